Background: an optimization exercise with open tools, aiming at small area and a short achievable clock period. Do not read the settings as production practice. In this exercise RTL edits were held to simulation tests only and were not proved equivalent to the original. The runs stand in the order in which they began. Some may have run side by side, so a run need not build on the results above it, and the first need not be the original design. The series may have gaps, and a smaller design here may also do less where the tests do not look. Power and IR drop assume default switching activity.

==> flow/design.v <==
`timescale 1 ns / 1 ps
module gaussian_lzd (
    input [60:0] data_in,         
    output [5:0] data_out         
);
wire [63:0] d;
wire p1 [31:0];
wire [31:0] v1;
wire [1:0] p2 [15:0];
wire [15:0] v2;
wire [2:0] p3 [7:0];
wire [7:0] v3;
wire [3:0] p4 [3:0];
wire [3:0] v4;
wire [4:0] p5 [1:0];
wire [1:0] v5;
wire [5:0] p6;
assign d = {data_in, 3'b111};     
assign p1[0 ] = ~d[1 ];
assign p1[1 ] = ~d[3 ];
assign p1[2 ] = ~d[5 ];
assign p1[3 ] = ~d[7 ];
assign p1[4 ] = ~d[9 ];
assign p1[5 ] = ~d[11];
assign p1[6 ] = ~d[13];
assign p1[7 ] = ~d[15];
assign p1[8 ] = ~d[17];
assign p1[9 ] = ~d[19];
assign p1[10] = ~d[21];
assign p1[11] = ~d[23];
assign p1[12] = ~d[25];
assign p1[13] = ~d[27];
assign p1[14] = ~d[29];
assign p1[15] = ~d[31];
assign p1[16] = ~d[33];
assign p1[17] = ~d[35];
assign p1[18] = ~d[37];
assign p1[19] = ~d[39];
assign p1[20] = ~d[41];
assign p1[21] = ~d[43];
assign p1[22] = ~d[45];
assign p1[23] = ~d[47];
assign p1[24] = ~d[49];
assign p1[25] = ~d[51];
assign p1[26] = ~d[53];
assign p1[27] = ~d[55];
assign p1[28] = ~d[57];
assign p1[29] = ~d[59];
assign p1[30] = ~d[61];
assign p1[31] = ~d[63];
assign v1[0 ] = d[0 ] | d[1 ];
assign v1[1 ] = d[2 ] | d[3 ];
assign v1[2 ] = d[4 ] | d[5 ];
assign v1[3 ] = d[6 ] | d[7 ];
assign v1[4 ] = d[8 ] | d[9 ];
assign v1[5 ] = d[10] | d[11];
assign v1[6 ] = d[12] | d[13];
assign v1[7 ] = d[14] | d[15];
assign v1[8 ] = d[16] | d[17];
assign v1[9 ] = d[18] | d[19];
assign v1[10] = d[20] | d[21];
assign v1[11] = d[22] | d[23];
assign v1[12] = d[24] | d[25];
assign v1[13] = d[26] | d[27];
assign v1[14] = d[28] | d[29];
assign v1[15] = d[30] | d[31];
assign v1[16] = d[32] | d[33];
assign v1[17] = d[34] | d[35];
assign v1[18] = d[36] | d[37];
assign v1[19] = d[38] | d[39];
assign v1[20] = d[40] | d[41];
assign v1[21] = d[42] | d[43];
assign v1[22] = d[44] | d[45];
assign v1[23] = d[46] | d[47];
assign v1[24] = d[48] | d[49];
assign v1[25] = d[50] | d[51];
assign v1[26] = d[52] | d[53];
assign v1[27] = d[54] | d[55];
assign v1[28] = d[56] | d[57];
assign v1[29] = d[58] | d[59];
assign v1[30] = d[60] | d[61];
assign v1[31] = d[62] | d[63];
assign p2[0 ] = {~v1[1 ], (v1[1 ] ? p1[1 ] : p1[0 ])};
assign p2[1 ] = {~v1[3 ], (v1[3 ] ? p1[3 ] : p1[2 ])};
assign p2[2 ] = {~v1[5 ], (v1[5 ] ? p1[5 ] : p1[4 ])};
assign p2[3 ] = {~v1[7 ], (v1[7 ] ? p1[7 ] : p1[6 ])};
assign p2[4 ] = {~v1[9 ], (v1[9 ] ? p1[9 ] : p1[8 ])};
assign p2[5 ] = {~v1[11], (v1[11] ? p1[11] : p1[10])};
assign p2[6 ] = {~v1[13], (v1[13] ? p1[13] : p1[12])};
assign p2[7 ] = {~v1[15], (v1[15] ? p1[15] : p1[14])};
assign p2[8 ] = {~v1[17], (v1[17] ? p1[17] : p1[16])};
assign p2[9 ] = {~v1[19], (v1[19] ? p1[19] : p1[18])};
assign p2[10] = {~v1[21], (v1[21] ? p1[21] : p1[20])};
assign p2[11] = {~v1[23], (v1[23] ? p1[23] : p1[22])};
assign p2[12] = {~v1[25], (v1[25] ? p1[25] : p1[24])};
assign p2[13] = {~v1[27], (v1[27] ? p1[27] : p1[26])};
assign p2[14] = {~v1[29], (v1[29] ? p1[29] : p1[28])};
assign p2[15] = {~v1[31], (v1[31] ? p1[31] : p1[30])};
assign v2[0 ] = v1[1 ] | v1[0 ];
assign v2[1 ] = v1[3 ] | v1[2 ];
assign v2[2 ] = v1[5 ] | v1[4 ];
assign v2[3 ] = v1[7 ] | v1[6 ];
assign v2[4 ] = v1[9 ] | v1[8 ];
assign v2[5 ] = v1[11] | v1[10];
assign v2[6 ] = v1[13] | v1[12];
assign v2[7 ] = v1[15] | v1[14];
assign v2[8 ] = v1[17] | v1[16];
assign v2[9 ] = v1[19] | v1[18];
assign v2[10] = v1[21] | v1[20];
assign v2[11] = v1[23] | v1[22];
assign v2[12] = v1[25] | v1[24];
assign v2[13] = v1[27] | v1[26];
assign v2[14] = v1[29] | v1[28];
assign v2[15] = v1[31] | v1[30];
assign p3[0] = {~v2[1 ], (v2[1 ] ? p2[1 ] : p2[0 ])};
assign p3[1] = {~v2[3 ], (v2[3 ] ? p2[3 ] : p2[2 ])};
assign p3[2] = {~v2[5 ], (v2[5 ] ? p2[5 ] : p2[4 ])};
assign p3[3] = {~v2[7 ], (v2[7 ] ? p2[7 ] : p2[6 ])};
assign p3[4] = {~v2[9 ], (v2[9 ] ? p2[9 ] : p2[8 ])};
assign p3[5] = {~v2[11], (v2[11] ? p2[11] : p2[10])};
assign p3[6] = {~v2[13], (v2[13] ? p2[13] : p2[12])};
assign p3[7] = {~v2[15], (v2[15] ? p2[15] : p2[14])};
assign v3[0] = v2[1 ] | v2[0 ];
assign v3[1] = v2[3 ] | v2[2 ];
assign v3[2] = v2[5 ] | v2[4 ];
assign v3[3] = v2[7 ] | v2[6 ];
assign v3[4] = v2[9 ] | v2[8 ];
assign v3[5] = v2[11] | v2[10];
assign v3[6] = v2[13] | v2[12];
assign v3[7] = v2[15] | v2[14];
assign p4[0] = {~v3[1], (v3[1] ? p3[1] : p3[0])};
assign p4[1] = {~v3[3], (v3[3] ? p3[3] : p3[2])};
assign p4[2] = {~v3[5], (v3[5] ? p3[5] : p3[4])};
assign p4[3] = {~v3[7], (v3[7] ? p3[7] : p3[6])};
assign v4[0] = v3[1] | v3[0];
assign v4[1] = v3[3] | v3[2];
assign v4[2] = v3[5] | v3[4];
assign v4[3] = v3[7] | v3[6];
assign p5[0] = {~v4[1], (v4[1] ? p4[1] : p4[0])};
assign p5[1] = {~v4[3], (v4[3] ? p4[3] : p4[2])};
assign v5[0] = v4[1] | v4[0];
assign v5[1] = v4[3] | v4[2];
assign p6 = {~v5[1], (v5[1] ? p5[1] : p5[0])};
assign data_out = p6;
endmodule
`timescale 1 ns / 1 ps
module gaussian_coef (
    input clk,                     
    input [7:0] addr,              
    output reg [17:0] c0,          
    output reg [17:0] c1,          
    output reg [16:0] c2           
);
reg [52:0] d;     
always @ (*) begin
    case (addr)
        8'd0  : d = 53'b000010101100101001_100110111110001110_10100011110000000;
        8'd1  : d = 53'b000001111101000111_101001011111011001_01011111011110011;
        8'd2  : d = 53'b000001010001100100_101010111101101110_00110010101000000;
        8'd3  : d = 53'b000000101000010001_101011101111111001_00001111111010011;
        8'd4  : d = 53'b000100100110011110_101100101100100010_10101101110011100;
        8'd5  : d = 53'b000100000010100011_101111010111110111_01110101000001100;
        8'd6  : d = 53'b000011100011000111_110001001011101011_01010011011010011;
        8'd7  : d = 53'b000011000110110001_110010011110011100_00111101101011001;
        8'd8  : d = 53'b000110001000101110_101111110110101010_10100011001000110;
        8'd9  : d = 53'b000101101010111101_110010010111100001_01101111010111011;
        8'd10 : d = 53'b000101010001011010_110100000101110001_01010000111111000;
        8'd11 : d = 53'b000100111010110110_110101010110001001_00111101100100011;
        8'd12 : d = 53'b000111011100110110_110001111001100101_10010111001100011;
        8'd13 : d = 53'b000111000010111111_110100001110101001_01100111010010101;
        8'd14 : d = 53'b000110101101000010_110101110100111010_01001011010000101;
        8'd15 : d = 53'b000110011001110111_110110111111100110_00111001011001010;
        8'd16 : d = 53'b001000100111011000_110011010110100101_10001100100110110;
        8'd17 : d = 53'b001000010000010000_110101100001001100_01011111111010010;
        8'd18 : d = 53'b000111111100110010_110111000000001000_01000101110011111;
        8'd19 : d = 53'b000111101011110111_111000000101011011_00110101001101001;
        8'd20 : d = 53'b001001101010111000_110100011100101111_10000011100100011;
        8'd21 : d = 53'b001001010101110100_110110011110011100_01011001100101001;
        8'd22 : d = 53'b001001000100001010_110111110111000110_01000001000110100;
        8'd23 : d = 53'b001000110100111000_111000110111101101_00110001100011100;
        8'd24 : d = 53'b001010101000111110_110101010011111110_01111011110111110;
        8'd25 : d = 53'b001010010101100000_110111001110000100_01010100001100011;
        8'd26 : d = 53'b001010000101010000_111000100001011001_00111101000110010;
        8'd27 : d = 53'b001001110111001111_111001011110000001_00101110011100100;
        8'd28 : d = 53'b001011100010101101_110110000000110101_01110101010001000;
        8'd29 : d = 53'b001011010000100011_110111110100011001_01001111100101010;
        8'd30 : d = 53'b001011000001011011_111001000011001010_00111001101011010;
        8'd31 : d = 53'b001010110100011010_111001111100011001_00101011110010110;
        8'd32 : d = 53'b001100011000111001_110110100110001001_01101111100010101;
        8'd33 : d = 53'b001100000111110011_111000010100000101_01001011100110010;
        8'd34 : d = 53'b001011111001100110_111001011110111001_00110110101110100;
        8'd35 : d = 53'b001011101101011011_111010010101001100_00101001100000110;
        8'd36 : d = 53'b001101001100000100_110111000101110100_01101010100010001;
        8'd37 : d = 53'b001100111011111001_111000101110110010_01001000000111110;
        8'd38 : d = 53'b001100101110011110_111001110110001010_00110100001010001;
        8'd39 : d = 53'b001100100010111110_111010101001111011_00100111100001111;
        8'd40 : d = 53'b001101111100101100_110111100001000101_01100110000110111;
        8'd41 : d = 53'b001101101101010011_111001000101101101_01000101000011110;
        8'd42 : d = 53'b001101100000100011_111010001010000011_00110001111001101;
        8'd43 : d = 53'b001101010101101000_111010111011100011_00100101110010101;
        8'd44 : d = 53'b001110101011000101_110111111000111001_01100010001010110;
        8'd45 : d = 53'b001110011100011000_111001011001101000_01000010010101101;
        8'd46 : d = 53'b001110010000001101_111010011011010001_00101111111001101;
        8'd47 : d = 53'b001110000101110011_111011001010110011_00100100010000001;
        8'd48 : d = 53'b001111010111100001_111000001101111010_01011110101000100;
        8'd49 : d = 53'b001111001001011011_111001101011001001_00111111111001110;
        8'd50 : d = 53'b001110111101110000_111010101010011000_00101110000111001;
        8'd51 : d = 53'b001110110011110011_111011011000001000_00100010111000010;
        8'd52 : d = 53'b010000000010001111_111000100000100111_01011011011100010;
        8'd53 : d = 53'b001111110100101011_111001111010101101_00111101101101001;
        8'd54 : d = 53'b001111101001011101_111010110111110001_00101100100000001;
        8'd55 : d = 53'b001111011111111001_111011100011111010_00100001101001010;
        8'd56 : d = 53'b010000101011011010_111000110001011010_01011000100010101;
        8'd57 : d = 53'b010000011110010100_111010001000101001_00111011101101101;
        8'd58 : d = 53'b010000010011100000_111011000011101110_00101011000010110;
        8'd59 : d = 53'b010000001010010010_111011101110011011_00100000100001110;
        8'd60 : d = 53'b010001010011001011_111001000000100110_01010101111001000;
        8'd61 : d = 53'b010001000110100001_111010010101001110_00111001111001011;
        8'd62 : d = 53'b010000111100000101_111011001110100000_00101001101101110;
        8'd63 : d = 53'b010000110011001011_111011110111111001_00011111100000110;
        8'd64 : d = 53'b010001111001101011_111001001110011010_01010011011101011;
        8'd65 : d = 53'b010001101101011010_111010100000101000_00111000001110110;
        8'd66 : d = 53'b010001100011010011_111011011000010001_00101000011111111;
        8'd67 : d = 53'b010001011010101100_111100000000011100_00011110100101010;
        8'd68 : d = 53'b010010011111000010_111001011011000010_01010001001101111;
        8'd69 : d = 53'b010010010011001000_111010101011000011_00110110101100101;
        8'd70 : d = 53'b010010001001010100_111011100001001011_00100111011000011;
        8'd71 : d = 53'b010010000000111110_111100001000001111_00011101101110101;
        8'd72 : d = 53'b010011000011010100_111001100110101010_01001111001001001;
        8'd73 : d = 53'b010010110111110000_111010110100101000_00110101010001111;
        8'd74 : d = 53'b010010101110001110_111011101001010101_00100110010110010;
        8'd75 : d = 53'b010010100110000111_111100001111011000_00011100111100001;
        8'd76 : d = 53'b010011100110101001_111001110001011000_01001101001101110;
        8'd77 : d = 53'b010011011011011000_111010111101011100_00110011111101110;
        8'd78 : d = 53'b010011010010000110_111011110000110110_00100101011000111;
        8'd79 : d = 53'b010011001010001101_111100010101111100_00011100001101100;
        8'd80 : d = 53'b010100001001000100_111001111011010100_01001011011010110;
        8'd81 : d = 53'b010011111110000101_111011000101100111_00110010101111010;
        8'd82 : d = 53'b010011110101000010_111011110111110011_00100100011111111;
        8'd83 : d = 53'b010011101101010110_111100011100000001_00011011100010000;
        8'd84 : d = 53'b010100101010101001_111010000100100011_01001001101111010;
        8'd85 : d = 53'b010100011111111011_111011001101001100_00110001100110000;
        8'd86 : d = 53'b010100010111000110_111011111110010000_00100011101010101;
        8'd87 : d = 53'b010100001111100110_111100100001101001_00011010111001100;
        8'd88 : d = 53'b010101001011011100_111010001101001011_01001000001010100;
        8'd89 : d = 53'b010101000000111110_111011010100010000_00110000100001100;
        8'd90 : d = 53'b010100111000010110_111100000100010001_00100010111000110;
        8'd91 : d = 53'b010100110001000001_111100100110111000_00011010010011100;
        8'd92 : d = 53'b010101101011100000_111010010101001111_01000110101011110;
        8'd93 : d = 53'b010101100001010001_111011011010111000_00101111100001000;
        8'd94 : d = 53'b010101011000110110_111100001001111000_00100010001010000;
        8'd95 : d = 53'b010101010001101011_111100101011110001_00011001110000000;
        8'd96 : d = 53'b010110001010111001_111010011100110100_01000101010010101;
        8'd97 : d = 53'b010110000000110111_111011100001000100_00101110100100011;
        8'd98 : d = 53'b010101111000101000_111100001111001001_00100001011110000;
        8'd99 : d = 53'b010101110001100111_111100110000010110_00011001001110100;
        8'd100: d = 53'b010110101001101001_111010100011111100_01000011111110011;
        8'd101: d = 53'b010110011111110100_111011100110111001_00101101101011001;
        8'd102: d = 53'b010110010111101111_111100010100000101_00100000110100100;
        8'd103: d = 53'b010110010000111000_111100110100101001_00011000101111000;
        8'd104: d = 53'b010111000111110010_111010101010101010_01000010101110101;
        8'd105: d = 53'b010110111110001010_111011101100011001_00101100110101000;
        8'd106: d = 53'b010110110110001111_111100011000101111_00100000001101010;
        8'd107: d = 53'b010110101111100000_111100111000101100_00011000010001010;
        8'd108: d = 53'b010111100101010111_111010110001000000_01000001100011001;
        8'd109: d = 53'b010111011011111010_111011110001100101_00101100000001110;
        8'd110: d = 53'b010111010100001000_111100011101001000_00011111101000001;
        8'd111: d = 53'b010111001101100010_111100111100100000_00010111110101000;
        8'd112: d = 53'b011000000010011001_111010110111000001_01000000011011011;
        8'd113: d = 53'b010111111001000111_111011110110011111_00101011010001001;
        8'd114: d = 53'b010111110001011110_111100100001010011_00011111000100111;
        8'd115: d = 53'b010111101011000000_111101000000000111_00010111011010010;
        8'd116: d = 53'b011000011110111010_111010111100101110_00111111010111001;
        8'd117: d = 53'b011000010101110010_111011111011001001_00101010100010111;
        8'd118: d = 53'b011000001110010011_111100100101001111_00011110100011011;
        8'd119: d = 53'b011000000111111011_111101000011100010_00010111000000111;
        8'd120: d = 53'b011000111010111100_111011000010001010_00111110010110001;
        8'd121: d = 53'b011000110001111110_111011111111100100_00101001110110111;
        8'd122: d = 53'b011000101010100111_111100101000111110_00011110000011100;
        8'd123: d = 53'b011000100100010110_111101000110110010_00010110101000110;
        8'd124: d = 53'b011001010110100001_111011000111010100_00111101011000001;
        8'd125: d = 53'b011001001101101100_111100000011110001_00101001001100110;
        8'd126: d = 53'b011001000110011100_111100101100100010_00011101100101001;
        8'd127: d = 53'b011001000000010011_111101001001111000_00010110010001110;
        8'd128: d = 53'b011001110001101001_111011001100001111_00111100011100111;
        8'd129: d = 53'b011001101000111101_111100000111110010_00101000100100101;
        8'd130: d = 53'b011001100001110101_111100101111111011_00011101001000001;
        8'd131: d = 53'b011001011011110010_111101001100110100_00010101111011110;
        8'd132: d = 53'b011010001100010110_111011010000111100_00111011100100001;
        8'd133: d = 53'b011010000011110011_111100001011100111_00100111111110010;
        8'd134: d = 53'b011001111100110010_111100110011001001_00011100101100011;
        8'd135: d = 53'b011001110110110101_111101001111100111_00010101100110101;
        8'd136: d = 53'b011010100110101010_111011010101011011_00111010101101111;
        8'd137: d = 53'b011010011110001111_111100001111010001_00100111011001101;
        8'd138: d = 53'b011010010111010101_111100110110001111_00011100010001111;
        8'd139: d = 53'b011010010001011101_111101010010010010_00010101010010101;
        8'd140: d = 53'b011011000000100101_111011011001101110_00111001111001110;
        8'd141: d = 53'b011010111000010010_111100010010110001_00100110110110011;
        8'd142: d = 53'b011010110001011110_111100111001001100_00011011111000011;
        8'd143: d = 53'b011010101011101100_111101010100110110_00010100111111010;
        8'd144: d = 53'b011011011010001001_111011011101110110_00111001000111110;
        8'd145: d = 53'b011011010001111101_111100010110000111_00100110010100100;
        8'd146: d = 53'b011011001011001111_111100111100000001_00011011100000000;
        8'd147: d = 53'b011011000101100010_111101010111010011_00010100101100111;
        8'd148: d = 53'b011011110011010110_111011100001110011_00111000010111101;
        8'd149: d = 53'b011011101011010001_111100011001010101_00100101110100000;
        8'd150: d = 53'b011011100100101001_111100111110101111_00011011001000100;
        8'd151: d = 53'b011011011111000010_111101011001101010_00010100011011000;
        8'd152: d = 53'b011100001100001101_111011100101100111_00110111101001100;
        8'd153: d = 53'b011100000100001111_111100011100011011_00100101010100110;
        8'd154: d = 53'b011011111101101101_111101000001010110_00011010110001111;
        8'd155: d = 53'b011011111000001010_111101011011111010_00010100001010000;
        8'd156: d = 53'b011100100100110000_111011101001010001_00110110111100111;
        8'd157: d = 53'b011100011100111000_111100011111011001_00100100110110110;
        8'd158: d = 53'b011100010110011100_111101000011110110_00011010011100010;
        8'd159: d = 53'b011100010000111110_111101011110000101_00010011111001101;
        8'd160: d = 53'b011100111100111110_111011101100110010_00110110010010000;
        8'd161: d = 53'b011100110101001101_111100100010001111_00100100011001110;
        8'd162: d = 53'b011100101110110110_111101000110010000_00011010000111010;
        8'd163: d = 53'b011100101001011100_111101100000001010_00010011101001110;
        8'd164: d = 53'b011101010100111001_111011110000001011_00110101101000101;
        8'd165: d = 53'b011101001101001110_111100100101000000_00100011111101110;
        8'd166: d = 53'b011101000110111100_111101001000100101_00011001110011001;
        8'd167: d = 53'b011101000001100111_111101100010001010_00010011011010100;
        8'd168: d = 53'b011101101100100001_111011110011011100_00110101000000101;
        8'd169: d = 53'b011101100100111101_111100100111101001_00100011100010111;
        8'd170: d = 53'b011101011110101111_111101001010110100_00011001011111101;
        8'd171: d = 53'b011101011001011110_111101100100000110_00010011001011110;
        8'd172: d = 53'b011110000011111000_111011110110100110_00110100011010000;
        8'd173: d = 53'b011101111100011001_111100101010001101_00100011001000110;
        8'd174: d = 53'b011101110110010000_111101001100111110_00011001001100111;
        8'd175: d = 53'b011101110001000011_111101100101111110_00010010111101101;
        8'd176: d = 53'b011110011010111101_111011111001101001_00110011110100110;
        8'd177: d = 53'b011110010011100100_111100101100101011_00100010101111100;
        8'd178: d = 53'b011110001101011111_111101001111000011_00011000111010110;
        8'd179: d = 53'b011110001000010110_111101100111110001_00010010101111111;
        8'd180: d = 53'b011110110001110001_111011111100100101_00110011010000101;
        8'd181: d = 53'b011110101010011101_111100101111000100_00100010010111001;
        8'd182: d = 53'b011110100100011101_111101010001000100_00011000101001001;
        8'd183: d = 53'b011110011111011000_111101101001100000_00010010100010100;
        8'd184: d = 53'b011111001000010110_111011111111011011_00110010101101101;
        8'd185: d = 53'b011111000001000111_111100110001011000_00100001111111101;
        8'd186: d = 53'b011110111011001011_111101010011000000_00011000011000001;
        8'd187: d = 53'b011110110110001001_111101101011001100_00010010010101110;
        8'd188: d = 53'b011111011110101010_111100000010001100_00110010001011110;
        8'd189: d = 53'b011111010111100000_111100110011100111_00100001101000110;
        8'd190: d = 53'b011111010001101001_111101010100111001_00011000000111101;
        8'd191: d = 53'b011111001100101010_111101101100110100_00010010001001010;
        8'd192: d = 53'b011111110100101111_111100000100110111_00110001101011000;
        8'd193: d = 53'b011111101101101010_111100110101110010_00100001010010101;
        8'd194: d = 53'b011111100111110111_111101010110101101_00010111110111110;
        8'd195: d = 53'b011111100010111100_111101101110011001_00010001111101010;
        8'd196: d = 53'b100000001010100110_111100000111011101_00110001001011010;
        8'd197: d = 53'b100000000011100101_111100110111111000_00100000111101010;
        8'd198: d = 53'b011111111101110110_111101011000011110_00010111101000010;
        8'd199: d = 53'b011111111000111110_111101101111111010_00010001110001100;
        8'd200: d = 53'b100000100000001110_111100001001111101_00110000101100101;
        8'd201: d = 53'b100000011001010010_111100111001111010_00100000101000100;
        8'd202: d = 53'b100000010011100110_111101011010001100_00010111011001011;
        8'd203: d = 53'b100000001110110010_111101110001011001_00010001100110010;
        8'd204: d = 53'b100000110101101001_111100001100011001_00110000001111001;
        8'd205: d = 53'b100000101110110001_111100111011111000_00100000010100101;
        8'd206: d = 53'b100000101001001001_111101011011110110_00010111001011000;
        8'd207: d = 53'b100000100100011000_111101110010110101_00010001011011011;
        8'd208: d = 53'b100001001010110110_111100001110110000_00101111110011010;
        8'd209: d = 53'b100001000100000010_111100111101110011_00100000000001101;
        8'd210: d = 53'b100000111110011110_111101011101011101_00010110111101010;
        8'd211: d = 53'b100000111001101111_111101110100001110_00010001010001000;
        8'd212: d = 53'b100001011111110110_111100010001000010_00101111011001100;
        8'd213: d = 53'b100001011001000111_111100111111101001_00011111101111111;
        8'd214: d = 53'b100001010011100101_111101011111000001_00010110110000010;
        8'd215: d = 53'b100001001110111010_111101110101100100_00010001000111001;
        8'd216: d = 53'b100001110100101001_111100010011001110_00101111000011000;
        8'd217: d = 53'b100001101101111110_111101000001011100_00011111100000001;
        8'd218: d = 53'b100001101000100000_111101100000100010_00010110100100101;
        8'd219: d = 53'b100001100011110111_111101110110111000_00010000111110001;
        8'd220: d = 53'b100010001001010000_111100010101010100_00101110110010010;
        8'd221: d = 53'b100010000010101001_111101000011001010_00011111010011101;
        8'd222: d = 53'b100001111101001110_111101100001111111_00010110011011000;
        8'd223: d = 53'b100001111000101000_111101111000001001_00010000110110100;
        8'd224: d = 53'b100010011101101011_111100010111010010_00101110101100100;
        8'd225: d = 53'b100010010111000111_111101000100110010_00011111001101001;
        8'd226: d = 53'b100010010001110000_111101100011011000_00010110010101000;
        8'd227: d = 53'b100010001101001101_111101111001010110_00010000110001010;
        8'd228: d = 53'b100010110001111010_111100011001000101_00101110111011101;
        8'd229: d = 53'b100010101011011010_111101000110010011_00011111010010001;
        8'd230: d = 53'b100010100110000110_111101100100101100_00010110010110000;
        8'd231: d = 53'b100010100001100101_111101111010100000_00010000110000101;
        8'd232: d = 53'b100011000101111110_111100011010100111_00101111110100001;
        8'd233: d = 53'b100010111111100010_111101000111101011_00011111101101110;
        8'd234: d = 53'b100010111010010000_111101100101111001_00010110100100111;
        8'd235: d = 53'b100010110101110010_111101111011100101_00010000111001000;
        8'd236: d = 53'b100011011001110111_111100101000100000_00000000000000000;
        8'd237: d = 53'b100011010011011110_111101010001001010_00000000000000000;
        8'd238: d = 53'b100011001110010000_111101101100110110_00000000000000000;
        8'd239: d = 53'b100011001001110100_111110000000111011_00000000000000000;
        8'd240: d = 53'b100011101101100101_000000000000000000_00000000000000000;
        8'd241: d = 53'b100011100111010000_000000000000000000_00000000000000000;
        8'd242: d = 53'b100011100010000100_000000000000000000_00000000000000000;
        8'd243: d = 53'b100011011101101011_000000000000000000_00000000000000000;
        8'd244: d = 53'b100100100111110000_000000000000000000_00000000000000000;
        8'd245: d = 53'b100100010100100001_000000000000000000_00000000000000000;
        8'd246: d = 53'b100100000001001000_000000000000000000_00000000000000000;
        8'd247: d = 53'b100011110101101101_000000000000000000_00000000000000000;
        default: d = 53'd0;
    endcase
end
always @ (posedge clk) begin
    c0 <= d[52:35];
    c1 <= d[34:17];
    c2 <= d[16:0];
end
endmodule
`timescale 1 ns / 1 ps
module gaussian_smul_16_18 (
    input clk,                   
    input [15:0] a,              
    input [17:0] b,              
    output [33:0] p              
);
reg signed [15:0] a_reg;
reg signed [17:0] b_reg;
reg signed [33:0] prod;
always @ (posedge clk) begin
    a_reg <= a;
    b_reg <= b;
end
always @ (posedge clk) begin
    prod <= a_reg * b_reg;
end
assign p = prod;
endmodule
`timescale 1 ns / 1 ps
module gaussian_smul_16_18_sadd_37 (
    input clk,                   
    input [15:0] a,              
    input [17:0] b,              
    input [36:0] c,              
    output [37:0] p              
);
reg signed [15:0] a_reg;
reg signed [17:0] b_reg;
reg signed [36:0] c_reg;
reg signed [33:0] prod;
wire signed [37:0] sum;
reg [37:0] result;
always @ (posedge clk) begin
    a_reg <= a;
    b_reg <= b;
    c_reg <= c;
end
always @ (posedge clk) begin
    prod <= a_reg * b_reg;
end
assign sum = c_reg + prod;
always @ (posedge clk) begin
    result <= sum;
end
assign p = result;
endmodule
`timescale 1 ns / 1 ps
module gaussian_ctg #(
    parameter INIT_Z1 = 64'd5030521883283424767,
    parameter INIT_Z2 = 64'd18445829279364155008,
    parameter INIT_Z3 = 64'd18436106298727503359
)
(
    input clk,                     
    input rstn,                    
    input ce,                      
    output reg valid_out,          
    output reg [63:0] data_out     
);
reg [63:0] z1, z2, z3;
wire [63:0] z1_next, z2_next, z3_next;
assign z1_next = {z1[39:1], z1[58:34] ^ z1[63:39]};
assign z2_next = {z2[50:6], z2[44:26] ^ z2[63:45]};
assign z3_next = {z3[56:9], z3[39:24] ^ z3[63:48]};
always @ (posedge clk) begin
    if (!rstn) begin
        z1 <= INIT_Z1;
        z2 <= INIT_Z2;
        z3 <= INIT_Z3;
    end
    else if (ce) begin
        z1 <= z1_next;
        z2 <= z2_next;
        z3 <= z3_next;
    end
end
always @ (posedge clk) begin
    if (!rstn)
        valid_out <= 1'b0;
    else
        valid_out <= ce;
end
always @ (posedge clk) begin
    if (!rstn)
        data_out <= 64'd0;
    else
        data_out <= z1_next ^ z2_next ^ z3_next;
end
endmodule
`timescale 1 ns / 1 ps
module gaussian_interp (
    input clk,                     
    input rstn,                    
    input valid_in,                
    input [63:0] data_in,          
    output reg valid_out,          
    output reg [15:0] data_out     
);
wire [5:0] num_lzd;
reg [5:0] num_lzd_r;
reg [14:0] mask;
reg [1:0] offset;
wire [7:0] addr;
wire [17:0] c0;     
wire [17:0] c1;     
wire [16:0] c2;     
reg [14:0] x;       
reg [14:0] x_r1, x_r2, x_r3, x_r4;    
reg [17:0] c1_r1;     
wire [37:0] sum1;     
wire [17:0] sum1_new;     
wire [33:0] mul1;     
wire signed [13:0] mul1_new;     
reg [17:0] c0_r1, c0_r2, c0_r3, c0_r4, c0_r5;    
reg signed [18:0] sum2;     
reg [14:0] sum2_rnd;     
reg [8:0] sign_r;
reg [8:0] valid_in_r;
gaussian_lzd u_gaussian_lzd (
    .data_in(data_in[63:3]),
    .data_out(num_lzd)
);
always @ (posedge clk) begin
    if (!rstn)
        num_lzd_r <= 6'd0;
    else
        num_lzd_r <= num_lzd;
end
always @ (posedge clk) begin
    if (!rstn)
        mask <= 15'b111111111111111;
    else begin
        case (num_lzd_r)
            6'd61:   mask <= 15'b111111111111111;
            6'd60:   mask <= 15'b011111111111111;
            6'd59:   mask <= 15'b101111111111111;
            6'd58:   mask <= 15'b110111111111111;
            6'd57:   mask <= 15'b111011111111111;
            6'd56:   mask <= 15'b111101111111111;
            6'd55:   mask <= 15'b111110111111111;
            6'd54:   mask <= 15'b111111011111111;
            6'd53:   mask <= 15'b111111101111111;
            6'd52:   mask <= 15'b111111110111111;
            6'd51:   mask <= 15'b111111111011111;
            6'd50:   mask <= 15'b111111111101111;
            6'd49:   mask <= 15'b111111111110111;
            6'd48:   mask <= 15'b111111111111011;
            6'd47:   mask <= 15'b111111111111101;
            6'd46:   mask <= 15'b111111111111110;
            default: mask <= 15'b111111111111111;
        endcase
    end
end
always @ (posedge clk) begin
    if (!rstn)
        offset <= 2'd0;
    else
        offset <= {data_in[1], data_in[2]};
end
assign addr = {num_lzd_r, offset};
gaussian_coef u_gaussian_coef (
    .clk(clk),
    .addr(addr),
    .c0(c0),
    .c1(c1),
    .c2(c2)
);
always @ (posedge clk) begin
    if (!rstn)
        x <= 15'd0;
    else
        x <= {data_in[3], data_in[4], data_in[5], data_in[6], data_in[7],
              data_in[8], data_in[9], data_in[10], data_in[11], data_in[12],
              data_in[13], data_in[14], data_in[15], data_in[16], data_in[17]};
end
always @ (posedge clk) begin
    x_r1 <= x & mask;
    x_r2 <= x_r1;
    x_r3 <= x_r2;
    x_r4 <= x_r3;
end
always @ (posedge clk) begin
    c1_r1 <= c1;
end
always @ (posedge clk) begin
    c0_r1 <= c0;
    c0_r2 <= c0_r1;
    c0_r3 <= c0_r2;
    c0_r4 <= c0_r3;
    c0_r5 <= c0_r4;
end
always @ (posedge clk) begin
    sign_r <= {sign_r[7:0], data_in[0]};
end
always @ (posedge clk) begin
    if (!rstn)
        valid_in_r <= 9'd0;
    else
        valid_in_r <= {valid_in_r[7:0], valid_in};
end
gaussian_smul_16_18_sadd_37 u_gaussian_smul_16_18_sadd_37 (
    .clk(clk),
    .a({1'b0, x_r1}),
    .b({1'b0, c2}),
    .c({c1_r1, 19'd0}),
    .p(sum1)
);
assign sum1_new = sum1[37:20];
gaussian_smul_16_18 u_gaussian_smul_16_18 (
    .clk(clk),
    .a({1'b0, x_r4}),
    .b(sum1_new),
    .p(mul1)
);
assign mul1_new = mul1[32:19];
always @ (posedge clk) begin
    sum2 <= $signed({1'b0, c0_r5}) + mul1_new;
end
always @ (posedge clk) begin
    sum2_rnd <= sum2[17:3] + sum2[2];
end
always @ (posedge clk) begin
    if (!rstn)
        valid_out <= 1'b0;
    else
        valid_out <= valid_in_r[8];
end
always @ (posedge clk) begin
    if (!rstn)
        data_out <= 16'd0;
    else if (sign_r[8])
        data_out <= {1'b1, ~sum2_rnd} + 1'b1;
    else
        data_out <= {1'b0, sum2_rnd};
end
endmodule
`timescale 1 ns / 1 ps
module gaussian #(
    parameter INIT_Z1 = 64'd5030521883283424767,
    parameter INIT_Z2 = 64'd18445829279364155008,
    parameter INIT_Z3 = 64'd18436106298727503359
)
(
    input clk,                     
    input rstn,                    
    input ce,                      
    output valid_out,              
    output [15:0] data_out         
);
wire valid_out_ctg;
wire [63:0] data_out_ctg;
gaussian_ctg #(
    .INIT_Z1(INIT_Z1),
    .INIT_Z2(INIT_Z2),
    .INIT_Z3(INIT_Z3)
) u_gaussian_ctg (
    .clk(clk),
    .rstn(rstn),
    .ce(ce),
    .valid_out(valid_out_ctg),
    .data_out(data_out_ctg)
);
gaussian_interp u_gaussian_interp (
    .clk(clk),
    .rstn(rstn),
    .valid_in(valid_out_ctg),
    .data_in(data_out_ctg),
    .valid_out(valid_out),
    .data_out(data_out)
);
endmodule
==> flow/run.sh <==
#!/bin/bash
# synth_recipe.tcl (not shown) runs the flow's synth.tcl, then flattens the netlist and writes it again
# the make line also repeats each setting of config.mk as NAME=value (left out here)
make -C /OpenROAD-flow-scripts/flow DESIGN_CONFIG=/design/flow/config.mk WORK_HOME=/design/flow/orfs CLKGATE_MAP_FILE= SYNTH_SCRIPT=/design/flow/synth_recipe.tcl finish
==> flow/config.mk <==
export PLATFORM = sky130hd
export DESIGN_NAME = gaussian
export DESIGN_NICKNAME = gaussian
export VERILOG_FILES = /design/flow/design.v
export SDC_FILE = /design/flow/constraint.sdc
export NUM_CORES = 4
export LEC_CHECK = 0
export CAP_MARGIN = 20
export CORE_MARGIN = 2
export CORE_UTILIZATION = 40
export SLEW_MARGIN = 20
export SYNTH_MEMORY_MAX_BITS = 32768
==> flow/constraint.sdc <==
create_clock -name core_clock -period 8.0 [get_ports {clk}]
set_input_delay 1.6000 -clock core_clock [delete_from_list [all_inputs] [get_ports {clk}]]
set_output_delay 1.6000 -clock core_clock [all_outputs]
set_load 0.01 [all_outputs]
==> PnR_summary.wiki, run 1 <==
{| class="wikitable"
! Metric !! Value
|-
| Required time of the critical path || 8600 ps
|-
| Slowest cell on the critical path || sky130_fd_sc_hd__dfxtp_1
|-
| Number of hold buffers added after CTS || 0
|-
| Synthesis-stage register bit count || 679
|-
| Count of cells resized by post-cts repair || 0
|-
| Worst slew margin relative to its limit || 0.137
|-
| Initial core utilization || 0.403
|-
| Max-capacitance violation count || 0
|-
| Initial antenna violation count || 39
|-
| Clock tree from TritonCTS || yes
|-
| Final setup skew || 55.4 ps
|-
| Highest achievable clock rate || 0.150 GHz
|-
| Delay contributed by the slowest stage of the critical path || 920 ps
|-
| Port buffer count || 19
|-
| Clock slew seen by the registers of the worst setup and hold paths || 60 ps
|-
| Final layout net count || 6,319
|-
| Fill cells || 12,298
|-
| Area of the multi-input gates || 32,500 um^2
|-
| Final Hold Fails || 0
|-
| Largest net degree at the start of global routing || 139
|-
| Total negative setup slack || 0 ps
|-
| Share of final-layout standard cells stronger than drive strength 1 || 0.0690
|-
| Final std cells w/o fill || 7,351
|-
| Sequential cell area fraction in the yosys report || 0.273
|-
| Global-route wire length before repair || 342,000 um
|-
| Arrival time worst endpoint || 7260 ps
|-
| Most frequent CP cell || sky130_fd_sc_hd__fa_1
|-
| Clock H-tree levels || 3
|-
| Net count after synthesis || 6,451
|-
| Die outline width || 357 um
|-
| Unique cell type count in the Yosys netlist || 86
|-
| Number of detailed-routing iterations run before antenna repair || 7
|-
| DIE AREA || 127,000 um^2
|-
| Vias in the first global route || 43,666
|-
| Ordered list of cells on the worst path || nand2_1 > fa_1 > fa_1 > inv_1 > fa_1 > fa_1 > fa_1 > inv_1 > fa_1 > inv_1 > ha_1 > a21oi_1 > o211ai_1 > a211oi_2 > o211ai_1 > a211oi_2 > o31ai_2 > a211o_1 > a21oi_2 > xnor2_1
|-
| Run status || timing/DRC/antenna clean
|-
| Design area || 54,700 um^2
|-
| Internal Power || 10,900 uW
|-
| YS warnings || 6
|-
| Fin crit period || 6650 ps
|-
| Register Area || 13,600 um^2
|-
| Mapped cell area || 49,700 um^2
|-
| Post-detail-place hpwl || 175,000 um
|-
| Post-Syn Area per Cell || 8.63 um^2
|-
| Placed cells || 7,185
|-
| CTS Buf Count || 76
|-
| Psw || 9770 uW
|-
| Most frequent standard cell in the layout excluding fill and tap cells || sky130_fd_sc_hd__nand2_1
|-
| Buffers & Inverters on Critical Path || 3
|-
| Total core area || 123,000 um^2
|-
| Dominant delay contributor by cell family on the critical path || adder cells
|-
| Final antenna-violating net count || 0
|-
| Placement row count || 129
|-
| Endpoint class of the critical path || flop
|-
| Postcts setup bufs || 0
|-
| Total number of vias || 44,736
|-
| Kind of path behind the tightest hold check || flop to flop
|-
| Power per cell area || 379 nW/um^2
|-
| Fin. max-slew vios || 0
|-
| Area delta synth->final || 9.97%
|-
| Routed length per placed instance || 33.2 um
|-
| Critical path peak fanout || 18
|-
| Most flops, register || u_gaussian_ctg.data_out
|-
| Cell at the root of the clock tree || sky130_fd_sc_hd__clkbuf_16
|-
| Sequential group share of total power || 0.251
|-
| Most frequently used flop master after synthesis || sky130_fd_sc_hd__dfxtp_1
|-
| Worst skew pair latency || 680 ps
|-
| Number of endpoints failing setup at the final stage || 0
|-
| Switching portion of total power || 0.472
|-
| Number of enable-type register cells in the synthesized netlist || 0
|-
| Top flop regs || u_gaussian_ctg.data_out (64), u_gaussian_ctg.z1 (63), u_gaussian_ctg.z2 (58)
|-
| WS Path Type || flop to flop
|-
| Detailed-route DRC error count || 0
|-
| Leak || 0.0236 uW
|-
| Placed Instance Area || 51,800 um^2
|-
| Worst Max-Slew Pin Slew || 1290 ps
|-
| Most frequent cells in the layout || sky130_fd_sc_hd__nand2_1, sky130_fd_sc_hd__dfxtp_1, sky130_fd_sc_hd__inv_1, sky130_fd_sc_hd__fa_1, sky130_fd_sc_hd__and2_1
|-
| Async S/R FF share, synth || 0
|-
| Part of the power in combinational logic || 0.571
|-
| Vias per Instance || 6.09
|-
| Clock Power Share || 0.177
|-
| Worst-case clock buffer depth || 3
|-
| Gpl congestion || 1.11
|-
| RSZ-0062 raised after global routing || false
|-
| I/O pin total || 20
|-
| 1st-iter DRT viols || 5,853
|-
| IR Drop Worst-Case VDD || 0.637 mV
|-
| Syn Inst Count || 5,762
|-
| Height of the die || 357 um
|-
| Number of flip-flops under the largest register name || 64
|-
| Overall Global Routing Usage || 0.382
|-
| Overflow left after global routing || 0
|-
| Kind of start point of the critical path || flop
|-
| Ratio of final minimum period to clock period || 0.832
|-
| Detailed Route WL || 244,000 um
|-
| CTS sink cnt || 679
|}
-- final cells by class --
cell class / count / share of cell area
clock buffers: 104 / 0.0396
flip-flops and latches: 679 / 0.249
diodes: 22 / 0.00101
inverters: 580 / 0.0398
multi-input cells: 4107 / 0.594
clock inverters: 36 / 0.00981
repair buffers: 186 / 0.0292
well taps: 1637 / 0.0374
-- path summary, 6_finish.rpt --
kind / endpoint / slack [ps] / cells after the start / startpoint
worst max-delay path: flop / 1350 / 20 / u_gaussian_interp.x_r2[6]
worst min-delay path: u_gaussian_interp.c0_r2[14] / 300 / 0 / u_gaussian_interp.c0_r1[14]
worst max register to register: flop / 1350 / 20 / u_gaussian_interp.x_r2[6]
worst min register to register: u_gaussian_interp.c0_r2[14] / 300 / 0 / u_gaussian_interp.c0_r1[14]
-- per-stage QoR --
| stage | hold WS (ps) | setup slack, ps | total power [uW] | utilization |
|---|---|---|---|---|
| final | 303 | 1350 | 20700 | 0.443 |
| after global routing | 310 | 1020 | 22200 | 0.443 |
| after CTS | 298 | 1340 | 20600 | 0.442 |
| after detailed placement | 312 | 1330 | 16800 | 0.420 |
| after global placement | 310 | 1520 | 16700 | 0.420 |
| after floorplan | 310 | 1980 | 12700 | - |
-- worst reg2reg max path, stage by stage (launching register included) --
cell and delay, ps:
sky130_fd_sc_hd__dfxtp_1 920, sky130_fd_sc_hd__nand2_1 190, sky130_fd_sc_hd__fa_1 540, sky130_fd_sc_hd__fa_1 530, sky130_fd_sc_hd__inv_1 60, sky130_fd_sc_hd__fa_1 550
sky130_fd_sc_hd__fa_1 430, sky130_fd_sc_hd__fa_1 490, sky130_fd_sc_hd__inv_1 50, sky130_fd_sc_hd__fa_1 520, sky130_fd_sc_hd__inv_1 60, sky130_fd_sc_hd__ha_1 300
sky130_fd_sc_hd__a21oi_1 270, sky130_fd_sc_hd__o211ai_1 170, sky130_fd_sc_hd__a211oi_2 210, sky130_fd_sc_hd__o211ai_1 260, sky130_fd_sc_hd__a211oi_2 350, sky130_fd_sc_hd__o31ai_2 130
sky130_fd_sc_hd__a211o_1 310, sky130_fd_sc_hd__a21oi_2 150, sky130_fd_sc_hd__xnor2_1 120
-- routing by layer --
| layer | vias to the layer above | GRT usage | routed length (um) |
|---|---|---|---|
| met5 | - | 0.00333 | 252 |
| met4 | 36 | 0.241 | 18600 |
| met3 | 886 | 0.148 | 28800 |
| met2 | 2804 | 0.533 | 99000 |
| met1 | 22053 | 0.491 | 97700 |
| li1 | 18957 | - | - |
-- power by group through the flow --
stage | combinational (uW) | clock [uW] | sequential (uW)
global route | 13100 | 3900 | 5280
CTS | 11600 | 3770 | 5190
global placement | 11500 | 0 | 5240
finish | 11800 | 3670 | 5200
floorplan | 8070 | 0 | 4640
detailed placement | 11500 | 0 | 5250
-- cell families after synthesis --
group / Yosys count / share of synthesized area
buffers and inverters: 976 / 0.0762
multiplexers: 154 / 0.0325
AND/OR/NAND/NOR: 1782 / 0.170
XOR/XNOR: 274 / 0.0482
adder cells (fa/ha/maj): 687 / 0.242
flip-flops: 679 / 0.273
AO/OA/AOI/OAI: 1210 / 0.158
-- synthesized netlist by cell type (9+ instances only) --
| master | n | share of area |
|---|---|---|
| sky130_fd_sc_hd__a311oi_1 | 29 | 0.0051 |
| sky130_fd_sc_hd__a21oi_1 | 319 | 0.032 |
| sky130_fd_sc_hd__fa_1 | 460 | 0.19 |
| sky130_fd_sc_hd__mux2i_1 | 146 | 0.029 |
| sky130_fd_sc_hd__ha_1 | 226 | 0.057 |
| sky130_fd_sc_hd__nor2b_1 | 81 | 0.010 |
| sky130_fd_sc_hd__o21a_1 | 12 | 0.0018 |
| sky130_fd_sc_hd__xnor2_1 | 227 | 0.040 |
| sky130_fd_sc_hd__nand3_1 | 82 | 0.0083 |
| sky130_fd_sc_hd__a211o_1 | 13 | 0.0023 |
| sky130_fd_sc_hd__o32ai_1 | 16 | 0.0028 |
| sky130_fd_sc_hd__and3_1 | 13 | 0.0016 |
| sky130_fd_sc_hd__o2111ai_1 | 17 | 0.0030 |
| sky130_fd_sc_hd__a31oi_1 | 79 | 0.0099 |
| sky130_fd_sc_hd__o31ai_1 | 33 | 0.0050 |
| sky130_fd_sc_hd__or2_2 | 9 | 0.0011 |
| sky130_fd_sc_hd__a21o_1 | 14 | 0.0021 |
| sky130_fd_sc_hd__buf_2 | 96 | 0.0097 |
| sky130_fd_sc_hd__nand2b_1 | 23 | 0.0029 |
| sky130_fd_sc_hd__o311ai_0 | 44 | 0.0077 |
| sky130_fd_sc_hd__nand4_1 | 18 | 0.0023 |
| sky130_fd_sc_hd__nor3_1 | 111 | 0.011 |
| sky130_fd_sc_hd__o211ai_1 | 62 | 0.0094 |
| sky130_fd_sc_hd__nor2_1 | 304 | 0.023 |
| sky130_fd_sc_hd__inv_1 | 578 | 0.044 |
| sky130_fd_sc_hd__a32oi_1 | 11 | 0.0019 |
| sky130_fd_sc_hd__o211a_1 | 23 | 0.0046 |
| sky130_fd_sc_hd__clkbuf_1 | 254 | 0.019 |
| sky130_fd_sc_hd__nand2_1 | 691 | 0.052 |
| sky130_fd_sc_hd__o21ai_0 | 310 | 0.031 |
| sky130_fd_sc_hd__o311a_1 | 9 | 0.0018 |
| sky130_fd_sc_hd__a221oi_1 | 23 | 0.0040 |
| sky130_fd_sc_hd__a211oi_1 | 50 | 0.0075 |
| sky130_fd_sc_hd__dfxtp_1 | 679 | 0.27 |
| sky130_fd_sc_hd__xor2_1 | 47 | 0.0083 |
| sky130_fd_sc_hd__or3_1 | 14 | 0.0018 |
| sky130_fd_sc_hd__nor4_1 | 19 | 0.0024 |
| sky130_fd_sc_hd__and2_1 | 396 | 0.050 |
| sky130_fd_sc_hd__o22ai_1 | 34 | 0.0043 |
| sky130_fd_sc_hd__buf_1 | 43 | 0.0032 |
| sky130_fd_sc_hd__o221ai_1 | 21 | 0.0037 |
| sky130_fd_sc_hd__a21boi_0 | 11 | 0.0017 |
==> run 2: changes to the inputs <==
==> flow/design.v (replaced) <==
`timescale 1 ns / 1 ps
module gaussian_lzd (
    input [60:0] data_in,         
    output [5:0] data_out         
);
wire [63:0] d;
wire p1 [31:0];
wire [31:0] v1;
wire [1:0] p2 [15:0];
wire [15:0] v2;
wire [2:0] p3 [7:0];
wire [7:0] v3;
wire [3:0] p4 [3:0];
wire [3:0] v4;
wire [4:0] p5 [1:0];
wire [1:0] v5;
wire [5:0] p6;
assign d = {data_in, 3'b111};     
assign p1[0 ] = ~d[1 ];
assign p1[1 ] = ~d[3 ];
assign p1[2 ] = ~d[5 ];
assign p1[3 ] = ~d[7 ];
assign p1[4 ] = ~d[9 ];
assign p1[5 ] = ~d[11];
assign p1[6 ] = ~d[13];
assign p1[7 ] = ~d[15];
assign p1[8 ] = ~d[17];
assign p1[9 ] = ~d[19];
assign p1[10] = ~d[21];
assign p1[11] = ~d[23];
assign p1[12] = ~d[25];
assign p1[13] = ~d[27];
assign p1[14] = ~d[29];
assign p1[15] = ~d[31];
assign p1[16] = ~d[33];
assign p1[17] = ~d[35];
assign p1[18] = ~d[37];
assign p1[19] = ~d[39];
assign p1[20] = ~d[41];
assign p1[21] = ~d[43];
assign p1[22] = ~d[45];
assign p1[23] = ~d[47];
assign p1[24] = ~d[49];
assign p1[25] = ~d[51];
assign p1[26] = ~d[53];
assign p1[27] = ~d[55];
assign p1[28] = ~d[57];
assign p1[29] = ~d[59];
assign p1[30] = ~d[61];
assign p1[31] = ~d[63];
assign v1[0 ] = d[0 ] | d[1 ];
assign v1[1 ] = d[2 ] | d[3 ];
assign v1[2 ] = d[4 ] | d[5 ];
assign v1[3 ] = d[6 ] | d[7 ];
assign v1[4 ] = d[8 ] | d[9 ];
assign v1[5 ] = d[10] | d[11];
assign v1[6 ] = d[12] | d[13];
assign v1[7 ] = d[14] | d[15];
assign v1[8 ] = d[16] | d[17];
assign v1[9 ] = d[18] | d[19];
assign v1[10] = d[20] | d[21];
assign v1[11] = d[22] | d[23];
assign v1[12] = d[24] | d[25];
assign v1[13] = d[26] | d[27];
assign v1[14] = d[28] | d[29];
assign v1[15] = d[30] | d[31];
assign v1[16] = d[32] | d[33];
assign v1[17] = d[34] | d[35];
assign v1[18] = d[36] | d[37];
assign v1[19] = d[38] | d[39];
assign v1[20] = d[40] | d[41];
assign v1[21] = d[42] | d[43];
assign v1[22] = d[44] | d[45];
assign v1[23] = d[46] | d[47];
assign v1[24] = d[48] | d[49];
assign v1[25] = d[50] | d[51];
assign v1[26] = d[52] | d[53];
assign v1[27] = d[54] | d[55];
assign v1[28] = d[56] | d[57];
assign v1[29] = d[58] | d[59];
assign v1[30] = d[60] | d[61];
assign v1[31] = d[62] | d[63];
assign p2[0 ] = {~v1[1 ], (v1[1 ] ? p1[1 ] : p1[0 ])};
assign p2[1 ] = {~v1[3 ], (v1[3 ] ? p1[3 ] : p1[2 ])};
assign p2[2 ] = {~v1[5 ], (v1[5 ] ? p1[5 ] : p1[4 ])};
assign p2[3 ] = {~v1[7 ], (v1[7 ] ? p1[7 ] : p1[6 ])};
assign p2[4 ] = {~v1[9 ], (v1[9 ] ? p1[9 ] : p1[8 ])};
assign p2[5 ] = {~v1[11], (v1[11] ? p1[11] : p1[10])};
assign p2[6 ] = {~v1[13], (v1[13] ? p1[13] : p1[12])};
assign p2[7 ] = {~v1[15], (v1[15] ? p1[15] : p1[14])};
assign p2[8 ] = {~v1[17], (v1[17] ? p1[17] : p1[16])};
assign p2[9 ] = {~v1[19], (v1[19] ? p1[19] : p1[18])};
assign p2[10] = {~v1[21], (v1[21] ? p1[21] : p1[20])};
assign p2[11] = {~v1[23], (v1[23] ? p1[23] : p1[22])};
assign p2[12] = {~v1[25], (v1[25] ? p1[25] : p1[24])};
assign p2[13] = {~v1[27], (v1[27] ? p1[27] : p1[26])};
assign p2[14] = {~v1[29], (v1[29] ? p1[29] : p1[28])};
assign p2[15] = {~v1[31], (v1[31] ? p1[31] : p1[30])};
assign v2[0 ] = v1[1 ] | v1[0 ];
assign v2[1 ] = v1[3 ] | v1[2 ];
assign v2[2 ] = v1[5 ] | v1[4 ];
assign v2[3 ] = v1[7 ] | v1[6 ];
assign v2[4 ] = v1[9 ] | v1[8 ];
assign v2[5 ] = v1[11] | v1[10];
assign v2[6 ] = v1[13] | v1[12];
assign v2[7 ] = v1[15] | v1[14];
assign v2[8 ] = v1[17] | v1[16];
assign v2[9 ] = v1[19] | v1[18];
assign v2[10] = v1[21] | v1[20];
assign v2[11] = v1[23] | v1[22];
assign v2[12] = v1[25] | v1[24];
assign v2[13] = v1[27] | v1[26];
assign v2[14] = v1[29] | v1[28];
assign v2[15] = v1[31] | v1[30];
assign p3[0] = {~v2[1 ], (v2[1 ] ? p2[1 ] : p2[0 ])};
assign p3[1] = {~v2[3 ], (v2[3 ] ? p2[3 ] : p2[2 ])};
assign p3[2] = {~v2[5 ], (v2[5 ] ? p2[5 ] : p2[4 ])};
assign p3[3] = {~v2[7 ], (v2[7 ] ? p2[7 ] : p2[6 ])};
assign p3[4] = {~v2[9 ], (v2[9 ] ? p2[9 ] : p2[8 ])};
assign p3[5] = {~v2[11], (v2[11] ? p2[11] : p2[10])};
assign p3[6] = {~v2[13], (v2[13] ? p2[13] : p2[12])};
assign p3[7] = {~v2[15], (v2[15] ? p2[15] : p2[14])};
assign v3[0] = v2[1 ] | v2[0 ];
assign v3[1] = v2[3 ] | v2[2 ];
assign v3[2] = v2[5 ] | v2[4 ];
assign v3[3] = v2[7 ] | v2[6 ];
assign v3[4] = v2[9 ] | v2[8 ];
assign v3[5] = v2[11] | v2[10];
assign v3[6] = v2[13] | v2[12];
assign v3[7] = v2[15] | v2[14];
assign p4[0] = {~v3[1], (v3[1] ? p3[1] : p3[0])};
assign p4[1] = {~v3[3], (v3[3] ? p3[3] : p3[2])};
assign p4[2] = {~v3[5], (v3[5] ? p3[5] : p3[4])};
assign p4[3] = {~v3[7], (v3[7] ? p3[7] : p3[6])};
assign v4[0] = v3[1] | v3[0];
assign v4[1] = v3[3] | v3[2];
assign v4[2] = v3[5] | v3[4];
assign v4[3] = v3[7] | v3[6];
assign p5[0] = {~v4[1], (v4[1] ? p4[1] : p4[0])};
assign p5[1] = {~v4[3], (v4[3] ? p4[3] : p4[2])};
assign v5[0] = v4[1] | v4[0];
assign v5[1] = v4[3] | v4[2];
assign p6 = {~v5[1], (v5[1] ? p5[1] : p5[0])};
assign data_out = p6;
endmodule
module gaussian_coef (
    input      [7:0]  addr,
    output     [16:0] c2,
    output     [16:0] k1,
    output     [17:0] kc
);
reg [51:0] d;
always @(*) begin
    case (addr)
        8'd0  : d = {17'd83840, 17'd28556, 18'd251090};
        8'd1  : d = {17'd48883, 17'd38871, 18'd254132};
        8'd2  : d = {17'd25920, 17'd44908, 18'd256919};
        8'd3  : d = {17'd8147, 17'd48119, 18'd259562};
        8'd4  : d = {17'd88988, 17'd52000, 18'd243293};
        8'd5  : d = {17'd59916, 17'd62965, 18'd245592};
        8'd6  : d = {17'd42707, 17'd70377, 18'd247604};
        8'd7  : d = {17'd31577, 17'd75674, 18'd249418};
        8'd8  : d = {17'd83526, 17'd64936, 18'd237005};
        8'd9  : d = {17'd57019, 17'd75231, 18'd238910};
        8'd10 : d = {17'd41464, 17'd82287, 18'd240545};
        8'd11 : d = {17'd31523, 17'd87431, 18'd241989};
        8'd12 : d = {17'd77411, 17'd73315, 18'd231621};
        8'd13 : d = {17'd52885, 17'd82855, 18'd233276};
        8'd14 : d = {17'd38533, 17'd89400, 18'd234681};
        8'd15 : d = {17'd29386, 17'd94180, 18'd235908};
        8'd16 : d = {17'd71990, 17'd79267, 18'd226851};
        8'd17 : d = {17'd49106, 17'd88138, 18'd228331};
        8'd18 : d = {17'd35743, 17'd94214, 18'd229577};
        8'd19 : d = {17'd27241, 17'd98649, 18'd230660};
        8'd20 : d = {17'd67363, 17'd83757, 18'd222531};
        8'd21 : d = {17'd45865, 17'd92058, 18'd223879};
        8'd22 : d = {17'd33332, 17'd97732, 18'd225009};
        8'd23 : d = {17'd25372, 17'd101867, 18'd225987};
        8'd24 : d = {17'd63422, 17'd87292, 18'd218557};
        8'd25 : d = {17'd43107, 17'd95106, 18'd219803};
        8'd26 : d = {17'd31282, 17'd100439, 18'd220843};
        8'd27 : d = {17'd23780, 17'd104319, 18'd221740};
        8'd28 : d = {17'd60040, 17'd90163, 18'd214862};
        8'd29 : d = {17'd40746, 17'd97559, 18'd216024};
        8'd30 : d = {17'd29530, 17'd102600, 18'd216992};
        8'd31 : d = {17'd22422, 17'd106263, 18'd217825};
        8'd32 : d = {17'd57109, 17'd92551, 18'd211394};
        8'd33 : d = {17'd38706, 17'd99587, 18'd212488};
        8'd34 : d = {17'd28020, 17'd104375, 18'd213397};
        8'd35 : d = {17'd21254, 17'd107850, 18'd214176};
        8'd36 : d = {17'd54545, 17'd94578, 18'd208119};
        8'd37 : d = {17'd36926, 17'd101296, 18'd209154};
        8'd38 : d = {17'd26705, 17'd105864, 18'd210013};
        8'd39 : d = {17'd20239, 17'd109177, 18'd210749};
        8'd40 : d = {17'd52279, 17'd96323, 18'd205007};
        8'd41 : d = {17'd35358, 17'd102763, 18'd205992};
        8'd42 : d = {17'd25549, 17'd107137, 18'd206808};
        8'd43 : d = {17'd19349, 17'd110305, 18'd207507};
        8'd44 : d = {17'd50262, 17'd97847, 18'd202038};
        8'd45 : d = {17'd33965, 17'd104038, 18'd202979};
        8'd46 : d = {17'd24525, 17'd108239, 18'd203758};
        8'd47 : d = {17'd18561, 17'd111281, 18'd204424};
        8'd48 : d = {17'd48452, 17'd99192, 18'd199194};
        8'd49 : d = {17'd32718, 17'd105159, 18'd200096};
        8'd50 : d = {17'd23609, 17'd109206, 18'd200843};
        8'd51 : d = {17'd17858, 17'd112134, 18'd201480};
        8'd52 : d = {17'd46818, 17'd100389, 18'd196460};
        8'd53 : d = {17'd31593, 17'd106155, 18'd197328};
        8'd54 : d = {17'd22785, 17'd110063, 18'd198046};
        8'd55 : d = {17'd17226, 17'd112888, 18'd198658};
        8'd56 : d = {17'd45333, 17'd101464, 18'd193825};
        8'd57 : d = {17'd30573, 17'd107047, 18'd194663};
        8'd58 : d = {17'd22038, 17'd110828, 18'd195355};
        8'd59 : d = {17'd16654, 17'd113561, 18'd195945};
        8'd60 : d = {17'd43976, 17'd102436, 18'd191280};
        8'd61 : d = {17'd29643, 17'd107852, 18'd192090};
        8'd62 : d = {17'd21358, 17'd111518, 18'd192758};
        8'd63 : d = {17'd16134, 17'd114167, 18'd193328};
        8'd64 : d = {17'd42731, 17'd103320, 18'd188816};
        8'd65 : d = {17'd28790, 17'd108582, 18'd189601};
        8'd66 : d = {17'd20735, 17'd112143, 18'd190248};
        8'd67 : d = {17'd15658, 17'd114714, 18'd190799};
        8'd68 : d = {17'd41583, 17'd104128, 18'd186425};
        8'd69 : d = {17'd28005, 17'd109249, 18'd187187};
        8'd70 : d = {17'd20163, 17'd112713, 18'd187815};
        8'd71 : d = {17'd15221, 17'd115213, 18'd188349};
        8'd72 : d = {17'd40521, 17'd104872, 18'd184103};
        8'd73 : d = {17'd27279, 17'd109862, 18'd184843};
        8'd74 : d = {17'd19634, 17'd113235, 18'd185453};
        8'd75 : d = {17'd14817, 17'd115670, 18'd185972};
        8'd76 : d = {17'd39534, 17'd105558, 18'd181842};
        8'd77 : d = {17'd26606, 17'd110426, 18'd182563};
        8'd78 : d = {17'd19143, 17'd113716, 18'd183157};
        8'd79 : d = {17'd14444, 17'd116090, 18'd183662};
        8'd80 : d = {17'd38614, 17'd106194, 18'd179639};
        8'd81 : d = {17'd25978, 17'd110949, 18'd180342};
        8'd82 : d = {17'd18687, 17'd114161, 18'd180921};
        8'd83 : d = {17'd14096, 17'd116479, 18'd181413};
        8'd84 : d = {17'd37754, 17'd106785, 18'd177490};
        8'd85 : d = {17'd25392, 17'd111434, 18'd178176};
        8'd86 : d = {17'd18261, 17'd114574, 18'd178741};
        8'd87 : d = {17'd13772, 17'd116839, 18'd179221};
        8'd88 : d = {17'd36948, 17'd107337, 18'd175391};
        8'd89 : d = {17'd24844, 17'd111886, 18'd176061};
        8'd90 : d = {17'd17862, 17'd114959, 18'd176613};
        8'd91 : d = {17'd13468, 17'd117174, 18'd177082};
        8'd92 : d = {17'd36190, 17'd107853, 18'd173339};
        8'd93 : d = {17'd24328, 17'd112310, 18'd173994};
        8'd94 : d = {17'd17488, 17'd115318, 18'd174533};
        8'd95 : d = {17'd13184, 17'd117487, 18'd174992};
        8'd96 : d = {17'd35477, 17'd108338, 18'd171330};
        8'd97 : d = {17'd23843, 17'd112706, 18'd171972};
        8'd98 : d = {17'd17136, 17'd115655, 18'd172499};
        8'd99 : d = {17'd12916, 17'd117780, 18'd172948};
        8'd100: d = {17'd34803, 17'd108794, 18'd169362};
        8'd101: d = {17'd23385, 17'd113079, 18'd169991};
        8'd102: d = {17'd16804, 17'd115971, 18'd170508};
        8'd103: d = {17'd12664, 17'd118055, 18'd170947};
        8'd104: d = {17'd34165, 17'd109224, 18'd167433};
        8'd105: d = {17'd22952, 17'd113431, 18'd168049};
        8'd106: d = {17'd16490, 17'd116269, 18'd168556};
        8'd107: d = {17'd12426, 17'd118314, 18'd168987};
        8'd108: d = {17'd33561, 17'd109630, 18'd165540};
        8'd109: d = {17'd22542, 17'd113763, 18'd166145};
        8'd110: d = {17'd16193, 17'd116550, 18'd166643};
        8'd111: d = {17'd12200, 17'd118558, 18'd167065};
        8'd112: d = {17'd32987, 17'd110015, 18'd163682};
        8'd113: d = {17'd22153, 17'd114077, 18'd164276};
        8'd114: d = {17'd15911, 17'd116817, 18'd164765};
        8'd115: d = {17'd11986, 17'd118789, 18'd165179};
        8'd116: d = {17'd32441, 17'd110380, 18'd161857};
        8'd117: d = {17'd21783, 17'd114375, 18'd162441};
        8'd118: d = {17'd15643, 17'd117069, 18'd162920};
        8'd119: d = {17'd11783, 17'd119008, 18'd163328};
        8'd120: d = {17'd31921, 17'd110728, 18'd160063};
        8'd121: d = {17'd21431, 17'd114658, 18'd160637};
        8'd122: d = {17'd15388, 17'd117308, 18'd161108};
        8'd123: d = {17'd11590, 17'd119216, 18'd161509};
        8'd124: d = {17'd31425, 17'd111058, 18'd158298};
        8'd125: d = {17'd21094, 17'd114927, 18'd158863};
        8'd126: d = {17'd15145, 17'd117536, 18'd159327};
        8'd127: d = {17'd11406, 17'd119414, 18'd159720};
        8'd128: d = {17'd30951, 17'd111373, 18'd156562};
        8'd129: d = {17'd20773, 17'd115184, 18'd157118};
        8'd130: d = {17'd14913, 17'd117753, 18'd157574};
        8'd131: d = {17'd11230, 17'd119602, 18'd157961};
        8'd132: d = {17'd30497, 17'd111674, 18'd154853};
        8'd133: d = {17'd20466, 17'd115429, 18'd155400};
        8'd134: d = {17'd14691, 17'd117959, 18'd155849};
        8'd135: d = {17'd11061, 17'd119781, 18'd156230};
        8'd136: d = {17'd30063, 17'd111961, 18'd153169};
        8'd137: d = {17'd20173, 17'd115663, 18'd153708};
        8'd138: d = {17'd14479, 17'd118157, 18'd154150};
        8'd139: d = {17'd10901, 17'd119952, 18'd154526};
        8'd140: d = {17'd29646, 17'd112236, 18'd151510};
        8'd141: d = {17'd19891, 17'd115887, 18'd152041};
        8'd142: d = {17'd14275, 17'd118346, 18'd152477};
        8'd143: d = {17'd10746, 17'd120116, 18'd152847};
        8'd144: d = {17'd29246, 17'd112500, 18'd149874};
        8'd145: d = {17'd19620, 17'd116101, 18'd150398};
        8'd146: d = {17'd14080, 17'd118527, 18'd150828};
        8'd147: d = {17'd10599, 17'd120273, 18'd151193};
        8'd148: d = {17'd28861, 17'd112753, 18'd148261};
        8'd149: d = {17'd19360, 17'd116307, 18'd148778};
        8'd150: d = {17'd13892, 17'd118701, 18'd149202};
        8'd151: d = {17'd10456, 17'd120424, 18'd149561};
        8'd152: d = {17'd28492, 17'd112997, 18'd146670};
        8'd153: d = {17'd19110, 17'd116505, 18'd147180};
        8'd154: d = {17'd13711, 17'd118868, 18'd147598};
        8'd155: d = {17'd10320, 17'd120568, 18'd147953};
        8'd156: d = {17'd28135, 17'd113231, 18'd145099};
        8'd157: d = {17'd18870, 17'd116695, 18'd145603};
        8'd158: d = {17'd13538, 17'd119028, 18'd146015};
        8'd159: d = {17'd10189, 17'd120707, 18'd146365};
        8'd160: d = {17'd27792, 17'd113456, 18'd143549};
        8'd161: d = {17'd18638, 17'd116877, 18'd144046};
        8'd162: d = {17'd13370, 17'd119182, 18'd144453};
        8'd163: d = {17'd10062, 17'd120840, 18'd144799};
        8'd164: d = {17'd27461, 17'd113673, 18'd142018};
        8'd165: d = {17'd18414, 17'd117054, 18'd142509};
        8'd166: d = {17'd13209, 17'd119331, 18'd142911};
        8'd167: d = {17'd9940, 17'd120968, 18'd143252};
        8'd168: d = {17'd27141, 17'd113882, 18'd140506};
        8'd169: d = {17'd18199, 17'd117223, 18'd140990};
        8'd170: d = {17'd13053, 17'd119474, 18'd141388};
        8'd171: d = {17'd9822, 17'd121092, 18'd141725};
        8'd172: d = {17'd26832, 17'd114084, 18'd139011};
        8'd173: d = {17'd17990, 17'd117387, 18'd139490};
        8'd174: d = {17'd12903, 17'd119612, 18'd139883};
        8'd175: d = {17'd9709, 17'd121212, 18'd140216};
        8'd176: d = {17'd26534, 17'd114279, 18'd137534};
        8'd177: d = {17'd17788, 17'd117545, 18'd138007};
        8'd178: d = {17'd12758, 17'd119745, 18'd138396};
        8'd179: d = {17'd9599, 17'd121327, 18'd138725};
        8'd180: d = {17'd26245, 17'd114467, 18'd136074};
        8'd181: d = {17'd17593, 17'd117698, 18'd136542};
        8'd182: d = {17'd12617, 17'd119874, 18'd136926};
        8'd183: d = {17'd9492, 17'd121438, 18'd137251};
        8'd184: d = {17'd25965, 17'd114649, 18'd134629};
        8'd185: d = {17'd17405, 17'd117846, 18'd135092};
        8'd186: d = {17'd12481, 17'd119998, 18'd135472};
        8'd187: d = {17'd9390, 17'd121546, 18'd135794};
        8'd188: d = {17'd25694, 17'd114826, 18'd133201};
        8'd189: d = {17'd17222, 17'd117989, 18'd133659};
        8'd190: d = {17'd12349, 17'd120119, 18'd134034};
        8'd191: d = {17'd9290, 17'd121650, 18'd134353};
        8'd192: d = {17'd25432, 17'd114997, 18'd131788};
        8'd193: d = {17'd17045, 17'd118128, 18'd132241};
        8'd194: d = {17'd12222, 17'd120235, 18'd132612};
        8'd195: d = {17'd9194, 17'd121751, 18'd132927};
        8'd196: d = {17'd25178, 17'd115163, 18'd130389};
        8'd197: d = {17'd16874, 17'd118262, 18'd130838};
        8'd198: d = {17'd12098, 17'd120348, 18'd131205};
        8'd199: d = {17'd9100, 17'd121848, 18'd131517};
        8'd200: d = {17'd24933, 17'd115323, 18'd129005};
        8'd201: d = {17'd16708, 17'd118392, 18'd129449};
        8'd202: d = {17'd11979, 17'd120458, 18'd129813};
        8'd203: d = {17'd9010, 17'd121943, 18'd130121};
        8'd204: d = {17'd24697, 17'd115479, 18'd127634};
        8'd205: d = {17'd16549, 17'd118518, 18'd128074};
        8'd206: d = {17'd11864, 17'd120564, 18'd128434};
        8'd207: d = {17'd8923, 17'd122035, 18'd128739};
        8'd208: d = {17'd24474, 17'd115630, 18'd126277};
        8'd209: d = {17'd16397, 17'd118641, 18'd126713};
        8'd210: d = {17'd11754, 17'd120667, 18'd127069};
        8'd211: d = {17'd8840, 17'd122124, 18'd127372};
        8'd212: d = {17'd24268, 17'd115776, 18'd124933};
        8'd213: d = {17'd16255, 17'd118759, 18'd125364};
        8'd214: d = {17'd11650, 17'd120767, 18'd125718};
        8'd215: d = {17'd8761, 17'd122210, 18'd126017};
        8'd216: d = {17'd24088, 17'd115916, 18'd123602};
        8'd217: d = {17'd16129, 17'd118874, 18'd124029};
        8'd218: d = {17'd11557, 17'd120864, 18'd124379};
        8'd219: d = {17'd8689, 17'd122294, 18'd124676};
        8'd220: d = {17'd23954, 17'd116050, 18'd122283};
        8'd221: d = {17'd16029, 17'd118984, 18'd122706};
        8'd222: d = {17'd11480, 17'd120957, 18'd123053};
        8'd223: d = {17'd8628, 17'd122375, 18'd123347};
        8'd224: d = {17'd23908, 17'd116176, 18'd120976};
        8'd225: d = {17'd15977, 17'd119088, 18'd121396};
        8'd226: d = {17'd11432, 17'd121046, 18'd121739};
        8'd227: d = {17'd8586, 17'd122452, 18'd122030};
        8'd228: d = {17'd24029, 17'd116291, 18'd119681};
        8'd229: d = {17'd16017, 17'd119185, 18'd120097};
        8'd230: d = {17'd11440, 17'd121130, 18'd120437};
        8'd231: d = {17'd8581, 17'd122526, 18'd120726};
        8'd232: d = {17'd24481, 17'd116389, 18'd118397};
        8'd233: d = {17'd16238, 17'd119273, 18'd118809};
        8'd234: d = {17'd11559, 17'd121207, 18'd119147};
        8'd235: d = {17'd8648, 17'd122595, 18'd119433};
        8'd236: d = {17'd0, 17'd117278, 18'd117124};
        8'd237: d = {17'd0, 17'd119880, 18'd117533};
        8'd238: d = {17'd0, 17'd121652, 18'd117867};
        8'd239: d = {17'd0, 17'd122937, 18'd118151};
        8'd240: d = {17'd0, 17'd131070, 18'd115862};
        8'd241: d = {17'd0, 17'd131070, 18'd116267};
        8'd242: d = {17'd0, 17'd131070, 18'd116599};
        8'd243: d = {17'd0, 17'd131070, 18'd116880};
        8'd244: d = {17'd0, 17'd131070, 18'd112139};
        8'd245: d = {17'd0, 17'd131070, 18'd113370};
        8'd246: d = {17'd0, 17'd131070, 18'd114611};
        8'd247: d = {17'd0, 17'd131070, 18'd115342};
        default: d = 52'd0;
    endcase
end
assign c2 = d[51:35];
assign k1 = d[34:18];
assign kc = d[17:0];
endmodule
`timescale 1 ns / 1 ps
module gaussian_ctg #(
    parameter INIT_Z1 = 64'd5030521883283424767,
    parameter INIT_Z2 = 64'd18445829279364155008,
    parameter INIT_Z3 = 64'd18436106298727503359
)
(
    input clk,
    input rstn,
    input ce,
    output [63:0] word,
    output word_rst
);
function [63:0] next1(input [63:0] z);
    next1 = {z[39:1], z[58:34] ^ z[63:39]};
endfunction
function [63:0] next2(input [63:0] z);
    next2 = {z[50:6], z[44:26] ^ z[63:45]};
endfunction
function [63:0] next3(input [63:0] z);
    next3 = {z[56:9], z[39:24] ^ z[63:48]};
endfunction
localparam [63:0] R1 = next1(INIT_Z1);
localparam [63:0] R2 = next2(INIT_Z2);
localparam [63:0] R3 = next3(INIT_Z3);
reg rst_r, ce_r;
reg [63:0] z1, z2, z3;
always @(posedge clk) begin
    rst_r <= !rstn;
    ce_r  <= ce;
end
always @(posedge clk) begin
    if (rst_r) begin
        z1 <= R1;
        z2 <= R2;
        z3 <= R3;
    end
    else if (ce_r) begin
        z1 <= next1(z1);
        z2 <= next2(z2);
        z3 <= next3(z3);
    end
end
assign word = z1 ^ z2 ^ z3;
assign word_rst = rst_r;
endmodule
`timescale 1 ns / 1 ps
module gaussian_interp (
    input clk,
    input rstn,
    input ce,
    input [63:0] word,
    input word_rst,
    output valid_out,
    output reg [15:0] data_out
);
reg [6:0] vld;
always @(posedge clk) begin
    if (!rstn)
        vld <= 7'd0;
    else
        vld <= {vld[5:0], ce};
end
assign valid_out = vld[6];
wire [5:0] lz;
gaussian_lzd u_gaussian_lzd (
    .data_in(word[63:3]),
    .data_out(lz)
);
reg [5:0]  a_lz;       
reg [5:0]  a_lzp;      
reg [1:0]  a_off;
reg [14:0] a_x;
reg        a_sign;
always @(posedge clk) begin
    a_lz   <= word_rst ? 6'd0 : lz;
    a_lzp  <= a_lz;
    a_off  <= {word[1], word[2]};
    a_x    <= {word[3], word[4], word[5], word[6], word[7],
               word[8], word[9], word[10], word[11], word[12],
               word[13], word[14], word[15], word[16], word[17]};
    a_sign <= word[0];
end
wire [16:0] c2, k1;
wire [17:0] kc;
gaussian_coef u_gaussian_coef (
    .addr({a_lz, a_off}),
    .c2(c2),
    .k1(k1),
    .kc(kc)
);
reg [14:0] mask_n;
integer i;
always @(*) begin
    for (i = 0; i < 15; i = i + 1)
        mask_n[i] = (a_lzp == 6'd46 + i);
end
reg [16:0] b_c2, b_k1;
reg [17:0] b_kc;
reg [14:0] b_x;
reg        b_sign;
always @(posedge clk) begin
    b_c2   <= c2;
    b_k1   <= k1;
    b_kc   <= kc;
    b_x    <= a_x & ~mask_n;
    b_sign <= a_sign;
end
reg [24:0] c_qlo;
reg [23:0] c_qhi;
reg [16:0] c_k1;
reg [17:0] c_kc;
reg [14:0] c_x;
reg        c_sign;
always @(posedge clk) begin
    c_qlo  <= b_x[7:0] * b_c2;
    c_qhi  <= b_x[14:8] * b_c2;
    c_k1   <= b_k1;
    c_kc   <= b_kc;
    c_x    <= b_x;
    c_sign <= b_sign;
end
wire [35:0] xsum = {c_k1, 19'd0} + {c_qhi, 8'd0} + c_qlo;
reg [15:0] d_n1;
reg [17:0] d_kc;
reg [14:0] d_x;
reg        d_sign;
always @(posedge clk) begin
    d_n1   <= ~xsum[35:20];
    d_kc   <= c_kc;
    d_x    <= c_x;
    d_sign <= c_sign;
end
reg [23:0] e_rlo;
reg [22:0] e_rhi;
reg [17:0] e_kc;
reg        e_sign;
always @(posedge clk) begin
    e_rlo  <= d_x[7:0] * d_n1;
    e_rhi  <= d_x[14:8] * d_n1;
    e_kc   <= d_kc;
    e_sign <= d_sign;
end
wire [37:0] usum = {1'b1, e_kc, 19'h7ffff} + {e_sign, 22'd0} + {e_rhi, 8'd0} + e_rlo;
always @(posedge clk) begin
    data_out <= usum[37:22] ^ {16{~e_sign}};
end
endmodule
`timescale 1 ns / 1 ps
module gaussian #(
    parameter INIT_Z1 = 64'd5030521883283424767,
    parameter INIT_Z2 = 64'd18445829279364155008,
    parameter INIT_Z3 = 64'd18436106298727503359
)
(
    input clk,
    input rstn,
    input ce,
    output valid_out,
    output [15:0] data_out
);
wire [63:0] word;      
wire        word_rst;  
gaussian_ctg #(
    .INIT_Z1(INIT_Z1),
    .INIT_Z2(INIT_Z2),
    .INIT_Z3(INIT_Z3)
) u_gaussian_ctg (
    .clk(clk),
    .rstn(rstn),
    .ce(ce),
    .word(word),
    .word_rst(word_rst)
);
gaussian_interp u_gaussian_interp (
    .clk(clk),
    .rstn(rstn),
    .ce(ce),
    .word(word),
    .word_rst(word_rst),
    .valid_out(valid_out),
    .data_out(data_out)
);
endmodule
==> PnR_summary.wiki, run 2 <==
{| class="wikitable"
! Metric !! Value
|-
| Total core area || 113,000 um^2
|-
| Final setup skew || 42.3 ps
|-
| Sequential cell area fraction in the yosys report || 0.230
|-
| Most used standard cells in the synthesized netlist || sky130_fd_sc_hd__dfxtp_1, sky130_fd_sc_hd__nand2_1, sky130_fd_sc_hd__nor2_1, sky130_fd_sc_hd__inv_1, sky130_fd_sc_hd__and2_1
|-
| Vias per Instance || 6.41
|-
| Most frequent cell after synthesis || sky130_fd_sc_hd__dfxtp_1
|-
| Initial core utilization || 0.404
|-
| Most frequent CP cell || sky130_fd_sc_hd__fa_1
|-
| Detailed Route WL || 233,000 um
|-
| Clock slew seen by the registers of the worst setup and hold paths || 90 ps
|-
| Height of the die || 341 um
|-
| YS warnings || 4
|-
| Worst-case clock buffer depth || 3
|-
| Async S/R FF share, synth || 0
|-
| Highest achievable clock rate || 0.183 GHz
|-
| Cell at the root of the clock tree || sky130_fd_sc_hd__clkbuf_16
|-
| Top flop regs || u_gaussian_ctg.z1 (64), u_gaussian_ctg.z2 (64), u_gaussian_ctg.z3 (64)
|-
| Met1 usage || 0.506
|-
| Top post-synthesis cells by area || sky130_fd_sc_hd__dfxtp_1, sky130_fd_sc_hd__fa_1, sky130_fd_sc_hd__ha_1
|-
| Post-Syn Area per Cell || 8.27 um^2
|-
| Synthesis-stage register bit count || 523
|-
| Vias in the first global route || 41,728
|-
| Most frequently used flop master after synthesis || sky130_fd_sc_hd__dfxtp_1
|-
| Largest net degree at the start of global routing || 105
|-
| Gpl congestion || 1.12
|-
| Number of enable-type register cells in the synthesized netlist || 0
|-
| Number of endpoints failing setup at the final stage || 0
|-
| WS Path Type || flop to flop
|-
| Delay contributed by the slowest stage of the critical path || 990 ps
|-
| Global-route track usage on met2 || 0.534
|-
| Overflow left after global routing || 0
|-
| Die outline width || 341 um
|-
| Most frequent standard cell in the layout excluding fill and tap cells || sky130_fd_sc_hd__dfxtp_1
|-
| Final Hold Fails || 0
|-
| CTS Buf Count || 61
|-
| Ratio of final minimum period to clock period || 0.681
|-
| Final layout net count || 5,983
|-
| RSZ-0062 raised after global routing || false
|-
| Dominant delay contributor by cell family on the critical path || adder cells
|-
| Final antenna-violating net count || 0
|-
| Net count after synthesis || 6,139
|-
| Layer carrying the most global-route usage || met2
|-
| Run status || timing/DRC/antenna clean
|-
| Top-area cell type share of the netlist area || 0.230
|-
| Critical path peak fanout || 15
|-
| Cell type with the largest total area after synthesis || sky130_fd_sc_hd__dfxtp_1
|-
| Global-route wire length before repair || 325,000 um
|-
| Routed length per placed instance || 33.7 um
|-
| CTS sink cnt || 523
|-
| Fill cells || 11,373
|-
| Worst slew margin relative to its limit || 0.0781
|-
| Kind of path behind the tightest hold check || flop to flop
|-
| Overall Global Routing Usage || 0.393
|-
| Area delta synth->final || 8.82%
|-
| Worst Max-Slew Pin Slew || 1380 ps
|-
| Fin crit period || 5450 ps
|-
| Endpoint class of the critical path || flop
|-
| GR Layer Usage met3 || 0.169
|-
| Postcts setup bufs || 0
|-
| Placement row count || 123
|-
| Total negative setup slack || 0 ps
|-
| Unique cell type count in the Yosys netlist || 88
|-
| Most frequent cells in the layout || sky130_fd_sc_hd__dfxtp_1, sky130_fd_sc_hd__nand2_1, sky130_fd_sc_hd__inv_1, sky130_fd_sc_hd__nor2_1, sky130_fd_sc_hd__and2_1
|-
| Share of final-layout standard cells stronger than drive strength 1 || 0.0708
|-
| Slowest cell on the critical path || sky130_fd_sc_hd__dfxtp_1
|-
| Clock H-tree levels || 2
|-
| Worst skew pair latency || 700 ps
|-
| 1st-iter DRT viols || 6,809
|-
| Count of cells resized by post-cts repair || 0
|-
| Total number of vias || 44,365
|-
| Fin. max-slew vios || 0
|-
| I/O pin total || 20
|-
| Detailed-route DRC error count || 0
|-
| Number of hold buffers added after CTS || 0
|-
| Arrival time worst endpoint || 6080 ps
|-
| Clock tree from TritonCTS || yes
|-
| Buffers & Inverters on Critical Path || 2
|-
| Required time of the critical path || 8630 ps
|-
| Number of detailed-routing iterations run before antenna repair || 9
|-
| Port buffer count || 19
|-
| Post-detail-place hpwl || 167,000 um
|-
| Ordered list of cells on the worst path || and2_1 > fa_1 > fa_1 > fa_1 > inv_1 > fa_1 > inv_1 > ha_1 > a21o_1 > a21o_1 > a21oi_1 > nor2_1 > a2111oi_0 > o21bai_1 > a21oi_1 > xnor2_1
|-
| Syn Inst Count || 5,499
|-
| DIE AREA || 116,000 um^2
|-
| Kind of start point of the critical path || flop
|-
| Initial antenna violation count || 44
|-
| Max-capacitance violation count || 0
|-
| Mapped cell area || 45,500 um^2
|}
[run 2: cell count changes in the layout (fill, tap and decap cells not counted), moves of 27 or more]
cell / change
sky130_fd_sc_hd__nand2_1: -237
sky130_fd_sc_hd__dfxtp_1: -159
sky130_fd_sc_hd__nor2_1: +146
sky130_fd_sc_hd__inv_1: -137
sky130_fd_sc_hd__fa_1: -131
sky130_fd_sc_hd__ha_1: +86
sky130_fd_sc_hd__mux2i_1: -82
sky130_fd_sc_hd__a211o_1: +71
sky130_fd_sc_hd__a211oi_1: +53
sky130_fd_sc_hd__or2_2: +43
sky130_fd_sc_hd__o21ai_0: -38
sky130_fd_sc_hd__a21o_1: +29
sky130_fd_sc_hd__nor2b_1: +27
[run 2: layout make-up]
class | count | area (um^2) | area share
Multi-Input combinational cell | 4140 | 31900 | 0.645
Timing Repair Buffer | 172 | 1360 | 0.0274
Clock buffer | 81 | 1680 | 0.0340
Tap cell | 1500 | 1880 | 0.0379
Sequential cell | 523 | 10500 | 0.212
Antenna cell | 31 | 77.6 | 0.00157
Inverter | 445 | 1670 | 0.0338
Clock inverter | 31 | 405 | 0.00819
[run 2: worst reg2reg max path: cells and delay by family, from the launching register on]
family          cells  cell delay, ps
fa+ha+maj           5            2260
compound gates      6            1530
flops               1             990
simple gates        2             380
xor+xnor            1             140
buf+inv             2              90
[run 2: cells by family (layout without fill, tap and decap cells)]
family	Yosys count	count (layout)	synth area share
and+or+nand+nor	1781	1781	0.192
adders and majority gates	637	637	0.229
other	0	31	0
xor gates and xnor gates	295	295	0.0600
AOI/OAI and AO/OA	1349	1349	0.198
buffers and inverters	836	729	0.0697
muxes	78	78	0.0208
DFF	523	523	0.230
[run 2: metrics by stage]
step | cells | worst slack [ps] | cell area, um^2 | hold slack (ps) | util
global route | 6898 | 2290 | 49500 | 303 | 0.439
detailed placement | 6777 | 2610 | 47300 | 312 | 0.420
finish | 6923 | 2550 | 49500 | 297 | 0.440
floorplan | 5499 | 3290 | 45500 | 310 | -
CTS | 6889 | 2590 | 49400 | 314 | 0.438
global placement | 6777 | 2660 | 47300 | 310 | 0.420
[run 2: path summary, 6_finish.rpt]
path	startpoint	end	slack (ps)	cells past startpoint
max	u_gaussian_interp.b_c2[9]	u_gaussian_interp.c_qhi[22]	2550	16
min	u_gaussian_interp.b_kc[17]	u_gaussian_interp.c_kc[17]	300	0
max reg2reg	u_gaussian_interp.b_c2[9]	u_gaussian_interp.c_qhi[22]	2550	16
min reg2reg	u_gaussian_interp.b_kc[17]	u_gaussian_interp.c_kc[17]	300	0
[run 2: per-layer routing]
metal,share of wire,routed length (um)
met1,0.40,93400
met2,0.39,91500
met3,0.13,30000
met4,0.078,18200
met5,0.00086,200
Power of run 2 is not shown: default switching activity piles up to over one toggle a cycle in this logic, so the estimate is an artifact.
==> run 3: too many edits to list; what changed since run 2 <==
flow/design.v: 593 -> 4369 lines; modules unchanged: 4
  gaussian_interp: edited, 101 -> 62 lines
  gaussian_poly: new, 3815 lines, shown in part
==> module gaussian_interp as of run 3 <==
module gaussian_interp (
    input clk,
    input rstn,
    input ce,
    input [63:0] word,         
    input word_rst,            
    output valid_out,
    output [15:0] data_out
);
localparam LAT = 7;        
localparam VL = LAT + 2;       
reg [VL-1:0] vld;
always @(posedge clk) begin
    if (!rstn)
        vld <= {VL{1'b0}};
    else
        vld <= {vld[VL-2:0], ce};
end
assign valid_out = vld[VL-1];
wire [5:0] lz;
gaussian_lzd u_gaussian_lzd (
    .data_in(word[63:3]),
    .data_out(lz)
);
reg [5:0]  a_lz;       
reg [5:0]  a_lzp;      
reg [1:0]  a_off;
reg [14:0] a_x;
reg        a_sign;
always @(posedge clk) begin
    a_lz   <= word_rst ? 6'd0 : lz;
    a_lzp  <= a_lz;
    a_off  <= {word[1], word[2]};
    a_x    <= {word[3], word[4], word[5], word[6], word[7],
               word[8], word[9], word[10], word[11], word[12],
               word[13], word[14], word[15], word[16], word[17]};
    a_sign <= word[0];
end
wire [16:0] c2, k1;
wire [17:0] kc;
gaussian_coef u_gaussian_coef (
    .addr({a_lz, a_off}),
    .c2(c2),
    .k1(k1),
    .kc(kc)
);
reg [14:0] mask_n;
integer i;
always @(*) begin
    for (i = 0; i < 15; i = i + 1)
        mask_n[i] = (a_lzp == 6'd46 + i);
end
gaussian_poly u_gaussian_poly (
    .clk(clk),
    .x(a_x & ~mask_n),
    .c2(c2),
    .k1(k1),
    .kc(kc),
    .sign(a_sign),
    .out(data_out)
);
endmodule
==> module gaussian_poly as of run 3, first 169 of 3815 lines <==
module gaussian_poly (
    input clk,
    input [14:0] x,
    input [16:0] c2,
    input [16:0] k1,
    input [17:0] kc,
    input sign,
    output reg [15:0] out
);
reg r1;
reg r2;
wire p3;
reg r4;
wire p5;
reg r6;
wire p7;
reg r8;
wire p9;
reg r10;
wire p11;
reg r12;
wire p13;
reg r14;
wire p15;
reg r16;
wire p17;
reg r18;
wire p19;
reg r20;
wire p21;
reg r22;
wire p23;
reg r24;
wire p25;
reg r26;
wire p27;
reg r28;
wire p29;
reg r30;
wire p31;
reg r32;
wire p33;
reg r34;
wire p35;
reg r36;
wire p37;
wire p38;
wire p39;
wire p40;
wire p41;
wire p42;
wire p43;
wire p44;
wire p45;
wire p46;
wire p47;
wire p48;
wire p49;
wire p50;
wire p51;
wire p52;
wire p53;
reg r54;
wire p55;
wire p56;
wire p57;
wire p58;
wire p59;
wire p60;
wire p61;
wire p62;
wire p63;
wire p64;
wire p65;
wire p66;
wire p67;
wire p68;
wire p69;
wire p70;
wire p71;
reg r72;
wire p73;
wire p74;
wire p75;
wire p76;
wire p77;
wire p78;
wire p79;
wire p80;
wire p81;
wire p82;
wire p83;
wire p84;
wire p85;
wire p86;
wire p87;
wire p88;
wire p89;
reg r90;
wire p91;
wire p92;
wire p93;
wire p94;
wire p95;
wire p96;
wire p97;
wire p98;
wire p99;
wire p100;
wire p101;
wire p102;
wire p103;
wire p104;
wire p105;
wire p106;
wire p107;
reg r108;
wire p109;
wire p110;
wire p111;
wire p112;
wire p113;
wire p114;
wire p115;
wire p116;
wire p117;
wire p118;
wire p119;
wire p120;
wire p121;
wire p122;
wire p123;
wire p124;
wire p125;
reg r126;
wire p127;
wire p128;
wire p129;
wire p130;
wire p131;
wire p132;
wire p133;
wire p134;
wire p135;
wire p136;
wire p137;
wire p138;
wire p139;
wire p140;
wire p141;
wire p142;
wire p143;
reg r144;
wire p145;
wire p146;
wire p147;
wire p148;
wire p149;
wire p150;
wire p151;
wire p152;
wire p153;
wire p154;
wire p155;
wire p156;
wire p157;
wire p158;
wire p159;
wire p160;
==> PnR_summary.wiki, run 3 <==
{| class="wikitable"
! Metric !! Value
|-
| CTS Buf Count || 83
|-
| Clock Power Share || 0.152
|-
| Register-to-Register Path Depth || 10
|-
| Design area || 50,700 um^2
|-
| Total negative setup slack || 0 ps
|-
| Final layout net count || 5,603
|-
| Worst r2r dst || u_gaussian_interp.u_gaussian_poly.r16
|-
| Number of enable-type register cells in the synthesized netlist || 0
|-
| Post-detail-place hpwl || 164,000 um
|-
| Final setup skew || 49.0 ps
|-
| Mapped cell area || 45,700 um^2
|-
| Leak || 0.0213 uW
|-
| Most frequent cells in the layout || sky130_fd_sc_hd__dfxtp_1, sky130_fd_sc_hd__nand2_1, sky130_fd_sc_hd__inv_1, sky130_fd_sc_hd__fa_1, sky130_fd_sc_hd__nor2_1
|-
| CTS sink cnt || 729
|-
| Top flop regs || u_gaussian_ctg.z1 (64), u_gaussian_ctg.z2 (64), u_gaussian_ctg.z3 (64)
|-
| Height of the die || 342 um
|-
| Initial antenna violation count || 32
|-
| Worst min-delay path endpoint || u_gaussian_interp.u_gaussian_poly.r1025
|-
| Dominant delay contributor by cell family on the critical path || compound AO/OA/AOI/OAI gates
|-
| Die outline width || 342 um
|-
| Top-area cell type share of the netlist area || 0.319
|-
| Final antenna-violating net count || 0
|-
| Syn Inst Count || 5,164
|-
| Kind of path behind the tightest hold check || flop to flop
|-
| Ordered list of cells on the worst path || buf_4 > inv_1 > ha_1 > buf_4 > and2_1 > nor3_1 > a21oi_1 > o22ai_1 > o311ai_0 > o21ai_0
|-
| Hold wc startpoint || u_gaussian_interp.u_gaussian_poly.r1024
|-
| Most frequent cell after synthesis || sky130_fd_sc_hd__dfxtp_1
|-
| Clock H-tree levels || 3
|-
| Overall Global Routing Usage || 0.389
|-
| WS Path Type || flop to flop
|-
| Endpoint class of the critical path || flop
|-
| Worst skew pair latency || 690 ps
|-
| Final total power || 25,200 uW
|-
| DIE AREA || 117,000 um^2
|-
| Critical path peak fanout || 25
|-
| Share of final-layout standard cells stronger than drive strength 1 || 0.0749
|-
| Tightest hold margin || 306 ps
|-
| Psw || 12,100 uW
|-
| Detailed-route DRC error count || 0
|-
| Number of hold buffers added after CTS || 0
|-
| Overflow left after global routing || 0
|-
| IR Drop Worst-Case VDD || 0.205 mV
|-
| Most frequently used flop master after synthesis || sky130_fd_sc_hd__dfxtp_1
|-
| Top post-synthesis cells by area || sky130_fd_sc_hd__dfxtp_1, sky130_fd_sc_hd__fa_1, sky130_fd_sc_hd__and2_1
|-
| Final Hold Fails || 0
|-
| Placement row count || 124
|-
| Fill cells || 11,286
|-
| Cell type with the largest total area after synthesis || sky130_fd_sc_hd__dfxtp_1
|-
| Fin crit period || 4720 ps
|-
| Part of the power in combinational logic || 0.599
|-
| I/O pin total || 20
|-
| Count of cells resized by post-cts repair || 0
|-
| Fin. max-slew vios || 0
|-
| Initial core utilization || 0.402
|-
| Worst-case clock buffer depth || 3
|-
| Vias in the first global route || 40,055
|-
| 1st-iter DRT viols || 5,278
|-
| Async S/R FF share, synth || 0
|-
| Area of the multi-input gates || 28,300 um^2
|-
| Unique cell type count in the Yosys netlist || 81
|-
| Switching portion of total power || 0.479
|-
| Slowest cell on the critical path || sky130_fd_sc_hd__and2_1
|-
| Buffers & Inverters on Critical Path || 3
|-
| Sequential group share of total power || 0.250
|-
| Share of the synthesized netlist area taken by xor and xnor gates || 0.0454
|-
| Detailed Route WL || 230,000 um
|-
| Main combinational cell family by area after synthesis || adder cells
|-
| RSZ-0062 raised after global routing || false
|-
| Fraction of the mapped netlist area in adder cells || 0.211
|-
| Kind of start point of the critical path || flop
|-
| Postcts setup bufs || 0
|-
| Fraction of the mapped netlist area in simple logic gates || 0.168
|-
| Arrival time worst endpoint || 5230 ps
|-
| Number of detailed-routing iterations run before antenna repair || 8
|-
| Total number of vias || 41,606
|-
| Worst slew margin relative to its limit || 0.0849
|-
| Portion of netlist area occupied by mux cells || 0.0150
|-
| Sequential cell area fraction in the yosys report || 0.319
|-
| Clock tree from TritonCTS || yes
|-
| YS warnings || 5
|-
| Cell at the root of the clock tree || sky130_fd_sc_hd__clkbuf_16
|-
| Most frequent standard cell in the layout excluding fill and tap cells || sky130_fd_sc_hd__dfxtp_1
|-
| Gpl congestion || 1.14
|-
| Power per cell area || 497 nW/um^2
|-
| Synthesis-stage register bit count || 729
|-
| Area delta synth->final || 10.8%
|-
| Hold depth || 0
|-
| Clock slew seen by the registers of the worst setup and hold paths || 70 ps
|-
| Register Area || 14,600 um^2
|-
| Total core area || 114,000 um^2
|-
| Required time of the critical path || 8500 ps
|-
| Max-capacitance violation count || 0
|-
| Startpoint of the most critical register-to-register path || u_gaussian_interp.a_off[0]
|-
| Placed Instance Area || 47,800 um^2
|-
| Ratio of final minimum period to clock period || 0.590
|-
| Most frequent CP cell || sky130_fd_sc_hd__buf_4
|-
| Post-synthesis compound-gate area fraction || 0.176
|-
| Internal Power || 13,100 uW
|-
| Worst Max-Slew Pin Slew || 1360 ps
|-
| Global-route wire length before repair || 319,000 um
|-
| Number of endpoints failing setup at the final stage || 0
|-
| Port buffer count || 19
|-
| Routed length per placed instance || 34.5 um
|-
| Most used standard cells in the synthesized netlist || sky130_fd_sc_hd__dfxtp_1, sky130_fd_sc_hd__nand2_1, sky130_fd_sc_hd__inv_1, sky130_fd_sc_hd__nor2_1, sky130_fd_sc_hd__fa_1
|-
| Highest achievable clock rate || 0.212 GHz
|-
| R2R Setup Slk || 3280 ps
|-
| Net count after synthesis || 5,701
|-
| Vias per Instance || 6.24
|-
| Delay contributed by the slowest stage of the critical path || 900 ps
|-
| Run status || timing/DRC/antenna clean
|-
| Post-Syn Area per Cell || 8.86 um^2
|-
| Largest net degree at the start of global routing || 229
|}
[run 3: cells by family after synthesis]
family | Yosys count
compound gates | 1225
xor+xnor | 234
fa+ha+maj | 534
buf+inv | 787
flops | 729
mux | 66
simple gates | 1589
[run 3: per-stage QoR]
stage	util	instances	setup WS, ps
3_3_place_gp	0.419	6487	3650
6_report	0.445	6666	3280
4_1_cts	0.444	6636	3620
2_1_floorplan	-	5164	4920
3_5_place_dp	0.420	6489	3660
5_1_grt	0.444	6640	3430
[run 3: power groups by stage]
stage | combinational (uW) | sequential (uW) | clock [uW]
finish | 15100 | 6290 | 3820
floorplan | 10400 | 5720 | 0
CTS | 15000 | 6280 | 3920
global placement | 14700 | 6350 | 0
global route | 17400 | 6420 | 4050
detailed placement | 15000 | 6360 | 0
[run 3: metal layers]
| metal | up-vias | wire, um | part of all wire | track usage |
|---|---|---|---|---|
| li1 | 17237 | - | - | - |
| met2 | 2692 | 91800 | 0.40 | 0.542 |
| met5 | - | 374 | 0.0016 | 0.0106 |
| met3 | 964 | 27300 | 0.12 | 0.164 |
| met4 | 34 | 18100 | 0.079 | 0.252 |
| met1 | 20679 | 92200 | 0.40 | 0.489 |
[run 3: worst max-delay path by stage]
stage	start	to	slack, ps	depth (start not counted)
CTS	u_gaussian_interp.a_off[0]	u_gaussian_interp.u_gaussian_poly.r16	3620	10
detailed placement	u_gaussian_interp.a_off[0]	u_gaussian_interp.u_gaussian_poly.r16	3660	10
finish	u_gaussian_interp.a_off[0]	u_gaussian_interp.u_gaussian_poly.r16	3280	10
global placement	u_gaussian_interp.a_off[0]	u_gaussian_interp.u_gaussian_poly.r16	3650	10
global route	u_gaussian_interp.a_off[0]	u_gaussian_interp.u_gaussian_poly.r16	3430	10
floorplan	u_gaussian_interp.u_gaussian_poly.r513	u_gaussian_interp.u_gaussian_poly.r870	4920	10
[run 3: layout make-up]
cell class | count | area share
inverters | 443 | 0.0329
repair buffers | 161 | 0.0270
clock buffers | 110 | 0.0460
clock inverters | 37 | 0.00820
flip-flops and latches | 729 | 0.289
multi-input cells | 3648 | 0.559
diodes | 26 | 0.00128
well taps | 1512 | 0.0373
[run 3: worst reg2reg max path, cell delays in order (launching register included)]
cell and delay [ps]:
sky130_fd_sc_hd__dfxtp_1 320, sky130_fd_sc_hd__buf_4 370, sky130_fd_sc_hd__inv_1 390, sky130_fd_sc_hd__ha_1 410
sky130_fd_sc_hd__buf_4 380, sky130_fd_sc_hd__and2_1 900, sky130_fd_sc_hd__nor3_1 340, sky130_fd_sc_hd__a21oi_1 470
sky130_fd_sc_hd__o22ai_1 150, sky130_fd_sc_hd__o311ai_0 610, sky130_fd_sc_hd__o21ai_0 210
==> run 4: changes to the inputs <==
--- a/flow/config.mk
+++ b/flow/config.mk
@@ -9,4 +9,5 @@
 export CORE_MARGIN = 2
 export CORE_UTILIZATION = 40
+export SETUP_SLACK_MARGIN = 5.0
 export SLEW_MARGIN = 20
 export SYNTH_MEMORY_MAX_BITS = 32768
==> PnR_summary.wiki, run 4 <==
{| class="wikitable"
! Metric !! Value
|-
| R2R Setup Slk || 4570 ps
|-
| Worst-case clock buffer depth || 3
|-
| Sequential cell area fraction in the yosys report || 0.319
|-
| Vias per Instance || 6.27
|-
| Initial core utilization || 0.402
|-
| Arrival time worst endpoint || 4000 ps
|-
| Overall Global Routing Usage || 0.405
|-
| 1st-iter DRT viols || 5,615
|-
| Cell at the root of the clock tree || sky130_fd_sc_hd__clkbuf_16
|-
| Cell type with the largest total area after synthesis || sky130_fd_sc_hd__dfxtp_1
|-
| Number of detailed-routing iterations run before antenna repair || 8
|-
| Most frequent standard cell in the layout excluding fill and tap cells || sky130_fd_sc_hd__dfxtp_1
|-
| Final std cells w/o fill || 6,789
|-
| Post-detail-place hpwl || 166,000 um
|-
| Syn Inst Count || 5,164
|-
| Share of final-layout standard cells stronger than drive strength 1 || 0.149
|-
| Detailed-route DRC error count || 0
|-
| Most used standard cells in the synthesized netlist || sky130_fd_sc_hd__dfxtp_1, sky130_fd_sc_hd__nand2_1, sky130_fd_sc_hd__inv_1, sky130_fd_sc_hd__nor2_1, sky130_fd_sc_hd__fa_1
|-
| Worst slew margin relative to its limit || 0.184
|-
| Critical path peak fanout || 21
|-
| Number of enable-type register cells in the synthesized netlist || 0
|-
| Fill cells || 11,125
|-
| Hold wc startpoint || u_gaussian_interp.u_gaussian_poly.r1384
|-
| Highest achievable clock rate || 0.292 GHz
|-
| YS warnings || 5
|-
| Top post-synthesis cells by area || sky130_fd_sc_hd__dfxtp_1, sky130_fd_sc_hd__fa_1, sky130_fd_sc_hd__and2_1
|-
| Worst min-delay path endpoint || u_gaussian_interp.u_gaussian_poly.r1385
|-
| Required time of the critical path || 8570 ps
|-
| Detailed Route WL || 241,000 um
|-
| Most frequent cell after synthesis || sky130_fd_sc_hd__dfxtp_1
|-
| Gpl congestion || 1.13
|-
| Total negative setup slack || 0 ps
|-
| Number of endpoints failing setup at the final stage || 0
|-
| Worst r2r dst || u_gaussian_interp.u_gaussian_poly.r22
|-
| Register-to-Register Path Depth || 12
|-
| Initial antenna violation count || 31
|-
| Port buffer count || 19
|-
| Final setup skew || 37.4 ps
|-
| IR Drop Worst-Case VDD || 0.245 mV
|-
| Total number of vias || 42,588
|-
| Worst Max-Slew Pin Slew || 1220 ps
|-
| DIE AREA || 117,000 um^2
|-
| Fin crit period || 3430 ps
|-
| Final total power || 26,300 uW
|-
| RSZ-0062 raised after global routing || true
|-
| Clock H-tree levels || 3
|-
| Clock tree from TritonCTS || yes
|-
| Kind of path behind the tightest hold check || flop to flop
|-
| Global-route wire length before repair || 330,000 um
|-
| Final layout net count || 5,726
|-
| Top flop regs || u_gaussian_ctg.z1 (64), u_gaussian_ctg.z2 (64), u_gaussian_ctg.z3 (64)
|-
| Kind of start point of the critical path || flop
|-
| Die outline width || 342 um
|-
| Placed cells || 6,490
|-
| Placement row count || 124
|-
| Total core area || 114,000 um^2
|-
| Post-Syn Area per Cell || 8.86 um^2
|-
| Synthesis-stage register bit count || 729
|-
| Vias in the first global route || 40,976
|-
| Largest net degree at the start of global routing || 186
|-
| CTS Buf Count || 83
|-
| Area delta synth->final || 17.4%
|-
| CTS sink cnt || 729
|-
| Final Hold Fails || 0
|-
| Most frequently used flop master after synthesis || sky130_fd_sc_hd__dfxtp_1
|-
| Overflow left after global routing || 0
|-
| Endpoint class of the critical path || flop
|-
| Hold depth || 0
|-
| I/O pin total || 20
|-
| Leak || 0.0224 uW
|-
| Max-capacitance violation count || 0
|-
| Unique cell type count in the Yosys netlist || 81
|-
| Final antenna-violating net count || 0
|-
| Height of the die || 342 um
|-
| Most frequent cells in the layout || sky130_fd_sc_hd__dfxtp_1, sky130_fd_sc_hd__inv_1, sky130_fd_sc_hd__nand2_1, sky130_fd_sc_hd__fa_1, sky130_fd_sc_hd__and2_1
|-
| Top-area cell type share of the netlist area || 0.319
|-
| Mapped cell area || 45,700 um^2
|-
| Routed length per placed instance || 35.5 um
|-
| Run status || timing/DRC/antenna clean
|-
| WS Path Type || flop to flop
|-
| Startpoint of the most critical register-to-register path || u_gaussian_interp.a_off[0]
|-
| Clock slew seen by the registers of the worst setup and hold paths || 70 ps
|-
| Ratio of final minimum period to clock period || 0.428
|-
| Power per cell area || 489 nW/um^2
|-
| Net count after synthesis || 5,701
|-
| Worst skew pair latency || 710 ps
|-
| Async S/R FF share, synth || 0
|-
| Fin. max-slew vios || 0
|}
run 4: per-layer routing:
layer  global-route usage  share of wire  vias to the layer above  wire, um
met4                0.269          0.087                       18     21000
li1                     -              -                    17496         -
met5               0.0106        0.00082                        -       197
met2                0.559           0.39                     2876     94800
met3                0.175           0.12                     1013     30000
met1                0.507           0.39                    21185     94900
run 4: logic make-up after synthesis:
kind of cell,share of synthesized area
DFF,0.319
adders and majority gates,0.211
and+or+nand+nor,0.168
muxes,0.0150
AOI/OAI and AO/OA,0.176
xor gates and xnor gates,0.0454
buffers and inverters,0.0651
run 4: how the worst max path moves through the flow:
stage | endpoint | slack [ps] | startpoint
3_5_place_dp | u_gaussian_interp.u_gaussian_poly.r10 | 3430 | u_gaussian_interp.a_off[0]
6_report | u_gaussian_interp.u_gaussian_poly.r22 | 4570 | u_gaussian_interp.a_off[0]
2_1_floorplan | u_gaussian_interp.u_gaussian_poly.r858 | 5020 | u_gaussian_interp.u_gaussian_poly.r513
4_1_cts | u_gaussian_interp.u_gaussian_poly.r10 | 4860 | u_gaussian_interp.a_off[1]
3_3_place_gp | u_gaussian_interp.u_gaussian_poly.r172 | 3490 | u_gaussian_interp.a_off[0]
5_1_grt | u_gaussian_interp.u_gaussian_poly.r22 | 4760 | u_gaussian_interp.a_off[0]
run 4: through the flow:
| step | hold WS (ps) | cell area, um^2 | utilization | setup WS, ps |
|---|---|---|---|---|
| final | 319 | 53700 | 0.472 | 4570 |
| after global routing | 315 | 53600 | 0.471 | 4760 |
| after CTS | 302 | 52100 | 0.458 | 4860 |
| after detailed placement | 312 | 47800 | 0.420 | 3430 |
| after global placement | 310 | 47800 | 0.419 | 3490 |
| after floorplan | 310 | 45700 | - | 5020 |
run 4: power breakdown:
group | total [uW] | switching (uW) | internal [uW] | leakage (uW)
sequential | 6270 | 1050 | 5220 | 0.00610
combinational | 16000 | 9830 | 6220 | 0.0150
clock | 3950 | 1660 | 2290 | 0.00137
run 4: area by class of cell:
class | count | area (um^2) | area share
clock inverters | 34 | 458 | 0.00853
well taps | 1512 | 1890 | 0.0352
multi-input cells | 3649 | 29500 | 0.550
diodes | 23 | 57.6 | 0.00107
clock buffers | 116 | 2340 | 0.0436
repair buffers | 283 | 2960 | 0.0552
inverters | 443 | 1680 | 0.0313
flip-flops and latches | 729 | 14800 | 0.275
run 4: critical path, cell delays in order (launching register included):
cell and delay, ps:
sky130_fd_sc_hd__dfxtp_4 370, sky130_fd_sc_hd__buf_12 140, sky130_fd_sc_hd__clkinvlp_4 150, sky130_fd_sc_hd__ha_2 230, sky130_fd_sc_hd__buf_12 210, sky130_fd_sc_hd__nor2_2 40, sky130_fd_sc_hd__buf_4 230, sky130_fd_sc_hd__nor2_1 620
sky130_fd_sc_hd__a21oi_2 160, sky130_fd_sc_hd__a211oi_4 530, sky130_fd_sc_hd__a31oi_2 130, sky130_fd_sc_hd__a211o_1 320, sky130_fd_sc_hd__o211ai_1 110
run 4: timing repair:
item	CTS	global route
gates resized for setup	314	218
cloned	4	1
endpoints found under the hold margin	0	0
setup endpoints to repair	193	201
hold buffers	0	0
pin swaps	19	45
setup buffers	43	78
## Run 5: large edit since run 4, in outline
flow/design.v: 4369 -> 8925 lines; modules unchanged: 4
  gaussian_coef: edited, 264 -> 4866 lines, shown in part
  gaussian_poly: edited, 3815 -> 3769 lines, not shown
==> module gaussian_coef as of run 5, first 116 of 4866 lines <==
module gaussian_coef(addr, c2, k1, kc);
  input [7:0] addr;
  wire [7:0] addr;
  output [16:0] c2;
  wire [16:0] c2;
  output [16:0] k1;
  wire [16:0] k1;
  output [17:0] kc;
  wire [17:0] kc;
  wire _0000_;
  wire _0001_;
  wire _0002_;
  wire _0003_;
  wire _0004_;
  wire _0005_;
  wire _0006_;
  wire _0007_;
  wire _0008_;
  wire _0009_;
  wire _0010_;
  wire _0011_;
  wire _0012_;
  wire _0013_;
  wire _0014_;
  wire _0015_;
  wire _0016_;
  wire _0017_;
  wire _0018_;
  wire _0019_;
  wire _0020_;
  wire _0021_;
  wire _0022_;
  wire _0023_;
  wire _0024_;
  wire _0025_;
  wire _0026_;
  wire _0027_;
  wire _0028_;
  wire _0029_;
  wire _0030_;
  wire _0031_;
  wire _0032_;
  wire _0033_;
  wire _0034_;
  wire _0035_;
  wire _0036_;
  wire _0037_;
  wire _0038_;
  wire _0039_;
  wire _0040_;
  wire _0041_;
  wire _0042_;
  wire _0043_;
  wire _0044_;
  wire _0045_;
  wire _0046_;
  wire _0047_;
  wire _0048_;
  wire _0049_;
  wire _0050_;
  wire _0051_;
  wire _0052_;
  wire _0053_;
  wire _0054_;
  wire _0055_;
  wire _0056_;
  wire _0057_;
  wire _0058_;
  wire _0059_;
  wire _0060_;
  wire _0061_;
  wire _0062_;
  wire _0063_;
  wire _0064_;
  wire _0065_;
  wire _0066_;
  wire _0067_;
  wire _0068_;
  wire _0069_;
  wire _0070_;
  wire _0071_;
  wire _0072_;
  wire _0073_;
  wire _0074_;
  wire _0075_;
  wire _0076_;
  wire _0077_;
  wire _0078_;
  wire _0079_;
  wire _0080_;
  wire _0081_;
  wire _0082_;
  wire _0083_;
  wire _0084_;
  wire _0085_;
  wire _0086_;
  wire _0087_;
  wire _0088_;
  wire _0089_;
  wire _0090_;
  wire _0091_;
  wire _0092_;
  wire _0093_;
  wire _0094_;
  wire _0095_;
  wire _0096_;
  wire _0097_;
  wire _0098_;
  wire _0099_;
  wire _0100_;
  wire _0101_;
  wire _0102_;
  wire _0103_;
  wire _0104_;
  wire _0105_;
  wire _0106_;
==> PnR_summary.wiki, run 5 <==
{| class="wikitable"
! Metric !! Value
|-
| Min setup slack post-route || 4770 ps
|-
| Detailed-route DRC error count || 0
|-
| Final setup skew || 44.1 ps
|-
| Overflow left after global routing || 0
|-
| Synthesis-stage register bit count || 701
|-
| WS Path Type || flop to flop
|-
| Vias in the first global route || 38,589
|-
| Post-Syn Area per Cell || 9.20 um^2
|-
| Mapped cell area || 44,300 um^2
|-
| Fin crit period || 3230 ps
|-
| Initial core utilization || 0.402
|-
| Total core area || 110,000 um^2
|-
| YS warnings || 4
|-
| Fin. max-slew vios || 0
|-
| Share of final-layout standard cells stronger than drive strength 1 || 0.139
|-
| Kind of path behind the tightest hold check || flop to flop
|-
| DIE AREA || 113,000 um^2
|-
| Async S/R FF share, synth || 0
|-
| Clock slew seen by the registers of the worst setup and hold paths || 60 ps
|-
| Worst-case clock buffer depth || 3
|-
| Worst Max-Slew Pin Slew || 1200 ps
|-
| Critical path peak fanout || 16
|-
| Top-area cell type share of the netlist area || 0.317
|-
| Area delta synth->final || 15.5%
|-
| Top flop regs || u_gaussian_ctg.z1 (64), u_gaussian_ctg.z2 (64), u_gaussian_ctg.z3 (64)
|-
| RSZ-0062 raised after global routing || true
|-
| Final antenna-violating net count || 0
|-
| Unique cell type count in the Yosys netlist || 83
|-
| Final Hold Fails || 0
|-
| Net count after synthesis || 5,353
|-
| Total number of vias || 39,904
|-
| Gpl congestion || 1.17
|-
| Leak || 0.0215 uW
|-
| Worst slew margin relative to its limit || 0.187
|-
| Final layout net count || 5,347
|-
| Highest achievable clock rate || 0.309 GHz
|-
| Die outline width || 337 um
|-
| Power per cell area || 496 nW/um^2
|-
| Endpoint class of the critical path || flop
|-
| Overall Global Routing Usage || 0.393
|-
| Max-capacitance violation count || 0
|-
| Most used standard cells in the synthesized netlist || sky130_fd_sc_hd__dfxtp_1, sky130_fd_sc_hd__nand2_1, sky130_fd_sc_hd__fa_1, sky130_fd_sc_hd__nor2_1, sky130_fd_sc_hd__inv_1
|-
| Cell type with the largest total area after synthesis || sky130_fd_sc_hd__dfxtp_1
|-
| Most frequent cells in the layout || sky130_fd_sc_hd__dfxtp_1, sky130_fd_sc_hd__nand2_1, sky130_fd_sc_hd__fa_1, sky130_fd_sc_hd__inv_1, sky130_fd_sc_hd__nor2_1
|-
| Largest net degree at the start of global routing || 121
|-
| Most frequent cell after synthesis || sky130_fd_sc_hd__dfxtp_1
|-
| Detailed Route WL || 226,000 um
|-
| Run status || timing/DRC/antenna clean
|-
| Vias per Instance || 6.26
|-
| Height of the die || 337 um
|-
| Port buffer count || 19
|-
| I/O pin total || 20
|-
| Required time of the critical path || 8610 ps
|-
| Design area || 51,200 um^2
|-
| Routed length per placed instance || 35.4 um
|-
| Number of enable-type register cells in the synthesized netlist || 0
|-
| CTS sink cnt || 701
|-
| Global-route wire length before repair || 308,000 um
|-
| Syn Inst Count || 4,811
|-
| Register-to-Register Path Depth || 10
|-
| Post-placement worst setup slack || 2890 ps
|-
| Most frequently used flop master after synthesis || sky130_fd_sc_hd__dfxtp_1
|-
| Hold depth || 0
|-
| Ratio of final minimum period to clock period || 0.404
|-
| Initial antenna violation count || 18
|-
| IR Drop Worst-Case VDD || 0.278 mV
|-
| Post-detail-place hpwl || 159,000 um
|-
| Sequential cell area fraction in the yosys report || 0.317
|-
| Fill cells || 10,697
|-
| Total negative setup slack || 0 ps
|-
| Placed Instance Area || 46,200 um^2
|-
| Placement row count || 122
|-
| Worst skew pair latency || 710 ps
|-
| CTS Buf Count || 78
|-
| 1st-iter DRT viols || 5,005
|-
| Top post-synthesis cells by area || sky130_fd_sc_hd__dfxtp_1, sky130_fd_sc_hd__fa_1, sky130_fd_sc_hd__nand2_1
|-
| Most frequent standard cell in the layout excluding fill and tap cells || sky130_fd_sc_hd__dfxtp_1
|-
| Clock H-tree levels || 3
|-
| Number of detailed-routing iterations run before antenna repair || 6
|-
| Cell at the root of the clock tree || sky130_fd_sc_hd__clkbuf_16
|-
| Arrival time worst endpoint || 3850 ps
|-
| Number of endpoints failing setup at the final stage || 0
|-
| Kind of start point of the critical path || flop
|-
| Clock tree from TritonCTS || yes
|}
[run 5: changes by cell type after synthesis, moves of 34 or more]
cell                      previous run  this run
sky130_fd_sc_hd__a21oi_1           309       243
sky130_fd_sc_hd__and2_1            348       262
sky130_fd_sc_hd__inv_1             441       358
sky130_fd_sc_hd__nand2_1           446       492
sky130_fd_sc_hd__nor2_1            401       367
sky130_fd_sc_hd__o21ai_0           272       219
sky130_fd_sc_hd__xnor2_1           197       116
sky130_fd_sc_hd__xnor3_1             2        39
[run 5: report_power, final]
| group | switching (uW) | internal [uW] |
|---|---|---|
| Combinational | 9160 | 6340 |
| Clock | 1600 | 2130 |
| Sequential | 1120 | 5030 |
[run 5: final timing paths]
| kind | from | end | slack (ps) |
|---|---|---|---|
| max | u_gaussian_interp.a_lz[0] | u_gaussian_interp.u_gaussian_poly.q1_168 | 4770 |
| max reg2reg | u_gaussian_interp.a_lz[0] | u_gaussian_interp.u_gaussian_poly.q1_168 | 4770 |
| min | u_gaussian_interp.u_gaussian_poly.q4_1407 | u_gaussian_interp.u_gaussian_poly.q5_1408 | 310 |
| min reg2reg | u_gaussian_interp.u_gaussian_poly.q4_1407 | u_gaussian_interp.u_gaussian_poly.q5_1408 | 310 |
[run 5: cell families after synthesis]
kind of cell,count (synthesis),share of synthesized area
and+or+nand+nor,1559,0.170
AOI/OAI and AO/OA,1067,0.162
buffers and inverters,691,0.0601
xor gates and xnor gates,184,0.0546
adders and majority gates,539,0.220
DFF,701,0.317
muxes,70,0.0167
[run 5: cell type report]
| class | instances | area [um^2] | area share |
|---|---|---|---|
| Inverter | 362 | 1400 | 0.0273 |
| Tap cell | 1488 | 1860 | 0.0364 |
| Multi-Input combinational cell | 3420 | 28700 | 0.560 |
| Clock buffer | 103 | 2200 | 0.0429 |
| Clock inverter | 40 | 477 | 0.00932 |
| Sequential cell | 701 | 14200 | 0.277 |
| Antenna cell | 17 | 42.5 | 0.000831 |
| Timing Repair Buffer | 242 | 2340 | 0.0457 |
[run 5: layer usage]
metal / global-route usage / vias to the layer above / routed length, um
met2: 0.548 / 2747 / 88800
met5: 0.0217 / - / 489
li1: - / 16337 / -
met4: 0.251 / 18 / 18400
met3: 0.170 / 952 / 28500
met1: 0.492 / 19850 / 89600
[run 5: what timing repair did]
item | 4_1_cts | 5_1_grt
cloned | 3 | 3
resized for setup | 280 | 105
pin swaps | 11 | 13
buffers inserted | 41 | 45
hold buffers | 0 | 0
setup endpoints to repair | 183 | 79
[run 5: critical path, stage by stage, from the launching register on]
cell	delay, ps
sky130_fd_sc_hd__dfxtp_4	430
sky130_fd_sc_hd__buf_16	180
sky130_fd_sc_hd__inv_6	120
sky130_fd_sc_hd__ha_4	240
sky130_fd_sc_hd__buf_8	190
sky130_fd_sc_hd__nand2b_1	380
sky130_fd_sc_hd__o21ai_4	580
sky130_fd_sc_hd__nor2_1	260
sky130_fd_sc_hd__o311a_1	410
sky130_fd_sc_hd__o21ai_0	160
sky130_fd_sc_hd__and3_1	160
[run 5: stage by stage]
step / hold slack [ps] / util / instances / total power (uW)
floorplan: 310 / - / 4811 / 16000
global placement: 310 / 0.419 / 6118 / 20800
detailed placement: 312 / 0.419 / 6121 / 21000
CTS: 307 / 0.456 / 6308 / 25100
global route: 318 / 0.464 / 6358 / 27800
finish: 312 / 0.464 / 6373 / 25400
## Run 6: large edit since run 5, in outline
flow/design.v: 8925 -> 9319 lines; modules unchanged: 3
  gaussian_coef: edited, 4866 -> 3384 lines, not shown
  gaussian_coef_kc: new, 1936 lines, not shown
  gaussian_interp: edited, 62 -> 60 lines
  gaussian_poly: edited, 3769 -> 3711 lines, shown in part
==> module gaussian_interp, changes in run 6 <==
@@ -38,10 +38,8 @@
 end
 wire [16:0] c2, k1;
-wire [17:0] kc;
 gaussian_coef u_gaussian_coef (
     .addr({a_lz, a_off}),
     .c2(c2),
-    .k1(k1),
-    .kc(kc)
+    .k1(k1)
 );
 reg [14:0] mask_n;
@@ -56,5 +54,5 @@
     .c2(c2),
     .k1(k1),
-    .kc(kc),
+    .addr({a_lz, a_off}),    
     .sign(a_sign),
     .out(data_out)
==> module gaussian_poly, changes in run 6, first 144 of 5082 lines <==
@@ -4,33 +4,34 @@
     input [16:0] c2,
     input [16:0] k1,
-    input [17:0] kc,
+    input [7:0] addr,
     input sign,
     output reg [15:0] out
 );
 reg q1_1;
-reg q1_2;
-wire p3;
+reg q2_2;
+reg q3_3;
 reg q1_4;
-wire p5;
-reg q1_6;
-wire p7;
-reg q1_8;
-wire p9;
+reg q2_5;
+reg q3_6;
+reg q1_7;
+reg q2_8;
+reg q3_9;
 reg q1_10;
-wire p11;
-reg q1_12;
-wire p13;
-reg q1_14;
-wire p15;
+reg q2_11;
+reg q3_12;
+reg q1_13;
+reg q2_14;
+reg q3_15;
 reg q1_16;
-wire p17;
-reg q1_18;
-wire p19;
-reg q1_20;
-wire p21;
+reg q2_17;
+reg q3_18;
+reg q1_19;
+reg q2_20;
+reg q3_21;
 reg q1_22;
-wire p23;
-reg q1_24;
-wire p25;
+reg q2_23;
+reg q3_24;
+wire [17:0] kcv;
+reg q1_25;
 reg q1_26;
 wire p27;
@@ -45,27 +46,27 @@
 reg q1_36;
 wire p37;
-wire p38;
+reg q1_38;
 wire p39;
-wire p40;
+reg q1_40;
 wire p41;
-wire p42;
+reg q1_42;
 wire p43;
-wire p44;
+reg q1_44;
 wire p45;
-wire p46;
+reg q1_46;
 wire p47;
-wire p48;
+reg q1_48;
 wire p49;
-wire p50;
+reg q1_50;
 wire p51;
-wire p52;
+reg q1_52;
 wire p53;
 reg q1_54;
 wire p55;
-wire p56;
+reg q1_56;
 wire p57;
-wire p58;
+reg q1_58;
 wire p59;
-wire p60;
+reg q1_60;
 wire p61;
 wire p62;
@@ -79,5 +80,5 @@
 wire p70;
 wire p71;
-reg q1_72;
+wire p72;
 wire p73;
 wire p74;
@@ -85,5 +86,5 @@
 wire p76;
 wire p77;
-wire p78;
+reg q1_78;
 wire p79;
 wire p80;
@@ -97,5 +98,5 @@
 wire p88;
 wire p89;
-reg q1_90;
+wire p90;
 wire p91;
 wire p92;
@@ -103,5 +104,5 @@
 wire p94;
 wire p95;
-wire p96;
+reg q1_96;
 wire p97;
 wire p98;
@@ -115,5 +116,5 @@
 wire p106;
 wire p107;
-reg q1_108;
+wire p108;
 wire p109;
 wire p110;
@@ -121,5 +122,5 @@
 wire p112;
 wire p113;
-wire p114;
+reg q1_114;
 wire p115;
 wire p116;
@@ -133,5 +134,5 @@
 wire p124;
 wire p125;
-reg q1_126;
+wire p126;
 wire p127;
 wire p128;
==> PnR_summary.wiki, run 6 <==
{| class="wikitable"
! Metric !! Value
|-
| Critical path peak fanout || 26
|-
| Share of final-layout standard cells stronger than drive strength 1 || 0.109
|-
| I/O pin total || 20
|-
| Kind of start point of the critical path || flop
|-
| Worst Max-Slew Pin Slew || 1260 ps
|-
| Cell at the root of the clock tree || sky130_fd_sc_hd__clkbuf_16
|-
| Arrival time worst endpoint || 3730 ps
|-
| Clock H-tree levels || 3
|-
| R2R Setup Slk || 4760 ps
|-
| Final antenna-violating net count || 0
|-
| DIE AREA || 113,000 um^2
|-
| Top flop regs || u_gaussian_ctg.z1 (64), u_gaussian_ctg.z2 (64), u_gaussian_ctg.z3 (64)
|-
| Detailed-route DRC error count || 0
|-
| Clock tree from TritonCTS || yes
|-
| Most frequently used flop master after synthesis || sky130_fd_sc_hd__dfxtp_1
|-
| Endpoint class of the critical path || flop
|-
| Delay contributed by the slowest stage of the critical path || 520 ps
|-
| Slowest cell on the critical path || sky130_fd_sc_hd__o21ai_0
|-
| Syn Inst Count || 4,935
|-
| CTS sink cnt || 665
|-
| CTS Buf Count || 78
|-
| Cell type with the largest total area after synthesis || sky130_fd_sc_hd__dfxtp_1
|-
| Worst r2r dst || u_gaussian_interp.u_gaussian_poly.q1_194
|-
| Total core area || 109,000 um^2
|-
| Startpoint of the most critical register-to-register path || u_gaussian_interp.a_off[0]
|-
| Die outline width || 336 um
|-
| Mapped cell area || 44,000 um^2
|-
| Post-detail-place hpwl || 129,000 um
|-
| Synthesis-stage register bit count || 665
|-
| 1st-iter DRT viols || 4,096
|-
| Vias per Instance || 5.99
|-
| Largest net degree at the start of global routing || 202
|-
| Fin crit period || 3240 ps
|-
| Initial core utilization || 0.403
|-
| Overall Global Routing Usage || 0.320
|-
| Clock slew seen by the registers of the worst setup and hold paths || 70 ps
|-
| Worst skew pair latency || 670 ps
|-
| Most used standard cells in the synthesized netlist || sky130_fd_sc_hd__dfxtp_1, sky130_fd_sc_hd__nand2_1, sky130_fd_sc_hd__fa_1, sky130_fd_sc_hd__nor2_1, sky130_fd_sc_hd__inv_1
|-
| Sequential cell area fraction in the yosys report || 0.303
|-
| Required time of the critical path || 8480 ps
|-
| Worst-case clock buffer depth || 3
|-
| Final setup skew || 37.9 ps
|-
| Final total power || 23,100 uW
|-
| RSZ-0062 raised after global routing || true
|-
| Most frequent cells in the layout || sky130_fd_sc_hd__nand2_1, sky130_fd_sc_hd__dfxtp_1, sky130_fd_sc_hd__fa_1, sky130_fd_sc_hd__inv_1, sky130_fd_sc_hd__nor2_1
|-
| Number of detailed-routing iterations run before antenna repair || 7
|-
| Most frequent standard cell in the layout excluding fill and tap cells || sky130_fd_sc_hd__nand2_1
|-
| Detailed Route WL || 183,000 um
|-
| Run status || timing/DRC/antenna clean
|-
| Async S/R FF share, synth || 0
|-
| Top post-synthesis cells by area || sky130_fd_sc_hd__dfxtp_1, sky130_fd_sc_hd__fa_1, sky130_fd_sc_hd__nand2_1
|-
| IR Drop Worst-Case VDD || 0.238 mV
|-
| Power per cell area || 462 nW/um^2
|-
| Global-route wire length before repair || 265,000 um
|-
| Unique cell type count in the Yosys netlist || 87
|-
| Vias in the first global route || 37,644
|-
| Kind of path behind the tightest hold check || flop to flop
|-
| Number of enable-type register cells in the synthesized netlist || 0
|-
| Final layout net count || 5,454
|-
| Routed length per placed instance || 28.7 um
|-
| YS warnings || 4
|-
| Leak || 0.0208 uW
|-
| Most frequent cell after synthesis || sky130_fd_sc_hd__dfxtp_1
|-
| Final Hold Fails || 0
|-
| Gpl congestion || 1.07
|-
| Post-Route Utilization || 0.459
|-
| Worst slew margin relative to its limit || 0.159
|-
| WS Path Type || flop to flop
|-
| Post-Syn Area per Cell || 8.91 um^2
|-
| Total number of vias || 38,132
|-
| Max-capacitance violation count || 0
|-
| Port buffer count || 19
|-
| Total negative setup slack || 0 ps
|-
| Placement row count || 121
|-
| Ratio of final minimum period to clock period || 0.405
|-
| Overflow left after global routing || 0
|-
| Ordered list of cells on the worst path || buf_12 > buf_16 > ha_1 > buf_8 > nor2_1 > buf_4 > nand2_1 > nor2_1 > a21oi_1 > o21ai_0 > a21oi_1 > o21ai_0
|-
| Net count after synthesis || 5,504
|-
| Fin. max-slew vios || 0
|-
| Number of endpoints failing setup at the final stage || 0
|-
| Hold depth || 0
|-
| Register-to-Register Path Depth || 12
|-
| Top-area cell type share of the netlist area || 0.303
|-
| Highest achievable clock rate || 0.308 GHz
|-
| Hold wc startpoint || u_gaussian_interp.u_gaussian_poly.q2_23
|-
| Height of the die || 336 um
|-
| Initial antenna violation count || 4
|-
| Worst min-delay path endpoint || u_gaussian_interp.u_gaussian_poly.q3_24
|-
| Area delta synth->final || 13.9%
|}
[run 6: changes by cell type after synthesis, moves of 36 or more]
| cell | previous run | this run |
|---|---|---|
| sky130_fd_sc_hd__dfxtp_1 | 701 | 665 |
| sky130_fd_sc_hd__or2_2 | 48 | 7 |
| sky130_fd_sc_hd__o21ai_0 | 219 | 271 |
| sky130_fd_sc_hd__a211o_1 | 75 | 5 |
| sky130_fd_sc_hd__nor2b_1 | 105 | 35 |
| sky130_fd_sc_hd__nand2_1 | 492 | 641 |
| sky130_fd_sc_hd__mux2i_1 | 67 | 140 |
[run 6: cell type report]
class | count | area (um^2)
timing repair buffer | 176 | 1760
clock buffer | 107 | 2280
inverter | 370 | 1440
antenna | 5 | 12.5
multi-input combinational | 3593 | 28900
timing repair inverter | 1 | 5.00
sequential | 665 | 13500
clock inverter | 33 | 480
tap | 1414 | 1770
fill | 10623 | 58900
[run 6: stage by stage]
stage	hold WS, ps	worst slack [ps]	std cells	cell area (um^2)
floorplan	310	5000	4935	44000
CTS	309	4970	6332	49300
global placement	310	3650	6156	45500
finish	302	4760	6364	50100
global route	317	4840	6359	50100
detailed placement	312	3710	6156	45500
[run 6: how the worst max path moves through the flow]
stage                                                   from                                         to  slack, ps  cells past startpoint
floorplan           u_gaussian_interp.u_gaussian_poly.q2_518   u_gaussian_interp.u_gaussian_poly.q3_878       5000                      8
global placement      u_gaussian_interp.u_gaussian_poly.q3_6  u_gaussian_interp.u_gaussian_poly.q4_1092       3650                      9
detailed placement    u_gaussian_interp.u_gaussian_poly.q3_6  u_gaussian_interp.u_gaussian_poly.q4_1092       3710                      9
CTS                               u_gaussian_interp.a_off[1]    u_gaussian_interp.u_gaussian_poly.q1_34       4970                     11
global route                       u_gaussian_interp.a_lz[1]    u_gaussian_interp.u_gaussian_poly.q1_26       4840                     11
finish                            u_gaussian_interp.a_off[0]   u_gaussian_interp.u_gaussian_poly.q1_194       4760                     12
[run 6: metal layers]
| metal | GRT usage | up-vias | share of wire |
|---|---|---|---|
| li1 | - | 16598 | - |
| met1 | 0.424 | 18890 | 0.41 |
| met2 | 0.484 | 2060 | 0.43 |
| met3 | 0.0742 | 580 | 0.091 |
| met4 | 0.174 | 4 | 0.063 |
| met5 | 0 | - | 0.00015 |
[run 6: kinds of logic (layout without fill, tap and decap cells)]
| logic type | after synthesis | count (layout) | share of synthesized area |
|---|---|---|---|
| DFF | 665 | 665 | 0.303 |
| muxes | 146 | 146 | 0.0347 |
| adders and majority gates | 567 | 567 | 0.230 |
| other | 0 | 5 | 0 |
| AOI/OAI and AO/OA | 1071 | 1071 | 0.157 |
| buffers and inverters | 677 | 687 | 0.0585 |
| xor gates and xnor gates | 214 | 214 | 0.0519 |
| and+or+nand+nor | 1595 | 1595 | 0.166 |
[run 6: timing repair]
action,in CTS,in global routing
pin swaps,4,9
setup endpoints to repair,175,90
cloned,2,1
hold endpoints to repair,0,0
resized for setup,243,141
hold buffers,0,0
setup buffers,34,24
[run 6: report_power, final]
part | switching, uW | total [uW] | internal (uW)
Combinational | 7820 | 13700 | 5830
Sequential | 949 | 5650 | 4700
Clock | 1540 | 3810 | 2270
Total | 10300 | 23100 | 12800
[run 6: worst max-delay path, delay by kind of cell, from the launching register on]
| family | cells | cell delay [ps] |
|---|---|---|
| AOI/OAI and AO/OA | 4 | 870 |
| DFF | 1 | 330 |
| buffers and inverters | 4 | 820 |
| adders and majority gates | 1 | 250 |
| and+or+nand+nor | 3 | 730 |
--- run 7: outline of the changes from run 6 ---
flow/design.v: 9319 -> 9570 lines; modules unchanged: 4
  gaussian_coef: edited, 3384 -> 1825 lines, not shown
  gaussian_coef_k1: new, 1837 lines, not shown
  gaussian_interp: edited, 60 -> 58 lines
  gaussian_poly: edited, 3711 -> 3686 lines, shown in part
==> module gaussian_interp, changes in run 7 <==
@@ -37,9 +37,8 @@
     a_sign <= word[0];
 end
-wire [16:0] c2, k1;
+wire [16:0] c2;
 gaussian_coef u_gaussian_coef (
     .addr({a_lz, a_off}),
-    .c2(c2),
-    .k1(k1)
+    .c2(c2)
 );
 reg [14:0] mask_n;
@@ -53,5 +52,4 @@
     .x(a_x & ~mask_n),
     .c2(c2),
-    .k1(k1),
     .addr({a_lz, a_off}),    
     .sign(a_sign),
==> module gaussian_poly, changes in run 7, first 144 of 5184 lines <==
@@ -3,5 +3,4 @@
     input [14:0] x,
     input [16:0] c2,
-    input [16:0] k1,
     input [7:0] addr,
     input sign,
@@ -9,25 +8,26 @@
 );
 reg q1_1;
-reg q2_2;
-reg q3_3;
+reg q1_2;
+reg q1_3;
 reg q1_4;
-reg q2_5;
-reg q3_6;
+reg q1_5;
+reg q1_6;
 reg q1_7;
-reg q2_8;
-reg q3_9;
-reg q1_10;
+reg q1_8;
+wire [16:0] k1v;
+reg q2_9;
+reg q3_10;
 reg q2_11;
 reg q3_12;
-reg q1_13;
-reg q2_14;
-reg q3_15;
-reg q1_16;
+reg q2_13;
+reg q3_14;
+reg q2_15;
+reg q3_16;
 reg q2_17;
 reg q3_18;
-reg q1_19;
-reg q2_20;
-reg q3_21;
-reg q1_22;
+reg q2_19;
+reg q3_20;
+reg q2_21;
+reg q3_22;
 reg q2_23;
 reg q3_24;
@@ -195,283 +195,283 @@
 wire p185;
 reg q1_186;
-reg q1_187;
-reg q1_188;
-reg q1_189;
-reg q1_190;
-reg q1_191;
-reg q1_192;
-reg q1_193;
-reg q1_194;
-reg q1_195;
-reg q1_196;
-reg q1_197;
-reg q1_198;
-reg q1_199;
-reg q1_200;
-reg q1_201;
-reg q1_202;
-wire s203;
-wire c204;
-wire s205;
-wire c206;
-wire s207;
-wire c208;
-wire s209;
-wire c210;
-wire s211;
-wire c212;
-wire s213;
-wire c214;
-wire s215;
-wire c216;
-wire s217;
-wire c218;
-wire s219;
-wire c220;
-wire s221;
-wire c222;
-wire s223;
-wire c224;
-wire s225;
-wire c226;
-wire s227;
-wire c228;
-wire s229;
-wire c230;
-wire s231;
-wire c232;
-wire s233;
-wire c234;
-wire s235;
-wire c236;
-wire s237;
-wire c238;
-wire s239;
-wire c240;
-wire s241;
-wire c242;
-wire s243;
-wire c244;
-wire s245;
-wire c246;
-wire s247;
-wire c248;
-wire s249;
-wire c250;
-wire s251;
-wire c252;
-wire s253;
-wire c254;
-wire s255;
-wire c256;
-wire s257;
-wire c258;
-wire s259;
-wire c260;
-wire s261;
-wire c262;
-wire s263;
-wire c264;
-wire s265;
-wire c266;
-wire s267;
-wire c268;
-wire s269;
-wire c270;
-wire s271;
-wire c272;
-wire s273;
-wire c274;
-wire s275;
-wire c276;
-wire s277;
-wire c278;
-wire s279;
==> PnR_summary.wiki, run 7 <==
{| class="wikitable"
! Metric !! Value
|-
| Overflow left after global routing || 0
|-
| Post-detail-place hpwl || 113,000 um
|-
| Run status || timing/DRC/antenna clean
|-
| Worst Max-Slew Pin Slew || 1060 ps
|-
| Highest achievable clock rate || 0.331 GHz
|-
| Leak || 0.0214 uW
|-
| Delay contributed by the slowest stage of the critical path || 460 ps
|-
| Mapped cell area || 45,500 um^2
|-
| Height of the die || 341 um
|-
| Kind of start point of the critical path || flop
|-
| Share of final-layout standard cells stronger than drive strength 1 || 0.0913
|-
| Worst r2r dst || u_gaussian_interp.u_gaussian_poly.q4_1089
|-
| Final layout net count || 5,536
|-
| Final setup skew || 44.7 ps
|-
| Detailed-route DRC error count || 0
|-
| Register-to-Register Path Depth || 11
|-
| CTS sink cnt || 652
|-
| Number of enable-type register cells in the synthesized netlist || 0
|-
| Syn Inst Count || 5,074
|-
| Post-Route Utilization || 0.450
|-
| Vias per Instance || 5.83
|-
| Fill cells || 11,087
|-
| Fin. max-slew vios || 0
|-
| Worst-case clock buffer depth || 3
|-
| Cell type with the largest total area after synthesis || sky130_fd_sc_hd__dfxtp_1
|-
| Number of endpoints failing setup at the final stage || 0
|-
| Ordered list of cells on the worst path || buf_12 > clkinvlp_4 > buf_4 > ha_1 > buf_4 > o21ai_0 > a211oi_1 > a21oi_1 > o22ai_1 > a21oi_1 > o21ai_0
|-
| R2R Setup Slk || 4980 ps
|-
| I/O pin total || 20
|-
| Most used standard cells in the synthesized netlist || sky130_fd_sc_hd__dfxtp_1, sky130_fd_sc_hd__nand2_1, sky130_fd_sc_hd__fa_1, sky130_fd_sc_hd__inv_1, sky130_fd_sc_hd__nor2_1
|-
| CTS Buf Count || 77
|-
| Die outline width || 341 um
|-
| Worst slew margin relative to its limit || 0.284
|-
| Top post-synthesis cells by area || sky130_fd_sc_hd__dfxtp_1, sky130_fd_sc_hd__fa_1, sky130_fd_sc_hd__ha_1
|-
| Cell at the root of the clock tree || sky130_fd_sc_hd__clkbuf_16
|-
| Most frequently used flop master after synthesis || sky130_fd_sc_hd__dfxtp_1
|-
| Worst skew pair latency || 680 ps
|-
| Buffers & Inverters on Critical Path || 4
|-
| Total number of vias || 37,979
|-
| Startpoint of the most critical register-to-register path || u_gaussian_interp.u_gaussian_poly.q3_10
|-
| Ratio of final minimum period to clock period || 0.377
|-
| Endpoint class of the critical path || flop
|-
| Critical path peak fanout || 18
|-
| Clock tree from TritonCTS || yes
|-
| Top-area cell type share of the netlist area || 0.287
|-
| Fraction of the mapped netlist area in simple logic gates || 0.172
|-
| Slowest cell on the critical path || sky130_fd_sc_hd__o22ai_1
|-
| Fraction of the mapped netlist area in adder cells || 0.228
|-
| Vias in the first global route || 37,597
|-
| Share of the synthesized netlist area taken by xor and xnor gates || 0.0517
|-
| RSZ-0062 raised after global routing || true
|-
| Clock slew seen by the registers of the worst setup and hold paths || 60 ps
|-
| Placed cells || 6,330
|-
| Kind of path behind the tightest hold check || flop to flop
|-
| Hold depth || 0
|-
| Power per cell area || 468 nW/um^2
|-
| Detailed Route WL || 160,000 um
|-
| Post-synthesis compound-gate area fraction || 0.164
|-
| Most frequent cell after synthesis || sky130_fd_sc_hd__dfxtp_1
|-
| Total negative setup slack || 0 ps
|-
| Fin crit period || 3020 ps
|-
| Clock H-tree levels || 3
|-
| Max-capacitance violation count || 0
|-
| Worst min-delay path endpoint || u_gaussian_interp.u_gaussian_poly.q5_1403
|-
| Tightest hold margin || 304 ps
|-
| Total core area || 113,000 um^2
|-
| Most frequent cells in the layout || sky130_fd_sc_hd__nand2_1, sky130_fd_sc_hd__dfxtp_1, sky130_fd_sc_hd__fa_1, sky130_fd_sc_hd__inv_1, sky130_fd_sc_hd__nor2_1
|-
| Portion of netlist area occupied by mux cells || 0.0366
|-
| Number of detailed-routing iterations run before antenna repair || 8
|-
| Area of the multi-input gates || 30,100 um^2
|-
| YS warnings || 4
|-
| Main combinational cell family by area after synthesis || adder cells
|-
| Global-route wire length before repair || 241,000 um
|-
| Gpl congestion || 1.02
|-
| Sequential cell area fraction in the yosys report || 0.287
|-
| Top flop regs || u_gaussian_ctg.z1 (64), u_gaussian_ctg.z2 (64), u_gaussian_ctg.z3 (64)
|-
| Overall Global Routing Usage || 0.270
|-
| Arrival time worst endpoint || 3610 ps
|-
| Hold wc startpoint || u_gaussian_interp.u_gaussian_poly.q4_1402
|-
| Most frequent standard cell in the layout excluding fill and tap cells || sky130_fd_sc_hd__nand2_1
|-
| Final antenna-violating net count || 0
|-
| Largest net degree at the start of global routing || 187
|-
| Final std cells w/o fill || 6,512
|-
| Area delta synth->final || 11.5%
|-
| Post-Syn Area per Cell || 8.96 um^2
|-
| Initial antenna violation count || 4
|-
| Routed length per placed instance || 24.5 um
|-
| Required time of the critical path || 8590 ps
|-
| Unique cell type count in the Yosys netlist || 92
|-
| Initial core utilization || 0.404
|-
| Port buffer count || 19
|-
| Register Area || 13,200 um^2
|-
| Async S/R FF share, synth || 0
|-
| Final Hold Fails || 0
|-
| Net count after synthesis || 5,664
|-
| 1st-iter DRT viols || 4,025
|-
| Synthesis-stage register bit count || 652
|-
| Dominant delay contributor by cell family on the critical path || compound AO/OA/AOI/OAI gates
|-
| IR Drop Worst-Case VDD || 0.234 mV
|-
| Placement row count || 123
|-
| DIE AREA || 116,000 um^2
|-
| WS Path Type || flop to flop
|}
-- run 7: changes by cell type in the layout (fill, tap and decap cells not counted), sizes merged, moves of 25 or more --
cell	change
buf	-56
nand2	-27
a21oi	-37
nor2b	+39
nor2	-25
nand2b	+40
-- run 7: power by group --
part,total [uW],internal [uW],switching (uW),leakage (uW)
Clock,3750,2200,1540,0.00133
Sequential,5640,4650,997,0.00546
Combinational,14300,6260,8080,0.0146
-- run 7: final cells by class --
cell class	count	share of cell area
well taps	1500	0.0370
flip-flops and latches	652	0.261
inverters	379	0.0288
repair buffers	121	0.0243
multi-input cells	3714	0.594
repair inverters	1	0.0000988
clock buffers	96	0.0416
clock inverters	45	0.0123
diodes	4	0.000198
-- run 7: per-stage QoR --
step | worst slack (ps) | total power, uW | area, um^2
finish | 4980 | 23700 | 50700
global route | 4910 | 26500 | 50700
CTS | 4990 | 23800 | 50000
detailed placement | 4060 | 19800 | 46700
global placement | 4110 | 19500 | 46700
floorplan | 4990 | 15600 | 45500
-- run 7: repair_timing --
action,4_1_cts,5_1_grt
pin swaps,3,7
setup endpoints to repair,168,102
gates cloned,1,4
buffers inserted,13,19
hold buffers,0,0
resized for setup,167,126
-- run 7: per-layer routing --
metal / global-route usage / routed length, um
met5: 0 / 0
met4: 0.131 / 8950
met3: 0.0473 / 13000
met2: 0.418 / 70300
met1: 0.365 / 67300
-- run 7: cell families after synthesis --
kind of cell / count (synthesis)
XOR/XNOR: 195
flip-flops: 652
AND/OR/NAND/NOR: 1661
AO/OA/AOI/OAI: 1121
buffers and inverters: 708
adder cells (fa/ha/maj): 587
multiplexers: 150
-- run 7: worst max path at each step --
stage / startpoint / slack (ps) / cells past startpoint / endpoint
after floorplan: u_gaussian_interp.u_gaussian_poly.q1_78 / 4990 / 9 / u_gaussian_interp.u_gaussian_poly.q2_589
after global placement: u_gaussian_interp.u_gaussian_poly.q3_10 / 4110 / 12 / u_gaussian_interp.u_gaussian_poly.q4_1084
after detailed placement: u_gaussian_interp.u_gaussian_poly.q3_10 / 4060 / 12 / u_gaussian_interp.u_gaussian_poly.q4_1084
after CTS: u_gaussian_interp.a_off[1] / 4990 / 10 / u_gaussian_interp.u_gaussian_poly.q1_46
after global routing: u_gaussian_interp.u_gaussian_poly.q3_10 / 4910 / 12 / u_gaussian_interp.u_gaussian_poly.q4_1079
final: u_gaussian_interp.u_gaussian_poly.q3_10 / 4980 / 11 / u_gaussian_interp.u_gaussian_poly.q4_1089
-- run 7: worst register-to-register path, stage by stage, from the launching register on --
cell	delay, ps
sky130_fd_sc_hd__dfxtp_4	370
sky130_fd_sc_hd__buf_12	160
sky130_fd_sc_hd__clkinvlp_4	110
sky130_fd_sc_hd__buf_4	250
sky130_fd_sc_hd__ha_1	190
sky130_fd_sc_hd__buf_4	300
sky130_fd_sc_hd__o21ai_0	300
sky130_fd_sc_hd__a211oi_1	310
sky130_fd_sc_hd__a21oi_1	70
sky130_fd_sc_hd__o22ai_1	460
sky130_fd_sc_hd__a21oi_1	190
sky130_fd_sc_hd__o21ai_0	240
==> run 8: changes to the inputs <==
--- a/flow/design.v
+++ b/flow/design.v
@@ -5814,15 +5814,19 @@
 );
 reg [5:0]  a_lz;       
-reg [5:0]  a_lzp;      
 reg [1:0]  a_off;
-reg [14:0] a_x;
+reg [14:0] a_x;        
 reg        a_sign;
+reg [14:0] mask_n;
+integer i;
+always @(*) begin
+    for (i = 0; i < 15; i = i + 1)
+        mask_n[i] = (a_lz == 6'd46 + i);
+end
 always @(posedge clk) begin
     a_lz   <= word_rst ? 6'd0 : lz;
-    a_lzp  <= a_lz;
     a_off  <= {word[1], word[2]};
     a_x    <= {word[3], word[4], word[5], word[6], word[7],
                word[8], word[9], word[10], word[11], word[12],
-               word[13], word[14], word[15], word[16], word[17]};
+               word[13], word[14], word[15], word[16], word[17]} & ~mask_n;
     a_sign <= word[0];
 end
@@ -5832,13 +5836,7 @@
     .c2(c2)
 );
-reg [14:0] mask_n;
-integer i;
-always @(*) begin
-    for (i = 0; i < 15; i = i + 1)
-        mask_n[i] = (a_lzp == 6'd46 + i);
-end
 gaussian_poly u_gaussian_poly (
     .clk(clk),
-    .x(a_x & ~mask_n),
+    .x(a_x),
     .c2(c2),
     .addr({a_lz, a_off}),    
@@ -7689,7 +7687,7 @@
 reg q6_1830;
 wire [37:0] us;
+wire [15:0] res;
 reg q5_1831;
 reg q6_1832;
-wire [15:0] res;
 gaussian_coef_k1 u_gaussian_coef_k1 (.addr({q1_8, q1_7, q1_6, q1_5, q1_4, q1_3, q1_2, q1_1}), .k1(k1v));
 gaussian_coef_kc u_gaussian_coef_kc (.addr({q3_24, q3_22, q3_20, q3_18, q3_16, q3_14, q3_12, q3_10}), .kc(kcv));
--- a/flow/config.mk
+++ b/flow/config.mk
@@ -8,5 +8,5 @@
 export CAP_MARGIN = 20
 export CORE_MARGIN = 2
-export CORE_UTILIZATION = 40
+export CORE_UTILIZATION = 50
 export SETUP_SLACK_MARGIN = 5.0
 export SLEW_MARGIN = 20
==> PnR_summary.wiki, run 8 <==
{| class="wikitable"
! Metric !! Value
|-
| Run status || timing/DRC/antenna clean
|-
| Most used standard cells in the synthesized netlist || sky130_fd_sc_hd__dfxtp_1, sky130_fd_sc_hd__nand2_1, sky130_fd_sc_hd__fa_1, sky130_fd_sc_hd__inv_1, sky130_fd_sc_hd__nor2_1
|-
| Overflow left after global routing || 0
|-
| Most frequent cells in the layout || sky130_fd_sc_hd__nand2_1, sky130_fd_sc_hd__dfxtp_1, sky130_fd_sc_hd__fa_1, sky130_fd_sc_hd__inv_1, sky130_fd_sc_hd__nor2_1
|-
| Port buffer count || 19
|-
| CTS Buf Count || 73
|-
| Startpoint of the most critical register-to-register path || u_gaussian_interp.u_gaussian_poly.q1_3
|-
| Clock H-tree levels || 3
|-
| DIE AREA || 91,800 um^2
|-
| Fin crit period || 3070 ps
|-
| Vias per Instance || 6.17
|-
| 1st-iter DRT viols || 5,254
|-
| Worst min-delay path endpoint || u_gaussian_interp.u_gaussian_poly.q3_24
|-
| RSZ-0062 raised after global routing || true
|-
| Worst-case clock buffer depth || 3
|-
| Initial antenna violation count || 5
|-
| Power per cell area || 449 nW/um^2
|-
| Worst Max-Slew Pin Slew || 1230 ps
|-
| Sequential cell area fraction in the yosys report || 0.292
|-
| Share of final-layout standard cells stronger than drive strength 1 || 0.0886
|-
| Largest net degree at the start of global routing || 201
|-
| Endpoint class of the critical path || flop
|-
| Final Hold Fails || 0
|-
| Synthesis-stage register bit count || 652
|-
| Placement row count || 109
|-
| Required time of the critical path || 8490 ps
|-
| Global-route wire length before repair || 231,000 um
|-
| Post-detail-place hpwl || 106,000 um
|-
| Total core area || 88,500 um^2
|-
| Max-capacitance violation count || 0
|-
| Top post-synthesis cells by area || sky130_fd_sc_hd__dfxtp_1, sky130_fd_sc_hd__fa_1, sky130_fd_sc_hd__nand2_1
|-
| Kind of start point of the critical path || flop
|-
| R2R Setup Slk || 4930 ps
|-
| Height of the die || 303 um
|-
| Number of detailed-routing iterations run before antenna repair || 9
|-
| Most frequent cell after synthesis || sky130_fd_sc_hd__dfxtp_1
|-
| Vias in the first global route || 37,363
|-
| Post-Syn Area per Cell || 8.83 um^2
|-
| Delay contributed by the slowest stage of the critical path || 760 ps
|-
| Overall Global Routing Usage || 0.329
|-
| Total number of vias || 38,080
|-
| Syn Inst Count || 5,062
|-
| CTS sink cnt || 652
|-
| IR Drop Worst-Case VDD || 0.244 mV
|-
| Area delta synth->final || 10.2%
|-
| Slowest cell on the critical path || sky130_fd_sc_hd__ha_1
|-
| Post-Route Utilization || 0.556
|-
| Critical path peak fanout || 41
|-
| Gpl congestion || 1.07
|-
| Top-area cell type share of the netlist area || 0.292
|-
| Detailed Route WL || 152,000 um
|-
| I/O pin total || 20
|-
| Async S/R FF share, synth || 0
|-
| Number of enable-type register cells in the synthesized netlist || 0
|-
| Number of endpoints failing setup at the final stage || 0
|-
| Initial core utilization || 0.505
|-
| Cell at the root of the clock tree || sky130_fd_sc_hd__clkbuf_16
|-
| Final layout net count || 5,535
|-
| Top flop regs || u_gaussian_ctg.z1 (64), u_gaussian_ctg.z2 (64), u_gaussian_ctg.z3 (64)
|-
| Clock slew seen by the registers of the worst setup and hold paths || 70 ps
|-
| Cell type with the largest total area after synthesis || sky130_fd_sc_hd__dfxtp_1
|-
| Die outline width || 303 um
|-
| Unique cell type count in the Yosys netlist || 88
|-
| Fill cells || 8,093
|-
| Net count after synthesis || 5,653
|-
| Register-to-Register Path Depth || 8
|-
| Arrival time worst endpoint || 3560 ps
|-
| Worst r2r dst || u_gaussian_interp.u_gaussian_poly.q2_560
|-
| Buffers & Inverters on Critical Path || 1
|-
| Hold wc startpoint || u_gaussian_interp.u_gaussian_poly.q2_23
|-
| WS Path Type || flop to flop
|-
| Clock tree from TritonCTS || yes
|-
| Ordered list of cells on the worst path || clkbuf_8 > ha_1 > nor3_1 > a2111oi_0 > a211o_1 > o21ai_0 > nand2_1 > o311ai_0
|-
| Worst slew margin relative to its limit || 0.182
|-
| Fin. max-slew vios || 0
|-
| Mapped cell area || 44,700 um^2
|-
| Leak || 0.0206 uW
|-
| Final setup skew || 36.8 ps
|-
| Dominant delay contributor by cell family on the critical path || compound AO/OA/AOI/OAI gates
|-
| Most frequently used flop master after synthesis || sky130_fd_sc_hd__dfxtp_1
|-
| Detailed-route DRC error count || 0
|-
| Ratio of final minimum period to clock period || 0.383
|-
| Worst skew pair latency || 650 ps
|-
| Most frequent standard cell in the layout excluding fill and tap cells || sky130_fd_sc_hd__nand2_1
|-
| Hold depth || 0
|-
| YS warnings || 4
|-
| Final antenna-violating net count || 0
|-
| Kind of path behind the tightest hold check || flop to flop
|-
| Routed length per placed instance || 24.6 um
|-
| Highest achievable clock rate || 0.326 GHz
|-
| Final antenna diode count || 0
|-
| Total negative setup slack || 0 ps
|}
-- run 8: changes by cell type after synthesis, sizes merged, moves of 12 or more --
cell    delta
a21oi     +25
a211o     -14
nand2     +29
xnor2     +26
o211ai    +16
xor3      -14
nor2b     -33
buf       -15
o21ai     +23
nand2b    -24
nand3     -12
nor3      +17
xor2      +23
a211oi    -27
-- run 8: worst max path at each step --
| stage | from | to | slack [ps] | depth (start not counted) |
|---|---|---|---|---|
| floorplan | u_gaussian_interp.u_gaussian_poly.q3_10 | u_gaussian_interp.u_gaussian_poly.q4_1078 | 5040 | 13 |
| global placement | u_gaussian_interp.u_gaussian_poly.q3_12 | u_gaussian_interp.u_gaussian_poly.q4_1081 | 4150 | 11 |
| detailed placement | u_gaussian_interp.u_gaussian_poly.q3_14 | u_gaussian_interp.u_gaussian_poly.q4_1079 | 4290 | 10 |
| CTS | u_gaussian_interp.u_gaussian_poly.q3_14 | u_gaussian_interp.u_gaussian_poly.q4_1079 | 4930 | 11 |
| global route | u_gaussian_interp.u_gaussian_poly.q3_10 | u_gaussian_interp.u_gaussian_poly.q4_1079 | 4970 | 10 |
| finish | u_gaussian_interp.u_gaussian_poly.q1_3 | u_gaussian_interp.u_gaussian_poly.q2_560 | 4930 | 8 |
-- run 8: routing by layer --
metal  GRT usage  vias to the layer above  routed length, um
met2       0.482                     2253              63400
met1       0.459                    18359              64000
met4       0.161                        4               8680
met5           0                        -                 26
li1            -                    16839                  -
met3      0.0735                      625              15700
-- run 8: report_power, final --
group          switching (uW)  internal [uW]  leakage, uW
clock network            1450           2030      0.00122
logic                    7380           5720       0.0140
registers                 951           4600      0.00545
-- run 8: repair_timing --
action	CTS	global route
endpoints found under the setup margin	173	105
resized for setup	156	117
endpoints found under the hold margin	0	0
hold buffers	0	0
setup buffers	28	19
gates cloned	1	2
pin swaps	2	1
-- run 8: worst reg2reg max path: cells and delay by family, from the launching register on --
kind	cells	cell delay, ps
adders and majority gates	1	760
DFF	1	330
buffers and inverters	1	350
AOI/OAI and AO/OA	4	960
and+or+nand+nor	2	510
-- run 8: kinds of logic after synthesis --
logic type	count (synthesis)	synth area share
xor gates and xnor gates	219	0.0492
buffers and inverters	707	0.0605
and+or+nand+nor	1662	0.174
DFF	652	0.292
AOI/OAI and AO/OA	1080	0.155
adders and majority gates	589	0.232
muxes	153	0.0369
-- run 8: stage by stage --
stage / power [uW] / instance area (um^2) / setup WS [ps] / hold slack [ps] / cells
finish: 22100 / 49200 / 4930 / 312 / 6167
floorplan: 14800 / 44700 / 5040 / 310 / 5062
detailed placement: 18600 / 45600 / 4290 / 312 / 5984
CTS: 22200 / 48600 / 4930 / 305 / 6146
global route: 24700 / 49200 / 4970 / 313 / 6167
global placement: 18300 / 45600 / 4150 / 310 / 5984
-- run 8: layout make-up --
cell class	count	area [um^2]	area share
Inverter	383	1480	0.0300
Clock inverter	34	433	0.00879
Timing Repair inverter	1	5.00	0.000102
Sequential cell	652	13200	0.268
Timing Repair Buffer	130	1240	0.0251
Clock buffer	99	2060	0.0417
Multi-Input combinational cell	3703	29400	0.596
Tap cell	1165	1460	0.0296
==> run 9: changes to the inputs <==
==> flow/flow/run.sh (new file) <==
#!/bin/bash
set -euo pipefail
sed 's/SETUP_SLACK_MARGIN=[0-9.]*/SETUP_SLACK_MARGIN=5.2/' standard.sh > standard_margin.sh
grep -q 'SETUP_SLACK_MARGIN=5.2' standard_margin.sh
bash standard_margin.sh finish > standard.log 2>&1
==> flow/standard.sh (new file) <==
#!/bin/bash
# synth_recipe.tcl (not shown) runs the flow's synth.tcl, then flattens the netlist and writes it again
# the make line also repeats each setting of config.mk as NAME=value (left out here)
make -C /OpenROAD-flow-scripts/flow DESIGN_CONFIG=/design/flow/config.mk WORK_HOME=/design/flow/orfs CLKGATE_MAP_FILE= SYNTH_SCRIPT=/design/flow/synth_recipe.tcl "${@:-finish}"
removed: flow/run.sh
==> PnR_summary.wiki, run 9 <==
{| class="wikitable"
! Metric !! Value
|-
| Run status || timing/DRC/antenna clean
|-
| Design area || 51,300 um^2
|-
| Number of hold buffers added after CTS || 0
|-
| I/O pin total || 20
|-
| Unique cell type count in the Yosys netlist || 88
|-
| Clock slew seen by the registers of the worst setup and hold paths || 60 ps
|-
| Total negative setup slack || 0 ps
|-
| Critical path peak fanout || 52
|-
| Mapped cell area || 44,700 um^2
|-
| Worst-case clock buffer depth || 3
|-
| Most used standard cells in the synthesized netlist || sky130_fd_sc_hd__dfxtp_1, sky130_fd_sc_hd__nand2_1, sky130_fd_sc_hd__fa_1, sky130_fd_sc_hd__inv_1, sky130_fd_sc_hd__nor2_1
|-
| Max-capacitance violation count || 0
|-
| Worst slew margin relative to its limit || 0.256
|-
| Kind of path behind the tightest hold check || flop to flop
|-
| Syn Inst Count || 5,062
|-
| Clock tree from TritonCTS || yes
|-
| Worst Max-Slew Pin Slew || 1110 ps
|-
| Post-detail-place hpwl || 108,000 um
|-
| Area delta synth->final || 14.8%
|-
| Slowest cell on the critical path || sky130_fd_sc_hd__a221oi_1
|-
| Port buffer count || 19
|-
| Initial core utilization || 0.505
|-
| Top flop regs || u_gaussian_ctg.z1 (64), u_gaussian_ctg.z2 (64), u_gaussian_ctg.z3 (64)
|-
| Detailed Route WL || 160,000 um
|-
| Most frequently used flop master after synthesis || sky130_fd_sc_hd__dfxtp_1
|-
| Global-route wire length before repair || 237,000 um
|-
| Initial antenna violation count || 6
|-
| Post-Syn Area per Cell || 8.83 um^2
|-
| Hold wc startpoint || u_gaussian_interp.a_x[9]
|-
| Leak || 0.0215 uW
|-
| Kind of start point of the critical path || flop
|-
| Overall Global Routing Usage || 0.340
|-
| CTS Buf Count || 76
|-
| R2R Setup Slk || 5070 ps
|-
| Final std cells w/o fill || 6,294
|-
| Number of endpoints failing setup at the final stage || 0
|-
| Final antenna-violating net count || 0
|-
| WS Path Type || flop to flop
|-
| Net count after synthesis || 5,653
|-
| Top-area cell type share of the netlist area || 0.292
|-
| Share of final-layout standard cells stronger than drive strength 1 || 0.139
|-
| RSZ-0062 raised after global routing || true
|-
| Die outline width || 303 um
|-
| Delay contributed by the slowest stage of the critical path || 590 ps
|-
| Most frequent cell after synthesis || sky130_fd_sc_hd__dfxtp_1
|-
| Largest net degree at the start of global routing || 92
|-
| Hold depth || 0
|-
| Ordered list of cells on the worst path || buf_4 > inv_1 > nand2_2 > a21oi_1 > a221oi_1 > a21oi_1
|-
| DIE AREA || 91,800 um^2
|-
| Top post-synthesis cells by area || sky130_fd_sc_hd__dfxtp_1, sky130_fd_sc_hd__fa_1, sky130_fd_sc_hd__nand2_1
|-
| Placement row count || 109
|-
| Most frequent cells in the layout || sky130_fd_sc_hd__nand2_1, sky130_fd_sc_hd__dfxtp_1, sky130_fd_sc_hd__fa_1, sky130_fd_sc_hd__inv_1, sky130_fd_sc_hd__nor2_1
|-
| Vias in the first global route || 37,913
|-
| Placed Instance Area || 45,600 um^2
|-
| Routed length per placed instance || 25.5 um
|-
| Fill cells || 7,943
|-
| CTS sink cnt || 652
|-
| Startpoint of the most critical register-to-register path || u_gaussian_interp.u_gaussian_poly.q3_22
|-
| Final layout net count || 5,657
|-
| Power per cell area || 445 nW/um^2
|-
| Worst min-delay path endpoint || u_gaussian_interp.u_gaussian_poly.q1_428
|-
| Cell type with the largest total area after synthesis || sky130_fd_sc_hd__dfxtp_1
|-
| Most frequent standard cell in the layout excluding fill and tap cells || sky130_fd_sc_hd__nand2_1
|-
| IR Drop Worst-Case VDD || 0.272 mV
|-
| Sequential cell area fraction in the yosys report || 0.292
|-
| Detailed-route DRC error count || 0
|-
| Fin crit period || 2930 ps
|-
| Arrival time worst endpoint || 3420 ps
|-
| Clock H-tree levels || 3
|-
| Gpl congestion || 1.07
|-
| Number of enable-type register cells in the synthesized netlist || 0
|-
| Most frequent CP cell || sky130_fd_sc_hd__a21oi_1
|-
| Final Hold Fails || 0
|-
| Total number of vias || 38,855
|-
| Vias per Instance || 6.17
|-
| Worst r2r dst || u_gaussian_interp.u_gaussian_poly.q4_1085
|-
| Required time of the critical path || 8500 ps
|-
| Ratio of final minimum period to clock period || 0.366
|-
| Tightest hold margin || 293 ps
|-
| 1st-iter DRT viols || 5,052
|-
| YS warnings || 4
|-
| Final setup skew || 52.1 ps
|-
| Overflow left after global routing || 0
|-
| Total core area || 88,500 um^2
|-
| Synthesis-stage register bit count || 652
|-
| Highest achievable clock rate || 0.342 GHz
|-
| Cell at the root of the clock tree || sky130_fd_sc_hd__clkbuf_16
|-
| Worst skew pair latency || 670 ps
|-
| Height of the die || 303 um
|-
| Fin. max-slew vios || 0
|-
| Register-to-Register Path Depth || 6
|-
| Number of detailed-routing iterations run before antenna repair || 20
|-
| Async S/R FF share, synth || 0
|-
| Placed cells || 5,983
|-
| Endpoint class of the critical path || flop
|}
[run 9: worst max-delay path by stage]
stage / startpoint / end / slack (ps) / cells after the start
floorplan: u_gaussian_interp.u_gaussian_poly.q2_465 / u_gaussian_interp.u_gaussian_poly.q3_858 / 5200 / 7
global placement: u_gaussian_interp.a_off[1] / u_gaussian_interp.u_gaussian_poly.q1_30 / 3920 / 11
detailed placement: u_gaussian_interp.a_off[1] / u_gaussian_interp.u_gaussian_poly.q1_30 / 3880 / 11
CTS: u_gaussian_interp.u_gaussian_poly.q4_1004 / u_gaussian_interp.u_gaussian_poly.q5_1511 / 5150 / 7
global route: u_gaussian_interp.u_gaussian_poly.q1_96 / u_gaussian_interp.u_gaussian_poly.q2_609 / 5080 / 7
finish: u_gaussian_interp.u_gaussian_poly.q3_22 / u_gaussian_interp.u_gaussian_poly.q4_1085 / 5070 / 6
[run 9: cells by family (layout without fill, tap and decap cells)]
kind of cell | count (synthesis) | count (layout) | synth area share
xor+xnor | 219 | 219 | 0.0492
fa+ha+maj | 589 | 589 | 0.232
flops | 652 | 652 | 0.292
simple gates | 1662 | 1662 | 0.174
other cells | 0 | 3 | 0
mux | 153 | 153 | 0.0369
buf+inv | 707 | 771 | 0.0605
compound gates | 1080 | 1080 | 0.155
[run 9: per-layer routing]
metal / GRT usage / part of all wire
met1: 0.463 / 0.41
met2: 0.502 / 0.42
met3: 0.0891 / 0.11
met4: 0.166 / 0.058
met5: 0 / 0.00034
[run 9: critical path, delay by kind of cell (launching register included)]
family | cells | cell delay (ps)
DFF | 1 | 340
and+or+nand+nor | 1 | 460
buffers and inverters | 2 | 1120
AOI/OAI and AO/OA | 3 | 800
[run 9: cell type report]
| cell class | count | area (um^2) | area share |
|---|---|---|---|
| diodes | 3 | 7.51 | 0.000146 |
| clock buffers | 108 | 2180 | 0.0426 |
| clock inverters | 30 | 359 | 0.00700 |
| inverters | 383 | 1500 | 0.0292 |
| multi-input cells | 3703 | 29900 | 0.584 |
| flip-flops and latches | 652 | 13300 | 0.260 |
| well taps | 1165 | 1460 | 0.0284 |
| repair buffers | 249 | 2510 | 0.0490 |
| repair inverters | 1 | 7.51 | 0.000146 |
[run 9: repair_timing]
| item | CTS | global route |
|---|---|---|
| pin swaps | 37 | 118 |
| endpoints found under the hold margin | 0 | 0 |
| endpoints found under the setup margin | 186 | 136 |
| gates resized for setup | 356 | 226 |
| gates cloned | 6 | 8 |
| buffers inserted | 75 | 81 |
[run 9: power by group]
group	total (uW)	switching, uW	leakage, uW	internal, uW
sequential	5540	912	0.00546	4630
clock	3520	1440	0.00122	2080
combinational	13700	7650	0.0148	6090
[run 9: per-stage QoR]
stage / power (uW) / util / worst slack (ps)
after floorplan: 14800 / - / 5200
after global placement: 18200 / 0.515 / 3920
after detailed placement: 18600 / 0.515 / 3880
after CTS: 22600 / 0.561 / 5150
after global routing: 25300 / 0.580 / 5080
final: 22800 / 0.580 / 5070
==> run 10: too many edits to list; what changed since run 9 <==
flow/design.v: 9568 -> 9572 lines; modules unchanged: 5
  gaussian_coef: edited, 1825 -> 1837 lines, not shown
  gaussian_coef_k1: edited, 1837 -> 1845 lines, not shown
  gaussian_coef_kc: edited, 1936 -> 1920 lines, shown in part
==> module gaussian_coef_kc as of run 10, first 117 of 1920 lines <==
module gaussian_coef_kc(addr, kc);
  input [7:0] addr;
  wire [7:0] addr;
  output [17:0] kc;
  wire [17:0] kc;
  wire _0000_;
  wire _0001_;
  wire _0002_;
  wire _0003_;
  wire _0004_;
  wire _0005_;
  wire _0006_;
  wire _0007_;
  wire _0008_;
  wire _0009_;
  wire _0010_;
  wire _0011_;
  wire _0012_;
  wire _0013_;
  wire _0014_;
  wire _0015_;
  wire _0016_;
  wire _0017_;
  wire _0018_;
  wire _0019_;
  wire _0020_;
  wire _0021_;
  wire _0022_;
  wire _0023_;
  wire _0024_;
  wire _0025_;
  wire _0026_;
  wire _0027_;
  wire _0028_;
  wire _0029_;
  wire _0030_;
  wire _0031_;
  wire _0032_;
  wire _0033_;
  wire _0034_;
  wire _0035_;
  wire _0036_;
  wire _0037_;
  wire _0038_;
  wire _0039_;
  wire _0040_;
  wire _0041_;
  wire _0042_;
  wire _0043_;
  wire _0044_;
  wire _0045_;
  wire _0046_;
  wire _0047_;
  wire _0048_;
  wire _0049_;
  wire _0050_;
  wire _0051_;
  wire _0052_;
  wire _0053_;
  wire _0054_;
  wire _0055_;
  wire _0056_;
  wire _0057_;
  wire _0058_;
  wire _0059_;
  wire _0060_;
  wire _0061_;
  wire _0062_;
  wire _0063_;
  wire _0064_;
  wire _0065_;
  wire _0066_;
  wire _0067_;
  wire _0068_;
  wire _0069_;
  wire _0070_;
  wire _0071_;
  wire _0072_;
  wire _0073_;
  wire _0074_;
  wire _0075_;
  wire _0076_;
  wire _0077_;
  wire _0078_;
  wire _0079_;
  wire _0080_;
  wire _0081_;
  wire _0082_;
  wire _0083_;
  wire _0084_;
  wire _0085_;
  wire _0086_;
  wire _0087_;
  wire _0088_;
  wire _0089_;
  wire _0090_;
  wire _0091_;
  wire _0092_;
  wire _0093_;
  wire _0094_;
  wire _0095_;
  wire _0096_;
  wire _0097_;
  wire _0098_;
  wire _0099_;
  wire _0100_;
  wire _0101_;
  wire _0102_;
  wire _0103_;
  wire _0104_;
  wire _0105_;
  wire _0106_;
  wire _0107_;
  wire _0108_;
  wire _0109_;
  wire _0110_;
  wire _0111_;
removed: flow/flow/run.sh
removed: flow/standard.sh
==> flow/run.sh (new file) <==
#!/bin/bash
# synth_recipe.tcl (not shown) runs the flow's synth.tcl, then flattens the netlist and writes it again
# the make line also repeats each setting of config.mk as NAME=value (left out here)
make -C /OpenROAD-flow-scripts/flow DESIGN_CONFIG=/design/flow/config.mk WORK_HOME=/design/flow/orfs CLKGATE_MAP_FILE= SYNTH_SCRIPT=/design/flow/synth_recipe.tcl finish
==> PnR_summary.wiki, run 10 <==
{| class="wikitable"
! Metric !! Value
|-
| Most frequent cells in the layout || sky130_fd_sc_hd__nand2_1, sky130_fd_sc_hd__dfxtp_1, sky130_fd_sc_hd__fa_1, sky130_fd_sc_hd__inv_1, sky130_fd_sc_hd__nor2_1
|-
| Highest achievable clock rate || 0.324 GHz
|-
| Total core area || 89,700 um^2
|-
| Syn Inst Count || 5,068
|-
| Area delta synth->final || 9.85%
|-
| Startpoint of the most critical register-to-register path || u_gaussian_interp.u_gaussian_poly.q3_10
|-
| CTS Buf Count || 76
|-
| Worst Max-Slew Pin Slew || 1090 ps
|-
| Number of cells on the critical path || 12
|-
| CTS sink cnt || 652
|-
| Fin crit period || 3090 ps
|-
| Fill cells || 8,254
|-
| Final total power || 22,600 uW
|-
| Vias per Instance || 6.18
|-
| Sequential cell area fraction in the yosys report || 0.289
|-
| Top flop regs || u_gaussian_ctg.z1 (64), u_gaussian_ctg.z2 (64), u_gaussian_ctg.z3 (64)
|-
| Clock tree from TritonCTS || yes
|-
| Overflow left after global routing || 0
|-
| Worst-case clock buffer depth || 3
|-
| I/O pin total || 20
|-
| Overall Global Routing Usage || 0.321
|-
| Most frequently used flop master after synthesis || sky130_fd_sc_hd__dfxtp_1
|-
| Synthesis-stage register bit count || 652
|-
| Final layout net count || 5,495
|-
| Final antenna-violating net count || 0
|-
| Register-to-Register Path Depth || 12
|-
| Number of detailed-routing iterations run before antenna repair || 10
|-
| Source of the critical timing path || u_gaussian_interp.u_gaussian_poly.q3_10
|-
| Most frequent cell after synthesis || sky130_fd_sc_hd__dfxtp_1
|-
| Final std cells w/o fill || 6,147
|-
| YS warnings || 4
|-
| Initial antenna violation count || 3
|-
| Mapped cell area || 45,100 um^2
|-
| Final setup skew || 26.1 ps
|-
| Top-area cell type share of the netlist area || 0.289
|-
| DIE AREA || 92,700 um^2
|-
| Required time of the critical path || 8540 ps
|-
| Top post-synthesis cells by area || sky130_fd_sc_hd__dfxtp_1, sky130_fd_sc_hd__fa_1, sky130_fd_sc_hd__nand2_1
|-
| Slowest cell on the critical path || sky130_fd_sc_hd__or3_1
|-
| Cell type with the largest total area after synthesis || sky130_fd_sc_hd__dfxtp_1
|-
| Worst skew pair latency || 650 ps
|-
| Largest net degree at the start of global routing || 93
|-
| Hold depth || 0
|-
| Detailed Route WL || 151,000 um
|-
| Run status || timing/DRC/antenna clean
|-
| Gpl congestion || 1.05
|-
| Power per cell area || 455 nW/um^2
|-
| Delay contributed by the slowest stage of the critical path || 430 ps
|-
| Placement row count || 110
|-
| Share of final-layout standard cells stronger than drive strength 1 || 0.0839
|-
| Cell at the root of the clock tree || sky130_fd_sc_hd__clkbuf_16
|-
| Hold wc startpoint || u_gaussian_interp.u_gaussian_poly.q3_1022
|-
| Leak || 0.0207 uW
|-
| Number of enable-type register cells in the synthesized netlist || 0
|-
| Endpoint class of the critical path || flop
|-
| IR Drop Worst-Case VDD || 0.217 mV
|-
| Number of endpoints failing setup at the final stage || 0
|-
| Tightest hold margin || 300 ps
|-
| Vias in the first global route || 37,302
|-
| Async S/R FF share, synth || 0
|-
| Clock slew seen by the registers of the worst setup and hold paths || 70 ps
|-
| Height of the die || 304 um
|-
| Arrival time worst endpoint || 3630 ps
|-
| Ratio of final minimum period to clock period || 0.386
|-
| Placed cells || 5,978
|-
| Unique cell type count in the Yosys netlist || 87
|-
| Max-capacitance violation count || 0
|-
| WS Path Type || flop to flop
|-
| Most frequent standard cell in the layout excluding fill and tap cells || sky130_fd_sc_hd__nand2_1
|-
| Global-route wire length before repair || 231,000 um
|-
| Kind of path behind the tightest hold check || flop to flop
|-
| Die outline width || 304 um
|-
| Number of hold buffers added after CTS || 0
|-
| Kind of start point of the critical path || flop
|-
| Port buffer count || 19
|-
| Routed length per placed instance || 24.6 um
|-
| 1st-iter DRT viols || 4,646
|-
| Clock H-tree levels || 3
|-
| Area of the multi-input gates || 29,700 um^2
|-
| Register Area || 13,200 um^2
|-
| Buffers & Inverters on Critical Path || 4
|-
| Post-detail-place hpwl || 107,000 um
|-
| Fin. max-slew vios || 0
|-
| Initial core utilization || 0.503
|-
| Most used standard cells in the synthesized netlist || sky130_fd_sc_hd__dfxtp_1, sky130_fd_sc_hd__nand2_1, sky130_fd_sc_hd__fa_1, sky130_fd_sc_hd__inv_1, sky130_fd_sc_hd__nor2_1
|-
| Critical path peak fanout || 15
|-
| Final Hold Fails || 0
|-
| Post-Syn Area per Cell || 8.91 um^2
|-
| Detailed-route DRC error count || 0
|-
| RSZ-0062 raised after global routing || true
|-
| Dominant delay contributor by cell family on the critical path || buffers and inverters
|-
| Net count after synthesis || 5,655
|-
| Ordered list of cells on the worst path || buf_12 > clkinv_4 > ha_4 > buf_8 > clkinvlp_4 > ha_4 > or3_1 > nand2_1 > o211ai_1 > o211ai_1 > o311ai_0 > o31ai_1
|-
| Total negative setup slack || 0 ps
|-
| Total number of vias || 37,965
|-
| Worst slew margin relative to its limit || 0.275
|}
==> run 10: changes by cell type after synthesis, moves of 11 or more <==
cell                       delta
sky130_fd_sc_hd__nor2_1      -46
sky130_fd_sc_hd__clkbuf_1    +43
sky130_fd_sc_hd__buf_2       -28
sky130_fd_sc_hd__nor3_1      -24
sky130_fd_sc_hd__a211oi_1    +23
sky130_fd_sc_hd__a21oi_1     +17
sky130_fd_sc_hd__xor2_1      -15
sky130_fd_sc_hd__o311ai_0    +13
sky130_fd_sc_hd__xnor2_1     -13
sky130_fd_sc_hd__a31oi_1     +12
sky130_fd_sc_hd__o211ai_1    -12
sky130_fd_sc_hd__o21ai_0     +11
sky130_fd_sc_hd__xnor3_1     +11
==> run 10: cell type report <==
type | instances | area share
Multi-Input combinational cell | 3697 | 0.599
Sequential cell | 652 | 0.267
Clock buffer | 97 | 0.0432
Inverter | 379 | 0.0298
Tap cell | 1176 | 0.0297
Timing Repair Buffer | 102 | 0.0190
Clock inverter | 42 | 0.0123
Antenna cell | 2 | 0.000101
==> run 10: cells by family after synthesis <==
family / after synthesis / synth area share
and+or+nand+nor: 1586 / 0.164
xor gates and xnor gates: 205 / 0.0504
DFF: 652 / 0.289
muxes: 165 / 0.0409
buffers and inverters: 719 / 0.0602
adders and majority gates: 584 / 0.228
AOI/OAI and AO/OA: 1157 / 0.166
==> run 10: worst paths after layout <==
| kind | to | slack (ps) |
|---|---|---|
| hold reg to reg | u_gaussian_interp.u_gaussian_poly.q4_1023 | 300 |
| hold / removal | u_gaussian_interp.u_gaussian_poly.q4_1023 | 300 |
| setup / recovery | u_gaussian_interp.u_gaussian_poly.q4_1089 | 4910 |
| setup reg to reg | u_gaussian_interp.u_gaussian_poly.q4_1089 | 4910 |
==> run 10: metal layers <==
metal | wire length, um | vias to the layer above | GRT usage
li1 | - | 16904 | -
met2 | 64500 | 2150 | 0.480
met4 | 7880 | 6 | 0.148
met5 | 66 | - | 0
met1 | 63500 | 18352 | 0.445
met3 | 14900 | 553 | 0.0682
==> run 10: report_power, final <==
part	total (uW)	leakage, uW	internal, uW	switching (uW)
logic	13300	0.0139	5800	7480
clock network	3760	0.00134	2280	1480
registers	5540	0.00545	4600	941
==> run 10: metrics by stage <==
| step | setup slack [ps] | utilization | instance area, um^2 |
|---|---|---|---|
| after floorplan | 5010 | - | 45100 |
| after global placement | 3950 | 0.512 | 46000 |
| after detailed placement | 3950 | 0.512 | 46000 |
| after CTS | 4920 | 0.547 | 49100 |
| after global routing | 4890 | 0.552 | 49600 |
| final | 4910 | 0.552 | 49600 |
==> run 10: timing repair <==
action	CTS	global route
gates cloned	0	1
pin swaps	0	3
resized for setup	128	118
setup endpoints to repair	168	93
setup buffers	12	15
==> run 10: worst register-to-register path, cell delays in order (launching register included) <==
cell and delay (ps):
sky130_fd_sc_hd__dfxtp_2 410, sky130_fd_sc_hd__buf_12 180, sky130_fd_sc_hd__clkinv_4 150, sky130_fd_sc_hd__ha_4 330, sky130_fd_sc_hd__buf_8 200, sky130_fd_sc_hd__clkinvlp_4 190
sky130_fd_sc_hd__ha_4 250, sky130_fd_sc_hd__or3_1 440, sky130_fd_sc_hd__nand2_1 170, sky130_fd_sc_hd__o211ai_1 120, sky130_fd_sc_hd__o211ai_1 220, sky130_fd_sc_hd__o311ai_0 210
sky130_fd_sc_hd__o31ai_1 110
==> run 11: changes to the inputs <==
==> flow/design.v: back to that of run 8 <==
--- a/flow/config.mk
+++ b/flow/config.mk
@@ -9,4 +9,5 @@
 export CORE_MARGIN = 2
 export CORE_UTILIZATION = 50
+export PLACE_DENSITY = 0.75
 export SETUP_SLACK_MARGIN = 5.0
 export SLEW_MARGIN = 20
==> PnR_summary.wiki, run 11 <==
{| class="wikitable"
! Metric !! Value
|-
| IR Drop Worst-Case VDD || 0.292 mV
|-
| Share of final-layout standard cells stronger than drive strength 1 || 0.0908
|-
| Largest net degree at the start of global routing || 105
|-
| Most used standard cells in the synthesized netlist || sky130_fd_sc_hd__dfxtp_1, sky130_fd_sc_hd__nand2_1, sky130_fd_sc_hd__fa_1, sky130_fd_sc_hd__inv_1, sky130_fd_sc_hd__nor2_1
|-
| Placement row count || 109
|-
| Clock slew seen by the registers of the worst setup and hold paths || 60 ps
|-
| Most frequent cell after synthesis || sky130_fd_sc_hd__dfxtp_1
|-
| Arrival time worst endpoint || 3580 ps
|-
| Number of endpoints failing setup at the final stage || 0
|-
| Hold depth || 0
|-
| Post-Syn Area per Cell || 8.83 um^2
|-
| Net count after synthesis || 5,653
|-
| 1st-iter DRT viols || 4,605
|-
| Overall Global Routing Usage || 0.333
|-
| Final layout net count || 5,543
|-
| Worst-case clock buffer depth || 3
|-
| Async S/R FF share, synth || 0
|-
| Cell type with the largest total area after synthesis || sky130_fd_sc_hd__dfxtp_1
|-
| RSZ-0062 raised after global routing || true
|-
| Endpoint class of the critical path || flop
|-
| Slowest cell on the critical path || sky130_fd_sc_hd__a311o_1
|-
| Max-capacitance violation count || 0
|-
| Hold wc startpoint || u_gaussian_interp.a_x[0]
|-
| Routed length per placed instance || 25.0 um
|-
| Total core area || 88,500 um^2
|-
| Highest achievable clock rate || 0.324 GHz
|-
| Clock tree from TritonCTS || yes
|-
| Worst min-delay path endpoint || u_gaussian_interp.u_gaussian_poly.q1_25
|-
| Top post-synthesis cells by area || sky130_fd_sc_hd__dfxtp_1, sky130_fd_sc_hd__fa_1, sky130_fd_sc_hd__nand2_1
|-
| Vias in the first global route || 38,075
|-
| Sequential cell area fraction in the yosys report || 0.292
|-
| Most frequent cells in the layout || sky130_fd_sc_hd__nand2_1, sky130_fd_sc_hd__dfxtp_1, sky130_fd_sc_hd__fa_1, sky130_fd_sc_hd__inv_1, sky130_fd_sc_hd__nor2_1
|-
| CTS sink cnt || 652
|-
| Total number of vias || 38,375
|-
| R2R Setup Slk || 4910 ps
|-
| Worst r2r dst || u_gaussian_interp.u_gaussian_poly.q2_565
|-
| Top flop regs || u_gaussian_ctg.z1 (64), u_gaussian_ctg.z2 (64), u_gaussian_ctg.z3 (64)
|-
| I/O pin total || 20
|-
| Number of detailed-routing iterations run before antenna repair || 24
|-
| YS warnings || 4
|-
| Detailed-route DRC error count || 0
|-
| Placed Instance Area || 45,600 um^2
|-
| Syn Inst Count || 5,062
|-
| Global-route wire length before repair || 233,000 um
|-
| Required time of the critical path || 8490 ps
|-
| Kind of path behind the tightest hold check || flop to flop
|-
| Final setup skew || 27.8 ps
|-
| Run status || timing/DRC/antenna clean
|-
| Total negative setup slack || 0 ps
|-
| Most frequently used flop master after synthesis || sky130_fd_sc_hd__dfxtp_1
|-
| Final antenna-violating net count || 0
|-
| CTS Buf Count || 72
|-
| Design area || 49,400 um^2
|-
| Most frequent standard cell in the layout excluding fill and tap cells || sky130_fd_sc_hd__nand2_1
|-
| Port buffer count || 19
|-
| Kind of start point of the critical path || flop
|-
| Synthesis-stage register bit count || 652
|-
| Fill cells || 7,904
|-
| Mapped cell area || 44,700 um^2
|-
| Final Hold Fails || 0
|-
| Fin crit period || 3090 ps
|-
| Ordered list of cells on the worst path || buf_12 > clkinvlp_4 > ha_1 > buf_4 > or2_2 > and2_1 > a311o_1 > a31oi_2 > o211ai_1
|-
| Worst slew margin relative to its limit || 0.300
|-
| Register-to-Register Path Depth || 9
|-
| Tightest hold margin || 312 ps
|-
| Vias per Instance || 6.21
|-
| Post-detail-place hpwl || 107,000 um
|-
| Area delta synth->final || 10.6%
|-
| Delay contributed by the slowest stage of the critical path || 420 ps
|-
| Overflow left after global routing || 0
|-
| Power per cell area || 453 nW/um^2
|-
| DIE AREA || 91,800 um^2
|-
| Detailed Route WL || 155,000 um
|-
| Initial core utilization || 0.505
|-
| Clock H-tree levels || 3
|-
| Fin. max-slew vios || 0
|-
| Initial antenna violation count || 2
|-
| Gpl congestion || 1.06
|-
| Cell at the root of the clock tree || sky130_fd_sc_hd__clkbuf_16
|-
| Worst skew pair latency || 650 ps
|-
| Critical path peak fanout || 26
|-
| Number of enable-type register cells in the synthesized netlist || 0
|-
| Unique cell type count in the Yosys netlist || 88
|-
| Top-area cell type share of the netlist area || 0.292
|-
| Leak || 0.0207 uW
|-
| Worst Max-Slew Pin Slew || 1050 ps
|-
| Height of the die || 303 um
|-
| Ratio of final minimum period to clock period || 0.386
|-
| WS Path Type || flop to flop
|-
| Startpoint of the most critical register-to-register path || u_gaussian_interp.u_gaussian_poly.q1_2
|-
| Die outline width || 303 um
|}
run 11: cell count changes in the layout (fill, tap and decap cells not counted), sizes merged, moves of 12 or more:
cell,before,now
nor2,320,368
buf,81,115
nor3,86,113
a211oi,92,70
a21oi,266,250
xnor3,30,15
xor2,31,46
xnor2,140,153
a31oi,63,51
o211ai,48,60
o311ai,44,32
run 11: layout make-up:
cell class	count	area, um^2	share of cell area
diodes	2	5.00	0.000101
clock buffers	98	2050	0.0415
clock inverters	34	378	0.00765
inverters	383	1480	0.0299
multi-input cells	3703	29400	0.596
flip-flops and latches	652	13200	0.267
well taps	1165	1460	0.0295
repair buffers	140	1400	0.0283
run 11: worst max-delay path by stage:
stage / cells past startpoint / slack, ps / from / end
after floorplan: 13 / 5040 / u_gaussian_interp.u_gaussian_poly.q3_10 / u_gaussian_interp.u_gaussian_poly.q4_1078
after global placement: 11 / 4120 / u_gaussian_interp.u_gaussian_poly.q3_10 / u_gaussian_interp.u_gaussian_poly.q4_1089
after detailed placement: 11 / 4080 / u_gaussian_interp.u_gaussian_poly.q3_10 / u_gaussian_interp.u_gaussian_poly.q4_1089
after CTS: 12 / 4920 / u_gaussian_interp.u_gaussian_poly.q3_12 / u_gaussian_interp.u_gaussian_poly.q4_1089
after global routing: 9 / 4930 / u_gaussian_interp.u_gaussian_poly.q1_2 / u_gaussian_interp.u_gaussian_poly.q2_565
final: 9 / 4910 / u_gaussian_interp.u_gaussian_poly.q1_2 / u_gaussian_interp.u_gaussian_poly.q2_565
run 11: worst max-delay path, delay by kind of cell, from the launching register on:
family / cells / cell delay, ps
DFF: 1 / 350
adders and majority gates: 1 / 260
AOI/OAI and AO/OA: 3 / 940
buffers and inverters: 3 / 720
and+or+nand+nor: 2 / 630
run 11: cell families after synthesis:
logic type / Yosys count / synth area share
adders and majority gates: 589 / 0.232
buffers and inverters: 707 / 0.0605
muxes: 153 / 0.0369
and+or+nand+nor: 1662 / 0.174
xor gates and xnor gates: 219 / 0.0492
DFF: 652 / 0.292
AOI/OAI and AO/OA: 1080 / 0.155
run 11: power breakdown:
part / internal [uW] / total [uW] / leakage, uW / switching (uW)
registers: 4590 / 5510 / 0.00545 / 916
logic: 5870 / 13500 / 0.0141 / 7590
clock network: 1990 / 3400 / 0.00120 / 1420
run 11: stage by stage:
stage          total power (uW)  cells  worst slack [ps]  utilization
5_1_grt                   24800   6175              4930        0.558
3_5_place_dp              18600   5983              4080        0.515
2_1_floorplan             14800   5062              5040            -
4_1_cts                   22300   6141              4920        0.549
6_report                  22400   6177              4910        0.558
3_3_place_gp              18100   5983              4120        0.515
run 11: timing repair:
action,CTS,global route
pin swaps,2,13
endpoints found under the setup margin,163,110
buffers inserted,24,29
gates resized for setup,154,136
hold buffers,0,0
gates cloned,2,4
run 11: routing by layer:
layer,vias up,GRT usage,routed length [um]
li1,16864,-,-
met1,18441,0.420,59500
met2,2340,0.527,68800
met3,728,0.0613,14200
met4,2,0.214,12000
met5,-,0,13
==> run 12: changes to the inputs <==
--- a/flow/config.mk
+++ b/flow/config.mk
@@ -8,6 +8,6 @@
 export CAP_MARGIN = 20
 export CORE_MARGIN = 2
-export CORE_UTILIZATION = 50
-export PLACE_DENSITY = 0.75
+export CORE_UTILIZATION = 55
+export CTS_BUF_LIST = sky130_fd_sc_hd__clkbuf_8
 export SETUP_SLACK_MARGIN = 5.0
 export SLEW_MARGIN = 20
==> PnR_summary.wiki, run 12 <==
{| class="wikitable"
! Metric !! Value
|-
| Run status || timing/DRC/antenna clean
|-
| Worst min-delay path endpoint || u_gaussian_interp.u_gaussian_poly.q1_186
|-
| Total number of vias || 38,568
|-
| Overflow left after global routing || 0
|-
| Vias in the first global route || 38,140
|-
| Syn Inst Count || 5,062
|-
| Ratio of final minimum period to clock period || 0.388
|-
| Die outline width || 289 um
|-
| Top-area cell type share of the netlist area || 0.292
|-
| Area delta synth->final || 9.92%
|-
| Clock slew seen by the registers of the worst setup and hold paths || 60 ps
|-
| Power per cell area || 448 nW/um^2
|-
| Worst-case clock buffer depth || 3
|-
| I/O pin total || 20
|-
| Post-placement worst setup slack || 4050 ps
|-
| Final std cells w/o fill || 6,127
|-
| Min setup slack post-route || 4890 ps
|-
| Share of final-layout standard cells stronger than drive strength 1 || 0.0983
|-
| Final Hold Fails || 0
|-
| Final setup skew || 33.0 ps
|-
| Fin crit period || 3110 ps
|-
| Height of the die || 289 um
|-
| Net count after synthesis || 5,653
|-
| Kind of start point of the critical path || flop
|-
| Async S/R FF share, synth || 0
|-
| Global-route wire length before repair || 230,000 um
|-
| IR Drop Worst-Case VDD || 0.255 mV
|-
| Top flop regs || u_gaussian_ctg.z1 (64), u_gaussian_ctg.z2 (64), u_gaussian_ctg.z3 (64)
|-
| Post-Syn Area per Cell || 8.83 um^2
|-
| Vias per Instance || 6.29
|-
| Detailed-route DRC error count || 0
|-
| DIE AREA || 83,500 um^2
|-
| Kind of path behind the tightest hold check || flop to flop
|-
| Number of detailed-routing iterations run before antenna repair || 10
|-
| WS Path Type || flop to flop
|-
| Number of endpoints failing setup at the final stage || 0
|-
| Placement row count || 104
|-
| Gpl congestion || 1.06
|-
| Cell type with the largest total area after synthesis || sky130_fd_sc_hd__dfxtp_1
|-
| Initial antenna violation count || 6
|-
| Top post-synthesis cells by area || sky130_fd_sc_hd__dfxtp_1, sky130_fd_sc_hd__fa_1, sky130_fd_sc_hd__nand2_1
|-
| Port buffer count || 19
|-
| Sequential cell area fraction in the yosys report || 0.292
|-
| Number of enable-type register cells in the synthesized netlist || 0
|-
| Initial core utilization || 0.555
|-
| Hold wc startpoint || u_gaussian_interp.a_x[8]
|-
| Most used standard cells in the synthesized netlist || sky130_fd_sc_hd__dfxtp_1, sky130_fd_sc_hd__nand2_1, sky130_fd_sc_hd__fa_1, sky130_fd_sc_hd__inv_1, sky130_fd_sc_hd__nor2_1
|-
| Fill cells || 6,928
|-
| Largest net degree at the start of global routing || 89
|-
| Final layout net count || 5,572
|-
| Register Area || 13,200 um^2
|-
| Total core area || 80,500 um^2
|-
| Area of the multi-input gates || 29,400 um^2
|-
| Worst slew margin relative to its limit || 0.240
|-
| CTS sink cnt || 652
|-
| Max-capacitance violation count || 0
|-
| Register-to-Register Path Depth || 10
|-
| Fin. max-slew vios || 0
|-
| Endpoint class of the critical path || flop
|-
| Most frequent cell after synthesis || sky130_fd_sc_hd__dfxtp_1
|-
| Placed cells || 5,880
|-
| Most frequently used flop master after synthesis || sky130_fd_sc_hd__dfxtp_1
|-
| Worst Max-Slew Pin Slew || 1140 ps
|-
| Detailed Route WL || 151,000 um
|-
| Clock H-tree levels || 3
|-
| Worst r2r dst || u_gaussian_interp.u_gaussian_poly.q1_32
|-
| Final antenna-violating net count || 0
|-
| Post-detail-place hpwl || 105,000 um
|-
| CTS Buf Count || 108
|-
| Cell at the root of the clock tree || sky130_fd_sc_hd__clkbuf_8
|-
| R2R Setup Slk || 4890 ps
|-
| Worst skew pair latency || 760 ps
|-
| Clock tree from TritonCTS || yes
|-
| Routed length per placed instance || 24.6 um
|-
| Arrival time worst endpoint || 3710 ps
|-
| Critical path peak fanout || 37
|-
| Hold depth || 0
|-
| Unique cell type count in the Yosys netlist || 88
|-
| Mapped cell area || 44,700 um^2
|-
| Startpoint of the most critical register-to-register path || u_gaussian_interp.a_off[1]
|-
| Highest achievable clock rate || 0.322 GHz
|-
| Required time of the critical path || 8600 ps
|-
| RSZ-0062 raised after global routing || true
|-
| Most frequent cells in the layout || sky130_fd_sc_hd__nand2_1, sky130_fd_sc_hd__dfxtp_1, sky130_fd_sc_hd__fa_1, sky130_fd_sc_hd__inv_1, sky130_fd_sc_hd__nor2_1
|-
| Total negative setup slack || 0 ps
|-
| Synthesis-stage register bit count || 652
|-
| 1st-iter DRT viols || 5,178
|-
| Number of hold buffers added after CTS || 0
|-
| Most frequent standard cell in the layout excluding fill and tap cells || sky130_fd_sc_hd__nand2_1
|-
| Overall Global Routing Usage || 0.359
|-
| Leak || 0.0207 uW
|-
| YS warnings || 4
|}
==> run 12: cell type report <==
class / count / area share
multi-input cells: 3703 / 0.599
flip-flops and latches: 652 / 0.269
clock buffers: 132 / 0.0370
inverters: 383 / 0.0302
well taps: 1060 / 0.0270
repair buffers: 132 / 0.0254
clock inverters: 61 / 0.0121
diodes: 3 / 0.000153
repair inverters: 1 / 0.000102
==> run 12: report_power, final <==
part	switching [uW]	internal, uW	total (uW)
logic	7480	5790	13300
clock network	1380	1850	3230
registers	938	4600	5530
==> run 12: logic make-up after synthesis <==
group / share of synthesized area
compound gates: 0.155
buf+inv: 0.0605
fa+ha+maj: 0.232
flops: 0.292
simple gates: 0.174
mux: 0.0369
xor+xnor: 0.0492
==> run 12: worst max path at each step <==
stage | from | slack, ps | to
2_1_floorplan | u_gaussian_interp.u_gaussian_poly.q3_10 | 5040 | u_gaussian_interp.u_gaussian_poly.q4_1078
3_3_place_gp | u_gaussian_interp.a_off[1] | 4050 | u_gaussian_interp.u_gaussian_poly.q1_30
3_5_place_dp | u_gaussian_interp.a_off[1] | 4050 | u_gaussian_interp.u_gaussian_poly.q1_30
4_1_cts | u_gaussian_interp.a_lz[1] | 4990 | u_gaussian_interp.u_gaussian_poly.q1_32
5_1_grt | u_gaussian_interp.a_off[0] | 4880 | u_gaussian_interp.u_gaussian_poly.q1_38
6_report | u_gaussian_interp.a_off[1] | 4890 | u_gaussian_interp.u_gaussian_poly.q1_32
==> run 12: metrics by stage <==
step                       util  hold slack (ps)  cell area [um^2]  total power, uW
after global placement    0.564              310             45400            18100
after CTS                 0.601              294             48400            22000
after global routing      0.610              317             49100            24500
after floorplan               -              310             44700            14800
final                     0.610              306             49100            22000
after detailed placement  0.564              312             45400            18600
==> run 12: routing by layer <==
metal / wire (um) / up-vias / GRT usage
met3: 17800 / 624 / 0.105
met5: 46 / - / 0
met2: 63600 / 2437 / 0.525
li1: - / 16931 / -
met1: 61500 / 18570 / 0.486
met4: 8090 / 6 / 0.173
==> run 12: worst max-delay path, stage by stage, from the launching register on <==
cell and delay (ps):
sky130_fd_sc_hd__dfxtp_1 320, sky130_fd_sc_hd__buf_12 180, sky130_fd_sc_hd__inv_4 200, sky130_fd_sc_hd__ha_1 490
sky130_fd_sc_hd__nand2_1 360, sky130_fd_sc_hd__a221oi_1 640, sky130_fd_sc_hd__o22ai_1 190, sky130_fd_sc_hd__nor2b_1 140
sky130_fd_sc_hd__nor3_1 60, sky130_fd_sc_hd__o31ai_1 260, sky130_fd_sc_hd__o21ai_0 110
==> run 12: repair_timing <==
| action | in CTS | in global routing |
|---|---|---|
| setup buffers | 18 | 28 |
| setup endpoints to repair | 162 | 107 |
| pin swaps | 1 | 3 |
| resized for setup | 150 | 138 |
| endpoints found under the hold margin | 0 | 0 |
| cloned | 2 | 3 |
==> run 13: changes to the inputs <==
--- a/flow/config.mk
+++ b/flow/config.mk
@@ -8,7 +8,6 @@
 export CAP_MARGIN = 20
 export CORE_MARGIN = 2
-export CORE_UTILIZATION = 55
-export CTS_BUF_LIST = sky130_fd_sc_hd__clkbuf_8
+export CORE_UTILIZATION = 50
 export SETUP_SLACK_MARGIN = 5.0
-export SLEW_MARGIN = 20
+export SLEW_MARGIN = 60
 export SYNTH_MEMORY_MAX_BITS = 32768
==> PnR_summary.wiki, run 13 <==
{| class="wikitable"
! Metric !! Value
|-
| Run status || timing/DRC/antenna clean
|-
| Worst-case clock buffer depth || 3
|-
| Leak || 0.0208 uW
|-
| Net count after synthesis || 5,653
|-
| Area delta synth->final || 11.0%
|-
| Initial core utilization || 0.505
|-
| Source of the critical timing path || u_gaussian_interp.u_gaussian_poly.q3_12
|-
| Delay contributed by the slowest stage of the critical path || 480 ps
|-
| IR Drop Worst-Case VDD || 0.213 mV
|-
| Hold wc startpoint || u_gaussian_interp.u_gaussian_poly.q4_1084
|-
| Final antenna-violating net count || 0
|-
| Detailed-route DRC error count || 0
|-
| Gpl congestion || 1.07
|-
| Die outline width || 303 um
|-
| Length of routed met3 wiring || 15,800 um
|-
| Kind of start point of the critical path || flop
|-
| DIE AREA || 91,800 um^2
|-
| Overall Global Routing Usage || 0.330
|-
| Placement row count || 109
|-
| Power per cell area || 448 nW/um^2
|-
| Worst Max-Slew Pin Slew || 641 ps
|-
| Most frequently used flop master after synthesis || sky130_fd_sc_hd__dfxtp_1
|-
| WS Path Type || flop to flop
|-
| Max Used Layer || met5
|-
| Worst slew margin relative to its limit || 0.573
|-
| Most frequent CP cell || sky130_fd_sc_hd__buf_4
|-
| Final Hold Fails || 0
|-
| Post-Syn Area per Cell || 8.83 um^2
|-
| Sequential group share of total power || 0.249
|-
| Clock H-tree levels || 3
|-
| Switching portion of total power || 0.440
|-
| Number of hold buffers added after CTS || 0
|-
| CTS Buf Count || 74
|-
| Final layout net count || 5,532
|-
| Synthesis-stage register bit count || 652
|-
| Vias per Instance || 6.18
|-
| Most frequent cells in the layout || sky130_fd_sc_hd__nand2_1, sky130_fd_sc_hd__dfxtp_1, sky130_fd_sc_hd__fa_1, sky130_fd_sc_hd__inv_1, sky130_fd_sc_hd__nor2_1
|-
| Number of endpoints failing setup at the final stage || 0
|-
| Arrival time worst endpoint || 3580 ps
|-
| YS warnings || 4
|-
| Fin. max-slew vios || 0
|-
| Endpoint class of the critical path || flop
|-
| Min setup slack post-route || 4930 ps
|-
| Sequential cell area fraction in the yosys report || 0.292
|-
| I/O pin total || 20
|-
| Slowest cell on the critical path || sky130_fd_sc_hd__mux4_2
|-
| Ratio of final minimum period to clock period || 0.383
|-
| Total negative setup slack || 0 ps
|-
| RSZ-0062 raised after global routing || true
|-
| Initial antenna violation count || 3
|-
| Most used standard cells in the synthesized netlist || sky130_fd_sc_hd__dfxtp_1, sky130_fd_sc_hd__nand2_1, sky130_fd_sc_hd__fa_1, sky130_fd_sc_hd__inv_1, sky130_fd_sc_hd__nor2_1
|-
| Critical path peak fanout || 13
|-
| Total number of vias || 38,094
|-
| Mapped cell area || 44,700 um^2
|-
| Clock slew seen by the registers of the worst setup and hold paths || 60 ps
|-
| Endpoint of the worst setup timing path || u_gaussian_interp.u_gaussian_poly.q4_1083
|-
| Largest net degree at the start of global routing || 76
|-
| Post-detail-place hpwl || 107,000 um
|-
| Total core area || 88,500 um^2
|-
| Register-to-Register Path Depth || 10
|-
| Length of routed met2 wiring || 64,300 um
|-
| Cell at the root of the clock tree || sky130_fd_sc_hd__clkbuf_16
|-
| CTS sink cnt || 652
|-
| Part of the power in combinational logic || 0.587
|-
| Detailed Route WL || 152,000 um
|-
| Worst skew pair latency || 670 ps
|-
| Routed length per placed instance || 24.7 um
|-
| Required time of the critical path || 8510 ps
|-
| Unique cell type count in the Yosys netlist || 88
|-
| Number of detailed-routing iterations run before antenna repair || 9
|-
| Cell type with the largest total area after synthesis || sky130_fd_sc_hd__dfxtp_1
|-
| Port buffer count || 19
|-
| Final antenna diode count || 0
|-
| Most frequent standard cell in the layout excluding fill and tap cells || sky130_fd_sc_hd__nand2_1
|-
| Top post-synthesis cells by area || sky130_fd_sc_hd__dfxtp_1, sky130_fd_sc_hd__fa_1, sky130_fd_sc_hd__nand2_1
|-
| Share of final-layout standard cells stronger than drive strength 1 || 0.0940
|-
| Vias in the first global route || 37,355
|-
| Kind of path behind the tightest hold check || flop to flop
|-
| Internal Power || 12,500 uW
|-
| 1st-iter DRT viols || 4,954
|-
| R2R Setup Slk || 4930 ps
|-
| Clock tree from TritonCTS || yes
|-
| Most frequent cell after synthesis || sky130_fd_sc_hd__dfxtp_1
|-
| Ordered list of cells on the worst path || buf_12 > clkinvlp_4 > buf_4 > ha_2 > buf_4 > nand2b_1 > o22ai_1 > mux4_2 > o21ai_0 > a21oi_1
|-
| Worst r2r dst || u_gaussian_interp.u_gaussian_poly.q4_1083
|-
| Height of the die || 303 um
|-
| Async S/R FF share, synth || 0
|-
| Syn Inst Count || 5,062
|-
| Top-area cell type share of the netlist area || 0.292
|-
| Startpoint of the most critical register-to-register path || u_gaussian_interp.u_gaussian_poly.q3_12
|-
| Psw || 9780 uW
|-
| Clock Power Share || 0.163
|-
| Number of enable-type register cells in the synthesized netlist || 0
|-
| Highest achievable clock rate || 0.326 GHz
|-
| Total routed wire length on the met1 layer || 64,300 um
|-
| Overflow left after global routing || 0
|-
| Final setup skew || 41.5 ps
|-
| Max-capacitance violation count || 0
|-
| Top flop regs || u_gaussian_ctg.z1 (64), u_gaussian_ctg.z2 (64), u_gaussian_ctg.z3 (64)
|-
| Post-placement worst setup slack || 4410 ps
|-
| Fin crit period || 3070 ps
|-
| Global-route wire length before repair || 231,000 um
|}
[run 13: cell counts after synthesis]
No cell type changed its count.
[run 13: worst max-delay path: cells and delay by family (launching register included)]
| family | cells | cell delay, ps |
|---|---|---|
| AO/OA/AOI/OAI | 3 | 460 |
| adder cells (fa/ha/maj) | 1 | 430 |
| buffers and inverters | 4 | 880 |
| flip-flops | 1 | 380 |
| multiplexers | 1 | 480 |
| AND/OR/NAND/NOR | 1 | 300 |
[run 13: worst min-delay path by stage]
stage | endpoint | depth (start not counted)
finish | u_gaussian_interp.u_gaussian_poly.q5_1525 | 0
global placement | u_gaussian_interp.u_gaussian_poly.q3_1060 | 0
global route | u_gaussian_interp.u_gaussian_poly.q5_1384 | 0
CTS | u_gaussian_interp.u_gaussian_poly.q5_1525 | 0
detailed placement | u_gaussian_interp.u_gaussian_poly.q1_60 | 0
floorplan | u_gaussian_interp.u_gaussian_poly.q1_1096 | 0
[run 13: stage by stage]
stage	util	area [um^2]	instances	power, uW	hold WS (ps)
4_1_cts	0.552	48900	6135	22300	293
6_report	0.560	49600	6163	22200	303
5_1_grt	0.560	49600	6163	24800	314
3_5_place_dp	0.519	46000	5989	18600	312
2_1_floorplan	-	44700	5062	14800	310
3_3_place_gp	0.515	45600	5984	18300	310
[run 13: power by group through the flow]
| stage | Sequential, uW | Clock [uW] | Combinational (uW) |
|---|---|---|---|
| after floorplan | 5070 | 0 | 9750 |
| after global placement | 5590 | 0 | 12700 |
| after detailed placement | 5600 | 0 | 13000 |
| after CTS | 5540 | 3720 | 13000 |
| after global routing | 5670 | 3840 | 15300 |
| final | 5550 | 3630 | 13100 |
[run 13: repair_timing]
item,CTS,global route
endpoints found under the setup margin,105,88
gates resized for setup,94,94
buffers inserted,13,24
pin swaps,2,2
cloned,0,3
[run 13: cell families (layout without fill, tap and decap cells)]
kind of cell | after synthesis | after routing | synth area share
fa+ha+maj | 589 | 589 | 0.232
compound gates | 1080 | 1080 | 0.155
xor+xnor | 219 | 219 | 0.0492
simple gates | 1662 | 1662 | 0.174
mux | 153 | 153 | 0.0369
flops | 652 | 652 | 0.292
buf+inv | 707 | 643 | 0.0605
[run 13: layout make-up]
cell class	count	area (um^2)
Fill cell	8088	38900
Multi-Input combinational cell	3703	29400
Sequential cell	652	13200
Clock buffer	93	2080
Inverter	383	1490
Tap cell	1165	1460
Timing Repair Buffer	127	1380
Clock inverter	40	539
[run 13: routing by layer]
metal,vias up,track usage
li1,16852,-
met3,558,0.0783
met2,2222,0.487
met4,4,0.153
met5,-,0
met1,18458,0.457
==> run 14: changes to the inputs <==
--- a/flow/design.v
+++ b/flow/design.v
@@ -4740,1004 +4740,952 @@
   wire _0927_;
   wire _0928_;
-  wire _0929_;
-  wire _0930_;
-  wire _0931_;
-  wire _0932_;
-  wire _0933_;
-  wire _0934_;
-  wire _0935_;
-  wire _0936_;
-  wire _0937_;
-  wire _0938_;
-  wire _0939_;
-  wire _0940_;
-  wire _0941_;
-  wire _0942_;
-  wire _0943_;
-  wire _0944_;
-  wire _0945_;
-  wire _0946_;
-  wire _0947_;
-  wire _0948_;
-  wire _0949_;
-  wire _0950_;
-  wire _0951_;
-  wire _0952_;
-  wire _0953_;
-  wire _0954_;
   wire [17:0] d;
-  assign _0168_ = ~addr[6];
-  assign _0178_ = ~addr[4];
-  assign _0189_ = addr[2] & ~(addr[1]);
-  assign _0200_ = _0189_ | addr[3];
-  assign _0211_ = _0178_ & ~(_0200_);
-  assign _0222_ = _0211_ & ~(addr[5]);
-  assign _0233_ = _0222_ | _0168_;
-  assign _0244_ = addr[7] & ~(_0233_);
-  assign _0255_ = ~addr[5];
-  assign _0265_ = addr[4] & addr[3];
-  assign _0276_ = _0265_ & ~(_0255_);
-  assign _0287_ = _0244_ & ~(_0276_);
-  assign _0298_ = ~addr[7];
-  assign _0309_ = ~(addr[6] | addr[5]);
-  assign _0320_ = ~_0309_;
-  assign _0331_ = ~addr[3];
-  assign _0342_ = ~(addr[0] | addr[1]);
-  assign _0352_ = _0331_ & ~(_0342_);
-  assign _0363_ = ~(addr[3] | addr[2]);
-  assign _0374_ = addr[4] & ~(_0363_);
-  assign _0385_ = _0374_ & ~(_0352_);
-  assign _0396_ = _0168_ & ~(_0385_);
-  assign _0407_ = _0320_ & ~(_0396_);
-  assign _0417_ = _0298_ & ~(_0407_);
-  assign kc[16] = _0417_ | _0287_;
-  assign _0438_ = addr[1] & ~(addr[3]);
-  assign _0449_ = _0438_ & ~(addr[2]);
-  assign _0460_ = addr[4] & ~(_0449_);
-  assign _0471_ = _0255_ & ~(_0460_);
-  assign _0481_ = _0471_ | _0407_;
-  assign _0492_ = _0363_ & ~(_0342_);
-  assign _0503_ = addr[4] & addr[5];
-  assign _0514_ = ~_0503_;
-  assign _0525_ = _0514_ | _0492_;
-  assign _0536_ = addr[6] & ~(_0525_);
-  assign _0547_ = _0536_ | addr[7];
-  assign _0557_ = _0481_ & ~(_0547_);
-  assign kc[15] = _0557_ | _0287_;
-  assign _0578_ = addr[0] & ~(_0189_);
-  assign _0589_ = _0578_ & ~(addr[3]);
-  assign _0600_ = _0374_ & ~(_0589_);
-  assign _0611_ = _0600_ & ~(_0255_);
-  assign _0622_ = ~(_0611_ | _0233_);
-  assign _0632_ = addr[1] & ~(addr[2]);
-  assign _0643_ = _0265_ & ~(_0632_);
-  assign _0654_ = ~(_0643_ | _0320_);
-  assign _0665_ = _0654_ | _0622_;
-  assign _0676_ = addr[4] & ~(_0492_);
-  assign _0687_ = _0676_ ^ addr[5];
-  assign _0698_ = addr[6] & ~(_0687_);
-  assign _0708_ = ~(_0632_ | _0189_);
-  assign _0719_ = _0178_ & ~(_0708_);
-  assign _0730_ = ~(_0719_ | _0222_);
-  assign _0741_ = _0363_ & ~(_0730_);
-  assign _0752_ = _0385_ | _0255_;
-  assign _0763_ = _0752_ | _0741_;
-  assign _0774_ = _0211_ | addr[5];
-  assign _0784_ = ~(_0774_ | _0460_);
-  assign _0795_ = _0784_ | addr[6];
-  assign _0806_ = _0763_ & ~(_0795_);
-  assign _0817_ = _0806_ | _0698_;
-  assign kc[14] = addr[7] ? _0665_ : _0817_;
-  assign _0837_ = ~addr[2];
-  assign _0848_ = _0837_ & ~(_0342_);
-  assign _0859_ = addr[2] ? addr[1] : _0342_;
-  assign _0870_ = _0331_ & ~(_0859_);
-  assign _0881_ = _0870_ | addr[4];
-  assign _0892_ = _0881_ | _0848_;
-  assign _0902_ = addr[0] & addr[1];
-  assign _0913_ = _0902_ & ~(addr[2]);
-  assign _0924_ = addr[4] & ~(_0913_);
-  assign _0935_ = addr[3] & ~(addr[2]);
-  assign _0946_ = addr[4] & ~(_0935_);
-  assign _0000_ = _0946_ | _0924_;
-  assign _0001_ = _0331_ & ~(_0632_);
-  assign _0002_ = _0000_ & ~(_0001_);
-  assign _0003_ = _0002_ | addr[5];
-  assign _0004_ = _0892_ & ~(_0003_);
-  assign _0005_ = addr[3] & addr[2];
-  assign _0006_ = _0178_ & ~(_0005_);
-  assign _0007_ = _0006_ & ~(_0449_);
-  assign _0008_ = _0007_ & ~(_0309_);
-  assign _0009_ = _0008_ | _0407_;
-  assign _0010_ = _0009_ | _0004_;
-  assign _0011_ = addr[6] & ~(_0676_);
-  assign _0012_ = _0011_ & ~(_0741_);
-  assign _0013_ = _0012_ | addr[7];
-  assign _0014_ = _0010_ & ~(_0013_);
-  assign _0015_ = _0178_ & ~(_0342_);
-  assign _0016_ = ~(_0015_ | _0006_);
-  assign _0017_ = _0200_ & ~(_0016_);
-  assign _0018_ = ~(_0017_ | _0643_);
-  assign _0019_ = _0255_ & ~(_0018_);
-  assign _0020_ = ~(_0019_ | _0016_);
-  assign _0021_ = _0168_ & ~(_0019_);
-  assign _0022_ = ~(_0021_ | _0654_);
-  assign _0023_ = _0022_ | _0020_;
-  assign _0024_ = _0265_ & _0189_;
-  assign _0025_ = _0024_ | _0774_;
-  assign _0026_ = addr[4] & ~(addr[3]);
-  assign _0027_ = _0902_ | _0837_;
-  assign _0028_ = _0026_ & ~(_0027_);
-  assign _0029_ = _0028_ | _0168_;
-  assign _0030_ = _0025_ & ~(_0029_);
-  assign _0031_ = _0030_ | _0298_;
-  assign _0032_ = _0023_ & ~(_0031_);
-  assign kc[13] = _0032_ | _0014_;
-  assign _0033_ = addr[3] & ~(_0632_);
-  assign _0034_ = _0033_ | ~(_0676_);
-  assign _0035_ = _0178_ & ~(_0363_);
-  assign _0036_ = addr[3] & ~(_0848_);
-  assign _0037_ = _0035_ & ~(_0036_);
-  assign _0038_ = _0034_ & ~(_0037_);
-  assign _0039_ = _0038_ | _0168_;
-  assign _0040_ = addr[0] & ~(addr[1]);
-  assign _0041_ = _0040_ & ~(addr[2]);
-  assign _0042_ = addr[1] & addr[2];
+  assign _0168_ = ~addr[7];
+  assign _0178_ = ~addr[6];
+  assign _0189_ = addr[4] & addr[5];
+  assign _0200_ = ~_0189_;
+  assign _0211_ = ~addr[3];
+  assign _0222_ = addr[2] & ~(addr[1]);
+  assign _0233_ = _0211_ & ~(_0222_);
+  assign _0244_ = addr[0] & ~(addr[3]);
+  assign _0255_ = ~(_0244_ | _0233_);
+  assign _0265_ = _0255_ & ~(_0200_);
+  assign _0276_ = _0178_ & ~(_0265_);
+  assign _0287_ = ~addr[5];
+  assign _0298_ = ~addr[4];
+  assign _0309_ = ~(_0233_ & _0298_);
+  assign _0320_ = _0287_ & ~(_0309_);
+  assign _0331_ = addr[6] & ~(_0320_);
+  assign kc[16] = _0168_ ? _0276_ : _0331_;
+  assign _0352_ = ~(addr[7] & addr[6]);
+  assign _0362_ = ~(_0352_ | _0320_);
+  assign _0373_ = addr[4] & addr[3];
+  assign _0384_ = ~_0373_;
+  assign _0395_ = addr[1] & ~(addr[2]);
+  assign _0406_ = addr[4] & ~(_0395_);
+  assign _0417_ = _0384_ & ~(_0406_);
+  assign _0427_ = _0417_ & ~(addr[5]);
+  assign _0438_ = _0427_ | ~(_0276_);
+  assign _0449_ = ~(addr[3] | addr[2]);
+  assign _0460_ = ~(addr[0] | addr[1]);
+  assign _0471_ = _0449_ & ~(_0460_);
+  assign _0482_ = addr[4] & ~(_0471_);
+  assign _0493_ = ~(addr[6] & addr[5]);
+  assign _0503_ = _0482_ & ~(_0493_);
+  assign _0514_ = _0503_ | addr[7];
+  assign _0525_ = _0438_ & ~(_0514_);
+  assign kc[15] = _0525_ | _0362_;
+  assign _0546_ = ~(addr[1] | addr[2]);
+  assign _0557_ = addr[1] & addr[2];
+  assign _0567_ = ~(_0557_ | _0546_);
+  assign _0578_ = addr[5] & ~(_0567_);
+  assign _0589_ = ~(_0449_ & _0298_);
+  assign _0600_ = ~(_0589_ | _0578_);
+  assign _0611_ = _0265_ | _0287_;
+  assign _0622_ = _0611_ | _0600_;
+  assign _0633_ = _0427_ & _0309_;
+  assign _0643_ = _0633_ | addr[6];
+  assign _0654_ = _0622_ & ~(_0643_);
+  assign _0665_ = addr[6] & ~(addr[5]);
+  assign _0676_ = ~_0665_;
+  assign _0687_ = _0482_ ? _0493_ : _0676_;
+  assign _0698_ = _0687_ & ~(_0654_);
+  assign _0708_ = _0168_ & ~(_0698_);
+  assign _0719_ = addr[0] & addr[1];
+  assign _0730_ = addr[2] & ~(_0719_);
+  assign _0741_ = _0730_ & ~(_0200_);
+  assign _0751_ = _0362_ & ~(_0741_);
+  assign _0762_ = _0395_ | ~(_0373_);
+  assign _0773_ = ~(addr[6] | addr[5]);
+  assign _0784_ = ~(_0773_ & addr[7]);
+  assign _0795_ = _0762_ & ~(_0784_);
+  assign _0806_ = _0795_ | _0751_;
+  assign kc[14] = _0806_ | _0708_;
+  assign _0826_ = ~_0773_;
+  assign _0837_ = _0460_ | addr[2];
+  assign _0848_ = _0546_ & ~(addr[0]);
+  assign _0859_ = _0211_ & ~(_0557_);
+  assign _0870_ = _0859_ & ~(_0848_);
+  assign _0880_ = _0298_ & ~(_0870_);
+  assign _0891_ = ~(_0880_ & _0837_);
+  assign _0902_ = addr[0] & ~(addr[2]);
+  assign _0913_ = addr[3] & addr[1];
+  assign _0924_ = _0913_ & _0902_;
+  assign _0927_ = _0211_ & ~(_0395_);
+  assign _0928_ = addr[4] & ~(_0927_);
+  assign _0000_ = _0928_ & ~(_0924_);
+  assign _0001_ = _0891_ & ~(_0000_);
+  assign _0002_ = _0001_ | _0826_;
+  assign _0003_ = addr[3] ? addr[2] : _0395_;
+  assign _0004_ = _0298_ & ~(_0003_);
+  assign _0005_ = _0004_ | _0287_;
+  assign _0006_ = _0276_ & ~(_0005_);
+  assign _0007_ = addr[6] & ~(_0482_);
+  assign _0008_ = _0007_ & ~(_0600_);
+  assign _0009_ = _0008_ | addr[7];
+  assign _0010_ = _0009_ | _0006_;
+  assign _0011_ = _0002_ & ~(_0010_);
+  assign _0012_ = _0741_ | _0178_;
+  assign _0013_ = addr[3] & addr[2];
+  assign _0014_ = _0013_ & ~(addr[1]);
+  assign _0015_ = _0014_ | addr[5];
+  assign _0016_ = addr[3] & ~(_0222_);
+  assign _0017_ = _0406_ & ~(_0016_);
+  assign _0018_ = _0287_ & ~(_0017_);
+  assign _0019_ = _0015_ & ~(_0018_);
+  assign _0020_ = _0309_ & ~(_0019_);
+  assign _0021_ = _0020_ | _0012_;
+  assign _0022_ = _0395_ | _0211_;
+  assign _0023_ = addr[2] & ~(addr[0]);
+  assign _0024_ = addr[3] & ~(addr[1]);
+  assign _0025_ = _0024_ & _0023_;
+  assign _0026_ = addr[4] ? _0022_ : _0025_;
+  assign _0027_ = _0200_ & ~(_0026_);
+  assign _0028_ = _0027_ & ~(_0633_);
+  assign _0029_ = _0178_ & ~(_0028_);
+  assign _0030_ = _0029_ | _0168_;
+  assign _0031_ = _0021_ & ~(_0030_);
+  assign kc[13] = _0031_ | _0011_;
+  assign _0032_ = _0022_ & ~(_0298_);
+  assign _0033_ = _0298_ & ~(_0013_);
+  assign _0034_ = _0024_ & ~(addr[0]);
+  assign _0035_ = _0033_ & ~(_0034_);
+  assign _0036_ = _0035_ & ~(_0449_);
+  assign _0037_ = _0036_ | _0032_;
+  assign _0038_ = _0037_ & ~(_0471_);
+  assign _0039_ = ~_0719_;
+  assign _0040_ = _0039_ & ~(_0837_);
+  assign _0041_ = _0859_ & ~(_0040_);
+  assign _0042_ = _0298_ & ~(_0041_);
   assign _0043_ = addr[1] & ~(addr[0]);
-  assign _0044_ = _0331_ & ~(_0043_);
-  assign _0045_ = _0044_ & ~(_0042_);
-  assign _0046_ = _0045_ & ~(_0041_);
-  assign _0047_ = _0178_ & ~(_0046_);
-  assign _0048_ = addr[3] & ~(_0189_);
-  assign _0049_ = ~_0048_;
-  assign _0050_ = ~(addr[0] | addr[2]);
-  assign _0051_ = addr[1] & ~(_0050_);
-  assign _0052_ = addr[3] & ~(_0342_);
-  assign _0053_ = _0052_ & ~(_0051_);
-  assign _0054_ = _0053_ | _0049_;
-  assign _0055_ = ~(_0054_ & _0047_);
-  assign _0056_ = ~addr[1];
-  assign _0057_ = addr[0] & addr[2];
-  assign _0058_ = ~(_0057_ | _0050_);
-  assign _0059_ = _0058_ & ~(_0056_);
-  assign _0060_ = _0048_ & ~(_0059_);
-  assign _0061_ = _0044_ & _0708_;
-  assign _0062_ = addr[4] & ~(_0061_);
-  assign _0063_ = _0062_ & ~(_0060_);
-  assign _0064_ = _0063_ | addr[6];
-  assign _0065_ = _0055_ & ~(_0064_);
-  assign _0066_ = _0039_ & ~(_0065_);
-  assign _0067_ = addr[4] & ~(_0005_);
-  assign _0068_ = _0492_ | ~(_0067_);
-  assign _0069_ = addr[3] & ~(addr[0]);
-  assign _0070_ = _0069_ & ~(_0632_);
-  assign _0071_ = _0007_ & ~(_0070_);
-  assign _0072_ = _0068_ & ~(_0071_);
-  assign _0073_ = _0072_ | _0168_;
-  assign _0074_ = _0189_ & ~(_0331_);
-  assign _0075_ = _0189_ & ~(addr[0]);
-  assign _0076_ = _0001_ & ~(_0075_);
-  assign _0077_ = ~(_0076_ | _0074_);
-  assign _0078_ = _0077_ | _0178_;
-  assign _0079_ = _0006_ & ~(_0076_);
-  assign _0080_ = _0079_ | addr[6];
-  assign _0081_ = _0078_ & ~(_0080_);
-  assign _0082_ = _0073_ & ~(_0081_);
-  assign _0083_ = _0255_ ? _0066_ : _0082_;
-  assign _0084_ = _0298_ & ~(_0083_);
-  assign _0085_ = _0037_ | _0255_;
-  assign _0086_ = _0085_ | ~(_0018_);
-  assign _0087_ = ~(_0086_ & _0021_);
-  assign _0088_ = _0460_ & ~(_0074_);
-  assign _0089_ = _0088_ | _0774_;
-  assign _0090_ = addr[4] & ~(_0028_);
-  assign _0091_ = addr[5] & ~(_0036_);
-  assign _0092_ = _0091_ & ~(_0090_);
-  assign _0093_ = _0092_ | _0168_;
-  assign _0094_ = _0089_ & ~(_0093_);
-  assign _0095_ = _0094_ | _0298_;
-  assign _0096_ = _0087_ & ~(_0095_);
-  assign kc[12] = _0096_ | _0084_;
-  assign _0097_ = ~(_0043_ | _0040_);
-  assign _0098_ = _0097_ & ~(_0837_);
-  assign _0099_ = ~(addr[1] | addr[2]);
-  assign _0100_ = _0331_ & ~(_0099_);
-  assign _0101_ = _0100_ & ~(_0098_);
-  assign _0102_ = _0048_ & ~(_0848_);
-  assign _0103_ = ~(_0102_ | _0101_);
-  assign _0104_ = _0103_ | _0178_;
-  assign _0105_ = _0837_ & ~(_0902_);
-  assign _0106_ = _0052_ & ~(_0105_);
-  assign _0107_ = ~(addr[3] | addr[1]);
-  assign _0108_ = _0107_ & ~(_0057_);
-  assign _0109_ = _0178_ & ~(_0108_);
-  assign _0110_ = _0109_ & ~(_0106_);
-  assign _0111_ = _0110_ | _0255_;
-  assign _0112_ = _0104_ & ~(_0111_);
-  assign _0113_ = _0935_ & ~(addr[0]);
-  assign _0114_ = addr[0] & ~(addr[2]);
-  assign _0115_ = addr[3] & ~(_0043_);
-  assign _0116_ = _0115_ & ~(_0114_);
-  assign _0117_ = ~(_0116_ | _0113_);
-  assign _0118_ = _0352_ & ~(_0058_);
-  assign _0119_ = _0118_ | addr[4];
-  assign _0120_ = _0119_ | ~(_0117_);
-  assign _0121_ = ~(_0097_ | _0449_);
-  assign _0122_ = addr[4] & ~(_0121_);
-  assign _0123_ = _0122_ | addr[5];
-  assign _0124_ = _0120_ & ~(_0123_);
-  assign _0125_ = _0124_ | _0112_;
-  assign _0126_ = ~(_0075_ | _0848_);
-  assign _0127_ = _0126_ & ~(_0331_);
-  assign _0128_ = _0127_ | addr[4];
-  assign _0129_ = ~(_0913_ | _0200_);
-  assign _0130_ = ~(_0129_ | _0128_);
-  assign _0131_ = addr[3] & ~(_0057_);
-  assign _0132_ = _0131_ & ~(_0708_);
-  assign _0133_ = _0090_ & ~(_0132_);
-  assign _0134_ = _0133_ | _0130_;
-  assign _0135_ = addr[2] & ~(addr[3]);
-  assign _0136_ = _0178_ & ~(_0135_);
-  assign _0137_ = ~_0136_;
-  assign _0138_ = _0137_ | _0132_;
-  assign _0139_ = _0600_ & ~(_0033_);
-  assign _0140_ = _0138_ & ~(_0139_);
-  assign _0141_ = _0255_ ? _0134_ : _0140_;
-  assign _0142_ = _0298_ ? _0125_ : _0141_;
-  assign _0143_ = _0331_ & ~(_0105_);
-  assign _0144_ = _0143_ | _0128_;
-  assign _0145_ = ~(_0126_ & _0331_);
-  assign _0146_ = _0033_ & ~(_0189_);
-  assign _0147_ = _0146_ | _0178_;
-  assign _0148_ = _0145_ & ~(_0147_);
-  assign _0149_ = _0148_ | addr[5];
-  assign _0150_ = _0144_ & ~(_0149_);
-  assign _0151_ = _0128_ | _0076_;
-  assign _0152_ = addr[4] & ~(addr[2]);
-  assign _0153_ = _0342_ & ~(_0935_);
-  assign _0154_ = _0152_ & ~(_0153_);
-  assign _0155_ = _0154_ | _0255_;
-  assign _0156_ = _0151_ & ~(_0155_);
-  assign _0157_ = _0156_ | addr[7];
-  assign _0158_ = _0157_ | _0150_;
-  assign _0159_ = _0331_ & ~(_0098_);
-  assign _0160_ = _0159_ & ~(_0105_);
-  assign _0161_ = addr[4] & ~(_0160_);
-  assign _0162_ = _0161_ | _0085_;
-  assign _0163_ = _0035_ & ~(_0005_);
-  assign _0164_ = _0859_ | ~(_0163_);
-  assign _0165_ = _0460_ & ~(_0048_);
-  assign _0166_ = _0164_ & ~(_0165_);
-  assign _0167_ = _0255_ & ~(_0166_);
-  assign _0169_ = _0167_ | _0298_;
-  assign _0170_ = _0162_ & ~(_0169_);
-  assign _0171_ = _0158_ & ~(_0170_);
-  assign kc[11] = _0168_ ? _0142_ : _0171_;
-  assign _0172_ = _0352_ & ~(_0105_);
-  assign _0173_ = ~(_0172_ | _0102_);
-  assign _0174_ = _0178_ & ~(_0173_);
-  assign _0175_ = addr[0] & ~(_0099_);
-  assign _0176_ = _0026_ & ~(_0175_);
-  assign _0177_ = _0176_ | _0255_;
-  assign _0179_ = _0177_ | _0174_;
-  assign _0180_ = ~_0342_;
-  assign _0181_ = addr[2] ? _0180_ : _0097_;
-  assign _0182_ = _0181_ & ~(_0331_);
-  assign _0183_ = _0182_ | _0881_;
-  assign _0184_ = addr[3] & ~(_0859_);
-  assign _0185_ = _0062_ & ~(_0184_);
-  assign _0186_ = _0183_ & ~(_0185_);
-  assign _0187_ = _0255_ & ~(_0186_);
-  assign _0188_ = _0179_ & ~(_0187_);
-  assign _0190_ = _0101_ | _0178_;
-  assign _0191_ = addr[2] & ~(addr[0]);
-  assign _0192_ = addr[3] & ~(_0191_);
-  assign _0193_ = _0192_ & _0708_;
-  assign _0194_ = _0193_ | _0190_;
-  assign _0195_ = addr[3] & ~(addr[1]);
-  assign _0196_ = _0195_ & ~(_0057_);
-  assign _0197_ = _0178_ & ~(_0438_);
-  assign _0198_ = _0197_ & ~(_0196_);
-  assign _0199_ = _0198_ & ~(_0172_);
-  assign _0201_ = _0194_ & ~(_0199_);
-  assign _0202_ = _0201_ | _0255_;
-  assign _0203_ = _0363_ & ~(_0097_);
-  assign _0204_ = _0189_ & ~(addr[3]);
-  assign _0205_ = ~(_0204_ | _0203_);
-  assign _0206_ = _0097_ & _0033_;
-  assign _0207_ = _0205_ & ~(_0206_);
-  assign _0208_ = _0207_ | addr[4];
-  assign _0209_ = addr[4] & ~(_0108_);
-  assign _0210_ = _0331_ & ~(_0902_);
-  assign _0212_ = ~(_0210_ | _0363_);
-  assign _0213_ = _0212_ & ~(_0196_);
-  assign _0214_ = _0209_ & ~(_0213_);
-  assign _0215_ = _0214_ | addr[5];
-  assign _0216_ = _0208_ & ~(_0215_);
-  assign _0217_ = _0202_ & ~(_0216_);
-  assign _0218_ = addr[6] ? _0188_ : _0217_;
-  assign _0219_ = _0033_ & ~(_0097_);
-  assign _0220_ = _0047_ & ~(_0219_);
-  assign _0221_ = _0902_ & ~(addr[3]);
-  assign _0223_ = ~(_0195_ | _0342_);
-  assign _0224_ = _0223_ & ~(_0221_);
-  assign _0225_ = addr[4] & ~(_0224_);
-  assign _0226_ = _0225_ | addr[5];
-  assign _0227_ = _0226_ | _0220_;
-  assign _0228_ = _0205_ & ~(_0196_);
-  assign _0229_ = _0228_ | _0178_;
-  assign _0230_ = _0097_ & ~(_0331_);
-  assign _0231_ = _0109_ & ~(_0230_);
-  assign _0232_ = _0229_ & ~(_0231_);
-  assign _0234_ = addr[5] & ~(_0232_);
-  assign _0235_ = _0227_ & ~(_0234_);
-  assign _0236_ = addr[3] & ~(_0099_);
-  assign _0237_ = addr[2] & ~(_0097_);
-  assign _0238_ = _0236_ & ~(_0237_);
-  assign _0239_ = _0238_ & ~(addr[4]);
-  assign _0240_ = ~addr[0];
-  assign _0241_ = _0374_ & ~(_0240_);
-  assign _0242_ = _0241_ | _0203_;
-  assign _0243_ = ~(_0242_ | _0239_);
-  assign _0245_ = _0043_ & ~(addr[2]);
-  assign _0246_ = _0040_ ^ _0837_;
-  assign _0247_ = ~(_0246_ & addr[3]);
-  assign _0248_ = ~(_0247_ | _0245_);
-  assign _0249_ = ~_0248_;
-  assign _0250_ = _0058_ & ~(addr[3]);
-  assign _0251_ = _0250_ & ~(_0632_);
-  assign _0252_ = _0251_ | _0178_;
-  assign _0253_ = _0249_ & ~(_0252_);
-  assign _0254_ = _0097_ & ~(addr[2]);
-  assign _0256_ = ~(_0237_ | _0254_);
-  assign _0257_ = _0256_ & ~(_0331_);
-  assign _0258_ = _0250_ | _0221_;
-  assign _0259_ = _0258_ | addr[4];
-  assign _0260_ = _0259_ | _0257_;
-  assign _0261_ = _0260_ & ~(_0253_);
-  assign _0262_ = _0255_ ? _0243_ : _0261_;
-  assign _0263_ = addr[6] ? _0235_ : _0262_;
-  assign kc[10] = addr[7] ? _0218_ : _0263_;
-  assign _0264_ = ~_0050_;
-  assign _0266_ = _0264_ & ~(_0200_);
-  assign _0267_ = addr[4] & ~(_0097_);
-  assign _0268_ = ~(_0267_ & _0266_);
-  assign _0269_ = addr[3] & ~(_0098_);
-  assign _0270_ = _0269_ & ~(_0050_);
-  assign _0271_ = _0246_ | addr[3];
-  assign _0272_ = _0271_ & ~(_0270_);
-  assign _0273_ = addr[4] ? _0248_ : _0272_;
+  assign _0044_ = _0043_ & ~(addr[2]);
+  assign _0045_ = ~_0913_;
+  assign _0046_ = addr[3] & ~(addr[0]);
+  assign _0047_ = _0046_ & ~(addr[2]);
+  assign _0048_ = _0045_ & ~(_0047_);
+  assign _0049_ = _0048_ | _0044_;
+  assign _0050_ = ~(_0049_ & _0042_);
+  assign _0051_ = ~addr[1];
+  assign _0052_ = ~(addr[0] | addr[2]);
+  assign _0053_ = addr[0] & addr[2];
+  assign _0054_ = ~(_0053_ | _0052_);
+  assign _0055_ = _0054_ & ~(_0051_);
+  assign _0056_ = _0016_ & ~(_0055_);
+  assign _0057_ = _0211_ & ~(_0043_);
+  assign _0058_ = _0057_ & ~(_0567_);
+  assign _0059_ = addr[4] & ~(_0058_);
+  assign _0060_ = _0059_ & ~(_0056_);
+  assign _0061_ = _0050_ & ~(_0060_);
+  assign _0062_ = addr[6] ? _0038_ : _0061_;
+  assign _0063_ = _0035_ | _0482_;
+  assign _0064_ = _0063_ & ~(_0003_);
+  assign _0065_ = _0064_ | _0178_;
+  assign _0066_ = addr[3] & ~(addr[2]);
+  assign _0067_ = _0053_ | addr[3];
+  assign _0068_ = _0567_ & ~(_0067_);
+  assign _0069_ = _0068_ | addr[4];
+  assign _0070_ = _0069_ | _0066_;
+  assign _0071_ = _0395_ | _0255_;
+  assign _0072_ = _0014_ | _0298_;
+  assign _0073_ = _0071_ & ~(_0072_);
+  assign _0074_ = _0073_ | addr[6];
+  assign _0075_ = _0070_ & ~(_0074_);
+  assign _0076_ = _0065_ & ~(_0075_);
+  assign _0077_ = _0287_ ? _0062_ : _0076_;
+  assign _0078_ = _0287_ ? _0014_ : _0035_;
+  assign _0079_ = _0078_ | _0012_;
+  assign _0080_ = _0079_ | _0633_;
+  assign _0081_ = ~_0449_;
+  assign _0082_ = _0081_ & ~(_0026_);
+  assign _0083_ = _0082_ | _0287_;
+  assign _0084_ = _0287_ & ~(_0233_);
+  assign _0085_ = _0084_ & ~(_0026_);
+  assign _0086_ = _0085_ | addr[6];
+  assign _0087_ = _0083_ & ~(_0086_);
+  assign _0088_ = _0080_ & ~(_0087_);
+  assign kc[12] = _0168_ ? _0077_ : _0088_;
+  assign _0089_ = _0016_ & _0837_;
+  assign _0090_ = addr[0] & addr[3];
+  assign _0091_ = _0090_ & _0222_;
+  assign _0092_ = _0298_ & ~(_0091_);
+  assign _0093_ = _0092_ & ~(_0089_);
+  assign _0094_ = _0093_ & _0071_;
+  assign _0095_ = ~(addr[3] | addr[1]);
+  assign _0096_ = _0095_ & ~(addr[0]);
+  assign _0097_ = addr[2] | ~(addr[4]);
+  assign _0098_ = ~(_0097_ | _0096_);
+  assign _0099_ = _0098_ | _0287_;
+  assign _0100_ = _0099_ | _0094_;
+  assign _0101_ = addr[2] & ~(addr[3]);
+  assign _0102_ = _0719_ & ~(addr[3]);
+  assign _0103_ = _0102_ | _0101_;
+  assign _0104_ = _0103_ | ~(_0093_);
+  assign _0105_ = ~addr[2];
+  assign _0106_ = _0244_ ? _0105_ : _0567_;
+  assign _0107_ = _0106_ & ~(_0298_);
+  assign _0108_ = _0107_ | addr[5];
+  assign _0109_ = _0104_ & ~(_0108_);
+  assign _0110_ = _0100_ & ~(_0109_);
+  assign _0111_ = _0168_ & ~(_0110_);
+  assign _0112_ = _0298_ & ~(_0036_);
+  assign _0113_ = ~addr[0];
+  assign _0114_ = _0105_ ? _0113_ : _0719_;
+  assign _0115_ = addr[4] & ~(_0114_);
+  assign _0116_ = _0115_ | _0287_;
+  assign _0117_ = addr[0] & ~(addr[1]);
+  assign _0118_ = addr[4] & ~(_0117_);
+  assign _0119_ = addr[2] & ~(_0043_);
+  assign _0120_ = _0118_ & ~(_0119_);
+  assign _0121_ = addr[5] & ~(_0120_);
+  assign _0122_ = addr[0] & ~(_0546_);
+  assign _0123_ = _0115_ & _0122_;
+  assign _0124_ = _0121_ & ~(_0123_);
+  assign _0125_ = _0116_ & ~(_0124_);
+  assign _0126_ = _0125_ | _0112_;
+  assign _0127_ = _0035_ & ~(_0233_);
+  assign _0128_ = _0018_ & ~(_0127_);
+  assign _0129_ = _0128_ | _0168_;
+  assign _0130_ = _0126_ & ~(_0129_);
+  assign _0131_ = _0130_ | _0111_;
+  assign _0132_ = _0211_ & ~(_0546_);
+  assign _0133_ = _0119_ & ~(_0117_);
+  assign _0134_ = _0132_ & ~(_0133_);
+  assign _0135_ = _0134_ | _0298_;
+  assign _0136_ = _0135_ | _0089_;
+  assign _0137_ = _0298_ & ~(_0044_);
+  assign _0138_ = _0024_ & ~(_0053_);
+  assign _0139_ = ~_0138_;
+  assign _0140_ = _0211_ & ~(_0460_);
+  assign _0141_ = _0140_ & ~(_0546_);
+  assign _0142_ = _0139_ & ~(_0141_);
+  assign _0143_ = _0142_ & _0137_;
+  assign _0144_ = addr[5] & ~(_0143_);
+  assign _0145_ = ~(_0144_ & _0136_);
+  assign _0146_ = _0298_ & ~(_0047_);
+  assign _0147_ = ~(addr[0] | addr[3]);
+  assign _0148_ = _0147_ ? _0395_ : _0119_;
+  assign _0149_ = _0148_ | ~(_0146_);
+  assign _0150_ = _0043_ & ~(_0449_);
+  assign _0151_ = _0118_ & ~(_0150_);
+  assign _0152_ = _0149_ & ~(_0151_);
+  assign _0153_ = _0287_ & ~(_0152_);
+  assign _0154_ = _0145_ & ~(_0153_);
+  assign _0155_ = _0053_ | _0211_;
+  assign _0156_ = _0567_ & ~(_0155_);
+  assign _0157_ = _0298_ & ~(_0101_);
+  assign _0158_ = _0156_ | ~(_0157_);
+  assign _0159_ = _0211_ & ~(_0730_);
+  assign _0160_ = _0032_ & ~(_0159_);
+  assign _0161_ = _0158_ & ~(_0160_);
+  assign _0162_ = _0161_ | _0287_;
+  assign _0163_ = _0395_ & ~(_0113_);
+  assign _0164_ = _0233_ & ~(_0163_);
+  assign _0165_ = _0164_ | ~(_0093_);
+  assign _0166_ = addr[4] & ~(addr[3]);
+  assign _0167_ = ~(_0166_ | _0406_);
+  assign _0169_ = addr[3] & ~(_0460_);
+  assign _0170_ = _0169_ | ~(_0730_);
+  assign _0171_ = _0170_ & ~(_0167_);
+  assign _0172_ = _0171_ | addr[5];
+  assign _0173_ = _0165_ & ~(_0172_);
+  assign _0174_ = _0162_ & ~(_0173_);
+  assign _0175_ = _0168_ ? _0154_ : _0174_;
+  assign kc[11] = addr[6] ? _0131_ : _0175_;
+  assign _0176_ = ~_0044_;
+  assign _0177_ = _0054_ & ~(addr[1]);
+  assign _0179_ = _0176_ & ~(_0177_);
+  assign _0180_ = _0179_ & ~(_0211_);
+  assign _0181_ = _0880_ & ~(_0180_);
+  assign _0182_ = _0557_ | _0211_;
+  assign _0183_ = ~(_0182_ | _0848_);
+  assign _0184_ = _0059_ & ~(_0183_);
+  assign _0185_ = _0184_ | addr[5];
+  assign _0186_ = _0185_ | _0181_;
+  assign _0187_ = addr[5] & ~(_0122_);
+  assign _0188_ = addr[5] & ~(addr[4]);
+  assign _0190_ = _0188_ | _0187_;
+  assign _0191_ = _0103_ & ~(_0133_);
+  assign _0192_ = _0298_ & ~(_0102_);
+  assign _0193_ = _0192_ & ~(_0089_);
+  assign _0194_ = _0193_ & ~(_0191_);
+  assign _0195_ = _0190_ & ~(_0194_);
+  assign _0196_ = _0186_ & ~(_0195_);
+  assign _0197_ = addr[7] & ~(_0196_);
+  assign _0198_ = ~(_0117_ | _0043_);
+  assign _0199_ = ~(_0198_ | _0022_);
+  assign _0201_ = _0042_ & ~(_0199_);
+  assign _0202_ = _0090_ & ~(addr[1]);
+  assign _0203_ = ~(_0202_ | _0198_);
+  assign _0204_ = addr[4] & ~(_0913_);
+  assign _0205_ = _0204_ & ~(_0203_);
+  assign _0206_ = _0205_ | addr[5];
+  assign _0207_ = _0206_ | _0201_;
+  assign _0208_ = _0198_ & ~(addr[2]);
+  assign _0209_ = _0859_ & ~(_0208_);
+  assign _0210_ = _0139_ & ~(_0209_);
+  assign _0212_ = _0189_ & ~(_0210_);
+  assign _0213_ = _0298_ & ~(_0460_);
+  assign _0214_ = addr[3] ? _0719_ : _0546_;
+  assign _0215_ = _0214_ | ~(_0213_);
+  assign _0216_ = addr[5] & ~(_0215_);
+  assign _0217_ = _0216_ | addr[7];
+  assign _0218_ = _0217_ | _0212_;
+  assign _0219_ = _0207_ & ~(_0218_);
+  assign _0220_ = _0219_ | _0197_;
+  assign _0221_ = ~_0022_;
+  assign _0223_ = _0221_ & ~(_0133_);
+  assign _0224_ = addr[3] & ~(_0223_);
+  assign _0225_ = _0198_ | _0081_;
+  assign _0226_ = _0224_ | ~(_0225_);
+  assign _0227_ = ~(_0226_ & _0298_);
+  assign _0228_ = addr[4] & ~(_0046_);
+  assign _0229_ = ~(_0067_ | _0040_);
+  assign _0230_ = _0228_ & ~(_0229_);
+  assign _0231_ = _0230_ | addr[5];
+  assign _0232_ = _0227_ & ~(_0231_);
+  assign _0234_ = addr[3] & ~(_0043_);
+  assign _0235_ = ~_0234_;
+  assign _0236_ = _0113_ ? _0105_ : _0567_;
+  assign _0237_ = _0236_ & ~(_0235_);
+  assign _0238_ = _0054_ & _0927_;
+  assign _0239_ = addr[4] & ~(_0238_);
+  assign _0240_ = _0237_ | ~(_0239_);
+  assign _0241_ = _0054_ | _0045_;
+  assign _0242_ = ~(_0054_ & _0045_);
+  assign _0243_ = ~(_0242_ & _0192_);
+  assign _0245_ = _0241_ & ~(_0243_);
+  assign _0246_ = _0245_ | _0287_;
+  assign _0247_ = _0240_ & ~(_0246_);
+  assign _0248_ = _0247_ | _0232_;
+  assign _0249_ = _0578_ & ~(_0235_);
+  assign _0250_ = _0138_ & ~(addr[5]);
+  assign _0251_ = _0250_ | _0249_;
+  assign _0252_ = _0251_ | _0135_;
+  assign _0253_ = addr[5] & ~(_0142_);
+  assign _0254_ = _0298_ & ~(_0253_);
+  assign _0256_ = _0198_ & ~(_0211_);
+  assign _0257_ = _0395_ | ~(_0256_);
+  assign _0258_ = _0257_ & ~(_0209_);
+  assign _0259_ = _0287_ & ~(_0258_);
+  assign _0260_ = _0254_ & ~(_0259_);
+  assign _0261_ = _0252_ & ~(_0260_);
+  assign _0262_ = _0168_ ? _0248_ : _0261_;
+  assign kc[10] = addr[6] ? _0220_ : _0262_;
+  assign _0263_ = addr[2] ? addr[0] : _0198_;
+  assign _0264_ = _0189_ & ~(_0263_);
+  assign _0266_ = _0264_ & ~(_0222_);
+  assign _0267_ = _0266_ | _0188_;
+  assign _0268_ = _0267_ | _0121_;
+  assign _0269_ = _0101_ & ~(_0117_);
+  assign _0270_ = _0225_ & ~(_0269_);
+  assign _0271_ = _0237_ | addr[4];
+  assign _0272_ = _0270_ & ~(_0271_);
+  assign _0273_ = _0272_ | _0178_;
   assign _0274_ = _0268_ & ~(_0273_);
-  assign _0275_ = _0255_ & ~(_0274_);
-  assign _0277_ = _0135_ & ~(_0040_);
-  assign _0278_ = _0277_ | _0203_;
-  assign _0279_ = _0278_ | addr[4];
-  assign _0280_ = _0279_ | _0248_;
-  assign _0281_ = ~_0152_;
-  assign _0282_ = _0097_ & ~(_0281_);
-  assign _0283_ = _0265_ | _0255_;
-  assign _0284_ = _0283_ | _0282_;
+  assign _0275_ = _0117_ & ~(addr[2]);
+  assign _0277_ = ~(_0275_ | _0155_);
+  assign _0278_ = _0211_ & ~(_0054_);
+  assign _0279_ = _0298_ & ~(_0278_);
+  assign _0280_ = _0277_ | ~(_0279_);
+  assign _0281_ = _0054_ & ~(addr[3]);
+  assign _0282_ = addr[4] & ~(_0281_);
+  assign _0283_ = addr[3] & ~(_0236_);
+  assign _0284_ = _0282_ & ~(_0283_);
   assign _0285_ = _0280_ & ~(_0284_);
-  assign _0286_ = _0285_ | _0298_;
-  assign _0288_ = _0286_ | _0275_;
-  assign _0289_ = ~(_0266_ | _0069_);
-  assign _0290_ = _0058_ & _0052_;
-  assign _0291_ = ~(_0196_ | _0118_);
-  assign _0292_ = _0291_ & ~(_0290_);
-  assign _0293_ = addr[5] ? _0289_ : _0292_;
-  assign _0294_ = _0293_ | addr[4];
-  assign _0295_ = _0578_ | ~(_0192_);
-  assign _0296_ = _0250_ | _0514_;
-  assign _0297_ = _0295_ & ~(_0296_);
-  assign _0299_ = addr[4] & ~(_0069_);
-  assign _0300_ = _0044_ | addr[5];
-  assign _0301_ = _0299_ & ~(_0300_);
-  assign _0302_ = _0301_ | addr[7];
-  assign _0303_ = _0302_ | _0297_;
-  assign _0304_ = _0294_ & ~(_0303_);
-  assign _0305_ = _0304_ | _0168_;
-  assign _0306_ = _0288_ & ~(_0305_);
-  assign _0307_ = _0331_ & ~(_0058_);
-  assign _0308_ = _0247_ & ~(_0307_);
-  assign _0310_ = addr[4] & ~(_0308_);
-  assign _0311_ = addr[0] & ~(_0632_);
-  assign _0312_ = addr[3] & ~(_0311_);
-  assign _0313_ = _0178_ & ~(_0307_);
-  assign _0314_ = _0313_ & ~(_0312_);
-  assign _0315_ = _0314_ | _0298_;
-  assign _0316_ = _0315_ | _0310_;
-  assign _0317_ = ~(_0097_ | _0708_);
-  assign _0318_ = _0317_ | _0137_;
-  assign _0319_ = _0067_ & ~(_0052_);
-  assign _0321_ = _0319_ & ~(_0076_);
-  assign _0322_ = _0321_ | addr[7];
-  assign _0323_ = _0318_ & ~(_0322_);
-  assign _0324_ = _0316_ & ~(_0323_);
-  assign _0325_ = _0270_ | _0252_;
-  assign _0326_ = _0246_ & ~(addr[4]);
-  assign _0327_ = addr[7] & ~(_0326_);
-  assign _0328_ = ~(_0327_ & _0325_);
-  assign _0329_ = _0046_ & ~(_0178_);
-  assign _0330_ = _0178_ & ~(_0195_);
-  assign _0332_ = ~(_0212_ | _0041_);
-  assign _0333_ = _0330_ & ~(_0332_);
-  assign _0334_ = addr[2] & ~(_0043_);
-  assign _0335_ = ~(_0245_ | _0334_);
-  assign _0336_ = _0265_ & ~(_0335_);
-  assign _0337_ = _0336_ | _0333_;
-  assign _0338_ = ~(_0337_ | _0329_);
+  assign _0286_ = _0285_ | addr[5];
+  assign _0288_ = ~(_0199_ | _0924_);
+  assign _0289_ = _0238_ | _0200_;
+  assign _0290_ = _0288_ & ~(_0289_);
+  assign _0291_ = ~_0188_;
+  assign _0292_ = _0236_ & ~(_0291_);
+  assign _0293_ = _0292_ | addr[6];
+  assign _0294_ = _0293_ | _0290_;
+  assign _0295_ = _0286_ & ~(_0294_);
+  assign _0296_ = ~(_0052_ | _0719_);
+  assign _0297_ = _0296_ & _0233_;
+  assign _0299_ = ~(_0297_ | _0237_);
+  assign _0300_ = ~(_0913_ | _0052_);
+  assign _0301_ = _0300_ & ~(_0095_);
+  assign _0302_ = _0301_ | _0054_;
+  assign _0303_ = _0395_ & _0244_;
+  assign _0304_ = _0303_ | _0034_;
+  assign _0305_ = _0302_ & ~(_0304_);
+  assign _0306_ = addr[4] ? _0299_ : _0305_;
+  assign _0307_ = _0665_ & ~(_0306_);
+  assign _0308_ = _0307_ | _0295_;
+  assign _0310_ = _0308_ | _0274_;
+  assign _0311_ = _0096_ | _0222_;
+  assign _0312_ = _0311_ | _0303_;
+  assign _0313_ = _0241_ & ~(_0312_);
+  assign _0314_ = addr[4] & ~(_0313_);
+  assign _0315_ = _0298_ & ~(_0024_);
+  assign _0316_ = addr[0] & ~(_0567_);
+  assign _0317_ = _0211_ & ~(_0316_);
+  assign _0318_ = _0315_ & ~(_0317_);
+  assign _0319_ = _0318_ | _0314_;
+  assign _0321_ = ~_0013_;
+  assign _0322_ = _0321_ & ~(_0169_);
+  assign _0323_ = _0322_ & _0071_;
+  assign _0324_ = addr[4] & ~(_0323_);
+  assign _0325_ = addr[2] & ~(addr[4]);
+  assign _0326_ = ~(_0325_ | _0043_);
+  assign _0327_ = _0013_ & ~(_0117_);
+  assign _0328_ = _0298_ & ~(_0327_);
+  assign _0329_ = _0328_ & ~(_0326_);
+  assign _0330_ = _0329_ | _0324_;
+  assign _0332_ = addr[5] ? _0319_ : _0330_;
+  assign _0333_ = addr[3] & ~(_0023_);
+  assign _0334_ = _0333_ | ~(_0067_);
+  assign _0335_ = _0043_ & ~(_0211_);
+  assign _0336_ = _0105_ & ~(_0057_);
+  assign _0337_ = _0336_ & ~(_0335_);
+  assign _0338_ = _0334_ & ~(_0337_);
   assign _0339_ = _0298_ & ~(_0338_);
-  assign _0340_ = _0328_ & ~(_0339_);
-  assign _0341_ = _0255_ ? _0324_ : _0340_;
-  assign _0343_ = _0168_ & ~(_0341_);
-  assign kc[9] = _0343_ | _0306_;
-  assign _0344_ = _0049_ & ~(_0256_);
-  assign _0345_ = _0238_ | _0178_;
-  assign _0346_ = _0345_ | _0344_;
-  assign _0347_ = _0048_ & ~(_0902_);
-  assign _0348_ = _0178_ & ~(_0221_);
-  assign _0349_ = _0348_ & ~(_0204_);
-  assign _0350_ = _0349_ & ~(_0347_);
+  assign _0340_ = ~(_0147_ | _0090_);
+  assign _0341_ = addr[4] & ~(_0095_);
+  assign _0342_ = _0341_ & ~(_0340_);
+  assign _0343_ = _0342_ | addr[5];
+  assign _0344_ = _0343_ | _0339_;
+  assign _0345_ = ~(_0091_ | _0047_);
+  assign _0346_ = ~(_0345_ & _0282_);
+  assign _0347_ = _0233_ & ~(_0052_);
+  assign _0348_ = addr[5] & ~(_0046_);
+  assign _0349_ = _0348_ & ~(_0347_);
+  assign _0350_ = _0200_ & ~(_0349_);
   assign _0351_ = _0346_ & ~(_0350_);
-  assign _0353_ = _0351_ | addr[5];
-  assign _0354_ = addr[4] | ~(addr[5]);
-  assign _0355_ = _0335_ & ~(_0354_);
-  assign _0356_ = _0043_ & ~(addr[3]);
-  assign _0357_ = _0503_ & ~(_0356_);
-  assign _0358_ = _0357_ | _0168_;
-  assign _0359_ = _0358_ | _0355_;
-  assign _0360_ = _0353_ & ~(_0359_);
-  assign _0361_ = _0267_ | _0225_;
-  assign _0362_ = _0331_ & ~(_0051_);
-  assign _0364_ = _0361_ & ~(_0362_);
-  assign _0365_ = _0837_ ? _0902_ : _0040_;
-  assign _0366_ = _0163_ & ~(_0365_);
-  assign _0367_ = _0366_ | addr[5];
-  assign _0368_ = _0367_ | _0364_;
-  assign _0369_ = _0347_ | _0178_;
-  assign _0370_ = _0369_ | _0045_;
-  assign _0371_ = addr[0] ? addr[1] : _0189_;
-  assign _0372_ = _0371_ & ~(_0331_);
-  assign _0373_ = _0348_ & ~(_0372_);
-  assign _0375_ = _0373_ | _0255_;
-  assign _0376_ = _0370_ & ~(_0375_);
-  assign _0377_ = _0368_ & ~(_0376_);
-  assign _0378_ = _0168_ & ~(_0377_);
-  assign _0379_ = _0378_ | _0360_;
-  assign _0380_ = _0374_ & ~(_0060_);
-  assign _0381_ = _0057_ & _0195_;
-  assign _0382_ = _0178_ & ~(_0381_);
-  assign _0383_ = _0097_ & ~(addr[3]);
-  assign _0384_ = _0383_ | _0363_;
-  assign _0386_ = _0382_ & ~(_0384_);
-  assign _0387_ = _0386_ | _0255_;
-  assign _0388_ = _0387_ | _0380_;
-  assign _0389_ = _0126_ | ~(_0197_);
-  assign _0390_ = _0026_ & ~(_0342_);
-  assign _0391_ = _0390_ | addr[5];
-  assign _0392_ = _0389_ & ~(_0391_);
-  assign _0393_ = _0392_ | ~(_0388_);
-  assign _0394_ = ~(_0219_ | _0307_);
-  assign _0395_ = addr[4] & ~(_0394_);
-  assign _0397_ = _0069_ & ~(_0099_);
-  assign _0398_ = _0178_ & ~(_0397_);
-  assign _0399_ = _0398_ & ~(_0307_);
-  assign _0400_ = _0399_ | _0255_;
-  assign _0401_ = _0400_ | _0395_;
-  assign _0402_ = _0033_ & ~(_0578_);
-  assign _0403_ = addr[4] & ~(_0402_);
-  assign _0404_ = ~(_0058_ & _0044_);
-  assign _0405_ = ~(_0404_ & _0403_);
-  assign _0406_ = _0178_ & ~(_0192_);
-  assign _0408_ = _0406_ & ~(_0101_);
-  assign _0409_ = _0408_ | addr[5];
-  assign _0410_ = _0405_ & ~(_0409_);
-  assign _0411_ = _0410_ | ~(_0401_);
-  assign _0412_ = addr[6] ? _0393_ : _0411_;
-  assign kc[8] = addr[7] ? _0379_ : _0412_;
-  assign _0413_ = ~(_0342_ & _0837_);
-  assign _0414_ = ~(_0413_ & _0384_);
-  assign _0415_ = _0005_ & ~(_0040_);
-  assign _0416_ = _0415_ | _0354_;
-  assign _0418_ = _0414_ & ~(_0416_);
-  assign _0419_ = addr[6] & ~(_0418_);
-  assign _0420_ = _0189_ | ~(_0001_);
-  assign _0421_ = _0420_ | addr[4];
-  assign _0422_ = _0040_ | ~(_0363_);
-  assign _0423_ = _0422_ & ~(_0052_);
-  assign _0424_ = addr[4] & ~(_0423_);
-  assign _0425_ = _0424_ | addr[5];
-  assign _0426_ = _0421_ & ~(_0425_);
-  assign _0427_ = addr[3] & ~(_0175_);
-  assign _0428_ = _0043_ & _0135_;
-  assign _0429_ = ~(_0428_ | _0383_);
-  assign _0430_ = _0429_ & ~(_0427_);
-  assign _0431_ = _0503_ & ~(_0430_);
-  assign _0432_ = _0431_ | _0426_;
-  assign _0433_ = _0419_ & ~(_0432_);
-  assign _0434_ = _0267_ & ~(_0192_);
-  assign _0435_ = _0001_ & ~(_0342_);
-  assign _0436_ = _0435_ | _0016_;
-  assign _0437_ = _0436_ & ~(_0434_);
-  assign _0439_ = _0153_ | ~(_0924_);
-  assign _0440_ = addr[0] & ~(_0042_);
-  assign _0441_ = _0440_ & ~(_0331_);
-  assign _0442_ = _0136_ & ~(_0441_);
-  assign _0443_ = _0439_ & ~(_0442_);
-  assign _0444_ = addr[5] ? _0437_ : _0443_;
-  assign _0445_ = _0168_ & ~(_0444_);
-  assign _0446_ = _0445_ | _0433_;
-  assign _0447_ = ~(_0181_ & _0026_);
-  assign _0448_ = _0113_ | addr[4];
-  assign _0450_ = ~(_0448_ | _0121_);
-  assign _0451_ = _0447_ & ~(_0450_);
-  assign _0452_ = addr[5] & ~(_0451_);
-  assign _0453_ = _0440_ ^ addr[3];
-  assign _0454_ = _0453_ | _0178_;
-  assign _0455_ = _0719_ & ~(_0196_);
-  assign _0456_ = _0455_ | addr[5];
-  assign _0457_ = _0454_ & ~(_0456_);
-  assign _0458_ = _0457_ | _0452_;
-  assign _0459_ = _0100_ & ~(_0057_);
-  assign _0461_ = ~(_0459_ | _0146_);
-  assign _0462_ = _0461_ | _0178_;
-  assign _0463_ = _0398_ & ~(_0356_);
-  assign _0464_ = _0462_ & ~(_0463_);
-  assign _0465_ = addr[5] & ~(_0464_);
-  assign _0466_ = ~(_0069_ & _0042_);
-  assign _0467_ = _0331_ & ~(_0059_);
-  assign _0468_ = _0466_ & ~(_0467_);
-  assign _0469_ = _0468_ | _0178_;
-  assign _0470_ = _0131_ & _0051_;
-  assign _0472_ = _0178_ & ~(_0470_);
-  assign _0473_ = _0175_ & ~(_0005_);
-  assign _0474_ = _0049_ & ~(_0473_);
-  assign _0475_ = _0472_ & ~(_0474_);
-  assign _0476_ = _0475_ | addr[5];
-  assign _0477_ = _0469_ & ~(_0476_);
-  assign _0478_ = _0477_ | _0465_;
-  assign _0479_ = addr[6] ? _0458_ : _0478_;
-  assign kc[7] = _0298_ ? _0446_ : _0479_;
-  assign _0480_ = _0001_ & ~(addr[0]);
-  assign _0482_ = _0269_ & ~(_0114_);
-  assign _0483_ = _0178_ & ~(_0482_);
-  assign _0484_ = _0480_ | ~(_0483_);
-  assign _0485_ = addr[4] & ~(_0204_);
-  assign _0486_ = _0485_ & ~(_0270_);
-  assign _0487_ = _0486_ | _0255_;
-  assign _0488_ = _0484_ & ~(_0487_);
-  assign _0489_ = addr[4] & ~(_0115_);
-  assign _0490_ = _0281_ & ~(_0489_);
+  assign _0353_ = _0344_ & ~(_0351_);
+  assign _0354_ = _0178_ ? _0332_ : _0353_;
+  assign kc[9] = addr[7] ? _0310_ : _0354_;
+  assign _0355_ = _0325_ ^ _0043_;
+  assign _0356_ = _0016_ & ~(_0719_);
+  assign _0357_ = _0244_ & ~(_0557_);
+  assign _0358_ = _0357_ | ~(_0341_);
+  assign _0359_ = _0358_ | _0356_;
+  assign _0360_ = _0298_ & ~(_0025_);
+  assign _0361_ = _0360_ & ~(_0719_);
+  assign _0363_ = _0359_ & ~(_0361_);
+  assign _0364_ = addr[6] ? _0355_ : _0363_;
+  assign _0365_ = _0057_ & ~(_0546_);
+  assign _0366_ = _0365_ | addr[4];
+  assign _0367_ = _0366_ | _0356_;
+  assign _0368_ = ~_0147_;
+  assign _0369_ = _0105_ ? _0051_ : _0043_;
+  assign _0370_ = ~(_0369_ & _0368_);
+  assign _0371_ = _0176_ & ~(_0133_);
+  assign _0372_ = _0211_ & ~(_0371_);
+  assign _0374_ = _0370_ & ~(_0372_);
+  assign _0375_ = addr[4] & ~(_0374_);
+  assign _0376_ = _0367_ & ~(_0375_);
+  assign _0377_ = _0376_ | _0178_;
+  assign _0378_ = _0719_ | ~(_0066_);
+  assign _0379_ = _0269_ | addr[4];
+  assign _0380_ = _0378_ & ~(_0379_);
+  assign _0381_ = _0301_ | ~(_0228_);
+  assign _0382_ = _0381_ & ~(addr[6]);
+  assign _0383_ = _0382_ & ~(_0380_);
+  assign _0385_ = _0377_ & ~(_0383_);
+  assign _0386_ = addr[5] ? _0364_ : _0385_;
+  assign _0387_ = _0298_ & ~(_0333_);
+  assign _0388_ = _0387_ & ~(_0134_);
+  assign _0389_ = addr[0] & ~(_0222_);
+  assign _0390_ = ~(_0389_ | _0022_);
+  assign _0391_ = addr[4] & ~(_0390_);
+  assign _0392_ = _0054_ & _0859_;
+  assign _0393_ = _0391_ & ~(_0392_);
+  assign _0394_ = _0287_ & ~(_0393_);
+  assign _0396_ = _0394_ & ~(_0388_);
+  assign _0397_ = ~(_0278_ | _0199_);
+  assign _0398_ = _0397_ | _0298_;
+  assign _0399_ = _0046_ & ~(_0546_);
+  assign _0400_ = _0399_ | addr[4];
+  assign _0401_ = ~(_0400_ | _0278_);
+  assign _0402_ = _0401_ | _0287_;
+  assign _0403_ = _0398_ & ~(_0402_);
+  assign _0404_ = _0403_ | _0396_;
+  assign _0405_ = ~_0092_;
+  assign _0407_ = _0057_ & ~(_0117_);
+  assign _0408_ = _0081_ & ~(_0407_);
+  assign _0409_ = _0408_ & ~(_0405_);
+  assign _0410_ = _0449_ | _0298_;
+  assign _0411_ = _0410_ | _0056_;
+  assign _0412_ = _0411_ & ~(_0287_);
+  assign _0413_ = _0412_ & ~(_0409_);
+  assign _0414_ = ~(_0183_ | _0177_);
+  assign _0415_ = _0414_ | _0405_;
+  assign _0416_ = _0166_ & ~(_0460_);
+  assign _0418_ = _0416_ | addr[5];
+  assign _0419_ = _0415_ & ~(_0418_);
+  assign _0420_ = _0419_ | _0413_;
+  assign _0421_ = _0178_ ? _0404_ : _0420_;
+  assign kc[8] = addr[7] ? _0386_ : _0421_;
+  assign _0422_ = _0140_ & ~(_0395_);
+  assign _0423_ = _0360_ & ~(_0422_);
+  assign _0424_ = addr[4] & ~(_0066_);
+  assign _0425_ = _0424_ & _0203_;
+  assign _0426_ = _0425_ | _0287_;
+  assign _0428_ = _0426_ | _0423_;
+  assign _0429_ = addr[4] & ~(_0163_);
+  assign _0430_ = _0066_ | ~(_0460_);
+  assign _0431_ = ~(_0430_ & _0429_);
+  assign _0432_ = _0090_ & ~(_0557_);
+  assign _0433_ = _0157_ & ~(_0432_);
+  assign _0434_ = _0433_ | addr[5];
+  assign _0435_ = _0431_ & ~(_0434_);
+  assign _0436_ = _0435_ | addr[6];
+  assign _0437_ = _0428_ & ~(_0436_);
+  assign _0439_ = _0368_ & ~(_0202_);
+  assign _0440_ = ~(_0439_ | _0023_);
+  assign _0441_ = _0169_ | ~(_0406_);
+  assign _0442_ = _0441_ | _0440_;
+  assign _0443_ = _0211_ & ~(_0567_);
+  assign _0444_ = _0443_ | addr[4];
+  assign _0445_ = ~(_0444_ & _0665_);
+  assign _0446_ = _0442_ & ~(_0445_);
+  assign _0447_ = ~(_0408_ | _0848_);
+  assign _0448_ = _0447_ | ~(_0328_);
+  assign _0450_ = _0043_ & _0449_;
+  assign _0451_ = addr[4] & ~(_0450_);
+  assign _0452_ = _0719_ & ~(_0211_);
+  assign _0453_ = _0117_ & ~(_0066_);
+  assign _0454_ = _0453_ | _0452_;
+  assign _0455_ = _0451_ & ~(_0454_);
+  assign _0456_ = _0455_ | _0493_;
+  assign _0457_ = _0448_ & ~(_0456_);
+  assign _0458_ = _0457_ | _0446_;
+  assign _0459_ = _0458_ | _0437_;
+  assign _0461_ = ~(_0325_ | _0279_);
+  assign _0462_ = addr[1] ? addr[0] : _0023_;
+  assign _0463_ = _0462_ | _0461_;
+  assign _0464_ = addr[4] & ~(_0179_);
+  assign _0465_ = _0463_ & ~(_0464_);
+  assign _0466_ = _0465_ & ~(_0178_);
+  assign _0467_ = _0024_ | addr[0];
+  assign _0468_ = _0467_ & ~(_0105_);
+  assign _0469_ = _0016_ & ~(_0043_);
+  assign _0470_ = _0468_ & ~(_0469_);
+  assign _0472_ = _0546_ & ~(addr[3]);
+  assign _0473_ = _0472_ | _0167_;
+  assign _0474_ = _0473_ | _0470_;
+  assign _0475_ = ~(_0400_ | _0043_);
+  assign _0476_ = _0474_ & ~(_0475_);
+  assign _0477_ = _0178_ & ~(_0476_);
+  assign _0478_ = _0477_ | _0287_;
+  assign _0479_ = _0478_ | _0466_;
+  assign _0480_ = ~(_0360_ & _0567_);
+  assign _0481_ = _0228_ & ~(_0357_);
+  assign _0483_ = _0481_ & ~(_0089_);
+  assign _0484_ = _0480_ & ~(_0483_);
+  assign _0485_ = _0665_ & ~(_0484_);
+  assign _0486_ = _0567_ & _0244_;
+  assign _0487_ = _0486_ | ~(_0192_);
+  assign _0488_ = _0487_ | _0056_;
+  assign _0489_ = _0913_ & _0023_;
+  assign _0490_ = ~_0341_;
   assign _0491_ = _0490_ | _0278_;
-  assign _0493_ = _0015_ & ~(_0473_);
-  assign _0494_ = _0493_ | addr[5];
-  assign _0495_ = _0491_ & ~(_0494_);
-  assign _0496_ = _0495_ | addr[6];
-  assign _0497_ = _0496_ | _0488_;
-  assign _0498_ = ~_0200_;
-  assign _0499_ = _0498_ & ~(_0059_);
-  assign _0500_ = _0178_ & ~(_0499_);
-  assign _0501_ = _0427_ & ~(_0342_);
-  assign _0502_ = _0500_ & ~(_0501_);
-  assign _0504_ = addr[4] & ~(_0480_);
-  assign _0505_ = _0048_ & ~(_0050_);
-  assign _0506_ = _0397_ | _0505_;
-  assign _0507_ = _0504_ & ~(_0506_);
-  assign _0508_ = _0507_ | _0255_;
-  assign _0509_ = _0508_ | _0502_;
-  assign _0510_ = _0210_ | _0135_;
-  assign _0511_ = _0195_ & ~(_0191_);
-  assign _0512_ = _0511_ | addr[4];
-  assign _0513_ = _0512_ | _0510_;
-  assign _0515_ = _0307_ | _0438_;
-  assign _0516_ = _0489_ & ~(_0515_);
-  assign _0517_ = _0513_ & ~(_0516_);
-  assign _0518_ = _0255_ & ~(_0517_);
-  assign _0519_ = _0518_ | _0168_;
-  assign _0520_ = _0509_ & ~(_0519_);
-  assign _0521_ = _0497_ & ~(_0520_);
-  assign _0522_ = _0131_ & ~(_0254_);
-  assign _0523_ = _0522_ | addr[4];
-  assign _0524_ = ~(_0523_ | _0352_);
-  assign _0526_ = _0107_ | ~(_0057_);
-  assign _0527_ = _0526_ & ~(_0105_);
-  assign _0528_ = addr[4] & ~(_0527_);
-  assign _0529_ = _0528_ | _0524_;
-  assign _0530_ = ~_0026_;
-  assign _0531_ = _0317_ & ~(_0530_);
-  assign _0532_ = _0189_ | addr[0];
-  assign _0533_ = _0035_ & ~(_0532_);
-  assign _0534_ = _0533_ | _0531_;
-  assign _0535_ = _0255_ ? _0529_ : _0534_;
-  assign _0537_ = _0535_ | _0168_;
-  assign _0538_ = _0240_ & ~(_0708_);
-  assign _0539_ = _0538_ & ~(addr[3]);
-  assign _0540_ = _0483_ & ~(_0539_);
-  assign _0541_ = _0161_ & ~(_0230_);
-  assign _0542_ = _0541_ | _0255_;
-  assign _0543_ = _0542_ | _0540_;
-  assign _0544_ = _0057_ | ~(_0708_);
-  assign _0545_ = _0115_ & ~(_0042_);
-  assign _0546_ = addr[4] & ~(_0545_);
-  assign _0548_ = ~(_0546_ & _0544_);
-  assign _0549_ = _0330_ & ~(_0277_);
-  assign _0550_ = _0549_ | addr[5];
-  assign _0551_ = _0548_ & ~(_0550_);
-  assign _0552_ = _0551_ | addr[6];
-  assign _0553_ = _0543_ & ~(_0552_);
-  assign _0554_ = _0537_ & ~(_0553_);
-  assign kc[6] = _0298_ ? _0521_ : _0554_;
-  assign _0555_ = _0048_ & ~(_0043_);
-  assign _0556_ = addr[4] & ~(_0555_);
-  assign _0558_ = _0335_ & ~(addr[3]);
-  assign _0559_ = _0556_ & ~(_0558_);
-  assign _0560_ = _0523_ & ~(_0559_);
-  assign _0561_ = _0560_ | _0255_;
-  assign _0562_ = _0334_ & ~(_0269_);
-  assign _0563_ = ~(_0336_ | _0299_);
-  assign _0564_ = _0563_ | _0562_;
-  assign _0565_ = _0097_ & _0363_;
-  assign _0566_ = _0058_ & _0195_;
-  assign _0567_ = _0178_ & ~(_0566_);
-  assign _0568_ = _0567_ & ~(_0565_);
-  assign _0569_ = _0568_ | addr[5];
-  assign _0570_ = _0564_ & ~(_0569_);
-  assign _0571_ = _0570_ | _0168_;
-  assign _0572_ = _0561_ & ~(_0571_);
-  assign _0573_ = _0467_ & ~(_0114_);
-  assign _0574_ = _0255_ & ~(_0230_);
-  assign _0575_ = _0574_ & ~(_0573_);
-  assign _0576_ = _0331_ & ~(_0371_);
-  assign _0577_ = _0192_ & ~(_0040_);
-  assign _0579_ = addr[5] & ~(_0577_);
-  assign _0580_ = _0579_ & ~(_0576_);
-  assign _0581_ = _0580_ | addr[4];
-  assign _0582_ = _0581_ | _0575_;
-  assign _0583_ = _0108_ & ~(_0050_);
-  assign _0584_ = _0317_ | _0331_;
-  assign _0585_ = _0584_ & ~(_0583_);
-  assign _0586_ = _0585_ | _0255_;
-  assign _0587_ = _0334_ | ~(_0001_);
-  assign _0588_ = _0048_ & ~(_0040_);
+  assign _0492_ = ~(_0491_ | _0489_);
+  assign _0494_ = _0492_ | _0826_;
+  assign _0495_ = _0488_ & ~(_0494_);
+  assign _0496_ = _0495_ | _0485_;
+  assign _0497_ = _0479_ & ~(_0496_);
+  assign kc[7] = _0168_ ? _0459_ : _0497_;
+  assign _0498_ = _0169_ & ~(_0389_);
+  assign _0499_ = _0146_ & ~(_0498_);
+  assign _0500_ = _0147_ & ~(_0395_);
+  assign _0501_ = _0500_ | ~(_0499_);
+  assign _0502_ = _0097_ & ~(_0341_);
+  assign _0504_ = _0288_ & ~(_0502_);
+  assign _0505_ = _0504_ | _0287_;
+  assign _0506_ = _0501_ & ~(_0505_);
+  assign _0507_ = _0013_ & ~(_0043_);
+  assign _0508_ = addr[4] & ~(_0507_);
+  assign _0509_ = ~(_0508_ & _0270_);
+  assign _0510_ = _0122_ & ~(_0013_);
+  assign _0511_ = _0213_ & ~(_0510_);
+  assign _0512_ = _0511_ | addr[5];
+  assign _0513_ = _0509_ & ~(_0512_);
+  assign _0515_ = _0513_ | _0506_;
+  assign _0516_ = _0927_ & ~(_0119_);
+  assign _0517_ = ~_0516_;
+  assign _0518_ = _0169_ & _0054_;
+  assign _0519_ = _0518_ | _0298_;
+  assign _0520_ = _0517_ & ~(_0519_);
+  assign _0521_ = _0379_ & ~(_0520_);
+  assign _0522_ = _0521_ | _0024_;
+  assign _0523_ = _0191_ | _0298_;
+  assign _0524_ = _0523_ | _0256_;
+  assign _0526_ = _0567_ & ~(_0368_);
+  assign _0527_ = _0499_ & ~(_0526_);
+  assign _0528_ = _0524_ & ~(_0527_);
+  assign _0529_ = _0287_ ? _0522_ : _0528_;
+  assign _0530_ = _0168_ ? _0515_ : _0529_;
+  assign _0531_ = _0211_ & ~(_0719_);
+  assign _0532_ = _0054_ & _0095_;
+  assign _0533_ = ~(_0532_ | _0335_);
+  assign _0534_ = _0298_ ? _0531_ : _0533_;
+  assign _0535_ = _0202_ | _0546_;
+  assign _0536_ = ~(_0535_ | _0443_);
+  assign _0537_ = _0298_ & ~(_0536_);
+  assign _0538_ = _0287_ & ~(_0537_);
+  assign _0539_ = _0538_ & ~(_0534_);
+  assign _0540_ = _0159_ & ~(_0163_);
+  assign _0541_ = _0298_ & ~(_0540_);
+  assign _0542_ = _0169_ & ~(_0122_);
+  assign _0543_ = _0542_ | ~(_0541_);
+  assign _0544_ = addr[4] & ~(_0500_);
+  assign _0545_ = _0051_ & ~(_0054_);
+  assign _0547_ = addr[3] & ~(_0545_);
+  assign _0548_ = _0544_ & ~(_0547_);
+  assign _0549_ = _0548_ | _0287_;
+  assign _0550_ = _0543_ & ~(_0549_);
+  assign _0551_ = _0550_ | addr[7];
+  assign _0552_ = _0551_ | _0539_;
+  assign _0553_ = _0211_ ? _0460_ : _0263_;
+  assign _0554_ = _0298_ & ~(_0553_);
+  assign _0555_ = _0115_ & ~(_0535_);
+  assign _0556_ = _0555_ | addr[5];
+  assign _0558_ = _0556_ | _0554_;
+  assign _0559_ = _0146_ & ~(_0150_);
+  assign _0560_ = _0097_ & ~(_0118_);
+  assign _0561_ = _0176_ & ~(_0560_);
+  assign _0562_ = addr[5] & ~(_0561_);
+  assign _0563_ = _0562_ & ~(_0559_);
+  assign _0564_ = _0563_ | _0168_;
+  assign _0565_ = _0558_ & ~(_0564_);
+  assign _0566_ = _0552_ & ~(_0565_);
+  assign kc[6] = _0178_ ? _0530_ : _0566_;
+  assign _0568_ = addr[3] & ~(_0263_);
+  assign _0569_ = _0568_ | addr[4];
+  assign _0570_ = ~_0053_;
+  assign _0571_ = _0233_ & ~(_0044_);
+  assign _0572_ = ~(_0571_ & _0570_);
+  assign _0573_ = _0469_ | _0298_;
+  assign _0574_ = _0572_ & ~(_0573_);
+  assign _0575_ = _0569_ & ~(_0574_);
+  assign _0576_ = _0453_ | _0132_;
+  assign _0577_ = _0576_ | ~(_0048_);
+  assign _0579_ = _0577_ & ~(_0303_);
+  assign _0580_ = _0579_ | addr[4];
+  assign _0581_ = ~(_0182_ | _0198_);
+  assign _0582_ = _0581_ | ~(_0406_);
+  assign _0583_ = _0517_ & ~(_0582_);
+  assign _0584_ = _0580_ & ~(_0583_);
+  assign _0585_ = addr[5] ? _0575_ : _0584_;
+  assign _0586_ = _0585_ | _0178_;
+  assign _0587_ = _0146_ & ~(_0452_);
+  assign _0588_ = _0039_ & ~(_0255_);
   assign _0590_ = _0587_ & ~(_0588_);
-  assign _0591_ = _0255_ & ~(_0590_);
-  assign _0592_ = _0591_ | _0178_;
-  assign _0593_ = _0586_ & ~(_0592_);
-  assign _0594_ = _0593_ | addr[6];
-  assign _0595_ = _0582_ & ~(_0594_);
-  assign _0596_ = _0595_ | _0572_;
-  assign _0597_ = _0001_ & ~(_0098_);
-  assign _0598_ = _0052_ & ~(_0632_);
-  assign _0599_ = _0598_ | addr[4];
-  assign _0601_ = _0599_ | _0597_;
-  assign _0602_ = _0097_ & ~(_0200_);
-  assign _0603_ = _0946_ & ~(_0602_);
-  assign _0604_ = _0603_ | _0255_;
-  assign _0605_ = _0601_ & ~(_0604_);
-  assign _0606_ = _0467_ | ~(_0556_);
-  assign _0607_ = _0178_ & ~(_0053_);
-  assign _0608_ = _0607_ & ~(_0583_);
-  assign _0609_ = _0608_ | addr[5];
-  assign _0610_ = _0606_ & ~(_0609_);
-  assign _0612_ = _0610_ | addr[6];
-  assign _0613_ = _0612_ | _0605_;
-  assign _0614_ = _0348_ & ~(_0146_);
-  assign _0615_ = _0299_ | _0152_;
-  assign _0616_ = _0040_ & ~(_0005_);
-  assign _0617_ = _0615_ & ~(_0616_);
-  assign _0618_ = _0617_ | addr[5];
-  assign _0619_ = _0618_ | _0614_;
-  assign _0620_ = _0114_ | ~(_0384_);
-  assign _0621_ = _0115_ & ~(_0050_);
-  assign _0623_ = _0621_ | _0354_;
-  assign _0624_ = _0620_ & ~(_0623_);
-  assign _0625_ = _0342_ | _0255_;
-  assign _0626_ = _0176_ & ~(_0625_);
-  assign _0627_ = _0626_ | _0168_;
-  assign _0628_ = _0627_ | _0624_;
-  assign _0629_ = _0619_ & ~(_0628_);
-  assign _0630_ = _0613_ & ~(_0629_);
-  assign kc[5] = _0298_ ? _0596_ : _0630_;
-  assign _0631_ = _0192_ & ~(_0254_);
-  assign _0633_ = _0100_ | addr[4];
-  assign _0634_ = _0633_ | _0631_;
-  assign _0635_ = addr[4] & ~(_0245_);
-  assign _0636_ = _0056_ & ~(_0363_);
-  assign _0637_ = _0635_ & ~(_0636_);
-  assign _0638_ = _0634_ & ~(_0637_);
-  assign _0639_ = _0638_ | addr[5];
-  assign _0640_ = _0837_ & ~(_0097_);
-  assign _0641_ = _0498_ & ~(_0640_);
-  assign _0642_ = _0555_ | addr[4];
-  assign _0644_ = _0642_ | _0641_;
-  assign _0645_ = _0319_ & ~(_0576_);
-  assign _0646_ = _0645_ | _0255_;
-  assign _0647_ = _0644_ & ~(_0646_);
-  assign _0648_ = _0168_ & ~(_0647_);
-  assign _0649_ = ~(_0648_ & _0639_);
-  assign _0650_ = _0159_ & ~(_0041_);
-  assign _0651_ = addr[4] & ~(_0650_);
-  assign _0652_ = _0420_ & ~(_0512_);
-  assign _0653_ = _0652_ | _0255_;
-  assign _0655_ = _0653_ | _0651_;
-  assign _0656_ = _0236_ & _0058_;
-  assign _0657_ = ~(_0656_ | _0383_);
-  assign _0658_ = _0657_ | _0178_;
-  assign _0659_ = _0044_ & ~(_0050_);
-  assign _0660_ = _0398_ & ~(_0659_);
-  assign _0661_ = _0660_ | addr[5];
-  assign _0662_ = _0658_ & ~(_0661_);
-  assign _0663_ = _0662_ | _0168_;
-  assign _0664_ = _0655_ & ~(_0663_);
-  assign _0666_ = _0649_ & ~(_0664_);
-  assign _0667_ = _0666_ | _0298_;
-  assign _0668_ = _0178_ & ~(_0210_);
-  assign _0669_ = _0668_ & ~(_0219_);
-  assign _0670_ = _0428_ | _0178_;
-  assign _0671_ = ~(_0670_ | _0511_);
-  assign _0672_ = _0671_ | addr[5];
-  assign _0673_ = _0672_ | _0669_;
-  assign _0674_ = _0935_ & ~(_0043_);
-  assign _0675_ = _0414_ & ~(_0674_);
-  assign _0677_ = _0675_ | _0178_;
-  assign _0678_ = _0100_ & ~(_0440_);
-  assign _0679_ = _0178_ & ~(_0132_);
-  assign _0680_ = _0679_ & ~(_0678_);
-  assign _0681_ = _0680_ | _0255_;
-  assign _0682_ = _0677_ & ~(_0681_);
-  assign _0683_ = _0673_ & ~(_0682_);
-  assign _0684_ = _0683_ | addr[6];
-  assign _0685_ = _0578_ | ~(_0052_);
-  assign _0686_ = _0440_ & _0100_;
-  assign _0688_ = _0685_ & ~(_0686_);
-  assign _0689_ = addr[4] & ~(_0688_);
-  assign _0690_ = _0114_ | ~(_0044_);
-  assign _0691_ = _0656_ | addr[4];
-  assign _0692_ = _0690_ & ~(_0691_);
-  assign _0693_ = _0692_ | addr[5];
-  assign _0694_ = _0693_ | _0689_;
-  assign _0695_ = ~_0708_;
-  assign _0696_ = _0311_ | addr[3];
+  assign _0591_ = _0233_ & ~(_0117_);
+  assign _0592_ = _0561_ & ~(_0591_);
+  assign _0593_ = _0592_ | _0287_;
+  assign _0594_ = _0593_ | _0590_;
+  assign _0595_ = _0048_ & ~(_0516_);
+  assign _0596_ = _0595_ | _0298_;
+  assign _0597_ = _0211_ ? _0222_ : _0198_;
+  assign _0598_ = _0279_ & ~(_0597_);
+  assign _0599_ = _0598_ | addr[5];
+  assign _0601_ = _0596_ & ~(_0599_);
+  assign _0602_ = _0594_ & ~(_0601_);
+  assign _0603_ = _0178_ & ~(_0602_);
+  assign _0604_ = _0603_ | addr[7];
+  assign _0605_ = _0586_ & ~(_0604_);
+  assign _0606_ = _0211_ & ~(_0133_);
+  assign _0607_ = _0606_ & ~(_0052_);
+  assign _0608_ = _0559_ & ~(_0607_);
+  assign _0609_ = _0267_ & ~(_0608_);
+  assign _0610_ = _0091_ | _0147_;
+  assign _0612_ = _0296_ & ~(_0610_);
+  assign _0613_ = _0612_ | _0298_;
+  assign _0614_ = addr[3] & ~(_0567_);
+  assign _0615_ = _0192_ & ~(_0614_);
+  assign _0616_ = _0615_ | addr[5];
+  assign _0617_ = _0613_ & ~(_0616_);
+  assign _0618_ = _0617_ | _0178_;
+  assign _0619_ = _0618_ | _0609_;
+  assign _0620_ = _0927_ & ~(_0133_);
+  assign _0621_ = _0169_ & ~(_0395_);
+  assign _0623_ = _0621_ | addr[4];
+  assign _0624_ = _0623_ | _0620_;
+  assign _0625_ = _0198_ & _0233_;
+  assign _0626_ = _0424_ & ~(_0625_);
+  assign _0627_ = _0624_ & ~(_0626_);
+  assign _0628_ = _0491_ | _0469_;
+  assign _0629_ = _0298_ & ~(_0581_);
+  assign _0630_ = _0629_ & ~(_0532_);
+  assign _0631_ = _0628_ & ~(_0630_);
+  assign _0632_ = addr[5] ? _0627_ : _0631_;
+  assign _0634_ = _0178_ & ~(_0632_);
+  assign _0635_ = _0634_ | _0168_;
+  assign _0636_ = _0619_ & ~(_0635_);
+  assign kc[5] = _0636_ | _0605_;
+  assign _0637_ = _0486_ | _0298_;
+  assign _0638_ = _0637_ | _0498_;
+  assign _0639_ = _0096_ | _0924_;
+  assign _0640_ = _0334_ & ~(_0639_);
+  assign _0641_ = _0298_ & ~(_0640_);
+  assign _0642_ = _0638_ & ~(_0641_);
+  assign _0644_ = _0287_ & ~(_0642_);
+  assign _0645_ = _0016_ & ~(_0052_);
+  assign _0646_ = _0645_ | _0069_;
+  assign _0647_ = addr[3] & ~(_0122_);
+  assign _0648_ = _0482_ & ~(_0647_);
+  assign _0649_ = _0648_ | _0287_;
+  assign _0650_ = _0646_ & ~(_0649_);
+  assign _0651_ = _0650_ | _0178_;
+  assign _0652_ = _0651_ | _0644_;
+  assign _0653_ = _0298_ & ~(_0531_);
+  assign _0655_ = _0653_ & ~(_0199_);
+  assign _0656_ = _0023_ | ~(_0024_);
+  assign _0657_ = _0147_ & _0557_;
+  assign _0658_ = _0657_ | _0298_;
+  assign _0659_ = _0656_ & ~(_0658_);
+  assign _0660_ = ~(_0659_ | _0655_);
+  assign _0661_ = _0467_ | _0870_;
+  assign _0662_ = _0560_ | _0013_;
+  assign _0663_ = _0661_ & ~(_0662_);
+  assign _0664_ = _0156_ | addr[4];
+  assign _0666_ = ~(_0269_ | _0450_);
+  assign _0667_ = _0666_ & ~(_0664_);
+  assign _0668_ = ~(_0667_ | _0663_);
+  assign _0669_ = _0287_ ? _0660_ : _0668_;
+  assign _0670_ = _0178_ & ~(_0669_);
+  assign _0671_ = _0652_ & ~(_0670_);
+  assign _0672_ = _0322_ & ~(_0588_);
+  assign _0673_ = addr[4] & ~(_0672_);
+  assign _0674_ = _0222_ | addr[4];
+  assign _0675_ = _0335_ | _0674_;
+  assign _0677_ = _0225_ & ~(_0675_);
+  assign _0678_ = _0677_ | _0287_;
+  assign _0679_ = _0678_ | _0673_;
+  assign _0680_ = ~(_0277_ & _0137_);
+  assign _0681_ = _0052_ | _0051_;
+  assign _0682_ = addr[4] & ~(_0681_);
+  assign _0683_ = _0472_ | addr[5];
+  assign _0684_ = _0683_ | _0682_;
+  assign _0685_ = _0680_ & ~(_0684_);
+  assign _0686_ = _0679_ & ~(_0685_);
+  assign _0688_ = _0321_ & ~(_0452_);
+  assign _0689_ = _0570_ & ~(_0688_);
+  assign _0690_ = ~(_0689_ | _0407_);
+  assign _0691_ = _0690_ | _0298_;
+  assign _0692_ = _0057_ & ~(_0052_);
+  assign _0693_ = ~(_0692_ | _0400_);
+  assign _0694_ = _0691_ & ~(_0693_);
+  assign _0695_ = _0694_ | addr[5];
+  assign _0696_ = _0124_ & ~(_0537_);
   assign _0697_ = _0695_ & ~(_0696_);
-  assign _0699_ = _0505_ | addr[4];
-  assign _0700_ = _0699_ | _0697_;
-  assign _0701_ = _0676_ & ~(_0427_);
-  assign _0702_ = _0701_ | _0255_;
-  assign _0703_ = _0700_ & ~(_0702_);
-  assign _0704_ = _0694_ & ~(_0703_);
-  assign _0705_ = addr[6] & ~(_0704_);
-  assign _0706_ = _0705_ | addr[7];
-  assign _0707_ = _0684_ & ~(_0706_);
-  assign kc[4] = _0667_ & ~(_0707_);
-  assign _0709_ = _0027_ & ~(_0254_);
-  assign _0710_ = _0709_ | _0331_;
-  assign _0711_ = _0710_ & ~(_0597_);
-  assign _0712_ = _0178_ & ~(_0711_);
-  assign _0713_ = _0356_ & ~(addr[2]);
-  assign _0714_ = _0546_ & ~(_0713_);
-  assign _0715_ = _0714_ | addr[5];
-  assign _0716_ = _0715_ | _0712_;
-  assign _0717_ = _0190_ | _0033_;
-  assign _0718_ = _0178_ & ~(_0428_);
-  assign _0720_ = _0718_ & ~(_0577_);
-  assign _0721_ = _0720_ | _0255_;
-  assign _0722_ = _0717_ & ~(_0721_);
-  assign _0723_ = _0716_ & ~(_0722_);
-  assign _0724_ = addr[6] & ~(_0723_);
-  assign _0725_ = _0192_ & ~(_0708_);
-  assign _0726_ = _0696_ & ~(_0725_);
-  assign _0727_ = _0048_ & ~(_0913_);
-  assign _0728_ = ~(_0708_ & _0352_);
-  assign _0729_ = _0728_ & ~(_0727_);
-  assign _0731_ = addr[4] ? _0726_ : _0729_;
-  assign _0732_ = _0731_ | _0255_;
-  assign _0733_ = _0640_ | _0178_;
-  assign _0734_ = _0545_ & ~(_0041_);
-  assign _0735_ = _0734_ | _0733_;
-  assign _0736_ = _0902_ & ~(addr[5]);
-  assign _0737_ = _0774_ & ~(_0736_);
-  assign _0738_ = _0737_ | _0239_;
-  assign _0739_ = _0735_ & ~(_0738_);
-  assign _0740_ = _0732_ & ~(_0739_);
-  assign _0742_ = _0168_ & ~(_0740_);
-  assign _0743_ = _0742_ | addr[7];
-  assign _0744_ = _0743_ | _0724_;
-  assign _0745_ = ~(_0264_ & _0015_);
-  assign _0746_ = _0620_ & ~(_0745_);
-  assign _0747_ = _0441_ & ~(_0099_);
-  assign _0748_ = _0504_ & ~(_0747_);
-  assign _0749_ = _0748_ | addr[5];
-  assign _0750_ = _0749_ | _0746_;
-  assign _0751_ = _0178_ & ~(_0074_);
-  assign _0753_ = ~(_0245_ | _0098_);
-  assign _0754_ = _0753_ | addr[3];
-  assign _0755_ = ~(_0754_ & _0751_);
-  assign _0756_ = _0299_ & ~(_0578_);
-  assign _0757_ = _0756_ | _0255_;
-  assign _0758_ = _0755_ & ~(_0757_);
-  assign _0759_ = _0750_ & ~(_0758_);
-  assign _0760_ = _0522_ | ~(_0676_);
-  assign _0761_ = _0382_ & ~(_0602_);
-  assign _0762_ = _0761_ & ~(_0674_);
-  assign _0764_ = _0760_ & ~(_0762_);
-  assign _0765_ = _0764_ | addr[5];
-  assign _0766_ = _0001_ | addr[4];
-  assign _0767_ = _0766_ | _0098_;
-  assign _0768_ = _0659_ & _0460_;
-  assign _0769_ = _0768_ | _0255_;
-  assign _0770_ = _0767_ & ~(_0769_);
-  assign _0771_ = _0765_ & ~(_0770_);
-  assign _0772_ = _0168_ ? _0759_ : _0771_;
-  assign _0773_ = addr[7] & ~(_0772_);
-  assign kc[3] = _0744_ & ~(_0773_);
-  assign _0775_ = addr[3] & ~(_0538_);
-  assign _0776_ = _0620_ & ~(_0775_);
-  assign _0777_ = _0776_ | addr[4];
-  assign _0778_ = ~(_0733_ | _0269_);
-  assign _0779_ = _0778_ | _0255_;
-  assign _0780_ = _0777_ & ~(_0779_);
-  assign _0781_ = ~(_0245_ | _0200_);
-  assign _0782_ = _0781_ | _0369_;
-  assign _0783_ = ~(_0448_ | _0051_);
+  assign _0699_ = _0178_ ? _0686_ : _0697_;
+  assign kc[4] = _0168_ ? _0671_ : _0699_;
+  assign _0700_ = _0408_ | _0902_;
+  assign _0701_ = _0460_ | ~(_0146_);
+  assign _0702_ = _0700_ & ~(_0701_);
+  assign _0703_ = _0090_ & _0567_;
+  assign _0704_ = _0544_ & ~(_0703_);
+  assign _0705_ = _0704_ | addr[5];
+  assign _0706_ = _0705_ | _0702_;
+  assign _0707_ = _0014_ | addr[4];
+  assign _0709_ = _0707_ | _0372_;
+  assign _0710_ = _0228_ & ~(_0389_);
+  assign _0711_ = _0710_ | _0287_;
+  assign _0712_ = _0709_ & ~(_0711_);
+  assign _0713_ = _0706_ & ~(_0712_);
+  assign _0714_ = _0395_ | addr[4];
+  assign _0715_ = ~(_0714_ | _0223_);
+  assign _0716_ = _0121_ & ~(_0715_);
+  assign _0717_ = _0568_ | ~(_0482_);
+  assign _0718_ = ~_0023_;
+  assign _0720_ = _0718_ & ~(_0327_);
+  assign _0721_ = _0720_ & ~(_0203_);
+  assign _0722_ = _0298_ & ~(_0721_);
+  assign _0723_ = _0722_ | addr[5];
+  assign _0724_ = _0717_ & ~(_0723_);
+  assign _0725_ = _0724_ | _0716_;
+  assign _0726_ = _0178_ ? _0713_ : _0725_;
+  assign _0727_ = _0182_ | _0040_;
+  assign _0728_ = _0013_ & ~(_0719_);
+  assign _0729_ = _0728_ | _0620_;
+  assign _0731_ = _0727_ & ~(_0729_);
+  assign _0732_ = _0731_ | addr[4];
+  assign _0733_ = _0432_ | _0024_;
+  assign _0734_ = _0451_ & ~(_0733_);
+  assign _0735_ = _0732_ & ~(_0734_);
+  assign _0736_ = _0366_ | _0223_;
+  assign _0737_ = _0182_ & ~(_0298_);
+  assign _0738_ = _0737_ & ~(_0040_);
+  assign _0739_ = _0736_ & ~(_0738_);
+  assign _0740_ = addr[6] ? _0735_ : _0739_;
+  assign _0742_ = _0032_ & ~(_0134_);
+  assign _0743_ = _0587_ & ~(_0657_);
+  assign _0744_ = ~(_0743_ | _0742_);
+  assign _0745_ = _0316_ | ~(_0559_);
+  assign _0746_ = _0406_ & ~(_0610_);
+  assign _0747_ = _0745_ & ~(_0746_);
+  assign _0748_ = addr[6] ? _0744_ : _0747_;
+  assign _0749_ = _0287_ ? _0740_ : _0748_;
+  assign kc[3] = addr[7] ? _0726_ : _0749_;
+  assign _0750_ = _0356_ | _0298_;
+  assign _0752_ = _0571_ | _0750_;
+  assign _0753_ = _0146_ & _0681_;
+  assign _0754_ = _0753_ | addr[5];
+  assign _0755_ = _0752_ & ~(_0754_);
+  assign _0756_ = _0090_ | ~(_0188_);
+  assign _0757_ = ~(_0756_ | _0614_);
+  assign _0758_ = _0757_ & _0700_;
+  assign _0759_ = _0066_ | ~(_0198_);
+  assign _0760_ = _0101_ | ~(_0189_);
+  assign _0761_ = _0759_ & ~(_0760_);
+  assign _0763_ = _0761_ | addr[7];
+  assign _0764_ = _0763_ | _0758_;
+  assign _0765_ = _0764_ | _0755_;
+  assign _0766_ = _0902_ | ~(_0234_);
+  assign _0767_ = _0347_ | addr[4];
+  assign _0768_ = _0766_ & ~(_0767_);
+  assign _0769_ = _0768_ | _0116_;
+  assign _0770_ = _0519_ | _0317_;
+  assign _0771_ = _0132_ | _0147_;
+  assign _0772_ = _0146_ & ~(_0771_);
+  assign _0774_ = _0772_ | addr[5];
+  assign _0775_ = _0770_ & ~(_0774_);
+  assign _0776_ = _0775_ | _0168_;
+  assign _0777_ = _0769_ & ~(_0776_);
+  assign _0778_ = _0765_ & ~(_0777_);
+  assign _0779_ = _0179_ & ~(_0221_);
+  assign _0780_ = _0779_ | _0072_;
+  assign _0781_ = _0067_ | _0681_;
+  assign _0782_ = _0545_ | addr[4];
+  assign _0783_ = _0781_ & ~(_0782_);
   assign _0785_ = _0783_ | addr[5];
-  assign _0786_ = _0782_ & ~(_0785_);
-  assign _0787_ = _0786_ | _0168_;
-  assign _0788_ = _0787_ | _0780_;
-  assign _0789_ = _0131_ & _0097_;
-  assign _0790_ = _0686_ | _0178_;
-  assign _0791_ = _0790_ | _0789_;
-  assign _0792_ = _0058_ & ~(addr[1]);
-  assign _0793_ = _0356_ | _0115_;
-  assign _0794_ = _0793_ | _0792_;
-  assign _0796_ = _0178_ & ~(_0794_);
-  assign _0797_ = _0791_ & ~(_0796_);
-  assign _0798_ = _0309_ & ~(_0797_);
-  assign _0799_ = ~(_0678_ | _0070_);
-  assign _0800_ = _0799_ | addr[4];
-  assign _0801_ = _0058_ & _0374_;
-  assign _0802_ = _0801_ & ~(_0230_);
-  assign _0803_ = addr[6] | ~(addr[5]);
-  assign _0804_ = _0803_ | _0802_;
-  assign _0805_ = _0800_ & ~(_0804_);
-  assign _0807_ = _0805_ | _0798_;
-  assign _0808_ = _0788_ & ~(_0807_);
-  assign _0809_ = _0331_ & ~(_0181_);
-  assign _0810_ = _0727_ | _0178_;
-  assign _0811_ = _0810_ | _0809_;
-  assign _0812_ = ~(_0699_ | _0256_);
-  assign _0813_ = _0812_ | addr[5];
-  assign _0814_ = _0811_ & ~(_0813_);
-  assign _0815_ = _0099_ | _0178_;
-  assign _0816_ = _0815_ | _0159_;
-  assign _0818_ = _0091_ & ~(_0075_);
-  assign _0819_ = _0514_ & ~(_0818_);
-  assign _0820_ = _0816_ & ~(_0819_);
-  assign _0821_ = _0820_ | addr[6];
-  assign _0822_ = _0821_ | _0814_;
-  assign _0823_ = addr[4] & ~(_0290_);
-  assign _0824_ = _0823_ & ~(_0332_);
-  assign _0825_ = _0264_ & ~(_0633_);
-  assign _0826_ = _0825_ | addr[5];
-  assign _0827_ = _0826_ | _0824_;
-  assign _0828_ = _0116_ | addr[4];
-  assign _0829_ = _0828_ | _0266_;
-  assign _0830_ = ~(_0058_ | _0200_);
-  assign _0831_ = addr[4] & ~(_0830_);
-  assign _0832_ = _0831_ | _0255_;
-  assign _0833_ = _0829_ & ~(_0832_);
-  assign _0834_ = _0833_ | _0168_;
-  assign _0835_ = _0827_ & ~(_0834_);
-  assign _0836_ = _0822_ & ~(_0835_);
-  assign kc[2] = _0298_ ? _0808_ : _0836_;
-  assign _0838_ = _0238_ | ~(_0500_);
-  assign _0839_ = _0299_ & ~(_0381_);
-  assign _0840_ = _0839_ & ~(_0597_);
-  assign _0841_ = _0838_ & ~(_0840_);
-  assign _0842_ = _0841_ | addr[5];
-  assign _0843_ = _0105_ | ~(_0269_);
-  assign _0844_ = _0843_ & ~(_0001_);
-  assign _0845_ = _0844_ | _0178_;
-  assign _0846_ = _0192_ & ~(_0056_);
-  assign _0847_ = _0313_ & ~(_0846_);
-  assign _0849_ = _0847_ | _0255_;
-  assign _0850_ = _0845_ & ~(_0849_);
-  assign _0851_ = _0842_ & ~(_0850_);
-  assign _0852_ = _0851_ | addr[6];
-  assign _0853_ = _0117_ & ~(_0670_);
-  assign _0854_ = _0006_ & ~(_0686_);
-  assign _0855_ = _0854_ | addr[5];
-  assign _0856_ = _0855_ | _0853_;
-  assign _0857_ = _0001_ & ~(_0902_);
-  assign _0858_ = ~(_0545_ | _0354_);
-  assign _0860_ = _0858_ & ~(_0857_);
-  assign _0861_ = _0510_ & ~(_0514_);
-  assign _0862_ = _0861_ | _0168_;
-  assign _0863_ = _0862_ | _0860_;
-  assign _0864_ = _0856_ & ~(_0863_);
-  assign _0865_ = _0852_ & ~(_0864_);
-  assign _0866_ = _0116_ | ~(_0330_);
-  assign _0867_ = _0866_ | _0160_;
-  assign _0868_ = _0209_ & ~(_0734_);
-  assign _0869_ = _0868_ | _0168_;
-  assign _0871_ = _0867_ & ~(_0869_);
-  assign _0872_ = _0438_ & ~(_0057_);
-  assign _0873_ = _0872_ | _0178_;
-  assign _0874_ = _0873_ | _0182_;
-  assign _0875_ = _0178_ & ~(_0312_);
-  assign _0876_ = addr[3] ? _0837_ : _0902_;
-  assign _0877_ = _0264_ & ~(_0876_);
-  assign _0878_ = _0875_ & ~(_0877_);
-  assign _0879_ = _0874_ & ~(_0878_);
-  assign _0880_ = _0168_ & ~(_0879_);
-  assign _0882_ = _0880_ | _0871_;
-  assign _0883_ = _0459_ | _0530_;
-  assign _0884_ = _0883_ & ~(_0267_);
-  assign _0885_ = _0040_ & ~(addr[3]);
-  assign _0886_ = _0885_ | _0884_;
-  assign _0887_ = _0197_ & ~(_0709_);
-  assign _0888_ = _0886_ & ~(_0887_);
-  assign _0889_ = _0168_ & ~(_0888_);
-  assign _0890_ = _0573_ | ~(_0472_);
-  assign _0891_ = _0403_ & ~(_0565_);
-  assign _0893_ = _0891_ | _0168_;
-  assign _0894_ = _0890_ & ~(_0893_);
-  assign _0895_ = _0894_ | _0889_;
-  assign _0896_ = _0255_ ? _0882_ : _0895_;
-  assign kc[1] = addr[7] ? _0865_ : _0896_;
-  assign _0897_ = ~(_0249_ & _0161_);
-  assign _0898_ = ~(_0258_ | _0192_);
-  assign _0899_ = _0751_ & ~(_0898_);
-  assign _0900_ = _0897_ & ~(_0899_);
-  assign _0901_ = _0255_ & ~(_0900_);
-  assign _0903_ = addr[2] ? addr[0] : _0097_;
-  assign _0904_ = _0903_ | _0530_;
-  assign _0905_ = _0043_ | _0200_;
-  assign _0906_ = _0905_ & ~(_0016_);
-  assign _0907_ = _0904_ & ~(_0906_);
-  assign _0908_ = addr[5] & ~(_0907_);
-  assign _0909_ = _0908_ | _0168_;
-  assign _0910_ = _0909_ | _0901_;
-  assign _0911_ = _0100_ & _0058_;
-  assign _0912_ = _0911_ | _0128_;
-  assign _0914_ = _0067_ & ~(_0371_);
-  assign _0915_ = _0914_ | addr[5];
-  assign _0916_ = _0912_ & ~(_0915_);
-  assign _0917_ = _0691_ | _0650_;
-  assign _0918_ = addr[4] & ~(_0589_);
-  assign _0919_ = _0918_ & ~(_0116_);
-  assign _0920_ = _0919_ | _0255_;
-  assign _0921_ = _0917_ & ~(_0920_);
-  assign _0922_ = _0921_ | _0916_;
-  assign _0923_ = _0168_ & ~(_0922_);
-  assign _0925_ = _0910_ & ~(_0923_);
-  assign _0926_ = ~(_0678_ | _0248_);
-  assign _0927_ = _0178_ & ~(_0926_);
-  assign _0928_ = _0152_ & ~(_0044_);
-  assign _0929_ = _0928_ | _0803_;
-  assign _0930_ = _0929_ | _0927_;
-  assign _0931_ = _0040_ | _0200_;
-  assign _0932_ = _0931_ & ~(_0427_);
-  assign _0933_ = addr[4] & ~(_0932_);
-  assign _0934_ = _0050_ & _0363_;
-  assign _0936_ = _0178_ & ~(_0934_);
-  assign _0937_ = _0936_ & ~(_0372_);
-  assign _0938_ = _0937_ | addr[5];
-  assign _0939_ = _0938_ | _0933_;
-  assign _0940_ = _0331_ ? _0695_ : _0753_;
-  assign _0941_ = _0503_ & ~(_0940_);
-  assign _0942_ = ~(_0354_ | _0118_);
-  assign _0943_ = _0942_ & ~(_0775_);
-  assign _0944_ = _0943_ | _0941_;
-  assign _0945_ = _0939_ & ~(_0944_);
-  assign _0947_ = addr[6] & ~(_0945_);
-  assign _0948_ = addr[4] & ~(_0510_);
-  assign _0949_ = _0060_ | ~(_0948_);
-  assign _0950_ = _0875_ & ~(_0538_);
-  assign _0951_ = _0949_ & ~(_0950_);
-  assign _0952_ = _0309_ & ~(_0951_);
-  assign _0953_ = _0952_ | _0947_;
-  assign _0954_ = _0930_ & ~(_0953_);
-  assign kc[0] = addr[7] ? _0925_ : _0954_;
-  assign kc[17] = ~_0244_;
+  assign _0786_ = _0780_ & ~(_0785_);
+  assign _0787_ = ~(_0424_ | _0032_);
+  assign _0788_ = _0787_ | _0606_;
+  assign _0789_ = addr[5] & ~(_0788_);
+  assign _0790_ = ~(_0188_ & _0837_);
+  assign _0791_ = _0255_ & ~(_0790_);
+  assign _0792_ = _0791_ | _0789_;
+  assign _0793_ = _0792_ | _0786_;
+  assign _0794_ = addr[7] & ~(_0793_);
+  assign _0796_ = _0198_ & ~(_0155_);
+  assign _0797_ = _0796_ | _0637_;
+  assign _0798_ = addr[3] ? _0043_ : _0263_;
+  assign _0799_ = _0798_ & ~(addr[4]);
+  assign _0800_ = _0797_ & ~(_0799_);
+  assign _0801_ = _0800_ | addr[5];
+  assign _0802_ = _0054_ & ~(_0410_);
+  assign _0803_ = _0802_ & ~(_0256_);
+  assign _0804_ = _0298_ & ~(_0666_);
+  assign _0805_ = _0046_ & ~(_0714_);
+  assign _0807_ = _0805_ | _0287_;
+  assign _0808_ = _0807_ | _0804_;
+  assign _0809_ = _0808_ | _0803_;
+  assign _0810_ = ~(_0809_ & _0168_);
+  assign _0811_ = _0801_ & ~(_0810_);
+  assign _0812_ = _0811_ | _0794_;
+  assign kc[2] = addr[6] ? _0778_ : _0812_;
+  assign _0813_ = _0541_ & ~(_0224_);
+  assign _0814_ = _0228_ & ~(_0091_);
+  assign _0815_ = _0814_ & ~(_0620_);
+  assign _0816_ = _0287_ & ~(_0815_);
+  assign _0817_ = _0816_ & ~(_0813_);
+  assign _0818_ = addr[3] & ~(_0371_);
+  assign _0819_ = _0138_ | _0287_;
+  assign _0820_ = _0819_ | _0417_;
+  assign _0821_ = _0820_ | _0818_;
+  assign _0822_ = addr[3] ? _0051_ : _0902_;
+  assign _0823_ = _0718_ & ~(_0822_);
+  assign _0824_ = _0188_ & ~(_0823_);
+  assign _0825_ = _0178_ & ~(_0824_);
+  assign _0827_ = ~(_0825_ & _0821_);
+  assign _0828_ = _0827_ | _0817_;
+  assign _0829_ = _0531_ & ~(_0395_);
+  assign _0830_ = _0432_ | ~(_0315_);
+  assign _0831_ = _0830_ | _0829_;
+  assign _0832_ = _0831_ & ~(_0429_);
+  assign _0833_ = _0832_ | _0287_;
+  assign _0834_ = _0507_ | _0047_;
+  assign _0835_ = _0834_ | _0658_;
+  assign _0836_ = _0033_ & ~(_0486_);
+  assign _0838_ = _0836_ | addr[5];
+  assign _0839_ = _0835_ & ~(_0838_);
+  assign _0840_ = _0839_ | _0178_;
+  assign _0841_ = _0833_ & ~(_0840_);
+  assign _0842_ = _0828_ & ~(_0841_);
+  assign _0843_ = ~(_0208_ & _0211_);
+  assign _0844_ = ~(_0843_ & _0391_);
+  assign _0845_ = _0639_ | _0489_;
+  assign _0846_ = _0279_ & ~(_0845_);
+  assign _0847_ = _0844_ & ~(_0846_);
+  assign _0849_ = _0460_ | _0298_;
+  assign _0850_ = _0849_ | _0472_;
+  assign _0851_ = _0727_ & ~(_0850_);
+  assign _0852_ = _0315_ & ~(_0507_);
+  assign _0853_ = _0852_ & ~(_0191_);
+  assign _0854_ = ~(_0853_ | _0851_);
+  assign _0855_ = addr[5] ? _0847_ : _0854_;
+  assign _0856_ = _0040_ & ~(_0147_);
+  assign _0857_ = _0119_ & ~(_0090_);
+  assign _0858_ = _0857_ | _0490_;
+  assign _0860_ = _0858_ | _0856_;
+  assign _0861_ = _0105_ & ~(_0439_);
+  assign _0862_ = _0192_ & ~(_0861_);
+  assign _0863_ = _0860_ & ~(_0862_);
+  assign _0864_ = _0347_ | _0316_;
+  assign _0865_ = _0137_ & ~(_0864_);
+  assign _0866_ = _0234_ | _0870_;
+  assign _0867_ = _0866_ & ~(_0440_);
+  assign _0868_ = addr[4] & ~(_0867_);
+  assign _0869_ = _0868_ | _0865_;
+  assign _0871_ = _0287_ ? _0863_ : _0869_;
+  assign _0872_ = addr[6] ? _0855_ : _0871_;
+  assign kc[1] = addr[7] ? _0842_ : _0872_;
+  assign _0873_ = ~(_0653_ | _0279_);
+  assign _0874_ = _0873_ | _0728_;
+  assign _0875_ = ~(_0523_ | _0237_);
+  assign _0876_ = _0874_ & ~(_0875_);
+  assign _0877_ = _0287_ & ~(_0876_);
+  assign _0878_ = _0043_ | ~(_0233_);
+  assign _0879_ = _0291_ | _0025_;
+  assign _0881_ = _0878_ & ~(_0879_);
+  assign _0882_ = _0881_ | _0168_;
+  assign _0883_ = _0882_ | _0264_;
+  assign _0884_ = _0883_ | _0877_;
+  assign _0885_ = _0211_ ? _0567_ : _0371_;
+  assign _0886_ = _0885_ | _0200_;
+  assign _0887_ = _0278_ & ~(_0460_);
+  assign _0888_ = _0757_ & ~(_0887_);
+  assign _0889_ = ~(_0591_ | _0647_);
+  assign _0890_ = _0889_ | _0298_;
+  assign _0892_ = ~(_0340_ | _0296_);
+  assign _0893_ = _0360_ & ~(_0892_);
+  assign _0894_ = _0893_ | addr[5];
+  assign _0895_ = _0890_ & ~(_0894_);
+  assign _0896_ = _0895_ | _0888_;
+  assign _0897_ = _0886_ & ~(_0896_);
+  assign _0898_ = _0168_ & ~(_0897_);
+  assign _0899_ = _0884_ & ~(_0898_);
+  assign _0900_ = addr[4] & ~(_0462_);
+  assign _0901_ = ~(_0900_ & _0688_);
+  assign _0903_ = _0132_ & _0054_;
+  assign _0904_ = _0093_ & ~(_0903_);
+  assign _0905_ = _0901_ & ~(_0904_);
+  assign _0906_ = ~(_0316_ | _0255_);
+  assign _0907_ = _0689_ | addr[4];
+  assign _0908_ = _0907_ | _0906_;
+  assign _0909_ = _0384_ & ~(_0710_);
+  assign _0910_ = _0766_ & ~(_0909_);
+  assign _0911_ = _0908_ & ~(_0910_);
+  assign _0912_ = _0287_ ? _0905_ : _0911_;
+  assign _0914_ = ~(_0666_ & _0188_);
+  assign _0915_ = _0914_ | _0237_;
+  assign _0916_ = _0189_ & ~(_0336_);
+  assign _0917_ = _0915_ & ~(_0916_);
+  assign _0918_ = ~(_0567_ & _0113_);
+  assign _0919_ = _0918_ & ~(_0277_);
+  assign _0920_ = _0919_ | addr[4];
+  assign _0921_ = _0429_ & ~(_0728_);
+  assign _0922_ = _0921_ | addr[5];
+  assign _0923_ = _0920_ & ~(_0922_);
+  assign _0925_ = _0917_ & ~(_0923_);
+  assign _0926_ = addr[7] ? _0912_ : _0925_;
+  assign kc[0] = addr[6] ? _0899_ : _0926_;
+  assign kc[17] = ~_0362_;
   assign d = kc;
 endmodule
--- a/flow/config.mk
+++ b/flow/config.mk
@@ -10,4 +10,4 @@
 export CORE_UTILIZATION = 50
 export SETUP_SLACK_MARGIN = 5.0
-export SLEW_MARGIN = 60
+export SLEW_MARGIN = 20
 export SYNTH_MEMORY_MAX_BITS = 32768
==> PnR_summary.wiki, run 14 <==
{| class="wikitable"
! Metric !! Value
|-
| Run status || timing/DRC/antenna clean
|-
| Vias per Instance || 6.21
|-
| Total core area || 89,900 um^2
|-
| Power per cell area || 459 nW/um^2
|-
| Hold depth || 0
|-
| CTS Buf Count || 75
|-
| Main combinational cell family by area after synthesis || adder cells
|-
| Worst Max-Slew Pin Slew || 1010 ps
|-
| Post-detail-place hpwl || 111,000 um
|-
| Share of final-layout standard cells stronger than drive strength 1 || 0.0893
|-
| Hold wc startpoint || u_gaussian_interp.u_gaussian_poly.q4_1440
|-
| Most frequently used flop master after synthesis || sky130_fd_sc_hd__dfxtp_1
|-
| RSZ-0062 raised after global routing || true
|-
| Final Hold Fails || 0
|-
| Fill cells || 8,217
|-
| Most used standard cells in the synthesized netlist || sky130_fd_sc_hd__dfxtp_1, sky130_fd_sc_hd__nand2_1, sky130_fd_sc_hd__fa_1, sky130_fd_sc_hd__inv_1, sky130_fd_sc_hd__nor2_1
|-
| Most frequent cell after synthesis || sky130_fd_sc_hd__dfxtp_1
|-
| Detailed-route DRC error count || 0
|-
| IR Drop Worst-Case VDD || 0.235 mV
|-
| Placement row count || 110
|-
| I/O pin total || 20
|-
| Final total power || 22,900 uW
|-
| Final std cells w/o fill || 6,173
|-
| Mapped cell area || 45,200 um^2
|-
| Worst min-delay path endpoint || u_gaussian_interp.u_gaussian_poly.q5_1441
|-
| Worst-case clock buffer depth || 3
|-
| Placed cells || 6,000
|-
| Most frequent standard cell in the layout excluding fill and tap cells || sky130_fd_sc_hd__nand2_1
|-
| Post-Route Utilization || 0.555
|-
| Net count after synthesis || 5,642
|-
| Routed length per placed instance || 25.4 um
|-
| Most frequent cells in the layout || sky130_fd_sc_hd__nand2_1, sky130_fd_sc_hd__dfxtp_1, sky130_fd_sc_hd__fa_1, sky130_fd_sc_hd__inv_1, sky130_fd_sc_hd__nor2_1
|-
| Register-to-Register Path Depth || 9
|-
| Max-capacitance violation count || 0
|-
| Final antenna-violating net count || 0
|-
| Clock tree from TritonCTS || yes
|-
| Clock slew seen by the registers of the worst setup and hold paths || 60 ps
|-
| Number of detailed-routing iterations run before antenna repair || 6
|-
| Ordered list of cells on the worst path || buf_4 > buf_4 > inv_1 > buf_4 > o21ai_0 > o21ai_0 > o21ai_0 > o21ai_0 > a221oi_1
|-
| Global-route wire length before repair || 239,000 um
|-
| Port buffer count || 19
|-
| Worst slew margin relative to its limit || 0.328
|-
| Kind of start point of the critical path || flop
|-
| Required time of the critical path || 8500 ps
|-
| Clock Power Share || 0.164
|-
| Total negative setup slack || 0 ps
|-
| Fraction of the mapped netlist area in adder cells || 0.227
|-
| Endpoint class of the critical path || flop
|-
| Startpoint of the most critical register-to-register path || u_gaussian_interp.a_lz[3]
|-
| Buffers & Inverters on Critical Path || 4
|-
| Number of hold buffers added after CTS || 0
|-
| Worst skew pair latency || 670 ps
|-
| Die outline width || 305 um
|-
| Async S/R FF share, synth || 0
|-
| Fin. max-slew vios || 0
|-
| Register Area || 13,200 um^2
|-
| Final setup skew || 32.2 ps
|-
| Cell at the root of the clock tree || sky130_fd_sc_hd__clkbuf_16
|-
| Initial core utilization || 0.503
|-
| Vias in the first global route || 37,964
|-
| Area of the multi-input gates || 29,900 um^2
|-
| Final layout net count || 5,520
|-
| Overflow left after global routing || 0
|-
| Unique cell type count in the Yosys netlist || 96
|-
| Largest net degree at the start of global routing || 78
|-
| Switching portion of total power || 0.440
|-
| Psw || 10,100 uW
|-
| Synthesis-stage register bit count || 652
|-
| Clock H-tree levels || 3
|-
| Portion of netlist area occupied by mux cells || 0.0407
|-
| Top-area cell type share of the netlist area || 0.289
|-
| Sequential cell area fraction in the yosys report || 0.289
|-
| Total number of vias || 38,344
|-
| Ratio of final minimum period to clock period || 0.388
|-
| Top post-synthesis cells by area || sky130_fd_sc_hd__dfxtp_1, sky130_fd_sc_hd__fa_1, sky130_fd_sc_hd__nand2_1
|-
| Kind of path behind the tightest hold check || flop to flop
|-
| WS Path Type || flop to flop
|-
| Sequential group share of total power || 0.240
|-
| DIE AREA || 92,800 um^2
|-
| Worst r2r dst || u_gaussian_interp.u_gaussian_poly.q1_54
|-
| Delay contributed by the slowest stage of the critical path || 550 ps
|-
| Most frequent CP cell || sky130_fd_sc_hd__o21ai_0
|-
| Detailed Route WL || 157,000 um
|-
| R2R Setup Slk || 4900 ps
|-
| Overall Global Routing Usage || 0.334
|-
| Syn Inst Count || 5,058
|-
| YS warnings || 4
|-
| 1st-iter DRT viols || 4,711
|-
| Critical path peak fanout || 30
|-
| Top flop regs || u_gaussian_ctg.z1 (64), u_gaussian_ctg.z2 (64), u_gaussian_ctg.z3 (64)
|-
| Area delta synth->final || 10.4%
|-
| Initial antenna violation count || 3
|-
| Highest achievable clock rate || 0.323 GHz
|-
| Number of enable-type register cells in the synthesized netlist || 0
|-
| Share of the synthesized netlist area taken by xor and xnor gates || 0.0531
|-
| Number of endpoints failing setup at the final stage || 0
|-
| Dominant delay contributor by cell family on the critical path || compound AO/OA/AOI/OAI gates
|-
| Post-synthesis compound-gate area fraction || 0.161
|-
| Height of the die || 305 um
|-
| Internal Power || 12,800 uW
|-
| Gpl congestion || 1.05
|-
| Leak || 0.0211 uW
|-
| Slowest cell on the critical path || sky130_fd_sc_hd__o21ai_0
|-
| Part of the power in combinational logic || 0.596
|-
| Fin crit period || 3100 ps
|-
| CTS sink cnt || 652
|-
| Post-Syn Area per Cell || 8.94 um^2
|-
| Arrival time worst endpoint || 3600 ps
|-
| Fraction of the mapped netlist area in simple logic gates || 0.170
|-
| Tightest hold margin || 319 ps
|-
| Cell type with the largest total area after synthesis || sky130_fd_sc_hd__dfxtp_1
|}
run 14: cell count changes after synthesis, sizes merged, moves of 8 or more:
cell	before	now
a21oi	250	234
o22ai	43	26
nor2	368	355
nor2b	41	53
a211oi	70	78
a32oi	2	17
o21ai	302	291
a21o	19	33
xor2	46	21
o211ai	60	49
o21a	9	22
xnor3	15	30
nand2	644	627
run 14: worst max path at each step:
stage	slack, ps	cells past startpoint	endpoint	start
2_1_floorplan	4990	9	u_gaussian_interp.u_gaussian_poly.q2_589	u_gaussian_interp.u_gaussian_poly.q1_78
3_3_place_gp	4060	9	u_gaussian_interp.u_gaussian_poly.q4_1088	u_gaussian_interp.u_gaussian_poly.q3_12
3_5_place_dp	4120	9	u_gaussian_interp.u_gaussian_poly.q4_1088	u_gaussian_interp.u_gaussian_poly.q3_12
4_1_cts	4940	9	u_gaussian_interp.u_gaussian_poly.q4_1088	u_gaussian_interp.u_gaussian_poly.q3_12
5_1_grt	4880	9	u_gaussian_interp.u_gaussian_poly.q1_32	u_gaussian_interp.a_lz[1]
6_report	4900	9	u_gaussian_interp.u_gaussian_poly.q1_54	u_gaussian_interp.a_lz[3]
run 14: logic make-up (layout without fill, tap and decap cells):
family | Yosys count | count (layout)
AND/OR/NAND/NOR | 1637 | 1637
AO/OA/AOI/OAI | 1110 | 1110
multiplexers | 166 | 166
buffers and inverters | 702 | 640
adder cells (fa/ha/maj) | 582 | 582
other | 0 | 1
XOR/XNOR | 209 | 209
flip-flops | 652 | 652
run 14: layout make-up:
class | count | share of cell area
tap | 1176 | 0.0295
multi-input combinational | 3704 | 0.599
antenna | 1 | 0.0000502
clock inverter | 38 | 0.0117
timing repair buffer | 123 | 0.0228
inverter | 380 | 0.0293
clock buffer | 99 | 0.0431
sequential | 652 | 0.264
run 14: power by group through the flow:
| stage | Combinational [uW] | Sequential (uW) | Clock (uW) |
|---|---|---|---|
| detailed placement | 13500 | 5550 | 0 |
| global route | 16000 | 5620 | 3950 |
| floorplan | 10000 | 5070 | 0 |
| CTS | 13600 | 5500 | 3840 |
| global placement | 13100 | 5540 | 0 |
| finish | 13600 | 5500 | 3760 |
run 14: metrics by stage:
step                instance area (um^2)  setup slack, ps
floorplan                          45200             4990
global placement                   46200             4060
detailed placement                 46200             4120
CTS                                49300             4940
global route                       49900             4880
finish                             49900             4900
run 14: worst register-to-register path: cells and delay by family, from the launching register on:
kind            cells  cell delay (ps)
flops               1              310
buf+inv             4             1170
compound gates      5             1450
run 14: what timing repair did:
item / 4_1_cts / 5_1_grt
cloned: 0 / 1
setup buffers: 10 / 24
endpoints found under the setup margin: 175 / 150
gates resized for setup: 139 / 119
hold endpoints to repair: 0 / 0
pin swaps: 0 / 6
run 14: layer usage:
layer,track usage,up-vias,share of wire
met4,0.172,2,0.057
met3,0.0633,562,0.090
met1,0.458,18590,0.42
li1,-,16954,-
met2,0.504,2236,0.43
met5,0.000517,-,0.00010
## Run 15: large edit since run 14, in outline
flow/design.v: 9516 -> 9591 lines; modules unchanged: 3
  gaussian_coef: edited, 1825 -> 1827 lines, not shown
  gaussian_coef_k1: edited, 1837 -> 1839 lines, not shown
  gaussian_coef_kc: edited, 1884 -> 1886 lines, not shown
  gaussian_interp: edited, 56 -> 61 lines
  gaussian_poly: edited, 3686 -> 3750 lines, shown in part
==> module gaussian_interp, changes in run 15 <==
@@ -25,4 +25,6 @@
 reg [5:0]  a_lz;       
 reg [1:0]  a_off;
+reg [5:0]  a_lzn;      
+reg [1:0]  a_offn;     
 reg [14:0] a_x;        
 reg        a_sign;
@@ -36,4 +38,6 @@
     a_lz   <= word_rst ? 6'd0 : lz;
     a_off  <= {word[1], word[2]};
+    a_lzn  <= word_rst ? 6'h3f : ~lz;
+    a_offn <= ~{word[1], word[2]};
     a_x    <= {word[3], word[4], word[5], word[6], word[7],
                word[8], word[9], word[10], word[11], word[12],
@@ -44,4 +48,5 @@
 gaussian_coef u_gaussian_coef (
     .addr({a_lz, a_off}),
+    .addr_n({a_lzn, a_offn}),
     .c2(c2)
 );
==> module gaussian_poly, changes in run 15, first 152 of 5203 lines <==
@@ -16,93 +16,93 @@
 reg q1_8;
 wire [16:0] k1v;
-reg q2_9;
-reg q3_10;
-reg q2_11;
-reg q3_12;
-reg q2_13;
-reg q3_14;
-reg q2_15;
-reg q3_16;
-reg q2_17;
-reg q3_18;
-reg q2_19;
-reg q3_20;
-reg q2_21;
-reg q3_22;
-reg q2_23;
-reg q3_24;
+wire na9;
+reg q1_10;
+wire na11;
+reg q1_12;
+wire na13;
+reg q1_14;
+wire na15;
+reg q1_16;
+wire na17;
+reg q1_18;
+wire na19;
+reg q1_20;
+wire na21;
+reg q1_22;
+wire na23;
+reg q1_24;
+reg q2_25;
+reg q3_26;
+reg q2_27;
+reg q3_28;
+reg q2_29;
+reg q3_30;
+reg q2_31;
+reg q3_32;
+reg q2_33;
+reg q3_34;
+reg q2_35;
+reg q3_36;
+reg q2_37;
+reg q3_38;
+reg q2_39;
+reg q3_40;
 wire [17:0] kcv;
-reg q1_25;
-reg q1_26;
-wire p27;
-reg q1_28;
-wire p29;
-reg q1_30;
-wire p31;
-reg q1_32;
-wire p33;
-reg q1_34;
-wire p35;
-reg q1_36;
-wire p37;
-reg q1_38;
-wire p39;
-reg q1_40;
-wire p41;
-reg q1_42;
-wire p43;
-reg q1_44;
-wire p45;
-reg q1_46;
-wire p47;
-reg q1_48;
-wire p49;
-reg q1_50;
-wire p51;
-reg q1_52;
-wire p53;
-reg q1_54;
-wire p55;
-reg q1_56;
-wire p57;
+wire na41;
+reg q3_42;
+wire na43;
+reg q3_44;
+wire na45;
+reg q3_46;
+wire na47;
+reg q3_48;
+wire na49;
+reg q3_50;
+wire na51;
+reg q3_52;
+wire na53;
+reg q3_54;
+wire na55;
+reg q3_56;
+reg q1_57;
 reg q1_58;
 wire p59;
 reg q1_60;
 wire p61;
-wire p62;
+reg q1_62;
 wire p63;
-wire p64;
+reg q1_64;
 wire p65;
-wire p66;
+reg q1_66;
 wire p67;
-wire p68;
+reg q1_68;
 wire p69;
-wire p70;
+reg q1_70;
 wire p71;
-wire p72;
+reg q1_72;
 wire p73;
-wire p74;
+reg q1_74;
 wire p75;
-wire p76;
+reg q1_76;
 wire p77;
 reg q1_78;
 wire p79;
-wire p80;
+reg q1_80;
 wire p81;
-wire p82;
+reg q1_82;
 wire p83;
-wire p84;
+reg q1_84;
 wire p85;
-wire p86;
+reg q1_86;
 wire p87;
-wire p88;
+reg q1_88;
 wire p89;
-wire p90;
+reg q1_90;
 wire p91;
-wire p92;
+reg q1_92;
==> PnR_summary.wiki, run 15 <==
{| class="wikitable"
! Metric !! Value
|-
| Run status || timing/DRC/antenna clean
|-
| Cell type with the largest total area after synthesis || sky130_fd_sc_hd__dfxtp_1
|-
| Unique cell type count in the Yosys netlist || 85
|-
| Register-to-Register Path Depth || 7
|-
| Post-Syn Area per Cell || 8.71 um^2
|-
| Total number of vias || 39,984
|-
| Worst Max-Slew Pin Slew || 1240 ps
|-
| IR Drop Worst-Case VDD || 0.266 mV
|-
| Kind of start point of the critical path || flop
|-
| Final antenna-violating net count || 0
|-
| Global-route wire length before repair || 252,000 um
|-
| Height of the die || 306 um
|-
| Clock slew seen by the registers of the worst setup and hold paths || 60 ps
|-
| Worst slew margin relative to its limit || 0.169
|-
| Detailed-route DRC error count || 0
|-
| Top post-synthesis cells by area || sky130_fd_sc_hd__dfxtp_1, sky130_fd_sc_hd__fa_1, sky130_fd_sc_hd__nand2_1
|-
| Sequential cell area fraction in the yosys report || 0.297
|-
| Kind of path behind the tightest hold check || flop to flop
|-
| Hold wc startpoint || u_gaussian_interp.u_gaussian_poly.q1_572
|-
| Number of enable-type register cells in the synthesized netlist || 0
|-
| Die outline width || 306 um
|-
| Final total power || 23,000 uW
|-
| R2R Setup Slk || 4790 ps
|-
| Area delta synth->final || 8.56%
|-
| Most frequent cell after synthesis || sky130_fd_sc_hd__dfxtp_1
|-
| I/O pin total || 20
|-
| Final Hold Fails || 0
|-
| Clock tree from TritonCTS || yes
|-
| Initial antenna violation count || 1
|-
| Number of endpoints failing setup at the final stage || 0
|-
| Share of final-layout standard cells stronger than drive strength 1 || 0.0785
|-
| CTS Buf Count || 75
|-
| Worst skew pair latency || 670 ps
|-
| Most frequently used flop master after synthesis || sky130_fd_sc_hd__dfxtp_1
|-
| RSZ-0062 raised after global routing || true
|-
| Clock H-tree levels || 3
|-
| CTS sink cnt || 676
|-
| Worst-case clock buffer depth || 3
|-
| Mapped cell area || 45,600 um^2
|-
| Top-area cell type share of the netlist area || 0.297
|-
| Gpl congestion || 1.06
|-
| Total core area || 90,100 um^2
|-
| Total negative setup slack || 0 ps
|-
| Async S/R FF share, synth || 0
|-
| Critical path peak fanout || 37
|-
| Top flop regs || u_gaussian_ctg.z1 (64), u_gaussian_ctg.z2 (64), u_gaussian_ctg.z3 (64)
|-
| Most frequent cells in the layout || sky130_fd_sc_hd__dfxtp_1, sky130_fd_sc_hd__nand2_1, sky130_fd_sc_hd__fa_1, sky130_fd_sc_hd__nor2_1, sky130_fd_sc_hd__inv_1
|-
| Placed cells || 6,151
|-
| Endpoint class of the critical path || flop
|-
| Synthesis-stage register bit count || 676
|-
| Max-capacitance violation count || 0
|-
| Most frequent standard cell in the layout excluding fill and tap cells || sky130_fd_sc_hd__dfxtp_1
|-
| Placement row count || 110
|-
| Fin. max-slew vios || 0
|-
| Fill cells || 8,215
|-
| Worst min-delay path endpoint || u_gaussian_interp.u_gaussian_poly.q2_573
|-
| Vias per Instance || 6.36
|-
| YS warnings || 4
|-
| Overflow left after global routing || 0
|-
| Routed length per placed instance || 26.5 um
|-
| Cell at the root of the clock tree || sky130_fd_sc_hd__clkbuf_16
|-
| Arrival time worst endpoint || 3720 ps
|-
| Net count after synthesis || 5,756
|-
| Required time of the critical path || 8510 ps
|-
| Hold depth || 0
|-
| Fin crit period || 3210 ps
|-
| Highest achievable clock rate || 0.311 GHz
|-
| Power per cell area || 465 nW/um^2
|-
| Syn Inst Count || 5,236
|-
| Overall Global Routing Usage || 0.354
|-
| Largest net degree at the start of global routing || 196
|-
| Final setup skew || 38.1 ps
|-
| Worst r2r dst || u_gaussian_interp.u_gaussian_poly.q2_601
|-
| Number of detailed-routing iterations run before antenna repair || 7
|-
| Startpoint of the most critical register-to-register path || u_gaussian_interp.u_gaussian_poly.q1_16
|-
| Most used standard cells in the synthesized netlist || sky130_fd_sc_hd__dfxtp_1, sky130_fd_sc_hd__nand2_1, sky130_fd_sc_hd__fa_1, sky130_fd_sc_hd__nor2_1, sky130_fd_sc_hd__inv_1
|-
| Detailed Route WL || 166,000 um
|-
| Initial core utilization || 0.506
|-
| Leak || 0.0207 uW
|-
| Final layout net count || 5,574
|-
| Port buffer count || 19
|-
| DIE AREA || 93,700 um^2
|-
| 1st-iter DRT viols || 4,599
|-
| WS Path Type || flop to flop
|-
| Post-detail-place hpwl || 115,000 um
|-
| Vias in the first global route || 40,052
|-
| Ratio of final minimum period to clock period || 0.401
|-
| Final std cells w/o fill || 6,287
|}
[run 15: cell types whose count changed in the layout (fill, tap and decap cells not counted), moves of 15 or more]
| cell | before | now |
|---|---|---|
| sky130_fd_sc_hd__xor2_1 | 21 | 42 |
| sky130_fd_sc_hd__or2_2 | 10 | 43 |
| sky130_fd_sc_hd__a211o_1 | 12 | 86 |
| sky130_fd_sc_hd__ha_1 | 152 | 116 |
| sky130_fd_sc_hd__a21oi_1 | 233 | 302 |
| sky130_fd_sc_hd__dfxtp_1 | 593 | 611 |
| sky130_fd_sc_hd__nor2_1 | 341 | 378 |
| sky130_fd_sc_hd__xnor3_1 | 26 | 10 |
| sky130_fd_sc_hd__a221oi_1 | 26 | 44 |
| sky130_fd_sc_hd__a31oi_1 | 55 | 70 |
| sky130_fd_sc_hd__nand2_1 | 624 | 535 |
| sky130_fd_sc_hd__ha_2 | 19 | 1 |
| sky130_fd_sc_hd__nor2b_1 | 42 | 110 |
| sky130_fd_sc_hd__mux2i_1 | 143 | 66 |
[run 15: stage by stage]
stage	setup slack (ps)	utilization	hold WS (ps)	area, um^2
2_1_floorplan	4990	-	310	45600
3_5_place_dp	4630	0.517	312	46600
5_1_grt	4840	0.549	329	49500
6_report	4790	0.549	321	49500
4_1_cts	4840	0.546	322	49300
3_3_place_gp	4500	0.517	310	46600
[run 15: final cells by class]
class	count	area, um^2	area share
clock inverters	34	450	0.00910
diodes	1	2.50	0.0000505
clock buffers	99	2100	0.0424
inverters	368	1380	0.0279
well taps	1176	1470	0.0297
multi-input cells	3818	29500	0.595
repair buffers	115	965	0.0195
flip-flops and latches	676	13700	0.276
[run 15: power breakdown]
part / switching (uW) / total, uW / internal [uW] / leakage, uW
Sequential: 967 / 5720 / 4760 / 0.00564
Clock: 1500 / 3570 / 2070 / 0.00125
Combinational: 7860 / 13700 / 5850 / 0.0138
Total: 10300 / 23000 / 12700 / 0.0207
[run 15: kinds of logic after synthesis]
group	count (synthesis)	synth area share
compound gates	1316	0.192
xor+xnor	223	0.0490
fa+ha+maj	517	0.208
buf+inv	742	0.0614
flops	676	0.297
mux	67	0.0150
simple gates	1695	0.178
[run 15: critical path: stages (launching register included)]
cell	delay [ps]
sky130_fd_sc_hd__dfxtp_2	310
sky130_fd_sc_hd__buf_4	410
sky130_fd_sc_hd__nor2b_1	1030
sky130_fd_sc_hd__a21oi_1	210
sky130_fd_sc_hd__o21ai_0	370
sky130_fd_sc_hd__a32oi_1	320
sky130_fd_sc_hd__a211oi_1	290
sky130_fd_sc_hd__a211oi_1	90
[run 15: routing by layer]
| metal | track usage | vias to the layer above | wire (um) |
|---|---|---|---|
| met4 | 0.208 | 0 | 11900 |
| met1 | 0.451 | 19268 | 65300 |
| met3 | 0.0807 | 727 | 16100 |
| met2 | 0.550 | 2473 | 73200 |
| li1 | - | 17516 | - |
| met5 | 0 | - | 0 |
[run 15: what timing repair did]
action / 4_1_cts / 5_1_grt
setup endpoints to repair: 150 / 82
buffers inserted: 0 / 1
hold buffers: 0 / 0
pin swaps: 0 / 2
resized for setup: 81 / 87
[run 15: worst max-delay path by stage]
stage                                        startpoint  depth (start not counted)                                       end
2_1_floorplan  u_gaussian_interp.u_gaussian_poly.q1_110                          9  u_gaussian_interp.u_gaussian_poly.q2_621
3_5_place_dp     u_gaussian_interp.u_gaussian_poly.q1_4                          9  u_gaussian_interp.u_gaussian_poly.q2_597
5_1_grt         u_gaussian_interp.u_gaussian_poly.q1_10                         10  u_gaussian_interp.u_gaussian_poly.q2_601
6_report        u_gaussian_interp.u_gaussian_poly.q1_16                          7  u_gaussian_interp.u_gaussian_poly.q2_601
4_1_cts          u_gaussian_interp.u_gaussian_poly.q1_3                          9  u_gaussian_interp.u_gaussian_poly.q2_597
3_3_place_gp     u_gaussian_interp.u_gaussian_poly.q1_4                          9  u_gaussian_interp.u_gaussian_poly.q2_597
==> run 16: changes to the inputs <==
==> flow/design.v: back to that of run 8 <==
--- a/flow/config.mk
+++ b/flow/config.mk
@@ -6,5 +6,5 @@
 export NUM_CORES = 4
 export LEC_CHECK = 0
-export CAP_MARGIN = 20
+export CAP_MARGIN = 40
 export CORE_MARGIN = 2
 export CORE_UTILIZATION = 50
==> PnR_summary.wiki, run 16 <==
{| class="wikitable"
! Metric !! Value
|-
| Cell type with the largest total area after synthesis || sky130_fd_sc_hd__dfxtp_1
|-
| Async S/R FF share, synth || 0
|-
| Register Area || 13,200 um^2
|-
| Total number of vias || 38,040
|-
| Most frequent CP cell || sky130_fd_sc_hd__buf_4
|-
| Worst min-delay path endpoint || u_gaussian_interp.u_gaussian_poly.q3_24
|-
| WS Path Type || flop to flop
|-
| Height of the die || 303 um
|-
| DIE AREA || 91,800 um^2
|-
| Initial core utilization || 0.505
|-
| Sequential cell area fraction in the yosys report || 0.292
|-
| Number of enable-type register cells in the synthesized netlist || 0
|-
| Most frequent cell after synthesis || sky130_fd_sc_hd__dfxtp_1
|-
| R2R Setup Slk || 4930 ps
|-
| Delay contributed by the slowest stage of the critical path || 470 ps
|-
| Min setup slack post-route || 4930 ps
|-
| Overflow left after global routing || 0
|-
| Most used standard cells in the synthesized netlist || sky130_fd_sc_hd__dfxtp_1, sky130_fd_sc_hd__nand2_1, sky130_fd_sc_hd__fa_1, sky130_fd_sc_hd__inv_1, sky130_fd_sc_hd__nor2_1
|-
| Port buffer count || 19
|-
| Required time of the critical path || 8490 ps
|-
| Top flop regs || u_gaussian_ctg.z1 (64), u_gaussian_ctg.z2 (64), u_gaussian_ctg.z3 (64)
|-
| Area of the multi-input gates || 29,400 um^2
|-
| Endpoint class of the critical path || flop
|-
| Worst Max-Slew Pin Slew || 1140 ps
|-
| Die outline width || 303 um
|-
| Cell at the root of the clock tree || sky130_fd_sc_hd__clkbuf_16
|-
| Most frequently used flop master after synthesis || sky130_fd_sc_hd__dfxtp_1
|-
| Number of detailed-routing iterations run before antenna repair || 9
|-
| Vias in the first global route || 37,367
|-
| Final Hold Fails || 0
|-
| Largest net degree at the start of global routing || 201
|-
| Top post-synthesis cells by area || sky130_fd_sc_hd__dfxtp_1, sky130_fd_sc_hd__fa_1, sky130_fd_sc_hd__nand2_1
|-
| CTS Buf Count || 75
|-
| Global-route wire length before repair || 231,000 um
|-
| Worst skew pair latency || 660 ps
|-
| Initial antenna violation count || 5
|-
| Final antenna diode count || 0
|-
| Most frequent cells in the layout || sky130_fd_sc_hd__nand2_1, sky130_fd_sc_hd__dfxtp_1, sky130_fd_sc_hd__fa_1, sky130_fd_sc_hd__inv_1, sky130_fd_sc_hd__nor2_1
|-
| Final total power || 22,200 uW
|-
| Share of final-layout standard cells stronger than drive strength 1 || 0.0889
|-
| 1st-iter DRT viols || 5,234
|-
| Critical path peak fanout || 13
|-
| Clock slew seen by the registers of the worst setup and hold paths || 60 ps
|-
| CTS sink cnt || 652
|-
| Hold wc startpoint || u_gaussian_interp.u_gaussian_poly.q2_23
|-
| Worst r2r dst || u_gaussian_interp.u_gaussian_poly.q4_1083
|-
| Ratio of final minimum period to clock period || 0.384
|-
| Fin crit period || 3070 ps
|-
| Post-Syn Area per Cell || 8.83 um^2
|-
| Power per cell area || 449 nW/um^2
|-
| Detailed Route WL || 153,000 um
|-
| Worst slew margin relative to its limit || 0.238
|-
| Max-capacitance violation count || 0
|-
| Clock tree from TritonCTS || yes
|-
| Fill cells || 8,152
|-
| Ordered list of cells on the worst path || buf_12 > clkinvlp_4 > buf_4 > buf_4 > ha_2 > buf_4 > nand2b_1 > a21oi_1 > mux4_2 > o21ai_0 > a21oi_1
|-
| Register-to-Register Path Depth || 11
|-
| Startpoint of the most critical register-to-register path || u_gaussian_interp.u_gaussian_poly.q3_12
|-
| Mapped cell area || 44,700 um^2
|-
| Run status || timing/DRC/antenna clean
|-
| Synthesis-stage register bit count || 652
|-
| Placement row count || 109
|-
| Fin. max-slew vios || 0
|-
| Syn Inst Count || 5,062
|-
| Kind of path behind the tightest hold check || flop to flop
|-
| Overall Global Routing Usage || 0.330
|-
| Leak || 0.0207 uW
|-
| Highest achievable clock rate || 0.326 GHz
|-
| Detailed-route DRC error count || 0
|-
| I/O pin total || 20
|-
| Gpl congestion || 1.07
|-
| YS warnings || 4
|-
| RSZ-0062 raised after global routing || true
|-
| Net count after synthesis || 5,653
|-
| Final setup skew || 35.4 ps
|-
| Routed length per placed instance || 24.7 um
|-
| Kind of start point of the critical path || flop
|-
| Final layout net count || 5,539
|-
| Worst-case clock buffer depth || 3
|-
| Total negative setup slack || 0 ps
|-
| Vias per Instance || 6.16
|-
| Unique cell type count in the Yosys netlist || 88
|-
| Final antenna-violating net count || 0
|-
| Area delta synth->final || 10.4%
|-
| Arrival time worst endpoint || 3560 ps
|-
| Post-detail-place hpwl || 107,000 um
|-
| Post-placement worst setup slack || 4300 ps
|-
| IR Drop Worst-Case VDD || 0.239 mV
|-
| Hold depth || 0
|-
| Clock H-tree levels || 3
|-
| Total core area || 88,500 um^2
|-
| Most frequent standard cell in the layout excluding fill and tap cells || sky130_fd_sc_hd__nand2_1
|-
| Number of endpoints failing setup at the final stage || 0
|-
| Slowest cell on the critical path || sky130_fd_sc_hd__mux4_2
|-
| Top-area cell type share of the netlist area || 0.292
|}
[run 16: cell count changes after synthesis, sizes merged, moves of 21 or more]
cell / previous run / this run
nand2: 544 / 644
clkbuf: 311 / 234
a211o: 86 / 10
mux2i: 66 / 141
nor2b: 114 / 41
ha: 117 / 188
a21oi: 305 / 250
or2: 43 / 15
buf: 63 / 90
nor2: 393 / 368
dfxtp: 676 / 652
a221oi: 47 / 26
[run 16: logic make-up after synthesis]
kind of cell | synth area share
and+or+nand+nor | 0.174
AOI/OAI and AO/OA | 0.155
buffers and inverters | 0.0605
DFF | 0.292
adders and majority gates | 0.232
xor gates and xnor gates | 0.0492
muxes | 0.0369
[run 16: metrics by stage]
stage	hold slack, ps	util	cell area, um^2	instances
finish	314	0.558	49400	6172
global route	316	0.558	49400	6172
CTS	311	0.550	48700	6150
detailed placement	312	0.516	45700	5992
global placement	310	0.515	45600	5984
floorplan	310	-	44700	5062
[run 16: worst max-delay path by stage]
stage / startpoint / endpoint / cells after the start
floorplan: u_gaussian_interp.u_gaussian_poly.q3_10 / u_gaussian_interp.u_gaussian_poly.q4_1078 / 13
global placement: u_gaussian_interp.u_gaussian_poly.q3_12 / u_gaussian_interp.u_gaussian_poly.q4_1081 / 11
detailed placement: u_gaussian_interp.u_gaussian_poly.q3_10 / u_gaussian_interp.u_gaussian_poly.q4_1087 / 12
CTS: u_gaussian_interp.u_gaussian_poly.q3_10 / u_gaussian_interp.u_gaussian_poly.q4_1081 / 12
global route: u_gaussian_interp.u_gaussian_poly.q3_12 / u_gaussian_interp.u_gaussian_poly.q4_1079 / 12
finish: u_gaussian_interp.u_gaussian_poly.q3_12 / u_gaussian_interp.u_gaussian_poly.q4_1083 / 11
[run 16: worst max-delay path: cells and delay by family, from the launching register on]
family | cells | cell delay, ps
flip-flops | 1 | 380
adder cells (fa/ha/maj) | 1 | 360
buffers and inverters | 5 | 920
AND/OR/NAND/NOR | 1 | 310
multiplexers | 1 | 470
AO/OA/AOI/OAI | 3 | 470
[run 16: cell type report]
type                       instances  share of cell area
clock buffer                     105              0.0438
timing repair buffer             132              0.0268
tap                             1165              0.0295
inverter                         383              0.0300
timing repair inverter             1            0.000101
clock inverter                    31             0.00715
multi-input combinational       3703               0.595
sequential                       652               0.268
[run 16: where the power goes]
| part | total [uW] | internal, uW | leakage (uW) | switching [uW] |
|---|---|---|---|---|
| Sequential | 5520 | 4600 | 0.00545 | 922 |
| Clock | 3470 | 2010 | 0.00122 | 1460 |
| Combinational | 13200 | 5740 | 0.0140 | 7430 |
[run 16: metal layers]
metal  routed length (um)  part of all wire  GRT usage  vias to the layer above
li1                     -                 -          -                    16851
met3                15800              0.10     0.0864                      596
met4                 7980             0.052      0.152                        6
met5                   30           0.00020          0                        -
met1                64500              0.42      0.453                    18385
met2                64400              0.42      0.486                     2202
[run 16: what timing repair did]
item | 4_1_cts | 5_1_grt
setup endpoints to repair | 173 | 95
gates cloned | 1 | 3
setup buffers | 21 | 19
hold endpoints to repair | 0 | 0
hold buffers | 0 | 0
pin swaps | 1 | 3
resized for setup | 153 | 125
==> run 17: changes to the inputs <==
--- a/flow/config.mk
+++ b/flow/config.mk
@@ -6,8 +6,8 @@
 export NUM_CORES = 4
 export LEC_CHECK = 0
-export CAP_MARGIN = 40
+export CAP_MARGIN = 50
 export CORE_MARGIN = 2
 export CORE_UTILIZATION = 50
 export SETUP_SLACK_MARGIN = 5.0
-export SLEW_MARGIN = 20
+export SLEW_MARGIN = 40
 export SYNTH_MEMORY_MAX_BITS = 32768
==> PnR_summary.wiki, run 17 <==
{| class="wikitable"
! Metric !! Value
|-
| Post-placement worst setup slack || 4310 ps
|-
| Die outline width || 303 um
|-
| Clock slew seen by the registers of the worst setup and hold paths || 60 ps
|-
| Critical path peak fanout || 30
|-
| Top post-synthesis cells by area || sky130_fd_sc_hd__dfxtp_1, sky130_fd_sc_hd__fa_1, sky130_fd_sc_hd__nand2_1
|-
| Most frequent cells in the layout || sky130_fd_sc_hd__nand2_1, sky130_fd_sc_hd__dfxtp_1, sky130_fd_sc_hd__fa_1, sky130_fd_sc_hd__inv_1, sky130_fd_sc_hd__nor2_1
|-
| Net count after synthesis || 5,653
|-
| Most frequently used flop master after synthesis || sky130_fd_sc_hd__dfxtp_1
|-
| Most frequent standard cell in the layout excluding fill and tap cells || sky130_fd_sc_hd__nand2_1
|-
| GR Layer Usage met3 || 0.0801
|-
| Gpl congestion || 1.07
|-
| Final layout net count || 5,555
|-
| Cell type with the largest total area after synthesis || sky130_fd_sc_hd__dfxtp_1
|-
| Port buffer count || 19
|-
| WS Path Type || flop to flop
|-
| Buffers & Inverters on Critical Path || 4
|-
| Sequential cell area fraction in the yosys report || 0.292
|-
| YS warnings || 4
|-
| Vias per Instance || 6.17
|-
| Dominant delay contributor by cell family on the critical path || buffers and inverters
|-
| Largest net degree at the start of global routing || 113
|-
| IR Drop Worst-Case VDD || 0.244 mV
|-
| Vias in the first global route || 37,599
|-
| Async S/R FF share, synth || 0
|-
| Max-capacitance violation count || 0
|-
| Cell at the root of the clock tree || sky130_fd_sc_hd__clkbuf_16
|-
| I/O pin total || 20
|-
| CTS Buf Count || 75
|-
| Overall Global Routing Usage || 0.331
|-
| Layer carrying the most global-route usage || met2
|-
| Kind of path behind the tightest hold check || flop to flop
|-
| Worst-case clock buffer depth || 3
|-
| Detailed Route WL || 153,000 um
|-
| Post-detail-place hpwl || 108,000 um
|-
| Highest achievable clock rate || 0.322 GHz
|-
| Placement row count || 109
|-
| Detailed-route DRC error count || 0
|-
| Global-route track usage on met2 || 0.489
|-
| Initial core utilization || 0.505
|-
| RSZ-0062 raised after global routing || true
|-
| Total core area || 88,500 um^2
|-
| Worst Max-Slew Pin Slew || 806 ps
|-
| Final antenna-violating net count || 0
|-
| Final antenna diode count || 0
|-
| Overflow left after global routing || 0
|-
| Global-route wire length before repair || 233,000 um
|-
| Worst slew margin relative to its limit || 0.461
|-
| Unique cell type count in the Yosys netlist || 88
|-
| Final setup skew || 41.6 ps
|-
| Worst skew pair latency || 660 ps
|-
| Total negative setup slack || 0 ps
|-
| Routed length per placed instance || 24.8 um
|-
| Final Hold Fails || 0
|-
| Height of the die || 303 um
|-
| Clock H-tree levels || 3
|-
| Met1 usage || 0.456
|-
| Min setup slack post-route || 4890 ps
|-
| Fin. max-slew vios || 0
|-
| Initial antenna violation count || 1
|-
| Leak || 0.0208 uW
|-
| Number of enable-type register cells in the synthesized netlist || 0
|-
| CTS sink cnt || 652
|-
| Area delta synth->final || 11.1%
|-
| Total number of vias || 38,172
|-
| Most used standard cells in the synthesized netlist || sky130_fd_sc_hd__dfxtp_1, sky130_fd_sc_hd__nand2_1, sky130_fd_sc_hd__fa_1, sky130_fd_sc_hd__inv_1, sky130_fd_sc_hd__nor2_1
|-
| DIE AREA || 91,800 um^2
|-
| Delay contributed by the slowest stage of the critical path || 590 ps
|-
| Fill cells || 8,114
|-
| Post-Route Utilization || 0.561
|-
| Top flop regs || u_gaussian_ctg.z1 (64), u_gaussian_ctg.z2 (64), u_gaussian_ctg.z3 (64)
|-
| Required time of the critical path || 8500 ps
|-
| Power per cell area || 450 nW/um^2
|-
| Clock tree from TritonCTS || yes
|-
| Syn Inst Count || 5,062
|-
| Ordered list of cells on the worst path || buf_4 > inv_1 > buf_4 > ha_1 > inv_1 > nand2_1 > o21ai_0 > a21oi_1 > nor4_1 > a221o_1
|-
| Arrival time worst endpoint || 3610 ps
|-
| Run status || timing/DRC/antenna clean
|-
| Kind of start point of the critical path || flop
|-
| Mapped cell area || 44,700 um^2
|-
| 1st-iter DRT viols || 5,146
|-
| Post-Syn Area per Cell || 8.83 um^2
|-
| Most frequent cell after synthesis || sky130_fd_sc_hd__dfxtp_1
|-
| Top-area cell type share of the netlist area || 0.292
|-
| Endpoint class of the critical path || flop
|-
| Fin crit period || 3110 ps
|-
| Ratio of final minimum period to clock period || 0.389
|-
| Synthesis-stage register bit count || 652
|-
| Share of final-layout standard cells stronger than drive strength 1 || 0.0918
|-
| Number of endpoints failing setup at the final stage || 0
|-
| Number of detailed-routing iterations run before antenna repair || 10
|-
| Slowest cell on the critical path || sky130_fd_sc_hd__ha_1
|-
| Tightest hold margin || 320 ps
|}
[run 17: cell counts after synthesis]
Identical to the previous run, type by type.
[run 17: what timing repair did]
action	CTS	global route
hold buffers	0	0
setup buffers	19	13
setup endpoints to repair	165	93
resized for setup	133	119
pin swaps	2	8
gates cloned	1	2
endpoints found under the hold margin	0	0
[run 17: layout make-up]
type                       instances  area [um^2]  share of cell area
clock inverter                    32          458             0.00923
inverter                         383         1480              0.0298
multi-input combinational       3703        29300               0.591
clock buffer                     104         2140              0.0430
tap                             1165         1460              0.0294
sequential                       652        13200               0.266
timing repair buffer             149         1590              0.0320
[run 17: final timing paths]
kind	startpoint	to	cells past startpoint	slack, ps
hold reg to reg	u_gaussian_interp.a_x[6]	u_gaussian_interp.u_gaussian_poly.q1_150	0	320
hold / removal	u_gaussian_interp.a_x[6]	u_gaussian_interp.u_gaussian_poly.q1_150	0	320
setup / recovery	u_gaussian_interp.a_lz[1]	u_gaussian_interp.u_gaussian_poly.q1_52	10	4890
setup reg to reg	u_gaussian_interp.a_lz[1]	u_gaussian_interp.u_gaussian_poly.q1_52	10	4890
[run 17: kinds of logic after synthesis]
group	count (synthesis)	synth area share
multiplexers	153	0.0369
adder cells (fa/ha/maj)	589	0.232
flip-flops	652	0.292
XOR/XNOR	219	0.0492
buffers and inverters	707	0.0605
AO/OA/AOI/OAI	1080	0.155
AND/OR/NAND/NOR	1662	0.174
[run 17: report_power, final]
part | internal [uW] | switching (uW)
clock network | 2170 | 1450
registers | 4590 | 902
logic | 5770 | 7440
[run 17: layer usage]
layer / vias to the layer above / wire length [um]
li1: 16890 / -
met1: 18339 / 64300
met2: 2304 / 64100
met3: 639 / 16200
met4: 0 / 8650
met5: - / 0
[run 17: per-stage QoR]
| stage | total power [uW] | std cells | instance area, um^2 |
|---|---|---|---|
| after floorplan | 14800 | 5062 | 44700 |
| after global placement | 18300 | 5984 | 45600 |
| after detailed placement | 18600 | 6011 | 45900 |
| after CTS | 22400 | 6167 | 49000 |
| after global routing | 24800 | 6188 | 49600 |
| final | 22300 | 6188 | 49600 |

port drivers added, routing unchanged:
In the flow no input, the clock included, has a driving cell. The finished layouts below were timed again as built, in two steps. Step 1 sets driving cells, clkbuf_16 on the clock port and buf_2 on the other inputs (assumed; they add their load-dependent delay and slew). Step 2 moves the port delays by t, midway between the first and last clock arrival at a register: inputs arrive t later, outputs are due t later. That takes back most of the time a late clock gives input paths. Three values: ideal ports, drivers, drivers and shift; two values: the first two.
| run | t, ns | setup WS [ns] | worst hold slack (ns) | worst setup path at the end | worst register clock-pin slew, ns |
|---|---|---|---|---|---|
| run 1 | 0.730 | 1.348 / 1.348 / 1.348 | 0.303 / 0.303 / 0.303 | register to register | 0.07 / 0.07 |
| run 2 | 0.770 | 2.550 / 2.550 / 2.550 | 0.297 / 0.297 / 0.297 | register to register | 0.09 / 0.09 |
| run 3 | 0.743 | 3.278 / 3.278 / 3.278 | 0.306 / 0.306 / 0.306 | register to register | 0.08 / 0.08 |
| run 4 | 0.770 | 4.572 / 4.572 / 4.572 | 0.319 / 0.319 / 0.319 | register to register | 0.09 / 0.09 |
| run 5 | 0.762 | 4.766 / 4.766 / 4.766 | 0.312 / 0.312 / 0.312 | register to register | 0.10 / 0.10 |
| run 6 | 0.726 | 4.757 / 4.757 / 4.757 | 0.302 / 0.302 / 0.302 | register to register | 0.08 / 0.08 |
| run 7 | 0.730 | 4.981 / 4.981 / 4.981 | 0.304 / 0.304 / 0.304 | register to register | 0.08 / 0.08 |
| run 8 | 0.706 | 4.935 / 4.935 / 4.935 | 0.312 / 0.312 / 0.312 | register to register | 0.07 / 0.07 |
| run 9 | 0.708 | 5.075 / 5.075 / 5.075 | 0.293 / 0.293 / 0.293 | register to register | 0.07 / 0.07 |
| run 10 | 0.705 | 4.915 / 4.915 / 4.915 | 0.300 / 0.300 / 0.300 | register to register | 0.07 / 0.07 |
| run 11 | 0.704 | 4.914 / 4.914 / 4.914 | 0.312 / 0.312 / 0.312 | register to register | 0.07 / 0.07 |
| run 12 | 0.800 | 4.892 / 4.892 / 4.892 | 0.306 / 0.306 / 0.306 | register to register | 0.07 / 0.07 |
| run 13 | 0.707 | 4.932 / 4.932 / 4.932 | 0.303 / 0.303 / 0.303 | register to register | 0.07 / 0.07 |
| run 14 | 0.730 | 4.900 / 4.900 / 4.900 | 0.319 / 0.319 / 0.319 | register to register | 0.07 / 0.07 |
| run 15 | 0.717 | 4.790 / 4.790 / 4.790 | 0.321 / 0.321 / 0.321 | register to register | 0.08 / 0.08 |
| run 16 | 0.705 | 4.930 / 4.930 / 4.930 | 0.314 / 0.314 / 0.314 | register to register | 0.07 / 0.07 |
| run 17 | 0.704 | 4.891 / 4.891 / 4.891 | 0.320 / 0.320 / 0.320 | register to register | 0.08 / 0.08 |
After both steps setup and hold are still met in every run listed.
